What follows belongs to an exercise in optimizing a design on an open flow for small area, a short achievable clock period and few clock cycles per item; a production flow would make more cautious choices.
Where RTL was checked, it was by simulation tests only, not by an equivalence proof against the original.
Runs are listed by start time; runs that overlapped did not see each other's results, and the first one shown may already differ from the original design.
Some runs may be left out. An edit can pass the tests and still lose a function that they never use.
No functional check of the RTL was part of runs 5, 6, 23, 28, 41, 49, 51, 52, 59, 60 and 65 to 68.
In runs 21 to 73 the design's own scripts or RTL, not TritonCTS, make the clock network.
The clock port is modelled as an ideal driver, which makes a skipped or thinned clock tree look cheaper than it is; a real chip needs a root buffer or a tree.

[flow/design.v]
`timescale 1ns / 1ps
`default_nettype none
module rom_scalefac_width(
    input wire         clk,
    input wire         enable,
    input wire  [1:0]  mode,
    input wire  [1:0]  freq,
    input wire  [4:0]  ch_width,
    output reg  [7:0]  data
    );
    always @(posedge clk) begin
        if (enable) begin
            case ({mode, freq, ch_width})
                9'd0: data <= 8'h04;
                9'd1: data <= 8'h04;
                9'd2: data <= 8'h04;
                9'd3: data <= 8'h04;
                9'd4: data <= 8'h06;
                9'd5: data <= 8'h08;
                9'd6: data <= 8'h0a;
                9'd7: data <= 8'h0c;
                9'd8: data <= 8'h0e;
                9'd9: data <= 8'h12;
                9'd10: data <= 8'h16;
                9'd11: data <= 8'h1e;
                9'd12: data <= 8'h38;
                9'd32: data <= 8'h04;
                9'd33: data <= 8'h04;
                9'd34: data <= 8'h04;
                9'd35: data <= 8'h04;
                9'd36: data <= 8'h06;
                9'd37: data <= 8'h06;
                9'd38: data <= 8'h0a;
                9'd39: data <= 8'h0c;
                9'd40: data <= 8'h0e;
                9'd41: data <= 8'h10;
                9'd42: data <= 8'h14;
                9'd43: data <= 8'h1a;
                9'd44: data <= 8'h42;
                9'd64: data <= 8'h04;
                9'd65: data <= 8'h04;
                9'd66: data <= 8'h04;
                9'd67: data <= 8'h04;
                9'd68: data <= 8'h06;
                9'd69: data <= 8'h08;
                9'd70: data <= 8'h0c;
                9'd71: data <= 8'h10;
                9'd72: data <= 8'h14;
                9'd73: data <= 8'h1a;
                9'd74: data <= 8'h22;
                9'd75: data <= 8'h2a;
                9'd76: data <= 8'h0c;
                9'd128: data <= 8'h04;
                9'd129: data <= 8'h04;
                9'd130: data <= 8'h04;
                9'd131: data <= 8'h04;
                9'd132: data <= 8'h04;
                9'd133: data <= 8'h04;
                9'd134: data <= 8'h06;
                9'd135: data <= 8'h06;
                9'd136: data <= 8'h04;
                9'd137: data <= 8'h06;
                9'd138: data <= 8'h08;
                9'd139: data <= 8'h0a;
                9'd140: data <= 8'h0c;
                9'd141: data <= 8'h0e;
                9'd142: data <= 8'h12;
                9'd143: data <= 8'h16;
                9'd144: data <= 8'h1e;
                9'd145: data <= 8'h38;
                9'd160: data <= 8'h04;
                9'd161: data <= 8'h04;
                9'd162: data <= 8'h04;
                9'd163: data <= 8'h04;
                9'd164: data <= 8'h04;
                9'd165: data <= 8'h04;
                9'd166: data <= 8'h06;
                9'd167: data <= 8'h06;
                9'd168: data <= 8'h04;
                9'd169: data <= 8'h06;
                9'd170: data <= 8'h06;
                9'd171: data <= 8'h0a;
                9'd172: data <= 8'h0c;
                9'd173: data <= 8'h0e;
                9'd174: data <= 8'h10;
                9'd175: data <= 8'h14;
                9'd176: data <= 8'h1a;
                9'd177: data <= 8'h42;
                9'd192: data <= 8'h04;
                9'd193: data <= 8'h04;
                9'd194: data <= 8'h04;
                9'd195: data <= 8'h04;
                9'd196: data <= 8'h04;
                9'd197: data <= 8'h04;
                9'd198: data <= 8'h06;
                9'd199: data <= 8'h06;
                9'd200: data <= 8'h04;
                9'd201: data <= 8'h06;
                9'd202: data <= 8'h08;
                9'd203: data <= 8'h0c;
                9'd204: data <= 8'h10;
                9'd205: data <= 8'h14;
                9'd206: data <= 8'h1a;
                9'd207: data <= 8'h22;
                9'd208: data <= 8'h2a;
                9'd209: data <= 8'h0c;
                9'd256: data <= 8'h04;
                9'd257: data <= 8'h04;
                9'd258: data <= 8'h04;
                9'd259: data <= 8'h04;
                9'd260: data <= 8'h04;
                9'd261: data <= 8'h04;
                9'd262: data <= 8'h06;
                9'd263: data <= 8'h06;
                9'd264: data <= 8'h08;
                9'd265: data <= 8'h08;
                9'd266: data <= 8'h0a;
                9'd267: data <= 8'h0c;
                9'd268: data <= 8'h10;
                9'd269: data <= 8'h14;
                9'd270: data <= 8'h18;
                9'd271: data <= 8'h1c;
                9'd272: data <= 8'h22;
                9'd273: data <= 8'h2a;
                9'd274: data <= 8'h32;
                9'd275: data <= 8'h36;
                9'd276: data <= 8'h4c;
                9'd277: data <= 8'h9e;
                9'd288: data <= 8'h04;
                9'd289: data <= 8'h04;
                9'd290: data <= 8'h04;
                9'd291: data <= 8'h04;
                9'd292: data <= 8'h04;
                9'd293: data <= 8'h04;
                9'd294: data <= 8'h06;
                9'd295: data <= 8'h06;
                9'd296: data <= 8'h06;
                9'd297: data <= 8'h08;
                9'd298: data <= 8'h0a;
                9'd299: data <= 8'h0c;
                9'd300: data <= 8'h10;
                9'd301: data <= 8'h12;
                9'd302: data <= 8'h16;
                9'd303: data <= 8'h1c;
                9'd304: data <= 8'h22;
                9'd305: data <= 8'h28;
                9'd306: data <= 8'h2e;
                9'd307: data <= 8'h36;
                9'd308: data <= 8'h36;
                9'd309: data <= 8'hc0;
                9'd320: data <= 8'h04;
                9'd321: data <= 8'h04;
                9'd322: data <= 8'h04;
                9'd323: data <= 8'h04;
                9'd324: data <= 8'h04;
                9'd325: data <= 8'h04;
                9'd326: data <= 8'h06;
                9'd327: data <= 8'h06;
                9'd328: data <= 8'h08;
                9'd329: data <= 8'h0a;
                9'd330: data <= 8'h0c;
                9'd331: data <= 8'h10;
                9'd332: data <= 8'h14;
                9'd333: data <= 8'h18;
                9'd334: data <= 8'h1e;
                9'd335: data <= 8'h26;
                9'd336: data <= 8'h2e;
                9'd337: data <= 8'h38;
                9'd338: data <= 8'h44;
                9'd339: data <= 8'h54;
                9'd340: data <= 8'h66;
                9'd341: data <= 8'h1a;
                default: data <= 8'h00;
            endcase
        end
    end
endmodule
`timescale 1ns / 1ps
`default_nettype none
module reorder_channel (
    input  wire clk,
    input  wire rst,	 
	 output reg   [9:0] granule_read_addr,
	 input  wire [17:0] granule_read_data, 
	 output reg         granule_write_enable,
	 output reg   [9:0] granule_write_addr, 
	 output reg  [17:0] granule_write_data, 
	 input  wire  [1:0] header_sampling_frequency,
	 input  wire  [1:0] sideinfo_block_type,
	 input  wire        sideinfo_window_switching_flag,
	 input  wire        sideinfo_mixed_block_flag,	 
    input  wire        channel_ready,
    output reg         channel_done
    );
	localparam
		STATE_IDLE = 0,
		STATE_COPY_PREPARE1 = 1,
		STATE_COPY_PREPARE2 = 2,
		STATE_COPY = 3,
		STATE_REORDER_START = 4,
		STATE_MIDDLE_LOOP_INIT = 5,
		STATE_INNER_LOOP_INIT = 6,
		STATE_INNER_LOOP_BODY1 = 7,
		STATE_INNER_LOOP_BODY2 = 8,
		STATE_INNER_LOOP_BODY3 = 9,
		STATE_MIDDLE_LOOP_INCR = 10,
		STATE_OUTER_LOOP_INCR = 11,
		STATE_DONE = 12;
	localparam
		MODE_SHORT = 0,
		MODE_MIXED = 1,
		MODE_LONG = 2;
	reg [3:0] state;              
	reg [9:0] read_index;         
	reg [9:0] write_index;        
	reg [9:0] scale;              
	reg [4:0] cb;                 
	reg [4:0] cb_stop;            
	reg [9:0] base;               
	reg [1:0] offset;             
	reg [9:0] dest;               
	reg [1:0] mode;               
	wire [7:0] scalefac_width;
	always @(*) begin
		if (sideinfo_window_switching_flag && sideinfo_block_type == 2) begin
			if (sideinfo_mixed_block_flag)
				mode = MODE_MIXED;
			else
				mode = MODE_SHORT;
		end else begin
			mode = MODE_LONG;
		end
	end
	rom_scalefac_width scalefac_inst  (
		clk,
		1'b1,
		mode,
		header_sampling_frequency,
		cb,
		scalefac_width
	);
	always @(posedge clk) begin
		if(rst) begin
			state <= STATE_IDLE;
			channel_done <= 0;
			granule_read_addr <= 0;
			granule_write_enable <= 0;
		end
		else begin
			channel_done <= 0;
			granule_write_enable <= 0;
			case(state)
				STATE_IDLE: begin
					if(channel_ready) begin
						state <= STATE_COPY_PREPARE1;
						read_index <= 0;
						write_index <= 0;
					end
				end
				STATE_COPY_PREPARE1: begin
					granule_read_addr <= read_index;
					state             <= STATE_COPY_PREPARE2;
				end
				STATE_COPY_PREPARE2: begin
					granule_read_addr <= read_index+1;
					read_index        <= read_index+1;
					state             <= STATE_COPY;
				end
				STATE_COPY: begin
					granule_write_enable   <= 1;
					granule_write_addr     <= write_index;
					granule_write_data     <= granule_read_data;
					granule_read_addr      <= read_index+1;
					read_index             <= read_index+1;
					write_index            <= write_index+1;
					if(write_index == 575) begin
						if (mode == MODE_LONG)
							state <= STATE_DONE;
						else
							state <= STATE_REORDER_START;	
					end	
				end
				STATE_REORDER_START: begin
					if (mode == MODE_SHORT) begin
						scale <= 0;
						cb_stop <= 13;
						cb <= 0;
						state <= STATE_MIDDLE_LOOP_INIT;
					end else begin	 
						scale <= 36;
						cb_stop <= 18;
						cb <= 8;
						state <= STATE_MIDDLE_LOOP_INIT;
					end
				end
				STATE_MIDDLE_LOOP_INIT: begin
					base <= scale;
					offset <= 0;
					state <= STATE_INNER_LOOP_INIT;
				end
				STATE_INNER_LOOP_INIT: begin
					read_index <= 0;
					write_index <= 0;
					dest <= base + {8'd0, offset};
					state <= STATE_INNER_LOOP_BODY1;
				end
				STATE_INNER_LOOP_BODY1: begin
					granule_read_addr <= scale;
					scale <= scale + 1;
					read_index <= read_index + 1;
					state <= STATE_INNER_LOOP_BODY2;
				end
				STATE_INNER_LOOP_BODY2: begin
					granule_read_addr <= scale;
					scale <= scale + 1;
					read_index <= read_index + 1;
					state <= STATE_INNER_LOOP_BODY3;
				end
				STATE_INNER_LOOP_BODY3: begin
					granule_read_addr <= scale;
					if (read_index < scalefac_width) begin
						scale <= scale + 1;
						read_index <= read_index + 1;
					end
					granule_write_enable   <= 1;
					granule_write_addr     <= dest;
					granule_write_data     <= granule_read_data;
					dest <= dest + 3;
					write_index <= write_index + 1;
					if (write_index + 1 < scalefac_width)
						state <= STATE_INNER_LOOP_BODY3;
					else
						state <= STATE_MIDDLE_LOOP_INCR;
				end
				STATE_MIDDLE_LOOP_INCR: begin
					offset <= offset + 1;
					if (offset + 1 < 3)
						state <= STATE_INNER_LOOP_INIT;
					else
						state <= STATE_OUTER_LOOP_INCR;
				end
				STATE_OUTER_LOOP_INCR: begin
					cb <= cb + 1;
					if (cb + 1 < cb_stop)
						state <= STATE_MIDDLE_LOOP_INIT;
					else
						state <= STATE_DONE;
				end
				STATE_DONE: begin
					channel_done <= 1;
					state <= STATE_IDLE;	
				end
				default: begin
					state <= STATE_IDLE;					
				end
			endcase
		end
	end
endmodule
`timescale 1ns / 1ps
`default_nettype none
module reorder(
    input  wire clk,
    input  wire rst,	 
	 output wire  [9:0] granule_ch0_read_addr,
	 input  wire [17:0] granule_ch0_read_data,
	 output wire        granule_ch0_write_enable,
	 output wire  [9:0] granule_ch0_write_addr, 
	 output wire [17:0] granule_ch0_write_data,	 
	 output wire  [9:0] granule_ch1_read_addr,
	 input  wire [17:0] granule_ch1_read_data,
	 output wire        granule_ch1_write_enable,
	 output wire  [9:0] granule_ch1_write_addr, 
	 output wire [17:0] granule_ch1_write_data,  
	 input  wire  [1:0] header_sampling_frequency,
	 input  wire  [1:0] sideinfo_ch0_block_type,
	 input  wire        sideinfo_ch0_window_switching_flag,
	 input  wire        sideinfo_ch0_mixed_block_flag,	 
	 input  wire  [1:0] sideinfo_ch1_block_type,
	 input  wire        sideinfo_ch1_window_switching_flag,
	 input  wire        sideinfo_ch1_mixed_block_flag,	 
    input  wire        stage_ready,
    output wire        stage_done
    );
	reg [1:0] state_done;
	wire done_ch0, done_ch1;
	reorder_channel channel0 (
		.clk(clk),
		.rst(rst),	 
		.granule_read_addr(granule_ch0_read_addr),
		.granule_read_data(granule_ch0_read_data),	 
		.granule_write_enable(granule_ch0_write_enable),
		.granule_write_addr(granule_ch0_write_addr), 
		.granule_write_data(granule_ch0_write_data),
		.header_sampling_frequency(header_sampling_frequency),
	   .sideinfo_block_type(sideinfo_ch0_block_type),
		.sideinfo_window_switching_flag(sideinfo_ch0_window_switching_flag),
		.sideinfo_mixed_block_flag(sideinfo_ch0_mixed_block_flag),	
		.channel_ready(stage_ready),
		.channel_done(done_ch0)
	);
	reorder_channel channel1 (
		.clk(clk),
		.rst(rst),	 
		.granule_read_addr(granule_ch1_read_addr),
		.granule_read_data(granule_ch1_read_data),	 
		.granule_write_enable(granule_ch1_write_enable),
		.granule_write_addr(granule_ch1_write_addr), 
		.granule_write_data(granule_ch1_write_data),	
		.header_sampling_frequency(header_sampling_frequency),
	   .sideinfo_block_type(sideinfo_ch1_block_type),
		.sideinfo_window_switching_flag(sideinfo_ch1_window_switching_flag),
		.sideinfo_mixed_block_flag(sideinfo_ch1_mixed_block_flag),	
		.channel_ready(stage_ready),
		.channel_done(done_ch1)
	);
	always @(posedge clk) begin
		if (rst) begin
			state_done <= 0;
		end else begin
			if (state_done == 2'b11)
				state_done <= 2'b00;
			else begin
				if (done_ch0)
					state_done[0] <= 1;
				if (done_ch1)
					state_done[1] <= 1;
			end
		end
	end
	assign stage_done = state_done == 2'b11;
endmodule
[flow/constraint.sdc]
create_clock -name core_clock -period 4.0 [get_ports {clk}]
set_input_delay 0.8000 -clock core_clock [delete_from_list [all_inputs] [get_ports {clk}]]
set_output_delay 0.8000 -clock core_clock [all_outputs]
set_load 0.01 [all_outputs]
[flow/config.mk]
export PLATFORM = sky130hd
export DESIGN_NAME = reorder
export DESIGN_NICKNAME = reorder
export VERILOG_FILES = /design/flow/design.v
export SDC_FILE = /design/flow/constraint.sdc
export NUM_CORES = 4
export LEC_CHECK = 0
export CAP_MARGIN = 20
export CORE_MARGIN = 2
export CORE_UTILIZATION = 40
export PLACE_DENSITY = 0.6
export SLEW_MARGIN = 20
[flow/run.sh]
#!/bin/bash
# synth_recipe.tcl (not shown) runs the flow's synth.tcl, then flattens the netlist and writes it again
# the make line also repeats each setting of config.mk as NAME=value (left out here)
make -C /OpenROAD-flow-scripts/flow DESIGN_CONFIG=/design/flow/config.mk WORK_HOME=/design/flow/orfs CLKGATE_MAP_FILE= SYNTH_SCRIPT=/design/flow/synth_recipe.tcl finish
==> results.txt, run 1 <==
initial core utilization -> 40.7%
CTS-repair resized insts -> 0
EDFF count, synth -> 174
CTS H-tree depth -> 1
first-pass GRT wire length -> 57,800 µm
top cell type by total area after synthesis -> edfxtp_1
CTS clock-pin slew for the worst setup and hold paths -> 0.06 ns
Period Utilization, post-route -> 69.2%
wire per inst -> 17.7 µm
Synth area leaders -> edfxtp_1 (38%), dfxtp_1 (7.0%), ha_1 (6.6%)
gr busiest metal -> met2
Post-synth ARST share -> 0%
Synth top area share -> 38.3%
Total GRT Usage -> 19.7%
fmax -> 361 MHz
diodes inserted -> 0
Data arrival, critical path -> 3.22 ns
drc violations -> 0
TritonCTS Buffers -> 27
Final Max Slew Viols -> 0
met3 capacity usage during global routing -> 2.89%
dpl hpwl -> 25,500 µm
Slew @ Worst Pin -> 0.971 ns
Crit Path Class -> reg2reg
setup TNS -> 0 ns
final hold slack -> 0.456 ns
vias in the first global route -> 11,000
cts hold-fix bufs -> 0
vias per cell -> 5.69
RSZ-0062 raised after global routing -> false
crit path launch type -> register
GRT overflow -> 0
fraction of layout cells with a size suffix above 1 -> 5.80%
DRT Pass-1 Iters -> 6
worst min path class -> reg2reg
clock skew -> 0.0125 ns
# Post-CTS Setup Buffers -> 0
top_reg_cell synth -> edfxtp_1
GRT met1 Usage -> 25.6%
vias after detailed routing -> 11,400
met2 usage -> 33.4%
Syn Inst Count -> 1,435
count of buffers from port buffering -> 127
NumNets Final -> 1,656
unique cell type count in the Yosys netlist -> 90
Clock Path Buffers -> 3
Boundary Pins -> 128
CTS tree -> built
maxcap violations -> 0
last weighted congestion value of the routability-driven placer -> 0.941
Post-DRT Antenna Nets -> 0
1st-iter DRT viols -> 1,317
post-synthesis net count -> 1,558
initial antenna violation count -> 0
core area -> 33,500 µm²
CP max FO -> 6
Synth-to-Final Area Change -> 18.5%
Seq/Total Area, Yosys -> 45.3%
WP data required -> 4.45 ns
Final Setup Violations -> 0
placed cell area -> 15,300 µm²
Cell Area, Synth -> 13,600 µm²
die area -> 35,600 µm²
# rows -> 67
final number of hold-violating endpoints -> 0
Sink Count -> 222
relative slew slack -> 35.1%
Synth Register Bits -> 222
Die Wd -> 189 µm
synth warn -> 3
syn avg cell area -> 9.51 µm²
Crit. End Element -> register
Clk Latency, worst-skew pair -> 0.53 ns
largest net degree at the start of global routing -> 48
status -> no timing/DRC/antenna violations
Final Critical Period -> 2.77 ns
design area -> 16,200 µm²
DIE HEIGHT -> 189 µm
Root Driver -> clkbuf_16
final wirelength -> 35,500 µm
[per-stage QoR]
step           std cells  setup slack, ns  util [%]
2_1_floorplan       1435             1.17         -
3_3_place_gp        1952             1.10      45.5
3_5_place_dp        1952             1.02      45.5
4_1_cts             2001             1.24      48.2
5_1_grt             2001             1.01      48.2
6_report            2001             1.23      48.2
[critical path, stage by stage, from the launching register on]
cell and delay (ns):
edfxtp_1 0.43, and4_1 0.32, nor2b_1 0.19, nand2_1 0.08, xnor2_1 0.25, ha_1 0.32, a211oi_1 0.24, nand2_1 0.11
or4_1 0.56, a31oi_1 0.19
[kinds of logic (layout without fill, tap and decap cells)]
group,Yosys count,in the layout,synth area share (%)
flip-flops,222,222,45.3
buffers and inverters,148,266,4.62
XOR/XNOR,86,86,5.52
multiplexers,16,16,1.27
adder cells (fa/ha/maj),74,74,6.90
AND/OR/NAND/NOR,527,527,18.7
AO/OA/AOI/OAI,362,362,17.7
[registers in the layout, summed over array words and instances, names as in the netlist, 10 cells and up]
name                         count
channel1.dest                   10
channel0.base                   10
channel1.write_index            10
channel1.granule_read_addr      10
channel1.base                   10
channel1.scale                  10
channel0.read_index             10
channel1.granule_write_data     18
channel1.read_index             10
channel1.granule_write_addr     10
channel0.write_index            10
channel0.granule_read_addr      10
channel0.scale                  10
channel0.granule_write_addr     10
channel0.dest                   10
channel0.granule_write_data     18
[cells in the final DEF, fill, tap and decap left out, types with 16 or more instances in the layout]
cell type / count
o22ai_1: 20
clkdlybuf4s50_1: 126
o21ai_0: 80
and3_1: 16
inv_1: 65
nand3_1: 51
xnor2_1: 40
nand2_1: 151
dfxtp_1: 48
ha_1: 72
clkbuf_16: 27
nor2_1: 141
nor3_1: 27
edfxtp_1: 174
nor2b_1: 42
a21oi_1: 92
xor2_1: 46
nand2b_1: 20
o211ai_1: 19
buf_4: 20
[worst paths after layout]
check / start / to / slack (ns) / cells past startpoint
hold / removal: channel1.channel_done$_SDFF_PP0_ / state_done[1]$_SDFFE_PP0P_ / 0.46 / 2
hold reg to reg: channel1.channel_done$_SDFF_PP0_ / state_done[1]$_SDFFE_PP0P_ / 0.46 / 2
setup reg to reg: channel1.write_index[3]$_SDFFCE_PN0P_ / channel1.state[0]$_SDFFE_PP0P_ / 1.23 / 9
setup / recovery: channel1.write_index[3]$_SDFFCE_PN0P_ / channel1.state[0]$_SDFFE_PP0P_ / 1.23 / 9
[layout make-up]
| cell class | count | area [µm²] |
|---|---|---|
| clock buffers | 34 | 722 |
| clock inverters | 15 | 186 |
| fillers | 3146 | 17400 |
| inverters | 70 | 263 |
| multi-input cells | 1065 | 6830 |
| flip-flops and latches | 222 | 6190 |
| well taps | 448 | 561 |
| repair buffers | 147 | 1420 |
[Yosys cell counts, types with 31 or more instances]
library cell	count
buf_2	36
inv_1	65
nor2_1	143
o21ai_0	80
xnor2_1	40
clkbuf_1	31
nand3_1	51
xor2_1	46
ha_1	72
nand2_1	151
dfxtp_1	48
nor2b_1	42
a21oi_1	92
edfxtp_1	174
[metal layers]
layer  share of wire [%]  vias to the layer above
met4                 3.6                        0
li1                    -                     5461
met5                   0                        -
met2                  47                      443
met3                 5.9                      106
met1                  43                     5384
Testbench counts, summed over its fixed seeds: cycles 124,108, granules 128.
Power of run 1 is not shown: the default activity estimate is doubtful for this run.
==> inputs of run 2 (changes only) <==
==> flow/design.v (replaced) <==
`timescale 1ns / 1ps
`default_nettype none
module reorder(
    input  wire clk,
    input  wire rst,
    output wire  [9:0] granule_ch0_read_addr,
    input  wire [17:0] granule_ch0_read_data,
    output wire        granule_ch0_write_enable,
    output wire  [9:0] granule_ch0_write_addr,
    output wire [17:0] granule_ch0_write_data,
    output wire  [9:0] granule_ch1_read_addr,
    input  wire [17:0] granule_ch1_read_data,
    output wire        granule_ch1_write_enable,
    output wire  [9:0] granule_ch1_write_addr,
    output wire [17:0] granule_ch1_write_data,
    input  wire  [1:0] header_sampling_frequency,
    input  wire  [1:0] sideinfo_ch0_block_type,
    input  wire        sideinfo_ch0_window_switching_flag,
    input  wire        sideinfo_ch0_mixed_block_flag,
    input  wire  [1:0] sideinfo_ch1_block_type,
    input  wire        sideinfo_ch1_window_switching_flag,
    input  wire        sideinfo_ch1_mixed_block_flag,
    input  wire        stage_ready,
    output wire        stage_done
    );
	reg [9:0] idx;       
	reg [9:0] src;       
	reg [1:0] win;       
	reg [3:0] band;      
	reg [6:0] width;     
	reg       act;       
	reg       busy;      
	reg       done;
	reg [9:0] waddr;     
	reg       perm0, perm1;    
	wire last = (idx == 10'd575);
	wire adv  = stage_ready | act;
	wire run  = adv & ~last & ~rst;
	wire [9:0] idx_inc = idx + 10'd1;
	wire       win2 = win[1];
	wire       band_end = win2 & (src == idx);
	reg [6:0] next_width;
	always @(*) begin
		case ({header_sampling_frequency, band})
			{2'd0, 4'd0}, {2'd0, 4'd1}, {2'd0, 4'd2}: next_width = 7'd4;
			{2'd0, 4'd3}: next_width = 7'd6;
			{2'd0, 4'd4}: next_width = 7'd8;
			{2'd0, 4'd5}: next_width = 7'd10;
			{2'd0, 4'd6}: next_width = 7'd12;
			{2'd0, 4'd7}: next_width = 7'd14;
			{2'd0, 4'd8}: next_width = 7'd18;
			{2'd0, 4'd9}: next_width = 7'd22;
			{2'd0, 4'd10}: next_width = 7'd30;
			{2'd0, 4'd11}: next_width = 7'd56;
			{2'd1, 4'd0}, {2'd1, 4'd1}, {2'd1, 4'd2}: next_width = 7'd4;
			{2'd1, 4'd3}: next_width = 7'd6;
			{2'd1, 4'd4}: next_width = 7'd6;
			{2'd1, 4'd5}: next_width = 7'd10;
			{2'd1, 4'd6}: next_width = 7'd12;
			{2'd1, 4'd7}: next_width = 7'd14;
			{2'd1, 4'd8}: next_width = 7'd16;
			{2'd1, 4'd9}: next_width = 7'd20;
			{2'd1, 4'd10}: next_width = 7'd26;
			{2'd1, 4'd11}: next_width = 7'd66;
			{2'd2, 4'd0}, {2'd2, 4'd1}, {2'd2, 4'd2}: next_width = 7'd4;
			{2'd2, 4'd3}: next_width = 7'd6;
			{2'd2, 4'd4}: next_width = 7'd8;
			{2'd2, 4'd5}: next_width = 7'd12;
			{2'd2, 4'd6}: next_width = 7'd16;
			{2'd2, 4'd7}: next_width = 7'd20;
			{2'd2, 4'd8}: next_width = 7'd26;
			{2'd2, 4'd9}: next_width = 7'd34;
			{2'd2, 4'd10}: next_width = 7'd42;
			{2'd2, 4'd11}: next_width = 7'd12;
			default: next_width = 7'd4;
		endcase
	end
	wire [9:0] step = win2 ? 10'd1 - {2'd0, width, 1'b0} : {3'd0, width};
	wire [9:0] src_next = band_end ? idx_inc : src + step;
	wire [3:0] band_next = band + {3'd0, band_end};
	wire short0 = sideinfo_ch0_window_switching_flag & (sideinfo_ch0_block_type == 2'd2);
	wire short1 = sideinfo_ch1_window_switching_flag & (sideinfo_ch1_block_type == 2'd2);
	wire ge3 = (band_next >= 4'd3);
	always @(posedge clk) begin
		waddr <= idx;
		busy  <= ~rst & adv;
		act   <= run;
		done  <= ~rst & act & last;
		perm0 <= short0 & (~sideinfo_ch0_mixed_block_flag | ge3);
		perm1 <= short1 & (~sideinfo_ch1_mixed_block_flag | ge3);
		if (run) begin
			idx   <= idx_inc;
			src   <= src_next;
			win   <= win2 ? 2'd0 : win + 2'd1;
			band  <= band_next;
			if (band_end)
				width <= next_width;
		end else begin
			idx   <= 10'd0;
			src   <= 10'd0;
			win   <= 2'd0;
			band  <= 4'd0;
			width <= 7'd4;
		end
	end
	assign granule_ch0_read_addr = perm0 ? src : idx;
	assign granule_ch1_read_addr = perm1 ? src : idx;
	assign granule_ch0_write_enable = busy;
	assign granule_ch1_write_enable = busy;
	assign granule_ch0_write_addr = waddr;
	assign granule_ch1_write_addr = waddr;
	assign granule_ch0_write_data = granule_ch0_read_data;
	assign granule_ch1_write_data = granule_ch1_read_data;
	assign stage_done = done;
endmodule
==> results.txt, run 2 <==
Synth Area in Compound Gates -> 11.9% (-5.8 points)
commonest non-fill, non-tap cell in the layout -> clkdlybuf4s50_1
XOR/XNOR Fraction of Synth Area -> 9.56% (+4.0 points)
diodes inserted -> 0 (unchanged)
Cell Chain, Critical Path -> inv_1, ha_1, xnor2_1, mux2_2, ha_1, a21oi_1, nor2b_1, a311o_1, o31ai_1, xor2_1, o21ai_1
1st-iter DRT viols -> 61 (-95%)
DIE HEIGHT -> 93.4 µm (-51%)
slowest CP cell -> dfxtp_1
CTS clock-pin slew for the worst setup and hold paths -> 0.10 ns (+0.04 ns)
synth warn -> 1 (-2)
GRT overflow -> 0 (unchanged)
Boundary Pins -> 128 (unchanged)
die area -> 8720 µm² (-76%)
Syn Inst Count -> 357 (-75%)
CP dominant cell by count -> ha_1
clock skew -> 0.00774 ns (-0.00480 ns)
dpl hpwl -> 5430 µm (-79%)
worst path bufs/invs -> 1 (+1)
final wirelength -> 6980 µm (-80%)
syn avg cell area -> 8.95 µm² (-5.9%)
Root Driver -> clkbuf_8
Post-synth ARST share -> 0% (unchanged)
Seq/Total Area, Yosys -> 29.5% (-16 points)
Period Utilization, post-route -> 67.8% (-1.5 points)
largest family of logic cells by synthesized area -> simple AND/OR/NAND/NOR gates
status -> no timing/DRC/antenna violations
FF-to-FF Start -> width[1]$_SDFFE_PN0P_
commonest non-fill, non-tap cells in the layout -> clkdlybuf4s50_1 (55), dfxtp_1 (47), nor2_1 (32)
CTS-repair resized insts -> 0 (unchanged)
EDFF count, synth -> 0 (-100%)
first-pass GRT wire length -> 11,300 µm (-80%)
Worst Hold Path EP -> win[0]$_SDFF_PP0_
Final Setup Violations -> 0 (unchanged)
RR Endpoint -> src[8]$_SDFF_PN0_
crit path launch type -> register
Sink Count -> 47 (-79%)
mux cell area share after synthesis -> 9.71% (+8.4 points)
top_reg_cell synth -> dfxtp_1
final hold slack -> 0.421 ns (-0.0345 ns)
Final Critical Period -> 2.71 ns (-0.0591 ns)
post-synthesis net count -> 425 (-73%)
RSZ-0062 raised after global routing -> false
Total GRT Usage -> 16.3% (-3.4 points)
CTS H-tree depth -> 2 (+1)
Post-Synth Simple-Gate Area -> 16.7% (-2.0 points)
post-layout util -> 46.0% (-2.2 points)
Die Wd -> 93.4 µm (-51%)
fmax -> 369 MHz (+2.2%)
Crit Path Class -> reg2reg
## run 2: final cells by class
type,count,share of cell area (%)
Inverter,12,1.27
Clock buffer,5,1.94
Timing Repair Buffer,55,15.5
Clock inverter,3,1.30
Multi-Input combinational cell,236,49.9
Sequential cell,47,26.5
Tap cell,102,3.59
## run 2: metal layers
metal  share of wire (%)  GRT usage (%)
met1                  45           20.0
met2                  48           28.5
met5                   0              0
met3                 4.6           3.79
met4                 1.7           4.17
## run 2: cells by family (layout without fill, tap and decap cells)
group | Yosys count | count (layout)
AO/OA/AOI/OAI | 56 | 56
flip-flops | 47 | 47
buffers and inverters | 74 | 75
XOR/XNOR | 31 | 31
adder cells (fa/ha/maj) | 19 | 19
AND/OR/NAND/NOR | 102 | 102
multiplexers | 28 | 28
## run 2: worst max path at each step
stage,slack [ns],from,cells past startpoint,to
2_1_floorplan,1.56,win[1]$_SDFF_PP0_,9,src[8]$_SDFF_PN0_
3_3_place_gp,1.30,width[1]$_SDFFE_PN0P_,11,src[8]$_SDFF_PN0_
3_5_place_dp,1.30,stage_ready,8,src[9]$_SDFF_PN0_
4_1_cts,1.29,width[1]$_SDFFE_PN0P_,11,src[8]$_SDFF_PN0_
5_1_grt,1.13,width[1]$_SDFFE_PN0P_,9,src[8]$_SDFF_PN0_
6_report,1.29,width[1]$_SDFFE_PN0P_,11,src[8]$_SDFF_PN0_
## run 2: metrics by stage
stage | cells | worst slack, ns
global placement | 452 | 1.30
finish | 460 | 1.29
floorplan | 357 | 1.56
detailed placement | 452 | 1.30
global route | 460 | 1.13
CTS | 460 | 1.29
Testbench counts for the RTL of run 2, summed over its fixed seeds: cycles 73,728, granules 128.
Power of run 2 is not shown: the default activity estimate is doubtful for this run.
==> inputs of run 3 (changes only) <==
--- a/flow/config.mk
+++ b/flow/config.mk
@@ -5,8 +5,10 @@
 export SDC_FILE = /design/flow/constraint.sdc
 export NUM_CORES = 4
 export LEC_CHECK = 0
+export ABC_CLOCK_PERIOD_IN_PS = 1700
 export CAP_MARGIN = 20
 export CORE_MARGIN = 2
 export CORE_UTILIZATION = 40
 export PLACE_DENSITY = 0.6
+export SETUP_SLACK_MARGIN = 2.3
 export SLEW_MARGIN = 20
==> results.txt, run 3 <==
RR Endpoint -> src[8]$_SDFF_PN0_
PnR worst setup slack -> 1.64 ns (+0.350 ns)
CTS-repair resized insts -> 215 (+215)
Final Critical Period -> 2.36 ns (-0.350 ns)
Syn Inst Count -> 357 (unchanged)
XOR/XNOR Fraction of Synth Area -> 9.56% (unchanged)
EDFF count, synth -> 0 (unchanged)
Root Driver -> clkbuf_8
Seq/Total Area, Yosys -> 29.5% (unchanged)
met2 usage -> 31.8% (+3.2 points)
Post-Place Cells -> 452 (unchanged)
final wirelength -> 8910 µm (+28%)
commonest non-fill, non-tap cells in the layout -> buf_6 (41), nor2_1 (30), buf_4 (25)
top sig layer -> met4
Clock Path Buffers -> 2
Post-Synth Simple-Gate Area -> 16.7% (unchanged)
final hold slack -> 0.413 ns (-0.00829 ns)
first-pass GRT wire length -> 13,100 µm (+16%)
synth warn -> 1 (unchanged)
syn avg cell area -> 8.95 µm² (unchanged)
met2 routed WL -> 4450 µm (+32%)
FF-to-FF Start -> width[1]$_SDFFE_PN0P_
Die Wd -> 93.4 µm (unchanged)
Sink Count -> 47 (unchanged)
Final Setup Violations -> 0 (unchanged)
crit path launch type -> register
1st-iter DRT viols -> 95 (+56%)
CP dominant cell by count -> ha_4
hold path depth -> 1
Cell Chain, Critical Path -> inv_4, ha_4, xnor2_1, mux2_4, ha_4, buf_4, a311o_1, o31ai_2, xor2_1, o21ai_1
Crit Path Class -> reg2reg
CP max stage delay -> 0.39 ns
GRT overflow -> 0 (unchanged)
met3 capacity usage during global routing -> 3.46% (-0.32 points)
fmax -> 424 MHz (+15%)
largest net degree at the start of global routing -> 16
top_reg_cell synth -> dfxtp_1
Worst Hold Path EP -> win[0]$_SDFF_PP0_
die area -> 8720 µm² (unchanged)
clock skew -> 0.00550 ns (-0.00224 ns)
slowest CP cell -> dfxtp_4
post-layout util -> 59.2% (+13 points)
Period Utilization, post-route -> 59.0% (-8.7 points)
gr busiest metal -> met2
Post-synth ARST share -> 0% (unchanged)
mux cell area share after synthesis -> 9.71% (unchanged)
non-filler cells in the finished layout -> 513 (+12%)
GRT met1 Usage -> 26.0% (+6.0 points)
CTS clock-pin slew for the worst setup and hold paths -> 0.09 ns (about the same)
CP max FO -> 4
status -> no timing/DRC/antenna violations
wire per inst -> 17.4 µm
Boundary Pins -> 128 (unchanged)
WL met1 -> 3960 µm (+25%)
DR WL met3 -> 433 µm (+35%)
CTS H-tree depth -> 2 (unchanged)
Synth top area share -> 29.5%
DIE HEIGHT -> 93.4 µm (unchanged)
Register Area -> 1020 µm²
pre-CTS WS -> 1.32 ns (+0.0219 ns)
dpl hpwl -> 5550 µm (+2.3%)
Synth Area in Compound Gates -> 11.9% (unchanged)
commonest non-fill, non-tap cell in the layout -> buf_6
RSZ-0062 raised after global routing -> true
Synth-to-Final Area Change -> 43.2%
post-synthesis net count -> 425 (unchanged)
diodes inserted -> 0 (unchanged)
maxcap violations -> 0
largest family of logic cells by synthesized area -> simple AND/OR/NAND/NOR gates
Total GRT Usage -> 19.1% (+2.9 points)
last weighted congestion value of the routability-driven placer -> 0.834
-- run 3: how the worst max path moves through the flow --
| stage | startpoint | end | slack, ns |
|---|---|---|---|
| detailed placement | stage_ready | src[8]$_SDFF_PN0_ | 1.32 |
| global placement | stage_ready | src[9]$_SDFF_PN0_ | 1.38 |
| finish | width[1]$_SDFFE_PN0P_ | src[8]$_SDFF_PN0_ | 1.64 |
| CTS | width[2]$_SDFFE_PN1P_ | src[8]$_SDFF_PN0_ | 1.65 |
| global route | width[1]$_SDFFE_PN0P_ | src[8]$_SDFF_PN0_ | 1.53 |
| floorplan | width[1]$_SDFFE_PN0P_ | src[8]$_SDFF_PN0_ | 1.78 |
-- run 3: logic make-up (layout without fill, tap and decap cells) --
family                     after synthesis  after routing
DFF                                     47             47
buffers and inverters                   74            126
adders and majority gates               19             19
muxes                                   28             28
xor gates and xnor gates                31             31
and+or+nand+nor                        102            104
AOI/OAI and AO/OA                       56             56
-- run 3: critical path: cells and delay by family, from the launching register on --
| kind | cells | cell delay, ns |
|---|---|---|
| buf+inv | 2 | 0.19 |
| flops | 1 | 0.39 |
| mux | 1 | 0.27 |
| fa+ha+maj | 2 | 0.38 |
| xor+xnor | 2 | 0.32 |
| compound gates | 3 | 0.71 |
-- run 3: cell type report --
cell class	count	area share, %
sequential	47	22.2
clock inverter	2	0.301
clock buffer	6	2.05
multi-input combinational	238	49.6
inverter	12	1.37
timing repair buffer	106	21.6
tap	102	2.79
Power of run 3 is not shown: the default activity estimate is doubtful for this run.
==> inputs of run 4 (changes only) <==
--- a/flow/config.mk
+++ b/flow/config.mk
@@ -10,5 +10,4 @@
 export CORE_MARGIN = 2
 export CORE_UTILIZATION = 40
 export PLACE_DENSITY = 0.6
-export SETUP_SLACK_MARGIN = 2.3
 export SLEW_MARGIN = 20
==> results.txt, run 4 <==
CP max FO -> 5 (+1)
DR WL met3 -> 320 µm (-26%)
maxcap violations -> 0 (unchanged)
PnR worst setup slack -> 1.29 ns (-0.350 ns)
Worst Hold Path EP -> win[0]$_SDFF_PP0_
hold path depth -> 1 (unchanged)
CTS-repair resized insts -> 0 (-100%)
GRT overflow -> 0 (unchanged)
Die Wd -> 93.4 µm (unchanged)
Boundary Pins -> 128 (unchanged)
final hold slack -> 0.421 ns (+0.00829 ns)
post-synthesis net count -> 425 (unchanged)
Cell Chain, Critical Path -> inv_1, ha_1, xnor2_1, mux2_2, ha_1, a21oi_1, nor2b_1, a311o_1, o31ai_1, xor2_1, o21ai_1
synth warn -> 1 (unchanged)
CP dominant cell by count -> ha_1
first-pass GRT wire length -> 11,300 µm (-14%)
syn avg cell area -> 8.95 µm² (unchanged)
Sink Count -> 47 (unchanged)
Seq/Total Area, Yosys -> 29.5% (unchanged)
crit path from -> width[1]$_SDFFE_PN0P_
Final Critical Period -> 2.71 ns (+0.350 ns)
1st-iter DRT viols -> 61 (-36%)
Final Setup Violations -> 0 (unchanged)
met2 routed WL -> 3380 µm (-24%)
commonest non-fill, non-tap cells in the layout -> clkdlybuf4s50_1 (55), dfxtp_1 (47), nor2_1 (32)
EDFF count, synth -> 0 (unchanged)
wire per inst -> 15.2 µm (-13%)
crit path launch type -> register
GRT met1 Usage -> 20.0% (-6.0 points)
gr busiest metal -> met2
Synth-to-Final Area Change -> 11.2%
slowest CP cell -> dfxtp_1
FF-to-FF Start -> width[1]$_SDFFE_PN0P_
Syn Inst Count -> 357 (unchanged)
Root Driver -> clkbuf_8
Crit Path Class -> reg2reg
largest net degree at the start of global routing -> 21 (+5)
WL met1 -> 3160 µm (-20%)
DIE HEIGHT -> 93.4 µm (unchanged)
last weighted congestion value of the routability-driven placer -> 0.843 (+1.1%)
fmax -> 369 MHz (-13%)
clock skew -> 0.00774 ns (+0.00224 ns)
diodes inserted -> 0 (unchanged)
CTS H-tree depth -> 2 (unchanged)
dpl hpwl -> 5430 µm (-2.3%)
status -> no timing/DRC/antenna violations
die area -> 8720 µm² (unchanged)
top_reg_cell synth -> dfxtp_1
worst setup path endpoint -> src[8]$_SDFF_PN0_
-- run 4: changes by cell type in the layout (fill, tap and decap cells not counted), sizes merged --
cell | before | now
buf | 71 | 0
bufinv | 0 | 1
clkbuf | 28 | 5
clkdlybuf4s15 | 3 | 0
clkdlybuf4s50 | 9 | 55
clkinv | 2 | 0
clkinvlp | 0 | 1
dlygate4sd2 | 1 | 0
inv | 12 | 13
nand2 | 17 | 15
-- run 4: kinds of logic (layout without fill, tap and decap cells) --
group / after synthesis / after routing / share of synthesized area [%]
fa+ha+maj: 19 / 19 / 7.68
xor+xnor: 31 / 31 / 9.56
buf+inv: 74 / 75 / 15.0
compound gates: 56 / 56 / 11.9
mux: 28 / 28 / 9.71
simple gates: 102 / 102 / 16.7
flops: 47 / 47 / 29.5
-- run 4: through the flow --
stage          std cells  util (%)
3_5_place_dp         452      44.5
4_1_cts              460      46.0
3_3_place_gp         452      44.5
6_report             460      46.0
2_1_floorplan        357         -
5_1_grt              460      46.0
-- run 4: worst max-delay path: cells and delay by family, from the launching register on --
family / cells / cell delay, ns
adders and majority gates: 2 / 0.57
muxes: 1 / 0.28
AOI/OAI and AO/OA: 4 / 0.88
buffers and inverters: 1 / 0.08
and+or+nand+nor: 1 / 0.06
DFF: 1 / 0.40
xor gates and xnor gates: 2 / 0.35
-- run 4: layout make-up --
type                    instances  area (µm²)
fillers                       744        4180
multi-input cells             236        1770
flip-flops and latches         47         941
repair buffers                 55         551
well taps                     102         128
clock buffers                   5        68.8
clock inverters                 3        46.3
inverters                      12        45.0
Power of run 4 is not shown: the default activity estimate is doubtful for this run.
==> inputs of run 5 (changes only) <==
--- a/flow/design.v
+++ b/flow/design.v
@@ -27,7 +27,8 @@
 	reg [9:0] src;       
 	reg [1:0] win;       
 	reg [3:0] band;      
-	reg [6:0] width;     
+	reg [5:0] hm1;       
+	wire [6:0] wm1 = {hm1, 1'b1};
 	reg       act;       
 	reg       busy;      
 	reg       done;
@@ -39,44 +40,44 @@
 	wire [9:0] idx_inc = idx + 10'd1;
 	wire       win2 = win[1];
 	wire       band_end = win2 & (src == idx);
-	reg [6:0] next_width;
+	reg [5:0] next_hm1;
 	always @(*) begin
 		case ({header_sampling_frequency, band})
-			{2'd0, 4'd0}, {2'd0, 4'd1}, {2'd0, 4'd2}: next_width = 7'd4;
-			{2'd0, 4'd3}: next_width = 7'd6;
-			{2'd0, 4'd4}: next_width = 7'd8;
-			{2'd0, 4'd5}: next_width = 7'd10;
-			{2'd0, 4'd6}: next_width = 7'd12;
-			{2'd0, 4'd7}: next_width = 7'd14;
-			{2'd0, 4'd8}: next_width = 7'd18;
-			{2'd0, 4'd9}: next_width = 7'd22;
-			{2'd0, 4'd10}: next_width = 7'd30;
-			{2'd0, 4'd11}: next_width = 7'd56;
-			{2'd1, 4'd0}, {2'd1, 4'd1}, {2'd1, 4'd2}: next_width = 7'd4;
-			{2'd1, 4'd3}: next_width = 7'd6;
-			{2'd1, 4'd4}: next_width = 7'd6;
-			{2'd1, 4'd5}: next_width = 7'd10;
-			{2'd1, 4'd6}: next_width = 7'd12;
-			{2'd1, 4'd7}: next_width = 7'd14;
-			{2'd1, 4'd8}: next_width = 7'd16;
-			{2'd1, 4'd9}: next_width = 7'd20;
-			{2'd1, 4'd10}: next_width = 7'd26;
-			{2'd1, 4'd11}: next_width = 7'd66;
-			{2'd2, 4'd0}, {2'd2, 4'd1}, {2'd2, 4'd2}: next_width = 7'd4;
-			{2'd2, 4'd3}: next_width = 7'd6;
-			{2'd2, 4'd4}: next_width = 7'd8;
-			{2'd2, 4'd5}: next_width = 7'd12;
-			{2'd2, 4'd6}: next_width = 7'd16;
-			{2'd2, 4'd7}: next_width = 7'd20;
-			{2'd2, 4'd8}: next_width = 7'd26;
-			{2'd2, 4'd9}: next_width = 7'd34;
-			{2'd2, 4'd10}: next_width = 7'd42;
-			{2'd2, 4'd11}: next_width = 7'd12;
-			default: next_width = 7'd4;
+			{2'd0, 4'd0}, {2'd0, 4'd1}, {2'd0, 4'd2}: next_hm1 = 6'd1;
+			{2'd0, 4'd3}: next_hm1 = 6'd2;
+			{2'd0, 4'd4}: next_hm1 = 6'd3;
+			{2'd0, 4'd5}: next_hm1 = 6'd4;
+			{2'd0, 4'd6}: next_hm1 = 6'd5;
+			{2'd0, 4'd7}: next_hm1 = 6'd6;
+			{2'd0, 4'd8}: next_hm1 = 6'd8;
+			{2'd0, 4'd9}: next_hm1 = 6'd10;
+			{2'd0, 4'd10}: next_hm1 = 6'd14;
+			{2'd0, 4'd11}: next_hm1 = 6'd27;
+			{2'd1, 4'd0}, {2'd1, 4'd1}, {2'd1, 4'd2}: next_hm1 = 6'd1;
+			{2'd1, 4'd3}: next_hm1 = 6'd2;
+			{2'd1, 4'd4}: next_hm1 = 6'd2;
+			{2'd1, 4'd5}: next_hm1 = 6'd4;
+			{2'd1, 4'd6}: next_hm1 = 6'd5;
+			{2'd1, 4'd7}: next_hm1 = 6'd6;
+			{2'd1, 4'd8}: next_hm1 = 6'd7;
+			{2'd1, 4'd9}: next_hm1 = 6'd9;
+			{2'd1, 4'd10}: next_hm1 = 6'd12;
+			{2'd1, 4'd11}: next_hm1 = 6'd32;
+			{2'd2, 4'd0}, {2'd2, 4'd1}, {2'd2, 4'd2}: next_hm1 = 6'd1;
+			{2'd2, 4'd3}: next_hm1 = 6'd2;
+			{2'd2, 4'd4}: next_hm1 = 6'd3;
+			{2'd2, 4'd5}: next_hm1 = 6'd5;
+			{2'd2, 4'd6}: next_hm1 = 6'd7;
+			{2'd2, 4'd7}: next_hm1 = 6'd9;
+			{2'd2, 4'd8}: next_hm1 = 6'd12;
+			{2'd2, 4'd9}: next_hm1 = 6'd16;
+			{2'd2, 4'd10}: next_hm1 = 6'd20;
+			{2'd2, 4'd11}: next_hm1 = 6'd5;
+			default: next_hm1 = 6'd1;
 		endcase
 	end
-	wire [9:0] step = win2 ? 10'd1 - {2'd0, width, 1'b0} : {3'd0, width};
-	wire [9:0] src_next = band_end ? idx_inc : src + step;
+	wire [9:0] step = win2 ? {2'b11, ~wm1, 1'b1} : {3'd0, wm1};
+	wire [9:0] src_next = band_end ? idx_inc : src + step + {9'd0, ~win2};
 	wire [3:0] band_next = band + {3'd0, band_end};
 	wire short0 = sideinfo_ch0_window_switching_flag & (sideinfo_ch0_block_type == 2'd2);
 	wire short1 = sideinfo_ch1_window_switching_flag & (sideinfo_ch1_block_type == 2'd2);
@@ -94,13 +95,13 @@
 			win   <= win2 ? 2'd0 : win + 2'd1;
 			band  <= band_next;
 			if (band_end)
-				width <= next_width;
+				hm1 <= next_hm1;
 		end else begin
 			idx   <= 10'd0;
 			src   <= 10'd0;
 			win   <= 2'd0;
 			band  <= 4'd0;
-			width <= 7'd4;
+			hm1 <= 6'd1;
 		end
 	end
 	assign granule_ch0_read_addr = perm0 ? src : idx;
==> flow/flow/run.sh (new file) <==
#!/bin/bash
# Standard layout, with the smallest buffer on the ports.
set -euo pipefail
export BUFFER_PORTS_ARGS="-buffer_cell sky130_fd_sc_hd__buf_1"
bash standard.sh > standard.log 2>&1
==> flow/standard.sh (new file) <==
#!/bin/bash
# synth_recipe.tcl (not shown) runs the flow's synth.tcl, then flattens the netlist and writes it again
# the make line also repeats each setting of config.mk as NAME=value (left out here)
make -C /OpenROAD-flow-scripts/flow DESIGN_CONFIG=/design/flow/config.mk WORK_HOME=/design/flow/orfs CLKGATE_MAP_FILE= SYNTH_SCRIPT=/design/flow/synth_recipe.tcl "${@:-finish}"
--- a/flow/config.mk
+++ b/flow/config.mk
@@ -5,7 +5,6 @@
 export SDC_FILE = /design/flow/constraint.sdc
 export NUM_CORES = 4
 export LEC_CHECK = 0
-export ABC_CLOCK_PERIOD_IN_PS = 1700
 export CAP_MARGIN = 20
 export CORE_MARGIN = 2
 export CORE_UTILIZATION = 40
removed: flow/run.sh
==> results.txt, run 5 <==
commonest non-fill, non-tap cells in the layout -> buf_1 (55), dfxtp_1 (47), nor2_1 (34)
Die Wd -> 92.0 µm (-1.5%)
hold path depth -> 1 (unchanged)
worst min path class -> reg2reg
post-synthesis net count -> 425 (unchanged)
WL met1 -> 3000 µm (-5.3%)
top_reg_cell synth -> dfxtp_1
Synth top area share -> 30.4%
wire per inst -> 14.0 µm (-7.5%)
hold_sp -> win[0]$_SDFF_PP0_
Clk Latency, worst-skew pair -> 0.31 ns
clock skew -> 0.00588 ns (-0.00186 ns)
NumNets Final -> 425
non-filler cells in the finished layout -> 460 (unchanged)
last weighted congestion value of the routability-driven placer -> 0.837 (-0.79%)
Sink Count -> 47 (unchanged)
DR WL met3 -> 335 µm (+4.7%)
FILL cells -> 787 (+5.8%)
R2R depth -> 6
CP dominant cell by count -> a211oi_1
FF-to-FF Start -> win[1]$_SDFF_PP0_
post-layout util -> 41.4% (-4.5 points)
DIE HEIGHT -> 92.0 µm (-1.5%)
pre-CTS WS -> 1.11 ns
synth warn -> 1 (unchanged)
Cell Chain, Critical Path -> mux2_2, ha_1, a2111oi_0, a211oi_1, nor4b_1, a211oi_1
CTS-repair resized insts -> 0 (unchanged)
Post-Place Cells -> 452 (unchanged)
Final Critical Period -> 2.93 ns (+0.215 ns)
Seq/Total Area, Yosys -> 30.4% (+0.92 points)
diodes inserted -> 0 (unchanged)
maxcap violations -> 0 (unchanged)
Synth-to-Final Area Change -> 1.78%
Post-synth ARST share -> 0%
Final Max Slew Viols -> 0
TritonCTS Buffers -> 5
largest net degree at the start of global routing -> 26 (+24%)
fmax -> 342 MHz (-7.3%)
EDFF count, synth -> 0 (unchanged)
PnR worst setup slack -> 1.07 ns (-0.215 ns)
Crit Path Class -> reg2reg
Worst Hold Path EP -> win[0]$_SDFF_PP0_
Syn Inst Count -> 357 (unchanged)
slowest CP cell -> a2111oi_0
die area -> 8460 µm² (-2.9%)
final hold slack -> 0.416 ns (-0.00484 ns)
first-pass GRT wire length -> 10,700 µm (-5.2%)
GRT met1 Usage -> 20.2% (+0.20 points)
unique cell type count in the Yosys netlist -> 46
syn avg cell area -> 8.68 µm² (-3.0%)
vias in the first global route -> 2,233
biggest regs -> idx: 10 flops, src: 10 flops, waddr: 10 flops
area of the multi-input gates -> 1700 µm² (-4.1%)
1st-iter DRT viols -> 94 (+54%)
Root Driver -> clkbuf_8
CTS H-tree depth -> 2 (unchanged)
gr busiest metal -> met2
DRT Pass-1 Iters -> 4
GRT overflow -> 0 (unchanged)
Final Setup Violations -> 0 (unchanged)
Boundary Pins -> 128 (unchanged)
met2 routed WL -> 3030 µm (-10%)
status -> no timing/DRC/antenna violations
CP max FO -> 15 (+10)
crit path launch type -> register
relative slew slack -> 39.1%
dpl hpwl -> 4780 µm (-12%)
Register Area -> 941 µm² (unchanged)
# Post-CTS Setup Buffers -> 0
drc violations -> 0
RSZ-0062 raised after global routing -> false
[run 5: cells by family (layout without fill, tap and decap cells)]
logic type	Yosys count	count (layout)	synth area share (%)
flops	47	47	30.4
mux	26	26	9.21
compound gates	63	63	13.7
buf+inv	73	74	14.9
fa+ha+maj	19	19	7.92
xor+xnor	25	25	7.31
simple gates	104	104	16.6
[run 5: worst max path at each step]
stage,startpoint,to,slack (ns),cells past startpoint
detailed placement,win[1]$_SDFF_PP0_,src[9]$_SDFF_PN0_,1.11,6
finish,win[1]$_SDFF_PP0_,src[9]$_SDFF_PN0_,1.07,6
CTS,win[1]$_SDFF_PP0_,src[9]$_SDFF_PN0_,1.11,6
global route,win[1]$_SDFF_PP0_,src[9]$_SDFF_PN0_,0.80,6
floorplan,win[1]$_SDFF_PP0_,src[9]$_SDFF_PN0_,1.45,7
global placement,win[1]$_SDFF_PP0_,src[9]$_SDFF_PN0_,1.23,6
[run 5: critical path: cells and delay by family, from the launching register on]
family | cells | cell delay, ns
flip-flops | 1 | 0.72
AND/OR/NAND/NOR | 1 | 0.32
AO/OA/AOI/OAI | 3 | 1.09
adder cells (fa/ha/maj) | 1 | 0.23
multiplexers | 1 | 0.41
[run 5: area by class of cell]
| class | count | area share, % |
|---|---|---|
| Inverter | 10 | 1.19 |
| Clock inverter | 2 | 1.90 |
| Sequential cell | 47 | 29.8 |
| Clock buffer | 6 | 2.30 |
| Tap cell | 102 | 4.05 |
| Timing Repair Buffer | 56 | 6.79 |
| Multi-Input combinational cell | 237 | 53.9 |
Power of run 5 is not shown: the default activity estimate is doubtful for this run.
==> inputs of run 6 (changes only) <==
--- a/flow/design.v
+++ b/flow/design.v
@@ -37,7 +37,10 @@
 	wire last = (idx == 10'd575);
 	wire adv  = stage_ready | act;
 	wire run  = adv & ~last & ~rst;
-	wire [9:0] idx_inc = idx + 10'd1;
+	wire [9:0] idx_inc;
+	wire [9:0] src_sum;
+	prefix_add10 inc_i (.a(idx), .b(10'd0), .ci(1'b1), .s(idx_inc));
+	prefix_add10 add_s (.a(src), .b(step), .ci(~win2), .s(src_sum));
 	wire       win2 = win[1];
 	wire       band_end = win2 & (src == idx);
 	reg [5:0] next_hm1;
@@ -77,7 +80,7 @@
 		endcase
 	end
 	wire [9:0] step = win2 ? {2'b11, ~wm1, 1'b1} : {3'd0, wm1};
-	wire [9:0] src_next = band_end ? idx_inc : src + step + {9'd0, ~win2};
+	wire [9:0] src_next = band_end ? idx_inc : src_sum;
 	wire [3:0] band_next = band + {3'd0, band_end};
 	wire short0 = sideinfo_ch0_window_switching_flag & (sideinfo_ch0_block_type == 2'd2);
 	wire short1 = sideinfo_ch1_window_switching_flag & (sideinfo_ch1_block_type == 2'd2);
@@ -114,3 +117,31 @@
 	assign granule_ch1_write_data = granule_ch1_read_data;
 	assign stage_done = done;
 endmodule
+module prefix_add10(
+    input  wire [9:0] a,
+    input  wire [9:0] b,
+    input  wire       ci,
+    output wire [9:0] s
+    );
+	wire [9:0] p = a ^ b;
+	wire [9:0] g = a & b;
+	reg  [9:0] G, P, Gn, Pn;
+	integer i, l;
+	always @(*) begin
+		G = g;
+		P = p;
+		G[0] = g[0] | (p[0] & ci);
+		for (l = 1; l < 16; l = l * 2) begin
+			Gn = G;
+			Pn = P;
+			for (i = 0; i < 10; i = i + 1)
+				if ((i / l) % 2 == 1) begin
+					Gn[i] = G[i] | (P[i] & G[(i / l) * l - 1]);
+					Pn[i] = P[i] & P[(i / l) * l - 1];
+				end
+			G = Gn;
+			P = Pn;
+		end
+	end
+	assign s = p ^ {G[8:0], ci};
+endmodule
==> flow/flow/run.sh (replaced) <==
#!/bin/bash
# Standard layout, with two changes: the smallest buffer on the ports,
# and adders left to ABC (no full/half-adder cells) for faster carries.
set -euo pipefail
export BUFFER_PORTS_ARGS="-buffer_cell sky130_fd_sc_hd__buf_1"
export ADDER_MAP_FILE=
bash standard.sh > standard.log 2>&1
==> results.txt, run 6 <==
synth warn -> 2 (+1)
maxcap violations -> 0 (unchanged)
CTS H-tree depth -> 2 (unchanged)
post-synthesis net count -> 426 (+0.24%)
die area -> 8410 µm² (-0.62%)
initial antenna violation count -> 0
Post-Synth Simple-Gate Area -> 18.0% (+1.4 points)
Final Max Slew Viols -> 0 (unchanged)
GRT overflow -> 0 (unchanged)
Final Critical Period -> 2.68 ns (-0.248 ns)
fraction of layout cells with a size suffix above 1 -> 10.6%
Die Wd -> 91.7 µm (-0.31%)
biggest regs -> idx: 10 flops, src: 10 flops, waddr: 10 flops
WP data required -> 4.20 ns
DR WL met3 -> 362 µm (+8.1%)
Seq/Total Area, Yosys -> 30.6% (+0.20 points)
TritonCTS Buffers -> 5 (unchanged)
clock skew -> 0.00577 ns (-0.000110 ns)
wire per inst -> 14.5 µm (+3.6%)
pre-CTS WS -> 1.37 ns (+0.261 ns)
FILL cells -> 768 (-2.4%)
hold path depth -> 1 (unchanged)
XOR/XNOR Fraction of Synth Area -> 10.8% (+3.5 points)
RSZ-0062 raised after global routing -> false
Clk Latency, worst-skew pair -> 0.31 ns (about the same)
WL met1 -> 3380 µm (+13%)
dpl hpwl -> 4840 µm (+1.3%)
diodes inserted -> 0 (unchanged)
top_reg_cell synth -> dfxtp_1
Synth top area share -> 30.6% (+0.20 points)
Root Driver -> clkbuf_8
non-filler cells in the finished layout -> 466 (+1.3%)
met2 routed WL -> 2870 µm (-5.2%)
Crit Path Class -> reg2reg
syn avg cell area -> 8.16 µm² (-5.9%)
Post-Place Cells -> 458 (+1.3%)
CP max FO -> 26 (+11)
DRT Pass-1 Iters -> 4 (unchanged)
NumNets Final -> 415 (-2.4%)
relative slew slack -> 45.2% (+6.1 points)
largest net degree at the start of global routing -> 27 (+3.8%)
hold_sp -> win[0]$_SDFF_PP0_
vias in the first global route -> 2,259 (+1.2%)
crit path from -> win[1]$_SDFF_PP0_
worst setup path endpoint -> src[7]$_SDFF_PN0_
R2R depth -> 7 (+1)
largest family of logic cells by synthesized area -> simple AND/OR/NAND/NOR gates
Sink Count -> 47 (unchanged)
FF-to-FF Start -> win[1]$_SDFF_PP0_
DIE HEIGHT -> 91.7 µm (-0.31%)
EDFF count, synth -> 0 (unchanged)
vias per cell -> 5.26
Syn Inst Count -> 377 (+5.6%)
crit path launch type -> register
unique cell type count in the Yosys netlist -> 54 (+17%)
last weighted congestion value of the routability-driven placer -> 0.791 (-5.5%)
worst min path class -> reg2reg
Worst Hold Path EP -> win[0]$_SDFF_PP0_
Synth-to-Final Area Change -> -0.650%
post-synthesis adder-cell area fraction -> 0.325% (-7.6 points)
mux cell area share after synthesis -> 7.24% (-2.0 points)
CTS tree -> built
Synth Area in Compound Gates -> 16.4% (+2.7 points)
Post-synth ARST share -> 0% (unchanged)
CTS-repair resized insts -> 0 (unchanged)
status -> no timing/DRC/antenna violations
fmax -> 373 MHz (+9.3%)
Boundary Pins -> 128 (unchanged)
drc violations -> 0 (unchanged)
# Post-CTS Setup Buffers -> 0 (unchanged)
gr busiest metal -> met2
run 6: cell count changes after synthesis, moves of 4 or more:
cell / change
mux2i_1: -4
xnor2_1: +9
ha_1: -18
a21o_1: -6
xor2_1: +5
o21ai_0: +5
a211oi_1: -7
a21oi_1: +4
nor2b_1: -5
clkbuf_1: +8
nand2_1: +12
run 6: worst max-delay path, cell delays in order, from the launching register on:
cell	delay, ns
dfxtp_1	0.86
o21ai_0	0.16
o211ai_1	0.28
a31oi_1	0.22
o31ai_2	0.43
a21oi_1	0.14
o31a_1	0.25
o31a_1	0.22
run 6: kinds of logic (layout without fill, tap and decap cells):
family | Yosys count | in the layout
fa+ha+maj | 1 | 1
simple gates | 113 | 113
buf+inv | 84 | 74
mux | 20 | 20
compound gates | 74 | 74
flops | 47 | 47
xor+xnor | 38 | 38
run 6: per-stage QoR:
stage | hold WS, ns | area, µm² | util, %
after floorplan | 0.329 | 3080 | -
after global placement | 0.412 | 2940 | 39.9
after detailed placement | 0.411 | 2940 | 39.9
after CTS | 0.423 | 3060 | 41.5
after global routing | 0.433 | 3060 | 41.5
final | 0.423 | 3060 | 41.5
run 6: area by class of cell:
type                            count  area, µm²  share of cell area (%)
Multi-Input combinational cell    246       1620                    53.1
Inverter                           10       37.5                    1.23
Clock inverter                      2       35.0                    1.15
Sequential cell                    47        941                    30.8
Tap cell                           99        124                    4.05
Clock buffer                        6       82.6                    2.70
Timing Repair Buffer               56        214                    7.00
Power of run 6 is not shown: the default activity estimate is doubtful for this run.
==> inputs of run 7 (changes only) <==
--- a/flow/design.v
+++ b/flow/design.v
@@ -28,21 +28,21 @@
 	reg [1:0] win;       
 	reg [3:0] band;      
 	reg [5:0] hm1;       
-	wire [6:0] wm1 = {hm1, 1'b1};
 	reg       act;       
 	reg       busy;      
 	reg       done;
 	reg [9:0] waddr;     
 	reg       perm0, perm1;    
-	wire last = (idx == 10'd575);
-	wire adv  = stage_ready | act;
-	wire run  = adv & ~last & ~rst;
+	wire [6:0] wm1  = {hm1, 1'b1};
+	wire       last = (idx == 10'd575);
+	wire       run  = act & ~last;    
+	wire       win2 = win[1];
+	wire       band_end = win2 & (src == idx);
+	wire [9:0] step = win2 ? {2'b11, ~wm1, 1'b1} : {3'd0, wm1};
 	wire [9:0] idx_inc;
 	wire [9:0] src_sum;
 	prefix_add10 inc_i (.a(idx), .b(10'd0), .ci(1'b1), .s(idx_inc));
 	prefix_add10 add_s (.a(src), .b(step), .ci(~win2), .s(src_sum));
-	wire       win2 = win[1];
-	wire       band_end = win2 & (src == idx);
 	reg [5:0] next_hm1;
 	always @(*) begin
 		case ({header_sampling_frequency, band})
@@ -79,16 +79,15 @@
 			default: next_hm1 = 6'd1;
 		endcase
 	end
-	wire [9:0] step = win2 ? {2'b11, ~wm1, 1'b1} : {3'd0, wm1};
-	wire [9:0] src_next = band_end ? idx_inc : src_sum;
+	wire [9:0] src_next  = band_end ? idx_inc : src_sum;
 	wire [3:0] band_next = band + {3'd0, band_end};
 	wire short0 = sideinfo_ch0_window_switching_flag & (sideinfo_ch0_block_type == 2'd2);
 	wire short1 = sideinfo_ch1_window_switching_flag & (sideinfo_ch1_block_type == 2'd2);
-	wire ge3 = (band_next >= 4'd3);
+	wire ge3 = run & (band_next >= 4'd3);
 	always @(posedge clk) begin
 		waddr <= idx;
-		busy  <= ~rst & adv;
-		act   <= run;
+		act   <= ~rst & (stage_ready | run);
+		busy  <= ~rst & (stage_ready | act);
 		done  <= ~rst & act & last;
 		perm0 <= short0 & (~sideinfo_ch0_mixed_block_flag | ge3);
 		perm1 <= short1 & (~sideinfo_ch1_mixed_block_flag | ge3);
@@ -100,11 +99,11 @@
 			if (band_end)
 				hm1 <= next_hm1;
 		end else begin
-			idx   <= 10'd0;
-			src   <= 10'd0;
-			win   <= 2'd0;
+			idx   <= {9'd0, stage_ready};
+			src   <= {7'd0, stage_ready, 2'd0};
+			win   <= {1'b0, stage_ready};
 			band  <= 4'd0;
-			hm1 <= 6'd1;
+			hm1   <= 6'd1;
 		end
 	end
 	assign granule_ch0_read_addr = perm0 ? src : idx;
--- a/flow/config.mk
+++ b/flow/config.mk
@@ -9,4 +9,5 @@
 export CORE_MARGIN = 2
 export CORE_UTILIZATION = 40
 export PLACE_DENSITY = 0.6
+export SETUP_SLACK_MARGIN = 1.7
 export SLEW_MARGIN = 20
==> results.txt, run 7 <==
status -> no timing/DRC/antenna violations
Register Area -> 963 µm² (+2.4%)
Root Driver -> clkbuf_8
CP max FO -> 7 (-73%)
Synth top area share -> 30.6% (about the same)
Post-Synth Simple-Gate Area -> 15.9% (-2.1 points)
wire per inst -> 13.8 µm (-4.8%)
drc violations -> 0 (unchanged)
Final Max Slew Viols -> 0 (unchanged)
unique cell type count in the Yosys netlist -> 52 (-3.7%)
biggest regs -> idx: 10 flops, src: 10 flops, waddr: 10 flops
GRT overflow -> 0 (unchanged)
initial antenna violation count -> 0 (unchanged)
largest family of logic cells by synthesized area -> buffers and inverters
vias per cell -> 5.17 (-1.7%)
fraction of layout cells with a size suffix above 1 -> 22.0% (+11 points)
Seq/Total Area, Yosys -> 30.6% (about the same)
slowest CP cell -> dfxtp_4
area of the multi-input gates -> 1770 µm² (+8.9%)
dpl hpwl -> 4380 µm (-9.5%)
CP max stage delay -> 0.37 ns (-0.49 ns)
maxcap violations -> 0 (unchanged)
Crit Path Class -> reg2reg
Final Critical Period -> 2.34 ns (-0.334 ns)
synth warn -> 2 (unchanged)
Cell Chain, Critical Path -> buf_12, clkinvlp_4, o21ai_4, a31oi_4, o31ai_4, buf_6, a21oi_1, a2111oi_4, xor2_1, o22a_1
XOR/XNOR Fraction of Synth Area -> 11.4% (+0.58 points)
CTS H-tree depth -> 2 (unchanged)
Syn Inst Count -> 364 (-3.4%)
fmax -> 427 MHz (+14%)
worst path bufs/invs -> 3 (+3)
Boundary Pins -> 128 (unchanged)
top_reg_cell synth -> dfxtp_1
DRT Pass-1 Iters -> 4 (unchanged)
Clk Latency, worst-skew pair -> 0.30 ns (about the same)
largest net degree at the start of global routing -> 22 (-19%)
clock skew -> 0.00728 ns (+0.00151 ns)
RSZ-0062 raised after global routing -> true
post-synthesis adder-cell area fraction -> 1.30% (+0.98 points)
TritonCTS Buffers -> 5 (unchanged)
syn avg cell area -> 8.45 µm² (+3.5%)
NumNets Final -> 426 (+2.7%)
diodes inserted -> 0 (unchanged)
FILL cells -> 683 (-11%)
Post-synth ARST share -> 0% (unchanged)
mux cell area share after synthesis -> 8.91% (+1.7 points)
last weighted congestion value of the routability-driven placer -> 0.835 (+5.6%)
WP data required -> 4.20 ns (about the same)
top cell type by total area after synthesis -> dfxtp_1
[run 7: what timing repair did]
item | CTS | global route
endpoints found under the setup margin | 25 | 15
pin swaps | 2 | 6
gates resized for setup | 12 | 34
gates cloned | 0 | 0
buffers inserted | 5 | 18
[run 7: per-stage QoR]
step | util (%) | cells | area [µm²] | hold slack, ns | setup WS, ns
detailed placement | 40.2 | 446 | 2950 | 0.409 | 1.06
global route | 46.6 | 477 | 3420 | 0.449 | 1.58
finish | 46.6 | 477 | 3420 | 0.428 | 1.66
global placement | 40.2 | 446 | 2950 | 0.397 | 1.16
CTS | 42.7 | 459 | 3130 | 0.425 | 1.70
floorplan | - | 364 | 3080 | 0.329 | 1.85
[run 7: final cells by class]
type | count | area share, %
clock buffer | 5 | 2.01
clock inverter | 3 | 1.28
inverter | 7 | 0.878
multi-input combinational | 236 | 51.7
sequential | 47 | 28.2
tap | 99 | 3.62
timing repair buffer | 80 | 12.3
[run 7: path summary, 6_finish.rpt]
path	cells past startpoint	to	from	slack (ns)
setup / recovery	10	src[7]$_SDFF_PN0_	win[1]$_SDFF_PP0_	1.66
hold / removal	0	waddr[5]$_DFF_P_	idx[5]$_SDFF_PN0_	0.43
setup reg to reg	10	src[7]$_SDFF_PN0_	win[1]$_SDFF_PP0_	1.66
hold reg to reg	0	waddr[5]$_DFF_P_	idx[5]$_SDFF_PN0_	0.43
[run 7: per-layer routing]
metal	share of wire, %	GRT usage, %	up-vias
met4	2.6	6.57	0
met1	46	19.5	1137
met5	0	0	-
li1	-	-	1237
met2	46	22.2	75
met3	5.0	3.53	15
Testbench counts for the RTL of run 7, summed over its fixed seeds: cycles 73,728, granules 128.
Power of run 7 is not shown: the default activity estimate is doubtful for this run.
==> inputs of run 8 (changes only) <==
--- a/flow/config.mk
+++ b/flow/config.mk
@@ -9,5 +9,5 @@
 export CORE_MARGIN = 2
 export CORE_UTILIZATION = 40
 export PLACE_DENSITY = 0.6
-export SETUP_SLACK_MARGIN = 1.7
+export SETUP_SLACK_MARGIN = 2.0
 export SLEW_MARGIN = 20
==> results.txt, run 8 <==
Syn Inst Count -> 364 (unchanged)
Final Max Slew Viols -> 0 (unchanged)
crit path from -> win[1]$_SDFF_PP0_
slowest CP cell -> dfxtp_4
R2R depth -> 11 (+1)
worst path bufs/invs -> 3 (unchanged)
largest family of logic cells by synthesized area -> buffers and inverters
fraction of layout cells with a size suffix above 1 -> 30.0% (+8.1 points)
Final Critical Period -> 2.29 ns (-0.0538 ns)
setup TNS -> 0 ns
Crit Path Class -> reg2reg
drc violations -> 0 (unchanged)
worst setup path endpoint -> src[8]$_SDFF_PN0_
count of buffers from port buffering -> 55
mux cell area share after synthesis -> 8.91% (unchanged)
synth warn -> 2 (unchanged)
Register Area -> 992 µm² (+3.0%)
placed cell area -> 2960 µm² (+0.21%)
TritonCTS Buffers -> 5 (unchanged)
XOR/XNOR Fraction of Synth Area -> 11.4% (unchanged)
Synth top area share -> 30.6% (unchanged)
post-synthesis adder-cell area fraction -> 1.30% (unchanged)
Post-Synth Simple-Gate Area -> 15.9% (unchanged)
Synth Area in Compound Gates -> 15.6%
Worst Hold Path EP -> waddr[5]$_DFF_P_
CTS H-tree depth -> 2 (unchanged)
die area -> 8410 µm²
top_reg_cell synth -> dfxtp_1
dpl hpwl -> 4540 µm (+3.6%)
WP data required -> 4.20 ns (about the same)
CP max stage delay -> 0.39 ns (+0.02 ns)
RR Endpoint -> src[8]$_SDFF_PN0_
Clk Latency, worst-skew pair -> 0.30 ns (about the same)
FILL cells -> 682 (-0.15%)
hold_sp -> idx[5]$_SDFF_PN0_
unique cell type count in the Yosys netlist -> 52 (unchanged)
syn avg cell area -> 8.45 µm² (unchanged)
diodes inserted -> 0 (unchanged)
DRT Pass-1 Iters -> 5 (+1)
commonest non-fill, non-tap cells in the layout -> buf_1 (37), nor2_1 (31), xnor2_1 (28)
largest net degree at the start of global routing -> 17 (-23%)
GRT overflow -> 0 (unchanged)
last weighted congestion value of the routability-driven placer -> 0.844 (+1.0%)
status -> no timing/DRC/antenna violations
DIE HEIGHT -> 91.7 µm
Seq/Total Area, Yosys -> 30.6% (unchanged)
design area -> 3610 µm² (+5.6%)
Root Driver -> clkbuf_8
biggest regs -> idx: 10 flops, src: 10 flops, waddr: 10 flops
area of the multi-input gates -> 1840 µm² (+4.0%)
Slew @ Worst Pin -> 0.493 ns
wire per inst -> 15.3 µm (+11%)
NumNets Final -> 421 (-1.2%)
fmax -> 437 MHz (+2.4%)
initial antenna violation count -> 0 (unchanged)
Post-synth ARST share -> 0% (unchanged)
maxcap violations -> 0 (unchanged)
Cell Chain, Critical Path -> buf_6, nor3b_4, a211oi_2, buf_4, a31oi_4, o31ai_4, buf_6, a222oi_1, a2bb2oi_1, xnor2_1, a22o_1
Clock Path Buffers -> 2
FF-to-FF Start -> win[1]$_SDFF_PP0_
R2R Setup Slk -> 1.71 ns (+0.05 ns)
RSZ-0062 raised after global routing -> true
CP max FO -> 8 (+1)
non-filler cells in the finished layout -> 472 (-1.0%)
CP Depth -> 11 (+1)
vias per cell -> 5.27 (+2.1%)
Post-Place Cells -> 445 (-0.22%)
Boundary Pins -> 128 (unchanged)
clock skew -> 0.00719 ns (-0.0000832 ns)
top cell type by total area after synthesis -> dfxtp_1
hold path depth -> 0 (unchanged)
-- run 8: cell counts after synthesis --
No cell type changed its count.
-- run 8: routing by layer --
metal | share of wire (%) | global-route usage (%) | wire, µm
met1 | 46 | 21.4 | 3290
met2 | 49 | 27.4 | 3520
met3 | 4.0 | 2.79 | 291
met4 | 1.7 | 6.82 | 125
met5 | 0 | 0 | 0
-- run 8: timing repair --
item / CTS / global route
buffers inserted: 14 / 4
resized for setup: 51 / 79
cloned: 1 / 0
pin swaps: 11 / 13
endpoints found under the hold margin: 0 / 0
setup endpoints to repair: 49 / 29
-- run 8: cell families after synthesis --
logic type / count (synthesis)
AOI/OAI and AO/OA: 66
DFF: 47
adders and majority gates: 4
and+or+nand+nor: 101
muxes: 25
buffers and inverters: 81
xor gates and xnor gates: 40
-- run 8: cell type report --
| class | instances | share of cell area (%) |
|---|---|---|
| clock inverter | 2 | 0.450 |
| timing repair buffer | 74 | 14.7 |
| tap | 99 | 3.43 |
| clock buffer | 6 | 2.29 |
| sequential | 47 | 27.5 |
| multi-input combinational | 237 | 50.9 |
| inverter | 7 | 0.727 |
-- run 8: through the flow --
step	utilization (%)	hold slack, ns	setup WS [ns]
after floorplan	-	0.329	1.88
after global placement	40.3	0.402	1.48
after detailed placement	40.3	0.409	1.40
after CTS	45.7	0.412	1.75
after global routing	49.3	0.416	1.62
final	49.3	0.410	1.71
Power of run 8 is not shown: the default activity estimate is doubtful for this run.
==> inputs of run 9 (changes only) <==
--- a/flow/config.mk
+++ b/flow/config.mk
@@ -5,9 +5,10 @@
 export SDC_FILE = /design/flow/constraint.sdc
 export NUM_CORES = 4
 export LEC_CHECK = 0
+export ABC_AREA = 1
 export CAP_MARGIN = 20
 export CORE_MARGIN = 2
 export CORE_UTILIZATION = 40
 export PLACE_DENSITY = 0.6
-export SETUP_SLACK_MARGIN = 2.0
+export SETUP_SLACK_MARGIN = 0
 export SLEW_MARGIN = 20
==> results.txt, run 9 <==
WP data required -> 3.20 ns (-1.00 ns)
vias per cell -> 4.83 (-8.3%)
Post-Place Cells -> 549 (+23%)
R2R Setup Slk -> 1.94 ns (+0.23 ns)
Syn Inst Count -> 452 (+24%)
TritonCTS Buffers -> 5 (unchanged)
Post-Synth Simple-Gate Area -> 31.5% (+16 points)
mux cell area share after synthesis -> 0% (-8.9 points)
XOR/XNOR Fraction of Synth Area -> 2.64% (-8.8 points)
DIE HEIGHT -> 90.4 µm (-1.4%)
Root Driver -> clkbuf_8
FILL cells -> 791 (+16%)
biggest regs -> idx: 10 flops, src: 10 flops, waddr: 10 flops
setup TNS -> 0 ns (unchanged)
post-synthesis adder-cell area fraction -> 0% (-1.3 points)
maxcap violations -> 0 (unchanged)
# Post-CTS Setup Buffers -> 0 (-14)
Boundary Pins -> 128 (unchanged)
synth warn -> 2 (unchanged)
CTS-repair resized insts -> 0 (-100%)
drc violations -> 0 (unchanged)
initial antenna violation count -> 0 (unchanged)
syn avg cell area -> 6.61 µm² (-22%)
Final Critical Period -> 2.21 ns (-0.0823 ns)
count of buffers from port buffering -> 55 (unchanged)
post-layout util -> 41.6% (-7.7 points)
gr busiest metal -> met2
top cell type by total area after synthesis -> dfxtp_1
PnR worst setup slack -> 1.79 ns (+0.0823 ns)
wire per inst -> 12.1 µm (-21%)
RSZ-0062 raised after global routing -> false
slowest CP cell -> dfxtp_1
CTS H-tree depth -> 2 (unchanged)
Cell Chain, Critical Path -> nand2_1, o21ai_0, buf_1
worst path bufs/invs -> 1 (-2)
status -> no timing/DRC/antenna violations
NumNets Final -> 506 (+20%)
clock skew -> 0.00630 ns (-0.000891 ns)
Seq/Total Area, Yosys -> 31.5% (+0.90 points)
largest net degree at the start of global routing -> 26 (+9)
Post-synth ARST share -> 0% (unchanged)
fraction of layout cells with a size suffix above 1 -> 7.21% (-23 points)
pre-CTS WS -> 1.92 ns (+0.523 ns)
Clk Latency, worst-skew pair -> 0.30 ns (about the same)
unique cell type count in the Yosys netlist -> 34 (-35%)
last weighted congestion value of the routability-driven placer -> 0.891 (+5.6%)
commonest non-fill, non-tap cells in the layout -> nand2_1 (126), buf_1 (55), dfxtp_1 (47)
DRT Pass-1 Iters -> 4 (-1)
Synth top area share -> 31.5% (+0.90 points)
[run 9: cell count changes after synthesis, sizes merged, moves of 8 or more]
cell,change
a21oi,+8
nand2b,-9
clkbuf,-11
inv,+50
xnor2,-25
nand2,+107
nand3,+22
mux2,-19
o21ai,+26
[run 9: through the flow]
step	hold slack (ns)	area (µm²)
6_report	0.404	3010
5_1_grt	0.412	3010
4_1_cts	0.409	3010
3_5_place_dp	0.396	2910
3_3_place_gp	0.392	2910
2_1_floorplan	0.374	2990
[run 9: per-layer routing]
metal  vias up  wire length, µm  part of all wire [%]
li1       1401                -                     -
met1      1197             3210                    48
met2        79             3000                    45
met3        16              386                   5.7
met4         0              133                   2.0
met5         -                0                     0
[run 9: path summary, 6_finish.rpt]
kind         cells past startpoint                        to         startpoint
min reg2reg                      0          waddr[9]$_DFF_P_  idx[9]$_SDFF_PN0_
max reg2reg                      9             perm0$_DFF_P_     idx[0]$_DFF_P_
min                              0          waddr[9]$_DFF_P_  idx[9]$_SDFF_PN0_
max                              3  granule_ch0_read_addr[4]      perm0$_DFF_P_
[run 9: area by class of cell]
cell class | instances | area, µm² | share of cell area (%)
Sequential cell | 47 | 941 | 31.2
Clock buffer | 7 | 96.3 | 3.20
Timing Repair Buffer | 55 | 206 | 6.85
Clock inverter | 1 | 7.51 | 0.249
Tap cell | 99 | 124 | 4.11
Inverter | 57 | 216 | 7.18
Multi-Input combinational cell | 291 | 1420 | 47.2
[run 9: cell families after synthesis]
family	count (synthesis)
xor+xnor	9
simple gates	209
flops	47
compound gates	73
buf+inv	114
Power of run 9 is not shown: the default activity estimate is doubtful for this run.
==> inputs of run 10 (changes only) <==
--- a/flow/config.mk
+++ b/flow/config.mk
@@ -9,6 +9,8 @@
 export CAP_MARGIN = 20
 export CORE_MARGIN = 2
 export CORE_UTILIZATION = 40
+export CTS_CLUSTER_DIAMETER = 100
+export CTS_CLUSTER_SIZE = 50
 export PLACE_DENSITY = 0.6
-export SETUP_SLACK_MARGIN = 0
+export SETUP_SLACK_MARGIN = 1.8
 export SLEW_MARGIN = 20
==> results.txt, run 10 <==
R2R Setup Slk -> 2.10 ns (+0.16 ns)
most frequent cell after synthesis -> nand2_1
crit path launch type -> register
Post-Synth Simple-Gate Area -> 31.5% (unchanged)
mux cell area share after synthesis -> 0% (unchanged)
Total GRT Usage -> 17.0%
RSZ-0062 raised after global routing -> false
NumNets Final -> 506 (unchanged)
worst setup path endpoint -> granule_ch1_read_addr[7]
Syn Inst Count -> 452 (unchanged)
maxcap violations -> 0 (unchanged)
Register Area -> 945 µm² (+0.40%)
biggest regs -> idx: 10 flops, src: 10 flops, waddr: 10 flops
drc violations -> 0 (unchanged)
slowest CP cell -> dfxtp_1
area of the multi-input gates -> 1430 µm² (+0.35%)
last weighted congestion value of the routability-driven placer -> 0.891 (unchanged)
dpl hpwl -> 5190 µm
clock skew -> 0.00630 ns (+0.0000000600 ns)
# Post-CTS Setup Buffers -> 0 (unchanged)
relative slew slack -> 76.3%
Synth top area share -> 31.5% (unchanged)
top cell type by total area after synthesis -> dfxtp_1
CTS H-tree depth -> 2 (unchanged)
status -> no timing/DRC/antenna violations
syn avg cell area -> 6.61 µm² (unchanged)
Clk Latency, worst-skew pair -> 0.30 ns (about the same)
Boundary Pins -> 128 (unchanged)
TritonCTS Buffers -> 5 (unchanged)
WP data required -> 3.20 ns (about the same)
vias after detailed routing -> 2,697
post-synthesis net count -> 501
initial antenna violation count -> 0 (unchanged)
setup TNS -> 0 ns (unchanged)
commonest non-fill, non-tap cell in the layout -> nand2_1
R2R depth -> 10 (+1)
DRT Pass-1 Iters -> 4 (unchanged)
Clock Path Buffers -> 2
FF-to-FF Start -> idx[5]$_SDFF_PN0_
largest net degree at the start of global routing -> 26 (unchanged)
Seq/Total Area, Yosys -> 31.5% (unchanged)
hold path depth -> 0 (unchanged)
worst min path class -> reg2reg
pre-CTS WS -> 1.92 ns (unchanged)
vias in the first global route -> 2,526
Final Critical Period -> 2.05 ns (-0.158 ns)
unique cell type count in the Yosys netlist -> 34 (unchanged)
DIE HEIGHT -> 90.4 µm (unchanged)
Post-synth ARST share -> 0% (unchanged)
wire per inst -> 12.1 µm (about the same)
PnR worst setup slack -> 1.95 ns (+0.158 ns)
commonest non-fill, non-tap cells in the layout -> nand2_1 (126), buf_1 (55), inv_1 (46)
crit path from -> idx[7]$_SDFF_PN0_
Post-DRT Antenna Nets -> 0
vias per cell -> 4.84 (+0.15%)
Root Driver -> clkbuf_8
Worst Hold Path EP -> waddr[9]$_DFF_P_
post-synthesis adder-cell area fraction -> 0% (unchanged)
hold_sp -> idx[9]$_SDFF_PN0_
Cell Chain, Critical Path -> inv_1, o21ai_0, buf_1
FILL cells -> 788 (-0.38%)
XOR/XNOR Fraction of Synth Area -> 2.64% (unchanged)
synth warn -> 2 (unchanged)
EDFF count, synth -> 0
RR Endpoint -> src[6]$_SDFF_PN0_
fraction of layout cells with a size suffix above 1 -> 7.86% (+0.66 points)
final number of hold-violating endpoints -> 0
Final Setup Violations -> 0
largest family of logic cells by synthesized area -> simple AND/OR/NAND/NOR gates
count of buffers from port buffering -> 55 (unchanged)
Sink Count -> 47
==> run 10: cell counts after synthesis <==
No cell type changed its count.
==> run 10: per-layer routing <==
layer  track usage (%)  up-vias  routed length, µm
li1                  -     1401                  -
met1              21.5     1201               3210
met2              28.3       79               2990
met3              4.01       16                387
met4              5.90        0                133
met5                 0        -                  0
==> run 10: area by class of cell <==
class                      instances  area share, %
clock buffer                       7           3.19
timing repair buffer              55           6.83
clock inverter                     1          0.248
sequential                        47           31.2
tap                               99           4.10
multi-input combinational        291           47.2
inverter                          57           7.16
==> run 10: critical path: cells and delay by family, from the launching register on <==
| kind | cells | cell delay [ns] |
|---|---|---|
| DFF | 1 | 0.51 |
| buffers and inverters | 2 | 0.28 |
| AOI/OAI and AO/OA | 1 | 0.16 |
==> run 10: stage by stage <==
| stage | cells | utilization, % | cell area (µm²) | hold WS (ns) |
|---|---|---|---|---|
| after global placement | 549 | 40.1 | 2910 | 0.392 |
| after CTS | 557 | 41.6 | 3020 | 0.409 |
| after floorplan | 452 | - | 2990 | 0.374 |
| after global routing | 557 | 41.7 | 3020 | 0.412 |
| after detailed placement | 549 | 40.1 | 2910 | 0.396 |
| final | 557 | 41.7 | 3020 | 0.404 |
==> run 10: repair_timing <==
action	4_1_cts	5_1_grt
hold buffers	0	0
endpoints found under the setup margin	20	6
gates resized for setup	2	2
Power of run 10 is not shown: the default activity estimate is doubtful for this run.
==> inputs of run 11 (changes only) <==
--- a/flow/config.mk
+++ b/flow/config.mk
@@ -9,6 +9,7 @@
 export CAP_MARGIN = 20
 export CORE_MARGIN = 2
 export CORE_UTILIZATION = 40
+export CTS_BUF_LIST = sky130_fd_sc_hd__clkbuf_16
 export CTS_CLUSTER_DIAMETER = 100
 export CTS_CLUSTER_SIZE = 50
 export PLACE_DENSITY = 0.6
==> results.txt, run 11 <==
status -> no timing/DRC/antenna violations
Clock Path Buffers -> 2 (unchanged)
CTS H-tree depth -> 2 (unchanged)
crit path from -> idx[7]$_SDFF_PN0_
worst path bufs/invs -> 2 (unchanged)
commonest non-fill, non-tap cell in the layout -> nand2_1
NumNets Final -> 506 (unchanged)
Slew @ Worst Pin -> 0.358 ns
Root Driver -> clkbuf_16
PnR worst setup slack -> 1.97 ns (+0.0191 ns)
syn avg cell area -> 6.61 µm² (unchanged)
Total GRT Usage -> 17.1% (+0.14 points)
RSZ-0062 raised after global routing -> false
delay-heaviest family, CP -> flip-flops
Post-Place Cells -> 549 (unchanged)
largest net degree at the start of global routing -> 26 (unchanged)
top cell type by total area after synthesis -> dfxtp_1
last weighted congestion value of the routability-driven placer -> 0.891 (unchanged)
Boundary Pins -> 128 (unchanged)
relative slew slack -> 76.1% (-0.18 points)
setup TNS -> 0 ns (unchanged)
# rows -> 31
crit path launch type -> register
DIE HEIGHT -> 90.4 µm (unchanged)
drc violations -> 0 (unchanged)
Final Setup Violations -> 0 (unchanged)
maxcap violations -> 0 (unchanged)
vias after detailed routing -> 2,721 (+0.89%)
worst min path class -> reg2reg
Post-DRT Antenna Nets -> 0 (unchanged)
fraction of layout cells with a size suffix above 1 -> 7.42% (-0.44 points)
initial antenna violation count -> 0 (unchanged)
unique cell type count in the Yosys netlist -> 34 (unchanged)
TritonCTS Buffers -> 5 (unchanged)
Clk Latency, worst-skew pair -> 0.28 ns (-0.02 ns)
CP max stage delay -> 0.50 ns
WP data required -> 3.20 ns (about the same)
commonest non-fill, non-tap cells in the layout -> nand2_1 (126), buf_1 (55), inv_1 (46)
Post-synth ARST share -> 0% (unchanged)
clock skew -> 0.00281 ns (-0.00349 ns)
CTS tree -> built
EDFF count, synth -> 0 (unchanged)
pre-CTS WS -> 1.92 ns (unchanged)
count of buffers from port buffering -> 55 (unchanged)
DRT Pass-1 Iters -> 4 (unchanged)
wire per inst -> 12.1 µm (+0.40%)
Crit. End Element -> output pin
post-synthesis net count -> 501 (unchanged)
vias in the first global route -> 2,523 (-0.12%)
cts hold-fix bufs -> 0 (unchanged)
slowest CP cell -> dfxtp_1
hold_sp -> idx[9]$_SDFF_PN0_
Cell Chain, Critical Path -> inv_1, o21ai_0, buf_1
Seq/Total Area, Yosys -> 31.5% (unchanged)
Synth top area share -> 31.5% (unchanged)
Crit Path Class -> reg2out
vias per cell -> 4.89 (+0.89%)
design area -> 3060 µm² (+1.2%)
Syn Inst Count -> 452 (unchanged)
biggest regs -> idx: 10 flops, src: 10 flops, waddr: 10 flops
Synth Register Bits -> 47
non-filler cells in the finished layout -> 557 (unchanged)
FF-to-FF Start -> idx[5]$_SDFF_PN0_
synth warn -> 2 (unchanged)
final number of hold-violating endpoints -> 0 (unchanged)
most frequent cell after synthesis -> nand2_1
Data arrival, critical path -> 1.23 ns
Sink Count -> 47 (unchanged)
placed cell area -> 2910 µm² (unchanged)
Final Critical Period -> 2.03 ns (-0.0191 ns)
die area -> 8180 µm²
run 11: path summary, 6_finish.rpt:
kind	to	slack (ns)	depth (start not counted)
setup reg to reg	src[6]$_SDFF_PN0_	2.09	10
hold reg to reg	waddr[9]$_DFF_P_	0.40	0
hold / removal	waddr[9]$_DFF_P_	0.40	0
setup / recovery	granule_ch1_read_addr[7]	1.97	3
run 11: layout make-up:
class                      instances  area [µm²]
clock buffer                       5         125
tap                               99         124
fill                             790        4190
timing repair buffer              55         206
clock inverter                     3        15.0
multi-input combinational        291        1430
inverter                          57         216
sequential                        47         945
run 11: repair_timing:
item	4_1_cts	5_1_grt
endpoints found under the setup margin	3	6
buffers inserted	0	0
gates resized for setup	2	2
run 11: cells by family after synthesis:
logic type / synth area share (%)
flip-flops: 31.5
AND/OR/NAND/NOR: 31.5
buffers and inverters: 20.9
AO/OA/AOI/OAI: 13.5
XOR/XNOR: 2.64
run 11: routing by layer:
layer  GRT usage (%)  wire, µm
met5               0         0
met4            6.03       148
met3            3.76       404
met2            28.4      3000
met1            21.9      3200
run 11: per-stage QoR:
step / utilization [%] / hold slack [ns]
finish: 42.2 / 0.402
global route: 42.2 / 0.408
CTS: 42.1 / 0.405
detailed placement: 40.1 / 0.396
global placement: 40.1 / 0.392
floorplan: - / 0.374
Power of run 11 is not shown: the default activity estimate is doubtful for this run.
==> inputs of run 12 (changes only) <==
--- a/flow/config.mk
+++ b/flow/config.mk
@@ -9,9 +9,6 @@
 export CAP_MARGIN = 20
 export CORE_MARGIN = 2
 export CORE_UTILIZATION = 40
-export CTS_BUF_LIST = sky130_fd_sc_hd__clkbuf_16
-export CTS_CLUSTER_DIAMETER = 100
-export CTS_CLUSTER_SIZE = 50
 export PLACE_DENSITY = 0.6
 export SETUP_SLACK_MARGIN = 1.8
 export SLEW_MARGIN = 20
==> results.txt, run 12 <==
status -> no timing/DRC/antenna violations
Clk Latency, worst-skew pair -> 0.30 ns (+0.02 ns)
CTS tree -> built
Crit Path Class -> reg2out
final number of hold-violating endpoints -> 0 (unchanged)
maxcap violations -> 0 (unchanged)
Crit. End Element -> output pin
worst path bufs/invs -> 2 (unchanged)
Post-Synth Simple-Gate Area -> 31.5% (unchanged)
slowest CP cell -> dfxtp_1
WP data required -> 3.20 ns (about the same)
DR WL met3 -> 387 µm (-4.2%)
gr busiest metal -> met2
DIE HEIGHT -> 90.4 µm (unchanged)
vias after detailed routing -> 2,697 (-0.88%)
delay-heaviest family, CP -> flip-flops
setup TNS -> 0 ns (unchanged)
NumNets Final -> 506 (unchanged)
relative slew slack -> 76.3% (+0.18 points)
last weighted congestion value of the routability-driven placer -> 0.891 (unchanged)
vias in the first global route -> 2,526 (+0.12%)
commonest non-fill, non-tap cell in the layout -> nand2_1
CTS H-tree depth -> 2 (unchanged)
CP max stage delay -> 0.51 ns (about the same)
Seq/Total Area, Yosys -> 31.5% (unchanged)
most frequent cell after synthesis -> nand2_1
Post-DRT Antenna Nets -> 0 (unchanged)
met2 usage -> 28.3% (-0.19 points)
wire per inst -> 12.1 µm (-0.40%)
Synth Register Bits -> 47 (unchanged)
# Post-CTS Setup Buffers -> 0 (unchanged)
Data arrival, critical path -> 1.25 ns (+0.02 ns)
Root Driver -> clkbuf_8
vias per cell -> 4.84 (-0.88%)
post-synthesis net count -> 501 (unchanged)
worst min path class -> reg2reg
RSZ-0062 raised after global routing -> false
Boundary Pins -> 128 (unchanged)
FILL cells -> 788 (-0.25%)
synth warn -> 2 (unchanged)
unique cell type count in the Yosys netlist -> 34 (unchanged)
TritonCTS Buffers -> 5 (unchanged)
clock skew -> 0.00630 ns (+0.00349 ns)
Final Critical Period -> 2.05 ns (+0.0191 ns)
fraction of layout cells with a size suffix above 1 -> 7.86% (+0.44 points)
commonest non-fill, non-tap cells in the layout -> nand2_1 (126), buf_1 (55), inv_1 (46)
Slew @ Worst Pin -> 0.355 ns (-0.00264 ns)
crit path launch type -> register
Clock Path Buffers -> 2 (unchanged)
top sig layer -> met4
largest family of logic cells by synthesized area -> simple AND/OR/NAND/NOR gates
# rows -> 31 (unchanged)
Total GRT Usage -> 17.0% (-0.14 points)
DRT Pass-1 Iters -> 4 (unchanged)
post-synthesis adder-cell area fraction -> 0% (unchanged)
Sink Count -> 47 (unchanged)
die area -> 8180 µm² (unchanged)
initial antenna violation count -> 0 (unchanged)
mux cell area share after synthesis -> 0% (unchanged)
Post-synth ARST share -> 0% (unchanged)
Synth Area in Compound Gates -> 13.5% (unchanged)
met2 routed WL -> 2990 µm (-0.33%)
met3 capacity usage during global routing -> 4.01% (+0.25 points)
Final Setup Violations -> 0 (unchanged)
largest net degree at the start of global routing -> 26 (unchanged)
syn avg cell area -> 6.61 µm² (unchanged)
Syn Inst Count -> 452 (unchanged)
Cell Chain, Critical Path -> inv_1, o21ai_0, buf_1
drc violations -> 0 (unchanged)
cts hold-fix bufs -> 0 (unchanged)
top cell type by total area after synthesis -> dfxtp_1
-- run 12: final timing paths --
path	startpoint	slack, ns	cells past startpoint	endpoint
max reg2reg	idx[5]$_SDFF_PN0_	2.10	10	src[6]$_SDFF_PN0_
max	idx[7]$_SDFF_PN0_	1.95	3	granule_ch1_read_addr[7]
min	idx[9]$_SDFF_PN0_	0.40	0	waddr[9]$_DFF_P_
min reg2reg	idx[9]$_SDFF_PN0_	0.40	0	waddr[9]$_DFF_P_
-- run 12: metrics by stage --
stage                     utilization, %  instance area [µm²]  worst slack [ns]  hold slack [ns]  cells
after floorplan                        -                 2990              2.28            0.374    452
after global placement              40.1                 2910              1.89            0.392    549
after detailed placement            40.1                 2910              1.92            0.396    549
after CTS                           41.6                 3020              1.91            0.409    557
after global routing                41.7                 3020              1.81            0.412    557
final                               41.7                 3020              1.95            0.404    557
-- run 12: cell type report --
class / instances / area (µm²) / share of cell area, %
Clock inverter: 1 / 7.51 / 0.248
Clock buffer: 7 / 96.3 / 3.19
Timing Repair Buffer: 55 / 206 / 6.83
Tap cell: 99 / 124 / 4.10
Sequential cell: 47 / 945 / 31.2
Inverter: 57 / 216 / 7.16
Multi-Input combinational cell: 291 / 1430 / 47.2
-- run 12: worst reg2reg max path, delay by kind of cell (launching register included) --
kind            cells  cell delay (ns)
simple gates        5             0.87
flops               1             0.47
buf+inv             3             0.35
compound gates      2             0.17
-- run 12: timing repair --
action / 4_1_cts / 5_1_grt
setup endpoints to repair: 20 / 6
gates cloned: 0 / 0
gates resized for setup: 2 / 2
endpoints found under the hold margin: 0 / 0
Power of run 12 is not shown: the default activity estimate is doubtful for this run.
==> inputs of run 13 (changes only) <==
--- a/flow/design.v
+++ b/flow/design.v
@@ -28,16 +28,15 @@
 	reg [1:0] win;       
 	reg [3:0] band;      
 	reg [5:0] hm1;       
+	reg       go;        
 	reg       act;       
 	reg       busy;      
 	reg       done;
 	reg [9:0] waddr;     
 	reg       perm0, perm1;    
 	wire [6:0] wm1  = {hm1, 1'b1};
-	wire       last = (idx == 10'd575);
-	wire       run  = act & ~last;    
 	wire       win2 = win[1];
-	wire       band_end = win2 & (src == idx);
+	wire       band_end = win2 & (src[7:1] == idx[7:1]);
 	wire [9:0] step = win2 ? {2'b11, ~wm1, 1'b1} : {3'd0, wm1};
 	wire [9:0] idx_inc;
 	wire [9:0] src_sum;
@@ -83,15 +82,16 @@
 	wire [3:0] band_next = band + {3'd0, band_end};
 	wire short0 = sideinfo_ch0_window_switching_flag & (sideinfo_ch0_block_type == 2'd2);
 	wire short1 = sideinfo_ch1_window_switching_flag & (sideinfo_ch1_block_type == 2'd2);
-	wire ge3 = run & (band_next >= 4'd3);
+	wire ge3 = go & (band_next >= 4'd3);
 	always @(posedge clk) begin
 		waddr <= idx;
-		act   <= ~rst & (stage_ready | run);
+		go    <= ~rst & (stage_ready | (go & (idx != 10'd574)));
+		act   <= ~rst & (stage_ready | go);
 		busy  <= ~rst & (stage_ready | act);
-		done  <= ~rst & act & last;
+		done  <= ~rst & act & ~go;
 		perm0 <= short0 & (~sideinfo_ch0_mixed_block_flag | ge3);
 		perm1 <= short1 & (~sideinfo_ch1_mixed_block_flag | ge3);
-		if (run) begin
+		if (go) begin
 			idx   <= idx_inc;
 			src   <= src_next;
 			win   <= win2 ? 2'd0 : win + 2'd1;
==> results.txt, run 13 <==
status -> no timing/DRC/antenna violations
Worst Hold Path EP -> waddr[0]$_DFF_P_
Syn Inst Count -> 450 (-0.44%)
largest net degree at the start of global routing -> 21 (-19%)
relative slew slack -> 57.8% (-19 points)
Boundary Pins -> 128 (unchanged)
met3 capacity usage during global routing -> 3.34% (-0.67 points)
Slew @ Worst Pin -> 0.632 ns (+0.277 ns)
WP data required -> 3.20 ns (about the same)
FILL cells -> 782 (-0.76%)
Post-DRT Antenna Nets -> 0 (unchanged)
crit path launch type -> register
DRT Pass-1 Iters -> 4 (unchanged)
DR WL met3 -> 322 µm (-17%)
Final Critical Period -> 2.00 ns (-0.0504 ns)
synth warn -> 2 (unchanged)
Crit. End Element -> output pin
CTS-repair resized insts -> 2 (unchanged)
# Post-CTS Setup Buffers -> 0 (unchanged)
hold_sp -> idx[0]$_DFF_P_
syn avg cell area -> 6.71 µm² (+1.5%)
vias in the first global route -> 2,338 (-7.4%)
# rows -> 31 (unchanged)
Root Driver -> clkbuf_8
Seq/Total Area, Yosys -> 31.8% (+0.34 points)
gr busiest metal -> met2
hold path depth -> 0 (unchanged)
initial core utilization -> 41.4%
CP max FO -> 20
CTS H-tree depth -> 2 (unchanged)
Synth Register Bits -> 48 (+2.1%)
Post-synth ARST share -> 0% (unchanged)
die area -> 8260 µm² (+1.0%)
vias per cell -> 4.78 (-1.3%)
R2R depth -> 4 (-6)
top cell type by total area after synthesis -> dfxtp_1
Crit Path Class -> reg2out
most frequent cell after synthesis -> nand2_1
setup TNS -> 0 ns (unchanged)
Total GRT Usage -> 15.9% (-1.0 points)
Period Utilization, post-route -> 50.0%
maxcap violations -> 0 (unchanged)
NumNets Final -> 506 (unchanged)
R2R Setup Slk -> 2.09 ns (about the same)
TritonCTS Buffers -> 5 (unchanged)
last weighted congestion value of the routability-driven placer -> 0.884 (-0.83%)
worst setup path endpoint -> granule_ch1_read_addr[1]
initial antenna violation count -> 0 (unchanged)
FF-to-FF Start -> go$_DFF_P_
crit path from -> perm1$_DFF_P_
top sig layer -> met4
CTS tree -> built
wire per inst -> 12.0 µm (-0.82%)
DIE HEIGHT -> 90.9 µm (+0.50%)
worst min path class -> reg2reg
Data arrival, critical path -> 1.20 ns (-0.05 ns)
commonest non-fill, non-tap cells in the layout -> nand2_1 (105), inv_1 (59), buf_1 (55)
commonest non-fill, non-tap cell in the layout -> nand2_1
cts hold-fix bufs -> 0 (unchanged)
met2 routed WL -> 3080 µm (+2.9%)
Clock Path Buffers -> 2 (unchanged)
Sink Count -> 48 (+2.1%)
Clk Latency, worst-skew pair -> 0.31 ns (about the same)
final number of hold-violating endpoints -> 0 (unchanged)
Final Setup Violations -> 0 (unchanged)
clock skew -> 0.0119 ns (+0.00564 ns)
unique cell type count in the Yosys netlist -> 38 (+12%)
Final Max Slew Viols -> 0
GRT overflow -> 0
post-synthesis net count -> 499 (-0.40%)
fraction of layout cells with a size suffix above 1 -> 10.0% (+2.2 points)
run 13: cell count changes after synthesis, moves of 4 or more:
cell / previous run / this run
nand3_2: 2 / 7
inv_2: 10 / 5
nor3_1: 6 / 2
nand2_2: 3 / 13
nand3_1: 27 / 17
nor2_1: 27 / 36
nand2_1: 126 / 105
inv_1: 46 / 59
o21ai_1: 7 / 2
run 13: worst max-delay path: stages, from the launching register on:
cell and delay (ns):
dfxtp_2 0.54, nand2_1 0.09, o21ai_0 0.09, buf_1 0.18
run 13: layout make-up:
type	instances	area, µm²	share of cell area (%)
clock inverter	2	15.0	0.492
timing repair buffer	58	229	7.50
inverter	64	240	7.87
multi-input combinational	280	1400	45.8
sequential	48	965	31.6
tap	99	124	4.06
clock buffer	6	82.6	2.70
run 13: through the flow:
stage | std cells | utilization, % | hold slack (ns) | setup WS [ns] | cell area (µm²)
2_1_floorplan | 450 | - | 0.350 | 2.28 | 3020
3_3_place_gp | 546 | 40.2 | 0.351 | 1.94 | 2930
3_5_place_dp | 546 | 40.2 | 0.359 | 1.86 | 2930
4_1_cts | 554 | 41.6 | 0.362 | 1.86 | 3030
5_1_grt | 557 | 41.9 | 0.379 | 1.84 | 3050
6_report | 557 | 41.9 | 0.359 | 2.00 | 3050
run 13: cell families (layout without fill, tap and decap cells):
logic type	Yosys count	after routing	synth area share, %
simple gates	200	200	30.8
compound gates	73	73	13.5
buf+inv	122	130	21.8
flops	48	48	31.8
xor+xnor	7	7	2.03
Testbench counts for the RTL of run 13, summed over its fixed seeds: cycles 73,728, granules 128.
Power of run 13 is not shown: the default activity estimate is doubtful for this run.
==> inputs of run 14 (changes only) <==
--- a/flow/config.mk
+++ b/flow/config.mk
@@ -10,5 +10,5 @@
 export CORE_MARGIN = 2
 export CORE_UTILIZATION = 40
 export PLACE_DENSITY = 0.6
-export SETUP_SLACK_MARGIN = 1.8
+export SETUP_SLACK_MARGIN = 2.2
 export SLEW_MARGIN = 20
==> results.txt, run 14 <==
status -> no timing/DRC/antenna violations
Synth Register Bits -> 48 (unchanged)
TritonCTS Buffers -> 5 (unchanged)
Boundary Pins -> 128 (unchanged)
final number of hold-violating endpoints -> 0 (unchanged)
Crit Path Class -> reg2out
Final Max Slew Viols -> 0 (unchanged)
FF-to-FF Start -> idx[1]$_SDFF_PN0_
Post-DRT Antenna Nets -> 0 (unchanged)
FILL cells -> 740 (-5.4%)
Post-synth ARST share -> 0% (unchanged)
DIE HEIGHT -> 90.9 µm (unchanged)
Syn Inst Count -> 450 (unchanged)
fraction of layout cells with a size suffix above 1 -> 23.6% (+14 points)
delay-heaviest family, CP -> flip-flops
NumNets Final -> 518 (+2.4%)
wire per inst -> 12.6 µm (+5.1%)
Sink Count -> 48 (unchanged)
Period Utilization, post-route -> 47.8% (-2.2 points)
syn avg cell area -> 6.71 µm² (unchanged)
GRT overflow -> 0 (unchanged)
hold_sp -> idx[0]$_DFF_P_
Non-clk bufs -> 70 (+21%)
inverters -> 64 (unchanged)
relative slew slack -> 64.3% (+6.5 points)
synth warn -> 2 (unchanged)
die area -> 8260 µm² (unchanged)
hold path depth -> 0 (unchanged)
vias per cell -> 4.88 (+2.2%)
pre-CTS WS -> 1.86 ns (unchanged)
number of well taps -> 99 (unchanged)
commonest non-fill, non-tap cells in the layout -> nand2_1 (103), inv_1 (58), nor2_1 (35), buf_1 (35), dfxtp_1 (31)
WP data required -> 3.20 ns (about the same)
Leading cell kind -> multi-input combinational cells
Clock Path Buffers -> 2 (unchanged)
Root Driver -> clkbuf_8
# rows -> 31 (unchanged)
worst min path class -> reg2reg
Cell Chain, Critical Path -> buf_8, o21ai_1, buf_2
multi-input combinational area share -> 44.2% (-1.6 points)
initial antenna violation count -> 0 (unchanged)
CP max stage delay -> 0.37 ns (-0.17 ns)
Register Area -> 1000 µm² (+3.9%)
gr busiest metal -> met2
vias in the first global route -> 2,376 (+1.6%)
unique cell type count in the Yosys netlist -> 38 (unchanged)
CP max FO -> 10 (-50%)
R2R Setup Slk -> 2.31 ns (+0.22 ns)
Seq/Total Area, Yosys -> 31.8% (unchanged)
[run 14: changes by cell type in the layout (fill, tap and decap cells not counted), moves of 2 or more]
cell / before / now
buf_2: 0 / 20
dfxtp_4: 0 / 8
o21ai_2: 0 / 13
buf_1: 55 / 35
buf_4: 3 / 11
buf_12: 0 / 3
nand2_1: 105 / 103
dfxtp_1: 45 / 31
o21ai_0: 35 / 15
dfxtp_2: 3 / 9
o21ai_1: 2 / 9
[run 14: layer usage]
metal,wire [µm],vias up
li1,-,1422
met1,3130,1256
met2,3470,84
met3,435,16
met4,126,0
met5,0,-
[run 14: cells by family after synthesis]
| group | Yosys count | share of synthesized area (%) |
|---|---|---|
| compound gates | 73 | 13.5 |
| xor+xnor | 7 | 2.03 |
| buf+inv | 122 | 21.8 |
| flops | 48 | 31.8 |
| simple gates | 200 | 30.8 |
[run 14: through the flow]
stage	instance area [µm²]	utilization, %	std cells
floorplan	3020	-	450
global placement	2930	40.2	546
detailed placement	2930	40.2	546
CTS	3070	42.2	556
global route	3330	45.7	569
finish	3330	45.7	569
[run 14: timing repair]
action                     CTS  global route
buffers inserted             2            13
hold buffers                 0             0
setup endpoints to repair   37            37
gates resized for setup     20            88
pin swaps                    1             3
[run 14: worst min path at each step]
stage | endpoint | slack, ns
floorplan | waddr[3]$_DFF_P_ | 0.35
global placement | waddr[3]$_DFF_P_ | 0.35
detailed placement | waddr[3]$_DFF_P_ | 0.36
CTS | waddr[0]$_DFF_P_ | 0.36
global route | waddr[0]$_DFF_P_ | 0.38
finish | waddr[0]$_DFF_P_ | 0.36
Power of run 14 is not shown: the default activity estimate is doubtful for this run.
==> inputs of run 15 (changes only) <==
--- a/flow/config.mk
+++ b/flow/config.mk
@@ -10,5 +10,5 @@
 export CORE_MARGIN = 2
 export CORE_UTILIZATION = 40
 export PLACE_DENSITY = 0.6
-export SETUP_SLACK_MARGIN = 2.2
+export SETUP_SLACK_MARGIN = 2.5
 export SLEW_MARGIN = 20
==> results.txt, run 15 <==
Synth Register Bits -> 48 (unchanged)
# Post-CTS Setup Buffers -> 44 (+42)
largest family of logic cells by synthesized area -> simple AND/OR/NAND/NOR gates
unique cell type count in the Yosys netlist -> 38 (unchanged)
Non-clk bufs -> 115 (+64%)
number of well taps -> 99 (unchanged)
cts hold-fix bufs -> 0 (unchanged)
vias per cell -> 5.13 (+5.0%)
GRT overflow -> 0 (unchanged)
Syn Inst Count -> 450 (unchanged)
R2R Setup Slk -> 2.20 ns (-0.11 ns)
fmax -> 521 MHz
Clock Path Buffers -> 2 (unchanged)
WP data required -> 3.20 ns (about the same)
fraction of layout cells with a size suffix above 1 -> 50.3% (+27 points)
synth warn -> 2 (unchanged)
CTS-repair resized insts -> 170 (+750%)
vias in the first global route -> 2,828 (+19%)
FF-to-FF Start -> idx[6]$_SDFF_PN0_
Register Area -> 1020 µm² (+1.4%)
wire per inst -> 15.0 µm (+19%)
seq_cells -> 48
DIE HEIGHT -> 90.9 µm (unchanged)
Seq/Total Area, Yosys -> 31.8% (unchanged)
Crit Path Class -> reg2out
Cell Chain, Critical Path -> inv_2, o21ai_1, buf_2
commonest non-fill, non-tap cells in the layout -> nand2_1 (77), buf_6 (46), inv_1 (45)
Crit. End Element -> output pin
Sink Count -> 48 (unchanged)
FILL cells -> 647 (-13%)
XOR/XNOR Fraction of Synth Area -> 2.03% (unchanged)
status -> no timing/DRC/antenna violations
Slew @ Worst Pin -> 0.353 ns
first-pass GRT wire length -> 13,300 µm
Leading cell kind -> multi-input combinational cells
# clk buffers -> 5
Cell Area, Synth -> 3020 µm²
delay-heaviest family, CP -> flip-flops
CP max stage delay -> 0.43 ns (+0.06 ns)
multi-input combinational area share -> 41.5% (-2.7 points)
post-synthesis adder-cell area fraction -> 0% (unchanged)
Total GRT Usage -> 20.0%
NumNets Final -> 563 (+8.7%)
# rows -> 31 (unchanged)
Synth top cells by count -> nand2_1 (105), inv_1 (59), dfxtp_1 (48), buf_4 (47), nor2_1 (36)
Period Utilization, post-route -> 48.0% (+0.25 points)
worst min path class -> reg2reg
mux cell area share after synthesis -> 0% (unchanged)
top cell type by total area after synthesis -> dfxtp_1
Post-synth ARST share -> 0% (unchanged)
biggest regs -> idx: 10 flops, src: 10 flops, waddr: 10 flops
DRT Pass-1 Iters -> 5
CTS clock-pin slew for the worst setup and hold paths -> 0.10 ns
final number of hold-violating endpoints -> 0 (unchanged)
Post-Synth Simple-Gate Area -> 30.8% (unchanged)
TritonCTS Buffers -> 5 (unchanged)
die area -> 8260 µm² (unchanged)
Root Driver -> clkbuf_8
syn avg cell area -> 6.71 µm² (unchanged)
relative slew slack -> 76.2% (+12 points)
Non-clock buffering overhead -> 23.2%
initial antenna violation count -> 0 (unchanged)
Boundary Pins -> 128 (unchanged)
top_reg_cell synth -> dfxtp_1
RSZ-0062 raised after global routing -> true
inverters -> 64 (unchanged)
CP max FO -> 4 (-6)
Synth Area in Compound Gates -> 13.5% (unchanged)
Multi-input comb cells -> 280
Post-DRT Antenna Nets -> 0 (unchanged)
Final Max Slew Viols -> 0 (unchanged)
==> run 15: cell counts after synthesis <==
Identical to the previous run, type by type.
==> run 15: routing by layer <==
metal | part of all wire [%] | up-vias | GRT usage [%]
met4 | 3.6 | 0 | 8.59
met3 | 6.9 | 30 | 3.59
met5 | 0 | - | 0
met1 | 41 | 1451 | 24.5
met2 | 49 | 152 | 34.3
li1 | - | 1516 | -
==> run 15: worst min path at each step <==
stage          cells past startpoint  slack [ns]                to              start
2_1_floorplan                      0        0.35  waddr[3]$_DFF_P_  idx[3]$_SDFF_PN0_
5_1_grt                            0        0.37  waddr[3]$_DFF_P_  idx[3]$_SDFF_PN0_
6_report                           0        0.36  waddr[3]$_DFF_P_  idx[3]$_SDFF_PN0_
4_1_cts                            0        0.36  waddr[3]$_DFF_P_  idx[3]$_SDFF_PN0_
3_5_place_dp                       0        0.35  waddr[3]$_DFF_P_  idx[3]$_SDFF_PN0_
3_3_place_gp                       0        0.35  waddr[3]$_DFF_P_  idx[3]$_SDFF_PN0_
==> run 15: metrics by stage <==
step | utilization [%] | cell area, µm² | cells | worst slack [ns] | hold slack, ns
6_report | 58.9 | 4290 | 614 | 2.08 | 0.360
5_1_grt | 58.9 | 4290 | 614 | 2.03 | 0.367
4_1_cts | 53.0 | 3870 | 599 | 2.10 | 0.361
3_5_place_dp | 40.3 | 2940 | 547 | 2.05 | 0.354
3_3_place_gp | 40.3 | 2940 | 547 | 2.02 | 0.351
2_1_floorplan | - | 3160 | 450 | 2.30 | 0.350
Power of run 15 is not shown: the default activity estimate is doubtful for this run.
==> inputs of run 16 (changes only) <==
--- a/flow/config.mk
+++ b/flow/config.mk
@@ -8,7 +8,7 @@
 export ABC_AREA = 1
 export CAP_MARGIN = 20
 export CORE_MARGIN = 2
-export CORE_UTILIZATION = 40
-export PLACE_DENSITY = 0.6
-export SETUP_SLACK_MARGIN = 2.5
+export CORE_UTILIZATION = 60
+export PLACE_DENSITY = 0.75
+export SETUP_SLACK_MARGIN = 1.8
 export SLEW_MARGIN = 20
==> results.txt, run 16 <==
status -> no timing/DRC/antenna violations
initial antenna violation count -> 0 (unchanged)
post-layout util -> 62.7% (+3.9 points)
crit path from -> perm0$_DFF_P_
commonest non-fill, non-tap cells in the layout -> nand2_1 (105), inv_1 (59), buf_1 (55)
CTS H-tree depth -> 2
Total GRT Usage -> 24.0% (+4.0 points)
area of the multi-input gates -> 1400 µm²
R2R depth -> 13
Boundary Pins -> 128 (unchanged)
Final Max Slew Viols -> 0 (unchanged)
commonest non-fill, non-tap cell in the layout -> nand2_1
fmax -> 502 MHz (-3.6%)
last weighted congestion value of the routability-driven placer -> 0.950
Syn Inst Count -> 450 (unchanged)
Register Area -> 965 µm² (-5.0%)
unique cell type count in the Yosys netlist -> 38 (unchanged)
top_reg_cell synth -> dfxtp_1
die area -> 5620 µm² (-32%)
FF-to-FF Start -> src[6]$_SDFF_PN0_
Cell Area, Synth -> 3020 µm² (unchanged)
first-pass GRT wire length -> 10,300 µm (-22%)
relative slew slack -> 60.8% (-15 points)
biggest regs -> idx: 10 flops, src: 10 flops, waddr: 10 flops
Worst Hold Path EP -> waddr[3]$_DFF_P_
fraction of layout cells with a size suffix above 1 -> 9.23% (-41 points)
hold path depth -> 0 (unchanged)
Crit Path Class -> reg2out
Period Utilization, post-route -> 49.8% (+1.8 points)
Clock Path Buffers -> 2 (unchanged)
Post-DRT Antenna Nets -> 0 (unchanged)
DIE HEIGHT -> 74.9 µm (-18%)
Root Driver -> clkbuf_8
RSZ-0062 raised after global routing -> false
top cell type by total area after synthesis -> dfxtp_1
wire per inst -> 12.3 µm (-18%)
synth warn -> 2 (unchanged)
final number of hold-violating endpoints -> 0 (unchanged)
FILL cells -> 479 (-26%)
Slew @ Worst Pin -> 0.587 ns (+0.235 ns)
vias in the first global route -> 2,283 (-19%)
worst min path class -> reg2reg
Synth top cells by count -> nand2_1 (105), inv_1 (59), dfxtp_1 (48), buf_4 (47), nor2_1 (36)
syn avg cell area -> 6.71 µm² (unchanged)
Synth Register Bits -> 48 (unchanged)
R2R Setup Slk -> 2.02 ns (-0.18 ns)
TritonCTS Buffers -> 5 (unchanged)
WP data required -> 3.20 ns (about the same)
Sink Count -> 48 (unchanged)
core area -> 4790 µm²
GRT overflow -> 0 (unchanged)
CTS tree -> built
vias after detailed routing -> 2,674
CP max FO -> 20 (+16)
worst setup path endpoint -> granule_ch0_read_addr[0]
Synth top area share -> 31.8%
Data arrival, critical path -> 1.19 ns
largest net degree at the start of global routing -> 21
vias per cell -> 5.12 (-0.12%)
hold_sp -> idx[3]$_SDFF_PN0_
Post-synth ARST share -> 0% (unchanged)
# rows -> 25 (-19%)
Crit. End Element -> output pin
maxcap violations -> 0
NumNets Final -> 503 (-11%)
cts hold-fix bufs -> 0 (unchanged)
Seq/Total Area, Yosys -> 31.8% (unchanged)
DRT Pass-1 Iters -> 4 (-1)
CTS clock-pin slew for the worst setup and hold paths -> 0.09 ns (about the same)
# Post-CTS Setup Buffers -> 0 (-100%)
1st-iter DRT viols -> 118
run 16: timing repair:
item / in CTS / in global routing
gates resized for setup: 1 / 2
pin swaps: 0 / 1
setup endpoints to repair: 1 / 15
run 16: metrics by stage:
step	instance area [µm²]	worst slack, ns	hold WS (ns)	std cells
2_1_floorplan	3020	2.28	0.350	450
4_1_cts	3000	1.80	0.368	522
3_5_place_dp	2890	1.94	0.356	514
6_report	3000	2.01	0.367	522
3_3_place_gp	2890	2.03	0.351	514
5_1_grt	3000	1.80	0.377	522
run 16: area by class of cell:
| class | count | area share [%] |
|---|---|---|
| Multi-Input combinational cell | 280 | 46.6 |
| Sequential cell | 48 | 32.1 |
| Inverter | 64 | 8.00 |
| Timing Repair Buffer | 55 | 6.88 |
| Tap cell | 67 | 2.79 |
| Clock buffer | 6 | 2.42 |
| Clock inverter | 2 | 1.17 |
run 16: per-layer routing:
layer | track usage (%) | wire, µm
met3 | 6.02 | 378
met2 | 38.3 | 3030
met1 | 31.9 | 2920
met4 | 7.74 | 112
met5 | 0 | 0
run 16: critical path, stage by stage, from the launching register on:
cell	delay (ns)
dfxtp_2	0.54
nand2_1	0.10
o21ai_0	0.08
buf_1	0.16
run 16: logic make-up (layout without fill, tap and decap cells):
logic type                after synthesis  in the layout  share of synthesized area (%)
and+or+nand+nor                       200            200                           30.8
xor gates and xnor gates                7              7                           2.03
buffers and inverters                 122            127                           21.8
DFF                                    48             48                           31.8
AOI/OAI and AO/OA                      73             73                           13.5
Power of run 16 is not shown: the default activity estimate is doubtful for this run.
==> inputs of run 17 (changes only) <==
--- a/flow/config.mk
+++ b/flow/config.mk
@@ -8,7 +8,7 @@
 export ABC_AREA = 1
 export CAP_MARGIN = 20
 export CORE_MARGIN = 2
-export CORE_UTILIZATION = 60
-export PLACE_DENSITY = 0.75
+export CORE_UTILIZATION = 75
+export PLACE_DENSITY = 0.9
 export SETUP_SLACK_MARGIN = 1.8
 export SLEW_MARGIN = 20
==> results.txt, run 17 <==
relative slew slack -> 58.1% (-2.7 points)
Crit Path Class -> reg2reg
hold_sp -> idx[3]$_SDFF_PN0_
slowest CP cell -> dfxtp_1
DIE HEIGHT -> 67.4 µm (-10%)
largest net degree at the start of global routing -> 21 (unchanged)
top cell type by total area after synthesis -> dfxtp_1
FILL cells -> 301 (-37%)
delay-heaviest family, CP -> simple AND/OR/NAND/NOR gates
RSZ-0062 raised after global routing -> false
R2R depth -> 12 (-1)
biggest regs -> idx: 10 flops, src: 10 flops, waddr: 10 flops
vias in the first global route -> 2,380 (+4.2%)
Post-DRT Antenna Nets -> 0 (unchanged)
vias per cell -> 5.45 (+6.3%)
Register Area -> 965 µm² (unchanged)
Worst Hold Path EP -> waddr[3]$_DFF_P_
# Post-CTS Setup Buffers -> 0 (unchanged)
non-filler cells in the finished layout -> 505 (-3.3%)
CTS H-tree depth -> 2 (unchanged)
DR WL met3 -> 575 µm (+52%)
top_reg_cell synth -> dfxtp_1
cts hold-fix bufs -> 0 (unchanged)
status -> no timing/DRC/antenna violations
CP Depth -> 12 (+9)
Synth top cells by count -> nand2_1 (105), inv_1 (59), dfxtp_1 (48), buf_4 (47), nor2_1 (36)
core area -> 3940 µm² (-18%)
Synth top area share -> 31.8% (unchanged)
top sig layer -> met4
Final Max Slew Viols -> 0 (unchanged)
1st-iter DRT viols -> 221 (+87%)
Data arrival, critical path -> 2.25 ns (+1.06 ns)
R2R Setup Slk -> 1.96 ns (-0.06 ns)
Period Utilization, post-route -> 50.9% (+1.1 points)
CP max FO -> 13 (-35%)
area of the multi-input gates -> 1400 µm² (unchanged)
final hold slack -> 0.367 ns (-0.000642 ns)
Post-Place Cells -> 497 (-3.3%)
post-layout util -> 75.9% (+13 points)
fraction of layout cells with a size suffix above 1 -> 9.45% (+0.22 points)
CTS clock-pin slew for the worst setup and hold paths -> 0.10 ns (about the same)
Clock Path Buffers -> 2 (unchanged)
last weighted congestion value of the routability-driven placer -> 0.906 (-4.6%)
CP max stage delay -> 0.47 ns (-0.07 ns)
syn avg cell area -> 6.71 µm² (unchanged)
# rows -> 23 (-8.0%)
worst min path class -> reg2reg
placed cell area -> 2870 µm² (-0.74%)
TritonCTS Buffers -> 5 (unchanged)
-- run 17: cell types whose count changed in the layout (fill, tap and decap cells not counted) --
cell	change
clkbuf_1	-1
clkinv_2	-1
clkinv_4	+1
clkbuf_8	+1
-- run 17: worst max-delay path by stage --
stage,to,start
floorplan,granule_ch0_write_data[0],granule_ch0_read_data[0]
global placement,src[9]$_SDFF_PN0_,win[1]$_SDFF_PP0_
detailed placement,perm0$_DFF_P_,win[1]$_SDFF_PP0_
CTS,granule_ch1_read_addr[0],perm1$_DFF_P_
global route,perm0$_DFF_P_,src[7]$_SDFF_PN0_
finish,perm0$_DFF_P_,src[7]$_SDFF_PN0_
-- run 17: repair_timing --
item                       CTS  global route
pin swaps                    0             0
resized for setup            1             2
gates cloned                 0             0
setup endpoints to repair    3            15
-- run 17: cell type report --
type | instances | area share, %
clock inverter | 2 | 1.30
clock buffer | 6 | 2.76
timing repair buffer | 55 | 6.90
tap | 50 | 2.09
multi-input combinational | 280 | 46.7
inverter | 64 | 8.02
sequential | 48 | 32.2
-- run 17: kinds of logic (layout without fill, tap and decap cells) --
logic type      count (synthesis)  count (layout)  share of synthesized area, %
buf+inv                       122             127                          21.8
flops                          48              48                          31.8
simple gates                  200             200                          30.8
compound gates                 73              73                          13.5
xor+xnor                        7               7                          2.03
-- run 17: metal layers --
metal | vias up | global-route usage, %
li1 | 1386 | -
met1 | 1194 | 36.6
met2 | 147 | 49.0
met3 | 23 | 6.50
met4 | 0 | 17.6
met5 | - | 0
Power of run 17 is not shown: the default activity estimate is doubtful for this run.
==> inputs of run 18 (changes only) <==
==> flow/flow/run.sh (replaced) <==
#!/bin/bash
# Standard layout, with three changes: the smallest buffer on the ports,
# adders left to ABC (no full/half-adder cells), and an area-oriented ABC
# mapping script (flow/abc_area.script, used as ABC_AREA is set).
set -euo pipefail
rm -rf scripts
cp -r "$FLOW_HOME/scripts" scripts
cp flow/abc_area.script scripts/abc_area.script
export SCRIPTS_DIR="$PWD/scripts"
export BUFFER_PORTS_ARGS="-buffer_cell sky130_fd_sc_hd__buf_1"
export ADDER_MAP_FILE=
bash standard.sh > standard.log 2>&1
==> flow/flow/abc_area.script (new file) <==
strash
dch
map -a
topo
--- a/flow/config.mk
+++ b/flow/config.mk
@@ -8,7 +8,7 @@
 export ABC_AREA = 1
 export CAP_MARGIN = 20
 export CORE_MARGIN = 2
-export CORE_UTILIZATION = 75
-export PLACE_DENSITY = 0.9
+export CORE_UTILIZATION = 40
+export PLACE_DENSITY = 0.6
 export SETUP_SLACK_MARGIN = 1.8
 export SLEW_MARGIN = 20
==> results.txt, run 18 <==
status -> no timing/DRC/antenna violations
TritonCTS Buffers -> 5 (unchanged)
fraction of layout cells with a size suffix above 1 -> 15.9% (+6.4 points)
# rows -> 29 (+26%)
core area -> 6420 µm² (+63%)
top cell type by total area after synthesis -> dfxtp_1
commonest non-fill, non-tap cell in the layout -> nand2_1
Clock Path Buffers -> 2 (unchanged)
setup TNS -> 0 ns
Register Area -> 977 µm² (+1.3%)
# clk buffers -> 6 (unchanged)
DIE HEIGHT -> 85.9 µm (+27%)
worst min path class -> reg2reg
commonest non-fill, non-tap cells in the layout -> nand2_1 (56), buf_1 (55), dfxtp_1 (39)
Synth-to-Final Area Change -> 11.6%
RSZ-0062 raised after global routing -> true
Cell Area, Synth -> 2680 µm²
Data arrival, critical path -> 2.36 ns (+0.11 ns)
placed cell area -> 2670 µm² (-7.0%)
slowest CP cell -> dfxtp_4
number of well taps -> 77 (+54%)
delay-heaviest family, CP -> compound AO/OA/AOI/OAI gates
Multi-input comb cells -> 238 (-15%)
largest net degree at the start of global routing -> 23 (+9.5%)
CTS H-tree depth -> 2 (unchanged)
unique cell type count in the Yosys netlist -> 27
Post-Synth Simple-Gate Area -> 20.4% (-10 points)
Synth top cells by count -> nand2_1 (60), clkinv_1 (49), dfxtp_1 (48), buf_4 (47), o21ai_0 (41)
CP max stage delay -> 0.38 ns (-0.09 ns)
Post-Place Cells -> 468 (-5.8%)
vias in the first global route -> 2,177 (-8.5%)
XOR/XNOR Fraction of Synth Area -> 2.94% (+0.91 points)
Seq area share -> 32.7% (+0.43 points)
top_reg_cell synth -> dfxtp_1
Slew @ Worst Pin -> 0.433 ns
Root Driver -> clkbuf_8
CTS clock-pin slew for the worst setup and hold paths -> 0.10 ns (about the same)
Boundary Pins -> 128
EDFF count, synth -> 0
Period Utilization, post-route -> 52.8% (+1.9 points)
seq_cells -> 48 (unchanged)
Post-DRT Antenna Nets -> 0 (unchanged)
Non-clock buffering overhead -> 9.78% (+2.9 points)
Non-clk bufs -> 66 (+20%)
multi-input combinational area share -> 43.2% (-3.5 points)
mux cell area share after synthesis -> 0% (unchanged)
FILL cells -> 660 (+120%)
clock skew -> 0.0119 ns
Synth top area share -> 35.8% (+4.0 points)
clk tree area frac -> 4.43% (+0.38 points)
inverters -> 49 (-23%)
most frequent cell after synthesis -> nand2_1
non-filler cells in the finished layout -> 486 (-3.8%)
Final Max Slew Viols -> 0 (unchanged)
Leading cell kind -> multi-input combinational cells
1st-iter DRT viols -> 132 (-40%)
post-layout util -> 46.6% (-29 points)
biggest regs -> idx: 10 flops, src: 10 flops, waddr: 10 flops
Crit Path Class -> reg2reg
final hold slack -> 0.389 ns (+0.0223 ns)
Die Wd -> 85.9 µm
largest family of logic cells by synthesized area -> compound AO/OA/AOI/OAI gates
vias per cell -> 5.12 (-6.0%)
relative slew slack -> 70.8% (+13 points)
last weighted congestion value of the routability-driven placer -> 0.874 (-3.6%)
CP max FO -> 10 (-3)
post-synthesis adder-cell area fraction -> 0% (unchanged)
area of the multi-input gates -> 1290 µm² (-7.5%)
syn avg cell area -> 7.02 µm² (+4.7%)
Synth Area in Compound Gates -> 20.8% (+7.3 points)
DRT Pass-1 Iters -> 27
[run 18: changes by cell type in the layout (fill, tap and decap cells not counted), moves of 8 or more]
cell,before,now
nand2_1,105,56
nand2_2,13,4
nand3_1,17,7
clkinv_1,0,36
a21oi_1,20,33
buf_4,0,10
nor3_1,2,12
nor2_1,36,28
inv_1,59,0
[run 18: layer usage]
layer	GRT usage (%)	up-vias	wire [µm]
met1	21.7	1109	2940
met2	27.1	86	2890
li1	-	1283	-
met3	4.52	10	288
met4	5.48	0	74
met5	0	-	0
[run 18: final timing paths]
| check | startpoint | to | slack, ns | depth (start not counted) |
|---|---|---|---|---|
| worst min register to register | idx[1]$_SDFF_PN0_ | waddr[1]$_DFF_P_ | 0.39 | 0 |
| worst max register to register | win[1]$_SDFF_PP0_ | src[9]$_SDFF_PN0_ | 1.89 | 11 |
| worst min-delay path | idx[1]$_SDFF_PN0_ | waddr[1]$_DFF_P_ | 0.39 | 0 |
| worst max-delay path | win[1]$_SDFF_PP0_ | src[9]$_SDFF_PN0_ | 1.89 | 11 |
[run 18: logic make-up after synthesis]
logic type,after synthesis
AO/OA/AOI/OAI,99
XOR/XNOR,9
buffers and inverters,96
flip-flops,48
AND/OR/NAND/NOR,130
[run 18: repair_timing]
item | in CTS | in global routing
hold buffers | 0 | 0
setup endpoints to repair | 27 | 7
setup buffers | 2 | 8
gates resized for setup | 10 | 34
pin swaps | 2 | 14
Power of run 18 is not shown: the default activity estimate is doubtful for this run.
==> inputs of run 19 (changes only) <==
==> flow/flow/abc_area.script (replaced) <==
strash
dch
map -a
mfs2
strash
dch
map -a
topo
==> results.txt, run 19 <==
Root Driver -> clkbuf_8
status -> no timing/DRC/antenna violations
CTS clock-pin slew for the worst setup and hold paths -> 0.09 ns (about the same)
largest net degree at the start of global routing -> 21 (-8.7%)
Post-Place Cells -> 470 (+0.43%)
Synth top area share -> 36.2% (+0.39 points)
unique cell type count in the Yosys netlist -> 29 (+7.4%)
largest family of logic cells by synthesized area -> simple AND/OR/NAND/NOR gates
syn avg cell area -> 6.91 µm² (-1.6%)
biggest regs -> idx: 10 flops, src: 10 flops, waddr: 10 flops
DIE HEIGHT -> 85.5 µm (-0.51%)
crit path from -> src[6]$_SDFF_PN0_
CP max stage delay -> 0.38 ns (about the same)
CTS-repair resized insts -> 27 (+17)
Post-DRT Antenna Nets -> 0 (unchanged)
hold_sp -> idx[9]$_SDFF_PN0_
DRT Pass-1 Iters -> 4 (-85%)
Die Wd -> 85.5 µm (-0.51%)
placed cell area -> 2630 µm² (-1.4%)
CP max FO -> 8 (-2)
FF-to-FF Start -> src[6]$_SDFF_PN0_
1st-iter DRT viols -> 128 (-3.0%)
Synth-to-Final Area Change -> 15.5%
CTS H-tree depth -> 2 (unchanged)
Register Area -> 977 µm² (unchanged)
post-layout util -> 48.0% (+1.4 points)
final hold slack -> 0.392 ns (+0.00260 ns)
TritonCTS Buffers -> 5 (unchanged)
top_reg_cell synth -> dfxtp_1
EDFF count, synth -> 0 (unchanged)
relative slew slack -> 62.7% (-8.1 points)
# rows -> 29 (unchanged)
Cell Area, Synth -> 2650 µm² (-1.1%)
Data arrival, critical path -> 2.32 ns (-0.04 ns)
# Post-CTS Setup Buffers -> 9 (+7)
core area -> 6390 µm² (-0.57%)
R2R depth -> 11 (unchanged)
Clock Path Buffers -> 2 (unchanged)
XOR/XNOR Fraction of Synth Area -> 3.30% (+0.36 points)
clock skew -> 0.00509 ns (-0.00680 ns)
hold path depth -> 0 (unchanged)
commonest non-fill, non-tap cell in the layout -> nand2_1
fraction of layout cells with a size suffix above 1 -> 17.3% (+1.4 points)
post-synthesis adder-cell area fraction -> 0% (unchanged)
setup TNS -> 0 ns (unchanged)
commonest non-fill, non-tap cells in the layout -> nand2_1 (64), buf_1 (55), nor2_1 (49)
RSZ-0062 raised after global routing -> true
slowest CP cell -> dfxtp_2
Synth top cells by count -> nand2_1 (65), nor2_1 (59), clkinv_1 (49), dfxtp_1 (48), buf_4 (47)
[run 19: cell count changes after synthesis, sizes merged, moves of 3 or more]
| cell | change |
|---|---|
| nand2 | +5 |
| a21oi | -6 |
| nor2 | +21 |
| a221oi | -3 |
| nor3 | -6 |
| nand3 | -4 |
[run 19: final timing paths]
path                                         end  slack (ns)
worst max-delay path               perm0$_DFF_P_        1.90
worst min-delay path            waddr[9]$_DFF_P_        0.39
worst max register to register     perm0$_DFF_P_        1.90
worst min register to register  waddr[9]$_DFF_P_        0.39
[run 19: logic make-up (layout without fill, tap and decap cells)]
group / after synthesis / count (layout)
and+or+nand+nor: 141 / 141
buffers and inverters: 96 / 135
AOI/OAI and AO/OA: 89 / 89
DFF: 48 / 48
xor gates and xnor gates: 10 / 10
[run 19: routing by layer]
| layer | share of wire [%] | track usage (%) |
|---|---|---|
| met5 | 0 | 0 |
| met4 | 0.94 | 4.62 |
| met3 | 7.1 | 5.16 |
| met2 | 48 | 29.0 |
| met1 | 44 | 22.6 |
[run 19: layout make-up]
class                   count  share of cell area (%)
flip-flops and latches     48                    31.9
repair buffers             78                    13.1
multi-input cells         240                    41.5
clock inverters             3                    1.39
inverters                  49                    6.82
well taps                  77                    3.14
clock buffers               5                    2.24
[run 19: worst reg2reg max path: stages, from the launching register on]
cell and delay (ns):
dfxtp_2 0.38, clkinv_1 0.13, a21oi_1 0.17, o221ai_1 0.14, a221oi_2 0.21, nand2_2 0.15
buf_8 0.17, clkinvlp_4 0.12, o21ai_1 0.09, nor2_2 0.18, a211oi_2 0.09, a21oi_1 0.19
Power of run 19 is not shown: the default activity estimate is doubtful for this run.
==> inputs of run 20 (changes only) <==
==> flow/flow/run.sh (replaced) <==
#!/bin/bash
# Standard layout, with two changes: the smallest buffer on the ports,
# and adders left to ABC (no full/half-adder cells) for faster carries.
set -euo pipefail
export BUFFER_PORTS_ARGS="-buffer_cell sky130_fd_sc_hd__buf_1"
export ADDER_MAP_FILE=
bash standard.sh > standard.log 2>&1
--- a/flow/config.mk
+++ b/flow/config.mk
@@ -10,5 +10,6 @@
 export CORE_MARGIN = 2
 export CORE_UTILIZATION = 40
 export PLACE_DENSITY = 0.6
-export SETUP_SLACK_MARGIN = 1.8
+export SETUP_SLACK_MARGIN = 2.2
 export SLEW_MARGIN = 20
+export TNS_END_PERCENT = 0
removed: flow/flow/abc_area.script
==> results.txt, run 20 <==
Post-DRT Antenna Nets -> 0 (unchanged)
Cell Area, Synth -> 3020 µm² (+14%)
last weighted congestion value of the routability-driven placer -> 0.884
Post-Place Cells -> 546 (+16%)
final number of hold-violating endpoints -> 0
largest net degree at the start of global routing -> 21 (unchanged)
CP max FO -> 10 (+2)
status -> no timing/DRC/antenna violations
Die Wd -> 90.9 µm (+6.4%)
Sink Count -> 48
most frequent cell after synthesis -> nand2_1
synth warn -> 2
slowest CP cell -> dfxtp_4
placed cell area -> 2930 µm² (+11%)
Clk Latency, worst-skew pair -> 0.31 ns
maxcap violations -> 0
CTS H-tree depth -> 2 (unchanged)
Root Driver -> clkbuf_8
clock skew -> 0.0129 ns (+0.00785 ns)
NumNets Final -> 514
1st-iter DRT viols -> 144 (+13%)
top_reg_cell synth -> dfxtp_1
commonest non-fill, non-tap cell in the layout -> nand2_1
non-filler cells in the finished layout -> 565
core area -> 7290 µm² (+14%)
area of the multi-input gates -> 1470 µm²
Cell Chain, Critical Path -> buf_12, o21ai_1, buf_2
count of buffers from port buffering -> 55
R2R Setup Slk -> 2.23 ns (+0.33 ns)
EDFF count, synth -> 0 (unchanged)
first-pass GRT wire length -> 10,800 µm
RSZ-0062 raised after global routing -> true
final hold slack -> 0.355 ns (-0.0366 ns)
vias per cell -> 4.93
initial core utilization -> 41.4%
Synth Register Bits -> 48
post-synthesis net count -> 499
Post-synth ARST share -> 0%
fraction of layout cells with a size suffix above 1 -> 21.7% (+4.4 points)
die area -> 8260 µm²
PnR worst setup slack -> 2.09 ns
unique cell type count in the Yosys netlist -> 38 (+31%)
Slew @ Worst Pin -> 0.548 ns
post-layout util -> 45.0% (-3.0 points)
Synth top cells by count -> nand2_1 (105), inv_1 (59), dfxtp_1 (48), buf_4 (47), nor2_1 (36)
relative slew slack -> 63.4% (+0.71 points)
Clock Path Buffers -> 2 (unchanged)
Register Area -> 991 µm² (+1.4%)
GRT overflow -> 0
Data arrival, critical path -> 1.11 ns (-1.21 ns)
Final Max Slew Viols -> 0
DRT Pass-1 Iters -> 4 (unchanged)
CTS clock-pin slew for the worst setup and hold paths -> 0.10 ns (about the same)
setup TNS -> 0 ns (unchanged)
Final Setup Violations -> 0
CP max stage delay -> 0.37 ns (about the same)
Synth top area share -> 31.8% (-4.4 points)
TritonCTS Buffers -> 5 (unchanged)
biggest regs -> idx: 10 flops, src: 10 flops, waddr: 10 flops
DIE HEIGHT -> 90.9 µm (+6.4%)
fmax -> 523 MHz
vias in the first global route -> 2,344
design area -> 3280 µm²
Synth-to-Final Area Change -> 8.62%
diodes inserted -> 0
commonest non-fill, non-tap cells in the layout -> nand2_1 (103), inv_1 (59), nor2_1 (36)
syn avg cell area -> 6.71 µm² (-2.9%)
Final Critical Period -> 1.91 ns
# rows -> 31 (+6.9%)
crit path launch type -> register
vias after detailed routing -> 2,783
run 20: final cells by class:
class	count	share of cell area, %
Sequential cell	48	30.2
Clock inverter	2	0.458
Clock buffer	6	2.52
Timing Repair Buffer	65	10.9
Tap cell	99	3.78
Multi-Input combinational cell	281	44.8
Inverter	64	7.40
run 20: repair_timing:
item                                    4_1_cts  5_1_grt
hold buffers                                  0        0
setup buffers                                 0       10
pin swaps                                     0        3
resized for setup                            10       92
hold endpoints to repair                      0        0
cloned                                        0        1
endpoints found under the setup margin       37       41
run 20: layer usage:
metal | vias up | GRT usage [%] | wire length, µm
li1 | 1422 | - | -
met1 | 1268 | 20.3 | 3230
met2 | 75 | 26.6 | 3410
met3 | 18 | 3.34 | 338
met4 | 0 | 6.06 | 143
met5 | - | 0 | 0
run 20: kinds of logic (layout without fill, tap and decap cells):
group,Yosys count,count (layout),share of synthesized area [%]
simple gates,200,201,30.8
buf+inv,122,137,21.8
compound gates,73,73,13.5
flops,48,48,31.8
xor+xnor,7,7,2.03
run 20: final timing paths:
| kind | startpoint | cells after the start | end |
|---|---|---|---|
| worst max-delay path | perm0$_DFF_P_ | 3 | granule_ch0_read_addr[0] |
| worst min-delay path | idx[0]$_DFF_P_ | 0 | waddr[0]$_DFF_P_ |
| worst max register to register | idx[6]$_SDFF_PN0_ | 10 | hm1[4]$_SDFFE_PN0P_ |
| worst min register to register | idx[0]$_DFF_P_ | 0 | waddr[0]$_DFF_P_ |
Power of run 20 is not shown: the default activity estimate is doubtful for this run.
==> inputs of run 21 (changes only) <==
==> flow/flow/run.sh (replaced) <==
#!/bin/bash
# Standard layout, with three changes: the smallest buffer on the ports,
# adders left to ABC (no full/half-adder cells), and a clock tree of one
# level of clock buffers (flow/cts_one_buffer.tcl) in place of TritonCTS.
set -euo pipefail
rm -rf scripts
cp -r "$FLOW_HOME/scripts" scripts
python3 - <<'PY'
p = 'scripts/cts.tcl'
s = open(p).read()
old = 'log_cmd clock_tree_synthesis {*}$cts_args'
assert old in s
s = s.replace(old, 'source $::env(ONE_CTS_TCL)')
open(p, 'w').write(s)
PY
export SCRIPTS_DIR="$PWD/scripts"
export ONE_CTS_TCL="$PWD/flow/cts_one_buffer.tcl"
export ONE_CLKPORT=clk
export ONE_CLKBUF=sky130_fd_sc_hd__clkbuf_8
export ONE_CLKGROUPS=4
export BUFFER_PORTS_ARGS="-buffer_cell sky130_fd_sc_hd__buf_1"
export ADDER_MAP_FILE=
bash standard.sh > standard.log 2>&1
==> flow/flow/cts_one_buffer.tcl (new file) <==
# Clock tree of one level: the clock port drives ONE_CLKGROUPS (1, 2 or 4)
# clock buffers, each placed at the centre of its group of flip-flops (the
# flip-flops split at the median x, then at the median y).
set cts_block [ord::get_db_block]
set cts_dbu [$cts_block getDbUnitsPerMicron]
set cts_net [[$cts_block findBTerm $::env(ONE_CLKPORT)] getNet]
set cts_netname [$cts_net getName]
set cts_sinks {}
foreach it [$cts_net getITerms] {
  set bb [[$it getInst] getBBox]
  lappend cts_sinks [list [expr {([$bb xMin] + [$bb xMax]) / 2.0 / $cts_dbu}] \
    [expr {([$bb yMin] + [$bb yMax]) / 2.0 / $cts_dbu}] \
    "[[$it getInst] getName]/[[$it getMTerm] getName]"]
}
proc cts_split {sinks idx} {
  set s [lsort -real -index $idx $sinks]
  set h [expr {[llength $s] / 2}]
  return [list [lrange $s 0 [expr {$h - 1}]] [lrange $s $h end]]
}
set cts_groups [list $cts_sinks]
if {$::env(ONE_CLKGROUPS) >= 2} { set cts_groups [cts_split $cts_sinks 0] }
if {$::env(ONE_CLKGROUPS) >= 4} {
  set g {}
  foreach grp $cts_groups { lappend g {*}[cts_split $grp 1] }
  set cts_groups $g
}
set cts_i 0
foreach grp $cts_groups {
  set x 0.0
  set y 0.0
  set pins {}
  foreach s $grp {
    set x [expr {$x + [lindex $s 0]}]
    set y [expr {$y + [lindex $s 1]}]
    lappend pins [get_pins [lindex $s 2]]
  }
  set x [expr {$x / [llength $grp]}]
  set y [expr {$y / [llength $grp]}]
  set buf [sta::sta_to_db_inst [insert_buffer -buffer_cell $::env(ONE_CLKBUF) \
    -net $cts_netname -load_pins $pins -location [list $x $y] \
    -buffer_name clkbuf_one_$cts_i -net_name clknet_one_$cts_i]]
  foreach it [$buf getITerms] {
    if {[$it isOutputSignal]} {
      [$it getNet] setSigType CLOCK
      puts "cts_one_buffer: [$buf getName] at $x $y drives [llength $grp] sinks on [[$it getNet] getName]"
    }
  }
  incr cts_i
}
set_propagated_clock [all_clocks]
--- a/flow/config.mk
+++ b/flow/config.mk
@@ -10,6 +10,5 @@
 export CORE_MARGIN = 2
 export CORE_UTILIZATION = 40
 export PLACE_DENSITY = 0.6
-export SETUP_SLACK_MARGIN = 2.2
+export SETUP_SLACK_MARGIN = 1.8
 export SLEW_MARGIN = 20
-export TNS_END_PERCENT = 0
==> results.txt, run 21 <==
Cell Chain, Critical Path -> inv_1, nor2_2, inv_1, o21ai_0
Data arrival, critical path -> 1.97 ns (+0.86 ns)
top_reg_cell synth -> dfxtp_1
biggest regs -> idx: 10 flops, src: 10 flops, waddr: 10 flops
final number of hold-violating endpoints -> 0 (unchanged)
initial core utilization -> 41.4% (unchanged)
largest net degree at the start of global routing -> 21 (unchanged)
# rows -> 31 (unchanged)
hold_sp -> idx[3]$_SDFF_PN0_
die area -> 8260 µm² (unchanged)
DRT Pass-1 Iters -> 4 (unchanged)
WL met1 -> 3060 µm (-5.3%)
Post-DRT Antenna Nets -> 0 (unchanged)
CP max stage delay -> 0.74 ns (+0.37 ns)
first-pass GRT wire length -> 10,700 µm (-0.83%)
fmax -> 527 MHz (+0.81%)
Synth-to-Final Area Change -> -0.249%
DR WL met3 -> 343 µm (+1.5%)
CP max FO -> 16 (+6)
unique cell type count in the Yosys netlist -> 38 (unchanged)
crit path from -> go$_DFF_P_
CTS-repair resized insts -> 0 (-10)
GRT overflow -> 0 (unchanged)
vias per cell -> 4.85 (-1.5%)
syn avg cell area -> 6.71 µm² (unchanged)
Final Setup Violations -> 0 (unchanged)
fraction of layout cells with a size suffix above 1 -> 9.25% (-12 points)
Final Max Slew Viols -> 0 (unchanged)
top sig layer -> met4
Final Critical Period -> 1.90 ns (-0.0153 ns)
Die Wd -> 90.9 µm (unchanged)
diodes inserted -> 0 (unchanged)
design area -> 3010 µm² (-8.2%)
setup TNS -> 0 ns (unchanged)
post-layout util -> 41.3% (-3.7 points)
status -> no timing/DRC/antenna violations
vias after detailed routing -> 2,683 (-3.6%)
# Post-CTS Setup Buffers -> 0 (unchanged)
DIE HEIGHT -> 90.9 µm (unchanged)
CTS clock-pin slew for the worst setup and hold paths -> 0.09 ns (about the same)
synth warn -> 2 (unchanged)
vias in the first global route -> 2,331 (-0.55%)
1st-iter DRT viols -> 128 (-11%)
placed cell area -> 2930 µm² (unchanged)
Synth top cells by count -> nand2_1 (105), inv_1 (59), dfxtp_1 (48), buf_4 (47), nor2_1 (36)
commonest non-fill, non-tap cells in the layout -> nand2_1 (105), inv_1 (59), buf_1 (55)
FF-to-FF Start -> go$_DFF_P_
maxcap violations -> 0 (unchanged)
Synth Register Bits -> 48 (unchanged)
[run 21: cell counts after synthesis]
Identical to the previous run, type by type.
[run 21: cell type report, clock buffers not listed]
class                      count  area (µm²)
fill                         792        4280
inverter                      64         240
multi-input combinational    280        1400
sequential                    48         965
tap                           99         124
timing repair buffer          58         229
[run 21: path summary, 6_finish.rpt]
kind	to	slack [ns]	cells past startpoint
setup / recovery	hm1[4]$_SDFFE_PN0P_	2.10	4
hold / removal	waddr[3]$_DFF_P_	0.37	0
setup reg to reg	hm1[4]$_SDFFE_PN0P_	2.10	4
hold reg to reg	waddr[3]$_DFF_P_	0.37	0
[run 21: cell families (layout without fill, tap and decap cells)]
family                    after synthesis  in the layout  share of synthesized area, %
AOI/OAI and AO/OA                      73             73                          13.5
DFF                                    48             48                          31.8
and+or+nand+nor                       200            200                          30.8
buffers and inverters                 122            126                          21.8
xor gates and xnor gates                7              7                          2.03
[run 21: metal layers]
layer | up-vias | GRT usage, %
met3 | 19 | 1.42
met4 | 0 | 3.79
met1 | 1209 | 19.9
met5 | - | 0
met2 | 68 | 26.7
li1 | 1387 | -
[run 21: worst reg2reg max path, stage by stage, from the launching register on]
cell     delay (ns)
dfxtp_1        0.74
inv_1          0.46
nor2_2         0.35
inv_1          0.12
o21ai_0        0.16
[run 21: metrics by stage]
stage	cells	hold slack, ns	worst slack (ns)
2_1_floorplan	450	0.350	2.28
3_3_place_gp	546	0.351	1.94
3_5_place_dp	546	0.359	1.86
4_1_cts	550	0.370	1.86
5_1_grt	553	0.380	1.86
6_report	553	0.367	2.10
Power of run 21 is not shown: the default activity estimate is doubtful for this run.
==> inputs of run 22 (changes only) <==
--- a/flow/flow/run.sh
+++ b/flow/flow/run.sh
@@ -16,8 +16,8 @@
 export SCRIPTS_DIR="$PWD/scripts"
 export ONE_CTS_TCL="$PWD/flow/cts_one_buffer.tcl"
 export ONE_CLKPORT=clk
-export ONE_CLKBUF=sky130_fd_sc_hd__clkbuf_8
-export ONE_CLKGROUPS=4
+export ONE_CLKBUF=sky130_fd_sc_hd__clkbuf_16
+export ONE_CLKGROUPS=2
 export BUFFER_PORTS_ARGS="-buffer_cell sky130_fd_sc_hd__buf_1"
 export ADDER_MAP_FILE=
 bash standard.sh > standard.log 2>&1
==> results.txt, run 22 <==
Worst Hold Path EP -> waddr[3]$_DFF_P_
Boundary Pins -> 128
cts hold-fix bufs -> 0
post-layout util -> 41.2% (-0.069 points)
Data arrival, critical path -> 1.98 ns (about the same)
Synth-to-Final Area Change -> -0.415%
first-pass GRT wire length -> 10,700 µm (-0.58%)
count of buffers from port buffering -> 55
Syn Inst Count -> 450
worst setup path endpoint -> hm1[4]$_SDFFE_PN0P_
hold_sp -> idx[3]$_SDFF_PN0_
Synth Register Bits -> 48 (unchanged)
R2R depth -> 4 (unchanged)
Clk Latency, worst-skew pair -> 0.16 ns
post-synthesis net count -> 499
commonest non-fill, non-tap cells in the layout -> nand2_1 (105), inv_1 (59), buf_1 (55)
NumNets Final -> 503
biggest regs -> idx: 10 flops, src: 10 flops, waddr: 10 flops
maxcap violations -> 0 (unchanged)
status -> no timing/DRC/antenna violations
top cell type by total area after synthesis -> dfxtp_1
Crit Path Class -> reg2reg
Post-synth ARST share -> 0%
vias per cell -> 4.81 (-0.83%)
Final Max Slew Viols -> 0 (unchanged)
Synth top cells by count -> nand2_1 (105), inv_1 (59), dfxtp_1 (48), buf_4 (47), nor2_1 (36)
Final Critical Period -> 1.89 ns (-0.00883 ns)
unique cell type count in the Yosys netlist -> 38 (unchanged)
R2R Setup Slk -> 2.11 ns (about the same)
vias in the first global route -> 2,318 (-0.56%)
final number of hold-violating endpoints -> 0 (unchanged)
DIE HEIGHT -> 90.9 µm (unchanged)
hold path depth -> 0 (unchanged)
RSZ-0062 raised after global routing -> false
Slew @ Worst Pin -> 0.637 ns
worst min path class -> reg2reg
die area -> 8260 µm² (unchanged)
Die Wd -> 90.9 µm (unchanged)
Total GRT Usage -> 15.0%
Post-Place Cells -> 546 (unchanged)
GRT overflow -> 0 (unchanged)
FF-to-FF Start -> go$_DFF_P_
Crit. End Element -> register
non-filler cells in the finished layout -> 551 (-0.36%)
crit path from -> go$_DFF_P_
Final Setup Violations -> 0 (unchanged)
initial antenna violation count -> 0
RR Endpoint -> hm1[4]$_SDFFE_PN0P_
WP data required -> 4.09 ns
setup TNS -> 0 ns (unchanged)
largest net degree at the start of global routing -> 25 (+19%)
Seq/Total Area, Yosys -> 31.8%
top_reg_cell synth -> dfxtp_1
CTS clock-pin slew for the worst setup and hold paths -> 0.09 ns (about the same)
Post-DRT Antenna Nets -> 0 (unchanged)
wire per inst -> 12.0 µm
1st-iter DRT viols -> 108 (-16%)
clock skew -> 0.00531 ns
initial core utilization -> 41.4% (unchanged)
DRT Pass-1 Iters -> 4 (unchanged)
fraction of layout cells with a size suffix above 1 -> 8.85% (-0.40 points)
# rows -> 31 (unchanged)
synth warn -> 2 (unchanged)
diodes inserted -> 0 (unchanged)
core area -> 7290 µm²
syn avg cell area -> 6.71 µm² (unchanged)
final wirelength -> 6610 µm
last weighted congestion value of the routability-driven placer -> 0.884
CP max FO -> 16 (unchanged)
fmax -> 530 MHz (+0.47%)
vias after detailed routing -> 2,651 (-1.2%)
run 22: cell types whose count changed in the layout (fill, tap and decap cells not counted), sizes merged:
cell / change
clkbuf: -2
run 22: timing repair:
| item | 4_1_cts | 5_1_grt |
|---|---|---|
| gates resized for setup | 0 | 3 |
| buffers inserted | 0 | 3 |
| setup endpoints to repair | 0 | 22 |
run 22: area by class of cell, clock buffers not listed:
type	count	area [µm²]
fill	791	4290
multi-input combinational	280	1400
sequential	48	965
inverter	64	240
timing repair buffer	58	229
tap	99	124
run 22: critical path: stages, from the launching register on:
cell and delay, ns:
dfxtp_1 0.74, inv_1 0.45, nor2_2 0.35, inv_1 0.12, o21ai_0 0.16
run 22: cell families (layout without fill, tap and decap cells):
kind of cell,Yosys count,in the layout,share of synthesized area [%]
AOI/OAI and AO/OA,73,73,13.5
xor gates and xnor gates,7,7,2.03
buffers and inverters,122,124,21.8
DFF,48,48,31.8
and+or+nand+nor,200,200,30.8
run 22: metal layers:
| metal | GRT usage, % | share of wire, % | vias up |
|---|---|---|---|
| met5 | 0 | 0 | - |
| met4 | 2.78 | 1.4 | 0 |
| met3 | 1.42 | 4.9 | 14 |
| met2 | 26.6 | 47 | 67 |
| met1 | 20.1 | 46 | 1186 |
| li1 | - | - | 1384 |
run 22: stage by stage:
step	setup WS (ns)	hold WS (ns)	cell area, µm²
6_report	2.11	0.369	3010
5_1_grt	1.86	0.384	3010
4_1_cts	1.85	0.372	2980
3_5_place_dp	1.86	0.359	2930
3_3_place_gp	1.94	0.351	2930
2_1_floorplan	2.28	0.350	3020
Power of run 22 is not shown: the default activity estimate is doubtful for this run.
==> inputs of run 23 (changes only) <==
--- a/flow/design.v
+++ b/flow/design.v
@@ -28,20 +28,22 @@
 	reg [1:0] win;       
 	reg [3:0] band;      
 	reg [5:0] hm1;       
+	reg       band_end;  
 	reg       go;        
 	reg       act;       
 	reg       busy;      
 	reg       done;
 	reg [9:0] waddr;     
 	reg       perm0, perm1;    
+	reg       seq0, seq1;      
 	wire [6:0] wm1  = {hm1, 1'b1};
 	wire       win2 = win[1];
-	wire       band_end = win2 & (src[7:1] == idx[7:1]);
-	wire [9:0] step = win2 ? {2'b11, ~wm1, 1'b1} : {3'd0, wm1};
+	wire [9:0] step = band_end ? 10'd0 : win2 ? {2'b11, ~wm1, 1'b1} : {3'd0, wm1};
 	wire [9:0] idx_inc;
 	wire [9:0] src_sum;
 	prefix_add10 inc_i (.a(idx), .b(10'd0), .ci(1'b1), .s(idx_inc));
-	prefix_add10 add_s (.a(src), .b(step), .ci(~win2), .s(src_sum));
+	prefix_add10 add_s (.a(src), .b(step), .ci(~win2 | band_end), .s(src_sum));
+	wire       band_end_next = win[0] & (idx_inc[7:1] == src_sum[7:1]);
 	reg [5:0] next_hm1;
 	always @(*) begin
 		case ({header_sampling_frequency, band})
@@ -78,22 +80,26 @@
 			default: next_hm1 = 6'd1;
 		endcase
 	end
-	wire [9:0] src_next  = band_end ? idx_inc : src_sum;
 	wire [3:0] band_next = band + {3'd0, band_end};
 	wire short0 = sideinfo_ch0_window_switching_flag & (sideinfo_ch0_block_type == 2'd2);
 	wire short1 = sideinfo_ch1_window_switching_flag & (sideinfo_ch1_block_type == 2'd2);
 	wire ge3 = go & (band_next >= 4'd3);
+	wire use0 = short0 & (~sideinfo_ch0_mixed_block_flag | ge3);
+	wire use1 = short1 & (~sideinfo_ch1_mixed_block_flag | ge3);
 	always @(posedge clk) begin
 		waddr <= idx;
 		go    <= ~rst & (stage_ready | (go & (idx != 10'd574)));
 		act   <= ~rst & (stage_ready | go);
 		busy  <= ~rst & (stage_ready | act);
 		done  <= ~rst & act & ~go;
-		perm0 <= short0 & (~sideinfo_ch0_mixed_block_flag | ge3);
-		perm1 <= short1 & (~sideinfo_ch1_mixed_block_flag | ge3);
+		perm0 <= use0;
+		perm1 <= use1;
+		seq0  <= ~use0;
+		seq1  <= ~use1;
 		if (go) begin
 			idx   <= idx_inc;
-			src   <= src_next;
+			src   <= src_sum;
+			band_end <= band_end_next;
 			win   <= win2 ? 2'd0 : win + 2'd1;
 			band  <= band_next;
 			if (band_end)
@@ -101,13 +107,14 @@
 		end else begin
 			idx   <= {9'd0, stage_ready};
 			src   <= {7'd0, stage_ready, 2'd0};
+			band_end <= 1'b0;
 			win   <= {1'b0, stage_ready};
 			band  <= 4'd0;
 			hm1   <= 6'd1;
 		end
 	end
-	assign granule_ch0_read_addr = perm0 ? src : idx;
-	assign granule_ch1_read_addr = perm1 ? src : idx;
+	assign granule_ch0_read_addr = (src & {10{perm0}}) | (idx & {10{seq0}});
+	assign granule_ch1_read_addr = (src & {10{perm1}}) | (idx & {10{seq1}});
 	assign granule_ch0_write_enable = busy;
 	assign granule_ch1_write_enable = busy;
 	assign granule_ch0_write_addr = waddr;
==> results.txt, run 23 <==
commonest non-fill, non-tap cells in the layout -> nand2_1 (80), inv_1 (59), buf_1 (55)
CP Depth -> 3 (-1)
met3 capacity usage during global routing -> 1.30% (-0.12 points)
Crit Path Class -> reg2out
Total GRT Usage -> 15.2% (+0.19 points)
top cell type by total area after synthesis -> dfxtp_1
fraction of layout cells with a size suffix above 1 -> 11.2% (+2.4 points)
post-synthesis net count -> 482 (-3.4%)
Cell Chain, Critical Path -> clkinv_1, o22ai_1, buf_1
design area -> 3080 µm² (+2.5%)
status -> no timing/DRC/antenna violations
biggest regs -> idx: 10 flops, src: 10 flops, waddr: 10 flops
NumNets Final -> 487 (-3.2%)
DRT Pass-1 Iters -> 4 (unchanged)
vias per cell -> 4.85 (+0.87%)
Post-Place Cells -> 536 (-1.8%)
GRT overflow -> 0 (unchanged)
initial core utilization -> 40.8% (-0.61 points)
Post-Synth Simple-Gate Area -> 30.6% (-0.23 points)
Synth Register Bits -> 51 (+6.3%)
fmax -> 476 MHz (-10%)
delay-heaviest family, CP -> buffers and inverters
Synth top cells by count -> nand2_1 (80), inv_1 (59), dfxtp_1 (51), buf_4 (47), nor2_1 (40)
gr busiest metal -> met2
placed cell area -> 3030 µm² (+3.4%)
largest net degree at the start of global routing -> 27 (+8.0%)
die area -> 8520 µm² (+3.2%)
Slew @ Worst Pin -> 0.776 ns (+0.139 ns)
Die Wd -> 92.3 µm (+1.6%)
syn avg cell area -> 7.20 µm² (+7.4%)
worst setup path endpoint -> granule_ch1_read_addr[4]
R2R Setup Slk -> 2.02 ns (-0.09 ns)
largest family of logic cells by synthesized area -> simple AND/OR/NAND/NOR gates
Post-synth ARST share -> 0% (unchanged)
slowest CP cell -> o22ai_1
pre-CTS WS -> 2.07 ns (+0.210 ns)
top sig layer -> met4
CTS clock-pin slew for the worst setup and hold paths -> 0.10 ns (about the same)
final hold slack -> 0.356 ns (-0.0130 ns)
initial antenna violation count -> 0 (unchanged)
mux cell area share after synthesis -> 0% (unchanged)
1st-iter DRT viols -> 96 (-11%)
Final Max Slew Viols -> 0 (unchanged)
RSZ-0062 raised after global routing -> false
clock skew -> 0.00649 ns (+0.00119 ns)
synth warn -> 2 (unchanged)
core area -> 7650 µm² (+4.9%)
Seq/Total Area, Yosys -> 32.7% (+0.90 points)
final wirelength -> 6640 µm (+0.51%)
run 23: cell types whose count changed after synthesis, sizes merged, moves of 3 or more:
cell and change:
dfxtp +3, nand3 +4, o21ai -26, nand4 +3
nand2 -23, clkinv +4, nor2 +4, xnor2 -3
clkbuf -4, o22ai +19
run 23: timing repair:
item,4_1_cts,5_1_grt
endpoints found under the setup margin,0,1
gates resized for setup,0,1
hold buffers,0,0
buffers inserted,0,0
run 23: layout make-up, clock buffers not listed:
cell class,instances,area [µm²]
Multi-Input combinational cell,257,1400
Timing Repair Buffer,56,214
Tap cell,102,128
Sequential cell,51,1020
Inverter,70,274
Fill cell,827,4560
run 23: worst min path at each step:
stage	from	to	slack, ns	cells after the start
6_report	idx[2]$_SDFF_PN0_	waddr[2]$_DFF_P_	0.36	0
5_1_grt	idx[2]$_SDFF_PN0_	waddr[2]$_DFF_P_	0.36	0
4_1_cts	idx[2]$_SDFF_PN0_	waddr[2]$_DFF_P_	0.36	0
3_5_place_dp	idx[2]$_SDFF_PN0_	waddr[2]$_DFF_P_	0.34	0
3_3_place_gp	idx[2]$_SDFF_PN0_	waddr[2]$_DFF_P_	0.34	0
2_1_floorplan	idx[2]$_SDFF_PN0_	waddr[2]$_DFF_P_	0.33	0
run 23: worst register-to-register path, stage by stage, from the launching register on:
cell	delay, ns
dfxtp_1	0.44
nand2_1	0.14
nor2_1	0.15
nand2_1	0.15
nor2_1	0.12
inv_1	0.07
nor2_1	0.08
inv_1	0.07
nor2_1	0.12
inv_1	0.07
nor2_1	0.24
a21oi_1	0.12
o21a_1	0.14
Power of run 23 is not shown: the default activity estimate is doubtful for this run.
==> inputs of run 24 (changes only) <==
==> flow/design.v: back to that of run 13 <==
--- a/flow/config.mk
+++ b/flow/config.mk
@@ -10,5 +10,5 @@
 export CORE_MARGIN = 2
 export CORE_UTILIZATION = 40
 export PLACE_DENSITY = 0.6
-export SETUP_SLACK_MARGIN = 1.8
+export SETUP_SLACK_MARGIN = 2.7
 export SLEW_MARGIN = 20
==> results.txt, run 24 <==
Register Area -> 1040 µm² (+2.0%)
area of the multi-input gates -> 2130 µm² (+52%)
Data arrival, critical path -> 1.01 ns
NumNets Final -> 574 (+18%)
gr busiest metal -> met2
Slew @ Worst Pin -> 0.354 ns (-0.422 ns)
GRT met1 Usage -> 24.4%
syn avg cell area -> 6.71 µm² (-6.9%)
wire per inst -> 15.9 µm
Die Wd -> 90.9 µm (-1.5%)
Clk Latency, worst-skew pair -> 0.16 ns
unique cell type count in the Yosys netlist -> 38
commonest non-fill, non-tap cell in the layout -> buf_6
Period Utilization, post-route -> 45.3%
Crit Path Class -> reg2out
post-synthesis net count -> 499 (+3.5%)
Seq/Total Area, Yosys -> 31.8% (-0.90 points)
crit path launch type -> register
CP max FO -> 8
FILL cells -> 559 (-32%)
Cell Area, Synth -> 3020 µm²
inverters -> 65 (-7.1%)
EDFF count, synth -> 0
CTS clock-pin slew for the worst setup and hold paths -> 0.10 ns (about the same)
delay-heaviest family, CP -> flip-flops
top cell type by total area after synthesis -> dfxtp_1
mux cell area share after synthesis -> 0% (unchanged)
Leading cell kind -> multi-input combinational cells
RSZ-0062 raised after global routing -> true
XOR/XNOR Fraction of Synth Area -> 2.03%
post-synthesis adder-cell area fraction -> 0%
initial antenna violation count -> 0 (unchanged)
fmax -> 552 MHz (+16%)
number of well taps -> 99 (-2.9%)
synth warn -> 2 (unchanged)
status -> no timing/DRC/antenna violations
Synth Register Bits -> 48 (-5.9%)
top_reg_cell synth -> dfxtp_1
commonest non-fill, non-tap cells in the layout -> buf_6 (54), nand2_1 (52), buf_4 (46)
Post-Synth Simple-Gate Area -> 30.8% (+0.23 points)
final wirelength -> 9890 µm (+49%)
multi-input combinational area share -> 43.4% (-1.9 points)
DRT Pass-1 Iters -> 4 (unchanged)
Syn Inst Count -> 450
largest net degree at the start of global routing -> 25 (-7.4%)
Total GRT Usage -> 19.3% (+4.1 points)
Post-DRT Antenna Nets -> 0
core area -> 7290 µm² (-4.6%)
Seq area share -> 21.2% (-12 points)
Cell Chain, Critical Path -> buf_12, nand2_4, o21ai_4, buf_2
Final Max Slew Viols -> 0 (unchanged)
die area -> 8260 µm² (-3.1%)
seq_cells -> 48 (-5.9%)
Multi-input comb cells -> 280 (+8.9%)
slowest CP cell -> dfxtp_4
Post-synth ARST share -> 0% (unchanged)
largest family of logic cells by synthesized area -> simple AND/OR/NAND/NOR gates
Synth top cells by count -> nand2_1 (105), inv_1 (59), dfxtp_1 (48), buf_4 (47), nor2_1 (36)
GRT overflow -> 0 (unchanged)
fraction of layout cells with a size suffix above 1 -> 62.1% (+51 points)
worst path bufs/invs -> 2
initial core utilization -> 41.4% (+0.61 points)
Synth-to-Final Area Change -> 62.4%
clock skew -> 0.00658 ns (+0.0000886 ns)
count of buffers from port buffering -> 55
vias per cell -> 5.09 (+4.8%)
DIE HEIGHT -> 90.9 µm
Crit. End Element -> output pin
met3 capacity usage during global routing -> 1.09% (-0.22 points)
1st-iter DRT viols -> 186 (+94%)
biggest regs -> idx: 10 flops, src: 10 flops, waddr: 10 flops
## run 24: cells by family after synthesis
family                    after synthesis
AOI/OAI and AO/OA                      73
buffers and inverters                 122
and+or+nand+nor                       200
DFF                                    48
xor gates and xnor gates                7
## run 24: final timing paths
kind,cells past startpoint,slack (ns),endpoint,startpoint
max,4,2.19,granule_ch1_read_addr[7],perm1$_DFF_P_
min,0,0.39,waddr[3]$_DFF_P_,idx[3]$_SDFF_PN0_
max reg2reg,12,2.22,band[3]$_SDFF_PN0_,src[6]$_SDFF_PN0_
min reg2reg,0,0.39,waddr[3]$_DFF_P_,idx[3]$_SDFF_PN0_
## run 24: repair_timing
action / in CTS / in global routing
resized for setup: 158 / 90
pin swaps: 27 / 38
setup buffers: 48 / 24
endpoints found under the setup margin: 107 / 108
cloned: 1 / 0
hold buffers: 0 / 0
## run 24: metrics by stage
step	instances	cell area (µm²)	hold WS, ns	setup slack [ns]	utilization, %
4_1_cts	598	4360	0.383	2.22	59.8
3_3_place_gp	547	3400	0.364	1.88	46.6
2_1_floorplan	450	3710	0.351	2.30	-
6_report	622	4900	0.393	2.19	67.2
3_5_place_dp	547	3400	0.366	1.85	46.6
5_1_grt	622	4900	0.391	2.11	67.2
## run 24: metal layers
| layer | routed length [µm] | vias up |
|---|---|---|
| met3 | 352 | 27 |
| met2 | 5400 | 91 |
| met1 | 3910 | 1511 |
| met4 | 233 | 0 |
| li1 | - | 1534 |
| met5 | 0 | - |
Testbench counts for the RTL of run 24, summed over its fixed seeds: cycles 73,728, granules 128.
Power of run 24 is not shown: the default activity estimate is doubtful for this run.
==> inputs of run 25 (changes only) <==
--- a/flow/config.mk
+++ b/flow/config.mk
@@ -10,5 +10,5 @@
 export CORE_MARGIN = 2
 export CORE_UTILIZATION = 40
 export PLACE_DENSITY = 0.6
-export SETUP_SLACK_MARGIN = 2.7
+export SETUP_SLACK_MARGIN = 2.4
 export SLEW_MARGIN = 20
==> results.txt, run 25 <==
status -> no timing/DRC/antenna violations
largest net degree at the start of global routing -> 25 (unchanged)
Seq/Total Area, Yosys -> 31.8% (unchanged)
met2 routed WL -> 3670 µm (-32%)
initial core utilization -> 41.4% (unchanged)
commonest non-fill, non-tap cells in the layout -> nand2_1 (89), inv_1 (49), buf_1 (34)
cts hold-fix bufs -> 0 (unchanged)
Synth top cells by count -> nand2_1 (105), inv_1 (59), dfxtp_1 (48), buf_4 (47), nor2_1 (36)
top_reg_cell synth -> dfxtp_1
pre-CTS WS -> 1.89 ns (+0.0364 ns)
placed cell area -> 2930 µm² (-14%)
unique cell type count in the Yosys netlist -> 38 (unchanged)
Cell Area, Synth -> 3020 µm² (unchanged)
crit path launch type -> register
die area -> 8260 µm² (unchanged)
post-synthesis net count -> 499 (unchanged)
EDFF count, synth -> 0 (unchanged)
Synth Register Bits -> 48 (unchanged)
clock skew -> 0.00814 ns (+0.00156 ns)
synth warn -> 2 (unchanged)
Final Max Slew Viols -> 0 (unchanged)
slowest CP cell -> dfxtp_4
met3 capacity usage during global routing -> 1.50% (+0.42 points)
Crit Path Class -> reg2out
vias after detailed routing -> 2,854
wire per inst -> 13.0 µm (-18%)
Total GRT Usage -> 16.1% (-3.2 points)
GRT overflow -> 0 (unchanged)
worst path bufs/invs -> 2 (unchanged)
NumNets Final -> 529 (-7.8%)
Post-DRT Antenna Nets -> 0 (unchanged)
Slew @ Worst Pin -> 0.415 ns (+0.0606 ns)
Post-synth ARST share -> 0% (unchanged)
PnR worst setup slack -> 2.24 ns (+0.0505 ns)
final number of hold-violating endpoints -> 0
design area -> 3600 µm² (-27%)
1st-iter DRT viols -> 164 (-12%)
core area -> 7290 µm² (unchanged)
DRT Pass-1 Iters -> 4 (unchanged)
CP max FO -> 10 (+2)
final wirelength -> 7510 µm (-24%)
diodes inserted -> 0
Period Utilization, post-route -> 44.1% (-1.3 points)
commonest non-fill, non-tap cell in the layout -> nand2_1
gr busiest metal -> met2
Clk Latency, worst-skew pair -> 0.16 ns (about the same)
Boundary Pins -> 128
Die Wd -> 90.9 µm (unchanged)
DIE HEIGHT -> 90.9 µm (unchanged)
DR WL met3 -> 423 µm (+20%)
Data arrival, critical path -> 0.96 ns (-0.05 ns)
dpl hpwl -> 5080 µm
GRT met1 Usage -> 21.6% (-2.8 points)
Synth-to-Final Area Change -> 19.2%
RSZ-0062 raised after global routing -> true
fmax -> 568 MHz (+2.9%)
initial antenna violation count -> 0 (unchanged)
Syn Inst Count -> 450 (unchanged)
top cell type by total area after synthesis -> dfxtp_1
top sig layer -> met4
biggest regs -> idx: 10 flops, src: 10 flops, waddr: 10 flops
WL met1 -> 3290 µm (-16%)
syn avg cell area -> 6.71 µm² (unchanged)
CTS clock-pin slew for the worst setup and hold paths -> 0.10 ns (about the same)
delay-heaviest family, CP -> flip-flops
Crit. End Element -> output pin
Cell Chain, Critical Path -> buf_12, o21ai_2, buf_2
vias per cell -> 4.95 (-2.7%)
fraction of layout cells with a size suffix above 1 -> 34.5% (-28 points)
count of buffers from port buffering -> 55 (unchanged)
Synth area leaders -> dfxtp_1 (32%), nand2_1 (13%), buf_4 (12%)
[run 25: logic make-up (layout without fill, tap and decap cells)]
family / count (synthesis) / count (layout) / synth area share [%]
AOI/OAI and AO/OA: 73 / 73 / 13.5
xor gates and xnor gates: 7 / 7 / 2.03
buffers and inverters: 122 / 150 / 21.8
DFF: 48 / 48 / 31.8
and+or+nand+nor: 200 / 200 / 30.8
[run 25: timing repair]
item,4_1_cts,5_1_grt
setup endpoints to repair,82,76
buffers inserted,15,14
pin swaps,5,23
resized for setup,95,68
[run 25: final timing paths]
path | from | endpoint | slack, ns | cells after the start
max | perm0$_DFF_P_ | granule_ch0_read_addr[2] | 2.24 | 3
min | idx[0]$_DFF_P_ | waddr[0]$_DFF_P_ | 0.38 | 0
max reg2reg | idx[2]$_SDFF_PN0_ | src[9]$_SDFF_PN0_ | 2.34 | 13
min reg2reg | idx[0]$_DFF_P_ | waddr[0]$_DFF_P_ | 0.38 | 0
[run 25: layout make-up, clock buffers not listed]
cell class | count | area (µm²)
repair buffers | 84 | 536
multi-input cells | 280 | 1620
well taps | 99 | 124
fillers | 748 | 3690
inverters | 64 | 251
flip-flops and latches | 48 | 1010
[run 25: stage by stage]
| step | hold WS, ns | util [%] | std cells |
|---|---|---|---|
| floorplan | 0.350 | - | 450 |
| global placement | 0.351 | 40.2 | 546 |
| detailed placement | 0.355 | 40.2 | 546 |
| CTS | 0.382 | 44.8 | 563 |
| global route | 0.395 | 49.3 | 577 |
| finish | 0.384 | 49.3 | 577 |
Power of run 25 is not shown: the default activity estimate is doubtful for this run.
==> inputs of run 26 (changes only) <==
--- a/flow/config.mk
+++ b/flow/config.mk
@@ -10,5 +10,5 @@
 export CORE_MARGIN = 2
 export CORE_UTILIZATION = 40
 export PLACE_DENSITY = 0.6
-export SETUP_SLACK_MARGIN = 2.4
+export SETUP_SLACK_MARGIN = 2.1
 export SLEW_MARGIN = 20
==> results.txt, run 26 <==
syn avg cell area -> 6.71 µm² (unchanged)
crit path launch type -> register
largest net degree at the start of global routing -> 25 (unchanged)
fmax -> 553 MHz (-2.6%)
RSZ-0062 raised after global routing -> true
final hold slack -> 0.369 ns (-0.0147 ns)
RR Endpoint -> src[9]$_SDFF_PN0_
cts hold-fix bufs -> 0 (unchanged)
Post-synth ARST share -> 0% (unchanged)
vias after detailed routing -> 2,719 (-4.7%)
Boundary Pins -> 128 (unchanged)
NumNets Final -> 503 (-4.9%)
R2R Setup Slk -> 2.30 ns (-0.04 ns)
dpl hpwl -> 5080 µm (about the same)
fraction of layout cells with a size suffix above 1 -> 10.6% (-24 points)
Clk Latency, worst-skew pair -> 0.16 ns (about the same)
Period Utilization, post-route -> 45.2% (+1.2 points)
post-layout util -> 41.6% (-7.7 points)
synth warn -> 2 (unchanged)
DRT Pass-1 Iters -> 4 (unchanged)
Crit. End Element -> output pin
diodes inserted -> 0 (unchanged)
non-filler cells in the finished layout -> 551 (-4.5%)
commonest non-fill, non-tap cell in the layout -> nand2_1
Synth-to-Final Area Change -> 0.580%
Final Max Slew Viols -> 0 (unchanged)
Synth Register Bits -> 48 (unchanged)
CP Depth -> 3 (unchanged)
Crit Path Class -> reg2out
count of buffers from port buffering -> 55 (unchanged)
slowest CP cell -> dfxtp_1
core area -> 7290 µm² (unchanged)
Total GRT Usage -> 15.2% (-0.95 points)
status -> no timing/DRC/antenna violations
clock skew -> 0.00608 ns (-0.00206 ns)
worst path bufs/invs -> 2 (unchanged)
Die Wd -> 90.9 µm (unchanged)
Post-DRT Antenna Nets -> 0 (unchanged)
Post-Place Cells -> 546 (unchanged)
PnR worst setup slack -> 2.19 ns (-0.0469 ns)
Syn Inst Count -> 450 (unchanged)
hold_sp -> idx[3]$_SDFF_PN0_
biggest regs -> idx: 10 flops, src: 10 flops, waddr: 10 flops
crit path from -> idx[2]$_SDFF_PN0_
delay-heaviest family, CP -> flip-flops
unique cell type count in the Yosys netlist -> 38 (unchanged)
CP max FO -> 5 (-5)
top cell type by total area after synthesis -> dfxtp_1
placed cell area -> 2930 µm² (unchanged)
==> run 26: cell counts after synthesis <==
Identical to the previous run, type by type.
==> run 26: layer usage <==
layer | track usage, % | share of wire, %
met5 | 0 | 0
met4 | 2.90 | 1.5
met3 | 1.50 | 5.7
met2 | 26.6 | 47
met1 | 20.3 | 46
==> run 26: cell families (layout without fill, tap and decap cells) <==
| family | after synthesis | in the layout | synth area share (%) |
|---|---|---|---|
| AOI/OAI and AO/OA | 73 | 73 | 13.5 |
| DFF | 48 | 48 | 31.8 |
| buffers and inverters | 122 | 124 | 21.8 |
| xor gates and xnor gates | 7 | 7 | 2.03 |
| and+or+nand+nor | 200 | 200 | 30.8 |
==> run 26: layout make-up, clock buffers not listed <==
cell class              instances  area (µm²)
flip-flops and latches         48         983
inverters                      64         243
repair buffers                 58         229
multi-input cells             280        1410
well taps                      99         124
fillers                       781        4260
==> run 26: worst min path at each step <==
stage,end,slack [ns],cells past startpoint
after global routing,waddr[3]$_DFF_P_,0.38,0
final,waddr[3]$_DFF_P_,0.37,0
after global placement,waddr[3]$_DFF_P_,0.35,0
after detailed placement,waddr[3]$_DFF_P_,0.36,0
after floorplan,waddr[3]$_DFF_P_,0.35,0
after CTS,waddr[3]$_DFF_P_,0.37,0
==> run 26: repair_timing <==
action,4_1_cts,5_1_grt
setup buffers,2,1
pin swaps,1,1
setup endpoints to repair,28,33
resized for setup,4,13
Power of run 26 is not shown: the default activity estimate is doubtful for this run.
==> inputs of run 27 (changes only) <==
--- a/flow/config.mk
+++ b/flow/config.mk
@@ -10,5 +10,5 @@
 export CORE_MARGIN = 2
 export CORE_UTILIZATION = 40
 export PLACE_DENSITY = 0.6
-export SETUP_SLACK_MARGIN = 2.1
+export SETUP_SLACK_MARGIN = 2.2
 export SLEW_MARGIN = 20
==> results.txt, run 27 <==
status -> no timing/DRC/antenna violations
maxcap violations -> 0
NumNets Final -> 516 (+2.6%)
vias after detailed routing -> 2,739 (+0.74%)
biggest regs -> idx: 10 flops, src: 10 flops, waddr: 10 flops
Boundary Pins -> 128 (unchanged)
clock skew -> 0.00697 ns (+0.000899 ns)
syn avg cell area -> 6.71 µm² (unchanged)
R2R Setup Slk -> 2.30 ns (about the same)
Post-DRT Antenna Nets -> 0 (unchanged)
Synth-to-Final Area Change -> 7.50%
Cell Chain, Critical Path -> buf_6, o21ai_1, clkbuf_2
cts hold-fix bufs -> 0 (unchanged)
Clk Latency, worst-skew pair -> 0.16 ns (about the same)
Final Max Slew Viols -> 0 (unchanged)
RSZ-0062 raised after global routing -> true
fraction of layout cells with a size suffix above 1 -> 20.6% (+10 points)
wire per inst -> 12.6 µm
unique cell type count in the Yosys netlist -> 38 (unchanged)
Syn Inst Count -> 450 (unchanged)
drc violations -> 0
dpl hpwl -> 5080 µm (unchanged)
vias per cell -> 4.86
slowest CP cell -> dfxtp_4
count of buffers from port buffering -> 55 (unchanged)
setup TNS -> 0 ns
DRT Pass-1 Iters -> 4 (unchanged)
hold path depth -> 0 (unchanged)
Data arrival, critical path -> 0.98 ns
1st-iter DRT viols -> 130
largest net degree at the start of global routing -> 25 (unchanged)
Die Wd -> 90.9 µm (unchanged)
Crit Path Class -> reg2out
Final Setup Violations -> 0
Synth top area share -> 31.8%
core area -> 7290 µm² (unchanged)
# rows -> 31
synth warn -> 2 (unchanged)
worst setup path endpoint -> granule_ch0_read_addr[0]
crit path launch type -> register
Total GRT Usage -> 15.2% (+0.038 points)
DIE HEIGHT -> 90.9 µm
Worst Hold Path EP -> waddr[3]$_DFF_P_
hold_sp -> idx[3]$_SDFF_PN0_
RR Endpoint -> src[9]$_SDFF_PN0_
initial antenna violation count -> 0
vias in the first global route -> 2,342
Crit. End Element -> output pin
post-synthesis net count -> 499
commonest non-fill, non-tap cell in the layout -> nand2_1
worst min path class -> reg2reg
crit path from -> perm0$_DFF_P_
CP Depth -> 3 (unchanged)
Seq/Total Area, Yosys -> 31.8%
worst path bufs/invs -> 2 (unchanged)
WP data required -> 3.20 ns
post-layout util -> 44.5% (+2.9 points)
CP max FO -> 10 (+5)
Post-synth ARST share -> 0% (unchanged)
diodes inserted -> 0 (unchanged)
top cell type by total area after synthesis -> dfxtp_1
delay-heaviest family, CP -> flip-flops
placed cell area -> 2930 µm² (unchanged)
area of the multi-input gates -> 1440 µm² (+2.5%)
EDFF count, synth -> 0
Synth top cells by count -> nand2_1 (105), inv_1 (59), dfxtp_1 (48), buf_4 (47), nor2_1 (36)
Register Area -> 1000 µm² (+1.7%)
Synth Register Bits -> 48 (unchanged)
FILL cells -> 753 (-3.6%)
fmax -> 563 MHz (+1.9%)
Period Utilization, post-route -> 44.4% (-0.82 points)
run 27: final cells by class, clock buffers not listed:
cell class,count,area share [%]
Tap cell,99,3.82
Multi-Input combinational cell,280,44.4
Inverter,64,7.56
Sequential cell,48,30.8
Timing Repair Buffer,71,11.8
run 27: repair_timing:
item | 4_1_cts | 5_1_grt
pin swaps | 1 | 3
setup endpoints to repair | 37 | 37
endpoints found under the hold margin | 0 | 0
buffers inserted | 2 | 14
resized for setup | 9 | 80
run 27: logic make-up after synthesis:
kind of cell	synth area share (%)
and+or+nand+nor	30.8
buffers and inverters	21.8
AOI/OAI and AO/OA	13.5
DFF	31.8
xor gates and xnor gates	2.03
run 27: metrics by stage:
| stage | setup slack (ns) | hold WS (ns) | std cells |
|---|---|---|---|
| 4_1_cts | 2.14 | 0.372 | 550 |
| 3_3_place_gp | 1.94 | 0.351 | 546 |
| 5_1_grt | 2.17 | 0.384 | 564 |
| 6_report | 2.22 | 0.371 | 564 |
| 2_1_floorplan | 2.28 | 0.350 | 450 |
| 3_5_place_dp | 1.86 | 0.359 | 546 |
run 27: routing by layer:
metal	vias up	part of all wire, %	GRT usage (%)
li1	1412	-	-
met1	1247	46	20.3
met2	68	48	26.7
met3	12	4.8	1.50
met4	0	1.0	2.90
met5	-	0	0
Power of run 27 is not shown: the default activity estimate is doubtful for this run.
==> inputs of run 28 (changes only) <==
--- a/flow/design.v
+++ b/flow/design.v
@@ -30,10 +30,10 @@
 	reg [5:0] hm1;       
 	reg       go;        
 	reg       act;       
-	reg       busy;      
 	reg       done;
 	reg [9:0] waddr;     
 	reg       perm0, perm1;    
+	reg       seq0, seq1;      
 	wire [6:0] wm1  = {hm1, 1'b1};
 	wire       win2 = win[1];
 	wire       band_end = win2 & (src[7:1] == idx[7:1]);
@@ -83,14 +83,17 @@
 	wire short0 = sideinfo_ch0_window_switching_flag & (sideinfo_ch0_block_type == 2'd2);
 	wire short1 = sideinfo_ch1_window_switching_flag & (sideinfo_ch1_block_type == 2'd2);
 	wire ge3 = go & (band_next >= 4'd3);
+	wire use0 = short0 & (~sideinfo_ch0_mixed_block_flag | ge3);
+	wire use1 = short1 & (~sideinfo_ch1_mixed_block_flag | ge3);
 	always @(posedge clk) begin
 		waddr <= idx;
 		go    <= ~rst & (stage_ready | (go & (idx != 10'd574)));
 		act   <= ~rst & (stage_ready | go);
-		busy  <= ~rst & (stage_ready | act);
 		done  <= ~rst & act & ~go;
-		perm0 <= short0 & (~sideinfo_ch0_mixed_block_flag | ge3);
-		perm1 <= short1 & (~sideinfo_ch1_mixed_block_flag | ge3);
+		perm0 <= use0;
+		perm1 <= use1;
+		seq0  <= ~use0;
+		seq1  <= ~use1;
 		if (go) begin
 			idx   <= idx_inc;
 			src   <= src_next;
@@ -106,8 +109,9 @@
 			hm1   <= 6'd1;
 		end
 	end
-	assign granule_ch0_read_addr = perm0 ? src : idx;
-	assign granule_ch1_read_addr = perm1 ? src : idx;
+	assign granule_ch0_read_addr = (src & {10{perm0}}) | (idx & {10{seq0}});
+	assign granule_ch1_read_addr = (src & {10{perm1}}) | (idx & {10{seq1}});
+	wire busy = act | done;
 	assign granule_ch0_write_enable = busy;
 	assign granule_ch1_write_enable = busy;
 	assign granule_ch0_write_addr = waddr;
--- a/flow/config.mk
+++ b/flow/config.mk
@@ -10,5 +10,5 @@
 export CORE_MARGIN = 2
 export CORE_UTILIZATION = 40
 export PLACE_DENSITY = 0.6
-export SETUP_SLACK_MARGIN = 2.2
+export SETUP_SLACK_MARGIN = 2.1
 export SLEW_MARGIN = 20
==> results.txt, run 28 <==
FF-to-FF Start -> src[4]$_SDFF_PN0_
1st-iter DRT viols -> 148 (+14%)
Period Utilization, post-route -> 45.9% (+1.5 points)
design area -> 3130 µm²
Post-DRT Antenna Nets -> 0 (unchanged)
Crit. End Element -> output pin
CTS clock-pin slew for the worst setup and hold paths -> 0.10 ns
crit path launch type -> register
biggest regs -> idx: 10 flops, src: 10 flops, waddr: 10 flops
Boundary Pins -> 128 (unchanged)
CP max FO -> 3 (-7)
drc violations -> 0 (unchanged)
diodes inserted -> 0 (unchanged)
count of buffers from port buffering -> 55 (unchanged)
Data arrival, critical path -> 1.04 ns (+0.06 ns)
EDFF count, synth -> 0 (unchanged)
final number of hold-violating endpoints -> 0
Post-Place Cells -> 530 (-2.9%)
Post-synth ARST share -> 0% (unchanged)
Synth top area share -> 32.5% (+0.69 points)
Synth top cells by count -> nand2_1 (88), inv_1 (53), dfxtp_1 (49), buf_4 (47), nand3_1 (27)
Synth Register Bits -> 49 (+2.1%)
Die Wd -> 90.8 µm (about the same)
post-synthesis net count -> 479 (-4.0%)
initial antenna violation count -> 0 (unchanged)
status -> no timing/DRC/antenna violations
fmax -> 544 MHz (-3.3%)
Final Max Slew Viols -> 0 (unchanged)
clock skew -> 0.00722 ns (+0.000250 ns)
dpl hpwl -> 5400 µm (+6.3%)
vias per cell -> 4.90 (+0.90%)
fraction of layout cells with a size suffix above 1 -> 14.7% (-5.9 points)
worst path bufs/invs -> 2 (unchanged)
wire per inst -> 13.4 µm (+6.4%)
placed cell area -> 2940 µm² (+0.34%)
crit path from -> src[5]$_SDFF_PN0_
DIE HEIGHT -> 90.8 µm (about the same)
post-layout util -> 42.9% (-1.6 points)
DRT Pass-1 Iters -> 4 (unchanged)
Synth-to-Final Area Change -> 3.61%
vias in the first global route -> 2,299 (-1.8%)
largest net degree at the start of global routing -> 26 (+4.0%)
slowest CP cell -> dfxtp_1
core area -> 7290 µm² (unchanged)
pre-CTS WS -> 1.90 ns (+0.0343 ns)
delay-heaviest family, CP -> flip-flops
final hold slack -> 0.356 ns (-0.0154 ns)
RSZ-0062 raised after global routing -> false
unique cell type count in the Yosys netlist -> 38 (unchanged)
# rows -> 31 (unchanged)
NumNets Final -> 492 (-4.7%)
maxcap violations -> 0 (unchanged)
commonest non-fill, non-tap cell in the layout -> nand2_1
Cell Chain, Critical Path -> inv_1, o22ai_1, buf_1
vias after detailed routing -> 2,646 (-3.4%)
synth warn -> 2 (unchanged)
Syn Inst Count -> 430 (-4.4%)
Seq/Total Area, Yosys -> 32.5% (+0.69 points)
Clk Latency, worst-skew pair -> 0.16 ns (about the same)
hold_sp -> idx[8]$_SDFF_PN0_
PnR worst setup slack -> 2.16 ns (-0.0607 ns)
Crit Path Class -> reg2out
non-filler cells in the finished layout -> 540 (-4.3%)
worst min path class -> reg2reg
Cell Area, Synth -> 3020 µm²
syn avg cell area -> 7.02 µm² (+4.6%)
Total GRT Usage -> 15.9% (+0.69 points)
WP data required -> 3.20 ns (about the same)
setup TNS -> 0 ns (unchanged)
Final Setup Violations -> 0 (unchanged)
top cell type by total area after synthesis -> dfxtp_1
## run 28: cell type report, clock buffers not listed
cell class,count,area (µm²)
multi-input combinational,261,1400
timing repair buffer,63,292
tap,99,124
sequential,49,998
inverter,66,264
fill,793,4170
## run 28: worst paths after layout
path	endpoint	slack, ns	cells after the start
max reg2reg	seq1$_DFF_P_	2.27	12
max	granule_ch0_read_addr[5]	2.16	3
min reg2reg	waddr[8]$_DFF_P_	0.36	0
min	waddr[8]$_DFF_P_	0.36	0
## run 28: per-layer routing
layer,vias up,GRT usage [%],routed length (µm)
met4,0,2.15,78
li1,1377,-,-
met1,1178,22.5,3340
met2,82,27.0,3320
met5,-,0,0
met3,9,1.50,485
## run 28: cell families (layout without fill, tap and decap cells)
family | Yosys count | in the layout | share of synthesized area, %
AND/OR/NAND/NOR | 180 | 181 | 28.6
buffers and inverters | 121 | 131 | 22.0
AO/OA/AOI/OAI | 69 | 69 | 13.7
flip-flops | 49 | 49 | 32.5
XOR/XNOR | 11 | 11 | 3.19
## run 28: repair_timing
item	in CTS	in global routing
resized for setup	7	25
pin swaps	0	3
gates cloned	0	2
setup buffers	0	6
hold buffers	0	0
endpoints found under the setup margin	33	27
## run 28: worst reg2reg max path: cells and delay by family (launching register included)
kind / cells / cell delay [ns]
AOI/OAI and AO/OA: 1 / 0.11
DFF: 1 / 0.35
and+or+nand+nor: 9 / 0.91
buffers and inverters: 2 / 0.23
Power of run 28 is not shown: the default activity estimate is doubtful for this run.
==> inputs of run 29 (changes only) <==
--- a/flow/design.v
+++ b/flow/design.v
@@ -30,10 +30,10 @@
 	reg [5:0] hm1;       
 	reg       go;        
 	reg       act;       
+	reg       busy;      
 	reg       done;
 	reg [9:0] waddr;     
 	reg       perm0, perm1;    
-	reg       seq0, seq1;      
 	wire [6:0] wm1  = {hm1, 1'b1};
 	wire       win2 = win[1];
 	wire       band_end = win2 & (src[7:1] == idx[7:1]);
@@ -82,18 +82,15 @@
 	wire [3:0] band_next = band + {3'd0, band_end};
 	wire short0 = sideinfo_ch0_window_switching_flag & (sideinfo_ch0_block_type == 2'd2);
 	wire short1 = sideinfo_ch1_window_switching_flag & (sideinfo_ch1_block_type == 2'd2);
-	wire ge3 = go & (band_next >= 4'd3);
-	wire use0 = short0 & (~sideinfo_ch0_mixed_block_flag | ge3);
-	wire use1 = short1 & (~sideinfo_ch1_mixed_block_flag | ge3);
+	wire ge3 = (band >= 4'd3);
 	always @(posedge clk) begin
 		waddr <= idx;
 		go    <= ~rst & (stage_ready | (go & (idx != 10'd574)));
 		act   <= ~rst & (stage_ready | go);
+		busy  <= ~rst & (stage_ready | act);
 		done  <= ~rst & act & ~go;
-		perm0 <= use0;
-		perm1 <= use1;
-		seq0  <= ~use0;
-		seq1  <= ~use1;
+		perm0 <= short0 & (~sideinfo_ch0_mixed_block_flag | ge3);
+		perm1 <= short1 & (~sideinfo_ch1_mixed_block_flag | ge3);
 		if (go) begin
 			idx   <= idx_inc;
 			src   <= src_next;
@@ -109,9 +106,8 @@
 			hm1   <= 6'd1;
 		end
 	end
-	assign granule_ch0_read_addr = (src & {10{perm0}}) | (idx & {10{seq0}});
-	assign granule_ch1_read_addr = (src & {10{perm1}}) | (idx & {10{seq1}});
-	wire busy = act | done;
+	assign granule_ch0_read_addr = perm0 ? src : idx;
+	assign granule_ch1_read_addr = perm1 ? src : idx;
 	assign granule_ch0_write_enable = busy;
 	assign granule_ch1_write_enable = busy;
 	assign granule_ch0_write_addr = waddr;
--- a/flow/flow/run.sh
+++ b/flow/flow/run.sh
@@ -1,10 +1,12 @@
 #!/bin/bash
-# Standard layout, with three changes: the smallest buffer on the ports,
+# Standard layout, with four changes: the smallest buffer on the ports,
+# an ABC mapping script of its own (flow/abc_area.script),
 # adders left to ABC (no full/half-adder cells), and a clock tree of one
 # level of clock buffers (flow/cts_one_buffer.tcl) in place of TritonCTS.
 set -euo pipefail
 rm -rf scripts
 cp -r "$FLOW_HOME/scripts" scripts
+cp flow/abc_area.script scripts/abc_area.script
 python3 - <<'PY'
 p = 'scripts/cts.tcl'
 s = open(p).read()
==> flow/flow/abc_area.script (new file) <==
strash
dch
map
topo
==> results.txt, run 29 <==
Leading cell kind -> multi-input combinational cells
unique cell type count in the Yosys netlist -> 32 (-16%)
setup TNS -> 0 ns (unchanged)
Data arrival, critical path -> 1.02 ns (-0.02 ns)
Synth top cells by count -> nand2_1 (68), dfxtp_1 (48), buf_4 (47), o21ai_0 (45), clkinv_1 (40)
Post-DRT Antenna Nets -> 0 (unchanged)
hold path depth -> 0 (unchanged)
worst setup path endpoint -> granule_ch0_read_addr[2]
Clk Latency, worst-skew pair -> 0.16 ns (about the same)
Cell Area, Synth -> 2800 µm² (-7.3%)
inverters -> 40 (-39%)
status -> no timing/DRC/antenna violations
largest net degree at the start of global routing -> 25 (-3.8%)
EDFF count, synth -> 0 (unchanged)
maxcap violations -> 0 (unchanged)
Die Wd -> 87.6 µm (-3.6%)
vias per cell -> 5.21 (+6.4%)
R2R depth -> 8 (-4)
Final Max Slew Viols -> 0 (unchanged)
Worst Hold Path EP -> waddr[4]$_DFF_P_
count of buffers from port buffering -> 55 (unchanged)
Post-synth ARST share -> 0% (unchanged)
Crit Path Class -> reg2out
fraction of layout cells with a size suffix above 1 -> 12.2% (-2.5 points)
vias in the first global route -> 2,260 (-1.7%)
area of the multi-input gates -> 1370 µm² (-2.1%)
worst min path class -> reg2reg
FF-to-FF Start -> win[1]$_SDFF_PP0_
hold_sp -> idx[4]$_SDFF_PN0_
syn avg cell area -> 7.09 µm² (+1.1%)
1st-iter DRT viols -> 141 (-4.7%)
Seq/Total Area, Yosys -> 34.4% (+1.9 points)
FILL cells -> 721 (-9.1%)
DRT Pass-1 Iters -> 4 (unchanged)
top cell type by total area after synthesis -> dfxtp_1
# rows -> 30 (-3.2%)
multi-input combinational area share -> 45.5% (+0.83 points)
crit path launch type -> register
number of well taps -> 96 (-3.0%)
vias after detailed routing -> 2,679 (+1.2%)
WP data required -> 3.20 ns (about the same)
NumNets Final -> 469 (-4.7%)
DIE HEIGHT -> 87.6 µm (-3.6%)
Seq area share -> 32.8% (+0.89 points)
final number of hold-violating endpoints -> 0 (unchanged)
Synth-to-Final Area Change -> 7.43%
crit path from -> idx[2]$_SDFF_PN0_
initial antenna violation count -> 0 (unchanged)
Register Area -> 986 µm² (-1.3%)
-- run 29: cell types whose count changed in the layout (fill, tap and decap cells not counted), moves of 12 or more --
| cell | previous run | this run |
|---|---|---|
| inv_1 | 51 | 0 |
| clkinv_1 | 1 | 34 |
| o21ai_0 | 15 | 42 |
| nand2_1 | 87 | 67 |
| o22ai_1 | 23 | 4 |
| nand3_1 | 27 | 11 |
| a21oi_1 | 12 | 24 |
-- run 29: per-layer routing --
metal	wire (µm)	GRT usage [%]
met5	0	0
met4	84	3.92
met3	362	2.26
met2	3370	30.1
met1	3290	23.7
-- run 29: critical path: stages, from the launching register on --
cell        delay [ns]
dfxtp_4           0.41
clkinvlp_4        0.14
o21ai_0           0.16
buf_1             0.16
-- run 29: cells by family after synthesis --
logic type      after synthesis  share of synthesized area, %
buf+inv                      87                          18.0
compound gates              105                          22.0
flops                        48                          34.4
xor+xnor                     11                          3.45
simple gates                143                          22.2
-- run 29: per-stage QoR --
stage | setup slack (ns) | util [%] | std cells | cell area (µm²) | hold slack (ns)
after floorplan | 2.28 | - | 394 | 2800 | 0.338
after global placement | 1.91 | 40.9 | 499 | 2780 | 0.341
after detailed placement | 1.83 | 40.9 | 499 | 2780 | 0.346
after CTS | 2.10 | 42.3 | 503 | 2870 | 0.367
after global routing | 2.03 | 44.2 | 514 | 3000 | 0.387
final | 2.18 | 44.2 | 514 | 3000 | 0.374
-- run 29: timing repair --
item,CTS,global route
hold buffers,0,0
setup buffers,2,11
pin swaps,1,12
endpoints found under the setup margin,36,28
gates resized for setup,14,23
Testbench counts for the RTL of run 29, summed over its fixed seeds: cycles 73,728, granules 128.
Power of run 29 is not shown: the default activity estimate is doubtful for this run.
==> inputs of run 30 (changes only) <==
==> flow/flow/abc_area.script (replaced) <==
strash
dch
map -a
topo
stime -c
buffer -c
upsize -c
dnsize -c
==> results.txt, run 30 <==
WP data required -> 4.10 ns (+0.90 ns)
design area -> 3150 µm² (+4.9%)
largest net degree at the start of global routing -> 25 (unchanged)
Post-Place Cells -> 494 (-1.0%)
drc violations -> 0
Seq/Total Area, Yosys -> 33.7% (-0.66 points)
Register Area -> 987 µm² (+0.13%)
Cell Chain, Critical Path -> buf_6, buf_4, o21ai_4, and2_4, buf_4, a31oi_4, nor2_2, a2111oi_4, o21ai_2, xor2_1, a21oi_1
NumNets Final -> 471 (+0.43%)
DRT Pass-1 Iters -> 4 (unchanged)
Final Max Slew Viols -> 0 (unchanged)
Crit Path Class -> reg2reg
mux cell area share after synthesis -> 0% (unchanged)
Syn Inst Count -> 400
vias per cell -> 4.98 (-4.5%)
setup TNS -> 0 ns (unchanged)
Post-synth ARST share -> 0% (unchanged)
crit path launch type -> register
vias after detailed routing -> 2,568 (-4.1%)
syn avg cell area -> 7.13 µm² (+0.44%)
CP Depth -> 11 (+8)
Data arrival, critical path -> 2.03 ns (+1.01 ns)
worst setup path endpoint -> src[9]$_SDFF_PN0_
worst min path class -> reg2reg
Post-Synth Simple-Gate Area -> 24.4% (+2.2 points)
EDFF count, synth -> 0 (unchanged)
XOR/XNOR Fraction of Synth Area -> 3.69% (+0.24 points)
unique cell type count in the Yosys netlist -> 42 (+31%)
Boundary Pins -> 128
area of the multi-input gates -> 1470 µm² (+7.3%)
Clk Latency, worst-skew pair -> 0.16 ns (about the same)
hold_sp -> idx[6]$_SDFF_PN0_
CP max FO -> 7
fraction of layout cells with a size suffix above 1 -> 21.2% (+9.0 points)
non-filler cells in the finished layout -> 516 (+0.39%)
final number of hold-violating endpoints -> 0 (unchanged)
DIE HEIGHT -> 88.4 µm (+0.94%)
vias in the first global route -> 2,162 (-4.3%)
final hold slack -> 0.398 ns (+0.0243 ns)
Post-DRT Antenna Nets -> 0 (unchanged)
R2R depth -> 11 (+3)
count of buffers from port buffering -> 55 (unchanged)
placed cell area -> 2770 µm² (-0.14%)
# rows -> 30 (unchanged)
CP dominant cell by count -> buf_4
initial antenna violation count -> 0 (unchanged)
FF-to-FF Start -> win[1]$_SDFF_PP0_
Cell Area, Synth -> 2850 µm² (+2.0%)
Synth-to-Final Area Change -> 10.5%
pre-CTS WS -> 1.59 ns (-0.238 ns)
PnR worst setup slack -> 2.07 ns (-0.110 ns)
Synth top cells by count -> nand2_1 (63), dfxtp_1 (48), buf_4 (47), nor2_1 (43), inv_1 (37)
largest family of logic cells by synthesized area -> simple AND/OR/NAND/NOR gates
1st-iter DRT viols -> 68 (-52%)
CP max stage delay -> 0.42 ns (about the same)
top cell type by total area after synthesis -> dfxtp_1
Final Setup Violations -> 0
delay-heaviest family, CP -> compound AO/OA/AOI/OAI gates
FILL cells -> 722 (+0.14%)
maxcap violations -> 0 (unchanged)
Synth Area in Compound Gates -> 18.1% (-3.8 points)
worst path bufs/invs -> 3 (+1)
Total GRT Usage -> 15.9%
crit path from -> win[1]$_SDFF_PP0_
Die Wd -> 88.4 µm (+0.94%)
status -> no timing/DRC/antenna violations
slowest CP cell -> dfxtp_4
cts hold-fix bufs -> 0 (unchanged)
post-layout util -> 46.1% (+1.9 points)
most frequent cell after synthesis -> nand2_1
post-synthesis adder-cell area fraction -> 0% (unchanged)
-- run 30: changes by cell type after synthesis, moves of 7 or more --
| cell | previous run | this run |
|---|---|---|
| o21ai_0 | 45 | 35 |
| clkinv_1 | 40 | 1 |
| nor2_1 | 35 | 43 |
| inv_1 | 0 | 37 |
| a31oi_1 | 8 | 1 |
| a21oi_1 | 24 | 32 |
| clkbuf_1 | 0 | 8 |
-- run 30: worst min path at each step --
| stage | cells after the start | to |
|---|---|---|
| after global placement | 0 | waddr[0]$_DFF_P_ |
| after CTS | 0 | waddr[9]$_DFF_P_ |
| after floorplan | 0 | waddr[6]$_DFF_P_ |
| after detailed placement | 0 | waddr[0]$_DFF_P_ |
| final | 0 | waddr[6]$_DFF_P_ |
| after global routing | 0 | waddr[4]$_DFF_P_ |
-- run 30: cell type report, clock buffers not listed --
type	count	share of cell area, %
Inverter	43	5.13
Multi-Input combinational cell	252	46.6
Sequential cell	48	31.3
Tap cell	96	3.81
Timing Repair Buffer	75	11.5
-- run 30: what timing repair did --
action	4_1_cts	5_1_grt
setup endpoints to repair	40	38
setup buffers	6	13
cloned	0	1
gates resized for setup	13	49
pin swaps	5	14
-- run 30: per-layer routing --
layer / GRT usage [%] / wire [µm] / up-vias
met5: 0 / 0 / -
met4: 1.24 / 73 / 0
met3: 1.40 / 474 / 9
met2: 27.7 / 3270 / 94
met1: 22.4 / 2910 / 1154
li1: - / - / 1311
Power of run 30 is not shown: the default activity estimate is doubtful for this run.
==> inputs of run 31 (changes only) <==
--- a/flow/flow/run.sh
+++ b/flow/flow/run.sh
@@ -1,12 +1,10 @@
 #!/bin/bash
-# Standard layout, with four changes: the smallest buffer on the ports,
-# an ABC mapping script of its own (flow/abc_area.script),
+# Standard layout, with three changes: the smallest buffer on the ports,
 # adders left to ABC (no full/half-adder cells), and a clock tree of one
 # level of clock buffers (flow/cts_one_buffer.tcl) in place of TritonCTS.
 set -euo pipefail
 rm -rf scripts
 cp -r "$FLOW_HOME/scripts" scripts
-cp flow/abc_area.script scripts/abc_area.script
 python3 - <<'PY'
 p = 'scripts/cts.tcl'
 s = open(p).read()
@@ -22,4 +20,5 @@
 export ONE_CLKGROUPS=2
 export BUFFER_PORTS_ARGS="-buffer_cell sky130_fd_sc_hd__buf_1"
 export ADDER_MAP_FILE=
+export SETUP_MOVE_SEQUENCE="sizeup,swap,buffer"
 bash standard.sh > standard.log 2>&1
removed: flow/flow/abc_area.script
==> results.txt, run 31 <==
CTS clock-pin slew for the worst setup and hold paths -> 0.09 ns
die area -> 8130 µm²
fmax -> 546 MHz
worst min path class -> reg2reg
WP data required -> 3.20 ns (-0.90 ns)
Boundary Pins -> 128 (unchanged)
worst setup path endpoint -> granule_ch1_read_addr[6]
Total GRT Usage -> 15.9% (about the same)
count of buffers from port buffering -> 55 (unchanged)
vias after detailed routing -> 2,642 (+2.9%)
CP Depth -> 3 (-8)
setup TNS -> 0 ns (unchanged)
initial antenna violation count -> 0 (unchanged)
maxcap violations -> 0 (unchanged)
DRT Pass-1 Iters -> 4 (unchanged)
crit path from -> idx[6]$_SDFF_PN0_
most frequent cell after synthesis -> nand2_1
DIE HEIGHT -> 90.2 µm (+2.0%)
worst path bufs/invs -> 2 (-1)
vias in the first global route -> 2,371 (+9.7%)
FF-to-FF Start -> src[1]$_SDFF_PN0_
syn avg cell area -> 6.81 µm² (-4.4%)
Cell Area, Synth -> 2970 µm² (+4.2%)
Die Wd -> 90.2 µm (+2.0%)
vias per cell -> 4.91 (-1.3%)
NumNets Final -> 490 (+4.0%)
hold path depth -> 0 (unchanged)
Syn Inst Count -> 436 (+9.0%)
Synth area leaders -> dfxtp_1 (32%), buf_4 (12%), nand2_1 (12%)
cts hold-fix bufs -> 0 (unchanged)
Synth top area share -> 32.4%
EDFF count, synth -> 0 (unchanged)
Data arrival, critical path -> 1.03 ns (-1.00 ns)
synth warn -> 2
biggest regs -> idx: 10 flops, src: 10 flops, waddr: 10 flops
dpl hpwl -> 5100 µm
slowest CP cell -> dfxtp_2
Crit. End Element -> output pin
R2R depth -> 9 (-2)
first-pass GRT wire length -> 11,100 µm
final wirelength -> 6640 µm
largest net degree at the start of global routing -> 25 (unchanged)
Crit Path Class -> reg2out
CP max stage delay -> 0.41 ns (about the same)
Clk Latency, worst-skew pair -> 0.16 ns (about the same)
Synth top cells by count -> nand2_1 (94), inv_1 (55), buf_4 (48), dfxtp_1 (48), o21ai_0 (40)
Slew @ Worst Pin -> 0.581 ns
drc violations -> 0 (unchanged)
final number of hold-violating endpoints -> 0 (unchanged)
Post-synth ARST share -> 0% (unchanged)
Cell Chain, Critical Path -> inv_1, o21ai_0, buf_1
Worst Hold Path EP -> waddr[8]$_DFF_P_
Seq/Total Area, Yosys -> 32.4% (-1.4 points)
Final Max Slew Viols -> 0 (unchanged)
1st-iter DRT viols -> 128 (+88%)
top cell type by total area after synthesis -> dfxtp_1
# rows -> 31 (+3.3%)
delay-heaviest family, CP -> flip-flops
unique cell type count in the Yosys netlist -> 36 (-14%)
GRT overflow -> 0
status -> no timing/DRC/antenna violations
Final Setup Violations -> 0 (unchanged)
commonest non-fill, non-tap cell in the layout -> nand2_1
crit path launch type -> register
fraction of layout cells with a size suffix above 1 -> 10.5% (-11 points)
Synth-to-Final Area Change -> 0.842%
Period Utilization, post-route -> 45.8%
diodes inserted -> 0
hold_sp -> idx[8]$_SDFF_PN0_
Post-DRT Antenna Nets -> 0 (unchanged)
CP max FO -> 5 (-2)
[run 31: changes by cell type in the layout (fill, tap and decap cells not counted), sizes merged, moves of 5 or more]
cell / change
nor3: -5
nand3: +18
a21oi: -16
buf: -16
nor2: -19
o22ai: +5
nand2: +41
inv: +18
[run 31: timing repair]
| item | CTS | global route |
|---|---|---|
| pin swaps | 0 | 0 |
| setup buffers | 0 | 2 |
| resized for setup | 5 | 14 |
| hold endpoints to repair | 0 | 0 |
| endpoints found under the setup margin | 26 | 37 |
[run 31: metrics by stage]
step           util [%]  cell area, µm²  hold WS [ns]  std cells  setup slack, ns
5_1_grt            41.5            3000         0.399        538             2.10
3_3_place_gp       40.1            2890         0.368        534             2.07
3_5_place_dp       40.1            2890         0.369        534             1.99
4_1_cts            40.9            2950         0.382        536             2.12
6_report           41.5            3000         0.382        538             2.17
2_1_floorplan         -            2970         0.351        436             2.28
[run 31: layout make-up, clock buffers not listed]
| type | instances | area [µm²] |
|---|---|---|
| fill | 756 | 4220 |
| multi-input combinational | 271 | 1390 |
| sequential | 48 | 982 |
| inverter | 61 | 231 |
| timing repair buffer | 57 | 221 |
| tap | 99 | 124 |
[run 31: routing by layer]
metal / GRT usage [%] / wire length, µm
met5: 0 / 0
met2: 27.0 / 3000
met3: 1.93 / 429
met1: 21.3 / 3140
met4: 4.10 / 74
[run 31: cells by family (layout without fill, tap and decap cells)]
group,after synthesis,in the layout,share of synthesized area [%]
simple gates,183,183,28.4
buf+inv,117,120,21.4
compound gates,76,76,14.3
flops,48,48,32.4
xor+xnor,12,12,3.54
Power of run 31 is not shown: the default activity estimate is doubtful for this run.
==> inputs of run 32 (changes only) <==
--- a/flow/flow/run.sh
+++ b/flow/flow/run.sh
@@ -20,5 +20,5 @@
 export ONE_CLKGROUPS=2
 export BUFFER_PORTS_ARGS="-buffer_cell sky130_fd_sc_hd__buf_1"
 export ADDER_MAP_FILE=
-export SETUP_MOVE_SEQUENCE="sizeup,swap,buffer"
+export SETUP_MOVE_SEQUENCE="unbuffer,sizeup,swap"
 bash standard.sh > standard.log 2>&1
==> results.txt, run 32 <==
status -> no timing/DRC/antenna violations
Total GRT Usage -> 15.9% (unchanged)
drc violations -> 0 (unchanged)
Final Setup Violations -> 0 (unchanged)
DRT Pass-1 Iters -> 4 (unchanged)
CP max stage delay -> 0.41 ns (about the same)
Final Max Slew Viols -> 0 (unchanged)
CTS clock-pin slew for the worst setup and hold paths -> 0.09 ns (about the same)
Data arrival, critical path -> 1.04 ns (about the same)
initial antenna violation count -> 0 (unchanged)
Post-Synth Simple-Gate Area -> 28.4% (unchanged)
Clk Latency, worst-skew pair -> 0.16 ns (about the same)
Syn Inst Count -> 436 (unchanged)
die area -> 8130 µm² (unchanged)
final wirelength -> 6660 µm (+0.18%)
Synth top area share -> 32.4% (unchanged)
synth warn -> 2 (unchanged)
Crit Path Class -> reg2out
pre-CTS WS -> 1.99 ns (unchanged)
first-pass GRT wire length -> 11,100 µm (unchanged)
EDFF count, synth -> 0 (unchanged)
Cell Chain, Critical Path -> inv_1, o21ai_0, buf_1
count of buffers from port buffering -> 55 (unchanged)
GRT overflow -> 0 (unchanged)
fraction of layout cells with a size suffix above 1 -> 10.3% (-0.18 points)
non-filler cells in the finished layout -> 536 (-0.37%)
worst min path class -> reg2reg
XOR/XNOR Fraction of Synth Area -> 3.54% (unchanged)
post-layout util -> 41.4% (-0.12 points)
Synth area leaders -> dfxtp_1 (32%), buf_4 (12%), nand2_1 (12%)
Boundary Pins -> 128 (unchanged)
top cell type by total area after synthesis -> dfxtp_1
Synth top cells by count -> nand2_1 (94), inv_1 (55), buf_4 (48), dfxtp_1 (48), o21ai_0 (40)
unique cell type count in the Yosys netlist -> 36 (unchanged)
mux cell area share after synthesis -> 0% (unchanged)
1st-iter DRT viols -> 147 (+15%)
maxcap violations -> 0 (unchanged)
largest net degree at the start of global routing -> 25 (unchanged)
Die Wd -> 90.2 µm (unchanged)
NumNets Final -> 488 (-0.41%)
placed cell area -> 2890 µm² (unchanged)
vias after detailed routing -> 2,667 (+0.95%)
fmax -> 544 MHz (-0.36%)
setup TNS -> 0 ns (unchanged)
CP max FO -> 5 (unchanged)
diodes inserted -> 0 (unchanged)
design area -> 2990 µm² (-0.29%)
largest family of logic cells by synthesized area -> simple AND/OR/NAND/NOR gates
final hold slack -> 0.383 ns (+0.000697 ns)
## run 32: worst max-delay path, delay by kind of cell (launching register included)
family | cells | cell delay, ns
flip-flops | 1 | 0.41
buffers and inverters | 2 | 0.29
AO/OA/AOI/OAI | 1 | 0.18
## run 32: logic make-up (layout without fill, tap and decap cells)
group	count (synthesis)	count (layout)
and+or+nand+nor	183	183
AOI/OAI and AO/OA	76	76
buffers and inverters	117	118
xor gates and xnor gates	12	12
DFF	48	48
## run 32: metal layers
metal	wire, µm	vias to the layer above	track usage [%]
li1	-	1353	-
met1	3100	1184	21.3
met2	3020	112	27.0
met3	464	18	1.93
met4	72	0	4.10
met5	0	-	0
## run 32: cell type report, clock buffers not listed
type                            instances  area, µm²
Fill cell                             759       4230
Multi-Input combinational cell        271       1390
Sequential cell                        48        982
Inverter                               61        231
Timing Repair Buffer                   55        206
Tap cell                               99        124
## run 32: final timing paths
path | from | endpoint | cells past startpoint
hold / removal | idx[8]$_SDFF_PN0_ | waddr[8]$_DFF_P_ | 0
hold reg to reg | idx[8]$_SDFF_PN0_ | waddr[8]$_DFF_P_ | 0
setup reg to reg | src[6]$_SDFF_PN0_ | src[5]$_SDFF_PN0_ | 9
setup / recovery | idx[6]$_SDFF_PN0_ | granule_ch1_read_addr[6] | 3
## run 32: repair_timing
action,CTS,global route
setup buffers,0,0
resized for setup,5,15
pin swaps,0,1
hold buffers,0,0
setup endpoints to repair,26,37
Power of run 32 is not shown: the default activity estimate is doubtful for this run.
==> inputs of run 33 (changes only) <==
--- a/flow/flow/run.sh
+++ b/flow/flow/run.sh
@@ -20,5 +20,4 @@
 export ONE_CLKGROUPS=2
 export BUFFER_PORTS_ARGS="-buffer_cell sky130_fd_sc_hd__buf_1"
 export ADDER_MAP_FILE=
-export SETUP_MOVE_SEQUENCE="unbuffer,sizeup,swap"
 bash standard.sh > standard.log 2>&1
--- a/flow/config.mk
+++ b/flow/config.mk
@@ -5,7 +5,7 @@
 export SDC_FILE = /design/flow/constraint.sdc
 export NUM_CORES = 4
 export LEC_CHECK = 0
-export ABC_AREA = 1
+export ABC_AREA = 0
 export CAP_MARGIN = 20
 export CORE_MARGIN = 2
 export CORE_UTILIZATION = 40
==> results.txt, run 33 <==
FF-to-FF Start -> win[1]$_SDFF_PP0_
final wirelength -> 6900 µm (+3.7%)
fraction of layout cells with a size suffix above 1 -> 24.3% (+14 points)
DR WL met3 -> 321 µm (-31%)
hold_sp -> idx[7]$_SDFF_PN0_
R2R Setup Slk -> 2.03 ns
wire per inst -> 14.6 µm
DIE HEIGHT -> 92.9 µm
final number of hold-violating endpoints -> 0
Crit Path Class -> reg2reg
maxcap violations -> 0 (unchanged)
initial core utilization -> 41.1%
EDFF count, synth -> 0 (unchanged)
die area -> 8620 µm² (+6.1%)
unique cell type count in the Yosys netlist -> 58 (+61%)
Period Utilization, post-route -> 49.3%
Final Critical Period -> 1.97 ns
initial antenna violation count -> 0 (unchanged)
design area -> 3430 µm² (+15%)
Die Wd -> 92.9 µm (+3.0%)
largest net degree at the start of global routing -> 25 (unchanged)
RSZ-0062 raised after global routing -> true
RR Endpoint -> src[7]$_SDFF_PN0_
vias after detailed routing -> 2,434 (-8.7%)
top sig layer -> met4
Synth top area share -> 30.4% (-1.9 points)
placed cell area -> 2990 µm² (+3.4%)
crit path from -> win[1]$_SDFF_PP0_
top cell type by total area after synthesis -> dfxtp_1
worst setup path endpoint -> src[7]$_SDFF_PN0_
commonest non-fill, non-tap cells in the layout -> buf_1 (41), dfxtp_1 (28), nor2_1 (26)
worst min path class -> reg2reg
Worst Hold Path EP -> waddr[7]$_DFF_P_
setup TNS -> 0 ns (unchanged)
status -> no timing/DRC/antenna violations
Boundary Pins -> 128 (unchanged)
Synth area leaders -> dfxtp_1 (30%), buf_4 (12%), xnor2_1 (7.5%)
commonest non-fill, non-tap cell in the layout -> buf_1
GRT overflow -> 0 (unchanged)
met2 routed WL -> 3230 µm (+7.1%)
diodes inserted -> 0 (unchanged)
fmax -> 507 MHz (-6.8%)
Total GRT Usage -> 14.1% (-1.8 points)
1st-iter DRT viols -> 108 (-27%)
post-layout util -> 44.6% (+3.2 points)
Cell Area, Synth -> 3160 µm²
synth warn -> 2 (unchanged)
first-pass GRT wire length -> 10,300 µm (-6.6%)
Syn Inst Count -> 377 (-14%)
vias in the first global route -> 2,108
drc violations -> 0 (unchanged)
NumNets Final -> 422 (-14%)
relative slew slack -> 63.8%
Synth top cells by count -> buf_4 (50), dfxtp_1 (48), nor2_1 (28), xnor2_1 (27), nand2_1 (22)
Post-synth ARST share -> 0%
CTS clock-pin slew for the worst setup and hold paths -> 0.10 ns (about the same)
count of buffers from port buffering -> 55 (unchanged)
CP max FO -> 7 (+2)
hold path depth -> 0 (unchanged)
Final Max Slew Viols -> 0 (unchanged)
# rows -> 32
WL met1 -> 3320 µm (+7.1%)
FILL cells -> 785 (+3.4%)
R2R depth -> 9 (unchanged)
Seq/Total Area, Yosys -> 30.4%
DRT Pass-1 Iters -> 4 (unchanged)
Final Setup Violations -> 0 (unchanged)
vias per cell -> 5.15
core area -> 7690 µm²
Clk Latency, worst-skew pair -> 0.16 ns (about the same)
Data arrival, critical path -> 2.03 ns (+0.99 ns)
run 33: logic make-up after synthesis:
kind of cell	after synthesis	synth area share, %
and+or+nand+nor	104	16.8
buffers and inverters	86	17.4
AOI/OAI and AO/OA	73	15.2
DFF	48	30.4
xor gates and xnor gates	38	10.5
muxes	26	8.99
adders and majority gates	2	0.634
run 33: worst max-delay path, cell delays in order (launching register included):
cell and delay (ns):
dfxtp_4 0.38, buf_12 0.13, nor3b_4 0.14, a211oi_2 0.19
buf_4 0.18, a31oi_4 0.12, o31ai_4 0.29, maj3_2 0.25
xnor2_2 0.11, a21oi_1 0.08
run 33: layout make-up, clock buffers not listed:
cell class	instances	area, µm²	area share, %
Tap cell	102	128	3.72
Timing Repair Buffer	69	457	13.3
Multi-Input combinational cell	243	1760	51.3
Inverter	9	33.8	0.985
Sequential cell	48	1000	29.2
run 33: per-layer routing:
| layer | GRT usage [%] | vias to the layer above |
|---|---|---|
| li1 | - | 1231 |
| met1 | 20.4 | 1137 |
| met2 | 23.9 | 58 |
| met3 | 1.06 | 8 |
| met4 | 1.10 | 0 |
| met5 | 0 | - |
run 33: per-stage QoR:
step                      worst slack (ns)  hold WS [ns]  cells
final                                 2.03         0.428    473
after global routing                  1.94         0.436    473
after CTS                             2.05         0.426    465
after detailed placement              1.45         0.435    459
after global placement                1.58         0.424    459
after floorplan                       2.18         0.329    377
run 33: timing repair:
action                     CTS  global route
cloned                       0             1
pin swaps                    1             9
setup buffers                4             7
hold buffers                 0             0
setup endpoints to repair   40            30
gates resized for setup     25            72
Power of run 33 is not shown: the default activity estimate is doubtful for this run.
==> inputs of run 34 (changes only) <==
--- a/flow/config.mk
+++ b/flow/config.mk
@@ -5,7 +5,7 @@
 export SDC_FILE = /design/flow/constraint.sdc
 export NUM_CORES = 4
 export LEC_CHECK = 0
-export ABC_AREA = 0
+export ABC_AREA = 1
 export CAP_MARGIN = 20
 export CORE_MARGIN = 2
 export CORE_UTILIZATION = 40
==> results.txt, run 34 <==
Post-Place Cells -> 534 (+16%)
final wirelength -> 6640 µm (-3.8%)
core area -> 7210 µm² (-6.2%)
initial antenna violation count -> 0 (unchanged)
first-pass GRT wire length -> 11,100 µm (+7.1%)
Data arrival, critical path -> 1.03 ns (-1.00 ns)
Clk Latency, worst-skew pair -> 0.16 ns (about the same)
RSZ-0062 raised after global routing -> false
maxcap violations -> 0 (unchanged)
Final Critical Period -> 1.83 ns (-0.140 ns)
design area -> 3000 µm² (-13%)
CP max FO -> 5 (-2)
WL met1 -> 3140 µm (-5.4%)
Total GRT Usage -> 15.9% (+1.8 points)
diodes inserted -> 0 (unchanged)
non-filler cells in the finished layout -> 538 (+14%)
PnR worst setup slack -> 2.17 ns (+0.140 ns)
Period Utilization, post-route -> 45.8% (-3.5 points)
count of buffers from port buffering -> 55 (unchanged)
initial core utilization -> 41.2% (+0.075 points)
Die Wd -> 90.2 µm (-2.9%)
cts hold-fix bufs -> 0 (unchanged)
largest net degree at the start of global routing -> 25 (unchanged)
NumNets Final -> 490 (+16%)
fmax -> 546 MHz (+7.6%)
status -> no timing/DRC/antenna violations
commonest non-fill, non-tap cell in the layout -> nand2_1
Synth area leaders -> dfxtp_1 (32%), buf_4 (12%), nand2_1 (12%)
delay-heaviest family, CP -> flip-flops
GRT overflow -> 0 (unchanged)
worst min path class -> reg2reg
Cell Chain, Critical Path -> inv_1, o21ai_0, buf_1
unique cell type count in the Yosys netlist -> 36 (-38%)
top cell type by total area after synthesis -> dfxtp_1
vias per cell -> 4.91 (-4.6%)
DIE HEIGHT -> 90.2 µm (-2.9%)
1st-iter DRT viols -> 128 (+19%)
FILL cells -> 756 (-3.7%)
Synth top area share -> 32.4% (+1.9 points)
top sig layer -> met4
CP max stage delay -> 0.41 ns (+0.03 ns)
Final Max Slew Viols -> 0 (unchanged)
setup TNS -> 0 ns (unchanged)
Seq/Total Area, Yosys -> 32.4% (+1.9 points)
Final Setup Violations -> 0 (unchanged)
synth warn -> 2 (unchanged)
placed cell area -> 2890 µm² (-3.3%)
met2 routed WL -> 3000 µm (-7.2%)
drc violations -> 0 (unchanged)
fraction of layout cells with a size suffix above 1 -> 10.5% (-14 points)
slowest CP cell -> dfxtp_2
Synth top cells by count -> nand2_1 (94), inv_1 (55), buf_4 (48), dfxtp_1 (48), o21ai_0 (40)
R2R Setup Slk -> 2.24 ns (+0.21 ns)
DR WL met3 -> 429 µm (+34%)
Crit Path Class -> reg2out
relative slew slack -> 61.2% (-2.6 points)
# rows -> 31 (-3.1%)
CTS clock-pin slew for the worst setup and hold paths -> 0.09 ns (about the same)
WP data required -> 3.20 ns
Boundary Pins -> 128 (unchanged)
pre-CTS WS -> 1.99 ns (+0.537 ns)
Cell Area, Synth -> 2970 µm² (-6.0%)
crit path launch type -> register
DRT Pass-1 Iters -> 4 (unchanged)
vias in the first global route -> 2,371 (+12%)
die area -> 8130 µm² (-5.7%)
worst path bufs/invs -> 2 (unchanged)
commonest non-fill, non-tap cells in the layout -> nand2_1 (94), buf_1 (55), inv_1 (54)
final hold slack -> 0.382 ns (-0.0463 ns)
vias after detailed routing -> 2,642 (+8.5%)
wire per inst -> 12.3 µm (-15%)
run 34: cell types whose count changed in the layout (fill, tap and decap cells not counted), sizes merged, moves of 9 or more:
cell,delta
mux2,-19
o21ai,+23
xnor2,-23
inv,+52
nand3,+23
and2,-9
buf,-9
nand2,+84
run 34: final timing paths:
kind                          start                       end  depth (start not counted)
setup / recovery  idx[6]$_SDFF_PN0_  granule_ch1_read_addr[6]                          3
hold / removal    idx[8]$_SDFF_PN0_          waddr[8]$_DFF_P_                          0
setup reg to reg  src[1]$_SDFF_PN0_         src[5]$_SDFF_PN0_                          9
hold reg to reg   idx[8]$_SDFF_PN0_          waddr[8]$_DFF_P_                          0
run 34: layer usage:
layer	up-vias	track usage (%)
met4	0	4.10
met2	83	27.0
met5	-	0
met1	1182	21.3
li1	1359	-
met3	18	1.93
run 34: layout make-up, clock buffers not listed:
cell class | instances | area [µm²] | area share [%]
repair buffers | 57 | 221 | 7.39
inverters | 61 | 231 | 7.73
well taps | 99 | 124 | 4.14
flip-flops and latches | 48 | 982 | 32.8
multi-input cells | 271 | 1390 | 46.3
run 34: cell families (layout without fill, tap and decap cells):
logic type	after synthesis	in the layout	share of synthesized area (%)
AND/OR/NAND/NOR	183	183	28.4
XOR/XNOR	12	12	3.54
flip-flops	48	48	32.4
buffers and inverters	117	120	21.4
AO/OA/AOI/OAI	76	76	14.3
run 34: what timing repair did:
action | 4_1_cts | 5_1_grt
setup buffers | 0 | 2
gates resized for setup | 5 | 14
setup endpoints to repair | 26 | 37
Power of run 34 is not shown: the default activity estimate is doubtful for this run.
==> inputs of run 35 (changes only) <==
--- a/flow/config.mk
+++ b/flow/config.mk
@@ -9,6 +9,6 @@
 export CAP_MARGIN = 20
 export CORE_MARGIN = 2
 export CORE_UTILIZATION = 40
-export PLACE_DENSITY = 0.6
+export PLACE_DENSITY = 0.45
 export SETUP_SLACK_MARGIN = 2.1
 export SLEW_MARGIN = 20
==> results.txt, run 35 <==
Cell Area, Synth -> 2970 µm² (unchanged)
worst path bufs/invs -> 2 (unchanged)
crit path launch type -> register
PnR worst setup slack -> 2.18 ns (+0.0143 ns)
Synth top area share -> 32.4% (unchanged)
Final Setup Violations -> 0 (unchanged)
R2R depth -> 10 (+1)
RSZ-0062 raised after global routing -> true
# rows -> 31 (unchanged)
Post-Place Cells -> 534 (unchanged)
CTS clock-pin slew for the worst setup and hold paths -> 0.09 ns (about the same)
FILL cells -> 799 (+5.7%)
Period Utilization, post-route -> 45.5% (-0.36 points)
slowest CP cell -> dfxtp_1
drc violations -> 0 (unchanged)
status -> no timing/DRC/antenna violations
CP max stage delay -> 0.38 ns (-0.03 ns)
GRT overflow -> 0 (unchanged)
NumNets Final -> 493 (+0.61%)
delay-heaviest family, CP -> flip-flops
Final Critical Period -> 1.82 ns (-0.0143 ns)
setup TNS -> 0 ns (unchanged)
vias in the first global route -> 2,464 (+3.9%)
Final Max Slew Viols -> 0 (unchanged)
wire per inst -> 13.7 µm (+11%)
vias per cell -> 4.91 (about the same)
fmax -> 550 MHz (+0.79%)
CP max FO -> 4 (-1)
1st-iter DRT viols -> 95 (-26%)
DR WL met3 -> 382 µm (-11%)
top cell type by total area after synthesis -> dfxtp_1
maxcap violations -> 0 (unchanged)
cts hold-fix bufs -> 0 (unchanged)
gr busiest metal -> met2
area of the multi-input gates -> 1390 µm² (+0.45%)
non-filler cells in the finished layout -> 541 (+0.56%)
Data arrival, critical path -> 1.02 ns (about the same)
fraction of layout cells with a size suffix above 1 -> 11.5% (+1.1 points)
vias after detailed routing -> 2,655 (+0.49%)
met2 usage -> 32.5% (+5.5 points)
WP data required -> 3.20 ns (about the same)
commonest non-fill, non-tap cell in the layout -> nand2_1
worst min path class -> reg2reg
final wirelength -> 7390 µm (+11%)
Cell Chain, Critical Path -> inv_1, o21ai_0, buf_1
final hold slack -> 0.394 ns (+0.0123 ns)
met3 capacity usage during global routing -> 1.51% (-0.42 points)
relative slew slack -> 61.6% (+0.42 points)
Synth area leaders -> dfxtp_1 (32%), buf_4 (12%), nand2_1 (12%)
run 35: cell counts after synthesis:
Identical to the previous run, type by type.
run 35: area by class of cell, clock buffers not listed:
type / count / area share [%]
inverter: 61 / 7.65
sequential: 48 / 32.5
timing repair buffer: 60 / 8.06
tap: 99 / 4.09
multi-input combinational: 271 / 46.0
run 35: cells by family after synthesis:
group                  share of synthesized area, %
AO/OA/AOI/OAI                                  14.3
XOR/XNOR                                       3.54
buffers and inverters                          21.4
flip-flops                                     32.4
AND/OR/NAND/NOR                                28.4
run 35: stage by stage:
stage	area [µm²]	utilization [%]
4_1_cts	2980	41.3
3_3_place_gp	2890	40.1
3_5_place_dp	2890	40.1
2_1_floorplan	2970	-
5_1_grt	3030	41.9
6_report	3030	41.9
run 35: path summary, 6_finish.rpt:
check	slack [ns]	end	startpoint
worst max-delay path	2.18	granule_ch0_read_addr[8]	idx[8]$_SDFF_PN0_
worst min-delay path	0.39	waddr[8]$_DFF_P_	idx[8]$_SDFF_PN0_
worst max register to register	2.26	src[9]$_SDFF_PN0_	idx[2]$_SDFF_PN0_
worst min register to register	0.39	waddr[8]$_DFF_P_	idx[8]$_SDFF_PN0_
run 35: worst register-to-register path, cell delays in order, from the launching register on:
cell and delay, ns:
dfxtp_1 0.40, inv_2 0.10, nand2_1 0.08, o21ai_0 0.10, nor4_2 0.32, nand2_2 0.17, buf_4 0.17, clkinv_1 0.11
a21oi_1 0.09, nand2_1 0.10, inv_1 0.04
run 35: repair_timing:
item                                    CTS  global route
pin swaps                                 1             2
gates resized for setup                   5            18
setup buffers                             4             1
endpoints found under the setup margin   34            38
Power of run 35 is not shown: the default activity estimate is doubtful for this run.
==> inputs of run 36 (changes only) <==
--- a/flow/config.mk
+++ b/flow/config.mk
@@ -9,6 +9,6 @@
 export CAP_MARGIN = 20
 export CORE_MARGIN = 2
 export CORE_UTILIZATION = 40
-export PLACE_DENSITY = 0.45
+export PLACE_DENSITY = 0.8
 export SETUP_SLACK_MARGIN = 2.1
 export SLEW_MARGIN = 20
==> results.txt, run 36 <==
vias after detailed routing -> 2,710 (+2.1%)
commonest non-fill, non-tap cells in the layout -> nand2_1 (94), inv_1 (55), buf_1 (55)
Synth top area share -> 32.4% (unchanged)
met3 capacity usage during global routing -> 2.35% (+0.84 points)
CP max stage delay -> 0.38 ns (about the same)
hold path depth -> 0
cts hold-fix bufs -> 0 (unchanged)
Data arrival, critical path -> 1.01 ns (about the same)
final wirelength -> 6500 µm (-12%)
initial core utilization -> 41.2%
fraction of layout cells with a size suffix above 1 -> 9.82% (-1.7 points)
worst min path class -> reg2reg
hold_sp -> idx[8]$_SDFF_PN0_
first-pass GRT wire length -> 10,800 µm
CTS clock-pin slew for the worst setup and hold paths -> 0.09 ns (about the same)
Final Setup Violations -> 0 (unchanged)
commonest non-fill, non-tap cell in the layout -> nand2_1
WP data required -> 3.20 ns (about the same)
top cell type by total area after synthesis -> dfxtp_1
Final Max Slew Viols -> 0 (unchanged)
worst setup path endpoint -> granule_ch0_read_addr[4]
GRT overflow -> 0 (unchanged)
FILL cells -> 759 (-5.0%)
worst path bufs/invs -> 2 (unchanged)
gr busiest metal -> met2
CP Depth -> 3
Seq/Total Area, Yosys -> 32.4%
delay-heaviest family, CP -> flip-flops
fmax -> 551 MHz (+0.23%)
die area -> 8130 µm²
drc violations -> 0 (unchanged)
biggest regs -> idx: 10 flops, src: 10 flops, waddr: 10 flops
unique cell type count in the Yosys netlist -> 36
post-synthesis net count -> 485
Die Wd -> 90.2 µm
crit path launch type -> register
RSZ-0062 raised after global routing -> true
NumNets Final -> 489 (-0.81%)
area of the multi-input gates -> 1390 µm² (-0.45%)
R2R depth -> 8 (-2)
clock skew -> 0.00640 ns
largest net degree at the start of global routing -> 25
met2 usage -> 26.8% (-5.8 points)
Crit. End Element -> output pin
maxcap violations -> 0 (unchanged)
# rows -> 31 (unchanged)
post-layout util -> 41.5% (-0.47 points)
Synth area leaders -> dfxtp_1 (32%), buf_4 (12%), nand2_1 (12%)
CP max FO -> 6 (+2)
Period Utilization, post-route -> 45.4% (-0.11 points)
final hold slack -> 0.387 ns (-0.00787 ns)
Synth Register Bits -> 48
relative slew slack -> 62.1% (+0.48 points)
setup TNS -> 0 ns (unchanged)
FF-to-FF Start -> src[6]$_SDFF_PN0_
slowest CP cell -> dfxtp_2
crit path from -> idx[4]$_SDFF_PN0_
1st-iter DRT viols -> 264 (+180%)
Worst Hold Path EP -> waddr[8]$_DFF_P_
Cell Area, Synth -> 2970 µm² (unchanged)
R2R Setup Slk -> 2.27 ns (about the same)
RR Endpoint -> band[2]$_SDFF_PN0_
DIE HEIGHT -> 90.2 µm
Cell Chain, Critical Path -> inv_1, o21ai_0, buf_1
Final Critical Period -> 1.81 ns (-0.00425 ns)
vias per cell -> 5.05 (+2.8%)
wire per inst -> 12.1 µm (-11%)
Total GRT Usage -> 15.3%
vias in the first global route -> 2,414 (-2.0%)
DRT Pass-1 Iters -> 5
status -> no timing/DRC/antenna violations
==> run 36: cell counts after synthesis <==
Identical to the previous run, type by type.
==> run 36: worst register-to-register path, cell delays in order, from the launching register on <==
cell     delay [ns]
dfxtp_1        0.40
inv_1          0.11
nand2_1        0.09
o21ai_0        0.08
nor3_1         0.18
nand3_1        0.27
nor2_2         0.26
xor2_1         0.16
nor2_1         0.05
==> run 36: stage by stage <==
stage	instances	setup WS, ns	area (µm²)
CTS	536	2.06	2950
finish	537	2.19	2990
global placement	534	2.09	2890
floorplan	436	2.28	2970
detailed placement	534	2.05	2890
global route	537	2.09	2990
==> run 36: logic make-up (layout without fill, tap and decap cells) <==
kind of cell	after synthesis	count (layout)	share of synthesized area, %
simple gates	183	183	28.4
flops	48	48	32.4
compound gates	76	76	14.3
buf+inv	117	119	21.4
xor+xnor	12	12	3.54
==> run 36: area by class of cell, clock buffers not listed <==
cell class | count | share of cell area (%)
multi-input combinational | 271 | 46.3
timing repair buffer | 56 | 7.15
tap | 99 | 4.14
sequential | 48 | 32.9
inverter | 61 | 7.82
==> run 36: routing by layer <==
metal,vias to the layer above,routed length (µm)
met4,0,105
met5,-,0
met2,117,3010
met3,18,574
li1,1358,-
met1,1217,2810
==> run 36: repair_timing <==
action,in CTS,in global routing
pin swaps,0,1
resized for setup,4,16
buffers inserted,0,1
setup endpoints to repair,21,29
cloned,0,0
Power of run 36 is not shown: the default activity estimate is doubtful for this run.
==> inputs of run 37 (changes only) <==
--- a/flow/design.v
+++ b/flow/design.v
@@ -44,8 +44,10 @@
 	prefix_add10 add_s (.a(src), .b(step), .ci(~win2), .s(src_sum));
 	reg [5:0] next_hm1;
 	always @(*) begin
-		case ({header_sampling_frequency, band})
-			{2'd0, 4'd0}, {2'd0, 4'd1}, {2'd0, 4'd2}: next_hm1 = 6'd1;
+		case ({header_sampling_frequency[1], header_sampling_frequency[1] ? 1'b0 : header_sampling_frequency[0], band})
+			{2'd0, 4'd0}: next_hm1 = 6'd1;
+			{2'd0, 4'd1}: next_hm1 = 6'd1;
+			{2'd0, 4'd2}: next_hm1 = 6'd1;
 			{2'd0, 4'd3}: next_hm1 = 6'd2;
 			{2'd0, 4'd4}: next_hm1 = 6'd3;
 			{2'd0, 4'd5}: next_hm1 = 6'd4;
@@ -55,7 +57,9 @@
 			{2'd0, 4'd9}: next_hm1 = 6'd10;
 			{2'd0, 4'd10}: next_hm1 = 6'd14;
 			{2'd0, 4'd11}: next_hm1 = 6'd27;
-			{2'd1, 4'd0}, {2'd1, 4'd1}, {2'd1, 4'd2}: next_hm1 = 6'd1;
+			{2'd1, 4'd0}: next_hm1 = 6'd1;
+			{2'd1, 4'd1}: next_hm1 = 6'd1;
+			{2'd1, 4'd2}: next_hm1 = 6'd1;
 			{2'd1, 4'd3}: next_hm1 = 6'd2;
 			{2'd1, 4'd4}: next_hm1 = 6'd2;
 			{2'd1, 4'd5}: next_hm1 = 6'd4;
@@ -65,7 +69,9 @@
 			{2'd1, 4'd9}: next_hm1 = 6'd9;
 			{2'd1, 4'd10}: next_hm1 = 6'd12;
 			{2'd1, 4'd11}: next_hm1 = 6'd32;
-			{2'd2, 4'd0}, {2'd2, 4'd1}, {2'd2, 4'd2}: next_hm1 = 6'd1;
+			{2'd2, 4'd0}: next_hm1 = 6'd1;
+			{2'd2, 4'd1}: next_hm1 = 6'd1;
+			{2'd2, 4'd2}: next_hm1 = 6'd1;
 			{2'd2, 4'd3}: next_hm1 = 6'd2;
 			{2'd2, 4'd4}: next_hm1 = 6'd3;
 			{2'd2, 4'd5}: next_hm1 = 6'd5;
--- a/flow/config.mk
+++ b/flow/config.mk
@@ -9,6 +9,6 @@
 export CAP_MARGIN = 20
 export CORE_MARGIN = 2
 export CORE_UTILIZATION = 40
-export PLACE_DENSITY = 0.8
+export PLACE_DENSITY = 0.6
 export SETUP_SLACK_MARGIN = 2.1
 export SLEW_MARGIN = 20
==> results.txt, run 37 <==
status -> no timing/DRC/antenna violations
NumNets Final -> 490 (+0.20%)
worst min path class -> reg2reg
unique cell type count in the Yosys netlist -> 34 (-5.6%)
Final Critical Period -> 1.83 ns (+0.0123 ns)
non-filler cells in the finished layout -> 538 (+0.19%)
top_reg_cell synth -> dfxtp_1
post-synthesis net count -> 481 (-0.82%)
dpl hpwl -> 4960 µm
fmax -> 547 MHz (-0.67%)
Crit. End Element -> output pin
GRT overflow -> 0 (unchanged)
met2 routed WL -> 3070 µm (+1.9%)
Synth Register Bits -> 48 (unchanged)
WL met1 -> 2990 µm (+6.3%)
Seq/Total Area, Yosys -> 32.7% (+0.34 points)
crit path launch type -> register
Final Setup Violations -> 0 (unchanged)
Data arrival, critical path -> 1.03 ns (+0.02 ns)
commonest non-fill, non-tap cell in the layout -> nand2_1
Die Wd -> 89.7 µm (-0.50%)
DR WL met3 -> 351 µm (-39%)
RSZ-0062 raised after global routing -> true
WP data required -> 3.20 ns (about the same)
DIE HEIGHT -> 89.7 µm (-0.50%)
post-layout util -> 41.7% (+0.24 points)
R2R Setup Slk -> 2.22 ns (-0.05 ns)
top sig layer -> met4
wire per inst -> 12.0 µm (-0.66%)
drc violations -> 0 (unchanged)
clock skew -> 0.00792 ns (+0.00152 ns)
final number of hold-violating endpoints -> 0
fraction of layout cells with a size suffix above 1 -> 10.9% (+1.1 points)
1st-iter DRT viols -> 134 (-49%)
Synth top area share -> 32.7% (+0.34 points)
setup TNS -> 0 ns (unchanged)
vias in the first global route -> 2,349 (-2.7%)
synth warn -> 2
commonest non-fill, non-tap cells in the layout -> nand2_1 (99), buf_1 (54), inv_1 (50)
vias after detailed routing -> 2,587 (-4.5%)
largest net degree at the start of global routing -> 25 (unchanged)
die area -> 8050 µm² (-1.0%)
CTS clock-pin slew for the worst setup and hold paths -> 0.10 ns (about the same)
Post-Place Cells -> 530 (-0.75%)
maxcap violations -> 0 (unchanged)
first-pass GRT wire length -> 10,900 µm (+0.96%)
Period Utilization, post-route -> 45.7% (+0.31 points)
Post-synth ARST share -> 0%
vias per cell -> 4.81 (-4.7%)
Synth area leaders -> dfxtp_1 (33%), nand2_1 (13%), buf_4 (12%)
Boundary Pins -> 128
# rows -> 31 (unchanged)
count of buffers from port buffering -> 55
most frequent cell after synthesis -> nand2_1
Cell Area, Synth -> 2940 µm² (-1.1%)
relative slew slack -> 60.6% (-1.5 points)
final wirelength -> 6470 µm (-0.48%)
DRT Pass-1 Iters -> 5 (unchanged)
Final Max Slew Viols -> 0 (unchanged)
initial antenna violation count -> 0
CP max FO -> 6 (unchanged)
biggest regs -> idx: 10 flops, src: 10 flops, waddr: 10 flops
EDFF count, synth -> 0
CTS-repair resized insts -> 3 (-1)
# Post-CTS Setup Buffers -> 0 (unchanged)
cts hold-fix bufs -> 0 (unchanged)
Total GRT Usage -> 15.4% (+0.16 points)
initial core utilization -> 41.0% (-0.21 points)
Slew @ Worst Pin -> 0.590 ns
core area -> 7180 µm²
top cell type by total area after synthesis -> dfxtp_1
[run 37: path summary, 6_finish.rpt]
check / endpoint / from / cells past startpoint
worst min-delay path: waddr[9]$_DFF_P_ / idx[9]$_SDFF_PN0_ / 0
worst max-delay path: granule_ch1_read_addr[4] / src[4]$_SDFF_PN0_ / 3
worst max register to register: band[1]$_SDFF_PN0_ / idx[4]$_SDFF_PN0_ / 9
worst min register to register: waddr[9]$_DFF_P_ / idx[9]$_SDFF_PN0_ / 0
[run 37: cell type report, clock buffers not listed]
type	instances	area, µm²
Timing Repair Buffer	61	253
Tap cell	99	124
Multi-Input combinational cell	270	1370
Fill cell	756	4180
Inverter	58	220
Sequential cell	48	978
[run 37: metal layers]
layer  vias to the layer above  GRT usage (%)
li1                       1355              -
met5                         -              0
met2                        77           28.2
met3                         9           1.51
met4                         0           1.67
met1                      1146           20.5
[run 37: cells by family after synthesis]
family | synth area share, %
AO/OA/AOI/OAI | 13.0
XOR/XNOR | 2.68
flip-flops | 32.7
AND/OR/NAND/NOR | 30.7
buffers and inverters | 20.9
[run 37: per-stage QoR]
stage / setup slack (ns) / hold slack, ns / instance area (µm²)
floorplan: 2.28 / 0.331 / 2940
global placement: 2.09 / 0.338 / 2870
detailed placement: 2.07 / 0.346 / 2870
CTS: 2.08 / 0.362 / 2930
global route: 2.06 / 0.386 / 2990
finish: 2.17 / 0.358 / 2990
[run 37: critical path: stages (launching register included)]
cell     delay, ns
dfxtp_1       0.50
nand2_1       0.11
o21ai_0       0.09
buf_1         0.18
Testbench counts for the RTL of run 37, summed over its fixed seeds: cycles 73,728, granules 128.
Power of run 37 is not shown: the default activity estimate is doubtful for this run.
==> inputs of run 38 (changes only) <==
--- a/flow/config.mk
+++ b/flow/config.mk
@@ -9,6 +9,6 @@
 export CAP_MARGIN = 20
 export CORE_MARGIN = 2
 export CORE_UTILIZATION = 40
-export PLACE_DENSITY = 0.6
+export PLACE_DENSITY = 0.8
 export SETUP_SLACK_MARGIN = 2.1
 export SLEW_MARGIN = 20
==> results.txt, run 38 <==
status -> no timing/DRC/antenna violations
Period Utilization, post-route -> 46.0% (+0.38 points)
fraction of layout cells with a size suffix above 1 -> 11.1% (+0.20 points)
delay-heaviest family, CP -> flip-flops
Synth area leaders -> dfxtp_1 (33%), nand2_1 (13%), buf_4 (12%)
relative slew slack -> 63.1% (+2.5 points)
Final Setup Violations -> 0 (unchanged)
dpl hpwl -> 5170 µm (+4.2%)
CP max stage delay -> 0.42 ns (-0.08 ns)
wire per inst -> 12.5 µm (+4.1%)
worst path bufs/invs -> 2 (+1)
# rows -> 31 (unchanged)
Crit. End Element -> output pin
drc violations -> 0 (unchanged)
top_reg_cell synth -> dfxtp_1
Post-synth ARST share -> 0% (unchanged)
placed cell area -> 2870 µm² (unchanged)
worst min path class -> reg2reg
core area -> 7180 µm² (unchanged)
vias per cell -> 5.03 (+4.6%)
design area -> 3000 µm² (about the same)
Synth top area share -> 32.7% (unchanged)
setup TNS -> 0 ns (unchanged)
initial antenna violation count -> 0 (unchanged)
cts hold-fix bufs -> 0 (unchanged)
count of buffers from port buffering -> 55 (unchanged)
GRT overflow -> 0 (unchanged)
synth warn -> 2 (unchanged)
largest net degree at the start of global routing -> 25 (unchanged)
PnR worst setup slack -> 2.16 ns (-0.0152 ns)
slowest CP cell -> dfxtp_1
Synth Register Bits -> 48 (unchanged)
commonest non-fill, non-tap cells in the layout -> nand2_1 (99), buf_1 (54), inv_1 (50)
first-pass GRT wire length -> 11,000 µm (+0.63%)
final wirelength -> 6750 µm (+4.3%)
fmax -> 543 MHz (-0.83%)
Seq/Total Area, Yosys -> 32.7% (unchanged)
clock skew -> 0.00765 ns (-0.000269 ns)
Slew @ Worst Pin -> 0.552 ns (-0.0375 ns)
Boundary Pins -> 128 (unchanged)
Cell Chain, Critical Path -> inv_1, o21ai_0, buf_1
pre-CTS WS -> 2.05 ns (-0.0199 ns)
EDFF count, synth -> 0 (unchanged)
post-layout util -> 41.7% (about the same)
top cell type by total area after synthesis -> dfxtp_1
vias in the first global route -> 2,486 (+5.8%)
CP max FO -> 5 (-1)
Final Critical Period -> 1.84 ns (+0.0152 ns)
DIE HEIGHT -> 89.7 µm (unchanged)
WP data required -> 3.20 ns (about the same)
biggest regs -> idx: 10 flops, src: 10 flops, waddr: 10 flops
crit path launch type -> register
most frequent cell after synthesis -> nand2_1
DRT Pass-1 Iters -> 6 (+1)
CTS clock-pin slew for the worst setup and hold paths -> 0.09 ns (about the same)
unique cell type count in the Yosys netlist -> 34 (unchanged)
Cell Area, Synth -> 2940 µm² (unchanged)
commonest non-fill, non-tap cell in the layout -> nand2_1
post-synthesis net count -> 481 (unchanged)
final number of hold-violating endpoints -> 0 (unchanged)
1st-iter DRT viols -> 199 (+49%)
die area -> 8050 µm² (unchanged)
NumNets Final -> 491 (+0.20%)
RSZ-0062 raised after global routing -> true
Total GRT Usage -> 15.6% (+0.12 points)
maxcap violations -> 0 (unchanged)
Data arrival, critical path -> 1.04 ns (about the same)
vias after detailed routing -> 2,710 (+4.8%)
initial core utilization -> 41.0% (unchanged)
Final Max Slew Viols -> 0 (unchanged)
Die Wd -> 89.7 µm (unchanged)
run 38: worst paths after layout:
kind,startpoint,to,slack [ns],cells past startpoint
setup / recovery,idx[1]$_SDFF_PN0_,granule_ch1_read_addr[1],2.16,3
hold reg to reg,idx[9]$_SDFF_PN0_,waddr[9]$_DFF_P_,0.36,0
setup reg to reg,src[5]$_SDFF_PN0_,src[7]$_SDFF_PN0_,2.21,9
hold / removal,idx[9]$_SDFF_PN0_,waddr[9]$_DFF_P_,0.36,0
run 38: per-stage QoR:
stage,std cells,hold slack (ns)
finish,539,0.360
global route,539,0.376
CTS,532,0.365
detailed placement,530,0.351
global placement,530,0.337
floorplan,432,0.331
run 38: area by class of cell, clock buffers not listed:
cell class	instances	area, µm²
Fill cell	736	4180
Inverter	58	220
Multi-Input combinational cell	270	1360
Sequential cell	48	978
Tap cell	99	124
Timing Repair Buffer	62	260
run 38: kinds of logic (layout without fill, tap and decap cells):
group                     after synthesis  after routing  synth area share, %
buffers and inverters                 114            122                 20.9
and+or+nand+nor                       192            192                 30.7
DFF                                    48             48                 32.7
xor gates and xnor gates                9              9                 2.68
AOI/OAI and AO/OA                      69             69                 13.0
run 38: layer usage:
metal	GRT usage, %	routed length (µm)	vias up
li1	-	-	1350
met1	20.3	2910	1196
met2	27.7	3240	145
met3	2.01	484	19
met4	3.21	113	0
met5	0	0	-
run 38: timing repair:
action / in CTS / in global routing
gates resized for setup: 3 / 11
setup buffers: 0 / 7
endpoints found under the hold margin: 0 / 0
pin swaps: 0 / 2
setup endpoints to repair: 25 / 26
Power of run 38 is not shown: the default activity estimate is doubtful for this run.
==> inputs of run 39 (changes only) <==
--- a/flow/config.mk
+++ b/flow/config.mk
@@ -9,6 +9,6 @@
 export CAP_MARGIN = 20
 export CORE_MARGIN = 2
 export CORE_UTILIZATION = 40
-export PLACE_DENSITY = 0.8
-export SETUP_SLACK_MARGIN = 2.1
+export PLACE_DENSITY = 0.6
+export SETUP_SLACK_MARGIN = 2.0
 export SLEW_MARGIN = 20
==> results.txt, run 39 <==
synth warn -> 2 (unchanged)
CTS clock-pin slew for the worst setup and hold paths -> 0.10 ns (about the same)
diodes inserted -> 0
Synth Register Bits -> 48 (unchanged)
DIE HEIGHT -> 89.7 µm (unchanged)
Period Utilization, post-route -> 47.3% (+1.2 points)
# rows -> 31 (unchanged)
1st-iter DRT viols -> 127 (-36%)
top_reg_cell synth -> dfxtp_1
WP data required -> 3.20 ns (about the same)
final wirelength -> 6450 µm (-4.5%)
CP max FO -> 20 (+15)
CP Depth -> 3 (unchanged)
RSZ-0062 raised after global routing -> true
die area -> 8050 µm² (unchanged)
NumNets Final -> 484 (-1.4%)
Cell Area, Synth -> 2940 µm² (unchanged)
met2 usage -> 28.2% (+0.44 points)
vias per cell -> 4.81 (-4.3%)
placed cell area -> 2870 µm² (unchanged)
Boundary Pins -> 128 (unchanged)
commonest non-fill, non-tap cell in the layout -> nand2_1
initial core utilization -> 41.0% (unchanged)
Post-synth ARST share -> 0% (unchanged)
largest net degree at the start of global routing -> 25 (unchanged)
most frequent cell after synthesis -> nand2_1
commonest non-fill, non-tap cells in the layout -> nand2_1 (99), buf_1 (55), inv_1 (50)
Synth area leaders -> dfxtp_1 (33%), nand2_1 (13%), buf_4 (12%)
clock skew -> 0.00717 ns (-0.000477 ns)
vias after detailed routing -> 2,560 (-5.5%)
slowest CP cell -> dfxtp_2
unique cell type count in the Yosys netlist -> 34 (unchanged)
Crit Path Class -> reg2out
Die Wd -> 89.7 µm (unchanged)
fmax -> 529 MHz (-2.6%)
drc violations -> 0 (unchanged)
dpl hpwl -> 4960 µm (-4.0%)
gr busiest metal -> met2
delay-heaviest family, CP -> flip-flops
count of buffers from port buffering -> 55 (unchanged)
crit path from -> perm1$_DFF_P_
non-filler cells in the finished layout -> 532 (-1.3%)
R2R Setup Slk -> 2.17 ns (-0.04 ns)
GRT met1 Usage -> 20.5% (+0.21 points)
CP max stage delay -> 0.54 ns (+0.12 ns)
RR Endpoint -> src[5]$_SDFF_PN0_
Post-Place Cells -> 530 (unchanged)
FF-to-FF Start -> go$_DFF_P_
final hold slack -> 0.360 ns (+0.000233 ns)
post-layout util -> 40.8% (-0.98 points)
Cell Chain, Critical Path -> nand2_1, o21ai_0, buf_1
R2R depth -> 4 (-5)
worst setup path endpoint -> granule_ch1_read_addr[4]
status -> no timing/DRC/antenna violations
crit path launch type -> register
worst path bufs/invs -> 1 (-1)
Final Critical Period -> 1.89 ns (+0.0496 ns)
worst min path class -> reg2reg
core area -> 7180 µm² (unchanged)
biggest regs -> idx: 10 flops, src: 10 flops, waddr: 10 flops
Synth top area share -> 32.7% (unchanged)
EDFF count, synth -> 0 (unchanged)
met3 capacity usage during global routing -> 1.51% (-0.50 points)
Final Setup Violations -> 0 (unchanged)
wire per inst -> 12.1 µm (-3.2%)
GRT overflow -> 0 (unchanged)
top cell type by total area after synthesis -> dfxtp_1
first-pass GRT wire length -> 10,900 µm (-0.63%)
Final Max Slew Viols -> 0 (unchanged)
setup TNS -> 0 ns (unchanged)
design area -> 2930 µm² (-2.3%)
## run 39: what timing repair did
action                     in CTS  in global routing
hold buffers                    0                  0
resized for setup               2                  1
pin swaps                       0                  0
setup endpoints to repair      20                 12
hold endpoints to repair        0                  0
setup buffers                   0                  0
## run 39: metal layers
metal	vias up	part of all wire (%)
met5	-	0
met4	0	0.95
met3	9	4.4
met2	61	48
met1	1149	47
li1	1341	-
## run 39: worst register-to-register path, stage by stage, from the launching register on
cell and delay (ns):
dfxtp_1 0.72, inv_1 0.47, nor3_1 0.36, a21oi_1 0.07, a31oi_1 0.15
## run 39: final cells by class, clock buffers not listed
class                      count  area, µm²  share of cell area (%)
tap                           99        124                    4.23
timing repair buffer          55        206                    7.06
inverter                      58        218                    7.44
sequential                    48        965                    33.0
multi-input combinational    270       1360                    46.6
## run 39: how the worst min path moves through the flow
stage,endpoint,depth (start not counted)
2_1_floorplan,waddr[9]$_DFF_P_,0
3_3_place_gp,waddr[9]$_DFF_P_,0
3_5_place_dp,waddr[9]$_DFF_P_,0
4_1_cts,waddr[9]$_DFF_P_,0
5_1_grt,waddr[9]$_DFF_P_,0
6_report,waddr[9]$_DFF_P_,0
## run 39: kinds of logic (layout without fill, tap and decap cells)
kind of cell,Yosys count,count (layout),share of synthesized area [%]
buf+inv,114,115,20.9
simple gates,192,192,30.7
compound gates,69,69,13.0
xor+xnor,9,9,2.68
flops,48,48,32.7
Power of run 39 is not shown: the default activity estimate is doubtful for this run.
==> inputs of run 40 (changes only) <==
--- a/flow/config.mk
+++ b/flow/config.mk
@@ -8,7 +8,7 @@
 export ABC_AREA = 1
 export CAP_MARGIN = 20
 export CORE_MARGIN = 2
-export CORE_UTILIZATION = 40
-export PLACE_DENSITY = 0.6
-export SETUP_SLACK_MARGIN = 2.0
+export CORE_UTILIZATION = 60
+export PLACE_DENSITY = 0.8
+export SETUP_SLACK_MARGIN = 2.1
 export SLEW_MARGIN = 20
==> results.txt, run 40 <==
status -> no timing/DRC/antenna violations
Total GRT Usage -> 22.5%
diodes inserted -> 0 (unchanged)
final hold slack -> 0.358 ns (-0.00240 ns)
first-pass GRT wire length -> 10,100 µm (-7.7%)
DR WL met3 -> 492 µm (+74%)
NumNets Final -> 488 (+0.83%)
commonest non-fill, non-tap cells in the layout -> nand2_1 (99), buf_1 (55), inv_1 (50)
WL met1 -> 2690 µm (-11%)
unique cell type count in the Yosys netlist -> 34 (unchanged)
Final Setup Violations -> 0 (unchanged)
worst min path class -> reg2reg
crit path launch type -> register
Post-Place Cells -> 498 (-6.0%)
Slew @ Worst Pin -> 0.561 ns
top cell type by total area after synthesis -> dfxtp_1
top_reg_cell synth -> dfxtp_1
met2 routed WL -> 2880 µm (-6.6%)
# rows -> 25 (-19%)
core area -> 4720 µm² (-34%)
RSZ-0062 raised after global routing -> true
CTS clock-pin slew for the worst setup and hold paths -> 0.09 ns (about the same)
PnR worst setup slack -> 2.18 ns
vias per cell -> 5.32 (+11%)
wire per inst -> 12.3 µm (+1.7%)
CP max FO -> 6 (-70%)
synth warn -> 2 (unchanged)
most frequent cell after synthesis -> nand2_1
Synth Register Bits -> 48 (unchanged)
last weighted congestion value of the routability-driven placer -> 0.920
Crit Path Class -> reg2out
Die Wd -> 74.0 µm (-18%)
cts hold-fix bufs -> 0 (unchanged)
GRT met1 Usage -> 29.8% (+9.3 points)
drc violations -> 0 (unchanged)
setup TNS -> 0 ns (unchanged)
WP data required -> 3.20 ns (about the same)
Synth area leaders -> dfxtp_1 (33%), nand2_1 (13%), buf_4 (12%)
final wirelength -> 6210 µm (-3.7%)
clock skew -> 0.00253 ns (-0.00464 ns)
CP max stage delay -> 0.49 ns (-0.05 ns)
GRT overflow -> 0 (unchanged)
count of buffers from port buffering -> 55 (unchanged)
placed cell area -> 2830 µm² (-1.4%)
gr busiest metal -> met2
Post-synth ARST share -> 0% (unchanged)
die area -> 5470 µm² (-32%)
DIE HEIGHT -> 74.0 µm (-18%)
Final Max Slew Viols -> 0 (unchanged)
Final Critical Period -> 1.82 ns (-0.0674 ns)
Period Utilization, post-route -> 45.6% (-1.7 points)
worst path bufs/invs -> 1 (unchanged)
Boundary Pins -> 128 (unchanged)
vias after detailed routing -> 2,680 (+4.7%)
commonest non-fill, non-tap cell in the layout -> nand2_1
Cell Chain, Critical Path -> nand2_1, o21ai_0, buf_1
dpl hpwl -> 4730 µm (-4.7%)
biggest regs -> idx: 10 flops, src: 10 flops, waddr: 10 flops
Synth top area share -> 32.7% (unchanged)
top sig layer -> met4
Cell Area, Synth -> 2940 µm² (unchanged)
met3 capacity usage during global routing -> 2.30% (+0.79 points)
non-filler cells in the finished layout -> 504 (-5.3%)
initial core utilization -> 62.2% (+21 points)
pre-CTS WS -> 2.07 ns
largest net degree at the start of global routing -> 25 (unchanged)
delay-heaviest family, CP -> flip-flops
fmax -> 548 MHz (+3.7%)
1st-iter DRT viols -> 168 (+32%)
post-layout util -> 62.2% (+21 points)
EDFF count, synth -> 0 (unchanged)
run 40: changes by cell type in the layout (fill, tap and decap cells not counted), moves of 2 or more:
cell     change
buf_4        +4
dfxtp_2      +2
dfxtp_4      +2
dfxtp_1      -4
run 40: final timing paths:
| kind | cells past startpoint | startpoint | endpoint | slack, ns |
|---|---|---|---|---|
| setup / recovery | 3 | src[4]$_SDFF_PN0_ | granule_ch1_read_addr[4] | 2.18 |
| hold / removal | 0 | idx[9]$_SDFF_PN0_ | waddr[9]$_DFF_P_ | 0.36 |
| setup reg to reg | 9 | idx[4]$_SDFF_PN0_ | hm1[0]$_SDFFE_PN1P_ | 2.24 |
| hold reg to reg | 0 | idx[9]$_SDFF_PN0_ | waddr[9]$_DFF_P_ | 0.36 |
run 40: kinds of logic (layout without fill, tap and decap cells):
logic type             after synthesis  in the layout  synth area share (%)
flip-flops                          48             48                  32.7
XOR/XNOR                             9              9                  2.68
buffers and inverters              114            119                  20.9
AND/OR/NAND/NOR                    192            192                  30.7
AO/OA/AOI/OAI                       69             69                  13.0
run 40: layout make-up, clock buffers not listed:
| class | count | area, µm² |
|---|---|---|
| Multi-Input combinational cell | 270 | 1380 |
| Sequential cell | 48 | 975 |
| Timing Repair Buffer | 59 | 236 |
| Inverter | 58 | 218 |
| Fill cell | 419 | 1780 |
| Tap cell | 67 | 83.8 |
run 40: timing repair:
action | 4_1_cts | 5_1_grt
buffers inserted | 0 | 4
pin swaps | 0 | 2
endpoints found under the setup margin | 25 | 28
resized for setup | 3 | 8
Power of run 40 is not shown: the default activity estimate is doubtful for this run.
==> inputs of run 41 (changes only) <==
--- a/flow/design.v
+++ b/flow/design.v
@@ -26,6 +26,7 @@
 	reg [9:0] idx;       
 	reg [9:0] src;       
 	reg [1:0] win;       
+	reg       back;      
 	reg [3:0] band;      
 	reg [5:0] hm1;       
 	reg       go;        
@@ -37,11 +38,11 @@
 	wire [6:0] wm1  = {hm1, 1'b1};
 	wire       win2 = win[1];
 	wire       band_end = win2 & (src[7:1] == idx[7:1]);
-	wire [9:0] step = win2 ? {2'b11, ~wm1, 1'b1} : {3'd0, wm1};
+	wire [9:0] step = back ? {2'b11, ~wm1, 1'b1} : {3'd0, wm1};
 	wire [9:0] idx_inc;
 	wire [9:0] src_sum;
 	prefix_add10 inc_i (.a(idx), .b(10'd0), .ci(1'b1), .s(idx_inc));
-	prefix_add10 add_s (.a(src), .b(step), .ci(~win2), .s(src_sum));
+	prefix_add10 add_s (.a(src), .b(step), .ci(~back), .s(src_sum));
 	reg [5:0] next_hm1;
 	always @(*) begin
 		case ({header_sampling_frequency[1], header_sampling_frequency[1] ? 1'b0 : header_sampling_frequency[0], band})
@@ -101,6 +102,7 @@
 			idx   <= idx_inc;
 			src   <= src_next;
 			win   <= win2 ? 2'd0 : win + 2'd1;
+			back  <= win[0];
 			band  <= band_next;
 			if (band_end)
 				hm1 <= next_hm1;
@@ -108,6 +110,7 @@
 			idx   <= {9'd0, stage_ready};
 			src   <= {7'd0, stage_ready, 2'd0};
 			win   <= {1'b0, stage_ready};
+			back  <= 1'b0;
 			band  <= 4'd0;
 			hm1   <= 6'd1;
 		end
--- a/flow/config.mk
+++ b/flow/config.mk
@@ -8,7 +8,7 @@
 export ABC_AREA = 1
 export CAP_MARGIN = 20
 export CORE_MARGIN = 2
-export CORE_UTILIZATION = 60
-export PLACE_DENSITY = 0.8
+export CORE_UTILIZATION = 40
+export PLACE_DENSITY = 0.6
 export SETUP_SLACK_MARGIN = 2.1
 export SLEW_MARGIN = 20
==> results.txt, run 41 <==
die area -> 8210 µm² (+50%)
CP Depth -> 3 (unchanged)
clock skew -> 0.0113 ns (+0.00876 ns)
vias per cell -> 4.95 (-7.0%)
R2R Setup Slk -> 2.23 ns (about the same)
dpl hpwl -> 5510 µm (+16%)
Die Wd -> 90.6 µm (+22%)
delay-heaviest family, CP -> flip-flops
Seq area share -> 33.0% (-0.12 points)
EDFF count, synth -> 0 (unchanged)
CTS clock-pin slew for the worst setup and hold paths -> 0.10 ns (about the same)
PnR worst setup slack -> 2.13 ns (-0.0472 ns)
pre-CTS WS -> 2.02 ns (-0.0495 ns)
diodes inserted -> 0 (unchanged)
area of the multi-input gates -> 1400 µm² (+1.7%)
RSZ-0062 raised after global routing -> true
FILL cells -> 791 (+89%)
number of well taps -> 99 (+48%)
final wirelength -> 7180 µm (+16%)
Final Max Slew Viols -> 0 (unchanged)
Synth area leaders -> dfxtp_1 (33%), nand2_1 (14%), buf_4 (12%)
wire per inst -> 13.0 µm (+5.7%)
Final Critical Period -> 1.87 ns (+0.0472 ns)
RR Endpoint -> src[8]$_SDFF_PN0_
Total GRT Usage -> 16.5% (-6.1 points)
drc violations -> 0 (unchanged)
Crit Path Class -> reg2out
Leading cell kind -> multi-input combinational cells
Post-Place Cells -> 547 (+9.8%)
initial core utilization -> 41.4% (-21 points)
met2 routed WL -> 3330 µm (+16%)
Cell Chain, Critical Path -> inv_1, o21ai_0, buf_1
Post-synth ARST share -> 0% (unchanged)
most frequent cell after synthesis -> nand2_1
Multi-input comb cells -> 281 (+4.1%)
hold_sp -> idx[8]$_SDFF_PN0_
CP max FO -> 6 (unchanged)
Final Setup Violations -> 0 (unchanged)
placed cell area -> 2940 µm² (+3.7%)
gr busiest metal -> met2
top_reg_cell synth -> dfxtp_1
setup TNS -> 0 ns (unchanged)
first-pass GRT wire length -> 11,600 µm (+15%)
top cell type by total area after synthesis -> dfxtp_1
worst path bufs/invs -> 2 (+1)
commonest non-fill, non-tap cell in the layout -> nand2_1
last weighted congestion value of the routability-driven placer -> 0.852 (-7.4%)
biggest regs -> idx: 10 flops, src: 10 flops, waddr: 10 flops
synth warn -> 2 (unchanged)
inverters -> 64 (+10%)
Synth top area share -> 32.7% (about the same)
Cell Area, Synth -> 3000 µm² (+2.1%)
# rows -> 31 (+24%)
DR WL met3 -> 446 µm (-9.3%)
core area -> 7250 µm² (+54%)
post-layout util -> 41.8% (-20 points)
NumNets Final -> 503 (+3.1%)
Period Utilization, post-route -> 46.8% (+1.2 points)
status -> no timing/DRC/antenna violations
final hold slack -> 0.364 ns (+0.00601 ns)
non-filler cells in the finished layout -> 551 (+9.3%)
worst min path class -> reg2reg
DIE HEIGHT -> 90.6 µm (+22%)
WP data required -> 3.20 ns (about the same)
1st-iter DRT viols -> 176 (+4.8%)
multi-input combinational area share -> 46.2% (-0.61 points)
WL met1 -> 3250 µm (+21%)
fmax -> 534 MHz (-2.5%)
hold path depth -> 0 (unchanged)
GRT met1 Usage -> 21.1% (-8.7 points)
unique cell type count in the Yosys netlist -> 34 (unchanged)
## run 41: changes by cell type in the layout (fill, tap and decap cells not counted), moves of 3 or more
cell / change
a21oi_1: +7
nand3_1: +3
o2111ai_1: +4
o21ai_0: -4
buf_4: -3
nor2_1: -8
inv_1: +8
o31ai_1: +3
nand2_1: +12
nor2_4: +3
## run 41: repair_timing
action / 4_1_cts / 5_1_grt
gates resized for setup: 7 / 14
pin swaps: 0 / 1
endpoints found under the setup margin: 24 / 29
endpoints found under the hold margin: 0 / 0
buffers inserted: 0 / 1
gates cloned: 0 / 1
hold buffers: 0 / 0
## run 41: how the worst max path moves through the flow
stage	start	end	slack (ns)
2_1_floorplan	granule_ch0_read_data[0]	granule_ch0_write_data[0]	2.28
3_3_place_gp	perm0$_DFF_P_	granule_ch0_read_addr[5]	2.02
3_5_place_dp	perm0$_DFF_P_	granule_ch0_read_addr[5]	2.02
4_1_cts	perm0$_DFF_P_	granule_ch0_read_addr[5]	2.07
5_1_grt	src[5]$_SDFF_PN0_	band[3]$_SDFF_PN0_	2.08
6_report	idx[5]$_SDFF_PN0_	granule_ch1_read_addr[5]	2.13
## run 41: cells by family after synthesis
| kind of cell | after synthesis | synth area share, % |
|---|---|---|
| AND/OR/NAND/NOR | 197 | 29.8 |
| buffers and inverters | 120 | 21.2 |
| AO/OA/AOI/OAI | 75 | 14.0 |
| flip-flops | 49 | 32.7 |
| XOR/XNOR | 8 | 2.33 |
Power of run 41 is not shown: the default activity estimate is doubtful for this run.
==> inputs of run 42 (changes only) <==
--- a/flow/design.v
+++ b/flow/design.v
@@ -26,7 +26,6 @@
 	reg [9:0] idx;       
 	reg [9:0] src;       
 	reg [1:0] win;       
-	reg       back;      
 	reg [3:0] band;      
 	reg [5:0] hm1;       
 	reg       go;        
@@ -38,11 +37,11 @@
 	wire [6:0] wm1  = {hm1, 1'b1};
 	wire       win2 = win[1];
 	wire       band_end = win2 & (src[7:1] == idx[7:1]);
-	wire [9:0] step = back ? {2'b11, ~wm1, 1'b1} : {3'd0, wm1};
+	wire [9:0] step = win2 ? {2'b11, ~wm1, 1'b1} : {3'd0, wm1};
 	wire [9:0] idx_inc;
 	wire [9:0] src_sum;
 	prefix_add10 inc_i (.a(idx), .b(10'd0), .ci(1'b1), .s(idx_inc));
-	prefix_add10 add_s (.a(src), .b(step), .ci(~back), .s(src_sum));
+	prefix_add10 add_s (.a(src), .b(step), .ci(~win2), .s(src_sum));
 	reg [5:0] next_hm1;
 	always @(*) begin
 		case ({header_sampling_frequency[1], header_sampling_frequency[1] ? 1'b0 : header_sampling_frequency[0], band})
@@ -102,7 +101,6 @@
 			idx   <= idx_inc;
 			src   <= src_next;
 			win   <= win2 ? 2'd0 : win + 2'd1;
-			back  <= win[0];
 			band  <= band_next;
 			if (band_end)
 				hm1 <= next_hm1;
@@ -110,7 +108,6 @@
 			idx   <= {9'd0, stage_ready};
 			src   <= {7'd0, stage_ready, 2'd0};
 			win   <= {1'b0, stage_ready};
-			back  <= 1'b0;
 			band  <= 4'd0;
 			hm1   <= 6'd1;
 		end
--- a/flow/flow/run.sh
+++ b/flow/flow/run.sh
@@ -1,10 +1,12 @@
 #!/bin/bash
-# Standard layout, with three changes: the smallest buffer on the ports,
+# Standard layout, with four changes: the smallest buffer on the ports,
+# an ABC mapping script of its own (flow/abc_area.script),
 # adders left to ABC (no full/half-adder cells), and a clock tree of one
 # level of clock buffers (flow/cts_one_buffer.tcl) in place of TritonCTS.
 set -euo pipefail
 rm -rf scripts
 cp -r "$FLOW_HOME/scripts" scripts
+cp flow/abc_area.script scripts/abc_area.script
 python3 - <<'PY'
 p = 'scripts/cts.tcl'
 s = open(p).read()
==> flow/flow/abc_area.script (new file) <==
strash
dch
map -B 0.5
topo
stime -c
buffer -c
upsize -c
dnsize -c
==> results.txt, run 42 <==
CTS clock-pin slew for the worst setup and hold paths -> 0.09 ns (about the same)
Final Setup Violations -> 0 (unchanged)
top_reg_cell synth -> dfxtp_1
Synth area leaders -> dfxtp_1 (33%), buf_4 (12%), nand2_1 (10%)
initial core utilization -> 41.9% (+0.47 points)
Post-synth ARST share -> 0% (unchanged)
Cell Chain, Critical Path -> inv_2, o21ai_0, buf_1
Synth Area in Compound Gates -> 19.9% (+5.9 points)
area of the multi-input gates -> 1340 µm² (-4.1%)
WP data required -> 3.20 ns (about the same)
wire per inst -> 13.1 µm (+0.63%)
Synth top area share -> 33.4% (+0.74 points)
vias per cell -> 5.08 (+2.6%)
status -> no timing/DRC/antenna violations
first-pass GRT wire length -> 10,400 µm (-11%)
commonest non-fill, non-tap cell in the layout -> nand2_1
post-synthesis adder-cell area fraction -> 0% (unchanged)
NumNets Final -> 461 (-8.3%)
# rows -> 30 (-3.2%)
dpl hpwl -> 4910 µm (-11%)
DIE HEIGHT -> 88.8 µm (-2.0%)
CTS-repair resized insts -> 8 (+1)
RSZ-0062 raised after global routing -> true
fmax -> 531 MHz (-0.71%)
unique cell type count in the Yosys netlist -> 42 (+24%)
clock skew -> 0.00858 ns (-0.00272 ns)
delay-heaviest family, CP -> flip-flops
Final Max Slew Viols -> 0 (unchanged)
largest family of logic cells by synthesized area -> simple AND/OR/NAND/NOR gates
CP max FO -> 5 (-1)
cts hold-fix bufs -> 0 (unchanged)
last weighted congestion value of the routability-driven placer -> 0.883 (+3.6%)
core area -> 6870 µm² (-5.3%)
EDFF count, synth -> 0 (unchanged)
Final Critical Period -> 1.88 ns (+0.0133 ns)
FILL cells -> 732 (-7.5%)
XOR/XNOR Fraction of Synth Area -> 2.74% (+0.41 points)
Total GRT Usage -> 16.0% (-0.48 points)
mux cell area share after synthesis -> 0% (unchanged)
final wirelength -> 6630 µm (-7.6%)
drc violations -> 0 (unchanged)
diodes inserted -> 0 (unchanged)
most frequent cell after synthesis -> nand2_1
worst min path class -> reg2reg
Die Wd -> 88.8 µm (-2.0%)
commonest non-fill, non-tap cells in the layout -> nand2_1 (78), buf_1 (53), inv_1 (41)
Cell Area, Synth -> 2880 µm² (-4.2%)
Period Utilization, post-route -> 47.1% (+0.33 points)
# Post-CTS Setup Buffers -> 0 (unchanged)
[run 42: cell types whose count changed after synthesis, moves of 4 or more]
cell       before  now
a21oi_1        17   26
nand2_1       112   79
nand3_1        19    8
inv_2           5    1
nor2_1         30   26
o2111ai_1       4    0
inv_1          59   42
[run 42: cell type report, clock buffers not listed]
cell class              instances  share of cell area (%)
multi-input cells             253                    45.6
flip-flops and latches         48                    33.2
repair buffers                 63                    9.56
inverters                      44                    5.86
well taps                      96                    4.08
[run 42: stage by stage]
stage	hold slack, ns	utilization (%)	area, µm²	cells	worst slack (ns)
after floorplan	0.351	-	2880	403	2.28
after global placement	0.362	40.4	2780	496	1.79
after detailed placement	0.367	40.4	2780	496	1.71
after CTS	0.380	41.4	2850	498	2.08
after global routing	0.394	42.9	2950	506	2.07
final	0.382	42.9	2950	506	2.12
[run 42: routing by layer]
metal | up-vias | GRT usage, % | part of all wire (%)
li1 | 1295 | - | -
met1 | 1188 | 21.9 | 47
met2 | 72 | 28.0 | 47
met3 | 14 | 0.840 | 4.2
met4 | 0 | 2.89 | 1.7
met5 | - | 0 | 0
[run 42: final timing paths]
kind                                   startpoint                        to  slack (ns)  cells after the start
worst max register to register  win[1]$_SDFF_PP0_         src[6]$_SDFF_PN0_        2.18                     10
worst max-delay path            idx[2]$_SDFF_PN0_  granule_ch0_read_addr[2]        2.12                      3
worst min-delay path            idx[8]$_SDFF_PN0_          waddr[8]$_DFF_P_        0.38                      0
worst min register to register  idx[8]$_SDFF_PN0_          waddr[8]$_DFF_P_        0.38                      0
Testbench counts for the RTL of run 42, summed over its fixed seeds: cycles 73,728, granules 128.
Power of run 42 is not shown: the default activity estimate is doubtful for this run.
==> inputs of run 43 (changes only) <==
==> flow/flow/abc_area.script (replaced) <==
strash
dch
dch
map -B 0.9
topo
stime -c
buffer -c
upsize -c
dnsize -c
--- a/flow/config.mk
+++ b/flow/config.mk
@@ -10,5 +10,5 @@
 export CORE_MARGIN = 2
 export CORE_UTILIZATION = 40
 export PLACE_DENSITY = 0.6
-export SETUP_SLACK_MARGIN = 2.1
+export SETUP_SLACK_MARGIN = 2.2
 export SLEW_MARGIN = 20
==> results.txt, run 43 <==
status -> no timing/DRC/antenna violations
CTS-repair resized insts -> 13 (+5)
non-filler cells in the finished layout -> 524 (+3.6%)
CTS clock-pin slew for the worst setup and hold paths -> 0.10 ns (about the same)
Syn Inst Count -> 419
DIE HEIGHT -> 88.2 µm (-0.64%)
vias per cell -> 4.90 (-3.4%)
final hold slack -> 0.359 ns (-0.0227 ns)
slowest CP cell -> dfxtp_4
last weighted congestion value of the routability-driven placer -> 0.839 (-5.0%)
Cell Area, Synth -> 2840 µm² (-1.3%)
Seq area share -> 33.3% (+0.071 points)
core area -> 6830 µm² (-0.55%)
top_reg_cell synth -> dfxtp_1
Final Setup Violations -> 0 (unchanged)
RSZ-0062 raised after global routing -> true
commonest non-fill, non-tap cells in the layout -> nand2_1 (102), inv_1 (49), buf_1 (40)
seq_cells -> 48 (unchanged)
clock skew -> 0.0105 ns (+0.00195 ns)
post-layout util -> 43.7% (+0.80 points)
Multi-input comb cells -> 261 (+3.2%)
FF-to-FF Start -> idx[0]$_DFF_P_
pre-CTS WS -> 1.97 ns (+0.262 ns)
Period Utilization, post-route -> 44.4% (-2.8 points)
worst min path class -> reg2reg
cts hold-fix bufs -> 0 (unchanged)
number of well taps -> 96 (unchanged)
Die Wd -> 88.2 µm (-0.64%)
Leading cell kind -> multi-input combinational cells
Total GRT Usage -> 16.2% (+0.19 points)
crit path from -> idx[0]$_DFF_P_
R2R Setup Slk -> 2.35 ns (+0.17 ns)
drc violations -> 0 (unchanged)
worst setup path endpoint -> granule_ch0_read_addr[0]
post-synthesis net count -> 468
area of the multi-input gates -> 1320 µm² (-2.0%)
top sig layer -> met4
vias in the first global route -> 2,236
final wirelength -> 6560 µm (-1.1%)
# rows -> 30 (unchanged)
EDFF count, synth -> 0 (unchanged)
diodes inserted -> 0 (unchanged)
Cell Chain, Critical Path -> inv_1, o21ai_0, buf_1
Synth area leaders -> dfxtp_1 (34%), nand2_1 (14%), buf_4 (13%)
Post-Place Cells -> 515 (+3.8%)
Synth top area share -> 33.9% (+0.46 points)
met2 routed WL -> 3110 µm (-0.99%)
FILL cells -> 743 (+1.5%)
delay-heaviest family, CP -> flip-flops
CP Depth -> 3 (unchanged)
PnR worst setup slack -> 2.23 ns (+0.110 ns)
DR WL met3 -> 271 µm (-3.2%)
unique cell type count in the Yosys netlist -> 36 (-14%)
placed cell area -> 2770 µm² (-0.32%)
most frequent cell after synthesis -> nand2_1
CP max FO -> 5 (unchanged)
WP data required -> 3.20 ns (about the same)
inverters -> 55 (+25%)
WL met1 -> 3060 µm (-1.3%)
design area -> 2980 µm² (+1.3%)
R2R depth -> 11 (+1)
RR Endpoint -> src[9]$_SDFF_PN0_
fmax -> 564 MHz (+6.2%)
# Post-CTS Setup Buffers -> 2 (+2)
first-pass GRT wire length -> 10,400 µm (+0.86%)
Post-DRT Antenna Nets -> 0
multi-input combinational area share -> 44.1% (-1.5 points)
Final Max Slew Viols -> 0 (unchanged)
dpl hpwl -> 4930 µm (+0.28%)
commonest non-fill, non-tap cell in the layout -> nand2_1
NumNets Final -> 479 (+3.9%)
-- run 43: layer usage --
| metal | vias to the layer above | GRT usage, % |
|---|---|---|
| met1 | 1175 | 22.2 |
| met2 | 61 | 27.8 |
| met4 | 0 | 3.86 |
| li1 | 1319 | - |
| met5 | - | 0 |
| met3 | 15 | 1.12 |
-- run 43: how the worst min path moves through the flow --
stage                                 start                to  slack, ns  depth (start not counted)
final                     idx[8]$_SDFF_PN0_  waddr[8]$_DFF_P_       0.36                          0
after global routing      idx[8]$_SDFF_PN0_  waddr[8]$_DFF_P_       0.37                          0
after CTS                 idx[8]$_SDFF_PN0_  waddr[8]$_DFF_P_       0.36                          0
after detailed placement  idx[8]$_SDFF_PN0_  waddr[8]$_DFF_P_       0.35                          0
after global placement    idx[8]$_SDFF_PN0_  waddr[8]$_DFF_P_       0.34                          0
after floorplan           idx[8]$_SDFF_PN0_  waddr[8]$_DFF_P_       0.33                          0
-- run 43: kinds of logic (layout without fill, tap and decap cells) --
kind of cell    after synthesis  in the layout  synth area share (%)
flops                        48             48                  33.9
xor+xnor                      6              6                  1.85
buf+inv                     110            119                  21.2
compound gates               77             77                  15.7
simple gates                178            178                  27.3
-- run 43: worst register-to-register path: stages, from the launching register on --
cell and delay (ns):
dfxtp_4 0.39, nand3_2 0.11, nor2_1 0.17, nand2_2 0.10, nor2_2 0.17, nand3_2 0.13, nor2_1 0.12, nand2_1 0.08
nand3_2 0.10, nand2_1 0.07, inv_1 0.06, nor2_1 0.04
Power of run 43 is not shown: the default activity estimate is doubtful for this run.
==> inputs of run 44 (changes only) <==
--- a/flow/config.mk
+++ b/flow/config.mk
@@ -9,6 +9,6 @@
 export CAP_MARGIN = 20
 export CORE_MARGIN = 2
 export CORE_UTILIZATION = 40
-export PLACE_DENSITY = 0.6
-export SETUP_SLACK_MARGIN = 2.2
+export PLACE_DENSITY = 0.8
+export SETUP_SLACK_MARGIN = 2.1
 export SLEW_MARGIN = 20
==> results.txt, run 44 <==
status -> no timing/DRC/antenna violations
Final Critical Period -> 1.82 ns
Final Setup Violations -> 0 (unchanged)
FF-to-FF Start -> idx[1]$_SDFF_PN0_
Syn Inst Count -> 419 (unchanged)
pre-CTS WS -> 1.99 ns (+0.0178 ns)
Die Wd -> 88.2 µm (unchanged)
placed cell area -> 2770 µm² (unchanged)
R2R Setup Slk -> 2.25 ns (-0.10 ns)
RSZ-0062 raised after global routing -> true
Cell Area, Synth -> 2840 µm² (unchanged)
slowest CP cell -> dfxtp_1
post-layout util -> 42.1% (-1.6 points)
diodes inserted -> 0 (unchanged)
met3 capacity usage during global routing -> 1.31% (+0.19 points)
Synth top area share -> 33.9% (unchanged)
dpl hpwl -> 4910 µm (-0.37%)
DIE HEIGHT -> 88.2 µm (unchanged)
clock skew -> 0.00873 ns (-0.00180 ns)
top_reg_cell synth -> dfxtp_1
Post-DRT Antenna Nets -> 0 (unchanged)
post-synthesis net count -> 468 (unchanged)
final wirelength -> 6240 µm (-4.9%)
Cell Chain, Critical Path -> inv_1, o21ai_0, buf_1
largest net degree at the start of global routing -> 25
Synth-to-Final Area Change -> 1.28%
GRT overflow -> 0
final hold slack -> 0.355 ns (-0.00433 ns)
Synth area leaders -> dfxtp_1 (34%), nand2_1 (14%), buf_4 (13%)
CP max FO -> 5 (unchanged)
initial core utilization -> 41.5%
fmax -> 550 MHz (-2.5%)
Post-Place Cells -> 515 (unchanged)
# Post-CTS Setup Buffers -> 0 (-2)
Clk Latency, worst-skew pair -> 0.16 ns
final number of hold-violating endpoints -> 0
# rows -> 30 (unchanged)
vias per cell -> 4.98 (+1.6%)
EDFF count, synth -> 0 (unchanged)
hold path depth -> 0 (unchanged)
PnR worst setup slack -> 2.18 ns (-0.0447 ns)
Total GRT Usage -> 14.9% (-1.3 points)
unique cell type count in the Yosys netlist -> 36 (unchanged)
CTS clock-pin slew for the worst setup and hold paths -> 0.09 ns (about the same)
NumNets Final -> 475 (-0.84%)
commonest non-fill, non-tap cell in the layout -> nand2_1
most frequent cell after synthesis -> nand2_1
RR Endpoint -> src[9]$_SDFF_PN0_
design area -> 2870 µm² (-3.7%)
Slew @ Worst Pin -> 0.628 ns
CTS-repair resized insts -> 3 (-10)
commonest non-fill, non-tap cells in the layout -> nand2_1 (104), buf_1 (55), inv_1 (49)
gr busiest metal -> met2
GRT met1 Usage -> 20.1% (-2.1 points)
drc violations -> 0 (unchanged)
last weighted congestion value of the routability-driven placer -> 0.935 (+11%)
worst min path class -> reg2reg
first-pass GRT wire length -> 9740 µm (-6.7%)
Final Max Slew Viols -> 0 (unchanged)
vias in the first global route -> 2,172 (-2.9%)
R2R depth -> 10 (-1)
Period Utilization, post-route -> 45.5% (+1.1 points)
non-filler cells in the finished layout -> 520 (-0.76%)
crit path from -> idx[2]$_SDFF_PN0_
delay-heaviest family, CP -> flip-flops
core area -> 6830 µm² (unchanged)
met2 usage -> 26.3% (-1.5 points)
Worst Hold Path EP -> waddr[8]$_DFF_P_
hold_sp -> idx[8]$_SDFF_PN0_
WP data required -> 3.20 ns (about the same)
cts hold-fix bufs -> 0 (unchanged)
## run 44: how the worst max path moves through the flow
stage	end	slack, ns	cells past startpoint
finish	granule_ch1_read_addr[2]	2.18	3
global route	src[9]$_SDFF_PN0_	2.06	12
CTS	src[8]$_SDFF_PN0_	2.12	9
detailed placement	src[9]$_SDFF_PN0_	1.99	13
global placement	src[9]$_SDFF_PN0_	2.12	13
floorplan	granule_ch0_write_data[0]	2.28	1
## run 44: kinds of logic (layout without fill, tap and decap cells)
kind of cell           after synthesis  count (layout)  share of synthesized area (%)
AND/OR/NAND/NOR                    178             178                           27.3
buffers and inverters              110             115                           21.2
AO/OA/AOI/OAI                       77              77                           15.7
flip-flops                          48              48                           33.9
XOR/XNOR                             6               6                           1.85
## run 44: layer usage
| metal | vias up | share of wire, % |
|---|---|---|
| li1 | 1309 | - |
| met1 | 1166 | 44 |
| met2 | 106 | 47 |
| met3 | 11 | 7.5 |
| met4 | 0 | 1.9 |
| met5 | - | 0 |
## run 44: cell type report, clock buffers not listed
class / instances / area (µm²)
Fill cell: 713 / 3960
Tap cell: 96 / 120
Sequential cell: 48 / 978
Timing Repair Buffer: 58 / 229
Multi-Input combinational cell: 261 / 1280
Inverter: 55 / 210
## run 44: worst register-to-register path, cell delays in order, from the launching register on
cell     delay, ns
dfxtp_2       0.41
nand3_2       0.15
nor2_1        0.17
nand2_1       0.14
nor2_2        0.17
nand3_2       0.13
o21ai_1       0.13
nand3_1       0.14
nand2_1       0.13
inv_1         0.05
nor2_1        0.08
Power of run 44 is not shown: the default activity estimate is doubtful for this run.
==> inputs of run 45 (changes only) <==
--- a/flow/config.mk
+++ b/flow/config.mk
@@ -9,6 +9,6 @@
 export CAP_MARGIN = 20
 export CORE_MARGIN = 2
 export CORE_UTILIZATION = 40
-export PLACE_DENSITY = 0.8
+export PLACE_DENSITY = 0.6
 export SETUP_SLACK_MARGIN = 2.1
 export SLEW_MARGIN = 20
==> results.txt, run 45 <==
post-synthesis net count -> 468 (unchanged)
top sig layer -> met4
Crit. End Element -> output pin
Final Critical Period -> 1.82 ns (-0.000340 ns)
CTS clock-pin slew for the worst setup and hold paths -> 0.09 ns (about the same)
status -> no timing/DRC/antenna violations
largest net degree at the start of global routing -> 25 (unchanged)
placed cell area -> 2770 µm² (unchanged)
final number of hold-violating endpoints -> 0 (unchanged)
fraction of layout cells with a size suffix above 1 -> 8.04%
drc violations -> 0 (unchanged)
commonest non-fill, non-tap cell in the layout -> nand2_1
FILL cells -> 759 (+6.5%)
RSZ-0062 raised after global routing -> true
final hold slack -> 0.361 ns (+0.00544 ns)
top_reg_cell synth -> dfxtp_1
Slew @ Worst Pin -> 0.614 ns (-0.0145 ns)
vias per cell -> 4.84 (-2.8%)
maxcap violations -> 0
GRT overflow -> 0 (unchanged)
Final Setup Violations -> 0 (unchanged)
Post-Place Cells -> 515 (unchanged)
synth warn -> 2
DR WL met3 -> 340 µm (-28%)
Final Max Slew Viols -> 0 (unchanged)
unique cell type count in the Yosys netlist -> 36 (unchanged)
final wirelength -> 6260 µm (+0.34%)
non-filler cells in the finished layout -> 519 (-0.19%)
Cell Area, Synth -> 2840 µm² (unchanged)
dpl hpwl -> 4930 µm (+0.37%)
Synth top area share -> 33.9% (unchanged)
Syn Inst Count -> 419 (unchanged)
clock skew -> 0.00650 ns (-0.00223 ns)
diodes inserted -> 0 (unchanged)
Boundary Pins -> 128
last weighted congestion value of the routability-driven placer -> 0.839 (-10%)
CP max FO -> 5 (unchanged)
DIE HEIGHT -> 88.2 µm (unchanged)
Post-DRT Antenna Nets -> 0 (unchanged)
delay-heaviest family, CP -> flip-flops
PnR worst setup slack -> 2.18 ns (+0.000340 ns)
Clk Latency, worst-skew pair -> 0.16 ns (about the same)
fmax -> 550 MHz (about the same)
CP max stage delay -> 0.40 ns
NumNets Final -> 474 (-0.21%)
Total GRT Usage -> 16.1% (+1.2 points)
core area -> 6830 µm² (unchanged)
pre-CTS WS -> 1.97 ns (-0.0178 ns)
Die Wd -> 88.2 µm (unchanged)
wire per inst -> 12.1 µm
worst min path class -> reg2reg
WP data required -> 3.20 ns (about the same)
crit path launch type -> register
vias in the first global route -> 2,242 (+3.2%)
Synth-to-Final Area Change -> 0.882%
most frequent cell after synthesis -> nand2_1
EDFF count, synth -> 0 (unchanged)
worst path bufs/invs -> 2
post-layout util -> 41.9% (-0.16 points)
design area -> 2860 µm² (-0.39%)
met2 routed WL -> 2900 µm (unchanged)
# rows -> 30 (unchanged)
slowest CP cell -> dfxtp_2
initial core utilization -> 41.5% (unchanged)
WL met1 -> 2900 µm (+5.3%)
Period Utilization, post-route -> 45.5% (about the same)
Cell Chain, Critical Path -> inv_1, o21ai_0, buf_1
vias after detailed routing -> 2,514
Synth area leaders -> dfxtp_1 (34%), nand2_1 (14%), buf_4 (13%)
first-pass GRT wire length -> 10,400 µm (+7.1%)
commonest non-fill, non-tap cells in the layout -> nand2_1 (103), buf_1 (55), inv_1 (49)
-- run 45: cell counts after synthesis --
No cell type changed its count.
-- run 45: routing by layer --
layer	global-route usage (%)	vias up
li1	-	1307
met1	22.1	1121
met2	27.8	71
met3	1.12	15
met4	3.86	0
met5	0	-
-- run 45: cells by family after synthesis --
family,count (synthesis),share of synthesized area [%]
buffers and inverters,110,21.2
flip-flops,48,33.9
AO/OA/AOI/OAI,77,15.7
AND/OR/NAND/NOR,178,27.3
XOR/XNOR,6,1.85
-- run 45: worst paths after layout --
| kind | start | to | slack [ns] | depth (start not counted) |
|---|---|---|---|---|
| setup / recovery | idx[7]$_SDFF_PN0_ | granule_ch0_read_addr[7] | 2.18 | 3 |
| hold reg to reg | idx[8]$_SDFF_PN0_ | waddr[8]$_DFF_P_ | 0.36 | 0 |
| hold / removal | idx[8]$_SDFF_PN0_ | waddr[8]$_DFF_P_ | 0.36 | 0 |
| setup reg to reg | idx[0]$_DFF_P_ | src[9]$_SDFF_PN0_ | 2.30 | 10 |
-- run 45: cell type report, clock buffers not listed --
class | instances | area [µm²] | area share [%]
well taps | 96 | 120 | 4.20
flip-flops and latches | 48 | 978 | 34.2
repair buffers | 57 | 221 | 7.74
multi-input cells | 261 | 1280 | 44.8
inverters | 55 | 210 | 7.35
-- run 45: repair_timing --
action | in CTS | in global routing
gates resized for setup | 4 | 10
setup buffers | 0 | 2
pin swaps | 0 | 1
endpoints found under the setup margin | 36 | 32
hold buffers | 0 | 0
Power of run 45 is not shown: the default activity estimate is doubtful for this run.
==> inputs of run 46 (changes only) <==
==> flow/flow/abc_area.script (replaced) <==
strash
dc2
dch
dch
map -B 0.9
topo
stime -c
buffer -c
upsize -c
dnsize -c
==> results.txt, run 46 <==
Syn Inst Count -> 393 (-6.2%)
R2R Setup Slk -> 2.23 ns (-0.07 ns)
GRT overflow -> 0 (unchanged)
Die Wd -> 88.0 µm (-0.21%)
top_reg_cell synth -> dfxtp_1
design area -> 2880 µm² (+0.61%)
maxcap violations -> 0 (unchanged)
area of the multi-input gates -> 1260 µm² (-1.5%)
Slew @ Worst Pin -> 0.695 ns (+0.0817 ns)
DIE HEIGHT -> 88.0 µm (-0.21%)
commonest non-fill, non-tap cell in the layout -> nand2_1
non-filler cells in the finished layout -> 497 (-4.2%)
Total GRT Usage -> 15.9% (-0.18 points)
most frequent cell after synthesis -> nand2_1
dpl hpwl -> 4740 µm (-3.7%)
diodes inserted -> 0 (unchanged)
Crit. End Element -> output pin
post-layout util -> 42.1% (+0.26 points)
initial core utilization -> 41.3% (-0.18 points)
post-synthesis net count -> 442 (-5.6%)
unique cell type count in the Yosys netlist -> 46 (+28%)
Cell Area, Synth -> 2820 µm² (-0.44%)
# rows -> 30 (unchanged)
FILL cells -> 750 (-1.2%)
Post-Place Cells -> 487 (-5.4%)
vias per cell -> 4.79 (-1.2%)
Worst Hold Path EP -> waddr[8]$_DFF_P_
commonest non-fill, non-tap cells in the layout -> nand2_1 (81), buf_1 (51), inv_1 (44)
Post-DRT Antenna Nets -> 0 (unchanged)
NumNets Final -> 452 (-4.6%)
RR Endpoint -> hm1[1]$_SDFFE_PN0P_
Synth top area share -> 34.0% (+0.15 points)
WP data required -> 3.20 ns (about the same)
Register Area -> 980 µm² (+0.13%)
RSZ-0062 raised after global routing -> true
fmax -> 543 MHz (-1.1%)
pre-CTS WS -> 1.87 ns (-0.0981 ns)
placed cell area -> 2730 µm² (-1.4%)
final wirelength -> 6430 µm (+2.7%)
biggest regs -> idx: 10 flops, src: 10 flops, waddr: 10 flops
Synth-to-Final Area Change -> 1.95%
vias after detailed routing -> 2,379 (-5.4%)
final number of hold-violating endpoints -> 0 (unchanged)
Period Utilization, post-route -> 46.0% (+0.53 points)
Synth area leaders -> dfxtp_1 (34%), buf_4 (12%), nand2_1 (11%)
Clk Latency, worst-skew pair -> 0.16 ns (about the same)
hold path depth -> 0 (unchanged)
CTS clock-pin slew for the worst setup and hold paths -> 0.10 ns (about the same)
cts hold-fix bufs -> 0 (unchanged)
first-pass GRT wire length -> 10,100 µm (-2.9%)
Post-synth ARST share -> 0%
last weighted congestion value of the routability-driven placer -> 0.804 (-4.2%)
clock skew -> 0.00713 ns (+0.000625 ns)
top cell type by total area after synthesis -> dfxtp_1
FF-to-FF Start -> idx[4]$_SDFF_PN0_
Final Setup Violations -> 0 (unchanged)
crit path launch type -> register
EDFF count, synth -> 0 (unchanged)
status -> no timing/DRC/antenna violations
synth warn -> 2 (unchanged)
largest net degree at the start of global routing -> 25 (unchanged)
crit path from -> perm1$_DFF_P_
final hold slack -> 0.394 ns (+0.0331 ns)
core area -> 6830 µm² (unchanged)
vias in the first global route -> 2,119 (-5.5%)
CP max FO -> 10 (+5)
Final Critical Period -> 1.84 ns (+0.0211 ns)
hold_sp -> idx[8]$_SDFF_PN0_
wire per inst -> 12.9 µm (+7.2%)
Final Max Slew Viols -> 0 (unchanged)
R2R depth -> 9 (-1)
run 46: cell count changes after synthesis, moves of 3 or more:
cell | before | now
nor2_1 | 34 | 25
o2111ai_1 | 3 | 0
inv_1 | 49 | 45
xor2_1 | 6 | 9
nand2_2 | 1 | 6
nand3_1 | 19 | 10
nand2_1 | 104 | 81
run 46: final cells by class, clock buffers not listed:
type                            count  area share [%]
Timing Repair Buffer               63            9.43
Sequential cell                    48            34.0
Multi-Input combinational cell    236            43.9
Inverter                           52            6.78
Tap cell                           96            4.17
run 46: cells by family (layout without fill, tap and decap cells):
group / count (synthesis) / count (layout) / share of synthesized area [%]
AO/OA/AOI/OAI: 79 / 79 / 16.6
XOR/XNOR: 11 / 11 / 3.41
buffers and inverters: 109 / 117 / 21.8
flip-flops: 48 / 48 / 34.0
AND/OR/NAND/NOR: 146 / 146 / 24.1
run 46: routing by layer:
layer / GRT usage, % / vias to the layer above / share of wire (%)
met4: 1.52 / 0 / 0.56
met5: 0 / - / 0
met3: 1.13 / 9 / 6.6
li1: - / 1231 / -
met1: 23.0 / 1073 / 46
met2: 27.1 / 66 / 47
run 46: timing repair:
item                                    4_1_cts  5_1_grt
gates resized for setup                       4       19
setup buffers                                 3        5
cloned                                        0        0
pin swaps                                     1        0
endpoints found under the setup margin       38       30
run 46: critical path, stage by stage, from the launching register on:
cell and delay (ns):
dfxtp_4 0.35, buf_4 0.17, o21ai_0 0.18, buf_1 0.17
Power of run 46 is not shown: the default activity estimate is doubtful for this run.
==> inputs of run 47 (changes only) <==
==> flow/flow/abc_area.script (replaced) <==
strash
dch
dch
dch
map -B 0.9
topo
stime -c
buffer -c
upsize -c
dnsize -c
==> results.txt, run 47 <==
final wirelength -> 6570 µm (+2.2%)
XOR/XNOR Fraction of Synth Area -> 1.53% (-1.9 points)
Syn Inst Count -> 415 (+5.6%)
Crit. End Element -> output pin
dpl hpwl -> 5160 µm (+8.7%)
vias in the first global route -> 2,264 (+6.8%)
largest net degree at the start of global routing -> 25 (unchanged)
initial core utilization -> 41.6% (+0.25 points)
RSZ-0062 raised after global routing -> true
last weighted congestion value of the routability-driven placer -> 0.843 (+4.9%)
post-synthesis net count -> 464 (+5.0%)
vias after detailed routing -> 2,491 (+4.7%)
synth warn -> 2 (unchanged)
wire per inst -> 12.7 µm (-1.6%)
WL met1 -> 3060 µm (+3.2%)
GRT overflow -> 0 (unchanged)
commonest non-fill, non-tap cells in the layout -> nand2_1 (99), buf_1 (54), inv_1 (47)
Total GRT Usage -> 16.5% (+0.56 points)
Final Setup Violations -> 0 (unchanged)
Cell Area, Synth -> 2860 µm² (+1.2%)
cts hold-fix bufs -> 0 (unchanged)
# Post-CTS Setup Buffers -> 0 (-3)
post-layout util -> 42.5% (+0.39 points)
Synth Area in Compound Gates -> 16.3% (-0.28 points)
FILL cells -> 732 (-2.4%)
Slew @ Worst Pin -> 0.421 ns (-0.274 ns)
top_reg_cell synth -> dfxtp_1
Synth top area share -> 33.6% (-0.39 points)
WP data required -> 3.20 ns (about the same)
Synth area leaders -> dfxtp_1 (34%), nand2_1 (13%), buf_4 (13%)
maxcap violations -> 0 (unchanged)
top sig layer -> met4
Post-DRT Antenna Nets -> 0 (unchanged)
vias per cell -> 4.83 (+0.85%)
most frequent cell after synthesis -> nand2_1
mux cell area share after synthesis -> 0% (unchanged)
met3 capacity usage during global routing -> 1.21% (+0.082 points)
slowest CP cell -> dfxtp_1
Final Max Slew Viols -> 0 (unchanged)
post-synthesis adder-cell area fraction -> 0% (unchanged)
status -> no timing/DRC/antenna violations
fmax -> 546 MHz (+0.41%)
Cell Chain, Critical Path -> inv_1, o21ai_0, buf_1
commonest non-fill, non-tap cell in the layout -> nand2_1
GRT met1 Usage -> 22.4% (-0.65 points)
core area -> 6870 µm² (+0.55%)
Post-synth ARST share -> 0% (unchanged)
Die Wd -> 88.5 µm (+0.55%)
Synth-to-Final Area Change -> 2.28%
run 47: cell types whose count changed in the layout (fill, tap and decap cells not counted), sizes merged, moves of 3 or more:
cell and delta:
clkbuf -3, nand2 +15, nand3 +9, o2111ai +3, o21ai +3, xor2 -4
run 47: cells by family (layout without fill, tap and decap cells):
logic type | count (synthesis) | in the layout
flip-flops | 48 | 48
AO/OA/AOI/OAI | 82 | 82
AND/OR/NAND/NOR | 171 | 171
XOR/XNOR | 5 | 5
buffers and inverters | 109 | 114
run 47: per-stage QoR:
stage	setup WS (ns)	std cells	area [µm²]	hold slack, ns
2_1_floorplan	2.28	415	2860	0.364
3_3_place_gp	1.74	510	2780	0.389
3_5_place_dp	1.69	510	2780	0.386
4_1_cts	2.12	512	2850	0.401
5_1_grt	2.08	516	2920	0.407
6_report	2.17	516	2920	0.394
run 47: final cells by class, clock buffers not listed:
| class | instances | area (µm²) | share of cell area, % |
|---|---|---|---|
| sequential | 48 | 983 | 33.7 |
| tap | 96 | 120 | 4.11 |
| multi-input combinational | 258 | 1320 | 45.1 |
| timing repair buffer | 59 | 250 | 8.57 |
| inverter | 53 | 199 | 6.81 |
run 47: path summary, 6_finish.rpt:
check,start,endpoint,slack (ns),depth (start not counted)
max,idx[6]$_SDFF_PN0_,granule_ch1_read_addr[6],2.17,3
min reg2reg,idx[0]$_DFF_P_,waddr[0]$_DFF_P_,0.39,0
max reg2reg,win[1]$_SDFF_PP0_,src[7]$_SDFF_PN0_,2.27,9
min,idx[0]$_DFF_P_,waddr[0]$_DFF_P_,0.39,0
Power of run 47 is not shown: the default activity estimate is doubtful for this run.
==> inputs of run 48 (changes only) <==
==> flow/flow/abc_area.script (replaced) <==
strash
balance
rewrite
refactor
balance
rewrite
rewrite -z
balance
refactor -z
rewrite -z
balance
dch
dch
map -B 0.9
topo
stime -c
buffer -c
upsize -c
dnsize -c
==> results.txt, run 48 <==
multi-input combinational area share -> 44.0% (-1.1 points)
worst path bufs/invs -> 2
GRT overflow -> 0 (unchanged)
final wirelength -> 6230 µm (-5.1%)
Post-synth ARST share -> 0% (unchanged)
Cell Chain, Critical Path -> inv_1, o21ai_0, buf_1
WL met1 -> 2950 µm (-3.7%)
R2R depth -> 9 (unchanged)
CTS clock-pin slew for the worst setup and hold paths -> 0.10 ns
RR Endpoint -> src[8]$_SDFF_PN0_
die area -> 7880 µm²
Synth area leaders -> dfxtp_1 (33%), buf_4 (12%), nand2_1 (10%)
hold path depth -> 0 (unchanged)
status -> no timing/DRC/antenna violations
Die Wd -> 88.7 µm (+0.27%)
number of well taps -> 96 (unchanged)
commonest non-fill, non-tap cells in the layout -> nand2_1 (77), inv_1 (53), buf_1 (53)
Multi-input comb cells -> 247 (-4.3%)
area of the multi-input gates -> 1270 µm² (-3.8%)
Synth top area share -> 33.4% (-0.19 points)
WP data required -> 3.20 ns (about the same)
Slew @ Worst Pin -> 0.608 ns (+0.188 ns)
# rows -> 30
Register Area -> 977 µm² (-0.64%)
most frequent cell after synthesis -> nand2_1
Synth top cells by count -> nand2_1 (78), inv_1 (53), dfxtp_1 (48), buf_4 (47), o21ai_0 (39)
top sig layer -> met4
vias in the first global route -> 2,217 (-2.1%)
Seq area share -> 33.9% (+0.24 points)
top cell type by total area after synthesis -> dfxtp_1
R2R Setup Slk -> 2.26 ns (about the same)
initial antenna violation count -> 0
synth warn -> 2 (unchanged)
CP max FO -> 5
commonest non-fill, non-tap cell in the layout -> nand2_1
Final Max Slew Viols -> 0 (unchanged)
Total GRT Usage -> 15.8% (-0.67 points)
last weighted congestion value of the routability-driven placer -> 0.867 (+2.9%)
Synth-to-Final Area Change -> 0.348%
vias after detailed routing -> 2,447 (-1.8%)
inverters -> 62 (+17%)
seq_cells -> 48 (unchanged)
Final Setup Violations -> 0 (unchanged)
gr busiest metal -> met2
met3 capacity usage during global routing -> 1.31% (+0.093 points)
dpl hpwl -> 4880 µm (-5.4%)
Syn Inst Count -> 413 (-0.48%)
Cell Area, Synth -> 2870 µm² (+0.57%)
crit path launch type -> register
Crit. End Element -> output pin
FILL cells -> 735 (+0.41%)
slowest CP cell -> dfxtp_2
core area -> 6870 µm² (unchanged)
Leading cell kind -> multi-input combinational cells
worst min path class -> reg2reg
Post-DRT Antenna Nets -> 0 (unchanged)
fmax -> 554 MHz (+1.4%)
top_reg_cell synth -> dfxtp_1
RSZ-0062 raised after global routing -> true
hold_sp -> idx[9]$_SDFF_PN0_
post-synthesis net count -> 462 (-0.43%)
wire per inst -> 12.1 µm (-4.6%)
Worst Hold Path EP -> waddr[9]$_DFF_P_
FF-to-FF Start -> src[2]$_DFF_P_
maxcap violations -> 0 (unchanged)
largest net degree at the start of global routing -> 25 (unchanged)
vias per cell -> 4.77 (-1.2%)
initial core utilization -> 41.8% (+0.24 points)
count of buffers from port buffering -> 55
GRT met1 Usage -> 21.5% (-0.90 points)
relative slew slack -> 59.4%
-- run 48: per-stage QoR --
step / utilization (%) / hold slack [ns] / setup WS (ns) / area (µm²) / cells
2_1_floorplan: - / 0.351 / 2.28 / 2870 / 413
3_5_place_dp: 40.6 / 0.367 / 1.84 / 2790 / 508
6_report: 42.0 / 0.381 / 2.19 / 2880 / 513
3_3_place_gp: 40.6 / 0.360 / 1.94 / 2790 / 508
4_1_cts: 41.4 / 0.381 / 2.11 / 2840 / 510
5_1_grt: 42.0 / 0.391 / 2.10 / 2880 / 513
-- run 48: what timing repair did --
action                     in CTS  in global routing
gates resized for setup         5                  9
pin swaps                       0                  1
setup endpoints to repair      40                 28
cloned                          0                  0
hold buffers                    0                  0
setup buffers                   0                  3
-- run 48: worst max path at each step --
| stage | to | slack, ns | cells past startpoint | start |
|---|---|---|---|---|
| floorplan | granule_ch0_write_data[0] | 2.28 | 1 | granule_ch0_read_data[0] |
| global placement | src[9]$_SDFF_PN0_ | 1.94 | 9 | win[1]$_SDFF_PP0_ |
| detailed placement | hm1[0]$_SDFFE_PN1P_ | 1.84 | 7 | win[1]$_SDFF_PP0_ |
| CTS | granule_ch1_read_addr[3] | 2.11 | 3 | perm1$_DFF_P_ |
| global route | src[2]$_DFF_P_ | 2.10 | 9 | src[2]$_DFF_P_ |
| finish | granule_ch0_read_addr[7] | 2.19 | 3 | idx[7]$_SDFF_PN0_ |
-- run 48: logic make-up after synthesis --
logic type	share of synthesized area [%]
simple gates	23.9
xor+xnor	2.44
flops	33.4
buf+inv	22.6
compound gates	17.6
Power of run 48 is not shown: the default activity estimate is doubtful for this run.
==> inputs of run 49 (changes only) <==
--- a/flow/design.v
+++ b/flow/design.v
@@ -34,6 +34,7 @@
 	reg       done;
 	reg [9:0] waddr;     
 	reg       perm0, perm1;    
+	reg       seq0, seq1;      
 	wire [6:0] wm1  = {hm1, 1'b1};
 	wire       win2 = win[1];
 	wire       band_end = win2 & (src[7:1] == idx[7:1]);
@@ -89,14 +90,18 @@
 	wire short0 = sideinfo_ch0_window_switching_flag & (sideinfo_ch0_block_type == 2'd2);
 	wire short1 = sideinfo_ch1_window_switching_flag & (sideinfo_ch1_block_type == 2'd2);
 	wire ge3 = (band >= 4'd3);
+	wire use0 = short0 & (~sideinfo_ch0_mixed_block_flag | ge3);
+	wire use1 = short1 & (~sideinfo_ch1_mixed_block_flag | ge3);
 	always @(posedge clk) begin
 		waddr <= idx;
 		go    <= ~rst & (stage_ready | (go & (idx != 10'd574)));
 		act   <= ~rst & (stage_ready | go);
 		busy  <= ~rst & (stage_ready | act);
 		done  <= ~rst & act & ~go;
-		perm0 <= short0 & (~sideinfo_ch0_mixed_block_flag | ge3);
-		perm1 <= short1 & (~sideinfo_ch1_mixed_block_flag | ge3);
+		perm0 <= use0;
+		perm1 <= use1;
+		seq0  <= ~use0;
+		seq1  <= ~use1;
 		if (go) begin
 			idx   <= idx_inc;
 			src   <= src_next;
@@ -112,8 +117,8 @@
 			hm1   <= 6'd1;
 		end
 	end
-	assign granule_ch0_read_addr = perm0 ? src : idx;
-	assign granule_ch1_read_addr = perm1 ? src : idx;
+	assign granule_ch0_read_addr = (src & {10{perm0}}) | (idx & {10{seq0}});
+	assign granule_ch1_read_addr = (src & {10{perm1}}) | (idx & {10{seq1}});
 	assign granule_ch0_write_enable = busy;
 	assign granule_ch1_write_enable = busy;
 	assign granule_ch0_write_addr = waddr;
==> flow/flow/abc_area.script (replaced) <==
strash
dch
dch
map -B 0.9
topo
stime -c
buffer -c
upsize -c
dnsize -c
==> results.txt, run 49 <==
Final Max Slew Viols -> 0 (unchanged)
first-pass GRT wire length -> 10,900 µm
commonest non-fill, non-tap cell in the layout -> nand2_1
Worst Hold Path EP -> waddr[7]$_DFF_P_
delay-heaviest family, CP -> flip-flops
Total GRT Usage -> 16.8% (+0.99 points)
crit path from -> src[5]$_SDFF_PN0_
Seq/Total Area, Yosys -> 34.1%
R2R Setup Slk -> 2.24 ns (-0.02 ns)
hold_sp -> idx[7]$_SDFF_PN0_
worst min path class -> reg2reg
CP max FO -> 4 (-1)
Post-synth ARST share -> 0% (unchanged)
vias after detailed routing -> 2,651 (+8.3%)
die area -> 8030 µm² (+2.0%)
most frequent cell after synthesis -> nand2_1
Final Critical Period -> 1.86 ns
design area -> 3010 µm² (+4.5%)
Final Setup Violations -> 0 (unchanged)
Post-DRT Antenna Nets -> 0 (unchanged)
Synth top area share -> 34.1% (+0.69 points)
post-layout util -> 42.0% (about the same)
placed cell area -> 2870 µm² (+2.9%)
synth warn -> 2 (unchanged)
count of buffers from port buffering -> 55 (unchanged)
Slew @ Worst Pin -> 0.604 ns (-0.00421 ns)
post-synthesis net count -> 465 (+0.65%)
# rows -> 31 (+3.3%)
Crit. End Element -> output pin
pre-CTS WS -> 1.89 ns (+0.0492 ns)
Synth top cells by count -> nand2_1 (88), inv_1 (57), dfxtp_1 (50), buf_4 (47), o22ai_1 (26)
Cell Chain, Critical Path -> inv_1, o22ai_1, buf_1
crit path launch type -> register
FF-to-FF Start -> src[5]$_SDFF_PN0_
RSZ-0062 raised after global routing -> true
maxcap violations -> 0 (unchanged)
final number of hold-violating endpoints -> 0
dpl hpwl -> 5340 µm (+9.5%)
top cell type by total area after synthesis -> dfxtp_1
RR Endpoint -> src[6]$_SDFF_PN0_
largest net degree at the start of global routing -> 26 (+4.0%)
vias per cell -> 5.05 (+5.9%)
WP data required -> 3.20 ns (about the same)
fmax -> 538 MHz (-2.9%)
drc violations -> 0
relative slew slack -> 59.7% (+0.29 points)
status -> no timing/DRC/antenna violations
core area -> 7180 µm² (+4.5%)
wire per inst -> 13.3 µm (+9.2%)
PnR worst setup slack -> 2.14 ns (-0.0531 ns)
Synth-to-Final Area Change -> 2.73%
R2R depth -> 9 (unchanged)
GRT overflow -> 0 (unchanged)
Die Wd -> 89.6 µm (+0.97%)
commonest non-fill, non-tap cells in the layout -> nand2_1 (88), inv_1 (57), buf_1 (54)
final hold slack -> 0.393 ns (+0.0117 ns)
vias in the first global route -> 2,302 (+3.8%)
non-filler cells in the finished layout -> 525 (+2.3%)
hold path depth -> 0 (unchanged)
worst path bufs/invs -> 2 (unchanged)
top_reg_cell synth -> dfxtp_1
Syn Inst Count -> 416 (+0.73%)
CTS clock-pin slew for the worst setup and hold paths -> 0.10 ns (about the same)
slowest CP cell -> dfxtp_1
Cell Area, Synth -> 2930 µm² (+2.0%)
initial antenna violation count -> 0 (unchanged)
initial core utilization -> 40.9% (-0.97 points)
Synth area leaders -> dfxtp_1 (34%), buf_4 (12%), nand2_1 (11%)
last weighted congestion value of the routability-driven placer -> 0.853 (-1.7%)
final wirelength -> 6960 µm (+12%)
Post-Place Cells -> 518 (+2.0%)
-- run 49: routing by layer --
layer	vias to the layer above	share of wire, %	track usage, %
met3	12	6.0	2.01
li1	1333	-	-
met2	92	48	29.4
met5	-	0	0
met1	1214	44	22.3
met4	0	2.1	3.53
-- run 49: cell type report, clock buffers not listed --
cell class,count,area (µm²)
fillers,734,4160
inverters,65,258
multi-input cells,249,1310
flip-flops and latches,50,1010
well taps,99,124
repair buffers,60,258
-- run 49: worst reg2reg max path, cell delays in order (launching register included) --
cell	delay, ns
dfxtp_1	0.40
inv_1	0.13
nand2_1	0.10
nand2_1	0.09
nor4_4	0.29
nand2_2	0.16
buf_4	0.20
clkinv_4	0.07
nand3_1	0.10
a21oi_1	0.15
-- run 49: worst max path at each step --
stage,end,cells past startpoint
after detailed placement,src[7]$_SDFF_PN0_,8
final,granule_ch0_read_addr[5],3
after CTS,granule_ch1_read_addr[3],3
after global routing,granule_ch0_read_addr[5],3
after global placement,src[7]$_SDFF_PN0_,8
after floorplan,granule_ch0_write_data[0],1
-- run 49: timing repair --
action                                  in CTS  in global routing
hold buffers                                 0                  0
pin swaps                                    1                  2
endpoints found under the setup margin      33                 24
buffers inserted                             3                  2
resized for setup                            5                 16
-- run 49: kinds of logic after synthesis --
logic type      after synthesis  share of synthesized area [%]
compound gates               76                           15.1
simple gates                167                           27.1
buf+inv                     117                           21.9
flops                        50                           34.1
xor+xnor                      6                           1.79
Power of run 49 is not shown: the default activity estimate is doubtful for this run.
==> inputs of run 50 (changes only) <==
--- a/flow/design.v
+++ b/flow/design.v
@@ -34,7 +34,6 @@
 	reg       done;
 	reg [9:0] waddr;     
 	reg       perm0, perm1;    
-	reg       seq0, seq1;      
 	wire [6:0] wm1  = {hm1, 1'b1};
 	wire       win2 = win[1];
 	wire       band_end = win2 & (src[7:1] == idx[7:1]);
@@ -90,18 +89,14 @@
 	wire short0 = sideinfo_ch0_window_switching_flag & (sideinfo_ch0_block_type == 2'd2);
 	wire short1 = sideinfo_ch1_window_switching_flag & (sideinfo_ch1_block_type == 2'd2);
 	wire ge3 = (band >= 4'd3);
-	wire use0 = short0 & (~sideinfo_ch0_mixed_block_flag | ge3);
-	wire use1 = short1 & (~sideinfo_ch1_mixed_block_flag | ge3);
 	always @(posedge clk) begin
 		waddr <= idx;
 		go    <= ~rst & (stage_ready | (go & (idx != 10'd574)));
 		act   <= ~rst & (stage_ready | go);
 		busy  <= ~rst & (stage_ready | act);
 		done  <= ~rst & act & ~go;
-		perm0 <= use0;
-		perm1 <= use1;
-		seq0  <= ~use0;
-		seq1  <= ~use1;
+		perm0 <= short0 & (~sideinfo_ch0_mixed_block_flag | ge3);
+		perm1 <= short1 & (~sideinfo_ch1_mixed_block_flag | ge3);
 		if (go) begin
 			idx   <= idx_inc;
 			src   <= src_next;
@@ -117,8 +112,8 @@
 			hm1   <= 6'd1;
 		end
 	end
-	assign granule_ch0_read_addr = (src & {10{perm0}}) | (idx & {10{seq0}});
-	assign granule_ch1_read_addr = (src & {10{perm1}}) | (idx & {10{seq1}});
+	assign granule_ch0_read_addr = perm0 ? src : idx;
+	assign granule_ch1_read_addr = perm1 ? src : idx;
 	assign granule_ch0_write_enable = busy;
 	assign granule_ch1_write_enable = busy;
 	assign granule_ch0_write_addr = waddr;
==> flow/flow/abc_area.script (replaced) <==
strash
balance
rewrite
refactor
balance
rewrite
rewrite -z
balance
refactor -z
rewrite -z
balance
dch
dch
map -B 0.9
topo
stime -c
buffer -c
upsize -c
dnsize -c
--- a/flow/config.mk
+++ b/flow/config.mk
@@ -9,6 +9,6 @@
 export CAP_MARGIN = 20
 export CORE_MARGIN = 2
 export CORE_UTILIZATION = 40
-export PLACE_DENSITY = 0.6
+export PLACE_DENSITY = 0.8
 export SETUP_SLACK_MARGIN = 2.1
 export SLEW_MARGIN = 20
==> results.txt, run 50 <==
Slew @ Worst Pin -> 0.623 ns (+0.0186 ns)
FILL cells -> 711 (-3.1%)
final hold slack -> 0.373 ns (-0.0199 ns)
RR Endpoint -> src[2]$_DFF_P_
Crit. End Element -> output pin
met2 usage -> 28.0% (-1.4 points)
most frequent cell after synthesis -> nand2_1
WL met1 -> 2770 µm (-9.4%)
crit path launch type -> register
count of buffers from port buffering -> 55 (unchanged)
# rows -> 30 (-3.2%)
Seq/Total Area, Yosys -> 33.4% (-0.69 points)
clock skew -> 0.00709 ns
final number of hold-violating endpoints -> 0 (unchanged)
Final Setup Violations -> 0 (unchanged)
WP data required -> 3.20 ns (about the same)
pre-CTS WS -> 1.85 ns (-0.0446 ns)
maxcap violations -> 0 (unchanged)
Syn Inst Count -> 413 (-0.72%)
RSZ-0062 raised after global routing -> true
die area -> 7880 µm² (-1.9%)
fmax -> 548 MHz (+2.0%)
DR WL met3 -> 393 µm (-6.7%)
top cell type by total area after synthesis -> dfxtp_1
status -> no timing/DRC/antenna violations
Cell Area, Synth -> 2870 µm² (-2.0%)
worst setup path endpoint -> granule_ch0_read_addr[2]
met3 capacity usage during global routing -> 2.05% (+0.041 points)
synth warn -> 2 (unchanged)
vias in the first global route -> 2,260 (-1.8%)
last weighted congestion value of the routability-driven placer -> 0.940 (+10%)
Worst Hold Path EP -> waddr[9]$_DFF_P_
Cell Chain, Critical Path -> inv_1, o21ai_0, buf_1
commonest non-fill, non-tap cells in the layout -> nand2_1 (77), inv_1 (53), buf_1 (53)
CTS clock-pin slew for the worst setup and hold paths -> 0.09 ns (about the same)
PnR worst setup slack -> 2.18 ns (+0.0361 ns)
Synth top area share -> 33.4% (-0.69 points)
hold path depth -> 0 (unchanged)
Die Wd -> 88.7 µm (-0.97%)
largest net degree at the start of global routing -> 25 (-3.8%)
commonest non-fill, non-tap cell in the layout -> nand2_1
met2 routed WL -> 2830 µm (-15%)
top sig layer -> met4
Post-synth ARST share -> 0% (unchanged)
hold_sp -> idx[9]$_SDFF_PN0_
CP max FO -> 5 (+1)
R2R Setup Slk -> 2.22 ns (-0.02 ns)
core area -> 6870 µm² (-4.3%)
cts hold-fix bufs -> 0 (unchanged)
vias after detailed routing -> 2,499 (-5.7%)
drc violations -> 0 (unchanged)
crit path from -> idx[2]$_SDFF_PN0_
Total GRT Usage -> 15.1% (-1.8 points)
Synth-to-Final Area Change -> 0.436%
Final Max Slew Viols -> 0 (unchanged)
Post-DRT Antenna Nets -> 0 (unchanged)
relative slew slack -> 58.4% (-1.2 points)
GRT met1 Usage -> 18.2% (-4.0 points)
Final Critical Period -> 1.82 ns (-0.0361 ns)
post-synthesis net count -> 462 (-0.65%)
Synth top cells by count -> nand2_1 (78), inv_1 (53), dfxtp_1 (48), buf_4 (47), o21ai_0 (39)
design area -> 2890 µm² (-4.2%)
Synth area leaders -> dfxtp_1 (33%), buf_4 (12%), nand2_1 (10%)
final wirelength -> 6100 µm (-12%)
GRT overflow -> 0 (unchanged)
vias per cell -> 4.86 (-3.7%)
worst min path class -> reg2reg
placed cell area -> 2790 µm² (-2.8%)
slowest CP cell -> dfxtp_1
FF-to-FF Start -> src[4]$_SDFF_PN0_
first-pass GRT wire length -> 9830 µm (-9.7%)
-- run 50: changes by cell type after synthesis, sizes merged, moves of 3 or more --
cell / previous run / this run
nor2: 29 / 36
nand3: 29 / 16
o22ai: 26 / 6
xnor2: 0 / 3
o21ai: 21 / 47
clkinv: 5 / 0
nand2: 94 / 91
clkbuf: 2 / 5
-- run 50: kinds of logic (layout without fill, tap and decap cells) --
kind of cell           after synthesis  count (layout)  share of synthesized area (%)
buffers and inverters              118             123                           22.6
AND/OR/NAND/NOR                    150             150                           23.9
flip-flops                          48              48                           33.4
XOR/XNOR                             8               8                           2.44
AO/OA/AOI/OAI                       89              89                           17.6
-- run 50: stage by stage --
step                      cells  utilization (%)
after floorplan             413                -
after global placement      508             40.6
after detailed placement    508             40.6
after CTS                   510             41.4
after global routing        514             42.0
final                       514             42.0
-- run 50: layout make-up, clock buffers not listed --
class / instances / area (µm²) / share of cell area, %
timing repair buffer: 59 / 236 / 8.20
inverter: 62 / 235 / 8.15
sequential: 48 / 977 / 33.9
multi-input combinational: 247 / 1270 / 43.9
tap: 96 / 120 / 4.16
-- run 50: timing repair --
action,in CTS,in global routing
buffers inserted,0,4
gates cloned,0,0
endpoints found under the setup margin,40,29
resized for setup,4,11
pin swaps,0,1
hold endpoints to repair,0,0
-- run 50: worst max-delay path, delay by kind of cell (launching register included) --
family	cells	cell delay [ns]
compound gates	1	0.17
buf+inv	2	0.27
flops	1	0.43
Testbench counts for the RTL of run 50, summed over its fixed seeds: cycles 73,728, granules 128.
Power of run 50 is not shown: the default activity estimate is doubtful for this run.
==> inputs of run 51 (changes only) <==
--- a/flow/design.v
+++ b/flow/design.v
@@ -97,7 +97,7 @@
 		done  <= ~rst & act & ~go;
 		perm0 <= short0 & (~sideinfo_ch0_mixed_block_flag | ge3);
 		perm1 <= short1 & (~sideinfo_ch1_mixed_block_flag | ge3);
-		if (go) begin
+		if (go | stage_ready) begin
 			idx   <= idx_inc;
 			src   <= src_next;
 			win   <= win2 ? 2'd0 : win + 2'd1;
@@ -105,9 +105,9 @@
 			if (band_end)
 				hm1 <= next_hm1;
 		end else begin
-			idx   <= {9'd0, stage_ready};
-			src   <= {7'd0, stage_ready, 2'd0};
-			win   <= {1'b0, stage_ready};
+			idx   <= 10'd0;
+			src   <= 10'd0;
+			win   <= 2'd0;
 			band  <= 4'd0;
 			hm1   <= 6'd1;
 		end
==> flow/flow/abc_area.script (replaced) <==
strash
dch
dch
map -B 0.9
topo
stime -c
buffer -c
upsize -c
dnsize -c
--- a/flow/config.mk
+++ b/flow/config.mk
@@ -9,6 +9,6 @@
 export CAP_MARGIN = 20
 export CORE_MARGIN = 2
 export CORE_UTILIZATION = 40
-export PLACE_DENSITY = 0.8
+export PLACE_DENSITY = 0.6
 export SETUP_SLACK_MARGIN = 2.1
 export SLEW_MARGIN = 20
==> results.txt, run 51 <==
placed cell area -> 2800 µm² (+0.63%)
slowest CP cell -> dfxtp_1
Synth top area share -> 33.5% (about the same)
Register Area -> 981 µm² (+0.38%)
worst min path class -> reg2reg
largest net degree at the start of global routing -> 25 (unchanged)
area of the multi-input gates -> 1310 µm² (+3.4%)
last weighted congestion value of the routability-driven placer -> 0.861 (-8.4%)
Total GRT Usage -> 16.0% (+0.95 points)
Die Wd -> 88.7 µm (about the same)
vias per cell -> 4.85 (-0.33%)
Final Max Slew Viols -> 0 (unchanged)
Crit. End Element -> output pin
dpl hpwl -> 4980 µm
clock skew -> 0.00397 ns (-0.00313 ns)
delay-heaviest family, CP -> flip-flops
WP data required -> 3.20 ns (about the same)
PnR worst setup slack -> 2.17 ns (-0.00931 ns)
Synth area leaders -> dfxtp_1 (33%), buf_4 (12%), nand2_1 (12%)
non-filler cells in the finished layout -> 525 (+2.1%)
relative slew slack -> 74.1% (+16 points)
CTS clock-pin slew for the worst setup and hold paths -> 0.09 ns (about the same)
maxcap violations -> 0 (unchanged)
first-pass GRT wire length -> 10,400 µm (+5.7%)
design area -> 2920 µm² (+1.3%)
DIE HEIGHT -> 88.7 µm
crit path launch type -> register
wire per inst -> 12.3 µm
Post-Place Cells -> 519 (+2.2%)
Synth top cells by count -> nand2_1 (94), inv_1 (53), dfxtp_1 (48), buf_4 (47), o21ai_0 (37)
core area -> 6870 µm² (unchanged)
FILL cells -> 738 (+3.8%)
Cell Chain, Critical Path -> inv_1, o21ai_0, buf_1
Synth-to-Final Area Change -> 1.87%
final hold slack -> 0.385 ns (+0.0121 ns)
FF-to-FF Start -> idx[5]$_SDFF_PP0_
vias after detailed routing -> 2,544 (+1.8%)
Syn Inst Count -> 423 (+2.4%)
fmax -> 546 MHz (-0.51%)
commonest non-fill, non-tap cell in the layout -> nand2_1
Seq/Total Area, Yosys -> 33.5% (about the same)
final wirelength -> 6450 µm (+5.7%)
Final Critical Period -> 1.83 ns (+0.00931 ns)
Cell Area, Synth -> 2870 µm² (about the same)
final number of hold-violating endpoints -> 0 (unchanged)
vias in the first global route -> 2,294 (+1.5%)
RSZ-0062 raised after global routing -> false
most frequent cell after synthesis -> nand2_1
GRT overflow -> 0 (unchanged)
cts hold-fix bufs -> 0 (unchanged)
post-layout util -> 42.6% (+0.56 points)
CP max FO -> 6 (+1)
status -> no timing/DRC/antenna violations
commonest non-fill, non-tap cells in the layout -> nand2_1 (93), buf_1 (55), inv_1 (53)
synth warn -> 2 (unchanged)
pre-CTS WS -> 1.68 ns (-0.170 ns)
Period Utilization, post-route -> 45.8%
hold_sp -> idx[9]$_SDFF_PP0_
Final Setup Violations -> 0 (unchanged)
die area -> 7870 µm² (about the same)
post-synthesis net count -> 472 (+2.2%)
count of buffers from port buffering -> 55 (unchanged)
drc violations -> 0 (unchanged)
top cell type by total area after synthesis -> dfxtp_1
Post-synth ARST share -> 0% (unchanged)
worst path bufs/invs -> 2 (unchanged)
# rows -> 30 (unchanged)
setup TNS -> 0 ns
crit path from -> idx[5]$_SDFF_PP0_
Slew @ Worst Pin -> 0.385 ns (-0.238 ns)
Post-DRT Antenna Nets -> 0 (unchanged)
==> run 51: changes by cell type after synthesis, sizes merged, moves of 5 or more <==
| cell | before | now |
|---|---|---|
| nand3 | 16 | 27 |
| o21ai | 47 | 38 |
| nand2 | 91 | 99 |
| a21oi | 23 | 17 |
| inv | 62 | 57 |
| nor3 | 3 | 8 |
==> run 51: routing by layer <==
layer  track usage, %  vias to the layer above  share of wire, %
li1                 -                     1328                 -
met1             20.1                     1114                45
met2             30.3                       88                48
met3             1.49                       14               6.4
met4             1.93                        0              0.77
met5                0                        -                 0
==> run 51: final cells by class, clock buffers not listed <==
type                       instances  area share (%)
sequential                        48            33.5
tap                               96            4.11
inverter                          58            7.62
timing repair buffer              60            8.26
multi-input combinational        261            44.8
==> run 51: worst paths after layout <==
check | endpoint | slack, ns | cells after the start
worst max-delay path | granule_ch1_read_addr[5] | 2.17 | 3
worst min register to register | waddr[9]$_DFF_P_ | 0.38 | 0
worst min-delay path | waddr[9]$_DFF_P_ | 0.38 | 0
worst max register to register | hm1[0]$_SDFFE_PP1P_ | 2.17 | 8
==> run 51: timing repair <==
action | CTS | global route
setup endpoints to repair | 40 | 30
gates cloned | 0 | 0
pin swaps | 1 | 0
setup buffers | 1 | 3
resized for setup | 7 | 13
==> run 51: logic make-up after synthesis <==
logic type	after synthesis	share of synthesized area (%)
AND/OR/NAND/NOR	184	29.3
buffers and inverters	114	21.6
XOR/XNOR	5	1.53
flip-flops	48	33.5
AO/OA/AOI/OAI	72	14.1
Power of run 51 is not shown: the default activity estimate is doubtful for this run.
==> inputs of run 52 (changes only) <==
--- a/flow/config.mk
+++ b/flow/config.mk
@@ -8,7 +8,7 @@
 export ABC_AREA = 1
 export CAP_MARGIN = 20
 export CORE_MARGIN = 2
-export CORE_UTILIZATION = 40
-export PLACE_DENSITY = 0.6
+export CORE_UTILIZATION = 60
+export PLACE_DENSITY = 0.8
 export SETUP_SLACK_MARGIN = 2.1
 export SLEW_MARGIN = 20
==> results.txt, run 52 <==
status -> no timing/DRC/antenna violations
pre-CTS WS -> 1.70 ns (+0.0229 ns)
FF-to-FF Start -> src[2]$_SDFF_PP0_
dpl hpwl -> 4660 µm (-6.3%)
met2 routed WL -> 3040 µm (-2.1%)
Synth-to-Final Area Change -> 1.22%
FILL cells -> 448 (-39%)
Final Setup Violations -> 0 (unchanged)
mux cell area share after synthesis -> 0% (unchanged)
R2R depth -> 10 (+2)
Crit. End Element -> output pin
# Post-CTS Setup Buffers -> 0 (-1)
Final Critical Period -> 1.84 ns (+0.00679 ns)
largest net degree at the start of global routing -> 25 (unchanged)
DIE HEIGHT -> 73.2 µm (-18%)
DR WL met3 -> 354 µm (-14%)
Post-synth ARST share -> 0% (unchanged)
CP Depth -> 3 (unchanged)
final wirelength -> 6140 µm (-4.9%)
Post-Synth Simple-Gate Area -> 29.3% (unchanged)
CTS-repair resized insts -> 7 (unchanged)
fmax -> 544 MHz (-0.37%)
Post-Place Cells -> 477 (-8.1%)
PnR worst setup slack -> 2.16 ns (-0.00679 ns)
vias in the first global route -> 2,189 (-4.6%)
Syn Inst Count -> 423 (unchanged)
die area -> 5350 µm² (-32%)
worst path bufs/invs -> 2 (unchanged)
Period Utilization, post-route -> 46.0% (+0.17 points)
vias per cell -> 5.34 (+10%)
final hold slack -> 0.388 ns (+0.00310 ns)
RR Endpoint -> src[7]$_SDFF_PP0_
XOR/XNOR Fraction of Synth Area -> 1.53% (unchanged)
Slew @ Worst Pin -> 0.447 ns (+0.0614 ns)
WL met1 -> 2650 µm (-8.1%)
commonest non-fill, non-tap cells in the layout -> nand2_1 (93), inv_1 (53), buf_1 (53)
clock skew -> 0.00578 ns (+0.00181 ns)
gr busiest metal -> met2
maxcap violations -> 0 (unchanged)
count of buffers from port buffering -> 55 (unchanged)
post-synthesis adder-cell area fraction -> 0% (unchanged)
Synth area leaders -> dfxtp_1 (33%), buf_4 (12%), nand2_1 (12%)
non-filler cells in the finished layout -> 486 (-7.4%)
Synth top area share -> 33.5% (unchanged)
Synth top cells by count -> nand2_1 (94), inv_1 (53), dfxtp_1 (48), buf_4 (47), o21ai_0 (37)
wire per inst -> 12.6 µm (+2.7%)
crit path launch type -> register
placed cell area -> 2750 µm² (-1.9%)
RSZ-0062 raised after global routing -> true
## run 52: cell families (layout without fill, tap and decap cells)
kind of cell | Yosys count | in the layout
simple gates | 184 | 184
buf+inv | 114 | 123
compound gates | 72 | 72
flops | 48 | 48
xor+xnor | 5 | 5
## run 52: worst reg2reg max path, stage by stage (launching register included)
cell and delay, ns:
dfxtp_1 0.41, inv_1 0.11, a21oi_1 0.18, o221ai_2 0.14, nor2_1 0.13, nand2_2 0.16
inv_6 0.16, nor2_4 0.08, or2_1 0.23, inv_1 0.06, nor2_1 0.04
## run 52: worst min-delay path by stage
| stage | startpoint | to | slack [ns] | cells after the start |
|---|---|---|---|---|
| after global routing | idx[9]$_SDFF_PP0_ | waddr[9]$_DFF_P_ | 0.40 | 0 |
| after floorplan | idx[9]$_SDFF_PP0_ | waddr[9]$_DFF_P_ | 0.35 | 0 |
| after detailed placement | idx[9]$_SDFF_PP0_ | waddr[9]$_DFF_P_ | 0.37 | 0 |
| final | idx[9]$_SDFF_PP0_ | waddr[9]$_DFF_P_ | 0.39 | 0 |
| after CTS | idx[9]$_SDFF_PP0_ | waddr[9]$_DFF_P_ | 0.39 | 0 |
| after global placement | idx[9]$_SDFF_PP0_ | waddr[9]$_DFF_P_ | 0.37 | 0 |
## run 52: layout make-up, clock buffers not listed
class	instances	area [µm²]	share of cell area, %
Inverter	58	225	7.75
Multi-Input combinational cell	261	1320	45.3
Sequential cell	48	978	33.7
Tap cell	54	67.6	2.33
Timing Repair Buffer	63	269	9.26
Power of run 52 is not shown: the default activity estimate is doubtful for this run.
==> inputs of run 53 (changes only) <==
--- a/flow/design.v
+++ b/flow/design.v
@@ -97,7 +97,7 @@
 		done  <= ~rst & act & ~go;
 		perm0 <= short0 & (~sideinfo_ch0_mixed_block_flag | ge3);
 		perm1 <= short1 & (~sideinfo_ch1_mixed_block_flag | ge3);
-		if (go | stage_ready) begin
+		if (go) begin
 			idx   <= idx_inc;
 			src   <= src_next;
 			win   <= win2 ? 2'd0 : win + 2'd1;
@@ -105,9 +105,9 @@
 			if (band_end)
 				hm1 <= next_hm1;
 		end else begin
-			idx   <= 10'd0;
-			src   <= 10'd0;
-			win   <= 2'd0;
+			idx   <= {9'd0, stage_ready};
+			src   <= {7'd0, stage_ready, 2'd0};
+			win   <= {1'b0, stage_ready};
 			band  <= 4'd0;
 			hm1   <= 6'd1;
 		end
==> flow/flow/abc_area.script (replaced) <==
strash
dch
dch
map -B 0.9
topo
stime -c
upsize -c
dnsize -c
==> results.txt, run 53 <==
status -> no timing/DRC/antenna violations
Slew @ Worst Pin -> 0.594 ns (+0.148 ns)
Total GRT Usage -> 23.0%
Synth area leaders -> dfxtp_1 (34%), nand2_1 (14%), buf_4 (13%)
top cell type by total area after synthesis -> dfxtp_1
fmax -> 544 MHz (about the same)
count of buffers from port buffering -> 55 (unchanged)
Seq/Total Area, Yosys -> 34.1%
Synth top area share -> 34.1% (+0.65 points)
Post-synth ARST share -> 0% (unchanged)
1st-iter DRT viols -> 218
vias after detailed routing -> 2,580
final wirelength -> 6180 µm (+0.72%)
RSZ-0062 raised after global routing -> false
wire per inst -> 13.1 µm (+3.5%)
first-pass GRT wire length -> 10000 µm
DIE HEIGHT -> 72.5 µm (-0.91%)
commonest non-fill, non-tap cells in the layout -> nand2_1 (102), buf_1 (54), clkinv_1 (40)
Final Max Slew Viols -> 0
FILL cells -> 426 (-4.9%)
last weighted congestion value of the routability-driven placer -> 0.950
Synth top cells by count -> nand2_1 (102), dfxtp_1 (48), buf_4 (47), clkinv_1 (45), o21ai_0 (37)
maxcap violations -> 0 (unchanged)
worst min path class -> reg2reg
WP data required -> 3.20 ns
Synth Register Bits -> 48
post-synthesis net count -> 460
Final Setup Violations -> 0 (unchanged)
largest net degree at the start of global routing -> 25 (unchanged)
PnR worst setup slack -> 2.16 ns (+0.000250 ns)
Period Utilization, post-route -> 46.0% (about the same)
biggest regs -> idx: 10 flops, src: 10 flops, waddr: 10 flops
Crit. End Element -> output pin
syn avg cell area -> 6.85 µm²
Crit Path Class -> reg2out
most frequent cell after synthesis -> nand2_1
Cell Chain, Critical Path -> clkinv_2, o21ai_0, buf_1
dpl hpwl -> 4810 µm (+3.1%)
relative slew slack -> 60.3%
pre-CTS WS -> 2.06 ns (+0.358 ns)
final hold slack -> 0.380 ns (-0.00755 ns)
Boundary Pins -> 128
setup TNS -> 0 ns
die area -> 5260 µm² (-1.8%)
core area -> 4440 µm²
vias per cell -> 5.45 (+2.2%)
Syn Inst Count -> 411 (-2.8%)
diodes inserted -> 0
Final Critical Period -> 1.84 ns (-0.000250 ns)
clock skew -> 0.00768 ns (+0.00191 ns)
drc violations -> 0
worst path bufs/invs -> 2 (unchanged)
cts hold-fix bufs -> 0
slowest CP cell -> dfxtp_2
Synth-to-Final Area Change -> 0.356%
Cell Area, Synth -> 2820 µm²
final number of hold-violating endpoints -> 0
Data arrival, critical path -> 1.04 ns
CP max stage delay -> 0.40 ns
initial core utilization -> 63.3%
Post-DRT Antenna Nets -> 0
CTS-repair resized insts -> 7 (unchanged)
NumNets Final -> 472
crit path launch type -> register
DRT Pass-1 Iters -> 4
CP max FO -> 5
GRT overflow -> 0
# Post-CTS Setup Buffers -> 0 (unchanged)
vias in the first global route -> 2,167 (-1.0%)
commonest non-fill, non-tap cell in the layout -> nand2_1
initial antenna violation count -> 0
-- run 53: logic make-up (layout without fill, tap and decap cells) --
group                  Yosys count  after routing  share of synthesized area, %
AO/OA/AOI/OAI                   77             77                          16.0
flip-flops                      48             48                          34.1
XOR/XNOR                         6              6                          1.87
buffers and inverters          102            112                          20.2
AND/OR/NAND/NOR                178            178                          27.8
-- run 53: worst paths after layout --
check | startpoint | to | cells past startpoint
setup / recovery | idx[4]$_SDFF_PN0_ | granule_ch0_read_addr[4] | 3
hold / removal | idx[8]$_SDFF_PN0_ | waddr[8]$_DFF_P_ | 0
setup reg to reg | go$_DFF_P_ | src[2]$_DFF_P_ | 5
hold reg to reg | idx[8]$_SDFF_PN0_ | waddr[8]$_DFF_P_ | 0
-- run 53: area by class of cell, clock buffers not listed --
cell class | instances | area, µm² | area share, %
tap | 52 | 65.1 | 2.30
sequential | 48 | 981 | 34.7
multi-input combinational | 261 | 1300 | 46.1
timing repair buffer | 55 | 208 | 7.35
inverter | 55 | 218 | 7.71
-- run 53: per-layer routing --
metal,wire [µm],up-vias,global-route usage (%)
met5,0,-,0
met4,66,0,3.70
met3,499,14,2.50
met2,2930,104,38.6
met1,2690,1145,32.7
li1,-,1317,-
-- run 53: metrics by stage --
stage / util (%) / std cells / cell area (µm²)
floorplan: - / 411 / 2820
CTS: 62.8 / 473 / 2790
global placement: 61.5 / 471 / 2730
finish: 63.6 / 473 / 2830
global route: 63.6 / 473 / 2830
detailed placement: 61.5 / 471 / 2730
Testbench counts for the RTL of run 53, summed over its fixed seeds: cycles 73,728, granules 128.
Power of run 53 is not shown: the default activity estimate is doubtful for this run.
==> inputs of run 54 (changes only) <==
==> flow/flow/abc_area.script (replaced) <==
strash
dch
dch
map -B 0.9
topo
stime -c
buffer -c
upsize -c
dnsize -c
dnsize -c
==> results.txt, run 54 <==
WP data required -> 3.20 ns (about the same)
PnR worst setup slack -> 2.20 ns (+0.0352 ns)
Worst Hold Path EP -> waddr[8]$_DFF_P_
Final Max Slew Viols -> 0 (unchanged)
die area -> 5290 µm² (+0.70%)
slowest CP cell -> dfxtp_1
RR Endpoint -> band[3]$_SDFF_PN0_
count of buffers from port buffering -> 55 (unchanged)
Cell Chain, Critical Path -> inv_1, o21ai_0, buf_1
vias per cell -> 5.43 (-0.40%)
DR WL met3 -> 497 µm (-0.40%)
crit path from -> idx[2]$_SDFF_PN0_
vias in the first global route -> 2,200 (+1.5%)
Cell Area, Synth -> 2840 µm² (+0.76%)
worst setup path endpoint -> granule_ch0_read_addr[2]
area of the multi-input gates -> 1280 µm² (-1.9%)
NumNets Final -> 473 (+0.21%)
status -> no timing/DRC/antenna violations
Period Utilization, post-route -> 45.1% (-0.88 points)
Slew @ Worst Pin -> 0.667 ns (+0.0724 ns)
CP max FO -> 5 (unchanged)
crit path launch type -> register
clock skew -> 0.00863 ns (+0.000943 ns)
WL met1 -> 2590 µm (-3.7%)
Total GRT Usage -> 22.4% (-0.61 points)
1st-iter DRT viols -> 166 (-24%)
met2 routed WL -> 2900 µm (-0.72%)
Crit. End Element -> output pin
initial core utilization -> 61.3% (-2.1 points)
Boundary Pins -> 128 (unchanged)
Synth area leaders -> dfxtp_1 (34%), nand2_1 (14%), buf_4 (13%)
top sig layer -> met4
syn avg cell area -> 6.77 µm² (-1.2%)
Post-DRT Antenna Nets -> 0 (unchanged)
diodes inserted -> 0 (unchanged)
CP max stage delay -> 0.41 ns (about the same)
core area -> 4630 µm² (+4.2%)
Synth-to-Final Area Change -> -1.37%
drc violations -> 0 (unchanged)
R2R depth -> 9 (+4)
Data arrival, critical path -> 1.00 ns (-0.04 ns)
Register Area -> 978 µm² (-0.26%)
dpl hpwl -> 4770 µm (-0.77%)
commonest non-fill, non-tap cells in the layout -> nand2_1 (104), buf_1 (54), inv_1 (49)
FILL cells -> 444 (+4.2%)
pre-CTS WS -> 1.95 ns (-0.108 ns)
biggest regs -> idx: 10 flops, src: 10 flops, waddr: 10 flops
DRT Pass-1 Iters -> 5 (+1)
Synth top area share -> 33.9% (-0.26 points)
Crit Path Class -> reg2out
commonest non-fill, non-tap cell in the layout -> nand2_1
post-synthesis net count -> 468 (+1.7%)
hold path depth -> 0 (unchanged)
setup TNS -> 0 ns (unchanged)
worst path bufs/invs -> 2 (unchanged)
relative slew slack -> 55.5% (-4.8 points)
Synth Register Bits -> 48 (unchanged)
final hold slack -> 0.361 ns (-0.0190 ns)
FF-to-FF Start -> src[1]$_SDFF_PN0_
Final Setup Violations -> 0 (unchanged)
GRT met1 Usage -> 29.5% (-3.3 points)
maxcap violations -> 0 (unchanged)
top cell type by total area after synthesis -> dfxtp_1
initial antenna violation count -> 0 (unchanged)
GRT overflow -> 0 (unchanged)
Syn Inst Count -> 419 (+1.9%)
DIE HEIGHT -> 72.8 µm (+0.35%)
last weighted congestion value of the routability-driven placer -> 0.909 (-4.3%)
first-pass GRT wire length -> 9830 µm (-1.7%)
Post-synth ARST share -> 0% (unchanged)
RSZ-0062 raised after global routing -> true
-- run 54: changes by cell type after synthesis, sizes merged --
cell,previous run,this run
clkinv,45,1
buf,47,49
inv,10,54
clkbuf,0,6
-- run 54: worst reg2reg max path, delay by kind of cell, from the launching register on --
kind | cells | cell delay [ns]
AOI/OAI and AO/OA | 1 | 0.13
buffers and inverters | 2 | 0.28
DFF | 1 | 0.43
and+or+nand+nor | 6 | 0.83
-- run 54: kinds of logic after synthesis --
kind of cell	Yosys count	share of synthesized area (%)
AND/OR/NAND/NOR	178	27.3
XOR/XNOR	6	1.85
flip-flops	48	33.9
buffers and inverters	110	21.2
AO/OA/AOI/OAI	77	15.7
-- run 54: cell type report, clock buffers not listed --
type	instances	area share [%]
Timing Repair Buffer	56	7.69
Sequential cell	48	35.0
Tap cell	54	2.42
Inverter	55	7.42
Multi-Input combinational cell	261	45.7
-- run 54: stage by stage --
step | cell area, µm² | utilization, % | instances
global route | 2800 | 60.4 | 476
floorplan | 2840 | - | 419
finish | 2800 | 60.4 | 476
global placement | 2720 | 58.7 | 473
detailed placement | 2720 | 58.7 | 473
CTS | 2770 | 59.8 | 475
-- run 54: what timing repair did --
item	in CTS	in global routing
endpoints found under the setup margin	36	33
setup buffers	0	1
hold endpoints to repair	0	0
pin swaps	0	1
resized for setup	3	10
Power of run 54 is not shown: the default activity estimate is doubtful for this run.
==> inputs of run 55 (changes only) <==
==> flow/flow/abc_area.script (replaced) <==
strash
dch
dch
map -B 0.9
topo
stime -c
buffer -c
upsize -c
dnsize -c
--- a/flow/config.mk
+++ b/flow/config.mk
@@ -10,5 +10,5 @@
 export CORE_MARGIN = 2
 export CORE_UTILIZATION = 60
 export PLACE_DENSITY = 0.8
-export SETUP_SLACK_MARGIN = 2.1
+export SETUP_SLACK_MARGIN = 2.0
 export SLEW_MARGIN = 20
==> results.txt, run 55 <==
NumNets Final -> 472 (-0.21%)
fraction of layout cells with a size suffix above 1 -> 6.41%
pre-CTS WS -> 1.95 ns (unchanged)
count of buffers from port buffering -> 55 (unchanged)
delay-heaviest family, CP -> flip-flops
status -> no timing/DRC/antenna violations
Crit. End Element -> output pin
vias after detailed routing -> 2,608
drc violations -> 0 (unchanged)
post-layout util -> 59.9% (-0.49 points)
GRT met1 Usage -> 29.5% (unchanged)
Synth Register Bits -> 48 (unchanged)
Final Setup Violations -> 0 (unchanged)
GRT overflow -> 0 (unchanged)
Synth area leaders -> dfxtp_1 (34%), nand2_1 (14%), buf_4 (13%)
Synth top area share -> 33.9% (unchanged)
Post-synth ARST share -> 0% (unchanged)
WP data required -> 3.20 ns (about the same)
unique cell type count in the Yosys netlist -> 36
1st-iter DRT viols -> 161 (-3.0%)
placed cell area -> 2720 µm² (unchanged)
biggest regs -> idx: 10 flops, src: 10 flops, waddr: 10 flops
diodes inserted -> 0 (unchanged)
syn avg cell area -> 6.77 µm² (unchanged)
non-filler cells in the finished layout -> 475 (-0.21%)
core area -> 4630 µm² (unchanged)
initial antenna violation count -> 0 (unchanged)
initial core utilization -> 61.3% (unchanged)
clock skew -> 0.00919 ns (+0.000562 ns)
Synth-to-Final Area Change -> -2.16%
relative slew slack -> 54.6% (-0.94 points)
Clk Latency, worst-skew pair -> 0.16 ns
Boundary Pins -> 128 (unchanged)
Die Wd -> 72.8 µm
EDFF count, synth -> 0
commonest non-fill, non-tap cell in the layout -> nand2_1
Syn Inst Count -> 419 (unchanged)
commonest non-fill, non-tap cells in the layout -> nand2_1 (104), buf_1 (55), inv_1 (49)
# Post-CTS Setup Buffers -> 0 (unchanged)
PnR worst setup slack -> 2.14 ns (-0.0523 ns)
Cell Chain, Critical Path -> nand2_1, o21ai_0, buf_1
Cell Area, Synth -> 2840 µm² (unchanged)
first-pass GRT wire length -> 9830 µm (unchanged)
dpl hpwl -> 4770 µm (unchanged)
RSZ-0062 raised after global routing -> true
maxcap violations -> 0 (unchanged)
Post-DRT Antenna Nets -> 0 (unchanged)
crit path launch type -> register
top cell type by total area after synthesis -> dfxtp_1
DRT Pass-1 Iters -> 4 (-1)
post-synthesis net count -> 468 (unchanged)
die area -> 5290 µm² (unchanged)
vias per cell -> 5.49 (+1.1%)
setup TNS -> 0 ns (unchanged)
Post-Place Cells -> 473 (unchanged)
Final Max Slew Viols -> 0 (unchanged)
design area -> 2780 µm² (-0.80%)
CP max FO -> 20 (+15)
Slew @ Worst Pin -> 0.681 ns (+0.0140 ns)
vias in the first global route -> 2,200 (unchanged)
DIE HEIGHT -> 72.8 µm (unchanged)
Period Utilization, post-route -> 46.4% (+1.3 points)
synth warn -> 2
last weighted congestion value of the routability-driven placer -> 0.909 (unchanged)
slowest CP cell -> dfxtp_2
Total GRT Usage -> 22.4% (unchanged)
worst path bufs/invs -> 1 (-1)
Data arrival, critical path -> 1.06 ns (+0.06 ns)
final hold slack -> 0.362 ns (+0.000651 ns)
Crit Path Class -> reg2out
CP max stage delay -> 0.54 ns (+0.13 ns)
==> run 55: area by class of cell, clock buffers not listed <==
cell class	instances	area, µm²
tap	54	67.6
timing repair buffer	55	206
fill	447	1850
inverter	55	208
multi-input combinational	261	1270
sequential	48	970
==> run 55: repair_timing <==
| action | in CTS | in global routing |
|---|---|---|
| endpoints found under the setup margin | 31 | 8 |
| cloned | 0 | 0 |
| hold buffers | 0 | 0 |
| endpoints found under the hold margin | 0 | 0 |
| gates resized for setup | 3 | 3 |
==> run 55: worst paths after layout <==
path / cells past startpoint / start / slack [ns] / end
setup / recovery: 3 / perm0$_DFF_P_ / 2.14 / granule_ch0_read_addr[7]
hold / removal: 0 / idx[8]$_SDFF_PN0_ / 0.36 / waddr[8]$_DFF_P_
setup reg to reg: 9 / src[1]$_SDFF_PN0_ / 2.19 / src[6]$_SDFF_PN0_
hold reg to reg: 0 / idx[8]$_SDFF_PN0_ / 0.36 / waddr[8]$_DFF_P_
==> run 55: kinds of logic after synthesis <==
kind of cell              count (synthesis)  share of synthesized area (%)
xor gates and xnor gates                  6                           1.85
and+or+nand+nor                         178                           27.3
buffers and inverters                   110                           21.2
AOI/OAI and AO/OA                        77                           15.7
DFF                                      48                           33.9
==> run 55: per-layer routing <==
layer | part of all wire, % | vias to the layer above | wire [µm]
met5 | 0 | - | 0
met1 | 43 | 1172 | 2650
met4 | 1.7 | 0 | 102
met3 | 6.5 | 20 | 398
li1 | - | 1314 | -
met2 | 48 | 102 | 2950
Power of run 55 is not shown: the default activity estimate is doubtful for this run.
==> inputs of run 56 (changes only) <==
--- a/flow/config.mk
+++ b/flow/config.mk
@@ -10,5 +10,5 @@
 export CORE_MARGIN = 2
 export CORE_UTILIZATION = 60
 export PLACE_DENSITY = 0.8
-export SETUP_SLACK_MARGIN = 2.0
+export SETUP_SLACK_MARGIN = 2.15
 export SLEW_MARGIN = 20
==> results.txt, run 56 <==
dpl hpwl -> 4770 µm (unchanged)
vias in the first global route -> 2,214 (+0.64%)
hold path depth -> 0 (unchanged)
initial core utilization -> 61.3% (unchanged)
initial antenna violation count -> 0 (unchanged)
post-layout util -> 60.9% (+1.0 points)
area of the multi-input gates -> 1290 µm² (+1.3%)
Slew @ Worst Pin -> 0.680 ns (-0.000669 ns)
core area -> 4630 µm² (unchanged)
post-synthesis net count -> 468 (unchanged)
R2R depth -> 5 (-4)
commonest non-fill, non-tap cells in the layout -> nand2_1 (104), buf_1 (52), inv_1 (49)
last weighted congestion value of the routability-driven placer -> 0.909 (unchanged)
Synth-to-Final Area Change -> -0.529%
Register Area -> 981 µm² (+1.2%)
final hold slack -> 0.361 ns (-0.00109 ns)
Period Utilization, post-route -> 44.9% (-1.5 points)
GRT overflow -> 0 (unchanged)
maxcap violations -> 0 (unchanged)
Data arrival, critical path -> 1.00 ns (-0.06 ns)
# Post-CTS Setup Buffers -> 0 (unchanged)
relative slew slack -> 54.6% (about the same)
Final Max Slew Viols -> 0 (unchanged)
hold_sp -> idx[8]$_SDFF_PN0_
die area -> 5290 µm² (unchanged)
Die Wd -> 72.8 µm (unchanged)
Multi-input comb cells -> 261 (unchanged)
PnR worst setup slack -> 2.20 ns (+0.0611 ns)
Boundary Pins -> 128 (unchanged)
EDFF count, synth -> 0 (unchanged)
synth warn -> 2 (unchanged)
DRT Pass-1 Iters -> 5 (+1)
multi-input combinational area share -> 45.7% (-0.18 points)
NumNets Final -> 474 (+0.42%)
1st-iter DRT viols -> 138 (-14%)
drc violations -> 0 (unchanged)
clock skew -> 0.00813 ns (-0.00106 ns)
RSZ-0062 raised after global routing -> true
commonest non-fill, non-tap cell in the layout -> nand2_1
pre-CTS WS -> 1.95 ns (unchanged)
vias per cell -> 5.47 (-0.30%)
Crit. End Element -> output pin
slowest CP cell -> dfxtp_2
seq_cells -> 48 (unchanged)
Total GRT Usage -> 22.5% (+0.029 points)
RR Endpoint -> src[2]$_DFF_P_
Clk Latency, worst-skew pair -> 0.16 ns (about the same)
Cell Chain, Critical Path -> inv_1, o21ai_0, buf_1
first-pass GRT wire length -> 9840 µm (+0.14%)
WP data required -> 3.20 ns (about the same)
Post-DRT Antenna Nets -> 0 (unchanged)
crit path launch type -> register
Synth area leaders -> dfxtp_1 (34%), nand2_1 (14%), buf_4 (13%)
Leading cell kind -> multi-input combinational cells
Cell Area, Synth -> 2840 µm² (unchanged)
top cell type by total area after synthesis -> dfxtp_1
Post-synth ARST share -> 0% (unchanged)
Final Setup Violations -> 0 (unchanged)
Syn Inst Count -> 419 (unchanged)
biggest regs -> idx: 10 flops, src: 10 flops, waddr: 10 flops
Synth Register Bits -> 48 (unchanged)
count of buffers from port buffering -> 55 (unchanged)
Worst Hold Path EP -> waddr[8]$_DFF_P_
vias after detailed routing -> 2,611 (+0.12%)
diodes inserted -> 0 (unchanged)
inverters -> 55 (unchanged)
status -> no timing/DRC/antenna violations
DIE HEIGHT -> 72.8 µm (unchanged)
cts hold-fix bufs -> 0 (unchanged)
setup TNS -> 0 ns (unchanged)
number of well taps -> 54 (unchanged)
-- run 56: critical path: cells and delay by family, from the launching register on --
family | cells | cell delay [ns]
compound gates | 1 | 0.17
flops | 1 | 0.39
buf+inv | 2 | 0.28
-- run 56: logic make-up after synthesis --
| group | Yosys count | synth area share (%) |
|---|---|---|
| simple gates | 178 | 27.3 |
| buf+inv | 110 | 21.2 |
| compound gates | 77 | 15.7 |
| flops | 48 | 33.9 |
| xor+xnor | 6 | 1.85 |
-- run 56: layer usage --
metal  GRT usage, %  share of wire (%)
met5              0                  0
met4           6.17                1.8
met3           3.04                6.7
met2           38.8                 48
met1           29.4                 44
-- run 56: worst max-delay path by stage --
stage                             startpoint                        end  slack [ns]  depth (start not counted)
global placement           win[1]$_SDFF_PP0_          src[3]$_SDFF_PN0_        2.07                          9
floorplan           granule_ch0_read_data[0]  granule_ch0_write_data[0]        2.28                          1
CTS                        win[1]$_SDFF_PP0_         band[3]$_SDFF_PN0_        2.16                          9
global route               idx[1]$_SDFF_PN0_          src[9]$_SDFF_PN0_        2.11                         11
detailed placement         win[1]$_SDFF_PP0_          src[3]$_SDFF_PN0_        1.95                          9
finish                     idx[7]$_SDFF_PN0_   granule_ch0_read_addr[7]        2.20                          3
-- run 56: per-stage QoR --
| stage | instances | instance area, µm² |
|---|---|---|
| 6_report | 477 | 2820 |
| 5_1_grt | 477 | 2820 |
| 4_1_cts | 475 | 2770 |
| 3_5_place_dp | 473 | 2720 |
| 3_3_place_gp | 473 | 2720 |
| 2_1_floorplan | 419 | 2840 |
Power of run 56 is not shown: the default activity estimate is doubtful for this run.
==> inputs of run 57 (changes only) <==
--- a/flow/config.mk
+++ b/flow/config.mk
@@ -8,7 +8,7 @@
 export ABC_AREA = 1
 export CAP_MARGIN = 20
 export CORE_MARGIN = 2
-export CORE_UTILIZATION = 60
-export PLACE_DENSITY = 0.8
-export SETUP_SLACK_MARGIN = 2.15
+export CORE_UTILIZATION = 70
+export PLACE_DENSITY = 0.85
+export SETUP_SLACK_MARGIN = 2.1
 export SLEW_MARGIN = 20
==> results.txt, run 57 <==
status -> no timing/DRC/antenna violations
clock skew -> 0.00707 ns (-0.00106 ns)
hold path depth -> 0 (unchanged)
Die Wd -> 67.7 µm (-7.0%)
WP data required -> 3.20 ns (about the same)
core area -> 3940 µm² (-15%)
crit path launch type -> register
die area -> 4580 µm² (-14%)
WL met1 -> 2570 µm (-4.3%)
Cell Area, Synth -> 2840 µm² (unchanged)
Boundary Pins -> 128 (unchanged)
area of the multi-input gates -> 1280 µm² (-0.78%)
vias in the first global route -> 2,222 (+0.36%)
initial core utilization -> 71.9% (+11 points)
Synth Register Bits -> 48 (unchanged)
maxcap violations -> 0 (unchanged)
commonest non-fill, non-tap cell in the layout -> nand2_1
hold_sp -> idx[8]$_SDFF_PN0_
EDFF count, synth -> 0 (unchanged)
worst setup path endpoint -> granule_ch1_read_addr[4]
Register Area -> 976 µm² (-0.51%)
DR WL met3 -> 412 µm (+0.24%)
PnR worst setup slack -> 2.17 ns (-0.0366 ns)
Cell Chain, Critical Path -> inv_1, o21ai_0, clkbuf_2
cts hold-fix bufs -> 0 (unchanged)
pre-CTS WS -> 1.98 ns (+0.0249 ns)
RR Endpoint -> src[8]$_SDFF_PN0_
post-synthesis net count -> 468 (unchanged)
Total GRT Usage -> 27.0% (+4.5 points)
drc violations -> 0 (unchanged)
Synth area leaders -> dfxtp_1 (34%), nand2_1 (14%), buf_4 (13%)
relative slew slack -> 59.7% (+5.1 points)
slowest CP cell -> dfxtp_1
Syn Inst Count -> 419 (unchanged)
first-pass GRT wire length -> 9780 µm (-0.56%)
NumNets Final -> 474 (unchanged)
Post-DRT Antenna Nets -> 0 (unchanged)
DIE HEIGHT -> 67.7 µm (-7.0%)
initial antenna violation count -> 0 (unchanged)
crit path from -> idx[4]$_SDFF_PN0_
GRT overflow -> 0 (unchanged)
Period Utilization, post-route -> 45.8% (+0.92 points)
Data arrival, critical path -> 1.03 ns (+0.03 ns)
last weighted congestion value of the routability-driven placer -> 0.903 (-0.64%)
Clk Latency, worst-skew pair -> 0.16 ns (about the same)
Synth-to-Final Area Change -> -1.32%
Crit. End Element -> output pin
Final Max Slew Viols -> 0 (unchanged)
final hold slack -> 0.359 ns (-0.00196 ns)
run 57: cell counts after synthesis:
Identical to the previous run, type by type.
run 57: repair_timing:
| action | 4_1_cts | 5_1_grt |
|---|---|---|
| pin swaps | 0 | 1 |
| resized for setup | 4 | 7 |
| buffers inserted | 0 | 2 |
| endpoints found under the setup margin | 36 | 25 |
run 57: cell families (layout without fill, tap and decap cells):
| kind of cell | Yosys count | after routing | synth area share [%] |
|---|---|---|---|
| AO/OA/AOI/OAI | 77 | 77 | 15.7 |
| XOR/XNOR | 6 | 6 | 1.85 |
| flip-flops | 48 | 48 | 33.9 |
| AND/OR/NAND/NOR | 178 | 178 | 27.3 |
| buffers and inverters | 110 | 114 | 21.2 |
run 57: metrics by stage:
stage	instance area [µm²]	util (%)	instances
3_3_place_gp	2710	68.8	469
6_report	2800	71.0	473
2_1_floorplan	2840	-	419
3_5_place_dp	2710	68.8	469
4_1_cts	2770	70.3	471
5_1_grt	2800	71.0	473
run 57: final cells by class, clock buffers not listed:
| type | instances | share of cell area (%) |
|---|---|---|
| Inverter | 55 | 7.42 |
| Multi-Input combinational cell | 261 | 45.7 |
| Sequential cell | 48 | 34.9 |
| Tap cell | 50 | 2.24 |
| Timing Repair Buffer | 57 | 7.96 |
run 57: critical path: cells and delay by family (launching register included):
family	cells	cell delay [ns]
DFF	1	0.39
buffers and inverters	2	0.30
AOI/OAI and AO/OA	1	0.19
run 57: metal layers:
metal / GRT usage (%) / vias to the layer above
met2: 50.5 / 98
met5: 0 / -
li1: - / 1310
met1: 31.7 / 1193
met3: 3.67 / 17
met4: 7.65 / 0
Power of run 57 is not shown: the default activity estimate is doubtful for this run.
==> inputs of run 58 (changes only) <==
--- a/flow/flow/run.sh
+++ b/flow/flow/run.sh
@@ -18,8 +18,8 @@
 export SCRIPTS_DIR="$PWD/scripts"
 export ONE_CTS_TCL="$PWD/flow/cts_one_buffer.tcl"
 export ONE_CLKPORT=clk
-export ONE_CLKBUF=sky130_fd_sc_hd__clkbuf_16
-export ONE_CLKGROUPS=2
+export ONE_CLKBUF=sky130_fd_sc_hd__clkbuf_8
+export ONE_CLKGROUPS=4
 export BUFFER_PORTS_ARGS="-buffer_cell sky130_fd_sc_hd__buf_1"
 export ADDER_MAP_FILE=
 bash standard.sh > standard.log 2>&1
--- a/flow/config.mk
+++ b/flow/config.mk
@@ -8,7 +8,7 @@
 export ABC_AREA = 1
 export CAP_MARGIN = 20
 export CORE_MARGIN = 2
-export CORE_UTILIZATION = 70
-export PLACE_DENSITY = 0.85
+export CORE_UTILIZATION = 60
+export PLACE_DENSITY = 0.8
 export SETUP_SLACK_MARGIN = 2.1
 export SLEW_MARGIN = 20
==> results.txt, run 58 <==
status -> no timing/DRC/antenna violations
met3 capacity usage during global routing -> 3.04% (-0.63 points)
CTS clock-pin slew for the worst setup and hold paths -> 0.08 ns
number of well taps -> 54 (+8.0%)
mux cell area share after synthesis -> 0% (unchanged)
Post-Synth Simple-Gate Area -> 27.3% (unchanged)
Seq/Total Area, Yosys -> 33.9%
top cell type by total area after synthesis -> dfxtp_1
Total GRT Usage -> 22.9% (-4.1 points)
Multi-input comb cells -> 261 (unchanged)
Synth Register Bits -> 48 (unchanged)
Leading cell kind -> multi-input combinational cells
fmax -> 555 MHz
most frequent cell after synthesis -> nand2_1
GRT overflow -> 0 (unchanged)
Cell Area, Synth -> 2840 µm² (unchanged)
gr busiest metal -> met2
GRT met1 Usage -> 30.0% (-1.7 points)
Final Critical Period -> 1.80 ns
worst min path class -> reg2reg
Seq area share -> 34.9% (about the same)
Die Wd -> 72.8 µm (+7.5%)
Synth Area in Compound Gates -> 15.7% (unchanged)
last weighted congestion value of the routability-driven placer -> 0.909 (+0.64%)
clock skew -> 0.00993 ns (+0.00287 ns)
Slew @ Worst Pin -> 0.640 ns
post-synthesis net count -> 468 (unchanged)
Final Max Slew Viols -> 0 (unchanged)
XOR/XNOR Fraction of Synth Area -> 1.85% (unchanged)
maxcap violations -> 0 (unchanged)
Boundary Pins -> 128 (unchanged)
WP data required -> 3.20 ns (about the same)
drc violations -> 0 (unchanged)
die area -> 5290 µm² (+16%)
Synth-to-Final Area Change -> -1.28% (about the same)
Syn Inst Count -> 419 (unchanged)
final number of hold-violating endpoints -> 0
post-synthesis adder-cell area fraction -> 0% (unchanged)
Final Setup Violations -> 0
Register Area -> 977 µm² (+0.13%)
DIE HEIGHT -> 72.8 µm (+7.5%)
EDFF count, synth -> 0 (unchanged)
met2 usage -> 39.6% (-11 points)
CP max FO -> 5
Crit Path Class -> reg2out
initial antenna violation count -> 0 (unchanged)
first-pass GRT wire length -> 9980 µm (+2.0%)
vias in the first global route -> 2,217 (-0.23%)
largest family of logic cells by synthesized area -> simple AND/OR/NAND/NOR gates
relative slew slack -> 57.2% (-2.5 points)
# rows -> 25
Synth area leaders -> dfxtp_1 (34%), nand2_1 (14%), buf_4 (13%)
seq_cells -> 48 (unchanged)
fraction of layout cells with a size suffix above 1 -> 7.78%
initial core utilization -> 61.3% (-11 points)
commonest non-fill, non-tap cell in the layout -> nand2_1
crit path launch type -> register
Data arrival, critical path -> 1.00 ns (-0.03 ns)
vias per cell -> 5.44
inverters -> 55 (unchanged)
NumNets Final -> 475 (+0.21%)
setup TNS -> 0 ns
multi-input combinational area share -> 45.7% (-0.065 points)
Clk Latency, worst-skew pair -> 0.14 ns (-0.02 ns)
Period Utilization, post-route -> 45.0% (-0.80 points)
area of the multi-input gates -> 1280 µm² (about the same)
largest net degree at the start of global routing -> 21
Crit. End Element -> output pin
Post-DRT Antenna Nets -> 0 (unchanged)
top_reg_cell synth -> dfxtp_1
core area -> 4630 µm² (+17%)
run 58: through the flow:
stage | hold WS, ns | instances | setup WS, ns | utilization [%] | instance area [µm²]
floorplan | 0.331 | 419 | 2.28 | - | 2840
global placement | 0.335 | 473 | 2.07 | 58.7 | 2720
detailed placement | 0.349 | 473 | 1.95 | 58.7 | 2720
CTS | 0.361 | 477 | 2.15 | 59.9 | 2780
global route | 0.371 | 478 | 2.09 | 60.5 | 2800
finish | 0.359 | 478 | 2.20 | 60.5 | 2800
run 58: metal layers:
layer	share of wire [%]	vias up
li1	-	1316
met4	1.9	0
met3	6.8	20
met2	48	95
met5	0	-
met1	43	1169
run 58: timing repair:
item | 4_1_cts | 5_1_grt
pin swaps | 0 | 1
setup buffers | 0 | 1
resized for setup | 3 | 9
hold buffers | 0 | 0
endpoints found under the setup margin | 36 | 26
run 58: worst paths after layout:
| path | start | cells past startpoint | to | slack [ns] |
|---|---|---|---|---|
| setup reg to reg | src[1]$_SDFF_PN0_ | 9 | band[3]$_SDFF_PN0_ | 2.26 |
| hold reg to reg | idx[8]$_SDFF_PN0_ | 0 | waddr[8]$_DFF_P_ | 0.36 |
| setup / recovery | idx[5]$_SDFF_PN0_ | 3 | granule_ch1_read_addr[5] | 2.20 |
| hold / removal | idx[8]$_SDFF_PN0_ | 0 | waddr[8]$_DFF_P_ | 0.36 |
run 58: worst max-delay path, stage by stage (launching register included):
cell	delay (ns)
dfxtp_1	0.42
inv_1	0.12
o21ai_0	0.16
buf_1	0.17
Power of run 58 is not shown: the default activity estimate is doubtful for this run.
==> inputs of run 59 (changes only) <==
--- a/flow/design.v
+++ b/flow/design.v
@@ -91,7 +91,7 @@
 	wire ge3 = (band >= 4'd3);
 	always @(posedge clk) begin
 		waddr <= idx;
-		go    <= ~rst & (stage_ready | (go & (idx != 10'd574)));
+		go    <= ~rst & (stage_ready | (go & (waddr != 10'd573)));
 		act   <= ~rst & (stage_ready | go);
 		busy  <= ~rst & (stage_ready | act);
 		done  <= ~rst & act & ~go;
--- a/flow/flow/run.sh
+++ b/flow/flow/run.sh
@@ -18,8 +18,8 @@
 export SCRIPTS_DIR="$PWD/scripts"
 export ONE_CTS_TCL="$PWD/flow/cts_one_buffer.tcl"
 export ONE_CLKPORT=clk
-export ONE_CLKBUF=sky130_fd_sc_hd__clkbuf_8
-export ONE_CLKGROUPS=4
+export ONE_CLKBUF=sky130_fd_sc_hd__clkbuf_16
+export ONE_CLKGROUPS=2
 export BUFFER_PORTS_ARGS="-buffer_cell sky130_fd_sc_hd__buf_1"
 export ADDER_MAP_FILE=
 bash standard.sh > standard.log 2>&1
==> results.txt, run 59 <==
wire per inst -> 12.7 µm
Boundary Pins -> 128 (unchanged)
GRT met1 Usage -> 28.4% (-1.6 points)
CP max FO -> 5 (unchanged)
crit path launch type -> register
status -> no timing/DRC/antenna violations
Period Utilization, post-route -> 44.9% (-0.077 points)
WL met1 -> 2730 µm (+1.6%)
top_reg_cell synth -> dfxtp_1
Die Wd -> 72.9 µm (+0.21%)
Crit Path Class -> reg2out
met3 capacity usage during global routing -> 3.04% (unchanged)
most frequent cell after synthesis -> nand2_1
clock skew -> 0.00614 ns (-0.00380 ns)
post-synthesis net count -> 474 (+1.3%)
Clk Latency, worst-skew pair -> 0.16 ns (+0.02 ns)
Seq/Total Area, Yosys -> 33.7% (-0.15 points)
GRT overflow -> 0 (unchanged)
placed cell area -> 2740 µm² (+0.88%)
Synth-to-Final Area Change -> 0.220%
DIE HEIGHT -> 72.9 µm (+0.21%)
core area -> 4660 µm² (+0.68%)
setup TNS -> 0 ns (unchanged)
initial core utilization -> 61.1% (-0.14 points)
CTS clock-pin slew for the worst setup and hold paths -> 0.09 ns (about the same)
drc violations -> 0 (unchanged)
Post-DRT Antenna Nets -> 0 (unchanged)
top cell type by total area after synthesis -> dfxtp_1
count of buffers from port buffering -> 55
last weighted congestion value of the routability-driven placer -> 1.02 (+12%)
# rows -> 25 (unchanged)
met2 usage -> 39.9% (+0.30 points)
NumNets Final -> 483 (+1.7%)
Total GRT Usage -> 22.3% (-0.57 points)
Syn Inst Count -> 425 (+1.4%)
design area -> 2860 µm² (+2.0%)
vias per cell -> 5.41 (-0.55%)
vias in the first global route -> 2,222 (+0.23%)
Crit. End Element -> output pin
gr busiest metal -> met2
Synth Register Bits -> 48 (unchanged)
EDFF count, synth -> 0 (unchanged)
Post-synth ARST share -> 0%
worst min path class -> reg2reg
WP data required -> 3.20 ns (about the same)
die area -> 5320 µm² (+0.41%)
Post-Place Cells -> 480 (+1.5%)
top sig layer -> met4
final wirelength -> 6170 µm
Cell Area, Synth -> 2850 µm² (+0.44%)
initial antenna violation count -> 0 (unchanged)
final number of hold-violating endpoints -> 0 (unchanged)
Slew @ Worst Pin -> 0.742 ns (+0.102 ns)
first-pass GRT wire length -> 9720 µm (-2.7%)
post-layout util -> 61.3% (+0.78 points)
commonest non-fill, non-tap cell in the layout -> nand2_1
fmax -> 556 MHz (+0.17%)
maxcap violations -> 0 (unchanged)
relative slew slack -> 50.5% (-6.8 points)
Final Max Slew Viols -> 0 (unchanged)
fraction of layout cells with a size suffix above 1 -> 9.95% (+2.2 points)
Data arrival, critical path -> 1.00 ns (about the same)
Final Critical Period -> 1.80 ns (-0.00307 ns)
largest net degree at the start of global routing -> 25 (+19%)
DR WL met3 -> 438 µm (+4.3%)
cts hold-fix bufs -> 0 (unchanged)
Synth area leaders -> dfxtp_1 (34%), nand2_1 (13%), buf_4 (13%)
non-filler cells in the finished layout -> 486 (+1.7%)
Final Setup Violations -> 0 (unchanged)
Synth top cells by count -> nand2_1 (101), inv_1 (50), buf_4 (48), dfxtp_1 (48), o21ai_0 (38)
met2 routed WL -> 2860 µm (-4.2%)
run 59: final timing paths:
check	start	endpoint	slack, ns	cells past startpoint
setup / recovery	idx[5]$_SDFF_PN0_	granule_ch1_read_addr[5]	2.20	3
hold / removal	idx[0]$_DFF_P_	waddr[0]$_DFF_P_	0.38	0
setup reg to reg	idx[3]$_SDFF_PN0_	src[7]$_SDFF_PN0_	2.24	10
hold reg to reg	idx[0]$_DFF_P_	waddr[0]$_DFF_P_	0.38	0
run 59: kinds of logic after synthesis:
| kind of cell | count (synthesis) | share of synthesized area [%] |
|---|---|---|
| compound gates | 78 | 15.8 |
| xor+xnor | 5 | 1.54 |
| buf+inv | 112 | 21.1 |
| flops | 48 | 33.7 |
| simple gates | 182 | 27.9 |
run 59: critical path, stage by stage, from the launching register on:
cell     delay [ns]
dfxtp_1        0.38
inv_1          0.13
o21ai_0        0.16
buf_1          0.17
run 59: timing repair:
| action | CTS | global route |
|---|---|---|
| buffers inserted | 0 | 4 |
| pin swaps | 0 | 3 |
| resized for setup | 3 | 15 |
| endpoints found under the setup margin | 31 | 30 |
run 59: cell type report, clock buffers not listed:
class                           instances  area [µm²]  area share (%)
Tap cell                               54        67.6            2.37
Multi-Input combinational cell        265        1300            45.6
Inverter                               58         218            7.62
Sequential cell                        48         981            34.4
Timing Repair Buffer                   59         236            8.28
run 59: through the flow:
step	setup WS [ns]	hold slack, ns
after floorplan	2.28	0.351
after global placement	2.04	0.356
after detailed placement	2.00	0.371
after CTS	2.12	0.384
after global routing	2.08	0.384
final	2.20	0.382
Power of run 59 is not shown: the default activity estimate is doubtful for this run.
==> inputs of run 60 (changes only) <==
--- a/flow/config.mk
+++ b/flow/config.mk
@@ -8,7 +8,7 @@
 export ABC_AREA = 1
 export CAP_MARGIN = 20
 export CORE_MARGIN = 2
-export CORE_UTILIZATION = 60
-export PLACE_DENSITY = 0.8
+export CORE_UTILIZATION = 40
+export PLACE_DENSITY = 0.6
 export SETUP_SLACK_MARGIN = 2.1
 export SLEW_MARGIN = 20
==> results.txt, run 60 <==
Slew @ Worst Pin -> 0.784 ns (+0.0419 ns)
first-pass GRT wire length -> 10,600 µm (+8.9%)
fmax -> 545 MHz (-2.1%)
Seq area share -> 33.6% (-0.76 points)
Syn Inst Count -> 425 (unchanged)
Total GRT Usage -> 16.5% (-5.8 points)
commonest non-fill, non-tap cell in the layout -> nand2_1
clock skew -> 0.00685 ns (+0.000714 ns)
Period Utilization, post-route -> 45.9% (+0.98 points)
post-synthesis adder-cell area fraction -> 0% (unchanged)
NumNets Final -> 483 (unchanged)
Post-synth ARST share -> 0% (unchanged)
met2 routed WL -> 2940 µm (+2.9%)
largest net degree at the start of global routing -> 25 (unchanged)
drc violations -> 0 (unchanged)
GRT overflow -> 0 (unchanged)
XOR/XNOR Fraction of Synth Area -> 1.54% (unchanged)
top sig layer -> met4
pre-CTS WS -> 1.86 ns (-0.142 ns)
wire per inst -> 12.2 µm (-3.7%)
crit path launch type -> register
Synth top cells by count -> nand2_1 (101), inv_1 (50), buf_4 (48), dfxtp_1 (48), o21ai_0 (38)
Data arrival, critical path -> 1.04 ns (+0.04 ns)
DIE HEIGHT -> 88.4 µm (+21%)
Final Max Slew Viols -> 0 (unchanged)
initial core utilization -> 41.7% (-19 points)
Crit. End Element -> output pin
vias in the first global route -> 2,260 (+1.7%)
Boundary Pins -> 128 (unchanged)
inverters -> 58 (unchanged)
largest family of logic cells by synthesized area -> simple AND/OR/NAND/NOR gates
WL met1 -> 3070 µm (+13%)
Synth Area in Compound Gates -> 15.8% (unchanged)
mux cell area share after synthesis -> 0% (unchanged)
Final Setup Violations -> 0 (unchanged)
status -> no timing/DRC/antenna violations
multi-input combinational area share -> 44.9% (-0.73 points)
Post-Synth Simple-Gate Area -> 27.9% (unchanged)
CP max FO -> 5 (unchanged)
setup TNS -> 0 ns (unchanged)
# rows -> 30 (+20%)
hold path depth -> 0 (unchanged)
CTS clock-pin slew for the worst setup and hold paths -> 0.09 ns (about the same)
gr busiest metal -> met2
Cell Area, Synth -> 2850 µm² (unchanged)
Register Area -> 978 µm² (-0.26%)
seq_cells -> 48 (unchanged)
count of buffers from port buffering -> 55 (unchanged)
Synth-to-Final Area Change -> 2.24%
DR WL met3 -> 349 µm (-20%)
die area -> 7810 µm² (+47%)
relative slew slack -> 47.7% (-2.8 points)
worst min path class -> reg2reg
number of well taps -> 96 (+78%)
last weighted congestion value of the routability-driven placer -> 0.865 (-15%)
Seq/Total Area, Yosys -> 33.7% (unchanged)
PnR worst setup slack -> 2.16 ns (-0.0394 ns)
top cell type by total area after synthesis -> dfxtp_1
Leading cell kind -> multi-input combinational cells
fraction of layout cells with a size suffix above 1 -> 10.2% (+0.23 points)
Clk Latency, worst-skew pair -> 0.16 ns (about the same)
R2R depth -> 8 (-2)
Die Wd -> 88.4 µm (+21%)
Synth area leaders -> dfxtp_1 (34%), nand2_1 (13%), buf_4 (13%)
maxcap violations -> 0 (unchanged)
final wirelength -> 6460 µm (+4.6%)
core area -> 6830 µm² (+47%)
WP data required -> 3.20 ns (about the same)
Multi-input comb cells -> 265 (unchanged)
Synth Register Bits -> 48 (unchanged)
Final Critical Period -> 1.84 ns (+0.0394 ns)
-- run 60: cell counts after synthesis --
No cell type changed its count.
-- run 60: critical path, cell delays in order, from the launching register on --
cell and delay [ns]:
dfxtp_1 0.46, inv_1 0.10, o21ai_0 0.16, buf_1 0.17
-- run 60: through the flow --
stage / area (µm²) / hold slack (ns) / std cells / utilization (%)
4_1_cts: 2850 / 0.373 / 524 / 41.7
2_1_floorplan: 2850 / 0.351 / 425 / -
5_1_grt: 2910 / 0.390 / 528 / 42.6
6_report: 2910 / 0.371 / 528 / 42.6
3_5_place_dp: 2790 / 0.360 / 522 / 40.9
3_3_place_gp: 2790 / 0.363 / 522 / 40.9
-- run 60: worst paths after layout --
kind | start | endpoint
setup / recovery | idx[2]$_SDFF_PN0_ | granule_ch1_read_addr[2]
hold / removal | idx[3]$_SDFF_PN0_ | waddr[3]$_DFF_P_
setup reg to reg | idx[5]$_SDFF_PN0_ | src[2]$_DFF_P_
hold reg to reg | idx[3]$_SDFF_PN0_ | waddr[3]$_DFF_P_
-- run 60: logic make-up (layout without fill, tap and decap cells) --
logic type,count (synthesis),in the layout
AND/OR/NAND/NOR,182,182
buffers and inverters,112,119
AO/OA/AOI/OAI,78,78
flip-flops,48,48
XOR/XNOR,5,5
-- run 60: what timing repair did --
action / in CTS / in global routing
buffers inserted: 0 / 4
pin swaps: 0 / 2
resized for setup: 4 / 13
hold endpoints to repair: 0 / 0
endpoints found under the setup margin: 38 / 30
Power of run 60 is not shown: the default activity estimate is doubtful for this run.
==> inputs of run 61 (changes only) <==
--- a/flow/design.v
+++ b/flow/design.v
@@ -91,7 +91,7 @@
 	wire ge3 = (band >= 4'd3);
 	always @(posedge clk) begin
 		waddr <= idx;
-		go    <= ~rst & (stage_ready | (go & (waddr != 10'd573)));
+		go    <= ~rst & (stage_ready | (go & (idx != 10'd574)));
 		act   <= ~rst & (stage_ready | go);
 		busy  <= ~rst & (stage_ready | act);
 		done  <= ~rst & act & ~go;
--- a/flow/config.mk
+++ b/flow/config.mk
@@ -8,7 +8,7 @@
 export ABC_AREA = 1
 export CAP_MARGIN = 20
 export CORE_MARGIN = 2
-export CORE_UTILIZATION = 40
-export PLACE_DENSITY = 0.6
+export CORE_UTILIZATION = 60
+export PLACE_DENSITY = 0.8
 export SETUP_SLACK_MARGIN = 2.1
 export SLEW_MARGIN = 20
==> results.txt, run 61 <==
dpl hpwl -> 4770 µm
CTS clock-pin slew for the worst setup and hold paths -> 0.09 ns (about the same)
FILL cells -> 444
syn avg cell area -> 6.77 µm²
crit path launch type -> register
clock skew -> 0.00863 ns (+0.00177 ns)
Cell Area, Synth -> 2840 µm² (-0.44%)
XOR/XNOR Fraction of Synth Area -> 1.85% (+0.32 points)
top_reg_cell synth -> dfxtp_1
worst min path class -> reg2reg
commonest non-fill, non-tap cell in the layout -> nand2_1
Final Critical Period -> 1.80 ns (-0.0323 ns)
Period Utilization, post-route -> 45.1% (-0.81 points)
fmax -> 554 MHz (+1.8%)
Final Max Slew Viols -> 0 (unchanged)
drc violations -> 0 (unchanged)
PnR worst setup slack -> 2.20 ns (+0.0323 ns)
design area -> 2800 µm² (-4.0%)
Crit. End Element -> output pin
final wirelength -> 6090 µm (-5.8%)
Seq/Total Area, Yosys -> 33.9% (+0.15 points)
Post-Synth Simple-Gate Area -> 27.3% (-0.58 points)
largest net degree at the start of global routing -> 25 (unchanged)
Synth Area in Compound Gates -> 15.7% (-0.019 points)
GRT overflow -> 0 (unchanged)
core area -> 4630 µm² (-32%)
wire per inst -> 12.8 µm (+4.5%)
Slew @ Worst Pin -> 0.667 ns (-0.117 ns)
cts hold-fix bufs -> 0
die area -> 5290 µm² (-32%)
Synth-to-Final Area Change -> -1.37%
NumNets Final -> 473 (-2.1%)
non-filler cells in the finished layout -> 476 (-9.8%)
Synth Register Bits -> 48 (unchanged)
placed cell area -> 2720 µm² (-2.7%)
relative slew slack -> 55.5% (+7.8 points)
Boundary Pins -> 128 (unchanged)
Data arrival, critical path -> 1.00 ns (-0.04 ns)
first-pass GRT wire length -> 9830 µm (-7.1%)
top cell type by total area after synthesis -> dfxtp_1
pre-CTS WS -> 1.95 ns (+0.0922 ns)
Clk Latency, worst-skew pair -> 0.16 ns (about the same)
mux cell area share after synthesis -> 0% (unchanged)
Syn Inst Count -> 419 (-1.4%)
vias in the first global route -> 2,200 (-2.7%)
post-synthesis adder-cell area fraction -> 0% (unchanged)
largest family of logic cells by synthesized area -> simple AND/OR/NAND/NOR gates
WP data required -> 3.20 ns (about the same)
unique cell type count in the Yosys netlist -> 36
Total GRT Usage -> 22.4% (+5.9 points)
synth warn -> 2
Synth top cells by count -> nand2_1 (104), inv_1 (49), buf_4 (48), dfxtp_1 (48), o21ai_0 (35)
gr busiest metal -> met2
Die Wd -> 72.8 µm (-18%)
# rows -> 25 (-17%)
post-layout util -> 60.4% (+18 points)
DIE HEIGHT -> 72.8 µm (-18%)
Synth area leaders -> dfxtp_1 (34%), nand2_1 (14%), buf_4 (13%)
Post-Place Cells -> 473 (-9.4%)
maxcap violations -> 0 (unchanged)
Final Setup Violations -> 0 (unchanged)
initial core utilization -> 61.3% (+20 points)
vias per cell -> 5.43
CP max FO -> 5 (unchanged)
fraction of layout cells with a size suffix above 1 -> 7.82% (-2.4 points)
setup TNS -> 0 ns (unchanged)
status -> no timing/DRC/antenna violations
count of buffers from port buffering -> 55 (unchanged)
last weighted congestion value of the routability-driven placer -> 0.909 (+5.1%)
Post-synth ARST share -> 0% (unchanged)
final hold slack -> 0.361 ns (-0.0101 ns)
-- run 61: cell types whose count changed after synthesis, moves of 3 or more --
cell	before	now
o2111ai_1	0	3
o22ai_1	6	3
nand2_2	6	1
o21ai_1	0	3
nand2_1	101	104
nand3_2	3	6
o21ai_0	38	35
-- run 61: per-layer routing --
layer	wire [µm]	vias to the layer above
met5	0	-
met3	497	18
li1	-	1312
met2	2900	97
met1	2590	1159
met4	95	0
-- run 61: cell type report, clock buffers not listed --
cell class,instances,area [µm²],share of cell area (%)
multi-input combinational,261,1280,45.7
sequential,48,978,35.0
timing repair buffer,56,215,7.69
inverter,55,208,7.42
tap,54,67.6,2.42
-- run 61: what timing repair did --
action | CTS | global route
buffers inserted | 0 | 1
pin swaps | 0 | 1
setup endpoints to repair | 36 | 33
gates resized for setup | 3 | 10
-- run 61: worst paths after layout --
check | from | to | slack [ns] | cells after the start
worst max register to register | src[1]$_SDFF_PN0_ | band[3]$_SDFF_PN0_ | 2.27 | 9
worst max-delay path | idx[2]$_SDFF_PN0_ | granule_ch0_read_addr[2] | 2.20 | 3
worst min register to register | idx[8]$_SDFF_PN0_ | waddr[8]$_DFF_P_ | 0.36 | 0
worst min-delay path | idx[8]$_SDFF_PN0_ | waddr[8]$_DFF_P_ | 0.36 | 0
-- run 61: worst max-delay path, stage by stage (launching register included) --
cell and delay, ns:
dfxtp_1 0.41, inv_1 0.12, o21ai_0 0.16, buf_1 0.17
Testbench counts for the RTL of run 61, summed over its fixed seeds: cycles 73,728, granules 128.
Power of run 61 is not shown: the default activity estimate is doubtful for this run.
==> inputs of run 62 (changes only) <==
--- a/flow/config.mk
+++ b/flow/config.mk
@@ -10,5 +10,6 @@
 export CORE_MARGIN = 2
 export CORE_UTILIZATION = 60
 export PLACE_DENSITY = 0.8
-export SETUP_SLACK_MARGIN = 2.1
+export SETUP_SLACK_MARGIN = 2.2
 export SLEW_MARGIN = 20
+export TNS_END_PERCENT = 0
==> results.txt, run 62 <==
Final Max Slew Viols -> 0 (unchanged)
fraction of layout cells with a size suffix above 1 -> 13.6% (+5.8 points)
final wirelength -> 6330 µm (+4.0%)
clock skew -> 0.00748 ns (-0.00115 ns)
PnR worst setup slack -> 2.20 ns (+0.00486 ns)
NumNets Final -> 477 (+0.85%)
diodes inserted -> 0
relative slew slack -> 57.5% (+2.0 points)
status -> no timing/DRC/antenna violations
Post-Place Cells -> 473 (unchanged)
worst min path class -> reg2reg
vias after detailed routing -> 2,626
Post-DRT Antenna Nets -> 0
vias in the first global route -> 2,214 (+0.64%)
commonest non-fill, non-tap cells in the layout -> nand2_1 (102), inv_1 (49), buf_1 (41)
initial core utilization -> 61.3% (unchanged)
unique cell type count in the Yosys netlist -> 36 (unchanged)
vias per cell -> 5.47 (+0.70%)
WP data required -> 3.20 ns (about the same)
final number of hold-violating endpoints -> 0
crit path launch type -> register
largest net degree at the start of global routing -> 25 (unchanged)
setup TNS -> 0 ns (unchanged)
Post-synth ARST share -> 0% (unchanged)
maxcap violations -> 0 (unchanged)
Period Utilization, post-route -> 45.0% (-0.12 points)
GRT overflow -> 0 (unchanged)
EDFF count, synth -> 0
# rows -> 25 (unchanged)
Seq/Total Area, Yosys -> 33.9% (unchanged)
fmax -> 556 MHz (+0.27%)
non-filler cells in the finished layout -> 480 (+0.84%)
dpl hpwl -> 4770 µm (unchanged)
design area -> 2890 µm² (+3.4%)
FILL cells -> 430 (-3.2%)
Synth top cells by count -> nand2_1 (104), inv_1 (49), buf_4 (48), dfxtp_1 (48), o21ai_0 (35)
syn avg cell area -> 6.77 µm² (unchanged)
cts hold-fix bufs -> 0 (unchanged)
Clk Latency, worst-skew pair -> 0.16 ns (about the same)
Final Setup Violations -> 0 (unchanged)
synth warn -> 2 (unchanged)
wire per inst -> 13.2 µm (+3.1%)
Boundary Pins -> 128 (unchanged)
Crit. End Element -> output pin
Final Critical Period -> 1.80 ns (-0.00486 ns)
Synth-to-Final Area Change -> 2.03%
last weighted congestion value of the routability-driven placer -> 0.909 (unchanged)
Slew @ Worst Pin -> 0.636 ns (-0.0304 ns)
placed cell area -> 2720 µm² (unchanged)
Data arrival, critical path -> 1.00 ns (about the same)
CP max FO -> 10 (+5)
post-layout util -> 62.5% (+2.1 points)
commonest non-fill, non-tap cell in the layout -> nand2_1
drc violations -> 0 (unchanged)
Cell Area, Synth -> 2840 µm² (unchanged)
post-synthesis net count -> 468
Synth Register Bits -> 48 (unchanged)
top_reg_cell synth -> dfxtp_1
final hold slack -> 0.361 ns (-0.000337 ns)
count of buffers from port buffering -> 55 (unchanged)
Syn Inst Count -> 419 (unchanged)
first-pass GRT wire length -> 9840 µm (+0.14%)
Total GRT Usage -> 22.5% (+0.029 points)
DIE HEIGHT -> 72.8 µm (unchanged)
top cell type by total area after synthesis -> dfxtp_1
Synth area leaders -> dfxtp_1 (34%), nand2_1 (14%), buf_4 (13%)
core area -> 4630 µm² (unchanged)
Die Wd -> 72.8 µm (unchanged)
die area -> 5290 µm² (unchanged)
CTS clock-pin slew for the worst setup and hold paths -> 0.10 ns (about the same)
pre-CTS WS -> 1.95 ns (unchanged)
## run 62: worst paths after layout
path	start	end	slack, ns	depth (start not counted)
min reg2reg	idx[8]$_SDFF_PN0_	waddr[8]$_DFF_P_	0.36	0
max reg2reg	go$_DFF_P_	src[2]$_DFF_P_	2.34	5
max	perm0$_DFF_P_	granule_ch0_read_addr[7]	2.20	3
min	idx[8]$_SDFF_PN0_	waddr[8]$_DFF_P_	0.36	0
## run 62: cell type report, clock buffers not listed
class	count	area, µm²	share of cell area (%)
multi-input cells	261	1310	45.1
flip-flops and latches	48	983	34.0
well taps	54	67.6	2.33
repair buffers	60	278	9.60
inverters	55	210	7.26
## run 62: critical path, cell delays in order, from the launching register on
cell      delay (ns)
dfxtp_4         0.37
buf_6           0.14
o21ai_1         0.16
clkbuf_2        0.16
## run 62: repair_timing
action	in CTS	in global routing
pin swaps	0	1
gates resized for setup	4	49
endpoints found under the hold margin	0	0
buffers inserted	0	5
gates cloned	0	0
endpoints found under the setup margin	40	42
## run 62: routing by layer
layer  global-route usage, %  share of wire [%]
met2                    38.8                 49
met4                    6.17                1.1
met5                       0                  0
met3                    3.04                7.7
met1                    29.4                 42
## run 62: cells by family after synthesis
| logic type | Yosys count | share of synthesized area (%) |
|---|---|---|
| and+or+nand+nor | 178 | 27.3 |
| buffers and inverters | 110 | 21.2 |
| xor gates and xnor gates | 6 | 1.85 |
| DFF | 48 | 33.9 |
| AOI/OAI and AO/OA | 77 | 15.7 |
Power of run 62 is not shown: the default activity estimate is doubtful for this run.
==> inputs of run 63 (changes only) <==
==> flow/flow/abc_area.script (replaced) <==
strash
dch
dch
map -B 0.95
topo
stime -c
buffer -c
upsize -c
dnsize -c
--- a/flow/config.mk
+++ b/flow/config.mk
@@ -10,6 +10,5 @@
 export CORE_MARGIN = 2
 export CORE_UTILIZATION = 60
 export PLACE_DENSITY = 0.8
-export SETUP_SLACK_MARGIN = 2.2
+export SETUP_SLACK_MARGIN = 2.1
 export SLEW_MARGIN = 20
-export TNS_END_PERCENT = 0
==> results.txt, run 63 <==
top cell type by total area after synthesis -> dfxtp_1
top sig layer -> met4
FILL cells -> 468 (+8.8%)
Synth top cells by count -> nand2_1 (98), dfxtp_1 (48), buf_4 (47), inv_1 (43)
# rows -> 25 (unchanged)
worst min path class -> reg2reg
gr busiest metal -> met2
relative slew slack -> 56.7% (-0.78 points)
dpl hpwl -> 4580 µm (-4.1%)
post-synthesis net count -> 464 (-0.85%)
setup TNS -> 0 ns (unchanged)
met3 capacity usage during global routing -> 1.66% (-1.4 points)
first-pass GRT wire length -> 9940 µm (+0.99%)
# Post-CTS Setup Buffers -> 0 (unchanged)
vias after detailed routing -> 2,559 (-2.6%)
Post-synth ARST share -> 0% (unchanged)
hold_sp -> idx[2]$_SDFF_PN0_
Synth-to-Final Area Change -> -1.44%
WP data required -> 3.20 ns (about the same)
vias in the first global route -> 2,228 (+0.63%)
vias per cell -> 5.43 (-0.69%)
Period Utilization, post-route -> 45.0% (about the same)
die area -> 5330 µm² (+0.72%)
Final Setup Violations -> 0 (unchanged)
status -> no timing/DRC/antenna violations
R2R Setup Slk -> 2.26 ns (-0.08 ns)
Total GRT Usage -> 22.7% (+0.25 points)
crit path from -> idx[7]$_SDFF_PN0_
Worst Hold Path EP -> waddr[2]$_DFF_P_
Crit. End Element -> output pin
Clk Latency, worst-skew pair -> 0.16 ns (about the same)
count of buffers from port buffering -> 55 (unchanged)
DIE HEIGHT -> 73.0 µm (+0.36%)
final wirelength -> 5970 µm (-5.6%)
Data arrival, critical path -> 1.00 ns (about the same)
Final Critical Period -> 1.80 ns (+0.00113 ns)
CTS clock-pin slew for the worst setup and hold paths -> 0.09 ns (about the same)
diodes inserted -> 0 (unchanged)
drc violations -> 0 (unchanged)
GRT overflow -> 0 (unchanged)
CP max FO -> 6 (-4)
Post-DRT Antenna Nets -> 0 (unchanged)
synth warn -> 2 (unchanged)
last weighted congestion value of the routability-driven placer -> 0.871 (-4.1%)
Slew @ Worst Pin -> 0.648 ns (+0.0116 ns)
unique cell type count in the Yosys netlist -> 37 (+2.8%)
commonest non-fill, non-tap cells in the layout -> nand2_1 (98), buf_1 (55), inv_1 (43)
top_reg_cell synth -> dfxtp_1
RR Endpoint -> src[3]$_SDFF_PN0_
-- run 63: changes by cell type in the layout (fill, tap and decap cells not counted), sizes merged, moves of 2 or more --
cell	previous run	this run
buf	50	55
clkbuf	12	2
inv	54	49
nor2	37	39
o2111ai	3	0
-- run 63: layout make-up, clock buffers not listed --
class / instances / area, µm² / share of cell area [%]
multi-input combinational: 262 / 1320 / 47.0
inverter: 50 / 193 / 6.84
timing repair buffer: 55 / 206 / 7.33
tap: 54 / 67.6 / 2.40
sequential: 48 / 977 / 34.7
-- run 63: cell families (layout without fill, tap and decap cells) --
kind of cell / count (synthesis) / in the layout / share of synthesized area [%]
AND/OR/NAND/NOR: 181 / 181 / 29.3
XOR/XNOR: 6 / 6 / 1.84
flip-flops: 48 / 48 / 33.6
AO/OA/AOI/OAI: 75 / 75 / 14.8
buffers and inverters: 105 / 107 / 20.4
-- run 63: worst max-delay path, stage by stage (launching register included) --
cell,delay (ns)
dfxtp_1,0.38
inv_1,0.13
o21ai_0,0.16
buf_1,0.17
-- run 63: timing repair --
action	CTS	global route
resized for setup	3	8
cloned	0	0
endpoints found under the setup margin	29	28
-- run 63: metrics by stage --
step | utilization [%] | instances | instance area (µm²) | worst slack (ns) | hold WS, ns
final | 60.4 | 471 | 2820 | 2.20 | 0.381
after global routing | 60.4 | 471 | 2820 | 2.10 | 0.397
after floorplan | - | 415 | 2860 | 2.28 | 0.351
after global placement | 58.8 | 469 | 2740 | 2.09 | 0.371
after CTS | 60.0 | 471 | 2800 | 2.09 | 0.382
after detailed placement | 58.8 | 469 | 2740 | 2.04 | 0.368
Power of run 63 is not shown: the default activity estimate is doubtful for this run.
==> inputs of run 64 (changes only) <==
==> flow/flow/abc_area.script (replaced) <==
strash
dch
dch
map -B 0.8
topo
stime -c
buffer -c
upsize -c
dnsize -c
==> results.txt, run 64 <==
commonest non-fill, non-tap cells in the layout -> nand2_1 (100), buf_1 (55), inv_1 (50)
crit path launch type -> register
GRT overflow -> 0 (unchanged)
post-synthesis adder-cell area fraction -> 0% (unchanged)
diodes inserted -> 0 (unchanged)
Post-Synth Simple-Gate Area -> 26.6% (-2.7 points)
largest family of logic cells by synthesized area -> simple AND/OR/NAND/NOR gates
Die Wd -> 73.1 µm
relative slew slack -> 45.7% (-11 points)
Crit. End Element -> output pin
Post-synth ARST share -> 0% (unchanged)
fmax -> 556 MHz
count of buffers from port buffering -> 55 (unchanged)
Post-DRT Antenna Nets -> 0 (unchanged)
top_reg_cell synth -> dfxtp_1
Worst Hold Path EP -> waddr[2]$_DFF_P_
PnR worst setup slack -> 2.20 ns (+0.00298 ns)
drc violations -> 0 (unchanged)
CP max stage delay -> 0.36 ns (-0.02 ns)
FILL cells -> 460 (-1.7%)
vias per cell -> 5.37 (-1.2%)
status -> no timing/DRC/antenna violations
mux cell area share after synthesis -> 0% (unchanged)
DRT Pass-1 Iters -> 5
top cell type by total area after synthesis -> dfxtp_1
die area -> 5340 µm² (+0.21%)
worst min path class -> reg2reg
Data arrival, critical path -> 1.00 ns (about the same)
Total GRT Usage -> 22.9% (+0.20 points)
Synth Area in Compound Gates -> 15.7% (+0.93 points)
pre-CTS WS -> 1.93 ns (-0.107 ns)
setup TNS -> 0 ns (unchanged)
CP max FO -> 4 (-2)
vias after detailed routing -> 2,561 (+0.078%)
post-synthesis net count -> 470 (+1.3%)
initial antenna violation count -> 0
final number of hold-violating endpoints -> 0
final wirelength -> 6140 µm (+2.7%)
crit path from -> idx[9]$_SDFF_PN0_
R2R Setup Slk -> 2.27 ns (about the same)
RSZ-0062 raised after global routing -> true
last weighted congestion value of the routability-driven placer -> 0.880 (+1.0%)
Synth-to-Final Area Change -> -1.62%
gr busiest metal -> met2
Final Critical Period -> 1.80 ns (-0.00298 ns)
Final Setup Violations -> 0 (unchanged)
slowest CP cell -> dfxtp_1
Synth top cells by count -> nand2_1 (100), inv_1 (50), buf_4 (48), dfxtp_1 (48), o21ai_0 (38)
synth warn -> 2 (unchanged)
dpl hpwl -> 4690 µm (+2.4%)
vias in the first global route -> 2,213 (-0.67%)
FF-to-FF Start -> idx[2]$_SDFF_PN0_
Slew @ Worst Pin -> 0.813 ns (+0.165 ns)
biggest regs -> idx: 10 flops, src: 10 flops, waddr: 10 flops
# rows -> 25 (unchanged)
met3 capacity usage during global routing -> 2.07% (+0.41 points)
unique cell type count in the Yosys netlist -> 37 (unchanged)
first-pass GRT wire length -> 10,100 µm (+1.5%)
wire per inst -> 12.9 µm
Crit Path Class -> reg2out
DIE HEIGHT -> 73.1 µm (+0.10%)
CTS clock-pin slew for the worst setup and hold paths -> 0.09 ns (about the same)
syn avg cell area -> 6.80 µm²
WP data required -> 3.20 ns (about the same)
hold_sp -> idx[2]$_SDFF_PN0_
Cell Chain, Critical Path -> inv_1, o21ai_0, buf_1
Clk Latency, worst-skew pair -> 0.16 ns (about the same)
XOR/XNOR Fraction of Synth Area -> 2.14% (+0.30 points)
most frequent cell after synthesis -> nand2_1
Period Utilization, post-route -> 44.9% (-0.074 points)
RR Endpoint -> src[2]$_DFF_P_
==> run 64: critical path: cells and delay by family (launching register included) <==
family / cells / cell delay (ns)
buffers and inverters: 2 / 0.29
DFF: 1 / 0.36
AOI/OAI and AO/OA: 1 / 0.19
==> run 64: cells by family (layout without fill, tap and decap cells) <==
family,Yosys count,count (layout)
DFF,48,48
AOI/OAI and AO/OA,78,78
xor gates and xnor gates,7,7
buffers and inverters,113,115
and+or+nand+nor,175,175
==> run 64: area by class of cell, clock buffers not listed <==
class	instances	area [µm²]	share of cell area, %
inverters	56	218	7.73
repair buffers	57	221	7.86
multi-input cells	260	1280	45.4
flip-flops and latches	48	981	34.8
well taps	54	67.6	2.40
==> run 64: stage by stage <==
| step | util [%] | hold slack (ns) | instances | cell area [µm²] |
|---|---|---|---|---|
| after global placement | 58.5 | 0.360 | 473 | 2730 |
| after CTS | 59.7 | 0.371 | 475 | 2780 |
| after floorplan | - | 0.351 | 421 | 2860 |
| after detailed placement | 58.5 | 0.358 | 473 | 2730 |
| after global routing | 60.5 | 0.378 | 477 | 2820 |
| final | 60.5 | 0.372 | 477 | 2820 |
==> run 64: layer usage <==
layer	wire [µm]	vias to the layer above
li1	-	1302
met1	2760	1157
met2	2910	88
met3	352	14
met4	113	0
met5	0	-
==> run 64: what timing repair did <==
action	in CTS	in global routing
pin swaps	0	1
endpoints found under the hold margin	0	0
setup buffers	0	2
gates resized for setup	3	11
setup endpoints to repair	39	40
gates cloned	0	0
Power of run 64 is not shown: the default activity estimate is doubtful for this run.
==> inputs of run 65 (changes only) <==
--- a/flow/design.v
+++ b/flow/design.v
@@ -37,11 +37,11 @@
 	wire [6:0] wm1  = {hm1, 1'b1};
 	wire       win2 = win[1];
 	wire       band_end = win2 & (src[7:1] == idx[7:1]);
-	wire [9:0] step = win2 ? {2'b11, ~wm1, 1'b1} : {3'd0, wm1};
+	wire [9:0] step = band_end ? 10'd0 : win2 ? {2'b11, ~wm1, 1'b1} : {3'd0, wm1};
 	wire [9:0] idx_inc;
 	wire [9:0] src_sum;
 	prefix_add10 inc_i (.a(idx), .b(10'd0), .ci(1'b1), .s(idx_inc));
-	prefix_add10 add_s (.a(src), .b(step), .ci(~win2), .s(src_sum));
+	prefix_add10 add_s (.a(src), .b(step), .ci(~win2 | band_end), .s(src_sum));
 	reg [5:0] next_hm1;
 	always @(*) begin
 		case ({header_sampling_frequency[1], header_sampling_frequency[1] ? 1'b0 : header_sampling_frequency[0], band})
@@ -84,7 +84,7 @@
 			default: next_hm1 = 6'd1;
 		endcase
 	end
-	wire [9:0] src_next  = band_end ? idx_inc : src_sum;
+	wire [9:0] src_next  = src_sum;
 	wire [3:0] band_next = band + {3'd0, band_end};
 	wire short0 = sideinfo_ch0_window_switching_flag & (sideinfo_ch0_block_type == 2'd2);
 	wire short1 = sideinfo_ch1_window_switching_flag & (sideinfo_ch1_block_type == 2'd2);
==> flow/flow/abc_area.script (replaced) <==
strash
dch
dch
map -B 0.9
topo
stime -c
buffer -c
upsize -c
dnsize -c
--- a/flow/config.mk
+++ b/flow/config.mk
@@ -8,7 +8,7 @@
 export ABC_AREA = 1
 export CAP_MARGIN = 20
 export CORE_MARGIN = 2
-export CORE_UTILIZATION = 60
-export PLACE_DENSITY = 0.8
+export CORE_UTILIZATION = 40
+export PLACE_DENSITY = 0.6
 export SETUP_SLACK_MARGIN = 2.1
 export SLEW_MARGIN = 20
==> results.txt, run 65 <==
status -> no timing/DRC/antenna violations
hold_sp -> idx[8]$_SDFF_PN0_
final hold slack -> 0.381 ns (+0.00901 ns)
crit path launch type -> register
GRT overflow -> 0 (unchanged)
wire per inst -> 11.6 µm (-10%)
Data arrival, critical path -> 2.00 ns (+1.00 ns)
last weighted congestion value of the routability-driven placer -> 0.896 (+1.8%)
biggest regs -> idx: 10 flops, src: 10 flops, waddr: 10 flops
post-synthesis net count -> 455 (-3.2%)
met2 routed WL -> 2870 µm (-1.4%)
FF-to-FF Start -> src[5]$_SDFF_PN0_
dpl hpwl -> 4310 µm (-8.0%)
post-layout util -> 47.3% (-13 points)
vias in the first global route -> 2,167 (-2.1%)
most frequent cell after synthesis -> nand2_1
Syn Inst Count -> 406
non-filler cells in the finished layout -> 530 (+11%)
R2R Setup Slk -> 2.06 ns (-0.21 ns)
relative slew slack -> 73.9% (+28 points)
DIE HEIGHT -> 87.6 µm (+20%)
Final Setup Violations -> 0 (unchanged)
syn avg cell area -> 6.89 µm² (+1.3%)
fraction of layout cells with a size suffix above 1 -> 24.0%
Post-Place Cells -> 501 (+5.9%)
CP max FO -> 8 (+4)
Synth top cells by count -> nand2_1 (83), inv_1 (54), dfxtp_1 (48), buf_4 (47), o21ai_0 (44)
PnR worst setup slack -> 2.06 ns (-0.140 ns)
Slew @ Worst Pin -> 0.392 ns (-0.422 ns)
first-pass GRT wire length -> 9760 µm (-3.2%)
Synth-to-Final Area Change -> 15.0%
pre-CTS WS -> 1.92 ns (-0.0115 ns)
final wirelength -> 6130 µm (about the same)
drc violations -> 0 (unchanged)
Period Utilization, post-route -> 48.4% (+3.5 points)
fmax -> 516 MHz (-7.2%)
Clk Latency, worst-skew pair -> 0.16 ns (about the same)
commonest non-fill, non-tap cells in the layout -> nand2_1 (70), buf_1 (53), inv_1 (47)
top sig layer -> met4
Crit. End Element -> register
vias after detailed routing -> 2,530 (-1.2%)
top cell type by total area after synthesis -> dfxtp_1
placed cell area -> 2740 µm² (+0.37%)
unique cell type count in the Yosys netlist -> 35 (-5.4%)
gr busiest metal -> met2
met3 capacity usage during global routing -> 1.23% (-0.85 points)
CTS clock-pin slew for the worst setup and hold paths -> 0.09 ns (about the same)
crit path from -> src[5]$_SDFF_PN0_
design area -> 3220 µm² (+14%)
count of buffers from port buffering -> 55 (unchanged)
cts hold-fix bufs -> 0
DRT Pass-1 Iters -> 4 (-1)
initial antenna violation count -> 0 (unchanged)
WL met1 -> 2840 µm (+2.9%)
RR Endpoint -> band[3]$_SDFF_PN0_
diodes inserted -> 0 (unchanged)
Crit Path Class -> reg2reg
worst min path class -> reg2reg
FILL cells -> 682 (+48%)
Die Wd -> 87.6 µm (+20%)
Final Critical Period -> 1.94 ns (+0.140 ns)
Post-synth ARST share -> 0% (unchanged)
vias per cell -> 4.77 (-11%)
# rows -> 30 (+20%)
top_reg_cell synth -> dfxtp_1
synth warn -> 2 (unchanged)
setup TNS -> 0 ns (unchanged)
Post-DRT Antenna Nets -> 0 (unchanged)
final number of hold-violating endpoints -> 0 (unchanged)
Total GRT Usage -> 15.0% (-7.9 points)
WP data required -> 4.06 ns (+0.86 ns)
==> run 65: repair_timing <==
item / CTS / global route
gates resized for setup: 32 / 51
pin swaps: 17 / 23
buffers inserted: 13 / 14
setup endpoints to repair: 29 / 31
==> run 65: kinds of logic after synthesis <==
logic type | share of synthesized area (%)
flip-flops | 34.3
AND/OR/NAND/NOR | 25.4
XOR/XNOR | 2.19
AO/OA/AOI/OAI | 16.4
buffers and inverters | 21.6
==> run 65: worst max-delay path, stage by stage (launching register included) <==
cell and delay, ns:
dfxtp_4 0.36, xnor2_2 0.18, nand2_2 0.09, nor2_4 0.12
nand2_4 0.11, buf_4 0.16, nor2_4 0.11, inv_4 0.07
nor2_4 0.09, inv_1 0.05, nor2_2 0.17, inv_2 0.06
nor2_4 0.09, a21oi_1 0.07, o21a_1 0.11
==> run 65: how the worst min path moves through the flow <==
stage          depth (start not counted)  slack, ns                to
4_1_cts                                0       0.38  waddr[8]$_DFF_P_
3_5_place_dp                           0       0.37  waddr[8]$_DFF_P_
5_1_grt                                0       0.39  waddr[8]$_DFF_P_
2_1_floorplan                          0       0.35  waddr[8]$_DFF_P_
6_report                               0       0.38  waddr[8]$_DFF_P_
3_3_place_gp                           0       0.38  waddr[7]$_DFF_P_
==> run 65: area by class of cell, clock buffers not listed <==
type	instances	area [µm²]	share of cell area, %
timing repair buffer	83	423	13.1
sequential	48	1010	31.5
tap	96	120	3.73
inverter	56	224	6.96
multi-input combinational	245	1390	43.1
Power of run 65 is not shown: the default activity estimate is doubtful for this run.
==> inputs of run 66 (changes only) <==
--- a/flow/config.mk
+++ b/flow/config.mk
@@ -8,7 +8,7 @@
 export ABC_AREA = 1
 export CAP_MARGIN = 20
 export CORE_MARGIN = 2
-export CORE_UTILIZATION = 40
-export PLACE_DENSITY = 0.6
+export CORE_UTILIZATION = 60
+export PLACE_DENSITY = 0.8
 export SETUP_SLACK_MARGIN = 2.1
 export SLEW_MARGIN = 20
==> results.txt, run 66 <==
hold path depth -> 0 (unchanged)
Post-synth ARST share -> 0% (unchanged)
Post-DRT Antenna Nets -> 0 (unchanged)
Crit. End Element -> register
Synth top cells by count -> nand2_1 (83), inv_1 (54), dfxtp_1 (48), buf_4 (47), o21ai_0 (44)
# rows -> 24 (-20%)
last weighted congestion value of the routability-driven placer -> 1.01 (+12%)
placed cell area -> 2680 µm² (-2.0%)
vias in the first global route -> 2,350 (+8.4%)
top cell type by total area after synthesis -> dfxtp_1
DIE HEIGHT -> 72.3 µm (-18%)
Period Utilization, post-route -> 48.1% (-0.29 points)
commonest non-fill, non-tap cells in the layout -> nand2_1 (72), buf_1 (54), inv_1 (45)
post-synthesis net count -> 455 (unchanged)
post-layout util -> 71.2% (+24 points)
vias after detailed routing -> 2,615 (+3.4%)
final number of hold-violating endpoints -> 0 (unchanged)
design area -> 3140 µm² (-2.3%)
syn avg cell area -> 6.89 µm² (unchanged)
wire per inst -> 13.4 µm (+16%)
final hold slack -> 0.390 ns (+0.00896 ns)
CTS clock-pin slew for the worst setup and hold paths -> 0.09 ns (about the same)
delay-heaviest family, CP -> simple AND/OR/NAND/NOR gates
Synth-to-Final Area Change -> 12.3%
fraction of layout cells with a size suffix above 1 -> 23.7% (-0.28 points)
Data arrival, critical path -> 1.98 ns (-0.02 ns)
PnR worst setup slack -> 2.07 ns (+0.0115 ns)
Final Critical Period -> 1.93 ns (-0.0115 ns)
status -> no timing/DRC/antenna violations
dpl hpwl -> 4390 µm (+1.7%)
diodes inserted -> 0 (unchanged)
Total GRT Usage -> 23.4% (+8.5 points)
CP max stage delay -> 0.34 ns (-0.02 ns)
unique cell type count in the Yosys netlist -> 35 (unchanged)
relative slew slack -> 71.2% (-2.6 points)
Die Wd -> 72.3 µm (-18%)
Clk Latency, worst-skew pair -> 0.16 ns (about the same)
Syn Inst Count -> 406 (unchanged)
setup TNS -> 0 ns (unchanged)
initial antenna violation count -> 0 (unchanged)
WP data required -> 4.05 ns (about the same)
most frequent cell after synthesis -> nand2_1
crit path launch type -> register
Cell Chain, Critical Path -> inv_2, nand2_1, nand2_1, nand2_2, nor2_4, nand2_4, nand2_4, nand2_4, nand2_4, nand3b_4, a21oi_4, nand2_2, nand2_2, nand2_2, a21oi_1, nor2_1
vias per cell -> 5.37 (+12%)
pre-CTS WS -> 1.89 ns (-0.0279 ns)
GRT overflow -> 0 (unchanged)
biggest regs -> idx: 10 flops, src: 10 flops, waddr: 10 flops
fmax -> 519 MHz (+0.60%)
-- run 66: changes by cell type in the layout (fill, tap and decap cells not counted), sizes merged --
| cell | delta |
|---|---|
| buf | +2 |
| clkbuf | -1 |
-- run 66: per-layer routing --
metal  vias to the layer above  wire [µm]  track usage, %
met4                         0        132            6.50
met1                      1160       2650            29.8
met3                        25        485            2.64
met5                         -          0               0
li1                       1308          -               -
met2                       122       3250            41.9
-- run 66: path summary, 6_finish.rpt --
path	start	to	slack, ns
worst min-delay path	idx[9]$_SDFF_PN0_	waddr[9]$_DFF_P_	0.39
worst max-delay path	idx[7]$_SDFF_PN0_	src[7]$_SDFF_PN0_	2.07
worst min register to register	idx[9]$_SDFF_PN0_	waddr[9]$_DFF_P_	0.39
worst max register to register	idx[7]$_SDFF_PN0_	src[7]$_SDFF_PN0_	2.07
-- run 66: what timing repair did --
action,4_1_cts,5_1_grt
resized for setup,31,50
buffers inserted,12,16
hold endpoints to repair,0,0
pin swaps,13,25
setup endpoints to repair,29,25
hold buffers,0,0
-- run 66: kinds of logic (layout without fill, tap and decap cells) --
kind of cell / count (synthesis) / after routing / share of synthesized area, %
flip-flops: 48 / 48 / 34.3
AND/OR/NAND/NOR: 158 / 158 / 25.4
buffers and inverters: 113 / 142 / 21.6
XOR/XNOR: 7 / 7 / 2.19
AO/OA/AOI/OAI: 80 / 80 / 16.4
-- run 66: cell type report, clock buffers not listed --
class,instances,area [µm²]
multi-input cells,245,1360
fillers,369,1270
flip-flops and latches,48,1010
inverters,56,219
repair buffers,84,433
well taps,52,65.1
Power of run 66 is not shown: the default activity estimate is doubtful for this run.
==> inputs of run 67 (changes only) <==
--- a/flow/design.v
+++ b/flow/design.v
@@ -30,18 +30,17 @@
 	reg [5:0] hm1;       
 	reg       go;        
 	reg       act;       
-	reg       busy;      
 	reg       done;
 	reg [9:0] waddr;     
 	reg       perm0, perm1;    
 	wire [6:0] wm1  = {hm1, 1'b1};
 	wire       win2 = win[1];
 	wire       band_end = win2 & (src[7:1] == idx[7:1]);
-	wire [9:0] step = band_end ? 10'd0 : win2 ? {2'b11, ~wm1, 1'b1} : {3'd0, wm1};
+	wire [9:0] step = win2 ? {2'b11, ~wm1, 1'b1} : {3'd0, wm1};
 	wire [9:0] idx_inc;
 	wire [9:0] src_sum;
 	prefix_add10 inc_i (.a(idx), .b(10'd0), .ci(1'b1), .s(idx_inc));
-	prefix_add10 add_s (.a(src), .b(step), .ci(~win2 | band_end), .s(src_sum));
+	prefix_add10 add_s (.a(src), .b(step), .ci(~win2), .s(src_sum));
 	reg [5:0] next_hm1;
 	always @(*) begin
 		case ({header_sampling_frequency[1], header_sampling_frequency[1] ? 1'b0 : header_sampling_frequency[0], band})
@@ -84,7 +83,7 @@
 			default: next_hm1 = 6'd1;
 		endcase
 	end
-	wire [9:0] src_next  = src_sum;
+	wire [9:0] src_next  = band_end ? idx_inc : src_sum;
 	wire [3:0] band_next = band + {3'd0, band_end};
 	wire short0 = sideinfo_ch0_window_switching_flag & (sideinfo_ch0_block_type == 2'd2);
 	wire short1 = sideinfo_ch1_window_switching_flag & (sideinfo_ch1_block_type == 2'd2);
@@ -93,7 +92,6 @@
 		waddr <= idx;
 		go    <= ~rst & (stage_ready | (go & (idx != 10'd574)));
 		act   <= ~rst & (stage_ready | go);
-		busy  <= ~rst & (stage_ready | act);
 		done  <= ~rst & act & ~go;
 		perm0 <= short0 & (~sideinfo_ch0_mixed_block_flag | ge3);
 		perm1 <= short1 & (~sideinfo_ch1_mixed_block_flag | ge3);
@@ -114,6 +112,7 @@
 	end
 	assign granule_ch0_read_addr = perm0 ? src : idx;
 	assign granule_ch1_read_addr = perm1 ? src : idx;
+	wire busy = act | done;
 	assign granule_ch0_write_enable = busy;
 	assign granule_ch1_write_enable = busy;
 	assign granule_ch0_write_addr = waddr;
--- a/flow/config.mk
+++ b/flow/config.mk
@@ -8,7 +8,7 @@
 export ABC_AREA = 1
 export CAP_MARGIN = 20
 export CORE_MARGIN = 2
-export CORE_UTILIZATION = 60
-export PLACE_DENSITY = 0.8
+export CORE_UTILIZATION = 40
+export PLACE_DENSITY = 0.6
 export SETUP_SLACK_MARGIN = 2.1
 export SLEW_MARGIN = 20
==> results.txt, run 67 <==
die area -> 7870 µm²
Total GRT Usage -> 17.1% (-6.3 points)
drc violations -> 0
last weighted congestion value of the routability-driven placer -> 0.834 (-17%)
top cell type by total area after synthesis -> dfxtp_1
DIE HEIGHT -> 88.7 µm (+23%)
commonest non-fill, non-tap cells in the layout -> nand2_1 (91), buf_1 (54), inv_1 (48)
biggest regs -> idx: 10 flops, src: 10 flops, waddr: 10 flops
Boundary Pins -> 128
diodes inserted -> 0 (unchanged)
core area -> 6870 µm²
non-filler cells in the finished layout -> 516
Die Wd -> 88.7 µm (+23%)
Crit Path Class -> reg2out
final number of hold-violating endpoints -> 0 (unchanged)
design area -> 2910 µm² (-7.4%)
initial core utilization -> 41.8%
unique cell type count in the Yosys netlist -> 44 (+26%)
Syn Inst Count -> 413 (+1.7%)
dpl hpwl -> 5200 µm (+18%)
Synth top area share -> 32.8%
post-synthesis net count -> 462 (+1.5%)
RSZ-0062 raised after global routing -> false
1st-iter DRT viols -> 98
Synth Register Bits -> 47
vias per cell -> 4.84 (-9.8%)
Clk Latency, worst-skew pair -> 0.16 ns (about the same)
top_reg_cell synth -> dfxtp_1
WP data required -> 3.20 ns (-0.85 ns)
Slew @ Worst Pin -> 0.415 ns
Post-synth ARST share -> 0% (unchanged)
syn avg cell area -> 6.95 µm² (+0.90%)
setup TNS -> 0 ns (unchanged)
Synth-to-Final Area Change -> 1.39%
Final Setup Violations -> 0
GRT overflow -> 0 (unchanged)
PnR worst setup slack -> 2.21 ns (+0.131 ns)
Data arrival, critical path -> 0.99 ns (-0.99 ns)
worst min path class -> reg2reg
Synth top cells by count -> nand2_1 (91), inv_1 (50), buf_4 (47), dfxtp_1 (47), o21ai_0 (42)
CP max FO -> 6
most frequent cell after synthesis -> nand2_1
EDFF count, synth -> 0
synth warn -> 2
crit path launch type -> register
count of buffers from port buffering -> 55
cts hold-fix bufs -> 0 (unchanged)
final wirelength -> 6720 µm
placed cell area -> 2810 µm² (+4.8%)
wire per inst -> 13.0 µm (-2.7%)
Final Max Slew Viols -> 0
fraction of layout cells with a size suffix above 1 -> 11.9% (-12 points)
post-layout util -> 42.4% (-29 points)
# rows -> 30 (+25%)
Post-Place Cells -> 511
initial antenna violation count -> 0 (unchanged)
FILL cells -> 730 (+98%)
Period Utilization, post-route -> 44.9% (-3.3 points)
largest net degree at the start of global routing -> 25
final hold slack -> 0.389 ns (-0.000995 ns)
Cell Area, Synth -> 2870 µm²
fmax -> 557 MHz (+7.3%)
vias after detailed routing -> 2,500 (-4.4%)
Seq/Total Area, Yosys -> 32.8%
clock skew -> 0.00313 ns
relative slew slack -> 72.2% (+0.91 points)
Post-DRT Antenna Nets -> 0 (unchanged)
pre-CTS WS -> 1.87 ns (-0.0241 ns)
Final Critical Period -> 1.79 ns (-0.131 ns)
DRT Pass-1 Iters -> 4
commonest non-fill, non-tap cell in the layout -> nand2_1
Crit. End Element -> output pin
Synth area leaders -> dfxtp_1 (33%), buf_4 (12%), nand2_1 (12%)
vias in the first global route -> 2,275 (-3.2%)
status -> no timing/DRC/antenna violations
first-pass GRT wire length -> 11,000 µm
NumNets Final -> 471
maxcap violations -> 0
CTS clock-pin slew for the worst setup and hold paths -> 0.09 ns (about the same)
run 67: worst max-delay path, stage by stage, from the launching register on:
cell     delay (ns)
dfxtp_1        0.49
nand2_1        0.09
o21ai_0        0.08
buf_1          0.17
run 67: worst paths after layout:
kind         slack [ns]                        to              start  depth (start not counted)
max reg2reg        2.31         src[5]$_SDFF_PN0_  win[1]$_SDFF_PP0_                          8
min reg2reg        0.39          waddr[3]$_DFF_P_  idx[3]$_SDFF_PN0_                          0
min                0.39          waddr[3]$_DFF_P_  idx[3]$_SDFF_PN0_                          0
max                2.21  granule_ch0_read_addr[2]     src[2]$_DFF_P_                          3
run 67: metal layers:
metal  GRT usage [%]  part of all wire (%)
met5               0                     0
met1            23.5                    46
met4            2.34                  0.43
met3            1.31                   5.5
met2            30.1                    48
run 67: cell type report, clock buffers not listed:
class	instances	area, µm²	area share, %
flip-flops and latches	47	958	32.9
inverters	55	213	7.31
multi-input cells	257	1330	45.8
repair buffers	59	238	8.17
well taps	96	120	4.13
run 67: timing repair:
item / 4_1_cts / 5_1_grt
endpoints found under the setup margin: 29 / 40
gates resized for setup: 3 / 14
buffers inserted: 0 / 3
pin swaps: 0 / 1
run 67: kinds of logic (layout without fill, tap and decap cells):
kind of cell           Yosys count  count (layout)  synth area share (%)
flip-flops                      47              47                  32.8
AO/OA/AOI/OAI                   77              77                  15.6
AND/OR/NAND/NOR                173             173                  28.5
buffers and inverters          109             116                  21.1
XOR/XNOR                         7               7                  2.14
Power of run 67 is not shown: the default activity estimate is doubtful for this run.
==> inputs of run 68 (changes only) <==
--- a/flow/config.mk
+++ b/flow/config.mk
@@ -8,7 +8,7 @@
 export ABC_AREA = 1
 export CAP_MARGIN = 20
 export CORE_MARGIN = 2
-export CORE_UTILIZATION = 40
-export PLACE_DENSITY = 0.6
+export CORE_UTILIZATION = 60
+export PLACE_DENSITY = 0.8
 export SETUP_SLACK_MARGIN = 2.1
 export SLEW_MARGIN = 20
==> results.txt, run 68 <==
status -> no timing/DRC/antenna violations
fraction of layout cells with a size suffix above 1 -> 10.3% (-1.6 points)
# rows -> 25 (-17%)
DIE HEIGHT -> 73.2 µm (-18%)
Synth top cells by count -> nand2_1 (91), inv_1 (50), buf_4 (47), dfxtp_1 (47), o21ai_0 (42)
Crit. End Element -> output pin
Synth-to-Final Area Change -> -1.39%
initial antenna violation count -> 0 (unchanged)
Cell Chain, Critical Path -> inv_1, o21ai_1, clkbuf_2
Die Wd -> 73.2 µm (-18%)
pre-CTS WS -> 1.97 ns (+0.100 ns)
Final Setup Violations -> 0 (unchanged)
core area -> 4660 µm² (-32%)
post-synthesis net count -> 462 (unchanged)
R2R depth -> 9 (+1)
Boundary Pins -> 128 (unchanged)
Cell Area, Synth -> 2870 µm² (unchanged)
synth warn -> 2 (unchanged)
Clk Latency, worst-skew pair -> 0.16 ns (about the same)
Period Utilization, post-route -> 45.6% (+0.73 points)
CP Depth -> 3 (unchanged)
clock skew -> 0.00349 ns (+0.000360 ns)
Post-DRT Antenna Nets -> 0 (unchanged)
CTS-repair resized insts -> 4 (+1)
final wirelength -> 6170 µm (-8.2%)
initial core utilization -> 61.6% (+20 points)
Syn Inst Count -> 413 (unchanged)
CTS clock-pin slew for the worst setup and hold paths -> 0.09 ns (about the same)
NumNets Final -> 468 (-0.64%)
vias per cell -> 5.42 (+12%)
Slew @ Worst Pin -> 0.416 ns (+0.00120 ns)
worst path bufs/invs -> 2 (+1)
slowest CP cell -> dfxtp_1
PnR worst setup slack -> 2.18 ns (-0.0293 ns)
most frequent cell after synthesis -> nand2_1
commonest non-fill, non-tap cell in the layout -> nand2_1
last weighted congestion value of the routability-driven placer -> 0.923 (+11%)
Final Critical Period -> 1.82 ns (+0.0293 ns)
syn avg cell area -> 6.95 µm² (unchanged)
Crit Path Class -> reg2out
Synth top area share -> 32.8% (unchanged)
crit path launch type -> register
final number of hold-violating endpoints -> 0 (unchanged)
vias after detailed routing -> 2,554 (+2.2%)
dpl hpwl -> 4680 µm (-9.9%)
RSZ-0062 raised after global routing -> true
CP max stage delay -> 0.39 ns (-0.10 ns)
# Post-CTS Setup Buffers -> 0 (unchanged)
worst min path class -> reg2reg
==> run 68: cell counts after synthesis <==
Identical to the previous run, type by type.
==> run 68: per-layer routing <==
metal / GRT usage (%) / vias up / share of wire, %
met5: 0 / - / 0
met2: 40.6 / 104 / 48
met4: 5.35 / 0 / 1.9
met1: 30.5 / 1138 / 43
met3: 2.76 / 15 / 7.3
li1: - / 1297 / -
==> run 68: through the flow <==
step	utilization, %	cells	instance area (µm²)
floorplan	-	413	2870
global placement	59.2	469	2760
detailed placement	59.2	469	2760
CTS	60.4	471	2820
global route	60.8	471	2830
finish	60.8	471	2830
==> run 68: cell families after synthesis <==
| group | Yosys count | synth area share, % |
|---|---|---|
| AO/OA/AOI/OAI | 77 | 15.6 |
| XOR/XNOR | 7 | 2.14 |
| AND/OR/NAND/NOR | 173 | 28.5 |
| buffers and inverters | 109 | 21.1 |
| flip-flops | 47 | 32.8 |
==> run 68: layout make-up, clock buffers not listed <==
type / count / area [µm²] / area share [%]
inverters: 55 / 210 / 7.42
multi-input cells: 257 / 1330 / 47.1
flip-flops and latches: 47 / 956 / 33.8
well taps: 54 / 67.6 / 2.39
repair buffers: 56 / 215 / 7.60
==> run 68: worst paths after layout <==
path | from | slack (ns) | end
min | idx[7]$_SDFF_PN0_ | 0.37 | waddr[7]$_DFF_P_
max | idx[2]$_SDFF_PN0_ | 2.18 | granule_ch1_read_addr[2]
min reg2reg | idx[7]$_SDFF_PN0_ | 0.37 | waddr[7]$_DFF_P_
max reg2reg | idx[2]$_SDFF_PN0_ | 2.27 | src[3]$_SDFF_PN0_
Power of run 68 is not shown: the default activity estimate is doubtful for this run.
==> inputs of run 69 (changes only) <==
--- a/flow/design.v
+++ b/flow/design.v
@@ -30,6 +30,7 @@
 	reg [5:0] hm1;       
 	reg       go;        
 	reg       act;       
+	reg       busy;      
 	reg       done;
 	reg [9:0] waddr;     
 	reg       perm0, perm1;    
@@ -92,6 +93,7 @@
 		waddr <= idx;
 		go    <= ~rst & (stage_ready | (go & (idx != 10'd574)));
 		act   <= ~rst & (stage_ready | go);
+		busy  <= ~rst & (stage_ready | act);
 		done  <= ~rst & act & ~go;
 		perm0 <= short0 & (~sideinfo_ch0_mixed_block_flag | ge3);
 		perm1 <= short1 & (~sideinfo_ch1_mixed_block_flag | ge3);
@@ -112,7 +114,6 @@
 	end
 	assign granule_ch0_read_addr = perm0 ? src : idx;
 	assign granule_ch1_read_addr = perm1 ? src : idx;
-	wire busy = act | done;
 	assign granule_ch0_write_enable = busy;
 	assign granule_ch1_write_enable = busy;
 	assign granule_ch0_write_addr = waddr;
--- a/flow/config.mk
+++ b/flow/config.mk
@@ -9,6 +9,7 @@
 export CAP_MARGIN = 20
 export CORE_MARGIN = 2
 export CORE_UTILIZATION = 60
+export GPL_TIMING_DRIVEN = 0
 export PLACE_DENSITY = 0.8
 export SETUP_SLACK_MARGIN = 2.1
 export SLEW_MARGIN = 20
==> results.txt, run 69 <==
CTS clock-pin slew for the worst setup and hold paths -> 0.09 ns (about the same)
WL met1 -> 2760 µm (+3.6%)
vias per cell -> 5.11 (-5.8%)
PnR worst setup slack -> 2.13 ns (-0.0415 ns)
pre-CTS WS -> 2.12 ns (+0.153 ns)
slowest CP cell -> dfxtp_1
fraction of layout cells with a size suffix above 1 -> 16.2% (+5.9 points)
RSZ-0062 raised after global routing -> true
Synth-to-Final Area Change -> 17.1%
hold_sp -> idx[8]$_SDFF_PN0_
R2R depth -> 10 (+1)
R2R Setup Slk -> 2.27 ns (about the same)
GRT met1 Usage -> 32.5% (+2.0 points)
Register Area -> 965 µm² (+0.92%)
Cell Chain, Critical Path -> buf_2, o21ai_0, buf_1
CP max stage delay -> 0.34 ns (-0.05 ns)
design area -> 3320 µm² (+17%)
initial antenna violation count -> 0 (unchanged)
DIE HEIGHT -> 72.8 µm (-0.58%)
met3 capacity usage during global routing -> 1.38% (-1.4 points)
Period Utilization, post-route -> 46.6% (+1.0 points)
Synth top cells by count -> nand2_1 (104), inv_1 (49), buf_4 (48), dfxtp_1 (48), o21ai_0 (35)
# rows -> 25 (unchanged)
Final Critical Period -> 1.87 ns (+0.0415 ns)
Synth top area share -> 33.9% (+1.1 points)
clock skew -> 0.00466 ns (+0.00116 ns)
drc violations -> 0
crit path launch type -> register
syn avg cell area -> 6.77 µm² (-2.6%)
core area -> 4630 µm² (-0.67%)
last weighted congestion value of the routability-driven placer -> 0.891 (-3.4%)
met2 usage -> 44.5% (+3.9 points)
initial core utilization -> 61.3% (-0.34 points)
Syn Inst Count -> 419 (+1.5%)
Clk Latency, worst-skew pair -> 0.16 ns (about the same)
DR WL met3 -> 497 µm (+11%)
NumNets Final -> 562 (+20%)
final number of hold-violating endpoints -> 0 (unchanged)
Data arrival, critical path -> 1.07 ns
FF-to-FF Start -> win[1]$_SDFF_PP0_
status -> no timing/DRC/antenna violations
RR Endpoint -> src[7]$_SDFF_PN0_
fmax -> 536 MHz
Crit. End Element -> output pin
met2 routed WL -> 3170 µm (+7.7%)
unique cell type count in the Yosys netlist -> 36
vias after detailed routing -> 2,885 (+13%)
worst path bufs/invs -> 2 (unchanged)
post-synthesis net count -> 468 (+1.3%)
Post-Place Cells -> 563 (+20%)
dpl hpwl -> 5110 µm (+9.2%)
synth warn -> 2 (unchanged)
Final Setup Violations -> 0 (unchanged)
most frequent cell after synthesis -> nand2_1
final wirelength -> 6480 µm (+5.0%)
area of the multi-input gates -> 1280 µm² (-3.6%)
worst min path class -> reg2reg
vias in the first global route -> 2,510
Die Wd -> 72.8 µm (-0.58%)
placed cell area -> 3240 µm² (+18%)
post-layout util -> 71.8% (+11 points)
gr busiest metal -> met2
Cell Area, Synth -> 2840 µm² (-1.2%)
Worst Hold Path EP -> waddr[8]$_DFF_P_
Slew @ Worst Pin -> 0.554 ns (+0.137 ns)
Boundary Pins -> 128 (unchanged)
commonest non-fill, non-tap cell in the layout -> nand2_1
non-filler cells in the finished layout -> 565 (+20%)
Post-DRT Antenna Nets -> 0 (unchanged)
top sig layer -> met4
Crit Path Class -> reg2out
[run 69: cell types whose count changed after synthesis, moves of 3 or more]
cell / before / now
nand4_1: 8 / 3
nand2_2: 6 / 1
inv_2: 2 / 5
nand2_1: 91 / 104
a21oi_1: 12 / 20
o21ai_0: 42 / 35
nor2_1: 28 / 34
[run 69: final cells by class, clock buffers not listed]
class                      instances  area share (%)
buffer                            55            12.2
sequential                        48            29.0
inverter                          55            6.25
multi-input combinational        261            38.7
tap                               54            2.03
timing repair buffer              90            10.3
[run 69: cells by family after synthesis]
group | Yosys count | share of synthesized area (%)
xor+xnor | 6 | 1.85
buf+inv | 110 | 21.2
flops | 48 | 33.9
simple gates | 178 | 27.3
compound gates | 77 | 15.7
[run 69: how the worst max path moves through the flow]
| stage | end | cells after the start | slack (ns) | startpoint |
|---|---|---|---|---|
| final | granule_ch1_read_addr[5] | 3 | 2.13 | perm1$_DFF_P_ |
| after CTS | granule_ch0_read_addr[5] | 4 | 2.11 | perm0$_DFF_P_ |
| after global placement | granule_ch0_read_addr[0] | 4 | 2.16 | perm0$_DFF_P_ |
| after detailed placement | granule_ch0_read_addr[5] | 4 | 2.12 | perm0$_DFF_P_ |
| after floorplan | granule_ch0_write_data[0] | 1 | 2.28 | granule_ch0_read_data[0] |
| after global routing | granule_ch1_read_addr[5] | 3 | 2.09 | idx[5]$_SDFF_PN0_ |
[run 69: timing repair]
| item | in CTS | in global routing |
|---|---|---|
| buffers inserted | 0 | 0 |
| gates resized for setup | 4 | 25 |
| endpoints found under the setup margin | 20 | 27 |
Testbench counts for the RTL of run 69, summed over its fixed seeds: cycles 73,728, granules 128.
Power of run 69 is not shown: the default activity estimate is doubtful for this run.
==> inputs of run 70 (changes only) <==
--- a/flow/config.mk
+++ b/flow/config.mk
@@ -9,7 +9,7 @@
 export CAP_MARGIN = 20
 export CORE_MARGIN = 2
 export CORE_UTILIZATION = 60
-export GPL_TIMING_DRIVEN = 0
+export GPL_ROUTABILITY_DRIVEN = 0
 export PLACE_DENSITY = 0.8
 export SETUP_SLACK_MARGIN = 2.1
 export SLEW_MARGIN = 20
==> results.txt, run 70 <==
status -> no timing/DRC/antenna violations
Final Max Slew Viols -> 0
fraction of layout cells with a size suffix above 1 -> 7.82% (-8.4 points)
final number of hold-violating endpoints -> 0 (unchanged)
CP max stage delay -> 0.41 ns (+0.07 ns)
Data arrival, critical path -> 1.00 ns (-0.07 ns)
DIE HEIGHT -> 72.8 µm (unchanged)
vias in the first global route -> 2,200 (-12%)
initial antenna violation count -> 0 (unchanged)
Cell Chain, Critical Path -> inv_1, o21ai_0, buf_1
crit path launch type -> register
Crit Path Class -> reg2out
WL met1 -> 2590 µm (-6.2%)
Cell Area, Synth -> 2840 µm² (unchanged)
Syn Inst Count -> 419 (unchanged)
biggest regs -> idx: 10 flops, src: 10 flops, waddr: 10 flops
clock skew -> 0.00863 ns (+0.00397 ns)
unique cell type count in the Yosys netlist -> 36 (unchanged)
pre-CTS WS -> 1.95 ns (-0.167 ns)
Post-DRT Antenna Nets -> 0 (unchanged)
core area -> 4630 µm² (unchanged)
met2 usage -> 38.8% (-5.8 points)
CP max FO -> 5
Synth top area share -> 33.9% (unchanged)
met3 capacity usage during global routing -> 3.04% (+1.7 points)
slowest CP cell -> dfxtp_1
CTS clock-pin slew for the worst setup and hold paths -> 0.09 ns (about the same)
worst min path class -> reg2reg
commonest non-fill, non-tap cell in the layout -> nand2_1
Synth area leaders -> dfxtp_1 (34%), nand2_1 (14%), buf_4 (13%)
Clk Latency, worst-skew pair -> 0.16 ns (about the same)
worst path bufs/invs -> 2 (unchanged)
PnR worst setup slack -> 2.20 ns (+0.0610 ns)
1st-iter DRT viols -> 166
vias after detailed routing -> 2,586 (-10%)
Crit. End Element -> output pin
top sig layer -> met4
final wirelength -> 6090 µm (-6.1%)
diodes inserted -> 0
Synth top cells by count -> nand2_1 (104), inv_1 (49), buf_4 (48), dfxtp_1 (48), o21ai_0 (35)
most frequent cell after synthesis -> nand2_1
Final Setup Violations -> 0 (unchanged)
gr busiest metal -> met2
met2 routed WL -> 2900 µm (-8.3%)
syn avg cell area -> 6.77 µm² (unchanged)
NumNets Final -> 473 (-16%)
fmax -> 554 MHz (+3.4%)
vias per cell -> 5.43 (+6.4%)
hold_sp -> idx[8]$_SDFF_PN0_
GRT met1 Usage -> 29.5% (-3.0 points)
Slew @ Worst Pin -> 0.667 ns (+0.113 ns)
RSZ-0062 raised after global routing -> true
synth warn -> 2 (unchanged)
CTS-repair resized insts -> 3 (-1)
DR WL met3 -> 497 µm (unchanged)
drc violations -> 0 (unchanged)
EDFF count, synth -> 0
DRT Pass-1 Iters -> 5
# Post-CTS Setup Buffers -> 0 (unchanged)
Final Critical Period -> 1.80 ns (-0.0610 ns)
dpl hpwl -> 4770 µm (-6.7%)
# rows -> 25 (unchanged)
post-synthesis net count -> 468 (unchanged)
Boundary Pins -> 128 (unchanged)
Synth-to-Final Area Change -> -1.37%
post-layout util -> 60.4% (-11 points)
Die Wd -> 72.8 µm (unchanged)
Period Utilization, post-route -> 45.1% (-1.5 points)
initial core utilization -> 61.3% (unchanged)
crit path from -> idx[2]$_SDFF_PN0_
FF-to-FF Start -> src[1]$_SDFF_PN0_
==> run 70: cell counts after synthesis <==
No cell type changed its count.
==> run 70: through the flow <==
| step | hold slack (ns) | instance area (µm²) | std cells |
|---|---|---|---|
| 2_1_floorplan | 0.331 | 2840 | 419 |
| 5_1_grt | 0.374 | 2800 | 476 |
| 6_report | 0.361 | 2800 | 476 |
| 3_3_place_gp | 0.335 | 2720 | 473 |
| 4_1_cts | 0.363 | 2770 | 475 |
| 3_5_place_dp | 0.349 | 2720 | 473 |
==> run 70: final timing paths <==
| path | to | slack [ns] | cells past startpoint |
|---|---|---|---|
| max | granule_ch0_read_addr[2] | 2.20 | 3 |
| min reg2reg | waddr[8]$_DFF_P_ | 0.36 | 0 |
| min | waddr[8]$_DFF_P_ | 0.36 | 0 |
| max reg2reg | band[3]$_SDFF_PN0_ | 2.27 | 9 |
==> run 70: cell families (layout without fill, tap and decap cells) <==
| group | after synthesis | in the layout | share of synthesized area [%] |
|---|---|---|---|
| DFF | 48 | 48 | 33.9 |
| buffers and inverters | 110 | 113 | 21.2 |
| AOI/OAI and AO/OA | 77 | 77 | 15.7 |
| xor gates and xnor gates | 6 | 6 | 1.85 |
| and+or+nand+nor | 178 | 178 | 27.3 |
==> run 70: area by class of cell, clock buffers not listed <==
class	count	area, µm²	share of cell area (%)
well taps	54	67.6	2.42
flip-flops and latches	48	978	35.0
repair buffers	56	215	7.69
multi-input cells	261	1280	45.7
inverters	55	208	7.42
Power of run 70 is not shown: the default activity estimate is doubtful for this run.
==> inputs of run 71 (changes only) <==
==> flow/flow/abc_area.script (replaced) <==
strash
dch
dch
map -B 0.9
strash
dch
dch
map -B 0.9
topo
stime -c
buffer -c
upsize -c
dnsize -c
--- a/flow/config.mk
+++ b/flow/config.mk
@@ -9,7 +9,6 @@
 export CAP_MARGIN = 20
 export CORE_MARGIN = 2
 export CORE_UTILIZATION = 60
-export GPL_ROUTABILITY_DRIVEN = 0
 export PLACE_DENSITY = 0.8
 export SETUP_SLACK_MARGIN = 2.1
 export SLEW_MARGIN = 20
==> results.txt, run 71 <==
vias after detailed routing -> 2,622 (+1.4%)
seq_cells -> 48 (unchanged)
met2 routed WL -> 3130 µm (+7.7%)
last weighted congestion value of the routability-driven placer -> 0.893
dpl hpwl -> 5160 µm (+8.2%)
# rows -> 25 (unchanged)
Boundary Pins -> 128 (unchanged)
initial core utilization -> 61.9% (+0.62 points)
DR WL met3 -> 452 µm (-9.1%)
worst path bufs/invs -> 2 (unchanged)
Cell Area, Synth -> 2900 µm² (+2.4%)
Post-DRT Antenna Nets -> 0 (unchanged)
Period Utilization, post-route -> 45.9% (+0.79 points)
met2 usage -> 43.0% (+4.2 points)
Seq area share -> 34.2% (-0.77 points)
area of the multi-input gates -> 1360 µm² (+6.2%)
vias in the first global route -> 2,386 (+8.5%)
WP data required -> 3.20 ns
vias per cell -> 5.57 (+2.5%)
Final Setup Violations -> 0 (unchanged)
fmax -> 545 MHz (-1.7%)
diodes inserted -> 0 (unchanged)
core area -> 4690 µm² (+1.4%)
RSZ-0062 raised after global routing -> false
Crit. End Element -> output pin
Register Area -> 980 µm² (+0.13%)
post-layout util -> 61.0% (+0.61 points)
final wirelength -> 6560 µm (+7.8%)
FF-to-FF Start -> idx[2]$_SDFF_PN0_
Synth top area share -> 33.1% (-0.79 points)
Final Max Slew Viols -> 0 (unchanged)
Multi-input comb cells -> 259 (-0.77%)
final number of hold-violating endpoints -> 0 (unchanged)
Clk Latency, worst-skew pair -> 0.16 ns (about the same)
RR Endpoint -> src[9]$_SDFF_PN0_
CTS clock-pin slew for the worst setup and hold paths -> 0.09 ns (about the same)
top sig layer -> met4
R2R depth -> 12 (+3)
Data arrival, critical path -> 1.04 ns (+0.04 ns)
unique cell type count in the Yosys netlist -> 38 (+5.6%)
hold path depth -> 0 (unchanged)
Die Wd -> 73.6 µm (+1.1%)
WL met1 -> 2820 µm (+8.8%)
commonest non-fill, non-tap cell in the layout -> nand2_1
met3 capacity usage during global routing -> 2.33% (-0.71 points)
multi-input combinational area share -> 47.4% (+1.7 points)
Cell Chain, Critical Path -> inv_1, o21ai_0, buf_1
R2R Setup Slk -> 2.30 ns (+0.03 ns)
biggest regs -> idx: 10 flops, src: 10 flops, waddr: 10 flops
syn avg cell area -> 7.01 µm² (+3.6%)
worst min path class -> reg2reg
DRT Pass-1 Iters -> 5 (unchanged)
1st-iter DRT viols -> 185 (+11%)
drc violations -> 0 (unchanged)
initial antenna violation count -> 0 (unchanged)
gr busiest metal -> met2
number of well taps -> 54 (unchanged)
Final Critical Period -> 1.84 ns (+0.0315 ns)
status -> no timing/DRC/antenna violations
hold_sp -> idx[6]$_SDFF_PN0_
CP max stage delay -> 0.42 ns (about the same)
Synth area leaders -> dfxtp_1 (33%), buf_4 (12%), nand2_1 (11%)
slowest CP cell -> dfxtp_1
fraction of layout cells with a size suffix above 1 -> 13.7% (+5.8 points)
Synth-to-Final Area Change -> -1.38% (about the same)
CP max FO -> 5 (unchanged)
clock skew -> 0.00380 ns (-0.00483 ns)
Leading cell kind -> multi-input combinational cells
crit path launch type -> register
post-synthesis net count -> 463 (-1.1%)
EDFF count, synth -> 0 (unchanged)
==> run 71: timing repair <==
item / in CTS / in global routing
pin swaps: 0 / 0
cloned: 0 / 0
setup buffers: 0 / 0
endpoints found under the setup margin: 38 / 35
endpoints found under the hold margin: 0 / 0
resized for setup: 3 / 15
==> run 71: through the flow <==
stage	instances	hold WS [ns]	worst slack, ns	cell area, µm²
3_5_place_dp	469	0.363	1.96	2780
4_1_cts	471	0.372	2.12	2840
6_report	471	0.370	2.16	2860
3_3_place_gp	469	0.357	2.04	2780
5_1_grt	471	0.378	2.10	2860
2_1_floorplan	414	0.346	2.28	2900
==> run 71: logic make-up after synthesis <==
kind of cell,count (synthesis),share of synthesized area [%]
AO/OA/AOI/OAI,78,15.6
XOR/XNOR,5,1.51
buffers and inverters,107,20.5
flip-flops,48,33.1
AND/OR/NAND/NOR,176,29.3
==> run 71: how the worst max path moves through the flow <==
stage | end | from | depth (start not counted) | slack (ns)
after floorplan | granule_ch0_write_data[0] | granule_ch0_read_data[0] | 1 | 2.28
after global placement | src[9]$_SDFF_PN0_ | win[1]$_SDFF_PP0_ | 11 | 2.04
after detailed placement | src[9]$_SDFF_PN0_ | win[1]$_SDFF_PP0_ | 11 | 1.96
after CTS | granule_ch1_read_addr[3] | perm1$_DFF_P_ | 3 | 2.12
after global routing | granule_ch0_read_addr[3] | idx[3]$_SDFF_PN0_ | 3 | 2.10
final | granule_ch0_read_addr[2] | idx[2]$_SDFF_PN0_ | 3 | 2.16
Power of run 71 is not shown: the default activity estimate is doubtful for this run.
==> inputs of run 72 (changes only) <==
==> flow/flow/abc_area.script (replaced) <==
strash
dch -f
dch
map -B 0.9
topo
stime -c
buffer -c
upsize -c
dnsize -c
==> results.txt, run 72 <==
status -> no timing/DRC/antenna violations
fraction of layout cells with a size suffix above 1 -> 13.4% (-0.27 points)
unique cell type count in the Yosys netlist -> 37 (-2.6%)
design area -> 2930 µm² (+2.3%)
core area -> 4690 µm² (unchanged)
Cell Chain, Critical Path -> inv_1, o21ai_0, buf_1
Synth-to-Final Area Change -> 1.08%
EDFF count, synth -> 0 (unchanged)
Data arrival, critical path -> 1.02 ns (-0.02 ns)
CP max FO -> 4 (-1)
post-layout util -> 62.4% (+1.4 points)
clock skew -> 0.00933 ns (+0.00553 ns)
fmax -> 550 MHz (+0.97%)
final number of hold-violating endpoints -> 0 (unchanged)
Post-DRT Antenna Nets -> 0 (unchanged)
multi-input combinational area share -> 47.0% (-0.37 points)
WP data required -> 3.20 ns (about the same)
vias in the first global route -> 2,295 (-3.8%)
Crit. End Element -> output pin
CP max stage delay -> 0.39 ns (-0.03 ns)
RSZ-0062 raised after global routing -> true
FILL cells -> 430
seq_cells -> 48 (unchanged)
final hold slack -> 0.382 ns (+0.0117 ns)
Leading cell kind -> multi-input combinational cells
DRT Pass-1 Iters -> 4 (-1)
worst min path class -> reg2reg
initial core utilization -> 61.8% (-0.13 points)
Synth area leaders -> dfxtp_1 (33%), buf_4 (12%), nand2_1 (11%)
top sig layer -> met4
biggest regs -> idx: 10 flops, src: 10 flops, waddr: 10 flops
diodes inserted -> 0 (unchanged)
post-synthesis net count -> 461 (-0.43%)
vias per cell -> 5.40 (-2.9%)
synth warn -> 2
drc violations -> 0 (unchanged)
Cell Area, Synth -> 2900 µm² (-0.22%)
CTS clock-pin slew for the worst setup and hold paths -> 0.10 ns (about the same)
area of the multi-input gates -> 1380 µm² (+1.5%)
Seq area share -> 33.4% (-0.76 points)
Boundary Pins -> 128 (unchanged)
final wirelength -> 6430 µm (-1.9%)
Synth top area share -> 33.2% (+0.071 points)
initial antenna violation count -> 0 (unchanged)
slowest CP cell -> dfxtp_1
vias after detailed routing -> 2,551 (-2.7%)
number of well taps -> 54 (unchanged)
Syn Inst Count -> 412
PnR worst setup slack -> 2.18 ns (+0.0176 ns)
pre-CTS WS -> 1.55 ns (-0.410 ns)
last weighted congestion value of the routability-driven placer -> 0.904 (+1.3%)
1st-iter DRT viols -> 163 (-12%)
Final Setup Violations -> 0 (unchanged)
commonest non-fill, non-tap cell in the layout -> nand2_1
Post-Place Cells -> 464 (-1.1%)
Final Max Slew Viols -> 0 (unchanged)
Clk Latency, worst-skew pair -> 0.16 ns (about the same)
placed cell area -> 2760 µm² (-0.81%)
Multi-input comb cells -> 253 (-2.3%)
Period Utilization, post-route -> 45.5% (-0.44 points)
inverters -> 55
syn avg cell area -> 7.03 µm² (+0.27%)
crit path launch type -> register
# rows -> 25 (unchanged)
dpl hpwl -> 4690 µm (-9.2%)
Final Critical Period -> 1.82 ns (-0.0176 ns)
WL met1 -> 2840 µm (+0.82%)
Die Wd -> 73.5 µm (-0.10%)
non-filler cells in the finished layout -> 472 (+0.21%)
Register Area -> 980 µm² (unchanged)
DR WL met3 -> 428 µm (-5.3%)
## run 72: repair_timing
item	4_1_cts	5_1_grt
resized for setup	8	14
gates cloned	0	1
setup endpoints to repair	40	35
hold endpoints to repair	0	0
setup buffers	0	5
pin swaps	0	1
## run 72: cell families (layout without fill, tap and decap cells)
| logic type | count (synthesis) | after routing | share of synthesized area (%) |
|---|---|---|---|
| buf+inv | 112 | 117 | 21.3 |
| simple gates | 166 | 167 | 27.8 |
| compound gates | 79 | 79 | 15.6 |
| xor+xnor | 7 | 7 | 2.12 |
| flops | 48 | 48 | 33.2 |
## run 72: critical path: cells and delay by family (launching register included)
kind | cells | cell delay, ns
AO/OA/AOI/OAI | 1 | 0.18
buffers and inverters | 2 | 0.29
flip-flops | 1 | 0.39
## run 72: layer usage
metal  GRT usage (%)  vias up
met3            1.92        8
met4            2.02        0
li1                -     1295
met2            43.4       84
met5               0        -
met1            29.8     1164
## run 72: worst paths after layout
path / start / endpoint / slack (ns) / depth (start not counted)
worst max-delay path: idx[3]$_SDFF_PN0_ / granule_ch1_read_addr[3] / 2.18 / 3
worst min-delay path: idx[6]$_SDFF_PN0_ / waddr[6]$_DFF_P_ / 0.38 / 0
worst max register to register: win[1]$_SDFF_PP0_ / hm1[0]$_SDFFE_PN1P_ / 2.20 / 10
worst min register to register: idx[6]$_SDFF_PN0_ / waddr[6]$_DFF_P_ / 0.38 / 0
Power of run 72 is not shown: the default activity estimate is doubtful for this run.
==> inputs of run 73 (changes only) <==
--- a/flow/flow/run.sh
+++ b/flow/flow/run.sh
@@ -22,4 +22,5 @@
 export ONE_CLKGROUPS=2
 export BUFFER_PORTS_ARGS="-buffer_cell sky130_fd_sc_hd__buf_1"
 export ADDER_MAP_FILE=
+export RECOVER_POWER=100
 bash standard.sh > standard.log 2>&1
==> flow/flow/abc_area.script (replaced) <==
strash
dch
dch
map -B 0.9
topo
stime -c
buffer -c
upsize -c
dnsize -c
==> results.txt, run 73 <==
initial antenna violation count -> 0 (unchanged)
syn avg cell area -> 6.77 µm² (-3.8%)
Boundary Pins -> 128 (unchanged)
diodes inserted -> 0 (unchanged)
final wirelength -> 6040 µm (-6.0%)
hold_sp -> idx[8]$_SDFF_PN0_
top sig layer -> met4
Worst Hold Path EP -> waddr[8]$_DFF_P_
WP data required -> 3.20 ns (about the same)
post-synthesis net count -> 468 (+1.5%)
Cell Chain, Critical Path -> o21ai_0, buf_1
largest net degree at the start of global routing -> 25
vias in the first global route -> 2,200 (-4.1%)
setup TNS -> 0 ns
design area -> 2750 µm² (-6.2%)
core area -> 4630 µm² (-1.3%)
Clk Latency, worst-skew pair -> 0.16 ns (about the same)
CTS clock-pin slew for the worst setup and hold paths -> 0.10 ns (about the same)
gr busiest metal -> met2
Crit. End Element -> output pin
GRT met1 Usage -> 29.5% (-0.33 points)
FILL cells -> 457 (+6.3%)
RSZ-0062 raised after global routing -> true
worst min path class -> reg2reg
cts hold-fix bufs -> 0
last weighted congestion value of the routability-driven placer -> 0.909 (+0.52%)
Final Setup Violations -> 0 (unchanged)
crit path launch type -> register
FF-to-FF Start -> idx[1]$_SDFF_PN0_
slowest CP cell -> dfxtp_1
Cell Area, Synth -> 2840 µm² (-2.1%)
1st-iter DRT viols -> 160 (-1.8%)
clock skew -> 0.00885 ns (-0.000479 ns)
Synth-to-Final Area Change -> -3.09%
Synth top area share -> 33.9% (+0.72 points)
Post-DRT Antenna Nets -> 0 (unchanged)
post-layout util -> 59.4% (-3.0 points)
EDFF count, synth -> 0 (unchanged)
R2R depth -> 9 (-1)
Final Critical Period -> 2.07 ns (+0.251 ns)
commonest non-fill, non-tap cell in the layout -> nand2_1
# rows -> 25 (unchanged)
DR WL met3 -> 504 µm (+18%)
non-filler cells in the finished layout -> 476 (+0.85%)
Post-Place Cells -> 473 (+1.9%)
Synth area leaders -> dfxtp_1 (34%), nand2_1 (14%), buf_4 (13%)
pre-CTS WS -> 1.95 ns (+0.399 ns)
Period Utilization, post-route -> 51.7% (+6.3 points)
CTS-repair resized insts -> 3 (-5)
vias after detailed routing -> 2,574 (+0.90%)
placed cell area -> 2720 µm² (-1.6%)
PnR worst setup slack -> 1.93 ns (-0.251 ns)
unique cell type count in the Yosys netlist -> 36 (-2.7%)
hold path depth -> 0 (unchanged)
Final Max Slew Viols -> 0 (unchanged)
fraction of layout cells with a size suffix above 1 -> 3.79% (-9.6 points)
synth warn -> 2 (unchanged)
WL met1 -> 2540 µm (-10%)
R2R Setup Slk -> 1.96 ns (-0.24 ns)
RR Endpoint -> src[3]$_SDFF_PN0_
fmax -> 483 MHz (-12%)
CP max FO -> 20 (+16)
dpl hpwl -> 4770 µm (+1.7%)
status -> no timing/DRC/antenna violations
drc violations -> 0 (unchanged)
vias per cell -> 5.41 (about the same)
CP max stage delay -> 0.72 ns (+0.33 ns)
Syn Inst Count -> 419 (+1.7%)
initial core utilization -> 61.3% (-0.49 points)
met3 capacity usage during global routing -> 3.04% (+1.1 points)
# Post-CTS Setup Buffers -> 0 (unchanged)
run 73: changes by cell type after synthesis, moves of 3 or more:
| cell | change |
|---|---|
| o2111ai_1 | +3 |
| nor2_4 | -3 |
| nand2_1 | +19 |
| nand2_2 | -8 |
| nor2_1 | +6 |
| o21ai_0 | -4 |
run 73: cells by family after synthesis:
kind of cell    synth area share, %
simple gates                   27.3
compound gates                 15.7
xor+xnor                       1.85
buf+inv                        21.2
flops                          33.9
run 73: worst max path at each step:
| stage | cells after the start | slack [ns] | to | startpoint |
|---|---|---|---|---|
| floorplan | 1 | 2.28 | granule_ch0_write_data[0] | granule_ch0_read_data[0] |
| global placement | 9 | 2.07 | src[3]$_SDFF_PN0_ | win[1]$_SDFF_PP0_ |
| detailed placement | 9 | 1.95 | src[3]$_SDFF_PN0_ | win[1]$_SDFF_PP0_ |
| CTS | 3 | 2.14 | granule_ch0_read_addr[4] | perm0$_DFF_P_ |
| global route | 9 | 1.72 | src[7]$_SDFF_PN0_ | idx[1]$_SDFF_PN0_ |
| finish | 2 | 1.93 | granule_ch0_read_addr[6] | perm0$_DFF_P_ |
run 73: final cells by class, clock buffers not listed:
class,instances,area [µm²],share of cell area [%]
inverter,55,208,7.56
multi-input combinational,261,1240,45.3
sequential,48,965,35.1
tap,54,67.6,2.46
timing repair buffer,56,214,7.78
run 73: critical path, delay by kind of cell (launching register included):
kind / cells / cell delay, ns
buffers and inverters: 1 / 0.16
AOI/OAI and AO/OA: 1 / 0.22
DFF: 1 / 0.72
Power of run 73 is not shown: the default activity estimate is doubtful for this run.

==> re-timing with driven ports <==
How much do the figures lean on ideal ports? The routed layouts below were timed once more, with nothing changed but the port constraints.
Step 1 sets driving cells, clkbuf_16 on the clock port and buf_2 on the other inputs (assumed; they add their load-dependent delay and slew).
Step 2 also shifts input and output timing later by t, the mid clock arrival at the registers, as if the neighbouring blocks saw the same clock.
Slacks: ideal ports / drivers / drivers and shift; pairs: ideal ports / drivers.
run	shift t [ns]	slack for setup (ns)	slew at the worst register clock pin (ns)
run 1	0.572	1.230 / 1.230 / 0.970	0.06 / 0.06
run 2	0.322	1.289 / 1.287 / 1.254	0.10 / 0.10
run 3	0.324	1.639 / 1.639 / 1.639	0.09 / 0.09
run 4	0.322	1.289 / 1.287 / 1.254	0.10 / 0.10
run 5	0.331	1.075 / 1.075 / 1.075	0.09 / 0.09
run 6	0.332	1.323 / 1.323 / 1.323	0.09 / 0.09
run 7	0.331	1.656 / 1.656 / 1.656	0.09 / 0.09
run 8	0.333	1.710 / 1.710 / 1.710	0.09 / 0.09
run 9	0.326	1.793 / 1.762 / 1.943	0.09 / 0.09
run 10	0.326	1.951 / 1.920 / 2.096	0.09 / 0.09
run 11	0.315	1.970 / 1.938 / 2.094	0.06 / 0.06
run 12	0.326	1.951 / 1.920 / 2.096	0.09 / 0.09
run 13	0.332	2.002 / 1.973 / 2.091	0.10 / 0.10
run 14	0.332	2.089 / 2.061 / 2.163	0.09 / 0.09
run 15	0.342	2.079 / 2.044 / 2.057	0.10 / 0.10
run 16	0.321	2.008 / 1.982 / 2.015	0.09 / 0.09
run 17	0.333	1.964 / 1.943 / 1.964	0.10 / 0.10
run 18	0.330	1.887 / 1.887 / 1.887	0.10 / 0.10
run 19	0.323	1.898 / 1.898 / 1.898	0.09 / 0.09
run 20	0.333	2.088 / 2.060 / 2.177	0.10 / 0.10
run 21	0.203	2.104 / 2.096 / 2.104	0.09 / 0.09
run 22	0.204	2.112 / 2.097 / 2.112	0.10 / 0.10
run 23	0.211	1.900 / 1.847 / 2.015	0.10 / 0.10
run 24	0.206	2.187 / 2.140 / 2.221	0.10 / 0.10
run 25	0.209	2.238 / 2.186 / 2.239	0.10 / 0.10
run 26	0.204	2.191 / 2.143 / 2.183	0.10 / 0.10
run 27	0.205	2.224 / 2.176 / 2.142	0.10 / 0.10
run 28	0.207	2.163 / 2.113 / 2.139	0.10 / 0.10
run 29	0.206	2.178 / 2.130 / 2.156	0.10 / 0.10
run 30	0.210	2.068 / 2.068 / 2.068	0.10 / 0.10
run 31	0.206	2.167 / 2.117 / 2.144	0.10 / 0.10
run 32	0.206	2.160 / 2.110 / 2.148	0.10 / 0.10
run 33	0.206	2.027 / 1.988 / 2.027	0.10 / 0.10
run 34	0.206	2.167 / 2.117 / 2.144	0.10 / 0.10
run 35	0.208	2.181 / 2.132 / 2.159	0.10 / 0.10
run 36	0.205	2.186 / 2.135 / 2.075	0.09 / 0.09
run 37	0.205	2.173 / 2.123 / 2.224	0.10 / 0.10
run 38	0.203	2.158 / 2.110 / 2.167	0.10 / 0.10
run 39	0.206	2.108 / 2.058 / 2.108	0.10 / 0.10
run 40	0.197	2.176 / 2.133 / 2.033	0.09 / 0.09
run 41	0.212	2.129 / 2.075 / 2.175	0.10 / 0.10
run 42	0.203	2.115 / 2.070 / 2.083	0.10 / 0.10
run 43	0.208	2.225 / 2.174 / 2.219	0.10 / 0.10
run 44	0.206	2.181 / 2.129 / 2.210	0.10 / 0.10
run 45	0.205	2.181 / 2.131 / 2.236	0.09 / 0.10
run 46	0.203	2.160 / 2.112 / 2.096	0.10 / 0.10
run 47	0.205	2.168 / 2.119 / 2.215	0.10 / 0.10
run 48	0.206	2.193 / 2.143 / 2.137	0.10 / 0.10
run 49	0.210	2.140 / 2.089 / 2.241	0.10 / 0.10
run 50	0.200	2.176 / 2.128 / 2.208	0.09 / 0.09
run 51	0.200	2.167 / 2.122 / 2.116	0.09 / 0.09
run 52	0.202	2.160 / 2.111 / 2.114	0.09 / 0.09
run 53	0.201	2.161 / 2.113 / 2.184	0.09 / 0.09
run 54	0.202	2.196 / 2.148 / 2.197	0.10 / 0.10
run 55	0.201	2.143 / 2.097 / 2.187	0.10 / 0.10
run 56	0.201	2.205 / 2.158 / 2.180	0.10 / 0.10
run 57	0.200	2.168 / 2.122 / 2.203	0.09 / 0.09
run 58	0.200	2.200 / 2.140 / 2.184	0.09 / 0.09
run 59	0.203	2.203 / 2.154 / 2.244	0.09 / 0.09
run 60	0.203	2.164 / 2.116 / 2.221	0.10 / 0.10
run 61	0.202	2.196 / 2.148 / 2.197	0.10 / 0.10
run 62	0.201	2.201 / 2.154 / 2.182	0.10 / 0.10
run 63	0.201	2.200 / 2.152 / 2.189	0.09 / 0.09
run 64	0.200	2.203 / 2.158 / 2.063	0.10 / 0.10
run 65	0.203	2.063 / 2.063 / 2.063	0.09 / 0.09
run 66	0.202	2.074 / 2.049 / 2.039	0.09 / 0.09
run 67	0.203	2.206 / 2.157 / 2.107	0.09 / 0.09
run 68	0.204	2.176 / 2.127 / 2.108	0.09 / 0.09
run 69	0.200	2.135 / 2.090 / 2.149	0.09 / 0.09
run 70	0.202	2.196 / 2.148 / 2.197	0.10 / 0.10
run 71	0.203	2.164 / 2.115 / 2.207	0.09 / 0.09
run 72	0.201	2.182 / 2.136 / 2.157	0.10 / 0.10
run 73	0.203	1.931 / 1.884 / 1.959	0.10 / 0.10
After both steps setup and hold are still met in every run listed. The setup slack of run 1, which loses most, moves by 0.000 ns with the drivers and by -0.260 ns with both steps.
